Context: an optimization exercise on an open-source flow, tuned for small area and a short achievable clock period. The choices shown serve that exercise and are no tape-out recipe. RTL that was checked went through simulation tests only; none was proved equivalent to the original. Order is by start time. A run may have started before the one above it ended, and the first run may already hold edits. Not every run is shown, and edits may drop behaviour that the tests do not exercise. For runs 3 to 8, 20 and 32, only the layout was checked, not whether the RTL still works. Power figures rest on the tool's default switching activity, not on a simulated workload.

==> design.v <==
module contador(clock, clear, out);
input clear, clock;
output [1:0] out;
reg [1:0] out;
always @(posedge clock) begin
	if(!clear) 
        out <= out + 1'b1;
	else out  <= 2'b00;
end
endmodule
module register(in, enable, clk, out);
input [15:0] in;
input enable, clk;
output [15:0] out;
reg [15:0] out;
always @(posedge clk) begin
	if(enable)
		out <= in;
end
endmodule
module decodificador(in, out);
input [2:0] in;
output [7:0] out;
reg [7:0] out;
always @(in) begin
    out = 8'b00000000;
    out[7 - in] = 1'b1; 
end
endmodule
module sinal(in, controle, out);
input [15:0] in;
input controle;
output reg [15:0] out;
always @(in or controle) begin
	if(controle)
		out = - in;
	else
		out = in;
end
endmodule
module ula(in_a, in_b, op_select, out);
    input [15:0] in_a, in_b;     
    input op_select;   
    output reg [15:0] out; 
    always @(*) begin
        case (op_select)
            1'b1: out = in_a + in_b;    
            1'b0: out = ~(in_a & in_b); 
        endcase
    end
endmodule 
module extensor(inn, out);
input [15:0]  inn;
output [15:0] out;
reg [15:0] out;
always @(inn) begin
	if(inn[9] == 1)
		out = {6'b111111, inn[9:0]};
	else
		out = {6'b000000, inn[9:0]};
end
endmodule
module mult(
	imediat, 
	r0,
	r1,
	r2,
	r3,
	r4,
	r5,
	r6,
	r7,
	r,
	imediat_select, 
	reg_select,
	r_select,
	bus);
input [15:0] imediat, r0, r1, r2, r3, r4, r5, r6, r7, r;
input imediat_select, r_select;
input [7:0] reg_select;
output [15:0] bus;
reg [15:0] bus;
 always @(*) begin
 	if(imediat_select == 1)begin
 		bus = imediat;
 	end
 	else if(r_select == 1)begin
 		bus = r;
 	end
 	else if(reg_select == 8'b10000000)begin
 		bus = r0;
 	end 
 	else if(reg_select == 8'b01000000)begin
 		bus = r1;
 	end 
 	else if(reg_select == 8'b00100000)begin
 		bus = r2;
 	end 
 	else if(reg_select == 8'b00010000)begin
 		bus = r3;
 	end 
 	else if(reg_select == 8'b00001000)begin
 		bus = r4;
 	end 
 	else if(reg_select == 8'b00000100)begin
 		bus = r5;
 	end 
 	else if(reg_select == 8'b00000010)begin
 		bus = r6;
 	end 
 	else if(reg_select == 8'b00000001)begin
 		bus = r7;
 	end
 	else bus = 16'b0000000000000000; 
 end
endmodule
module unidade_controle
(
clk,
in, 
resetn,
cont,
reg_select,
r_select,
immediate_select,
r0_enable, 
r1_enable,
r2_enable,
r3_enable,
r4_enable,
r5_enable,
r6_enable,
r7_enable,
a_enable,
r_enable,
opSelect,
clear,
negativo
);
input clk;
input [8:0] in;
input [1:0] cont;
input resetn;
output reg r_select, immediate_select;
output reg [7:0] reg_select;
output reg r0_enable, r1_enable, r2_enable, r3_enable, r4_enable, r5_enable, r6_enable, r7_enable, a_enable, r_enable, clear;
output reg opSelect, negativo;
reg [2:0] opcode;
reg [2:0] register1, register2;
reg [1:0] status;
reg negar;
wire [7:0] outRegister1, outRegister2, outEnableRegister;
decodificador d1(register1, outRegister1);
decodificador d2(register2, outRegister2);
decodificador d3(register1, outEnableRegister);
always @(*) begin
	opcode = {in[8], in[7], in[6]};
	register1 = {in[5], in[4], in[3]};
	register2 = {in[2], in[1], in[0]};
	clear = !resetn;
end
always @(posedge clk) begin
	if(!resetn) begin
		opSelect <= 1;
		status <= 2'b00;
		negar <= 0;
	end
	else if(cont == 2'b00) begin
		if(opcode == 3'b111) begin
				opSelect <= 1;  
				status <= 2'b01;
				negar <= 0;
		end
		else if(opcode == 3'b101) begin
				opSelect <= 1;  
				status <= 2'b11;
				negar <= 0;
		end
		else if(opcode == 3'b000) begin
			opSelect <= 1; 
			status <= 2'b00;
			negar <= 0;
		end 
		else if(opcode == 3'b001) begin
				opSelect <= 1; 
				status <= 2'b00;
				negar <= 1;
		end
		else if(opcode == 3'b010) begin
				opSelect <= 0;  
				status <= 2'b00;
				negar <= 0;
		end
		else if(opcode == 3'b100) begin
				opSelect <= 1;  
				status <= 2'b01;
				negar <= 0;
		end
	end
end
always @(*) begin
	r_select = 0;
	immediate_select = 0;
	reg_select = 8'b00000000;
	a_enable = 0;
	r_enable = 0;
	negativo = 0;
	r0_enable = 0;
	r1_enable = 0;
	r2_enable = 0;
	r3_enable = 0;
	r4_enable = 0;
	r5_enable = 0;
	r6_enable = 0;
	r7_enable = 0;
	case (cont)
			2'b00:begin 
			end
			2'b01:begin 
				a_enable = 1;
				if(status == 2'b00)
					reg_select = outRegister1;
			end
			2'b10:begin 
				r_enable = 1;
				if(status != 2'b11)
					reg_select = outRegister2;
				else
					immediate_select = 1;
				negativo = negar;
			end
			2'b11:begin 
				r_select = 1;
				r0_enable = outEnableRegister[7] & resetn;
				r1_enable = outEnableRegister[6] & resetn;
				r2_enable = outEnableRegister[5] & resetn;
				r3_enable = outEnableRegister[4] & resetn;
				r4_enable = outEnableRegister[3] & resetn;
				r5_enable = outEnableRegister[2] & resetn;
				r6_enable = outEnableRegister[1] & resetn;
				r7_enable = outEnableRegister[0] & resetn;
			end
		endcase
end
endmodule
module processador(clk, iin, resetn, outProcessador);
input clk, resetn;
input [15:0] iin;
output reg [15:0] outProcessador;
wire [15:0] imediat;
wire [1:0] cont;
reg [8:0] iin9;
wire immediate_select, r_select;
wire [7:0] reg_select;
wire r0_enable, r1_enable, r2_enable, r3_enable, r4_enable, r5_enable, r6_enable, r7_enable, a_enable, r_enable;
wire opSelect, clear, negativo;
wire [15:0] bus1, bus;
wire [15:0] out;
wire [15:0] r0, r1, r2, r3, r4, r5, r6, r7, r, a;
always @(*) begin 
	outProcessador = bus1;
end
always @(*) begin
	iin9 = {iin[15], iin[14],iin[13], iin[12], iin[11], iin[10],iin[9], iin[8], iin[7]};
end
sinal c2(bus1, negativo, bus);
extensor ext (iin, imediat);
contador contad(clk, clear, cont);
unidade_controle uc(
clk,
iin9, 
resetn,
cont,
reg_select, 
r_select,
immediate_select,
r0_enable, 
r1_enable,
r2_enable,
r3_enable,
r4_enable,
r5_enable,
r6_enable,
r7_enable,
a_enable,
r_enable,
opSelect,
clear, 
negativo
);
mult m(
	imediat, 
	r0,
	r1,
	r2,
	r3,
	r4,
	r5,
	r6,
	r7,
	r,
	immediate_select, 
	reg_select,
	r_select,
	bus1);
ula u(a, bus, opSelect, out);
register Rr0(bus,r0_enable, clk, r0);
register Rr1(bus,r1_enable, clk, r1);
register Rr2(bus,r2_enable, clk, r2);
register Rr3(bus,r3_enable, clk, r3);
register Rr4(bus,r4_enable, clk, r4);
register Rr5(bus,r5_enable, clk, r5);
register Rr6(bus,r6_enable, clk, r6);
register Rr7(bus,r7_enable, clk, r7);
register Rr(out,r_enable, clk, r);
register Ra(bus,a_enable, clk, a);
endmodule
==> run.sh <==
#!/bin/bash
# synth_recipe.tcl (not shown) runs the flow's synth.tcl, then flattens the netlist and writes it again
# the make line also repeats each setting of config.mk as NAME=value (left out here)
make -C /OpenROAD-flow-scripts/flow DESIGN_CONFIG=/design/flow/config.mk WORK_HOME=/design/flow/orfs CLKGATE_MAP_FILE= SYNTH_SCRIPT=/design/flow/synth_recipe.tcl finish
==> config.mk <==
export PLATFORM = sky130hd
export DESIGN_NAME = processador
export DESIGN_NICKNAME = processador
export VERILOG_FILES = /design/flow/design.v
export SDC_FILE = /design/flow/constraint.sdc
export NUM_CORES = 4
export LEC_CHECK = 0
export CAP_MARGIN = 20
export CORE_MARGIN = 2
export CORE_UTILIZATION = 40
export PLACE_DENSITY = 0.6
export SLEW_MARGIN = 20
==> constraint.sdc <==
create_clock -name core_clock -period 7.0 [get_ports {clk}]
set_input_delay 1.4000 -clock core_clock [delete_from_list [all_inputs] [get_ports {clk}]]
set_output_delay 1.4000 -clock core_clock [all_outputs]
set_load 0.01 [all_outputs]
==> reports/qor.yml, run 1 <==
status: "no timing/DRC/antenna violations"
io_pins: 34
netlist_instances: 654
final_cells: 1119
ys_ff_latch: 166
finalPower_mw: 2.826
critPathMaxFanout: 12
wire_per_inst_um: 20.29
grt_usage: 0.2120
slowest_delay_ps: 590
fin_ws_ps: 257.1
ant_nets: 0
ys.flop_type: "edfxtp_1"
synthTopCellsByArea: "edfxtp_1 (58%), ha_1 (5.2%), nand2_1 (2.8%), a221oi_1 (2.5%), o21ai_0 (2.2%)"
fillers: 1705
coreArea_mm2: 0.02036
start_kind: "input port"
crit_type: "input port to output pin"
relSlewSlack: 0.2885
port_buffers: 33
rows: 52
insertedDiodeCount: 0
yosysSeqAreaShare: 0.5901
synth_commonest_cells: "edfxtp_1 (160), nand2_1 (62), o21ai_0 (36)"
fmax_mhz: 148.3
vias_per_cell: 5.546
worstHoldStart: "contad.out[0]"
synth_top_area_share: 0.5757
place_congestion: 0.9160
die_w_um: 148.4
nets: 890
cts_tree: "done"
antenna_found_initial: 0
final_area_mm2: 0.01085
grt_pass1_vias: 6258
drv_slew: 0
placed_area_mm2: 0.01004
powerDensity_mw_per_mm2: 260.5
crit_buf_inv: 7
cp_data_arrival_time_ps: 5340
mappedNetlistNets: 708
setup_tns_ps: 0
drc: 0
cts_buffer_depth: 2
synth_cell_types: 85
path_clk_slew_ps: 70
die_y_um: 148.4
r2r_start: "contad.out[1]"
setup_violations: 0
vias: 6206
power_leakage_nw: 4.158
worst_pin_slew_ps: 1066
synth_area_mm2: 0.008346
skew_ps: 13.91
cp_top_family: "buffers and inverters"
start_util: 0.4098
areaGrowthSynthToFinish_pct: 29.97
pre_cts_ws_ps: -465.0
hpwl_um: 16720
cap_viol_max_count: 0
slowest_stage: "clkdlybuf4s50_1"
cp-end-kind: "output pin"
first_iter_violations: 490
drt-pass1-iter-count: 5
grt_max_degree: 33
hold_buffers: 0
insertion_delay_ps: 440
yosysTopAreaCell: "edfxtp_1"
dp_cells: 1080
syn_area_per_cell_um2: 12.76
synthArstFlopShare: 0
path_cells: "clkdlybuf4s50_1 > ha_1 > ha_2 > inv_1 > or4_4 > a211oi_2 > buf_4 > buf_4 > a22oi_1 > o311ai_1 > a221o_1 > a21oi_2 > buf_4 > inv_1 > clkdlybuf4s50_1"
cp-startpoint: "iin[10]"
wl_um: 22700
cts_num_sinks: 166
finalHoldViolations: 0
hold_class: "flop to flop"
grt.overflow.total: 0
numCtsBuffers: 17
required_ps: 5600
root_buffer: "clkbuf_16"
seq_area_mm2: 0.004925
min_period_ps: 6743
h-tree-depth: 4
synth.most_common_cell: "edfxtp_1"
yosysWarningCount: 9
cpMostUsedCell: "buf_4"
multi_input_area_mm2: 0.003372
grt_pass1_wl_um: 35180
dieArea_mm2: 0.02203
vdd_ir_drop_max_mv: 0.2058
finalCritPeriodShare: 0.9633
drive_gt1_frac: 0.3015
synth-edff-count: 160
## layout by cell type, fill, tap and decap left out, drive strengths merged, types with 6 or more instances in the layout
cell type and instances:
a22o 8, xnor2 19, edfxtp 160, clkdlybuf4s50 33
a21o 8, a21oi 28, inv 28, and2 8
nor2 34, clkbuf 18, ha 35, nor4 8
buf 156, o211ai 9, or4 6, xor2 7
nand2b 7, o22ai 7, nor2b 6, a22oi 16
or2 7, nor3 23, o21ai 37, a31oi 8
nand2 63, a221oi 24, dfxtp 6
## routing by layer
layer	track usage	share of wire	vias up
met2	0.3549	0.49	197
met1	0.2860	0.44	3045
li1	-	-	2936
met3	0.03067	0.050	28
met5	0	0	-
met4	0.06857	0.017	0
## what timing repair did
action                     CTS  global route
setup endpoints to repair    1             6
buffers inserted             0             7
pin swaps                    0            12
hold endpoints to repair     0             0
gates resized for setup      1            24
## report_power, final
group	internal, mW	switching (mW)	total, mW	leakage (nW)
Sequential	1.16	0.0145	1.17	1.53
Clock	0.579	0.421	1.00	0.307
Combinational	0.310	0.341	0.651	2.32
## through the flow
stage                     utilization  hold slack (ps)
after floorplan                     -            454.8
after global placement         0.4929            476.5
after detailed placement       0.4929            486.3
after CTS                      0.5243            505.8
after global routing           0.5326            548.9
final                          0.5326            496.5
## worst register-to-register path, delay by kind of cell (launching register included)
family                     cells  cell delay (ps)
AOI/OAI and AO/OA              9             1670
xor gates and xnor gates       2              260
adders and majority gates      2              580
buffers and inverters          7             1130
DFF                            1              380
and+or+nand+nor                8             1520
## sequential cells by signal (all words and copies together), names as in the netlist
register	count
Rr4.out	16
Rr5.out	16
Rr1.out	16
Rr2.out	16
Rr0.out	16
Rr7.out	16
Ra.out	16
uc.negar	1
contad.out	2
uc.opSelect	1
Rr3.out	16
uc.status	2
Rr.out	16
Rr6.out	16
## final cells by class
| cell class | instances | area share |
|---|---|---|
| inverters | 20 | 0.006921 |
| clock buffers | 18 | 0.03957 |
| repair buffers | 189 | 0.1388 |
| flip-flops and latches | 166 | 0.4540 |
| clock inverters | 14 | 0.01869 |
| well taps | 270 | 0.03115 |
| multi-input cells | 442 | 0.3109 |
## worst paths after layout
kind	depth (start not counted)	slack, ps	end
max	15	260	outProcessador[6]
min	1	500	contad.out[0]
max reg2reg	28	1180	Rr.out[13]
min reg2reg	1	500	contad.out[0]
## kinds of logic (layout without fill, tap and decap cells)
group,after synthesis,after routing,share of synthesized area
AO/OA/AOI/OAI,185,185,0.1688
XOR/XNOR,26,26,0.02729
adder cells (fa/ha/maj),36,36,0.05487
buffers and inverters,46,241,0.02549
flip-flops,166,166,0.5901
multiplexers,2,2,0.002399
AND/OR/NAND/NOR,193,193,0.1310
==> run 2: changes to the inputs <==
--- a/design.v
+++ b/design.v
@@ -246,72 +246,59 @@
 module processador(clk, iin, resetn, outProcessador);
 input clk, resetn;
 input [15:0] iin;
-output reg [15:0] outProcessador;
-wire [15:0] imediat;
-wire [1:0] cont;
-reg [8:0] iin9;
-wire immediate_select, r_select;
-wire [7:0] reg_select;
-wire r0_enable, r1_enable, r2_enable, r3_enable, r4_enable, r5_enable, r6_enable, r7_enable, a_enable, r_enable;
-wire opSelect, clear, negativo;
-wire [15:0] bus1, bus;
-wire [15:0] out;
-wire [15:0] r0, r1, r2, r3, r4, r5, r6, r7, r, a;
-always @(*) begin 
-	outProcessador = bus1;
+output [15:0] outProcessador;
+reg [1:0] cont;
+reg [2:0] hop;           
+reg [7:0] sel;           
+reg [15:0] X, Y;
+wire [2:0] op = iin[15:13];
+wire [2:0] rx = iin[12:10];
+wire [2:0] ry = iin[9:7];
+wire c0 = (cont == 2'd0);
+wire c2 = (cont == 2'd2);
+wire c3 = (cont == 2'd3);
+always @(posedge clk) begin
+	if (!resetn) cont <= 2'd0;
+	else cont <= cont + 2'd1;
 end
+always @(posedge clk) begin
+	if (!resetn) hop <= 3'b000;
+	else if (c0 && op != 3'b011 && op != 3'b110) hop <= op;
+end
+wire [7:0] rx_oh = 8'd1 << rx;
+wire [7:0] ry_oh = 8'd1 << ry;
+always @(posedge clk)
+	sel <= c0 ? ry_oh : rx_oh;
+wire [7:0] rsel = c0 ? rx_oh : sel;
+wire [15:0] rq [0:7];
+genvar g;
+generate for (g = 0; g < 8; g = g + 1) begin : R
+	reg [15:0] q;
+	always @(posedge clk)
+		if (c3 && resetn && sel[g]) q <= X;
+	assign rq[g] = q;
+end endgenerate
+wire [15:0] rd = ({16{rsel[0]}} & rq[0]) | ({16{rsel[1]}} & rq[1]) |
+                 ({16{rsel[2]}} & rq[2]) | ({16{rsel[3]}} & rq[3]) |
+                 ({16{rsel[4]}} & rq[4]) | ({16{rsel[5]}} & rq[5]) |
+                 ({16{rsel[6]}} & rq[6]) | ({16{rsel[7]}} & rq[7]);
+wire is_sub = (hop == 3'b001);
+wire is_nan = (hop == 3'b010);
+wire is_ldi = (hop == 3'b101);
+wire is_mov = hop[2] & ~is_ldi;       
+wire pass_y = cont[0] | is_mov;
+wire [15:0] imm = {{6{iin[9]}}, iin[9:0]};
+wire [15:0] sum = X + (Y ^ {16{is_sub}}) + {15'd0, is_sub};
+reg [15:0] alu;
 always @(*) begin
-	iin9 = {iin[15], iin[14],iin[13], iin[12], iin[11], iin[10],iin[9], iin[8], iin[7]};
+	if (pass_y) alu = Y;
+	else if (is_ldi) alu = imm;
+	else if (is_nan) alu = ~(X & Y);
+	else alu = sum;
+end
+always @(posedge clk) begin
+	Y <= rd;
+	X <= alu;
 end
-sinal c2(bus1, negativo, bus);
-extensor ext (iin, imediat);
-contador contad(clk, clear, cont);
-unidade_controle uc(
-clk,
-iin9, 
-resetn,
-cont,
-reg_select, 
-r_select,
-immediate_select,
-r0_enable, 
-r1_enable,
-r2_enable,
-r3_enable,
-r4_enable,
-r5_enable,
-r6_enable,
-r7_enable,
-a_enable,
-r_enable,
-opSelect,
-clear, 
-negativo
-);
-mult m(
-	imediat, 
-	r0,
-	r1,
-	r2,
-	r3,
-	r4,
-	r5,
-	r6,
-	r7,
-	r,
-	immediate_select, 
-	reg_select,
-	r_select,
-	bus1);
-ula u(a, bus, opSelect, out);
-register Rr0(bus,r0_enable, clk, r0);
-register Rr1(bus,r1_enable, clk, r1);
-register Rr2(bus,r2_enable, clk, r2);
-register Rr3(bus,r3_enable, clk, r3);
-register Rr4(bus,r4_enable, clk, r4);
-register Rr5(bus,r5_enable, clk, r5);
-register Rr6(bus,r6_enable, clk, r6);
-register Rr7(bus,r7_enable, clk, r7);
-register Rr(out,r_enable, clk, r);
-register Ra(bus,a_enable, clk, a);
+assign outProcessador = X;
 endmodule
==> run 2 against run 1 <==
Still clean on timing, DRC and antenna. Setup slack gained 3300 ps. Sequential cell count is 7 higher. Synthesized cell count is 13% lower. Non-clock buffer count fell by 149. Utilization fell by 5.8 points. Worst hold slack worse by 15 ps. Fmax increased by 95%. Sequential share of layout area grew 10 points. Critical path type is now flop to flop. Largest cell class unchanged.
==> reports/qor.yml, run 2 <==
status: "no timing/DRC/antenna violations"  # unchanged
synth-edff-count: 128  # was 160
ant_nets: 0  # unchanged
synth_top_area_share: 0.5250  # was 0.5757
synth-xor-area-share: 0.02991  # was 0.02729
cap_viol_max_count: 0  # unchanged
grt_usage: 0.1974  # was 0.2120
min_period_ps: 3450  # was 6743 ps
numCtsBuffers: 17  # unchanged
ys.flop_type: "edfxtp_1"  # unchanged
areaGrowthSynthToFinish_pct: 16.37  # was 29.97%
drc: 0  # unchanged
synth.most_common_cell: "edfxtp_1"  # unchanged
synth_top_family_by_area: "compound AO/OA/AOI/OAI gates"  # unchanged
grt_pass1_vias: 4967  # was 6,258
synth_compound_area_frac: 0.1607  # was 0.1688
finalCritPeriodShare: 0.4929  # was 0.9633
worst_pin_slew_ps: 1128  # was 1066 ps
critPathMaxFanout: 17  # was 12
start_kind: "flop"  # was input port
final_common_cell: "edfxtp_1"  # unchanged
coreArea_mm2: 0.01796  # was 0.02036 mm^2
grt_pass1_wl_um: 28480  # was 35,180 um
antenna_found_initial: 0  # unchanged
cts_buffer_depth: 2  # unchanged
placed_area_mm2: 0.007918  # was 0.01004 mm^2
vias: 5019  # was 6,206
finalHoldViolations: 0  # unchanged
hold_depth: 2  # was 1
vdd_ir_drop_max_mv: 0.1922  # was 0.2058 mV
die_y_um: 139.3  # was 148.4 um
hold_end: "Y[15]"  # was contad.out[0]
synth.area.mux_share: 0.006153  # was 0.002399
port_buffers: 33  # unchanged
yosysTopAreaCell: "edfxtp_1"  # unchanged
syn_area_per_cell_um2: 12.91  # was 12.76 um^2
path_clk_slew_ps: 70  # about the same
rows: 49  # was 52
synthAdderAreaFrac: 0.03521  # was 0.05487
insertion_delay_ps: 430  # was 440 ps
grt.overflow.total: 0  # unchanged
yosysSeqAreaShare: 0.6481  # was 0.5901
crit_type: "flop to flop"  # was input port to output pin
ff2ff_path_depth: 9  # was 28
synth_cell_types: 57  # was 85
final_cell_mix: "edfxtp_1 (128), a22oi_1 (64), nand2_1 (47), dfxtp_1 (45), clkdlybuf4s50_1 (33)"  # was edfxtp_1 (160), buf_4 (155), nand2_1 (62), ha_1 (34)
fin_util: 0.4743  # was 0.5326
synth_area_mm2: 0.007321  # was 0.008346 mm^2
start_util: 0.4075  # was 0.4098
cts_tree: "done"  # unchanged
netlist_instances: 567  # was 654
synth_commonest_cells: "edfxtp_1 (128), a22oi_1 (64), nand2_1 (47)"  # was edfxtp_1 (160), nand2_1 (62), o21ai_0 (36)
grt_max_degree: 18  # was 33
setup_violations: 0  # unchanged
drive_gt1_frac: 0.07916  # was 0.3015
relSlewSlack: 0.2470  # was 0.2885
cts_num_sinks: 173  # was 166
synthTopCellsByArea: "edfxtp_1 (53%), dfxtp_1 (12%), a22oi_1 (6.6%), ha_1 (3.2%), nand2_1 (2.4%)"  # was edfxtp_1 (58%), ha_1 (5.2%), nand2_1 (2.8%), a221oi_1 (2.5%), o21ai_0 (2.2%)
wire_per_inst_um: 22.10  # was 20.29 um
hold_buffers: 0  # unchanged
worstHoldStart: "R[2].q[15]"  # was contad.out[0]
drv_slew: 0  # unchanged
fillers: 1568  # was 1,705
cp-startpoint: "hop[0]"  # was iin[10]
setup_tns_ps: 0  # unchanged
yosysWarningCount: 1  # was 9
cts_setup_buffers: 0  # unchanged
r2r_end: "X[14]"  # was Rr.out[13]
wl_um: 18740  # was 22,700 um
synthSimpleGateAreaFrac: 0.1044  # was 0.1310
cp-end-kind: "flop"  # was output pin
dp_cells: 816  # was 1,080
final_area_mm2: 0.008519  # was 0.01085 mm^2
die_w_um: 139.3  # was 148.4 um
place_congestion: 0.8861  # was 0.9160
largest_reg_flops: 128
required_ps: 7370  # was 5600 ps
root_buffer: "clkbuf_16"  # unchanged
worst-r2r-setup-slack_ps: 3550  # was 1180 ps
cp_data_arrival_time_ps: 3820  # was 5340 ps
hold_class: "flop to flop"  # unchanged
hpwl_um: 11980  # was 16,720 um
final_cells: 848  # was 1,119
io_pins: 34  # unchanged
vias_per_cell: 5.919  # was 5.546
rsz0062_at_grt: "false"
r2r_start: "hop[0]"  # was contad.out[1]
insertedDiodeCount: 0  # unchanged
reg_top3: "R.q (128), X (16), Y (16)"
ys_ff_latch: 173  # was 166
synthArstFlopShare: 0  # unchanged
drt-pass1-iter-count: 5  # unchanged
powerDensity_mw_per_mm2: 399.8  # was 260.5 mW/mm^2
mappedNetlistNets: 605  # was 708
fmax_mhz: 289.8  # was 148.3 MHz
nets: 644  # was 890
dieArea_mm2: 0.01940  # was 0.02203 mm^2
first_iter_violations: 370  # was 490
skew_ps: 8.287  # was 13.91 ps
finalPower_mw: 3.406  # was 2.826 mW
largest_register: "R.q"
power_leakage_nw: 3.003  # was 4.158 nW
cts_resized: 0  # was 1
h-tree-depth: 4  # unchanged
## run 2: cell types whose count changed after synthesis, moves of 15 or more
cell | previous run | this run
a22oi_1 | 16 | 64
dfxtp_1 | 6 | 45
edfxtp_1 | 160 | 128
a221oi_1 | 24 | 0
ha_1 | 35 | 19
o21ai_0 | 36 | 20
nand2_1 | 62 | 47
nand4_1 | 4 | 19
## run 2: worst max-delay path, stage by stage, from the launching register on
cell and delay [ps]:
dfxtp_1 450, nor3b_4 960, xor2_1 230, fa_1 470, a21o_1 190, a21o_1 210, a31oi_1 280, o21ai_0 190
a311o_1 340, nand3_1 70
## run 2: cells by family after synthesis
family / Yosys count
fa+ha+maj: 20
mux: 4
flops: 173
simple gates: 146
xor+xnor: 25
buf+inv: 28
compound gates: 171
## run 2: report_power, final
| group | total [mW] | internal [mW] | switching [mW] |
|---|---|---|---|
| clock | 0.957 | 0.559 | 0.398 |
| sequential | 1.51 | 1.29 | 0.215 |
| combinational | 0.941 | 0.423 | 0.518 |
| total | 3.41 | 2.28 | 1.13 |
## run 2: worst max-delay path by stage
stage                     slack [ps]  cells after the start  endpoint
final                           3550                      9     X[14]
after CTS                       3520                      9     X[14]
after floorplan                 4040                     12     X[15]
after global routing            3340                      9     X[11]
after detailed placement        3520                      9     X[14]
after global placement          3590                      9     X[14]
## run 2: final cells by class
cell class                 count  area (um^2)  share of cell area
sequential                   173         4745              0.5569
tap                          229        286.5             0.03363
inverter                       8        30.03            0.003525
multi-input combinational    366         2474              0.2904
clock buffer                  21        470.5             0.05522
clock inverter                11        131.4             0.01542
timing repair buffer          40        382.9             0.04494
## run 2: through the flow
stage / worst slack [ps] / hold WS (ps)
finish: 3550 / 482.0
global route: 3338 / 498.4
CTS: 3516 / 486.1
detailed placement: 3517 / 473.2
global placement: 3588 / 458.9
floorplan: 4043 / 444.4
## run 2: per-layer routing
metal,GRT usage,vias to the layer above,routed length (um)
met5,0,-,0
met2,0.3135,200,8992
li1,-,2311,-
met3,0.05093,28,1439
met4,0.07230,0,425
met1,0.2629,2480,7884
==> run 3: changes to the inputs <==
--- a/design.v
+++ b/design.v
@@ -282,18 +282,25 @@
                  ({16{rsel[2]}} & rq[2]) | ({16{rsel[3]}} & rq[3]) |
                  ({16{rsel[4]}} & rq[4]) | ({16{rsel[5]}} & rq[5]) |
                  ({16{rsel[6]}} & rq[6]) | ({16{rsel[7]}} & rq[7]);
-wire is_sub = (hop == 3'b001);
-wire is_nan = (hop == 3'b010);
-wire is_ldi = (hop == 3'b101);
-wire is_mov = hop[2] & ~is_ldi;       
-wire pass_y = cont[0] | is_mov;
+wire h_sub = (hop == 3'b001);
+wire h_nan = (hop == 3'b010);
+wire h_ldi = (hop == 3'b101);
+wire h_mov = hop[2] & ~h_ldi;       
+wire go = (cont == 2'd1);
+reg k_sub, k_nan, k_ldi, k_pass;
+always @(posedge clk) begin
+	k_sub  <= go & h_sub;
+	k_nan  <= go & h_nan;
+	k_ldi  <= go & h_ldi;
+	k_pass <= ~go | h_mov;
+end
 wire [15:0] imm = {{6{iin[9]}}, iin[9:0]};
-wire [15:0] sum = X + (Y ^ {16{is_sub}}) + {15'd0, is_sub};
+wire [15:0] sum = X + (Y ^ {16{k_sub}}) + {15'd0, k_sub};
 reg [15:0] alu;
 always @(*) begin
-	if (pass_y) alu = Y;
-	else if (is_ldi) alu = imm;
-	else if (is_nan) alu = ~(X & Y);
+	if (k_pass) alu = Y;
+	else if (k_ldi) alu = imm;
+	else if (k_nan) alu = ~(X & Y);
 	else alu = sum;
 end
 always @(posedge clk) begin
--- a/config.mk
+++ b/config.mk
@@ -5,8 +5,10 @@
 export SDC_FILE = /design/flow/constraint.sdc
 export NUM_CORES = 4
 export LEC_CHECK = 0
+export ABC_CLOCK_PERIOD_IN_PS = 2500
 export CAP_MARGIN = 20
 export CORE_MARGIN = 2
 export CORE_UTILIZATION = 40
 export PLACE_DENSITY = 0.6
+export SETUP_SLACK_MARGIN = 4.5
 export SLEW_MARGIN = 20
==> run 3 against run 2 <==
Still clean on timing, DRC and antenna. Utilization up 2.4 points. Area after synthesis up 1.8%. Sequential power is 9% lower. Combinational power shrank 9.6%. Sequential share of layout area is 1.6 points lower. Design area grew 6.2%. Non-clock buffer count rose by 29. Setup slack improved by 970 ps. Sequential cell count increased by 4. Critical endpoint is now Y[4]. Largest cell class unchanged.
==> reports/qor.yml, run 3 <==
status: "no timing/DRC/antenna violations"  # unchanged
worstHoldStart: "R[0].q[6]"  # was R[2].q[15]
p_clk_frac: 0.296  # was 0.281
start_kind: "input port"  # was flop
die_y_um: 140.5  # was 139.3 um
final_cell_mix: "edfxtp_1 (128), dfxtp_1 (31), a22oi_1 (31), a21oi_1 (30), buf_4 (30)"  # was edfxtp_1 (128), a22oi_1 (64), nand2_1 (47), dfxtp_1 (45), clkdlybuf4s50_1 (33)
synth_cell_types: 58  # was 57
vdd_ir_drop_max_mv: 0.1953  # was 0.1922 mV
grt_usage: 0.1946  # was 0.1974
ys.flop_type: "edfxtp_1"  # unchanged
h-tree-depth: 4  # unchanged
grt_max_degree: 36  # was 18
reg_top3: "R.q (128), X (16), Y (16)"  # unchanged
grt_pass1_wl_um: 28150  # was 28,480 um
rsz0062_at_grt: "true"  # was false
pwr-share-seq: 0.435  # was 0.443
synthTopCellsByArea: "edfxtp_1 (52%), dfxtp_1 (13%), a22oi_1 (3.2%), ha_1 (3.2%), xor2_1 (2.4%)"  # was edfxtp_1 (53%), dfxtp_1 (12%), a22oi_1 (6.6%), ha_1 (3.2%), nand2_1 (2.4%)
pre_cts_ws_ps: 3555  # was 3517 ps
drc: 0  # unchanged
crit_type: "input port to flop"  # was flop to flop
mappedNetlistNets: 593  # was 605
powerDensity_mw_per_mm2: 349.5  # was 399.8 mW/mm^2
cp_data_arrival_time_ps: 2750  # was 3820 ps
coreArea_mm2: 0.01815  # was 0.01796 mm^2
largest_reg_flops: 128  # unchanged
netlist_instances: 555  # was 567
die_w_um: 140.5  # was 139.3 um
yosysSeqAreaShare: 0.6475  # was 0.6481
synthArstFlopShare: 0  # unchanged
largest_register: "R.q"  # unchanged
vias_per_cell: 5.724  # was 5.919
vias: 4894  # was 5,019
first_iter_violations: 415  # was 370
cp-end-kind: "flop"  # unchanged
final_area_mm2: 0.009046  # was 0.008519 mm^2
hold_end: "Y[6]"  # was Y[15]
yosysTopAreaCell: "edfxtp_1"  # unchanged
drv_slew: 0  # unchanged
combinationalPowerShare: 0.269  # was 0.276
synth_area_mm2: 0.007451  # was 0.007321 mm^2
cts_num_sinks: 177  # was 173
dp_cells: 793  # was 816
drt-pass1-iter-count: 5  # unchanged
worst_pin_slew_ps: 625.2  # was 1128 ps
cap_viol_max_count: 0  # unchanged
final_common_cell: "edfxtp_1"  # unchanged
critPathMaxFanout: 16  # was 17
synth-edff-count: 128  # unchanged
hold_depth: 2  # unchanged
fmax_mhz: 403.4  # was 289.8 MHz
fillers: 1552  # was 1,568
syn_area_per_cell_um2: 13.43  # was 12.91 um^2
synth_commonest_cells: "edfxtp_1 (128), dfxtp_1 (49), a22oi_1 (32)"  # was edfxtp_1 (128), a22oi_1 (64), nand2_1 (47)
wl_um: 18650  # was 18,740 um
finalPower_mw: 3.161  # was 3.406 mW
hold_buffers: 0  # unchanged
grt.overflow.total: 0  # unchanged
power_leakage_nw: 3.229  # was 3.003 nW
rows: 49  # unchanged
cts_tree: "done"  # unchanged
whs_ps: 468.3  # was 482.0 ps
p_sw_uw: 981.6  # was 1.131 mW
fin_util: 0.4985  # was 0.4743
port_buffers: 33  # unchanged
setup_tns_ps: 0  # unchanged
insertion_delay_ps: 430  # about the same
insertedDiodeCount: 0  # unchanged
required_ps: 7270  # was 7370 ps
numCtsBuffers: 17  # unchanged
worst-r2r-setup-slack_ps: 4650  # was 3550 ps
r2r_end: "X[12]"  # was X[14]
drive_gt1_frac: 0.2284  # was 0.07916
areaGrowthSynthToFinish_pct: 21.41  # was 16.37%
place_congestion: 0.8514  # was 0.8861
yosysWarningCount: 1  # unchanged
ff2ff_path_depth: 9  # unchanged
synth_top_area_share: 0.5159  # was 0.5250
fin_ws_ps: 4521  # was 3550 ps
finalHoldViolations: 0  # unchanged
r2r_start: "X[0]"  # was hop[0]
synth.most_common_cell: "edfxtp_1"  # unchanged
sw_frac_of_total: 0.3105  # was 0.3320
placed_area_mm2: 0.008059  # was 0.007918 mm^2
start_util: 0.4106  # was 0.4075
hold_class: "flop to flop"  # unchanged
hpwl_um: 10750  # was 11,980 um
path_clk_slew_ps: 70  # about the same
relSlewSlack: 0.5823  # was 0.2470
ant_nets: 0  # unchanged
ys_ff_latch: 177  # was 173
cts_buffer_depth: 2  # unchanged
setup_violations: 0  # unchanged
final_cells: 855  # was 848
antenna_found_initial: 0  # unchanged
root_buffer: "clkbuf_16"  # unchanged
nets: 651  # was 644
min_period_ps: 2479  # was 3450 ps
wire_per_inst_um: 21.81  # was 22.10 um
dieArea_mm2: 0.01973  # was 0.01940 mm^2
grt_pass1_vias: 4762  # was 4,967
io_pins: 34  # unchanged
skew_ps: 10.23  # was 8.287 ps
finalCritPeriodShare: 0.3541  # was 0.4929
power.internal_mw: 2.180  # was 2.275 mW
run 3: changes by cell type in the layout (fill, tap and decap cells not counted), moves of 17 or more:
cell,change
a22oi_1,-33
buf_4,+23
clkdlybuf4s50_1,-21
dfxtp_4,+17
nand2_1,-18
nand3_1,+18
nand4_1,-17
run 3: per-layer routing:
metal / vias to the layer above / part of all wire / global-route usage
met1: 2466 / 0.46 / 0.2686
met3: 24 / 0.043 / 0.04205
met4: 0 / 0.021 / 0.06526
met5: - / 0 / 0
li1: 2289 / - / -
met2: 115 / 0.47 / 0.3078
run 3: repair_timing:
action	4_1_cts	5_1_grt
cloned	1	1
pin swaps	0	2
endpoints found under the setup margin	173	155
resized for setup	92	25
setup buffers	15	13
run 3: worst max path at each step:
stage / startpoint / end / depth (start not counted)
floorplan: iin[10] / Y[1] / 7
global placement: resetn / R[3].q[11] / 2
detailed placement: resetn / R[3].q[11] / 2
CTS: resetn / R[6].q[9] / 2
global route: iin[12] / Y[12] / 7
finish: iin[12] / Y[4] / 7
run 3: power groups by stage:
stage	Clock, mW	Combinational (mW)	Sequential, mW
after CTS	0.945	0.811	1.38
after global placement	0	0.701	1.43
after detailed placement	0	0.710	1.44
final	0.936	0.851	1.37
after global routing	0.989	0.948	1.38
after floorplan	0	0.513	1.39
run 3: worst max-delay path, cell delays in order:
cell and delay (ps):
clkdlybuf4s18_2 310, nand3b_1 190, mux2i_2 100, buf_6 210, a22o_1 200, a221oi_2 170, nand3_1 180
run 3: cell families (layout without fill, tap and decap cells):
| kind of cell | after synthesis | after routing | share of synthesized area |
|---|---|---|---|
| AOI/OAI and AO/OA | 164 | 164 | 0.1634 |
| xor gates and xnor gates | 29 | 29 | 0.03409 |
| adders and majority gates | 20 | 20 | 0.03459 |
| buffers and inverters | 43 | 112 | 0.02720 |
| DFF | 177 | 177 | 0.6475 |
| muxes | 11 | 13 | 0.01679 |
| and+or+nand+nor | 111 | 111 | 0.07640 |
run 3: final cells by class:
cell class | instances | area [um^2] | area share
clock buffers | 18 | 429.2 | 0.04744
clock inverters | 14 | 155.1 | 0.01715
inverters | 11 | 41.29 | 0.004564
multi-input cells | 337 | 2619 | 0.2895
flip-flops and latches | 177 | 4890 | 0.5405
well taps | 229 | 286.5 | 0.03167
repair buffers | 69 | 625.6 | 0.06916
==> run 4: changes to the inputs <==
==> config.mk (replaced) <==
export PLATFORM = sky130hd
export DESIGN_NAME = processador
export DESIGN_NICKNAME = processador
export VERILOG_FILES = /design/flow/design.v
export SDC_FILE = /design/flow/constraint.sdc
export NUM_CORES = 4
export LEC_CHECK = 0
export ABC_CLOCK_PERIOD_IN_PS = 2000
export CAP_MARGIN = 20
export CORE_MARGIN = 2
export CORE_UTILIZATION = 60
export PLACE_DENSITY = 0.75
export SETUP_SLACK_MARGIN = 4.6
export SLEW_MARGIN = 20
==> run 4 against run 3 <==
Largest cell class unchanged. Global-route usage grew 11 points. Non-clock buffer count rose by 12. Via count up 7.0%. Highest routed layer unchanged. Still clean.
==> reports/qor.yml, run 4 <==
areaGrowthSynthToFinish_pct: 23.43  # was 21.41%
relSlewSlack: 0.3264  # was 0.5823
worst_pin_slew_ps: 1010  # was 625.2 ps
finalHoldViolations: 0  # unchanged
p_clk_frac: 0.301  # was 0.296
insertion_delay_ps: 430  # about the same
drv_slew: 0  # unchanged
first_iter_violations: 527  # was 415
cts_num_sinks: 177  # unchanged
port_buffers: 33  # unchanged
hold_depth: 2  # unchanged
synth_cell_types: 58  # unchanged
whs_ps: 479.2  # was 468.3 ps
die_y_um: 115.4  # was 140.5 um
skew_ps: 7.688  # was 10.23 ps
cp_data_arrival_time_ps: 2750  # about the same
final_cell_mix: "edfxtp_1 (128), buf_4 (36), a22oi_1 (32), dfxtp_1 (31), a21oi_1 (30)"  # was edfxtp_1 (128), dfxtp_1 (31), a22oi_1 (31), a21oi_1 (30), buf_4 (30)
start_util: 0.6177  # was 0.4106
coreArea_mm2: 0.01206  # was 0.01815 mm^2
yosysSeqAreaShare: 0.6475  # unchanged
path_clk_slew_ps: 60  # was 70 ps
powerDensity_mw_per_mm2: 352.9  # was 349.5 mW/mm^2
drive_gt1_frac: 0.2586  # was 0.2284
syn_area_per_cell_um2: 13.43  # unchanged
required_ps: 7310  # was 7270 ps
dp_cells: 728  # was 793
place_congestion: 0.8678  # was 0.8514
numCtsBuffers: 17  # unchanged
antenna_found_initial: 1  # was 0
hold_buffers: 0  # unchanged
drt-pass1-iter-count: 5  # unchanged
combinationalPowerShare: 0.281  # was 0.269
ant_nets: 0  # unchanged
cap_viol_max_count: 0  # unchanged
vias: 5236  # was 4,894
reg_top3: "R.q (128), X (16), Y (16)"  # unchanged
grt_pass1_vias: 5136  # was 4,762
ys_ff_latch: 177  # unchanged
yosysTopAreaCell: "edfxtp_1"  # unchanged
vdd_ir_drop_max_mv: 0.2277  # was 0.1953 mV
hpwl_um: 10590  # was 10,750 um
cp-end-kind: "flop"  # unchanged
ys.flop_type: "edfxtp_1"  # unchanged
start_kind: "flop"  # was input port
vias_per_cell: 6.496  # was 5.724
min_period_ps: 2443  # was 2479 ps
final_common_cell: "edfxtp_1"  # unchanged
worst-r2r-setup-slack_ps: 4560  # was 4650 ps
ff2ff_path_depth: 9  # unchanged
finalCritPeriodShare: 0.3490  # was 0.3541
setup_tns_ps: 0  # unchanged
grt_usage: 0.3094  # was 0.1946
largest_reg_flops: 128  # unchanged
synth_area_mm2: 0.007451  # unchanged
h-tree-depth: 4  # unchanged
cts_tree: "done"  # unchanged
grt.overflow.total: 0  # unchanged
rows: 40  # was 49
synth_commonest_cells: "edfxtp_1 (128), dfxtp_1 (49), a22oi_1 (32)"  # unchanged
power_leakage_nw: 3.321  # was 3.229 nW
dieArea_mm2: 0.01333  # was 0.01973 mm^2
status: "no timing/DRC/antenna violations"  # unchanged
synth-edff-count: 128  # unchanged
nets: 663  # was 651
power.internal_mw: 2.224  # was 2.180 mW
crit_type: "flop to flop"  # was input port to flop
wire_per_inst_um: 24.25  # was 21.81 um
setup_violations: 0  # unchanged
wl_um: 19550  # was 18,650 um
insertedDiodeCount: 0  # unchanged
cts_buffer_depth: 2  # unchanged
critPathMaxFanout: 8  # was 16
synthArstFlopShare: 0  # unchanged
sw_frac_of_total: 0.3146  # was 0.3105
root_buffer: "clkbuf_16"  # unchanged
drc: 0  # unchanged
rsz0062_at_grt: "true"  # unchanged
synth_top_area_share: 0.5159  # unchanged
finalPower_mw: 3.245  # was 3.161 mW
fillers: 722  # was 1,552
pwr-share-seq: 0.418  # was 0.435
final_cells: 806  # was 855
grt_pass1_wl_um: 29480  # was 28,150 um
mappedNetlistNets: 593  # unchanged
grt_max_degree: 36  # unchanged
synth.most_common_cell: "edfxtp_1"  # unchanged
synthTopCellsByArea: "edfxtp_1 (52%), dfxtp_1 (13%), a22oi_1 (3.2%), ha_1 (3.2%), xor2_1 (2.4%)"  # unchanged
p_sw_mw: 1.021  # was 981.6 uW
die_w_um: 115.4  # was 140.5 um
largest_register: "R.q"  # unchanged
yosysWarningCount: 1  # unchanged
fmax_mhz: 409.4  # was 403.4 MHz
hold_class: "flop to flop"  # unchanged
netlist_instances: 555  # unchanged
io_pins: 34  # unchanged
[run 4: cell counts after synthesis]
Identical to the previous run, type by type.
[run 4: what timing repair did]
action | CTS | global route
gates resized for setup | 130 | 13
pin swaps | 8 | 4
endpoints found under the setup margin | 174 | 20
cloned | 2 | 0
buffers inserted | 38 | 6
[run 4: power by group through the flow]
stage | clock network (mW) | logic, mW | registers, mW
final | 0.978 | 0.911 | 1.36
after global routing | 1.02 | 0.991 | 1.36
after CTS | 0.974 | 0.870 | 1.35
after detailed placement | 0 | 0.710 | 1.44
after global placement | 0 | 0.691 | 1.42
after floorplan | 0 | 0.516 | 1.39
[run 4: final cells by class]
| cell class | count | area (um^2) | share of cell area |
|---|---|---|---|
| tap | 168 | 210.2 | 0.02286 |
| multi-input combinational | 337 | 2669 | 0.2902 |
| clock inverter | 14 | 180.2 | 0.01959 |
| timing repair buffer | 81 | 777.0 | 0.08449 |
| inverter | 11 | 41.29 | 0.004490 |
| sequential | 177 | 4890 | 0.5317 |
| clock buffer | 18 | 429.2 | 0.04667 |
[run 4: kinds of logic (layout without fill, tap and decap cells)]
logic type,Yosys count,after routing,synth area share
flip-flops,177,177,0.6475
AO/OA/AOI/OAI,164,164,0.1634
AND/OR/NAND/NOR,111,111,0.07640
XOR/XNOR,29,29,0.03409
multiplexers,11,13,0.01679
adder cells (fa/ha/maj),20,20,0.03459
buffers and inverters,43,124,0.02720
[run 4: path summary, 6_finish.rpt]
check,end,start
hold reg to reg,Y[2],R[0].q[2]
setup / recovery,X[14],k_sub
hold / removal,Y[2],R[0].q[2]
setup reg to reg,X[14],k_sub
[run 4: critical path: stages, from the launching register on]
cell and delay (ps):
dfxtp_4 380, buf_4 190, xor2_1 170, ha_1 390
a21o_1 190, a211oi_1 370, o2bb2ai_1 180, a21oi_1 80
xnor2_1 250, a21oi_1 120
[run 4: stage by stage]
stage	utilization	instance area [um^2]	setup slack, ps
floorplan	-	7625	4372
global placement	0.6624	7990	3610
detailed placement	0.6624	7990	3524
CTS	0.7586	9150	4583
global route	0.7624	9196	4438
finish	0.7624	9196	4557
[run 4: per-layer routing]
metal | vias up | share of wire | GRT usage
li1 | 2306 | - | -
met1 | 2628 | 0.41 | 0.4171
met2 | 274 | 0.49 | 0.5084
met3 | 28 | 0.083 | 0.05492
met4 | 0 | 0.018 | 0.1149
met5 | - | 0 | 0
==> run 5: changes to the inputs <==
--- a/design.v
+++ b/design.v
@@ -250,12 +250,11 @@
 reg [1:0] cont;
 reg [2:0] hop;           
 reg [7:0] sel;           
-reg [15:0] X, Y;
+reg [15:0] X;
 wire [2:0] op = iin[15:13];
 wire [2:0] rx = iin[12:10];
 wire [2:0] ry = iin[9:7];
 wire c0 = (cont == 2'd0);
-wire c2 = (cont == 2'd2);
 wire c3 = (cont == 2'd3);
 always @(posedge clk) begin
 	if (!resetn) cont <= 2'd0;
@@ -265,11 +264,8 @@
 	if (!resetn) hop <= 3'b000;
 	else if (c0 && op != 3'b011 && op != 3'b110) hop <= op;
 end
-wire [7:0] rx_oh = 8'd1 << rx;
-wire [7:0] ry_oh = 8'd1 << ry;
 always @(posedge clk)
-	sel <= c0 ? ry_oh : rx_oh;
-wire [7:0] rsel = c0 ? rx_oh : sel;
+	sel <= (cont == 2'd1) ? (8'd1 << ry) : (8'd1 << rx);
 wire [15:0] rq [0:7];
 genvar g;
 generate for (g = 0; g < 8; g = g + 1) begin : R
@@ -278,10 +274,10 @@
 		if (c3 && resetn && sel[g]) q <= X;
 	assign rq[g] = q;
 end endgenerate
-wire [15:0] rd = ({16{rsel[0]}} & rq[0]) | ({16{rsel[1]}} & rq[1]) |
-                 ({16{rsel[2]}} & rq[2]) | ({16{rsel[3]}} & rq[3]) |
-                 ({16{rsel[4]}} & rq[4]) | ({16{rsel[5]}} & rq[5]) |
-                 ({16{rsel[6]}} & rq[6]) | ({16{rsel[7]}} & rq[7]);
+wire [15:0] rd = ({16{sel[0]}} & rq[0]) | ({16{sel[1]}} & rq[1]) |
+                 ({16{sel[2]}} & rq[2]) | ({16{sel[3]}} & rq[3]) |
+                 ({16{sel[4]}} & rq[4]) | ({16{sel[5]}} & rq[5]) |
+                 ({16{sel[6]}} & rq[6]) | ({16{sel[7]}} & rq[7]);
 wire h_sub = (hop == 3'b001);
 wire h_nan = (hop == 3'b010);
 wire h_ldi = (hop == 3'b101);
@@ -295,17 +291,15 @@
 	k_pass <= ~go | h_mov;
 end
 wire [15:0] imm = {{6{iin[9]}}, iin[9:0]};
-wire [15:0] sum = X + (Y ^ {16{k_sub}}) + {15'd0, k_sub};
+wire [15:0] sum = X + (rd ^ {16{k_sub}}) + {15'd0, k_sub};
 reg [15:0] alu;
 always @(*) begin
-	if (k_pass) alu = Y;
+	if (k_pass) alu = rd;
 	else if (k_ldi) alu = imm;
-	else if (k_nan) alu = ~(X & Y);
+	else if (k_nan) alu = ~(X & rd);
 	else alu = sum;
 end
-always @(posedge clk) begin
-	Y <= rd;
+always @(posedge clk)
 	X <= alu;
-end
 assign outProcessador = X;
 endmodule
==> config.mk (replaced) <==
export PLATFORM = sky130hd
export DESIGN_NAME = processador
export DESIGN_NICKNAME = processador
export VERILOG_FILES = /design/flow/design.v
export SDC_FILE = /design/flow/constraint.sdc
export NUM_CORES = 4
export LEC_CHECK = 0
export ABC_CLOCK_PERIOD_IN_PS = 2500
export CAP_MARGIN = 20
export CORE_MARGIN = 2
export CORE_UTILIZATION = 40
export PLACE_DENSITY = 0.6
export SETUP_SLACK_MARGIN = 4.5
export SLEW_MARGIN = 20
==> run 5 against run 4 <==
Still clean. Power decreased by 3.7%. Die area increased by 37%. Design area is 0.98% lower. Clock-buffer cell count is 4 higher. Largest power group unchanged.
==> reports/qor.yml, run 5 <==
cp_data_arrival_time_ps: 3680  # was 2750 ps
dieArea_mm2: 0.01831  # was 0.01333 mm^2
cts_num_sinks: 161  # was 177
yosysWarningCount: 1  # unchanged
start_kind: "flop"  # unchanged
syn_area_per_cell_um2: 13.39  # was 13.43 um^2
worstHoldStart: "cont[0]"  # was R[0].q[2]
synth_top_area_share: 0.5573  # was 0.5159
ys_ff_latch: 161  # was 177
skew_ps: 9.524  # was 7.688 ps
worst-r2r-setup-slack_ps: 3610  # was 4560 ps
drc: 0  # unchanged
crit_type: "flop to flop"  # unchanged
numCtsBuffers: 17  # unchanged
relSlewSlack: 0.2919  # was 0.3264
synth_area_mm2: 0.006897  # was 0.007451 mm^2
r2r_start: "R[2].q[0]"  # was k_sub
largest_reg_flops: 128  # unchanged
mappedNetlistNets: 553  # was 593
ant_nets: 0  # unchanged
yosysTopAreaCell: "edfxtp_1"  # unchanged
rows: 48  # was 40
ff2ff_path_depth: 12  # was 9
io_pins: 34  # unchanged
worst_pin_slew_ps: 1061  # was 1010 ps
setup_violations: 0  # unchanged
grt_usage: 0.2134  # was 0.3094
synth.most_common_cell: "edfxtp_1"  # unchanged
synth_cell_types: 55  # was 58
areaGrowthSynthToFinish_pct: 32.04  # was 23.43%
grt_pass1_wl_um: 28050  # was 29,480 um
start_util: 0.4043  # was 0.6177
die_y_um: 135.3  # was 115.4 um
setup_tns_ps: 0  # unchanged
insertion_delay_ps: 420  # was 430 ps
largest_register: "R.q"  # unchanged
required_ps: 7290  # was 7310 ps
cap_viol_max_count: 0  # unchanged
first_iter_violations: 537  # was 527
grt.overflow.total: 0  # unchanged
ys.flop_type: "edfxtp_1"  # unchanged
reg_top3: "R.q (128), X (16), sel (8)"  # was R.q (128), X (16), Y (16)
nets: 660  # was 663
drt-pass1-iter-count: 6  # was 5
grt_max_degree: 31  # was 36
drive_gt1_frac: 0.3055  # was 0.2586
rsz0062_at_grt: "true"  # unchanged
synthArstFlopShare: 0  # unchanged
critPathMaxFanout: 3  # was 8
finalHoldViolations: 0  # unchanged
h-tree-depth: 4  # unchanged
path_clk_slew_ps: 60  # about the same
wl_um: 19200  # was 19,550 um
synth-edff-count: 128  # unchanged
r2r_end: "X[12]"  # was X[14]
insertedDiodeCount: 0  # unchanged
hold_depth: 1  # was 2
netlist_instances: 515  # was 555
vdd_ir_drop_max_mv: 0.2197  # was 0.2277 mV
antenna_found_initial: 0  # was 1
fillers: 1384  # was 722
fmax_mhz: 295.0  # was 409.4 MHz
hold_buffers: 0  # unchanged
yosysSeqAreaShare: 0.6531  # was 0.6475
synth_commonest_cells: "edfxtp_1 (128), a22oi_1 (61), dfxtp_1 (33)"  # was edfxtp_1 (128), dfxtp_1 (49), a22oi_1 (32)
vias_per_cell: 5.759  # was 6.496
drv_slew: 0  # unchanged
power_leakage_nw: 3.250  # was 3.321 nW
hold_class: "flop to flop"  # unchanged
finalPower_mw: 3.127  # was 3.245 mW
final_cell_mix: "edfxtp_1 (128), buf_4 (70), a22oi_1 (52), nor2_1 (30), dfxtp_4 (20)"  # was edfxtp_1 (128), buf_4 (36), a22oi_1 (32), dfxtp_1 (31), a21oi_1 (30)
port_buffers: 33  # unchanged
powerDensity_mw_per_mm2: 343.4  # was 352.9 mW/mm^2
status: "no timing/DRC/antenna violations"  # unchanged
dp_cells: 748  # was 728
cp-end-kind: "flop"  # unchanged
die_w_um: 135.3  # was 115.4 um
grt_pass1_vias: 4826  # was 5,136
synthTopCellsByArea: "edfxtp_1 (56%), dfxtp_1 (9.6%), a22oi_1 (6.6%), ha_1 (3.4%), xor2_1 (1.9%)"  # was edfxtp_1 (52%), dfxtp_1 (13%), a22oi_1 (3.2%), ha_1 (3.2%), xor2_1 (2.4%)
hold_end: "cont[0]"  # was Y[2]
place_congestion: 0.8606  # was 0.8678
final_cells: 860  # was 806
finalCritPeriodShare: 0.4842  # was 0.3490
cts_tree: "done"  # unchanged
final_common_cell: "edfxtp_1"  # unchanged
cts_buffer_depth: 2  # unchanged
vias: 4953  # was 5,236
wire_per_inst_um: 22.33  # was 24.25 um
root_buffer: "clkbuf_16"  # unchanged
min_period_ps: 3390  # was 2443 ps
hpwl_um: 10550  # was 10,590 um
coreArea_mm2: 0.01706  # was 0.01206 mm^2
[run 5: changes by cell type in the layout (fill, tap and decap cells not counted), sizes merged, moves of 7 or more]
cell and change:
a22o -12, dfxtp -16, o21ai -8, a22oi +29, a311oi -8, nor2 +14
clkdlybuf4s50 +7, a21oi -10, nand3 -19, buf +19, nand4 +9, a221oi -16
a31oi +7, nand2 -11
[run 5: critical path, cell delays in order (launching register included)]
cell and delay, ps:
edfxtp_1 370, a22o_1 250, or4_4 550, mux2_2 300
fa_2 350, a21o_1 200, a21oi_2 180, o211ai_1 150
a41oi_2 200, o21bai_2 130, a211oi_1 330, a31o_2 180
a31oi_1 80
[run 5: layout make-up]
class                   instances  area [um^2]  share of cell area
inverters                      11        41.29            0.004534
repair buffers                118         1109              0.1217
clock inverters                10        156.4             0.01718
well taps                     225        281.5             0.03092
multi-input cells             313         2462              0.2704
flip-flops and latches        161         4582              0.5032
clock buffers                  22        474.2             0.05207
[run 5: through the flow]
stage / util / cell area, um^2 / hold WS [ps] / worst slack (ps)
floorplan: - / 7066 / 440.1 / 3770
global placement: 0.4387 / 7483 / 455.3 / 3330
detailed placement: 0.4387 / 7483 / 468.7 / 3240
CTS: 0.5213 / 8891 / 483.3 / 3709
global route: 0.5339 / 9106 / 488.6 / 3485
finish: 0.5339 / 9106 / 480.2 / 3610
[run 5: worst max path at each step]
stage                         start  depth (start not counted)    end  slack [ps]
final                     R[2].q[0]                         12  X[12]        3610
after global routing         sel[1]                         13  X[12]        3480
after CTS                 R[2].q[0]                         12  X[14]        3710
after detailed placement     sel[0]                         12  X[15]        3240
after global placement       sel[4]                         12  X[14]        3330
after floorplan              sel[4]                         14  X[14]        3770
[run 5: power by group]
part	switching, mW	leakage (nW)	internal, mW
clock network	0.360	0.300	0.623
logic	0.471	1.51	0.441
registers	0.0714	1.44	1.16
total	0.902	3.25	2.22
[run 5: logic make-up (layout without fill, tap and decap cells)]
kind of cell    count (synthesis)  count (layout)  synth area share
buf+inv                        41             161           0.02304
simple gates                  105             105           0.08055
flops                         161             161            0.6531
mux                             4               4          0.006168
compound gates                156             156            0.1620
xor+xnor                       28              28           0.03774
fa+ha+maj                      20              20           0.03737
[run 5: layer usage]
| layer | routed length (um) | global-route usage | up-vias |
|---|---|---|---|
| met5 | 0 | 0 | - |
| met4 | 949 | 0.1291 | 0 |
| met3 | 891 | 0.03741 | 45 |
| met2 | 9367 | 0.3474 | 148 |
| met1 | 7993 | 0.2669 | 2517 |
| li1 | - | - | 2243 |
[run 5: repair_timing]
action	4_1_cts	5_1_grt
pin swaps	22	26
endpoints found under the setup margin	159	28
resized for setup	101	29
setup buffers	65	15
hold endpoints to repair	0	0
==> run 6: changes to the inputs <==
==> config.mk (replaced) <==
export PLATFORM = sky130hd
export DESIGN_NAME = processador
export DESIGN_NICKNAME = processador
export VERILOG_FILES = /design/flow/design.v
export SDC_FILE = /design/flow/constraint.sdc
export NUM_CORES = 4
export LEC_CHECK = 0
export ABC_CLOCK_PERIOD_IN_PS = 2000
export CAP_MARGIN = 20
export CORE_MARGIN = 2
export CORE_UTILIZATION = 60
export PLACE_DENSITY = 0.75
export SETUP_SLACK_MARGIN = 4.6
export SLEW_MARGIN = 20
==> run 6 against run 5 <==
Routed wire length rose by 3.0%. Non-clock buffer count fell by 6. Sequential cell count did not move. Worst hold slack improved by 2.9 ps. Via count rose by 4.0%.
==> reports/qor.yml, run 6 <==
power.internal_mw: 2.180  # was 2.225 mW
insertion_delay_ps: 440  # was 420 ps
die_y_um: 111.2  # was 135.3 um
powerDensity_mw_per_mm2: 352.1  # was 343.4 mW/mm^2
h-tree-depth: 4  # unchanged
cp_top_family: "compound AO/OA/AOI/OAI gates"  # unchanged
final_area_mm2: 0.008895  # was 0.009106 mm^2
yosysSeqAreaShare: 0.6531  # unchanged
slowest_stage: "or4_4"  # unchanged
synth-edff-count: 128  # unchanged
cpMostUsedCell: "a41oi_2"
drv_slew: 0  # unchanged
drt-pass1-iter-count: 5  # was 6
ant_nets: 0  # unchanged
synth_cell_types: 55  # unchanged
mappedNetlistNets: 553  # unchanged
synthArstFlopShare: 0  # unchanged
crit_buf_inv: 0  # unchanged
status: "no timing/DRC/antenna violations"  # unchanged
drive_gt1_frac: 0.3238  # was 0.3055
grt.overflow.total: 0  # unchanged
cts_buffer_depth: 2  # unchanged
antenna_found_initial: 0  # unchanged
ys.flop_type: "edfxtp_1"  # unchanged
worstHoldStart: "cont[0]"  # unchanged
pwr-share-seq: 0.395  # was 0.394
dieArea_mm2: 0.01237  # was 0.01831 mm^2
vias_per_cell: 6.662  # was 5.759
cp-startpoint: "R[4].q[0]"  # was R[2].q[0]
syn_area_per_cell_um2: 13.39  # unchanged
p_sw_uw: 952.1  # was 902.1 uW
path_cells: "a22o_1 > or4_4 > mux2_2 > fa_2 > a21o_1 > a21oi_2 > o211ai_1 > a41oi_2 > o21bai_2 > a41oi_2 > xor2_1 > o41ai_2"  # was a22o_1 > or4_4 > mux2_2 > fa_2 > a21o_1 > a21oi_2 > o211ai_1 > a41oi_2 > o21bai_2 > a211oi_1 > a31o_2 > a31oi_1
setup_tns_ps: 0  # unchanged
combinationalPowerShare: 0.301  # was 0.292
yosysTopAreaCell: "edfxtp_1"  # unchanged
path_clk_slew_ps: 60  # about the same
r2r_start: "R[4].q[0]"  # was R[2].q[0]
relSlewSlack: 0.2714  # was 0.2919
cap_viol_max_count: 0  # unchanged
yosysWarningCount: 1  # unchanged
min_period_ps: 3353  # was 3390 ps
skew_ps: 14.70  # was 9.524 ps
required_ps: 7280  # was 7290 ps
dp_cells: 663  # was 748
wire_per_inst_um: 25.57  # was 22.33 um
hpwl_um: 10260  # was 10,550 um
start_util: 0.6092  # was 0.4043
critPathMaxFanout: 3  # unchanged
crit_type: "flop to flop"  # unchanged
place_congestion: 0.9575  # was 0.8606
coreArea_mm2: 0.01132  # was 0.01706 mm^2
power_leakage_nw: 3.206  # was 3.250 nW
synth_area_mm2: 0.006897  # unchanged
grt_usage: 0.3100  # was 0.2134
synth_commonest_cells: "edfxtp_1 (128), a22oi_1 (61), dfxtp_1 (33)"  # unchanged
first_iter_violations: 630  # was 537
root_buffer: "clkbuf_16"  # unchanged
numCtsBuffers: 17  # unchanged
final_cells: 773  # was 860
p_clk_frac: 0.303  # was 0.314
largest_reg_flops: 128  # unchanged
io_pins: 34  # unchanged
areaGrowthSynthToFinish_pct: 28.97  # was 32.04%
hold_class: "flop to flop"  # unchanged
fmax_mhz: 298.3  # was 295.0 MHz
finalHoldViolations: 0  # unchanged
grt_max_degree: 31  # unchanged
grt_pass1_vias: 5025  # was 4,826
synthTopCellsByArea: "edfxtp_1 (56%), dfxtp_1 (9.6%), a22oi_1 (6.6%), ha_1 (3.4%), xor2_1 (1.9%)"  # unchanged
synth.most_common_cell: "edfxtp_1"  # unchanged
vias: 5150  # was 4,953
final_common_cell: "edfxtp_1"  # unchanged
hold_buffers: 0  # unchanged
drc: 0  # unchanged
rows: 39  # was 48
slowest_delay_ps: 540  # was 550 ps
cp-end-kind: "flop"  # unchanged
nets: 655  # was 660
grt_pass1_wl_um: 28350  # was 28,050 um
placed_area_mm2: 0.007365  # was 0.007483 mm^2
port_buffers: 33  # unchanged
start_kind: "flop"  # unchanged
setup_violations: 0  # unchanged
reg_top3: "R.q (128), X (16), sel (8)"  # unchanged
largest_register: "R.q"  # unchanged
cp_data_arrival_time_ps: 3630  # was 3680 ps
synth_top_area_share: 0.5573  # unchanged
finalCritPeriodShare: 0.4790  # was 0.4842
rsz0062_at_grt: "true"  # unchanged
worst_pin_slew_ps: 1091  # was 1061 ps
die_w_um: 111.2  # was 135.3 um
ys_ff_latch: 161  # unchanged
netlist_instances: 515  # unchanged
sw_frac_of_total: 0.3040  # was 0.2885
cts_tree: "done"  # unchanged
wl_um: 19770  # was 19,200 um
vdd_ir_drop_max_mv: 0.2513  # was 0.2197 mV
final_cell_mix: "edfxtp_1 (128), buf_4 (67), a22oi_1 (48), nor2_1 (30), dfxtp_4 (21)"  # was edfxtp_1 (128), buf_4 (70), a22oi_1 (52), nor2_1 (30), dfxtp_4 (20)
insertedDiodeCount: 0  # unchanged
cts_num_sinks: 161  # unchanged
## run 6: cell counts after synthesis
Identical to the previous run, type by type.
## run 6: what timing repair did
item / 4_1_cts / 5_1_grt
gates resized for setup: 120 / 32
gates cloned: 1 / 1
buffers inserted: 60 / 16
setup endpoints to repair: 159 / 84
pin swaps: 35 / 24
## run 6: routing by layer
| layer | vias up | track usage | share of wire |
|---|---|---|---|
| li1 | 2241 | - | - |
| met1 | 2501 | 0.3770 | 0.35 |
| met2 | 346 | 0.5285 | 0.52 |
| met3 | 62 | 0.05413 | 0.083 |
| met4 | 0 | 0.1679 | 0.046 |
| met5 | - | 0 | 0 |
## run 6: through the flow
stage	util	hold slack [ps]	power, mW	setup WS, ps
2_1_floorplan	-	440.1	1.717	3770
3_3_place_gp	0.6505	453.4	1.905	3412
3_5_place_dp	0.6505	469.4	1.932	3150
4_1_cts	0.7612	483.4	3.016	3677
5_1_grt	0.7857	514.5	3.246	3529
6_report	0.7857	483.1	3.132	3647
## run 6: cells by family (layout without fill, tap and decap cells)
| family | count (synthesis) | count (layout) | synth area share |
|---|---|---|---|
| DFF | 161 | 161 | 0.6531 |
| AOI/OAI and AO/OA | 156 | 156 | 0.1620 |
| and+or+nand+nor | 105 | 106 | 0.08055 |
| buffers and inverters | 41 | 155 | 0.02304 |
| xor gates and xnor gates | 28 | 28 | 0.03774 |
| adders and majority gates | 20 | 20 | 0.03737 |
| muxes | 4 | 4 | 0.006168 |
## run 6: power groups by stage
stage	Sequential, mW	Clock, mW	Combinational (mW)
floorplan	1.25	0	0.469
global placement	1.30	0	0.608
detailed placement	1.31	0	0.627
CTS	1.24	0.949	0.827
global route	1.24	0.999	1.01
finish	1.24	0.951	0.944
## run 6: worst paths after layout
| path | end | slack, ps | cells past startpoint |
|---|---|---|---|
| setup / recovery | X[14] | 3650 | 12 |
| hold / removal | cont[0] | 480 | 1 |
| setup reg to reg | X[14] | 3650 | 12 |
| hold reg to reg | cont[0] | 480 | 1 |
## run 6: cell type report
cell class              count  area, um^2
clock buffers              19       452.9
flip-flops and latches    161        4587
well taps                 143       178.9
clock inverters            13       160.2
repair buffers            112       962.2
multi-input cells         314        2512
inverters                  11       41.29
fillers                   645        2426
## run 6: worst reg2reg max path, delay by kind of cell (launching register included)
| family | cells | cell delay (ps) |
|---|---|---|
| AND/OR/NAND/NOR | 1 | 540 |
| flip-flops | 1 | 370 |
| AO/OA/AOI/OAI | 8 | 1410 |
| multiplexers | 1 | 300 |
| XOR/XNOR | 1 | 230 |
| adder cells (fa/ha/maj) | 1 | 360 |
==> run 7: changes to the inputs <==
--- a/design.v
+++ b/design.v
@@ -283,21 +283,22 @@
 wire h_ldi = (hop == 3'b101);
 wire h_mov = hop[2] & ~h_ldi;       
 wire go = (cont == 2'd1);
-reg k_sub, k_nan, k_ldi, k_pass;
+reg k_inv, k_sub, k_nan, k_ldi, k_pass;
 always @(posedge clk) begin
+	k_inv  <= c0 & (op == 3'b001 || ((op == 3'b011 || op == 3'b110) && h_sub));
 	k_sub  <= go & h_sub;
 	k_nan  <= go & h_nan;
 	k_ldi  <= go & h_ldi;
 	k_pass <= ~go | h_mov;
 end
 wire [15:0] imm = {{6{iin[9]}}, iin[9:0]};
-wire [15:0] sum = X + (rd ^ {16{k_sub}}) + {15'd0, k_sub};
+wire [15:0] sum = X + rd;
 reg [15:0] alu;
 always @(*) begin
-	if (k_pass) alu = rd;
+	if (k_pass) alu = rd ^ {16{k_inv}};
 	else if (k_ldi) alu = imm;
 	else if (k_nan) alu = ~(X & rd);
-	else alu = sum;
+	else alu = sum ^ {16{k_sub}};
 end
 always @(posedge clk)
 	X <= alu;
==> config.mk (replaced) <==
export PLATFORM = sky130hd
export DESIGN_NAME = processador
export DESIGN_NICKNAME = processador
export VERILOG_FILES = /design/flow/design.v
export SDC_FILE = /design/flow/constraint.sdc
export NUM_CORES = 4
export LEC_CHECK = 0
export ABC_CLOCK_PERIOD_IN_PS = 1500
export CAP_MARGIN = 20
export CORE_MARGIN = 2
export CORE_UTILIZATION = 40
export PLACE_DENSITY = 0.6
export SETUP_SLACK_MARGIN = 4.6
export SLEW_MARGIN = 20
==> run 7 against run 6 <==
Area after synthesis up 2.6%. Still clean on timing, DRC and antenna. Non-clock buffer count up 15. Final cell count up 15%. Fmax up 29%. Register-to-register slack better by 760 ps. First-iteration DRC count down 14%. Clock-buffer cell count up 1. Sequential cell count up 1. Synthesized cell count up 4.3%.
==> reports/qor.yml, run 7 <==
hold_class: "flop to flop"  # unchanged
insertedDiodeCount: 0  # unchanged
synth_cell_types: 53  # was 55
grt_pass1_vias: 5120  # was 5,025
syn_area_per_cell_um2: 13.18  # was 13.39 um^2
coreArea_mm2: 0.01730  # was 0.01132 mm^2
port_buffers: 33  # unchanged
first_iter_violations: 544  # was 630
cp_data_arrival_time_ps: 2920  # was 3630 ps
largest_reg_flops: 128  # unchanged
grt.overflow.total: 0  # unchanged
numCtsBuffers: 17  # unchanged
r2r_start: "sel[2]"  # was R[4].q[0]
reg_top3: "R.q (128), X (16), sel (8)"  # unchanged
worst_pin_slew_ps: 1015  # was 1091 ps
crit_type: "flop to flop"  # unchanged
h-tree-depth: 4  # unchanged
crit_path_end: "X[15]"  # was X[14]
cts_buffer_depth: 2  # unchanged
synth_top_area_share: 0.5430  # was 0.5573
rsz0062_at_grt: "true"  # unchanged
slowest_stage: "dfxtp_4"  # was or4_4
slowest_delay_ps: 410  # was 540 ps
grt_pass1_wl_um: 29860  # was 28,350 um
cts_tree: "done"  # unchanged
ff2ff_path_depth: 10  # was 12
finalHoldViolations: 0  # unchanged
cap_viol_max_count: 0  # unchanged
skew_ps: 11.27  # was 14.70 ps
place_congestion: 0.8780  # was 0.9575
synth_commonest_cells: "edfxtp_1 (128), a22oi_1 (69), a21oi_1 (35)"  # was edfxtp_1 (128), a22oi_1 (61), dfxtp_1 (33)
finalCritPeriodShare: 0.3699  # was 0.4790
setup_violations: 0  # unchanged
nets: 691  # was 655
final_common_cell: "edfxtp_1"  # unchanged
drv_slew: 0  # unchanged
vias_per_cell: 5.903  # was 6.662
power_leakage_nw: 3.284  # was 3.206 nW
synth_area_mm2: 0.007078  # was 0.006897 mm^2
netlist_instances: 537  # was 515
dieArea_mm2: 0.01877  # was 0.01237 mm^2
final_cell_mix: "edfxtp_1 (128), buf_4 (76), a22oi_1 (58), a21oi_1 (30), dfxtp_4 (24)"  # was edfxtp_1 (128), buf_4 (67), a22oi_1 (48), nor2_1 (30), dfxtp_4 (21)
grt_max_degree: 35  # was 31
yosysWarningCount: 1  # unchanged
yosysSeqAreaShare: 0.6392  # was 0.6531
worst-r2r-setup-slack_ps: 4410  # was 3650 ps
largest_register: "R.q"  # unchanged
vdd_ir_drop_max_mv: 0.1778  # was 0.2513 mV
cp-end-kind: "flop"  # unchanged
min_period_ps: 2589  # was 3353 ps
drive_gt1_frac: 0.3333  # was 0.3238
areaGrowthSynthToFinish_pct: 31.62  # was 28.97%
status: "no timing/DRC/antenna violations"  # unchanged
worstHoldStart: "X[13]"  # was cont[0]
root_buffer: "clkbuf_16"  # unchanged
die_w_um: 137.0  # was 111.2 um
synth-edff-count: 128  # unchanged
die_y_um: 137.0  # was 111.2 um
insertion_delay_ps: 420  # was 440 ps
grt_usage: 0.2223  # was 0.3100
relSlewSlack: 0.3223  # was 0.2714
path_cells: "buf_8 > buf_4 > a22oi_2 > nand4_1 > ha_4 > a221o_1 > a221oi_2 > or3_1 > o311ai_2 > a41oi_1"  # was a22o_1 > or4_4 > mux2_2 > fa_2 > a21o_1 > a21oi_2 > o211ai_1 > a41oi_2 > o21bai_2 > a41oi_2 > xor2_1 > o41ai_2
rows: 48  # was 39
wire_per_inst_um: 23.13  # was 25.57 um
io_pins: 34  # unchanged
vias: 5242  # was 5,150
cp-startpoint: "sel[2]"  # was R[4].q[0]
finalPower_mw: 3.190  # was 3.132 mW
synthArstFlopShare: 0  # unchanged
antenna_found_initial: 0  # unchanged
fin_util: 0.5386  # was 0.7857
drc: 0  # unchanged
dp_cells: 764  # was 663
path_clk_slew_ps: 60  # about the same
start_kind: "flop"  # unchanged
synth.most_common_cell: "edfxtp_1"  # unchanged
ys_ff_latch: 162  # was 161
ys.flop_type: "edfxtp_1"  # unchanged
powerDensity_mw_per_mm2: 342.4  # was 352.1 mW/mm^2
final_cells: 888  # was 773
fillers: 1419  # was 645
hpwl_um: 11030  # was 10,260 um
mappedNetlistNets: 578  # was 553
yosysTopAreaCell: "edfxtp_1"  # unchanged
critPathMaxFanout: 8  # was 3
wl_um: 20540  # was 19,770 um
ant_nets: 0  # unchanged
drt-pass1-iter-count: 5  # unchanged
setup_tns_ps: 0  # unchanged
cts_num_sinks: 162  # was 161
required_ps: 7330  # was 7280 ps
synthTopCellsByArea: "edfxtp_1 (54%), dfxtp_1 (9.6%), a22oi_1 (7.3%), ha_1 (3.9%), xnor2_1 (3.0%)"  # was edfxtp_1 (56%), dfxtp_1 (9.6%), a22oi_1 (6.6%), ha_1 (3.4%), xor2_1 (1.9%)
start_util: 0.4092  # was 0.6092
fmax_mhz: 386.2  # was 298.3 MHz
r2r_end: "X[15]"  # was X[14]
-- run 7: cell types whose count changed in the layout (fill, tap and decap cells not counted), sizes merged, moves of 8 or more --
cell and delta:
a211oi +11, a21oi +14, a22oi +8, buf +19, xnor2 +12, nand4 +10
-- run 7: cell type report --
cell class                      instances  area [um^2]  share of cell area
Sequential cell                       162         4614              0.4953
Multi-Input combinational cell        331         2731              0.2932
Timing Repair Buffer                  127         1095              0.1175
Clock buffer                           20        436.7             0.04687
Tap cell                              225        281.5             0.03022
Clock inverter                         12        116.4             0.01249
Inverter                               11        41.29            0.004432
-- run 7: kinds of logic (layout without fill, tap and decap cells) --
| logic type | count (synthesis) | in the layout | synth area share |
|---|---|---|---|
| compound gates | 162 | 162 | 0.1584 |
| xor+xnor | 43 | 43 | 0.05321 |
| fa+ha+maj | 23 | 23 | 0.04172 |
| buf+inv | 44 | 170 | 0.02758 |
| flops | 162 | 162 | 0.6392 |
| mux | 3 | 3 | 0.004419 |
| simple gates | 100 | 100 | 0.07548 |
-- run 7: how the worst min path moves through the flow --
stage / slack (ps) / cells past startpoint / to
after floorplan: 440 / 1 / cont[0]
after global placement: 460 / 1 / cont[0]
after detailed placement: 480 / 1 / cont[0]
after CTS: 490 / 0 / R[4].q[13]
after global routing: 490 / 0 / R[1].q[11]
final: 480 / 0 / R[1].q[13]
-- run 7: worst max-delay path, delay by kind of cell (launching register included) --
family | cells | cell delay, ps
compound gates | 5 | 1090
fa+ha+maj | 1 | 280
buf+inv | 2 | 310
flops | 1 | 410
simple gates | 2 | 430
-- run 7: stage by stage --
stage | setup slack [ps] | hold WS [ps] | area (um^2)
finish | 4411 | 483.0 | 9316
global route | 4336 | 491.6 | 9316
CTS | 4484 | 487.6 | 9161
detailed placement | 3642 | 478.8 | 7557
global placement | 3717 | 457.6 | 7557
floorplan | 4600 | 440.1 | 7117
-- run 7: repair_timing --
item / in CTS / in global routing
pin swaps: 45 / 33
hold buffers: 0 / 0
resized for setup: 182 / 19
setup endpoints to repair: 159 / 17
setup buffers: 82 / 10
-- run 7: report_power, final --
part	internal (mW)	leakage, nW	switching [mW]
registers	1.18	1.45	0.0631
logic	0.503	1.57	0.562
clock network	0.519	0.260	0.360
-- run 7: per-layer routing --
layer | GRT usage | vias to the layer above | wire length, um
li1 | - | 2321 | -
met1 | 0.2867 | 2667 | 8377
met2 | 0.3762 | 230 | 10420
met3 | 0.04370 | 24 | 1460
met4 | 0.07216 | 0 | 282
met5 | 0 | - | 0
==> run 8: changes to the inputs <==
--- a/design.v
+++ b/design.v
@@ -292,7 +292,43 @@
 	k_pass <= ~go | h_mov;
 end
 wire [15:0] imm = {{6{iin[9]}}, iin[9:0]};
-wire [15:0] sum = X + rd;
+wire [15:0] sum;
+wire [15:0] pp = X ^ rd;
+wire [15:0] gg = X & rd;
+wire [15:0] G1, P1, G2, P2, G3, P3, G4, P4;
+genvar b;
+generate for (b = 0; b < 16; b = b + 1) begin : PFX
+	if (b & 1) begin
+		assign G1[b] = gg[b] | (pp[b] & gg[b-1]);
+		assign P1[b] = pp[b] & pp[b-1];
+	end else begin
+		assign G1[b] = gg[b];
+		assign P1[b] = pp[b];
+	end
+	if (b & 2) begin
+		assign G2[b] = G1[b] | (P1[b] & G1[(b & ~1) - 1]);
+		assign P2[b] = P1[b] & P1[(b & ~1) - 1];
+	end else begin
+		assign G2[b] = G1[b];
+		assign P2[b] = P1[b];
+	end
+	if (b & 4) begin
+		assign G3[b] = G2[b] | (P2[b] & G2[(b & ~3) - 1]);
+		assign P3[b] = P2[b] & P2[(b & ~3) - 1];
+	end else begin
+		assign G3[b] = G2[b];
+		assign P3[b] = P2[b];
+	end
+	if (b & 8) begin
+		assign G4[b] = G3[b] | (P3[b] & G3[(b & ~7) - 1]);
+		assign P4[b] = P3[b] & P3[(b & ~7) - 1];
+	end else begin
+		assign G4[b] = G3[b];
+		assign P4[b] = P3[b];
+	end
+	if (b == 0) assign sum[b] = pp[b];
+	else assign sum[b] = pp[b] ^ G4[b-1];
+end endgenerate
 reg [15:0] alu;
 always @(*) begin
 	if (k_pass) alu = rd ^ {16{k_inv}};
==> run 8 against run 7 <==
Via count decreased by 12%. Final cell count decreased by 6.0%. Sequential share of layout area increased by 2.2 points. Die area decreased by 1.7%. Combinational power decreased by 7%. Clock-buffer cell count increased by 4. First-iteration DRC count decreased by 8.6%. Routed wire length decreased by 14%. Clock power decreased by 2%. Non-clock buffer count decreased by 26. Critical endpoint is now X[8]. Highest routed layer unchanged.
==> reports/qor.yml, run 8 <==
worst_pin_slew_ps: 984.8  # was 1015 ps
areaGrowthSynthToFinish_pct: 27.80  # was 31.62%
die_y_um: 135.9  # was 137.0 um
wl_um: 17670  # was 20,540 um
io_pins: 34  # unchanged
reg_top3: "R.q (128), X (16), sel (8)"  # unchanged
hold_class: "flop to flop"  # unchanged
finalHoldViolations: 0  # unchanged
r2r_end: "X[8]"  # was X[15]
status: "no timing/DRC/antenna violations"  # unchanged
grt_pass1_vias: 4531  # was 5,120
setup_violations: 0  # unchanged
die_w_um: 135.9  # was 137.0 um
dieArea_mm2: 0.01846  # was 0.01877 mm^2
yosysWarningCount: 1  # unchanged
ant_nets: 0  # unchanged
critPathMaxFanout: 5  # was 8
skew_ps: 10.62  # was 11.27 ps
fillers: 1421  # was 1,419
final_cells: 835  # was 888
first_iter_violations: 497  # was 544
drt-pass1-iter-count: 8  # was 5
finalCritPeriodShare: 0.4784  # was 0.3699
power.internal_mw: 2.195  # was 2.204 mW
wire_per_inst_um: 21.16  # was 23.13 um
setup_tns_ps: 0  # unchanged
place_congestion: 0.8085  # was 0.8780
start_util: 0.4063  # was 0.4092
hold_end: "R[3].q[14]"  # was R[1].q[13]
cap_viol_max_count: 0  # unchanged
final_common_cell: "edfxtp_1"  # unchanged
vdd_ir_drop_max_mv: 0.1863  # was 0.1778 mV
grt_max_degree: 34  # was 35
grt_usage: 0.1951  # was 0.2223
synth.most_common_cell: "edfxtp_1"  # unchanged
ys_ff_latch: 162  # unchanged
grt_pass1_wl_um: 25860  # was 29,860 um
rows: 48  # unchanged
syn_area_per_cell_um2: 13.74  # was 13.18 um^2
placed_area_mm2: 0.007521  # was 0.007557 mm^2
numCtsBuffers: 17  # unchanged
synth_top_area_share: 0.5527  # was 0.5430
required_ps: 7290  # was 7330 ps
hold_buffers: 0  # unchanged
drive_gt1_frac: 0.3000  # was 0.3333
grt.overflow.total: 0  # unchanged
antenna_found_initial: 0  # unchanged
dp_cells: 738  # was 764
root_buffer: "clkbuf_16"  # unchanged
worst-r2r-setup-slack_ps: 3650  # was 4410 ps
synth_cell_types: 50  # was 53
sw_frac_of_total: 0.3003  # was 0.3091
synthTopCellsByArea: "edfxtp_1 (55%), dfxtp_1 (9.8%), a22oi_1 (6.9%), ha_1 (3.4%), xnor2_1 (3.0%)"  # was edfxtp_1 (54%), dfxtp_1 (9.6%), a22oi_1 (7.3%), ha_1 (3.9%), xnor2_1 (3.0%)
nets: 638  # was 691
r2r_start: "sel[3]"  # was sel[2]
mappedNetlistNets: 547  # was 578
ff2ff_path_depth: 15  # was 10
insertedDiodeCount: 0  # unchanged
cts_num_sinks: 162  # unchanged
yosysTopAreaCell: "edfxtp_1"  # unchanged
crit_type: "flop to flop"  # unchanged
coreArea_mm2: 0.01712  # was 0.01730 mm^2
powerDensity_mw_per_mm2: 352.9  # was 342.4 mW/mm^2
cts_buffer_depth: 2  # unchanged
power_leakage_nw: 3.125  # was 3.284 nW
rsz0062_at_grt: "true"  # unchanged
pwr-share-seq: 0.407  # was 0.390
largest_reg_flops: 128  # unchanged
start_kind: "flop"  # unchanged
port_buffers: 33  # unchanged
final_area_mm2: 0.008887  # was 0.009316 mm^2
largest_register: "R.q"  # unchanged
synth-edff-count: 128  # unchanged
synth_commonest_cells: "edfxtp_1 (128), a22oi_1 (64), dfxtp_1 (34)"  # was edfxtp_1 (128), a22oi_1 (69), a21oi_1 (35)
ys.flop_type: "edfxtp_1"  # unchanged
vias: 4592  # was 5,242
cts_tree: "done"  # unchanged
combinationalPowerShare: 0.317  # was 0.334
synthArstFlopShare: 0  # unchanged
min_period_ps: 3349  # was 2589 ps
vias_per_cell: 5.499  # was 5.903
hold_depth: 0  # unchanged
p_clk_frac: 0.276  # about the same
worstHoldStart: "X[14]"  # was X[13]
insertion_delay_ps: 430  # was 420 ps
fmax_mhz: 298.6  # was 386.2 MHz
hpwl_um: 10350  # was 11,030 um
p_sw_uw: 941.8  # was 985.8 uW
path_clk_slew_ps: 60  # about the same
cp-end-kind: "flop"  # unchanged
synth_area_mm2: 0.006954  # was 0.007078 mm^2
drc: 0  # unchanged
yosysSeqAreaShare: 0.6506  # was 0.6392
netlist_instances: 506  # was 537
relSlewSlack: 0.3426  # was 0.3223
final_cell_mix: "edfxtp_1 (128), a22oi_1 (59), buf_4 (54), nor2_1 (23), xnor2_1 (20)"  # was edfxtp_1 (128), buf_4 (76), a22oi_1 (58), a21oi_1 (30), dfxtp_4 (24)
drv_slew: 0  # unchanged
h-tree-depth: 4  # unchanged
cp_data_arrival_time_ps: 3640  # was 2920 ps
[run 8: changes by cell type after synthesis, moves of 4 or more]
cell / previous run / this run
o21ai_1: 1 / 11
a21oi_1: 35 / 18
nand4_1: 21 / 16
a22oi_1: 69 / 64
mux2i_1: 2 / 6
a31oi_1: 7 / 3
[run 8: area by class of cell]
type                    instances  area (um^2)  share of cell area
inverters                       8        30.03            0.003379
well taps                     225        281.5             0.03168
clock inverters                 8        52.55            0.005913
repair buffers                101        888.4             0.09996
multi-input cells             307         2530              0.2847
flip-flops and latches        162         4601              0.5177
clock buffers                  24        504.2             0.05674
[run 8: metal layers]
| metal | vias to the layer above | share of wire | GRT usage |
|---|---|---|---|
| met1 | 2279 | 0.42 | 0.2520 |
| met3 | 21 | 0.067 | 0.04884 |
| met5 | - | 0 | 0 |
| met2 | 153 | 0.49 | 0.3165 |
| li1 | 2139 | - | - |
| met4 | 0 | 0.016 | 0.07813 |
[run 8: critical path, stage by stage (launching register included)]
cell and delay, ps:
dfxtp_2 330, buf_12 130, a22oi_2 150, nand4_1 210, ha_2 270, fa_2 400, a211oi_4 260, o21ai_2 90
a21o_1 200, a21oi_2 140, fa_2 460, xnor2_1 140, nor2_1 140, a21oi_1 60, mux2i_1 170, o21ai_1 70
[run 8: worst max-delay path by stage]
stage,from,end,cells after the start
6_report,sel[3],X[8],15
5_1_grt,sel[3],X[8],15
4_1_cts,R[2].q[0],X[8],14
3_5_place_dp,sel[2],X[8],14
3_3_place_gp,sel[0],X[8],14
2_1_floorplan,sel[1],X[8],16
[run 8: timing repair]
item,CTS,global route
setup endpoints to repair,160,51
buffers inserted,38,27
endpoints found under the hold margin,0,0
pin swaps,20,23
gates resized for setup,119,27
[run 8: cell families after synthesis]
kind of cell / after synthesis / share of synthesized area
adder cells (fa/ha/maj): 23 / 0.04570
AND/OR/NAND/NOR: 95 / 0.07359
flip-flops: 162 / 0.6506
AO/OA/AOI/OAI: 138 / 0.1436
multiplexers: 8 / 0.01187
XOR/XNOR: 43 / 0.05416
buffers and inverters: 37 / 0.02051
[run 8: per-stage QoR]
stage	util	hold slack (ps)	total power [mW]	worst slack (ps)
CTS	0.4977	486.8	3.019	3668
floorplan	-	440.1	1.793	3839
finish	0.5192	485.7	3.136	3651
detailed placement	0.4394	483.7	2.029	3318
global route	0.5192	494.3	3.281	3503
global placement	0.4394	469.3	2.015	3466
[run 8: power groups by stage]
stage               logic (mW)  clock network (mW)  registers (mW)
floorplan                0.514                   0            1.28
global placement         0.678                   0            1.34
detailed placement       0.686                   0            1.34
CTS                      0.868               0.874            1.28
global route              1.08               0.918            1.28
finish                   0.995               0.865            1.28
==> run 9: changes to the inputs <==
--- a/design.v
+++ b/design.v
@@ -250,22 +250,26 @@
 reg [1:0] cont;
 reg [2:0] hop;           
 reg [7:0] sel;           
-reg [15:0] X;
+reg [15:0] X, Y;
 wire [2:0] op = iin[15:13];
 wire [2:0] rx = iin[12:10];
 wire [2:0] ry = iin[9:7];
 wire c0 = (cont == 2'd0);
 wire c3 = (cont == 2'd3);
+wire rep = (op == 3'b011) || (op == 3'b110);
 always @(posedge clk) begin
 	if (!resetn) cont <= 2'd0;
 	else cont <= cont + 2'd1;
 end
 always @(posedge clk) begin
 	if (!resetn) hop <= 3'b000;
-	else if (c0 && op != 3'b011 && op != 3'b110) hop <= op;
+	else if (c0 && !rep) hop <= op;
 end
+wire [7:0] rx_oh = 8'd1 << rx;
+wire [7:0] ry_oh = 8'd1 << ry;
 always @(posedge clk)
-	sel <= (cont == 2'd1) ? (8'd1 << ry) : (8'd1 << rx);
+	sel <= c0 ? ry_oh : rx_oh;
+wire [7:0] rsel = c0 ? rx_oh : sel;
 wire [15:0] rq [0:7];
 genvar g;
 generate for (g = 0; g < 8; g = g + 1) begin : R
@@ -274,10 +278,10 @@
 		if (c3 && resetn && sel[g]) q <= X;
 	assign rq[g] = q;
 end endgenerate
-wire [15:0] rd = ({16{sel[0]}} & rq[0]) | ({16{sel[1]}} & rq[1]) |
-                 ({16{sel[2]}} & rq[2]) | ({16{sel[3]}} & rq[3]) |
-                 ({16{sel[4]}} & rq[4]) | ({16{sel[5]}} & rq[5]) |
-                 ({16{sel[6]}} & rq[6]) | ({16{sel[7]}} & rq[7]);
+wire [15:0] rd = ({16{rsel[0]}} & rq[0]) | ({16{rsel[1]}} & rq[1]) |
+                 ({16{rsel[2]}} & rq[2]) | ({16{rsel[3]}} & rq[3]) |
+                 ({16{rsel[4]}} & rq[4]) | ({16{rsel[5]}} & rq[5]) |
+                 ({16{rsel[6]}} & rq[6]) | ({16{rsel[7]}} & rq[7]);
 wire h_sub = (hop == 3'b001);
 wire h_nan = (hop == 3'b010);
 wire h_ldi = (hop == 3'b101);
@@ -285,58 +289,24 @@
 wire go = (cont == 2'd1);
 reg k_inv, k_sub, k_nan, k_ldi, k_pass;
 always @(posedge clk) begin
-	k_inv  <= c0 & (op == 3'b001 || ((op == 3'b011 || op == 3'b110) && h_sub));
+	k_inv  <= c0 & (rep ? h_sub : (op == 3'b001));
 	k_sub  <= go & h_sub;
 	k_nan  <= go & h_nan;
 	k_ldi  <= go & h_ldi;
 	k_pass <= ~go | h_mov;
 end
 wire [15:0] imm = {{6{iin[9]}}, iin[9:0]};
-wire [15:0] sum;
-wire [15:0] pp = X ^ rd;
-wire [15:0] gg = X & rd;
-wire [15:0] G1, P1, G2, P2, G3, P3, G4, P4;
-genvar b;
-generate for (b = 0; b < 16; b = b + 1) begin : PFX
-	if (b & 1) begin
-		assign G1[b] = gg[b] | (pp[b] & gg[b-1]);
-		assign P1[b] = pp[b] & pp[b-1];
-	end else begin
-		assign G1[b] = gg[b];
-		assign P1[b] = pp[b];
-	end
-	if (b & 2) begin
-		assign G2[b] = G1[b] | (P1[b] & G1[(b & ~1) - 1]);
-		assign P2[b] = P1[b] & P1[(b & ~1) - 1];
-	end else begin
-		assign G2[b] = G1[b];
-		assign P2[b] = P1[b];
-	end
-	if (b & 4) begin
-		assign G3[b] = G2[b] | (P2[b] & G2[(b & ~3) - 1]);
-		assign P3[b] = P2[b] & P2[(b & ~3) - 1];
-	end else begin
-		assign G3[b] = G2[b];
-		assign P3[b] = P2[b];
-	end
-	if (b & 8) begin
-		assign G4[b] = G3[b] | (P3[b] & G3[(b & ~7) - 1]);
-		assign P4[b] = P3[b] & P3[(b & ~7) - 1];
-	end else begin
-		assign G4[b] = G3[b];
-		assign P4[b] = P3[b];
-	end
-	if (b == 0) assign sum[b] = pp[b];
-	else assign sum[b] = pp[b] ^ G4[b-1];
-end endgenerate
+wire [15:0] sum = X + Y;
 reg [15:0] alu;
 always @(*) begin
-	if (k_pass) alu = rd ^ {16{k_inv}};
+	if (k_pass) alu = Y ^ {16{k_inv}};
 	else if (k_ldi) alu = imm;
-	else if (k_nan) alu = ~(X & rd);
+	else if (k_nan) alu = ~(X & Y);
 	else alu = sum ^ {16{k_sub}};
 end
-always @(posedge clk)
+always @(posedge clk) begin
+	Y <= rd;
 	X <= alu;
+end
 assign outProcessador = X;
 endmodule
--- a/config.mk
+++ b/config.mk
@@ -5,7 +5,7 @@
 export SDC_FILE = /design/flow/constraint.sdc
 export NUM_CORES = 4
 export LEC_CHECK = 0
-export ABC_CLOCK_PERIOD_IN_PS = 1500
+export ABC_CLOCK_PERIOD_IN_PS = 2500
 export CAP_MARGIN = 20
 export CORE_MARGIN = 2
 export CORE_UTILIZATION = 40
==> run 9 against run 8 <==
Critical endpoint is now outProcessador[5]. Critical path type is now flop to output pin. Final cell count grew 2.4%. Utilization fell by 1.5 points. Sequential share of layout area grew 1.9 points. Largest cell class unchanged. Clock power grew 13%. Sequential power is 9% higher.
==> reports/qor.yml, run 9 <==
yosysTopAreaCell: "edfxtp_1"  # unchanged
synthAdderAreaFrac: 0.03449  # was 0.04570
mappedNetlistNets: 590  # was 547
insertion_delay_ps: 430  # about the same
synth_compound_area_frac: 0.1589  # was 0.1436
finalHoldViolations: 0  # unchanged
p_sw_mw: 1.014  # was 941.8 uW
wl_um: 19220  # was 17,670 um
cap_viol_max_count: 0  # unchanged
sw_frac_of_total: 0.3082  # was 0.3003
combinationalPowerShare: 0.278  # was 0.317
cp-end-kind: "output pin"  # was flop
rows: 49  # was 48
r2r_end: "X[14]"  # was X[8]
vias: 4928  # was 4,592
ys_ff_latch: 178  # was 162
pwr-share-seq: 0.425  # was 0.407
yosysSeqAreaShare: 0.6484  # was 0.6506
setup_tns_ps: 0  # unchanged
grt_use_met1: 0.2933  # was 0.2520
insertedDiodeCount: 0  # unchanged
port_buffers: 33  # unchanged
first_iter_violations: 409  # was 497
ys.flop_type: "edfxtp_1"  # unchanged
grt_pass1_wl_um: 30030  # was 25,860 um
crit_buf_inv: 1  # unchanged
power.internal_mw: 2.275  # was 2.195 mW
crit_type: "flop to output pin"  # was flop to flop
finalCritPeriodShare: 0.3350  # was 0.4784
die_y_um: 140.7  # was 135.9 um
cp_data_arrival_time_ps: 950  # was 3640 ps
h-tree-depth: 4  # unchanged
final_cell_mix: "edfxtp_1 (128), dfxtp_1 (34), a22oi_1 (33), buf_4 (32), a21oi_1 (26)"  # was edfxtp_1 (128), a22oi_1 (59), buf_4 (54), nor2_1 (23), xnor2_1 (20)
ant_nets: 0  # unchanged
vdd_ir_drop_max_mv: 0.1955  # was 0.1863 mV
synth_area_mm2: 0.007472  # was 0.006954 mm^2
p_clk_frac: 0.297  # was 0.276
power_leakage_nw: 3.270  # was 3.125 nW
rsz0062_at_grt: "false"  # was true
final_common_cell: "edfxtp_1"  # unchanged
areaGrowthSynthToFinish_pct: 22.37  # was 27.80%
largest_reg_flops: 128  # unchanged
slowest_delay_ps: 370  # was 460 ps
hpwl_um: 11340  # was 10,350 um
hold_class: "flop to flop"  # unchanged
worst_pin_slew_ps: 1114  # was 984.8 ps
drv_slew: 0  # unchanged
synth-edff-count: 128  # unchanged
cp.depth: 1  # was 15
grt_use_met2: 0.3181  # was 0.3165
synth_top_area_share: 0.5144  # was 0.5527
synth.most_common_cell: "edfxtp_1"  # unchanged
synth-xor-area-share: 0.05157  # was 0.05416
grt.overflow.total: 0  # unchanged
reg_top3: "R.q (128), X (16), Y (16)"  # was R.q (128), X (16), sel (8)
powerDensity_mw_per_mm2: 359.6  # was 352.9 mW/mm^2
synth.area.mux_share: 0.01256  # was 0.01187
pre_cts_ws_ps: 3584  # was 3318 ps
start_kind: "flop"  # unchanged
numCtsBuffers: 17  # unchanged
netlist_instances: 552  # was 506
relSlewSlack: 0.2572  # was 0.3426
worst-r2r-setup-slack_ps: 4710  # was 3650 ps
critPathMaxFanout: 6  # was 5
cts_num_sinks: 178  # was 162
nets: 651  # was 638
use_met3: 0.04993  # was 0.04884
place_congestion: 0.8455  # was 0.8085
cts_tree: "done"  # unchanged
largest_register: "R.q"  # unchanged
cp_top_family: "flip-flops"  # was adder cells
required_ps: 5600  # was 7290 ps
syn_area_per_cell_um2: 13.54  # was 13.74 um^2
coreArea_mm2: 0.01815  # was 0.01712 mm^2
die_w_um: 140.7  # was 135.9 um
drt-pass1-iter-count: 5  # was 8
dieArea_mm2: 0.01979  # was 0.01846 mm^2
synth_commonest_cells: "edfxtp_1 (128), dfxtp_1 (50), a22oi_1 (35)"  # was edfxtp_1 (128), a22oi_1 (64), dfxtp_1 (34)
io_pins: 34  # unchanged
cp-startpoint: "X[5]"  # was sel[3]
vias_per_cell: 5.764  # was 5.499
slowest_stage: "dfxtp_4"  # was fa_2
synth_cell_types: 54  # was 50
grt_max_degree: 37  # was 34
wire_per_inst_um: 22.48  # was 21.16 um
path_clk_slew_ps: 60  # about the same
cts_buffer_depth: 2  # unchanged
synthTopCellsByArea: "edfxtp_1 (51%), dfxtp_1 (13%), a22oi_1 (3.5%), ha_1 (3.2%), xor2_1 (2.7%)"  # was edfxtp_1 (55%), dfxtp_1 (9.8%), a22oi_1 (6.9%), ha_1 (3.4%), xnor2_1 (3.0%)
fmax_mhz: 426.4  # was 298.6 MHz
fin_ws_ps: 4655  # was 3651 ps
drive_gt1_frac: 0.2412  # was 0.3000
fillers: 1552  # was 1,421
r2r_start: "Y[0]"  # was sel[3]
grt_usage: 0.2052  # was 0.1951
antenna_found_initial: 0  # unchanged
synthArstFlopShare: 0  # unchanged
grt_pass1_vias: 4986  # was 4,531
gr-max-usage-layer: "met2"  # unchanged
synth_top_family_by_area: "compound AO/OA/AOI/OAI gates"  # unchanged
path_cells: "buf_4"  # was buf_12 > a22oi_2 > nand4_1 > ha_2 > fa_2 > a211oi_4 > o21ai_2 > a21o_1 > a21oi_2 > fa_2 > xnor2_1 > nor2_1 > a21oi_1 > mux2i_1 > o21ai_1
min_period_ps: 2345  # was 3349 ps
whs_ps: 475.3  # was 485.7 ps
root_buffer: "clkbuf_16"  # unchanged
crit_path_end: "outProcessador[5]"  # was X[8]
yosysWarningCount: 1  # unchanged
ff2ff_path_depth: 8  # was 15
setup_violations: 0  # unchanged
drc: 0  # unchanged
status: "no timing/DRC/antenna violations"  # unchanged
finalPower_mw: 3.288  # was 3.136 mW
skew_ps: 9.624  # was 10.62 ps
start_util: 0.4117  # was 0.4063
synthSimpleGateAreaFrac: 0.07251  # was 0.07359
==> run 9: cell types whose count changed in the layout (fill, tap and decap cells not counted), sizes merged, moves of 9 or more <==
cell and change:
a221oi +19, nor2 -12, a22o +16, nand3 +22, o21ai -9, a22oi -30
nand4 -15, buf -25, dfxtp +16
==> run 9: cells by family (layout without fill, tap and decap cells) <==
| logic type | after synthesis | count (layout) |
|---|---|---|
| flops | 178 | 178 |
| buf+inv | 39 | 112 |
| compound gates | 160 | 160 |
| simple gates | 102 | 102 |
| xor+xnor | 44 | 44 |
| mux | 9 | 10 |
| fa+ha+maj | 20 | 20 |
==> run 9: per-layer routing <==
| layer | wire length, um | part of all wire |
|---|---|---|
| met1 | 8621 | 0.45 |
| met2 | 9019 | 0.47 |
| met3 | 1307 | 0.068 |
| met4 | 273 | 0.014 |
| met5 | 0 | 0 |
==> run 9: repair_timing <==
action	in CTS	in global routing
resized for setup	127	11
setup endpoints to repair	167	23
pin swaps	4	2
hold buffers	0	0
gates cloned	1	0
buffers inserted	28	3
==> run 9: layout make-up <==
type / count / area [um^2] / area share
clock buffer: 18 / 429.2 / 0.04693
multi-input combinational: 336 / 2739 / 0.2995
tap: 229 / 286.5 / 0.03134
inverter: 10 / 37.54 / 0.004105
timing repair buffer: 70 / 573.1 / 0.06267
clock inverter: 14 / 173.9 / 0.01902
sequential: 178 / 4905 / 0.5364
==> run 9: worst min path at each step <==
| stage | start | cells after the start | endpoint |
|---|---|---|---|
| after detailed placement | R[1].q[4] | 2 | Y[4] |
| after CTS | R[7].q[9] | 2 | Y[9] |
| after floorplan | cont[0] | 1 | cont[0] |
| after global placement | R[2].q[15] | 2 | Y[15] |
| final | cont[0] | 1 | cont[0] |
| after global routing | X[11] | 0 | R[3].q[11] |
==> run 9: power by group through the flow <==
stage,registers (mW),logic (mW),clock network (mW)
after floorplan,1.41,0.542,0
after global placement,1.47,0.738,0
after detailed placement,1.47,0.753,0
after CTS,1.40,0.885,0.986
after global routing,1.41,1.02,1.03
final,1.40,0.915,0.976
==> run 9: through the flow <==
stage,cells,instance area [um^2],util
floorplan,552,7726,-
global placement,790,8179,0.4507
detailed placement,791,8194,0.4515
CTS,852,9119,0.5025
global route,855,9144,0.5039
finish,855,9144,0.5039
==> run 10: changes to the inputs <==
--- a/config.mk
+++ b/config.mk
@@ -12,3 +12,4 @@
 export PLACE_DENSITY = 0.6
 export SETUP_SLACK_MARGIN = 4.6
 export SLEW_MARGIN = 20
+export TNS_END_PERCENT = 10
==> run 10 against run 9 <==
Via count fell by 0.79%. Global-route usage shrank 0.76 points. Design area fell by 1.1%. Largest cell class unchanged. Critical endpoint is now Y[3]. Final cell count is 0.12% lower. Die area stayed put. Worst hold slack improved by 5.7 ps. Clock power down 7.2%. Routed wire length shrank 2.2%. Highest routed layer unchanged. Sequential power hardly changed. Combinational power down 3.7%.
==> reports/qor.yml, run 10 <==
worst_pin_slew_ps: 771.8  # was 1114 ps
largest_register: "R.q"  # unchanged
hold_buffers: 0  # unchanged
hold_class: "flop to flop"  # unchanged
vias: 4889  # was 4,928
vias_per_cell: 5.725  # was 5.764
slowest_stage: "clkdlybuf4s15_2"  # was dfxtp_4
start_kind: "input port"  # was flop
drc: 0  # unchanged
cp_top_family: "compound AO/OA/AOI/OAI gates"  # was flip-flops
hold_depth: 1  # unchanged
wire_per_inst_um: 22.01  # was 22.48 um
skew_ps: 5.711  # was 9.624 ps
cp-end-kind: "flop"  # was output pin
worstHoldStart: "hop[1]"  # was cont[0]
r2r_start: "Y[0]"  # unchanged
mappedNetlistNets: 590  # unchanged
powerDensity_mw_per_mm2: 351.4  # was 359.6 mW/mm^2
relSlewSlack: 0.4844  # was 0.2572
power_leakage_nw: 3.237  # was 3.270 nW
syn_area_per_cell_um2: 13.54  # unchanged
grt_max_degree: 37  # unchanged
rows: 49  # unchanged
setup_violations: 0  # unchanged
yosysTopAreaCell: "edfxtp_1"  # unchanged
grt_usage: 0.1976  # was 0.2052
synthSimpleGateAreaFrac: 0.07251  # unchanged
path_clk_slew_ps: 70  # was 60 ps
r2r_end: "X[14]"  # unchanged
insertedDiodeCount: 0  # unchanged
dp_cells: 791  # unchanged
nets: 650  # was 651
synth-xor-area-share: 0.05157  # unchanged
ff2ff_path_depth: 8  # unchanged
final_common_cell: "edfxtp_1"  # unchanged
finalCritPeriodShare: 0.3589  # was 0.3350
hpwl_um: 10940  # was 11,340 um
insertion_delay_ps: 430  # about the same
yosysSeqAreaShare: 0.6484  # unchanged
final_cells: 854  # was 855
areaGrowthSynthToFinish_pct: 21.08  # was 22.37%
cap_viol_max_count: 0  # unchanged
cts_tree: "done"  # unchanged
synthArstFlopShare: 0  # unchanged
first_iter_violations: 356  # was 409
synthAdderAreaFrac: 0.03449  # unchanged
fillers: 1530  # was 1,552
synthTopCellsByArea: "edfxtp_1 (51%), dfxtp_1 (13%), a22oi_1 (3.5%), ha_1 (3.2%), xor2_1 (2.7%)"  # unchanged
wl_um: 18800  # was 19,220 um
dieArea_mm2: 0.01979  # unchanged
h-tree-depth: 4  # unchanged
critPathMaxFanout: 16  # was 6
status: "no timing/DRC/antenna violations"  # unchanged
synth_top_family_by_area: "compound AO/OA/AOI/OAI gates"  # unchanged
fmax_mhz: 398.1  # was 426.4 MHz
drv_slew: 0  # unchanged
ys_ff_latch: 178  # unchanged
synth.area.mux_share: 0.01256  # unchanged
root_buffer: "clkbuf_16"  # unchanged
final_cell_mix: "edfxtp_1 (128), a22oi_1 (35), dfxtp_1 (34), buf_4 (29), a21oi_1 (26)"  # was edfxtp_1 (128), dfxtp_1 (34), a22oi_1 (33), buf_4 (32), a21oi_1 (26)
netlist_instances: 552  # unchanged
numCtsBuffers: 17  # unchanged
start_util: 0.4117  # unchanged
rsz0062_at_grt: "true"  # was false
synth_compound_area_frac: 0.1589  # unchanged
finalHoldViolations: 0  # unchanged
yosysWarningCount: 1  # unchanged
grt_pass1_wl_um: 28640  # was 30,030 um
drt-pass1-iter-count: 7  # was 5
hold_end: "k_nan"  # was cont[0]
synth_cell_types: 54  # unchanged
slowest_delay_ps: 290  # was 370 ps
ant_nets: 0  # unchanged
io_pins: 34  # unchanged
grt.overflow.total: 0  # unchanged
synth_area_mm2: 0.007472  # unchanged
grt_pass1_vias: 4839  # was 4,986
antenna_found_initial: 0  # unchanged
crit_buf_inv: 2  # was 1
synth_top_area_share: 0.5144  # unchanged
synth.most_common_cell: "edfxtp_1"  # unchanged
min_period_ps: 2512  # was 2345 ps
port_buffers: 33  # unchanged
reg_top3: "R.q (128), X (16), Y (16)"  # unchanged
cts_buffer_depth: 2  # unchanged
cts_num_sinks: 178  # unchanged
worst-r2r-setup-slack_ps: 4540  # was 4710 ps
place_congestion: 0.8120  # was 0.8455
setup_tns_ps: 0  # unchanged
synth_commonest_cells: "edfxtp_1 (128), dfxtp_1 (50), a22oi_1 (35)"  # unchanged
required_ps: 7290  # was 5600 ps
path_cells: "clkdlybuf4s15_2 > nand3b_1 > mux2i_4 > buf_12 > a22o_1 > a221oi_1 > nand3_1"  # was buf_4
crit_type: "input port to flop"  # was flop to output pin
coreArea_mm2: 0.01815  # unchanged
largest_reg_flops: 128  # unchanged
cp_data_arrival_time_ps: 2800  # was 950 ps
die_w_um: 140.7  # unchanged
ys.flop_type: "edfxtp_1"  # unchanged
synth-edff-count: 128  # unchanged
die_y_um: 140.7  # unchanged
vdd_ir_drop_max_mv: 0.1814  # was 0.1955 mV
drive_gt1_frac: 0.2160  # was 0.2412
run 10: cell types whose count changed in the layout (fill, tap and decap cells not counted), sizes merged:
cell	previous run	this run
buf	55	51
bufinv	3	0
clkbuf	20	19
clkdlybuf4s15	0	2
clkinv	4	6
dlygate4sd2	1	2
inv	16	18
run 10: through the flow:
| step | cell area [um^2] | total power, mW | utilization | setup slack (ps) | hold slack [ps] |
|---|---|---|---|---|---|
| global route | 9047 | 3.327 | 0.4986 | 4397 | 496.5 |
| floorplan | 7642 | 1.949 | - | 4443 | 440.1 |
| detailed placement | 8103 | 2.213 | 0.4465 | 3558 | 463.1 |
| finish | 9047 | 3.179 | 0.4986 | 4488 | 481.0 |
| global placement | 8103 | 2.199 | 0.4465 | 3584 | 456.2 |
| CTS | 9041 | 3.184 | 0.4982 | 4495 | 481.8 |
run 10: metal layers:
metal / GRT usage / vias up / wire length, um
li1: - / 2287 / -
met1: 0.2748 / 2451 / 8580
met2: 0.3186 / 135 / 9025
met3: 0.03872 / 16 / 954
met4: 0.05421 / 0 / 235
met5: 0 / - / 0
run 10: final cells by class:
type                       count  area [um^2]  area share
sequential                   178         4905      0.5421
multi-input combinational    336         2649      0.2928
timing repair buffer          69        601.8     0.06652
clock buffer                  17        425.4     0.04702
tap                          229        286.5     0.03167
clock inverter                15        142.6     0.01577
inverter                      10        37.54    0.004149
run 10: how the worst max path moves through the flow:
| stage | slack (ps) | endpoint | depth (start not counted) | start |
|---|---|---|---|---|
| 6_report | 4490 | Y[3] | 7 | iin[11] |
| 5_1_grt | 4400 | Y[3] | 7 | iin[11] |
| 4_1_cts | 4500 | X[11] | 6 | iin[9] |
| 3_5_place_dp | 3560 | R[0].q[11] | 2 | resetn |
| 3_3_place_gp | 3580 | R[0].q[11] | 2 | resetn |
| 2_1_floorplan | 4440 | X[13] | 5 | iin[9] |
run 10: logic make-up after synthesis:
logic type,Yosys count
adders and majority gates,20
DFF,178
and+or+nand+nor,102
AOI/OAI and AO/OA,160
muxes,9
xor gates and xnor gates,44
buffers and inverters,39
run 10: what timing repair did:
item,in CTS,in global routing
pin swaps,5,1
buffers inserted,29,1
gates cloned,1,0
setup endpoints to repair,167,25
resized for setup,120,8
run 10: power by group:
group          switching, mW  total, mW  internal, mW
Combinational          0.504      0.881         0.377
Clock                  0.433      0.906         0.473
Sequential            0.0809       1.39          1.31
==> run 11: changes to the inputs <==
--- a/config.mk
+++ b/config.mk
@@ -9,7 +9,8 @@
 export CAP_MARGIN = 20
 export CORE_MARGIN = 2
 export CORE_UTILIZATION = 40
+export CTS_BUF_LIST = sky130_fd_sc_hd__clkbuf_8
+export CTS_CLUSTER_SIZE = 20
 export PLACE_DENSITY = 0.6
 export SETUP_SLACK_MARGIN = 4.6
 export SLEW_MARGIN = 20
-export TNS_END_PERCENT = 10
==> run 11 against run 10 <==
Sequential cell count is the same. Worst hold slack hardly changed. Clock power down 19%. Global-route usage is 0.60 points higher. Synthesized cell count is the same. Via count is 1.5% higher. Power fell by 3.2%. Final cell count fell by 0.12%. Die area is the same. Routed wire length grew 2.2%. Setup slack gained 140 ps. Critical path type is now flop to output pin. Largest power group unchanged.
==> reports/qor.yml, run 11 <==
vias_per_cell: 5.817  # was 5.725
crit_buf_inv: 1  # was 2
nets: 649  # was 650
cap_viol_max_count: 0  # unchanged
synth_top_area_share: 0.5144  # unchanged
setup_tns_ps: 0  # unchanged
grt_usage: 0.2036  # was 0.1976
vias: 4962  # was 4,889
synth.area.mux_share: 0.01256  # unchanged
fin_util: 0.4958  # was 0.4986
mappedNetlistNets: 590  # unchanged
final_common_cell: "edfxtp_1"  # unchanged
finalPower_mw: 3.078  # was 3.179 mW
slowest_stage: "dfxtp_4"  # was clkdlybuf4s15_2
areaGrowthSynthToFinish_pct: 20.41  # was 21.08%
start_kind: "flop"  # was input port
coreArea_mm2: 0.01815  # unchanged
cp_top_family: "flip-flops"  # was compound AO/OA/AOI/OAI gates
largest_reg_flops: 128  # unchanged
path_clk_slew_ps: 90  # was 70 ps
synth-xor-area-share: 0.05157  # unchanged
powerDensity_mw_per_mm2: 342.1  # was 351.4 mW/mm^2
yosysSeqAreaShare: 0.6484  # unchanged
cp-end-kind: "output pin"  # was flop
grt_pass1_vias: 4911  # was 4,839
drv_slew: 0  # unchanged
insertedDiodeCount: 0  # unchanged
yosysWarningCount: 1  # unchanged
worst_pin_slew_ps: 841.1  # was 771.8 ps
ant_nets: 0  # unchanged
dieArea_mm2: 0.01979  # unchanged
finalCritPeriodShare: 0.3388  # was 0.3589
synth_cell_types: 54  # unchanged
reg_top3: "R.q (128), X (16), Y (16)"  # unchanged
port_buffers: 33  # unchanged
fmax_mhz: 421.6  # was 398.1 MHz
syn_area_per_cell_um2: 13.54  # unchanged
cts_num_sinks: 178  # unchanged
finalHoldViolations: 0  # unchanged
setup_violations: 0  # unchanged
drive_gt1_frac: 0.2436  # was 0.2160
wire_per_inst_um: 22.52  # was 22.01 um
insertion_delay_ps: 460  # was 430 ps
h-tree-depth: 4  # unchanged
die_w_um: 140.7  # unchanged
synth_commonest_cells: "edfxtp_1 (128), dfxtp_1 (50), a22oi_1 (35)"  # unchanged
path_cells: "buf_4"  # was clkdlybuf4s15_2 > nand3b_1 > mux2i_4 > buf_12 > a22o_1 > a221oi_1 > nand3_1
synthTopCellsByArea: "edfxtp_1 (51%), dfxtp_1 (13%), a22oi_1 (3.5%), ha_1 (3.2%), xor2_1 (2.7%)"  # unchanged
synth.most_common_cell: "edfxtp_1"  # unchanged
synth_top_family_by_area: "compound AO/OA/AOI/OAI gates"  # unchanged
cts_buffer_depth: 2  # unchanged
rows: 49  # unchanged
relSlewSlack: 0.4381  # was 0.4844
synth_compound_area_frac: 0.1589  # unchanged
ys.flop_type: "edfxtp_1"  # unchanged
drt-pass1-iter-count: 5  # was 7
grt.overflow.total: 0  # unchanged
synth_area_mm2: 0.007472  # unchanged
yosysTopAreaCell: "edfxtp_1"  # unchanged
synth-edff-count: 128  # unchanged
synthArstFlopShare: 0  # unchanged
fillers: 1578  # was 1,530
cts_tree: "done"  # unchanged
final_cell_mix: "edfxtp_1 (128), dfxtp_1 (34), a22oi_1 (33), buf_4 (32), a21oi_1 (26)"  # was edfxtp_1 (128), a22oi_1 (35), dfxtp_1 (34), buf_4 (29), a21oi_1 (26)
ys_ff_latch: 178  # unchanged
power_leakage_nw: 3.187  # was 3.237 nW
grt_pass1_wl_um: 29870  # was 28,640 um
critPathMaxFanout: 3  # was 16
grt_max_degree: 37  # unchanged
root_buffer: "clkbuf_8"  # was clkbuf_16
drc: 0  # unchanged
antenna_found_initial: 0  # unchanged
start_util: 0.4117  # unchanged
place_congestion: 0.8455  # was 0.8120
numCtsBuffers: 17  # unchanged
required_ps: 5600  # was 7290 ps
netlist_instances: 552  # unchanged
die_y_um: 140.7  # unchanged
rsz0062_at_grt: "false"  # was true
hpwl_um: 11340  # was 10,940 um
io_pins: 34  # unchanged
cp_data_arrival_time_ps: 970  # was 2800 ps
first_iter_violations: 361  # was 356
min_period_ps: 2372  # was 2512 ps
skew_ps: 10.96  # was 5.711 ps
crit_type: "flop to output pin"  # was input port to flop
slowest_delay_ps: 370  # was 290 ps
synthAdderAreaFrac: 0.03449  # unchanged
vdd_ir_drop_max_mv: 0.1449  # was 0.1814 mV
synthSimpleGateAreaFrac: 0.07251  # unchanged
wl_um: 19210  # was 18,800 um
largest_register: "R.q"  # unchanged
hold_class: "flop to flop"  # unchanged
status: "no timing/DRC/antenna violations"  # unchanged
-- run 11: per-layer routing --
metal,global-route usage,wire (um),up-vias
met5,0,0,-
met4,0.05684,284,0
met3,0.04042,1202,19
met2,0.3163,8824,154
met1,0.2929,8895,2509
li1,-,-,2280
-- run 11: final timing paths --
| path | from | to | slack [ps] | cells after the start |
|---|---|---|---|---|
| max | X[7] | outProcessador[7] | 4630 | 1 |
| min | R[7].q[9] | Y[9] | 480 | 2 |
| max reg2reg | X[0] | X[12] | 4730 | 9 |
| min reg2reg | R[7].q[9] | Y[9] | 480 | 2 |
-- run 11: cell families after synthesis --
kind of cell             count (synthesis)
flip-flops                             178
AO/OA/AOI/OAI                          160
AND/OR/NAND/NOR                        102
XOR/XNOR                                44
buffers and inverters                   39
adder cells (fa/ha/maj)                 20
multiplexers                             9
-- run 11: through the flow --
| stage | area, um^2 | setup slack [ps] | std cells | hold WS (ps) |
|---|---|---|---|---|
| 2_1_floorplan | 7726 | 4443 | 552 | 440.1 |
| 5_1_grt | 8997 | 4600 | 853 | 487.7 |
| 3_3_place_gp | 8179 | 3641 | 790 | 453.0 |
| 4_1_cts | 8947 | 4490 | 852 | 482.4 |
| 6_report | 8997 | 4628 | 853 | 480.7 |
| 3_5_place_dp | 8194 | 3584 | 791 | 467.4 |
-- run 11: final cells by class --
cell class	instances	area (um^2)	area share
flip-flops and latches	178	4905	0.5451
multi-input cells	336	2778	0.3087
repair buffers	68	579.3	0.06439
well taps	229	286.5	0.03185
clock buffers	17	234.0	0.02600
clock inverters	15	177.7	0.01975
inverters	10	37.54	0.004172
-- run 11: where the power goes --
group          total, mW  internal (mW)  switching, mW
sequential          1.40           1.31         0.0857
clock              0.736          0.357          0.379
combinational      0.946          0.414          0.532
total               3.08           2.08          0.997
-- run 11: repair_timing --
action / in CTS / in global routing
cloned: 1 / 0
pin swaps: 5 / 7
resized for setup: 125 / 23
endpoints found under the setup margin: 167 / 23
hold buffers: 0 / 0
buffers inserted: 28 / 1
==> run 12: changes to the inputs <==
--- a/config.mk
+++ b/config.mk
@@ -6,11 +6,11 @@
 export NUM_CORES = 4
 export LEC_CHECK = 0
 export ABC_CLOCK_PERIOD_IN_PS = 2500
-export CAP_MARGIN = 20
+export CAP_MARGIN = 5
 export CORE_MARGIN = 2
 export CORE_UTILIZATION = 40
 export CTS_BUF_LIST = sky130_fd_sc_hd__clkbuf_8
 export CTS_CLUSTER_SIZE = 20
 export PLACE_DENSITY = 0.6
 export SETUP_SLACK_MARGIN = 4.6
-export SLEW_MARGIN = 20
+export SLEW_MARGIN = 5
==> run 12 against run 11 <==
Design area shrank 0.26%. Worst hold slack gained 1.9 ps. Critical endpoint is now outProcessador[1]. Utilization shrank 0.13 points. Setup slack lost 82 ps.
==> reports/qor.yml, run 12 <==
status: "no timing/DRC/antenna violations"  # unchanged
mappedNetlistNets: 590  # unchanged
drt-pass1-iter-count: 4  # was 5
vias: 4990  # was 4,962
vias_per_cell: 5.829  # was 5.817
hold_class: "flop to flop"  # unchanged
sw_frac_of_total: 0.3359  # was 0.3238
cp_top_family: "flip-flops"  # unchanged
first_iter_violations: 370  # was 361
worst-r2r-setup-slack_ps: 4690  # was 4730 ps
synthArstFlopShare: 0  # unchanged
numCtsBuffers: 17  # unchanged
p_sw_mw: 1.023  # was 996.6 uW
wire_per_inst_um: 22.81  # was 22.52 um
cap_viol_max_count: 0  # unchanged
r2r_start: "X[0]"  # unchanged
finalHoldViolations: 0  # unchanged
finalCritPeriodShare: 0.3505  # was 0.3388
coreArea_mm2: 0.01815  # unchanged
rows: 49  # unchanged
combinationalPowerShare: 0.315  # was 0.307
ys_ff_latch: 178  # unchanged
root_buffer: "clkbuf_8"  # unchanged
netlist_instances: 552  # unchanged
grt_pass1_wl_um: 30230  # was 29,870 um
synth_cell_types: 54  # unchanged
path_cells: "clkdlybuf4s15_1"  # was buf_4
dieArea_mm2: 0.01979  # unchanged
whs_ps: 482.6  # was 480.7 ps
power_leakage_nw: 3.175  # was 3.187 nW
synthTopCellsByArea: "edfxtp_1 (51%), dfxtp_1 (13%), a22oi_1 (3.5%), ha_1 (3.2%), xor2_1 (2.7%)"  # unchanged
setup_tns_ps: 0  # unchanged
crit_path_end: "outProcessador[1]"  # was outProcessador[7]
place_congestion: 0.8455  # unchanged
required_ps: 5600  # about the same
min_period_ps: 2454  # was 2372 ps
synth-edff-count: 128  # unchanged
nets: 652  # was 649
critPathMaxFanout: 2  # was 3
start_kind: "flop"  # unchanged
rsz0062_at_grt: "true"  # was false
ant_nets: 0  # unchanged
r2r_end: "X[14]"  # was X[12]
worst_pin_slew_ps: 847.5  # was 841.1 ps
insertedDiodeCount: 0  # unchanged
port_buffers: 33  # unchanged
path_clk_slew_ps: 90  # about the same
final_cell_mix: "edfxtp_1 (128), buf_4 (36), dfxtp_1 (34), a22oi_1 (33), a21oi_1 (26)"  # was edfxtp_1 (128), dfxtp_1 (34), a22oi_1 (33), buf_4 (32), a21oi_1 (26)
synth_commonest_cells: "edfxtp_1 (128), dfxtp_1 (50), a22oi_1 (35)"  # unchanged
largest_register: "R.q"  # unchanged
drv_slew: 0  # unchanged
grt_pass1_vias: 5029  # was 4,911
cp.depth: 1  # unchanged
die_w_um: 140.7  # unchanged
wl_um: 19530  # was 19,210 um
yosysWarningCount: 1  # unchanged
start_util: 0.4117  # unchanged
synth_top_area_share: 0.5144  # unchanged
hold_buffers: 0  # unchanged
syn_area_per_cell_um2: 13.54  # unchanged
cp-startpoint: "X[1]"  # was X[7]
setup_violations: 0  # unchanged
skew_ps: 10.60  # was 10.96 ps
cp-end-kind: "output pin"  # unchanged
grt.overflow.total: 0  # unchanged
cts_buffer_depth: 2  # unchanged
ff2ff_path_depth: 9  # unchanged
areaGrowthSynthToFinish_pct: 20.09  # was 20.41%
reg_top3: "R.q (128), X (16), Y (16)"  # unchanged
relSlewSlack: 0.4338  # was 0.4381
ys.flop_type: "edfxtp_1"  # unchanged
synth.most_common_cell: "edfxtp_1"  # unchanged
yosysTopAreaCell: "edfxtp_1"  # unchanged
drive_gt1_frac: 0.2472  # was 0.2436
yosysSeqAreaShare: 0.6484  # unchanged
powerDensity_mw_per_mm2: 339.4  # was 342.1 mW/mm^2
crit_buf_inv: 1  # unchanged
largest_reg_flops: 128  # unchanged
synth_area_mm2: 0.007472  # unchanged
slowest_delay_ps: 360  # was 370 ps
pwr-share-seq: 0.459  # was 0.454
cts_num_sinks: 178  # unchanged
die_y_um: 140.7  # unchanged
crit_type: "flop to output pin"  # unchanged
insertion_delay_ps: 470  # was 460 ps
io_pins: 34  # unchanged
grt_usage: 0.2066  # was 0.2036
final_common_cell: "edfxtp_1"  # unchanged
vdd_ir_drop_max_mv: 0.1502  # was 0.1449 mV
antenna_found_initial: 0  # unchanged
h-tree-depth: 4  # unchanged
grt_max_degree: 37  # unchanged
p_clk_frac: 0.226  # was 0.239
fillers: 1570  # was 1,578
cts_tree: "done"  # unchanged
drc: 0  # unchanged
hpwl_um: 11280  # was 11,340 um
cp_data_arrival_time_ps: 1050  # was 970 ps
power.internal_mw: 2.023  # was 2.081 mW
fmax_mhz: 407.6  # was 421.6 MHz
slowest_stage: "dfxtp_4"  # unchanged
## run 12: cell types whose count changed in the layout (fill, tap and decap cells not counted), moves of 2 or more
cell,change
clkinvlp_4,+2
buf_4,+4
bufinv_16,-2
buf_6,+3
buf_2,-2
## run 12: kinds of logic after synthesis
| kind of cell | count (synthesis) | synth area share |
|---|---|---|
| DFF | 178 | 0.6484 |
| AOI/OAI and AO/OA | 160 | 0.1589 |
| and+or+nand+nor | 102 | 0.07251 |
| xor gates and xnor gates | 44 | 0.05157 |
| buffers and inverters | 39 | 0.02160 |
| adders and majority gates | 20 | 0.03449 |
| muxes | 9 | 0.01256 |
## run 12: repair_timing
item,CTS,global route
buffers inserted,32,1
pin swaps,4,3
cloned,1,0
endpoints found under the setup margin,167,24
gates resized for setup,128,18
## run 12: power groups by stage
stage                     Clock (mW)  Sequential [mW]  Combinational (mW)
final                          0.688             1.40               0.959
after global routing           0.736             1.41                1.06
after CTS                      0.695             1.40               0.934
after detailed placement           0             1.47               0.753
after global placement             0             1.47               0.738
after floorplan                    0             1.41               0.542
## run 12: layout make-up
class	count	area [um^2]	share of cell area
inverters	10	37.54	0.004183
flip-flops and latches	178	4905	0.5466
clock inverters	15	145.1	0.01617
repair buffers	71	603.1	0.06721
clock buffers	17	234.0	0.02607
multi-input cells	336	2763	0.3079
well taps	229	286.5	0.03193
## run 12: how the worst min path moves through the flow
stage                     cells past startpoint        end  startpoint
after floorplan                               1    cont[0]     cont[0]
after detailed placement                      1      k_nan      hop[1]
after global routing                          0  R[6].q[8]        X[8]
after global placement                        2      Y[15]  R[2].q[15]
after CTS                                     1    cont[0]     cont[0]
final                                         1    cont[0]     cont[0]
## run 12: layer usage
metal  GRT usage  routed length, um  vias up
met5           0                  0        -
met4     0.04368                218        0
met3     0.05435               1038       16
met2      0.3227               9097      122
met1      0.2929               9173     2560
li1            -                  -     2292
## run 12: per-stage QoR
stage               instances  utilization  setup WS (ps)  power [mW]  cell area (um^2)
floorplan                 552            -           4443       1.955              7726
global placement          790       0.4507           3641       2.204              8179
detailed placement        790       0.4507           3556       2.228              8179
CTS                       855       0.4927           4480       3.024              8941
global route              856       0.4945           4517       3.197              8974
finish                    856       0.4945           4546       3.046              8974
==> run 13: changes to the inputs <==
--- a/config.mk
+++ b/config.mk
@@ -6,11 +6,11 @@
 export NUM_CORES = 4
 export LEC_CHECK = 0
 export ABC_CLOCK_PERIOD_IN_PS = 2500
-export CAP_MARGIN = 5
+export CAP_MARGIN = 20
 export CORE_MARGIN = 2
-export CORE_UTILIZATION = 40
+export CORE_UTILIZATION = 55
 export CTS_BUF_LIST = sky130_fd_sc_hd__clkbuf_8
 export CTS_CLUSTER_SIZE = 20
-export PLACE_DENSITY = 0.6
+export PLACE_DENSITY = 0.7
 export SETUP_SLACK_MARGIN = 4.6
-export SLEW_MARGIN = 5
+export SLEW_MARGIN = 20
==> run 13 against run 12 <==
Still clean on timing, DRC and antenna. Utilization grew 17 points. Clock-buffer cell count did not move. Synthesized cell count is the same. First-iteration DRC count increased by 26%. Clock power decreased by 4.4%.
==> reports/qor.yml, run 13 <==
status: "no timing/DRC/antenna violations"  # unchanged
rsz0062_at_grt: "false"  # was true
hpwl_um: 10660  # was 11,280 um
synth_top_area_share: 0.5144  # unchanged
relSlewSlack: 0.4551  # was 0.4338
min_period_ps: 2387  # was 2454 ps
vias: 5033  # was 4,990
path_clk_slew_ps: 90  # about the same
yosysTopAreaCell: "edfxtp_1"  # unchanged
start_kind: "input port"  # was flop
worst_pin_slew_ps: 814.2  # was 847.5 ps
grt.overflow.total: 0  # unchanged
insertion_delay_ps: 460  # was 470 ps
yosysSeqAreaShare: 0.6484  # unchanged
nets: 653  # was 652
rows: 42  # was 49
final_cell_mix: "edfxtp_1 (128), buf_4 (36), dfxtp_1 (34), a22oi_1 (33), a21oi_1 (26)"  # unchanged
syn_area_per_cell_um2: 13.54  # unchanged
cts_buffer_depth: 2  # unchanged
drv_slew: 0  # unchanged
fillers: 971  # was 1,570
synth_cell_types: 54  # unchanged
port_buffers: 33  # unchanged
grt_pass1_wl_um: 28470  # was 30,230 um
fin_ws_ps: 4613  # was 4546 ps
cp_data_arrival_time_ps: 2710  # was 1050 ps
skew_ps: 9.784  # was 10.60 ps
wire_per_inst_um: 23.45  # was 22.81 um
root_buffer: "clkbuf_8"  # unchanged
pre_cts_ws_ps: 3553  # was 3556 ps
critPathMaxFanout: 8  # was 2
grt_max_degree: 37  # unchanged
power_leakage_nw: 3.173  # was 3.175 nW
netlist_instances: 552  # unchanged
drt-pass1-iter-count: 5  # was 4
h-tree-depth: 4  # unchanged
drt-met1-wl_um: 8207  # was 9173 um
final_common_cell: "edfxtp_1"  # unchanged
cts_num_sinks: 178  # unchanged
insertedDiodeCount: 0  # unchanged
antenna_found_initial: 0  # unchanged
numCtsBuffers: 17  # unchanged
synth.most_common_cell: "edfxtp_1"  # unchanged
largest_reg_flops: 128  # unchanged
worst-r2r-setup-slack_ps: 4740  # was 4690 ps
setup_tns_ps: 0  # unchanged
wl_um: 18850  # was 19,530 um
io_pins: 34  # unchanged
setup_violations: 0  # unchanged
crit_type: "input port to flop"  # was flop to output pin
ys.flop_type: "edfxtp_1"  # unchanged
hold_buffers: 0  # unchanged
finalHoldViolations: 0  # unchanged
vias_per_cell: 6.260  # was 5.829
powerDensity_mw_per_mm2: 335.9  # was 339.4 mW/mm^2
cts_tree: "done"  # unchanged
highest_layer: "met4"  # unchanged
hold_depth: 2  # was 1
drc: 0  # unchanged
required_ps: 7330  # was 5600 ps
areaGrowthSynthToFinish_pct: 18.25  # was 20.09%
hold_class: "flop to flop"  # unchanged
hold_end: "Y[12]"  # was cont[0]
fmax_mhz: 419.0  # was 407.6 MHz
die_y_um: 120.6  # was 140.7 um
mappedNetlistNets: 590  # unchanged
coreArea_mm2: 0.01324  # was 0.01815 mm^2
grt_pass1_vias: 4973  # was 5,029
synth-edff-count: 128  # unchanged
wl_met2_um: 8714  # was 9097 um
vdd_ir_drop_max_mv: 0.1636  # was 0.1502 mV
drive_gt1_frac: 0.2389  # was 0.2472
finalPower_mw: 2.968  # was 3.046 mW
worstHoldStart: "R[3].q[12]"  # was cont[0]
synth_area_mm2: 0.007472  # unchanged
synth_commonest_cells: "edfxtp_1 (128), dfxtp_1 (50), a22oi_1 (35)"  # unchanged
ff2ff_path_depth: 8  # was 9
ys_ff_latch: 178  # unchanged
die_w_um: 120.6  # was 140.7 um
dieArea_mm2: 0.01453  # was 0.01979 mm^2
largest_register: "R.q"  # unchanged
r2r_end: "X[14]"  # unchanged
cap_viol_max_count: 0  # unchanged
first_iter_violations: 467  # was 370
grt_usage: 0.2716  # was 0.2066
synthTopCellsByArea: "edfxtp_1 (51%), dfxtp_1 (13%), a22oi_1 (3.5%), ha_1 (3.2%), xor2_1 (2.7%)"  # unchanged
start_util: 0.5642  # was 0.4117
finalCritPeriodShare: 0.3409  # was 0.3505
place_congestion: 0.8635  # was 0.8455
synthArstFlopShare: 0  # unchanged
cp-end-kind: "flop"  # was output pin
r2r_start: "Y[0]"  # was X[0]
wl_met3_um: 1617  # was 1038 um
whs_ps: 477.7  # was 482.6 ps
yosysWarningCount: 1  # unchanged
ant_nets: 0  # unchanged
reg_top3: "R.q (128), X (16), Y (16)"  # unchanged
==> run 13: cell types whose count changed in the layout (fill, tap and decap cells not counted), moves of 2 or more <==
cell	delta
buf_2	+6
buf_6	-6
inv_6	-6
inv_1	+4
clkinv_2	+3
inv_8	-2
==> run 13: through the flow <==
step	instance area, um^2	instances	util
after detailed placement	8120	737	0.6132
after floorplan	7726	552	-
final	8836	804	0.6672
after global routing	8836	804	0.6672
after CTS	8821	801	0.6661
after global placement	8113	737	0.6126
==> run 13: how the worst max path moves through the flow <==
stage	to	start	cells after the start
2_1_floorplan	X[13]	iin[9]	5
4_1_cts	outProcessador[2]	X[2]	1
5_1_grt	outProcessador[9]	X[9]	1
6_report	Y[6]	iin[10]	6
3_3_place_gp	R[7].q[14]	resetn	2
3_5_place_dp	R[7].q[9]	resetn	2
==> run 13: cell families (layout without fill, tap and decap cells) <==
logic type,Yosys count,in the layout,share of synthesized area
muxes,9,10,0.01256
xor gates and xnor gates,44,44,0.05157
adders and majority gates,20,20,0.03449
DFF,178,178,0.6484
AOI/OAI and AO/OA,160,160,0.1589
and+or+nand+nor,102,102,0.07251
buffers and inverters,39,114,0.02160
==> run 13: layout make-up <==
type                    instances  area, um^2  area share
repair buffers                 72       571.8     0.06471
multi-input cells             336        2738      0.3098
inverters                      10       37.54    0.004248
flip-flops and latches        178        4905      0.5551
clock buffers                  17       234.0     0.02648
well taps                     176       220.2     0.02492
clock inverters                15       130.1     0.01473
==> run 13: power breakdown <==
group,switching [mW],internal (mW)
Sequential,0.0781,1.31
Clock,0.351,0.308
Combinational,0.525,0.397
==> run 13: worst max-delay path, cell delays in order <==
cell and delay [ps]:
clkdlybuf4s15_2 250, nor3b_4 200, mux2_4 350, a22o_1 220, a221oi_2 170, nand3_1 110
==> run 13: repair_timing <==
action,in CTS,in global routing
resized for setup,125,8
pin swaps,4,4
setup buffers,31,3
gates cloned,1,0
endpoints found under the setup margin,167,15
==> run 13: layer usage <==
metal / vias up / GRT usage
met4: 0 / 0.07922
li1: 2291 / -
met2: 245 / 0.4216
met3: 28 / 0.05519
met5: - / 0
met1: 2469 / 0.3912
==> run 14: changes to the inputs <==
--- a/config.mk
+++ b/config.mk
@@ -5,7 +5,7 @@
 export SDC_FILE = /design/flow/constraint.sdc
 export NUM_CORES = 4
 export LEC_CHECK = 0
-export ABC_CLOCK_PERIOD_IN_PS = 2500
+export ABC_CLOCK_PERIOD_IN_PS = 4000
 export CAP_MARGIN = 20
 export CORE_MARGIN = 2
 export CORE_UTILIZATION = 55
==> run 14 against run 13 <==
Final cell count did not move. Register-to-register slack hardly changed. Still clean. Sequential power barely moved. Via count unchanged. Clock skew stayed put. Combinational power about the same. Synthesized cell count did not move.
==> reports/qor.yml, run 14 <==
cp-end-kind: "flop"  # unchanged
drt-pass1-iter-count: 5  # unchanged
grt_usage: 0.2716  # unchanged
ys_ff_latch: 178  # unchanged
cp_data_arrival_time_ps: 2710  # about the same
skew_ps: 9.784  # unchanged
hold_buffers: 0  # unchanged
yosysWarningCount: 1  # unchanged
synthTopCellsByArea: "edfxtp_1 (51%), dfxtp_1 (13%), a22oi_1 (3.5%), ha_1 (3.2%), xor2_1 (2.7%)"  # unchanged
place_congestion: 0.8635  # unchanged
netlist_instances: 552  # unchanged
syn_area_per_cell_um2: 13.54  # unchanged
mappedNetlistNets: 590  # unchanged
cts_buffer_depth: 2  # unchanged
start_util: 0.5642  # unchanged
powerDensity_mw_per_mm2: 335.9  # unchanged
antenna_found_initial: 0  # unchanged
insertedDiodeCount: 0  # unchanged
numCtsBuffers: 17  # unchanged
areaGrowthSynthToFinish_pct: 18.25  # unchanged
io_pins: 34  # unchanged
vias: 5033  # unchanged
start_kind: "input port"  # unchanged
cts_num_sinks: 178  # unchanged
finalHoldViolations: 0  # unchanged
hold_class: "flop to flop"  # unchanged
h-tree-depth: 4  # unchanged
drive_gt1_frac: 0.2389  # unchanged
drc: 0  # unchanged
yosysSeqAreaShare: 0.6484  # unchanged
synth.most_common_cell: "edfxtp_1"  # unchanged
setup_tns_ps: 0  # unchanged
insertion_delay_ps: 460  # about the same
grt_pass1_vias: 4973  # unchanged
largest_reg_flops: 128  # unchanged
die_y_um: 120.6  # unchanged
ys.flop_type: "edfxtp_1"  # unchanged
final_cells: 804  # unchanged
finalCritPeriodShare: 0.3409  # unchanged
synthArstFlopShare: 0  # unchanged
dieArea_mm2: 0.01453  # unchanged
ant_nets: 0  # unchanged
rows: 42  # unchanged
status: "no timing/DRC/antenna violations"  # unchanged
root_buffer: "clkbuf_8"  # unchanged
dp_cells: 737  # unchanged
grt_pass1_wl_um: 28470  # unchanged
crit_type: "input port to flop"  # unchanged
coreArea_mm2: 0.01324  # unchanged
first_iter_violations: 467  # unchanged
synth-edff-count: 128  # unchanged
path_clk_slew_ps: 90  # about the same
drv_slew: 0  # unchanged
grt_max_degree: 37  # unchanged
vdd_ir_drop_max_mv: 0.1636  # unchanged
port_buffers: 33  # unchanged
final_cell_mix: "edfxtp_1 (128), buf_4 (36), dfxtp_1 (34), a22oi_1 (33), a21oi_1 (26)"  # unchanged
grt.overflow.total: 0  # unchanged
wire_per_inst_um: 23.45  # unchanged
largest_register: "R.q"  # unchanged
fmax_mhz: 419.0  # unchanged
rsz0062_at_grt: "false"  # unchanged
yosysTopAreaCell: "edfxtp_1"  # unchanged
vias_per_cell: 6.260  # unchanged
critPathMaxFanout: 8  # unchanged
cts_tree: "done"  # unchanged
reg_top3: "R.q (128), X (16), Y (16)"  # unchanged
nets: 653  # unchanged
required_ps: 7330  # about the same
wl_um: 18850  # unchanged
min_period_ps: 2387  # unchanged
worst_pin_slew_ps: 814.2  # unchanged
cap_viol_max_count: 0  # unchanged
power_leakage_nw: 3.173  # unchanged
synth_top_area_share: 0.5144  # unchanged
final_common_cell: "edfxtp_1"  # unchanged
synth_area_mm2: 0.007472  # unchanged
relSlewSlack: 0.4551  # unchanged
hpwl_um: 10660  # unchanged
die_w_um: 120.6  # unchanged
synth_commonest_cells: "edfxtp_1 (128), dfxtp_1 (50), a22oi_1 (35)"  # unchanged
setup_violations: 0  # unchanged
synth_cell_types: 54  # unchanged
==> run 14: cell counts after synthesis <==
No cell type changed its count.
==> run 14: worst max-delay path, stage by stage <==
cell and delay (ps):
clkdlybuf4s15_2 250, nor3b_4 200, mux2_4 350, a22o_1 220
a221oi_2 170, nand3_1 110
==> run 14: repair_timing <==
item,CTS,global route
pin swaps,4,4
resized for setup,125,8
buffers inserted,31,3
cloned,1,0
endpoints found under the setup margin,167,15
==> run 14: cell type report <==
class / instances / area [um^2]
Clock buffer: 17 / 234.0
Timing Repair Buffer: 72 / 571.8
Sequential cell: 178 / 4905
Clock inverter: 15 / 130.1
Tap cell: 176 / 220.2
Inverter: 10 / 37.54
Multi-Input combinational cell: 336 / 2738
Fill cell: 971 / 4407
==> run 14: per-layer routing <==
layer	GRT usage	wire [um]
met3	0.05519	1617
met1	0.3912	8207
met4	0.07922	315
met5	0	0
met2	0.4216	8714
==> run 14: path summary, 6_finish.rpt <==
check | cells after the start | from | slack [ps] | to
max | 6 | iin[10] | 4610 | Y[6]
min | 2 | R[3].q[12] | 480 | Y[12]
max reg2reg | 8 | Y[0] | 4740 | X[14]
min reg2reg | 2 | R[3].q[12] | 480 | Y[12]
==> run 14: where the power goes <==
part	total, mW	internal [mW]	switching [mW]
combinational	0.922	0.397	0.525
sequential	1.39	1.31	0.0781
clock	0.658	0.308	0.351
==> run 14: metrics by stage <==
step / setup WS [ps] / power [mW] / util / hold WS [ps] / area [um^2]
global route: 4604 / 3.107 / 0.6672 / 505.3 / 8836
CTS: 4488 / 2.944 / 0.6661 / 475.0 / 8821
detailed placement: 3553 / 2.216 / 0.6132 / 459.4 / 8120
global placement: 3630 / 2.191 / 0.6126 / 452.4 / 8113
finish: 4613 / 2.968 / 0.6672 / 477.7 / 8836
floorplan: 4443 / 1.955 / - / 440.1 / 7726
==> run 14: logic make-up after synthesis <==
group / after synthesis / synth area share
AO/OA/AOI/OAI: 160 / 0.1589
buffers and inverters: 39 / 0.02160
XOR/XNOR: 44 / 0.05157
adder cells (fa/ha/maj): 20 / 0.03449
flip-flops: 178 / 0.6484
AND/OR/NAND/NOR: 102 / 0.07251
multiplexers: 9 / 0.01256
==> run 15: changes to the inputs <==
--- a/config.mk
+++ b/config.mk
@@ -5,7 +5,7 @@
 export SDC_FILE = /design/flow/constraint.sdc
 export NUM_CORES = 4
 export LEC_CHECK = 0
-export ABC_CLOCK_PERIOD_IN_PS = 4000
+export ABC_AREA = 1
 export CAP_MARGIN = 20
 export CORE_MARGIN = 2
 export CORE_UTILIZATION = 55
==> run 15 against run 14 <==
Via count increased by 10%. Still clean on timing, DRC and antenna. Clock skew up 3.8 ps. Highest routed layer unchanged. Sequential power barely moved. First-iteration DRC count is 15% higher. Power increased by 12%. Utilization fell by 1.4 points. Synthesized cell count is 35% higher. Final cell count is 25% higher. Clock power rose by 22%. Worst hold slack worse by 36 ps. Register-to-register slack gained 80 ps. Area after synthesis rose by 3.7%.
==> reports/qor.yml, run 15 <==
status: "no timing/DRC/antenna violations"  # unchanged
finalCritPeriodShare: 0.3416  # was 0.3409
crit_type: "input port to flop"  # unchanged
required_ps: 7150  # was 7330 ps
synthTopCellsByArea: "edfxtp_1 (50%), dfxtp_1 (13%), nand2_1 (9.6%), a21oi_1 (4.5%), ha_1 (3.1%)"  # was edfxtp_1 (51%), dfxtp_1 (13%), a22oi_1 (3.5%), ha_1 (3.2%), xor2_1 (2.7%)
setup_tns_ps: 0  # unchanged
setup_violations: 0  # unchanged
place_congestion: 0.8935  # was 0.8635
cp-startpoint: "resetn"  # was iin[10]
r2r_start: "cont[0]"  # was Y[0]
path_cells: "clkdlybuf4s50_1 > nand2_4 > nor2_1 > buf_4"  # was clkdlybuf4s15_2 > nor3b_4 > mux2_4 > a22o_1 > a221oi_2 > nand3_1
h-tree-depth: 4  # unchanged
syn_area_per_cell_um2: 10.43  # was 13.54 um^2
hold_buffers: 0  # unchanged
ant_nets: 0  # unchanged
pre_cts_ws_ps: 3674  # was 3553 ps
die_y_um: 122.7  # was 120.6 um
vias: 5547  # was 5,033
die_w_um: 122.7  # was 120.6 um
insertedDiodeCount: 0  # unchanged
fillers: 1098  # was 971
cts_num_sinks: 178  # unchanged
r2r_end: "Y[0]"  # was X[14]
crit_path_end: "R[0].q[8]"  # was Y[6]
wire_per_inst_um: 18.69  # was 23.45 um
power_leakage_nw: 3.600  # was 3.173 nW
cp.depth: 4  # was 6
cap_viol_max_count: 0  # unchanged
yosysSeqAreaShare: 0.6250  # was 0.6484
slowest_stage: "clkdlybuf4s50_1"  # was mux2_4
mappedNetlistNets: 781  # was 590
numCtsBuffers: 17  # unchanged
finalPower_mw: 3.336  # was 2.968 mW
synth_area_mm2: 0.007751  # was 0.007472 mm^2
ff2ff_path_depth: 10  # was 8
ys.flop_type: "edfxtp_1"  # unchanged
synth_cell_types: 34  # was 54
start_util: 0.5606  # was 0.5642
first_iter_violations: 538  # was 467
worst_pin_slew_ps: 991.2  # was 814.2 ps
final_common_cell: "nand2_1"  # was edfxtp_1
insertion_delay_ps: 470  # was 460 ps
skew_ps: 13.63  # was 9.784 ps
grt_max_degree: 27  # was 37
start_kind: "input port"  # unchanged
synthArstFlopShare: 0  # unchanged
synth_top_area_share: 0.4959  # was 0.5144
synth_commonest_cells: "nand2_1 (198), edfxtp_1 (128), a21oi_1 (69)"  # was edfxtp_1 (128), dfxtp_1 (50), a22oi_1 (35)
synth.most_common_cell: "nand2_1"  # was edfxtp_1
nets: 851  # was 653
powerDensity_mw_per_mm2: 369.3  # was 335.9 mW/mm^2
wl_um: 18810  # was 18,850 um
hold_class: "flop to flop"  # unchanged
worst-r2r-setup-slack_ps: 4820  # was 4740 ps
fin_ws_ps: 4609  # was 4613 ps
coreArea_mm2: 0.01383  # was 0.01324 mm^2
reg_top3: "R.q (128), X (16), Y (16)"  # unchanged
antenna_found_initial: 0  # unchanged
grt_pass1_wl_um: 28910  # was 28,470 um
cts_tree: "done"  # unchanged
yosysTopAreaCell: "edfxtp_1"  # unchanged
vias_per_cell: 5.514  # was 6.260
cp-end-kind: "flop"  # unchanged
hpwl_um: 11880  # was 10,660 um
cp_data_arrival_time_ps: 2540  # was 2710 ps
areaGrowthSynthToFinish_pct: 16.51  # was 18.25%
yosysWarningCount: 1  # unchanged
crit_buf_inv: 2  # was 1
min_period_ps: 2391  # was 2387 ps
ys_ff_latch: 178  # unchanged
synth-edff-count: 128  # unchanged
dieArea_mm2: 0.01506  # was 0.01453 mm^2
drive_gt1_frac: 0.1646  # was 0.2389
port_buffers: 33  # unchanged
largest_register: "R.q"  # unchanged
final_cell_mix: "nand2_1 (194), edfxtp_1 (128), a21oi_1 (65), inv_1 (56), nand3_1 (39)"  # was edfxtp_1 (128), buf_4 (36), dfxtp_1 (34), a22oi_1 (33), a21oi_1 (26)
grt_pass1_vias: 5388  # was 4,973
slowest_delay_ps: 610  # was 350 ps
drt-pass1-iter-count: 6  # was 5
fmax_mhz: 418.2  # was 419.0 MHz
drc: 0  # unchanged
cp_top_family: "buffers and inverters"  # was compound AO/OA/AOI/OAI gates
path_clk_slew_ps: 90  # about the same
netlist_instances: 743  # was 552
drv_slew: 0  # unchanged
finalHoldViolations: 0  # unchanged
vdd_ir_drop_max_mv: 0.1949  # was 0.1636 mV
critPathMaxFanout: 16  # was 8
rsz0062_at_grt: "true"  # was false
root_buffer: "clkbuf_8"  # unchanged
grt.overflow.total: 0  # unchanged
io_pins: 34  # unchanged
rows: 43  # was 42
relSlewSlack: 0.3383  # was 0.4551
grt_usage: 0.2627  # was 0.2716
cts_buffer_depth: 2  # unchanged
largest_reg_flops: 128  # unchanged
## run 15: changes by cell type after synthesis, moves of 10 or more
cell / change
a22oi_1: -27
nand2_1: +177
a211oi_1: -12
and3_1: -10
xnor2_1: -10
nand4_1: +26
nand3_1: +17
a22o_1: -14
a221oi_1: -18
nor2_1: +20
inv_1: +48
a21oi_1: +43
## run 15: cell type report
class	count	area, um^2	share of cell area
inverter	67	271.5	0.03006
tap	180	225.2	0.02494
clock inverter	15	227.7	0.02521
clock buffer	17	234.0	0.02591
timing repair buffer	75	616.8	0.06830
multi-input combinational	474	2551	0.2825
sequential	178	4905	0.5431
## run 15: how the worst min path moves through the flow
stage,from,to,slack (ps),cells after the start
finish,hop[0],k_nan,440,1
global route,hop[0],k_nan,460,1
CTS,hop[0],k_nan,430,1
detailed placement,hop[0],k_nan,420,1
global placement,hop[0],k_nan,410,1
floorplan,hop[0],k_nan,400,1
## run 15: report_power, final
part | total (mW) | switching, mW | internal [mW]
clock | 0.800 | 0.371 | 0.429
sequential | 1.42 | 0.0965 | 1.32
combinational | 1.12 | 0.682 | 0.435
total | 3.34 | 1.15 | 2.19
## run 15: stage by stage
stage	hold WS, ps	util	instances	instance area [um^2]
after floorplan	398.7	-	743	7751
after global placement	412.5	0.5940	941	8213
after detailed placement	417.5	0.5940	941	8213
after CTS	432.6	0.6456	1000	8927
after global routing	459.1	0.6532	1006	9031
final	441.6	0.6532	1006	9031
## run 15: timing repair
item                                    4_1_cts  5_1_grt
pin swaps                                     1        1
resized for setup                           110       30
gates cloned                                  0        1
endpoints found under the setup margin      160      147
setup buffers                                27        5
## run 15: routing by layer
layer,global-route usage,share of wire
met1,0.3581,0.44
met3,0.08364,0.088
met4,0.07615,0.014
met5,0,0
met2,0.4054,0.46
## run 15: cells by family (layout without fill, tap and decap cells)
kind of cell             Yosys count  count (layout)  synth area share
AND/OR/NAND/NOR                  311             311            0.1700
flip-flops                       178             178            0.6250
AO/OA/AOI/OAI                    107             107           0.07748
buffers and inverters             91             174           0.05359
XOR/XNOR                          36              36           0.04068
adder cells (fa/ha/maj)           20              20           0.03325
==> run 16: changes to the inputs <==
--- a/config.mk
+++ b/config.mk
@@ -5,12 +5,12 @@
 export SDC_FILE = /design/flow/constraint.sdc
 export NUM_CORES = 4
 export LEC_CHECK = 0
-export ABC_AREA = 1
+export ABC_CLOCK_PERIOD_IN_PS = 2500
 export CAP_MARGIN = 20
 export CORE_MARGIN = 2
 export CORE_UTILIZATION = 55
 export CTS_BUF_LIST = sky130_fd_sc_hd__clkbuf_8
 export CTS_CLUSTER_SIZE = 20
 export PLACE_DENSITY = 0.7
-export SETUP_SLACK_MARGIN = 4.6
+export SETUP_SLACK_MARGIN = 4.45
 export SLEW_MARGIN = 20
==> run 16 against run 15 <==
Non-clock buffer count shrank 17. Clock power shrank 14%. Largest cell class unchanged. Routed wire length shrank 4.7%. Power shrank 11%. Still clean. Final cell count shrank 21%. Sequential cell count is the same. Sequential power is essentially flat. Design area shrank 4.2%. Synthesized cell count shrank 26%. Fmax shrank 9.2%. Setup slack lost 240 ps. Critical path type unchanged. Critical path depth shrank 2.
==> reports/qor.yml, run 16 <==
status: "no timing/DRC/antenna violations"  # unchanged
critPathMaxFanout: 16  # unchanged
cp_top_family: "buffers and inverters"  # unchanged
largest_register: "R.q"  # unchanged
hold_buffers: 0  # unchanged
drt-pass1-iter-count: 8  # was 6
crit_type: "input port to flop"  # unchanged
areaGrowthSynthToFinish_pct: 15.76  # was 16.51%
r2r_start: "X[0]"  # was cont[0]
yosysWarningCount: 1  # unchanged
root_buffer: "clkbuf_8"  # unchanged
drv_slew: 0  # unchanged
place_congestion: 0.8596  # was 0.8935
highest_layer: "met4"  # unchanged
grt_max_degree: 37  # was 27
insertedDiodeCount: 0  # unchanged
syn_area_per_cell_um2: 13.54  # was 10.43 um^2
slowest_delay_ps: 740  # was 610 ps
required_ps: 7100  # was 7150 ps
drc: 0  # unchanged
setup_violations: 0  # unchanged
vdd_ir_drop_max_mv: 0.2270  # was 0.1949 mV
nets: 639  # was 851
rsz0062_at_grt: "true"  # unchanged
fillers: 996  # was 1,098
dieArea_mm2: 0.01453  # was 0.01506 mm^2
grt_usage: 0.2552  # was 0.2627
finalCritPeriodShare: 0.3764  # was 0.3416
reg_top3: "R.q (128), X (16), Y (16)"  # unchanged
start_kind: "input port"  # unchanged
io_pins: 34  # unchanged
hold_class: "flop to flop"  # unchanged
seq_area_mm2: 0.004905  # unchanged
wire_per_inst_um: 22.69  # was 18.69 um
power_leakage_nw: 3.084  # was 3.600 nW
cp-startpoint: "resetn"  # unchanged
wl_um: 17930  # was 18,810 um
cap_viol_max_count: 0  # unchanged
start_util: 0.5642  # was 0.5606
die_w_um: 120.6  # was 122.7 um
ys_ff_latch: 178  # unchanged
grt.overflow.total: 0  # unchanged
powerDensity_mw_per_mm2: 343.8  # was 369.3 mW/mm^2
grt_pass1_wl_um: 26680  # was 28,910 um
synth_cell_types: 54  # was 34
antenna_found_initial: 0  # unchanged
die_y_um: 120.6  # was 122.7 um
cts_tree: "done"  # unchanged
synth_commonest_cells: "edfxtp_1 (128), dfxtp_1 (50), a22oi_1 (35)"  # was nand2_1 (198), edfxtp_1 (128), a21oi_1 (69)
largest_reg_flops: 128  # unchanged
h-tree-depth: 4  # unchanged
path_cells: "clkdlybuf4s50_1 > and3_2"  # was clkdlybuf4s50_1 > nand2_4 > nor2_1 > buf_4
rows: 42  # was 43
vias: 4950  # was 5,547
insertion_delay_ps: 460  # was 470 ps
synthArstFlopShare: 0  # unchanged
final_cell_mix: "edfxtp_1 (128), a22oi_1 (35), dfxtp_1 (34), a21oi_1 (26), nand3_1 (24)"  # was nand2_1 (194), edfxtp_1 (128), a21oi_1 (65), inv_1 (56), nand3_1 (39)
final_cells: 790  # was 1,006
cts_buffer_depth: 2  # unchanged
whs_ps: 482.6  # was 441.6 ps
final_common_cell: "edfxtp_1"  # was nand2_1
relSlewSlack: 0.2936  # was 0.3383
slowest_stage: "clkdlybuf4s50_1"  # unchanged
fin_util: 0.6532  # about the same
wl_met3_um: 1272  # was 1654 um
multi_input_area_mm2: 0.002591  # was 0.002551 mm^2
wl_met2_um: 8704  # was 8699 um
final_area_mm2: 0.008650  # was 0.009031 mm^2
fmax_mhz: 379.5  # was 418.2 MHz
ys.flop_type: "edfxtp_1"  # unchanged
port_buffers: 33  # unchanged
drt-met1-wl_um: 7609  # was 8184 um
yosysSeqAreaShare: 0.6484  # was 0.6250
worstHoldStart: "R[4].q[10]"  # was hop[0]
netlist_instances: 552  # was 743
synth_area_mm2: 0.007472  # was 0.007751 mm^2
numCtsBuffers: 17  # unchanged
cp_data_arrival_time_ps: 2740  # was 2540 ps
placed_area_mm2: 0.007976  # was 0.008213 mm^2
grt_pass1_vias: 4736  # was 5,388
setup_tns_ps: 0  # unchanged
path_clk_slew_ps: 80  # was 90 ps
coreArea_mm2: 0.01324  # was 0.01383 mm^2
dp_cells: 737  # was 941
synth-edff-count: 128  # unchanged
mappedNetlistNets: 590  # was 781
vias_per_cell: 6.266  # was 5.514
cp-end-kind: "flop"  # unchanged
min_period_ps: 2635  # was 2391 ps
yosysTopAreaCell: "edfxtp_1"  # unchanged
synthTopCellsByArea: "edfxtp_1 (51%), dfxtp_1 (13%), a22oi_1 (3.5%), ha_1 (3.2%), xor2_1 (2.7%)"  # was edfxtp_1 (50%), dfxtp_1 (13%), nand2_1 (9.6%), a21oi_1 (4.5%), ha_1 (3.1%)
synth.most_common_cell: "edfxtp_1"  # was nand2_1
ant_nets: 0  # unchanged
hpwl_um: 10610  # was 11,880 um
crit_buf_inv: 1  # was 2
cts_num_sinks: 178  # unchanged
synth_top_area_share: 0.5144  # was 0.4959
finalHoldViolations: 0  # unchanged
first_iter_violations: 565  # was 538
worst_pin_slew_ps: 1060  # was 991.2 ps
drive_gt1_frac: 0.1694  # was 0.1646
skew_ps: 12.26  # was 13.63 ps
[run 16: cell count changes in the layout (fill, tap and decap cells not counted), sizes merged, moves of 26 or more]
cell   change
a21oi     -43
buf       -32
a22oi     +27
nand2    -180
nand4     -26
inv       -54
[run 16: path summary, 6_finish.rpt]
check	endpoint	slack (ps)	depth (start not counted)
worst max-delay path	R[7].q[12]	4370	2
worst min-delay path	Y[10]	480	2
worst max register to register	X[12]	4540	9
worst min register to register	Y[10]	480	2
[run 16: cell type report]
class / instances / share of cell area
Clock buffer: 17 / 0.02705
Clock inverter: 15 / 0.01721
Inverter: 10 / 0.004340
Multi-Input combinational cell: 336 / 0.2996
Sequential cell: 178 / 0.5670
Tap cell: 176 / 0.02546
Timing Repair Buffer: 58 / 0.05931
[run 16: layer usage]
layer	up-vias	GRT usage
met5	-	0
met4	0	0.07994
met3	27	0.05236
met2	210	0.4160
met1	2447	0.3469
li1	2266	-
[run 16: report_power, final]
group          leakage [nW]  internal (mW)  switching [mW]
clock                 0.202          0.343           0.343
sequential             1.58           1.31          0.0919
combinational          1.30          0.394           0.492
total                  3.08           2.05           0.926
[run 16: stage by stage]
step	setup slack [ps]	power (mW)
floorplan	4441	1.939
global placement	3382	2.177
detailed placement	3521	2.202
CTS	4383	2.919
global route	4324	3.110
finish	4365	2.973
[run 16: cell families (layout without fill, tap and decap cells)]
| group | count (synthesis) | after routing | synth area share |
|---|---|---|---|
| buf+inv | 39 | 100 | 0.02160 |
| mux | 9 | 10 | 0.01256 |
| flops | 178 | 178 | 0.6484 |
| compound gates | 160 | 160 | 0.1589 |
| simple gates | 102 | 102 | 0.07251 |
| fa+ha+maj | 20 | 20 | 0.03449 |
| xor+xnor | 44 | 44 | 0.05157 |
[run 16: timing repair]
action,in CTS,in global routing
gates cloned,0,1
pin swaps,0,3
setup endpoints to repair,164,91
buffers inserted,10,10
resized for setup,81,18
==> run 17: changes to the inputs <==
--- a/config.mk
+++ b/config.mk
@@ -11,6 +11,7 @@
 export CORE_UTILIZATION = 55
 export CTS_BUF_LIST = sky130_fd_sc_hd__clkbuf_8
 export CTS_CLUSTER_SIZE = 20
+export GPL_TIMING_DRIVEN = 0
 export PLACE_DENSITY = 0.7
-export SETUP_SLACK_MARGIN = 4.45
+export SETUP_SLACK_MARGIN = 4.6
 export SLEW_MARGIN = 20
==> run 17 against run 16 <==
Non-clock buffer count grew 39. Sequential power barely moved. Largest power group unchanged. Critical endpoint is now Y[1]. Utilization up 3.0 points. Fmax increased by 9.7%. Area after synthesis unchanged. Final cell count rose by 5.2%. Clock power shrank 5.2%. Critical path depth up 5. Highest routed layer unchanged. Clock skew decreased by 2.0 ps. Register-to-register slack improved by 220 ps. Via count increased by 3.3%.
==> reports/qor.yml, run 17 <==
yosysSeqAreaShare: 0.6484  # unchanged
cap_viol_max_count: 0  # unchanged
crit_type: "input port to flop"  # unchanged
yosysTopAreaCell: "edfxtp_1"  # unchanged
final_common_cell: "edfxtp_1"  # unchanged
die_w_um: 120.6  # unchanged
numCtsBuffers: 17  # unchanged
synth_top_area_share: 0.5144  # unchanged
min_period_ps: 2402  # was 2635 ps
setup_tns_ps: 0  # unchanged
rsz0062_at_grt: "false"  # was true
grt_max_degree: 17  # was 37
cp.depth: 7  # was 2
critPathMaxFanout: 8  # was 16
cp-startpoint: "iin[10]"  # was resetn
power_leakage_nw: 3.308  # was 3.084 nW
dp_cells: 758  # was 737
cp-end-kind: "flop"  # unchanged
cts_tree: "done"  # unchanged
ant_nets: 0  # unchanged
synthArstFlopShare: 0  # unchanged
grt.overflow.total: 0  # unchanged
antenna_found_initial: 0  # unchanged
synth-edff-count: 128  # unchanged
ff2ff_path_depth: 8  # was 9
hold_depth: 1  # was 2
required_ps: 7300  # was 7100 ps
dieArea_mm2: 0.01453  # unchanged
crit_buf_inv: 2  # was 1
wire_per_inst_um: 23.17  # was 22.69 um
vdd_ir_drop_max_mv: 0.1710  # was 0.2270 mV
ys_ff_latch: 178  # unchanged
nets: 680  # was 639
path_cells: "buf_4 > nor3b_4 > mux2_4 > buf_4 > a22o_1 > a221oi_2 > nand3_1"  # was clkdlybuf4s50_1 > and3_2
r2r_start: "cont[0]"  # was X[0]
place_congestion: 0.8846  # was 0.8596
vias_per_cell: 6.152  # was 6.266
cts_num_sinks: 178  # unchanged
worst_pin_slew_ps: 723.6  # was 1060 ps
drv_slew: 0  # unchanged
drive_gt1_frac: 0.2504  # was 0.1694
h-tree-depth: 4  # unchanged
largest_register: "R.q"  # unchanged
whs_ps: 479.1  # was 482.6 ps
insertion_delay_ps: 450  # was 460 ps
synth_cell_types: 54  # unchanged
hold_class: "flop to flop"  # unchanged
grt_pass1_vias: 4872  # was 4,736
synth.most_common_cell: "edfxtp_1"  # unchanged
port_buffers: 30  # was 33
cp_data_arrival_time_ps: 2710  # was 2740 ps
drc: 0  # unchanged
start_kind: "input port"  # unchanged
slowest_delay_ps: 310  # was 740 ps
grt_usage: 0.2751  # was 0.2552
crit_path_end: "Y[1]"  # was R[7].q[12]
path_clk_slew_ps: 80  # about the same
drt-pass1-iter-count: 6  # was 8
ys.flop_type: "edfxtp_1"  # unchanged
r2r_end: "Y[1]"  # was X[12]
fmax_mhz: 416.4  # was 379.5 MHz
largest_reg_flops: 128  # unchanged
netlist_instances: 552  # unchanged
reg_top3: "R.q (128), X (16), Y (16)"  # unchanged
vias: 5112  # was 4,950
cpMostUsedCell: "buf_4"
coreArea_mm2: 0.01324  # unchanged
root_buffer: "clkbuf_8"  # unchanged
relSlewSlack: 0.5167  # was 0.2936
final_cell_mix: "edfxtp_1 (128), buf_4 (38), dfxtp_1 (34), a22oi_1 (33), a21oi_1 (25)"  # was edfxtp_1 (128), a22oi_1 (35), dfxtp_1 (34), a21oi_1 (26), nand3_1 (24)
cts_buffer_depth: 2  # unchanged
yosysWarningCount: 1  # unchanged
slowest_stage: "mux2_4"  # was clkdlybuf4s50_1
areaGrowthSynthToFinish_pct: 21.08  # was 15.76%
rows: 42  # unchanged
final_cells: 831  # was 790
skew_ps: 10.28  # was 12.26 ps
grt_pass1_wl_um: 28530  # was 26,680 um
fin_util: 0.6832  # was 0.6532
start_util: 0.5642  # unchanged
io_pins: 34  # unchanged
synth_commonest_cells: "edfxtp_1 (128), dfxtp_1 (50), a22oi_1 (35)"  # unchanged
syn_area_per_cell_um2: 13.54  # unchanged
insertedDiodeCount: 0  # unchanged
wl_um: 19250  # was 17,930 um
finalHoldViolations: 0  # unchanged
die_y_um: 120.6  # unchanged
worst-r2r-setup-slack_ps: 4760  # was 4540 ps
mappedNetlistNets: 590  # unchanged
finalCritPeriodShare: 0.3431  # was 0.3764
setup_violations: 0  # unchanged
synth_area_mm2: 0.007472  # unchanged
cp_top_family: "compound AO/OA/AOI/OAI gates"  # was buffers and inverters
first_iter_violations: 428  # was 565
hpwl_um: 11610  # was 10,610 um
status: "no timing/DRC/antenna violations"  # unchanged
powerDensity_mw_per_mm2: 329.8  # was 343.8 mW/mm^2
synthTopCellsByArea: "edfxtp_1 (51%), dfxtp_1 (13%), a22oi_1 (3.5%), ha_1 (3.2%), xor2_1 (2.7%)"  # unchanged
## run 17: changes by cell type in the layout (fill, tap and decap cells not counted), moves of 5 or more
cell / delta
clkdlybuf4s15_1: -5
dlygate4sd2_1: -5
buf_2: +19
a221oi_2: +13
clkbuf_8: +5
clkdlybuf4s15_2: -5
a221oi_1: -13
buf_4: +16
clkbuf_1: +8
## run 17: per-layer routing
| metal | up-vias | GRT usage | share of wire |
|---|---|---|---|
| met5 | - | 0 | 0 |
| met3 | 21 | 0.05142 | 0.077 |
| met4 | 0 | 0.08067 | 0.017 |
| li1 | 2350 | - | - |
| met1 | 2518 | 0.3925 | 0.44 |
| met2 | 223 | 0.4340 | 0.47 |
## run 17: cell type report
type	count	area (um^2)
plain buffers	29	222.7
clock buffers	18	247.7
clock inverters	14	112.6
fillers	978	4195
inverters	10	37.54
multi-input cells	338	2736
flip-flops and latches	178	4905
well taps	176	220.2
repair buffers	68	565.5
## run 17: kinds of logic (layout without fill, tap and decap cells)
| logic type | after synthesis | count (layout) | share of synthesized area |
|---|---|---|---|
| xor+xnor | 44 | 44 | 0.05157 |
| compound gates | 160 | 160 | 0.1589 |
| fa+ha+maj | 20 | 20 | 0.03449 |
| buf+inv | 39 | 139 | 0.02160 |
| flops | 178 | 178 | 0.6484 |
| mux | 9 | 9 | 0.01256 |
| simple gates | 102 | 105 | 0.07251 |
## run 17: how the worst min path moves through the flow
stage | start | end | slack (ps)
after floorplan | cont[0] | cont[0] | 440
after global placement | cont[0] | cont[0] | 450
after detailed placement | cont[0] | cont[0] | 470
after CTS | hop[1] | k_nan | 490
after global routing | hop[1] | k_nan | 500
final | cont[0] | cont[0] | 480
## run 17: worst register-to-register path, cell delays in order, from the launching register on
cell and delay, ps:
dfxtp_1 380, inv_1 60, ha_1 180, buf_2 230
buf_2 230, o21ai_2 520, clkbuf_8 330, a22oi_1 100
nand3_1 140
## run 17: timing repair
action                                  in CTS  in global routing
setup buffers                               31                  7
gates cloned                                 0                  3
pin swaps                                    5                  8
gates resized for setup                    109                 22
hold buffers                                 0                  0
endpoints found under the setup margin     163                 93
## run 17: where the power goes
group | total (mW) | internal [mW] | switching [mW]
clock network | 0.650 | 0.314 | 0.336
registers | 1.38 | 1.31 | 0.0719
logic | 0.952 | 0.409 | 0.543
## run 17: metrics by stage
stage               instance area, um^2  total power [mW]  worst slack (ps)
CTS                                8884             2.943              4388
global placement                   8247             2.212              3502
detailed placement                 8247             2.229              3523
floorplan                          7726             1.955              4443
global route                       9047             3.125              4600
finish                             9047             2.984              4598
==> run 18: changes to the inputs <==
--- a/config.mk
+++ b/config.mk
@@ -9,9 +9,8 @@
 export CAP_MARGIN = 20
 export CORE_MARGIN = 2
 export CORE_UTILIZATION = 55
-export CTS_BUF_LIST = sky130_fd_sc_hd__clkbuf_8
+export CTS_BUF_LIST = sky130_fd_sc_hd__clkbuf_4 sky130_fd_sc_hd__clkbuf_8
 export CTS_CLUSTER_SIZE = 20
-export GPL_TIMING_DRIVEN = 0
 export PLACE_DENSITY = 0.7
-export SETUP_SLACK_MARGIN = 4.6
+export SETUP_SLACK_MARGIN = 4.7
 export SLEW_MARGIN = 20
==> run 18 against run 17 <==
Utilization increased by 0.39 points. Sequential cell count unchanged. Power increased by 3.8%. Combinational power increased by 4.3%. Register-to-register slack about the same. Critical endpoint is now outProcessador[4].
==> reports/qor.yml, run 18 <==
slowest_stage: "dfxtp_4"  # was mux2_4
largest_register: "R.q"  # unchanged
grt.overflow.total: 0  # unchanged
synth-edff-count: 128  # unchanged
setup_tns_ps: 0  # unchanged
grt_usage: 0.2761  # was 0.2751
vias_per_cell: 6.240  # was 6.152
required_ps: 5600  # was 7300 ps
h-tree-depth: 4  # unchanged
synth.most_common_cell: "edfxtp_1"  # unchanged
worst_pin_slew_ps: 960.0  # was 723.6 ps
relSlewSlack: 0.3591  # was 0.5167
nets: 659  # was 680
synth_cell_types: 54  # unchanged
numCtsBuffers: 17  # unchanged
placed_area_mm2: 0.008133  # was 0.008247 mm^2
mappedNetlistNets: 590  # unchanged
rsz0062_at_grt: "true"  # was false
powerDensity_mw_per_mm2: 340.3  # was 329.8 mW/mm^2
grt_pass1_vias: 4998  # was 4,872
critPathMaxFanout: 2  # was 8
reg_top3: "R.q (128), X (16), Y (16)"  # unchanged
antenna_found_initial: 0  # unchanged
rows: 42  # unchanged
cp_data_arrival_time_ps: 960  # was 2710 ps
first_iter_violations: 617  # was 428
synth_commonest_cells: "edfxtp_1 (128), dfxtp_1 (50), a22oi_1 (35)"  # unchanged
place_congestion: 0.8575  # was 0.8846
synth_area_mm2: 0.007472  # unchanged
crit_buf_inv: 1  # was 2
dp_cells: 737  # was 758
yosysTopAreaCell: "edfxtp_1"  # unchanged
vias: 5054  # was 5,112
finalHoldViolations: 0  # unchanged
ant_nets: 0  # unchanged
cp_top_family: "flip-flops"  # was compound AO/OA/AOI/OAI gates
final_cells: 810  # was 831
final_common_cell: "edfxtp_1"  # unchanged
port_buffers: 33  # was 30
netlist_instances: 552  # unchanged
root_buffer: "clkbuf_8"  # unchanged
grt_max_degree: 37  # was 17
status: "no timing/DRC/antenna violations"  # unchanged
synth_top_area_share: 0.5144  # unchanged
crit_type: "flop to output pin"  # was input port to flop
vdd_ir_drop_max_mv: 0.1971  # was 0.1710 mV
finalPower_mw: 3.096  # was 2.984 mW
cts_buffer_depth: 2  # unchanged
final_cell_mix: "edfxtp_1 (128), buf_4 (38), dfxtp_1 (33), a22oi_1 (29), a21oi_1 (26)"  # was edfxtp_1 (128), buf_4 (38), dfxtp_1 (34), a22oi_1 (33), a21oi_1 (25)
finalCritPeriodShare: 0.3374  # was 0.3431
drv_slew: 0  # unchanged
cts_num_sinks: 178  # unchanged
hpwl_um: 10940  # was 11,610 um
syn_area_per_cell_um2: 13.54  # unchanged
io_pins: 34  # unchanged
fillers: 968  # was 978
fmax_mhz: 423.4  # was 416.4 MHz
fin_util: 0.6871  # was 0.6832
grt_pass1_wl_um: 29010  # was 28,530 um
path_cells: "buf_6"  # was buf_4 > nor3b_4 > mux2_4 > buf_4 > a22o_1 > a221oi_2 > nand3_1
slowest_delay_ps: 380  # was 310 ps
yosysSeqAreaShare: 0.6484  # unchanged
cp-end-kind: "output pin"  # was flop
coreArea_mm2: 0.01324  # unchanged
areaGrowthSynthToFinish_pct: 21.77  # was 21.08%
hold_class: "flop to flop"  # unchanged
drive_gt1_frac: 0.2729  # was 0.2504
cts_tree: "done"  # unchanged
power_leakage_nw: 3.246  # was 3.308 nW
die_y_um: 120.6  # unchanged
setup_violations: 0  # unchanged
final_area_mm2: 0.009099  # was 0.009047 mm^2
insertion_delay_ps: 470  # was 450 ps
start_util: 0.5642  # unchanged
insertedDiodeCount: 0  # unchanged
synthArstFlopShare: 0  # unchanged
die_w_um: 120.6  # unchanged
dieArea_mm2: 0.01453  # unchanged
min_period_ps: 2362  # was 2402 ps
drt-pass1-iter-count: 6  # unchanged
hold_buffers: 0  # unchanged
ys_ff_latch: 178  # unchanged
ys.flop_type: "edfxtp_1"  # unchanged
wire_per_inst_um: 23.68  # was 23.17 um
wl_um: 19180  # was 19,250 um
start_kind: "flop"  # was input port
drc: 0  # unchanged
yosysWarningCount: 1  # unchanged
synthTopCellsByArea: "edfxtp_1 (51%), dfxtp_1 (13%), a22oi_1 (3.5%), ha_1 (3.2%), xor2_1 (2.7%)"  # unchanged
largest_reg_flops: 128  # unchanged
skew_ps: 16.26  # was 10.28 ps
cap_viol_max_count: 0  # unchanged
path_clk_slew_ps: 90  # was 80 ps
[run 18: cell counts after synthesis]
Identical to the previous run, type by type.
[run 18: cell type report]
| cell class | count | area [um^2] | share of cell area |
|---|---|---|---|
| Clock buffer | 23 | 304.0 | 0.03342 |
| Tap cell | 176 | 220.2 | 0.02420 |
| Multi-Input combinational cell | 336 | 2795 | 0.3072 |
| Sequential cell | 178 | 4906 | 0.5392 |
| Timing Repair Buffer | 78 | 742.0 | 0.08155 |
| Clock inverter | 9 | 93.84 | 0.01031 |
| Inverter | 10 | 37.54 | 0.004125 |
[run 18: final timing paths]
path | from | cells after the start | slack [ps] | endpoint
max | X[4] | 1 | 4640 | outProcessador[4]
min reg2reg | R[2].q[15] | 2 | 470 | Y[15]
max reg2reg | X[0] | 9 | 4750 | X[12]
min | R[2].q[15] | 2 | 470 | Y[15]
[run 18: routing by layer]
layer,global-route usage,share of wire,up-vias
met4,0.09593,0.024,0
li1,-,-,2303
met1,0.3763,0.42,2479
met3,0.07689,0.091,40
met5,0,0,-
met2,0.4290,0.47,232
[run 18: what timing repair did]
item / 4_1_cts / 5_1_grt
endpoints found under the setup margin: 167 / 28
buffers inserted: 34 / 6
gates cloned: 1 / 0
gates resized for setup: 148 / 12
pin swaps: 7 / 7
[run 18: cells by family (layout without fill, tap and decap cells)]
kind of cell / count (synthesis) / in the layout / share of synthesized area
buffers and inverters: 39 / 120 / 0.02160
flip-flops: 178 / 178 / 0.6484
XOR/XNOR: 44 / 44 / 0.05157
adder cells (fa/ha/maj): 20 / 20 / 0.03449
multiplexers: 9 / 10 / 0.01256
AND/OR/NAND/NOR: 102 / 102 / 0.07251
AO/OA/AOI/OAI: 160 / 160 / 0.1589
[run 18: where the power goes]
part | total [mW] | switching [mW] | internal, mW
combinational | 0.993 | 0.532 | 0.461
sequential | 1.40 | 0.0931 | 1.31
clock | 0.699 | 0.368 | 0.331
total | 3.10 | 0.993 | 2.10
[run 18: metrics by stage]
stage / hold slack (ps) / setup slack (ps)
final: 467.8 / 4638
after CTS: 473.9 / 4493
after floorplan: 440.1 / 4443
after detailed placement: 460.1 / 3620
after global routing: 495.4 / 4611
after global placement: 450.0 / 3664
==> run 19: changes to the inputs <==
--- a/config.mk
+++ b/config.mk
@@ -9,8 +9,8 @@
 export CAP_MARGIN = 20
 export CORE_MARGIN = 2
 export CORE_UTILIZATION = 55
-export CTS_BUF_LIST = sky130_fd_sc_hd__clkbuf_4 sky130_fd_sc_hd__clkbuf_8
+export CTS_BUF_LIST = sky130_fd_sc_hd__clkbuf_8
 export CTS_CLUSTER_SIZE = 20
 export PLACE_DENSITY = 0.7
-export SETUP_SLACK_MARGIN = 4.7
+export SETUP_SLACK_MARGIN = 4.8
 export SLEW_MARGIN = 20
==> run 19 against run 18 <==
Still clean. First-iteration DRC count is 27% lower. Clock-buffer cell count is 6 lower. Area after synthesis stayed put. Final cell count is 0.37% higher. Clock power hardly changed. Non-clock buffer count is 3 higher. Sequential share of layout area is 0.67 points lower. Critical path type unchanged. Largest cell class unchanged.
==> reports/qor.yml, run 19 <==
yosysWarningCount: 1  # unchanged
skew_ps: 16.02  # was 16.26 ps
synth_area_mm2: 0.007472  # unchanged
vias_per_cell: 6.241  # was 6.240
start_kind: "flop"  # unchanged
final_cell_mix: "edfxtp_1 (128), buf_4 (40), dfxtp_1 (33), a22oi_1 (29), a21oi_1 (25)"  # was edfxtp_1 (128), buf_4 (38), dfxtp_1 (33), a22oi_1 (29), a21oi_1 (26)
final_common_cell: "edfxtp_1"  # unchanged
synthArstFlopShare: 0  # unchanged
coreArea_mm2: 0.01324  # unchanged
synth.most_common_cell: "edfxtp_1"  # unchanged
drt-pass1-iter-count: 5  # was 6
insertedDiodeCount: 0  # unchanged
cts_tree: "done"  # unchanged
wl_um: 18580  # was 19,180 um
gr-max-usage-layer: "met2"  # unchanged
cp_data_arrival_time_ps: 950  # was 960 ps
ant_nets: 0  # unchanged
dp_cells: 737  # unchanged
antenna_found_initial: 0  # unchanged
use_met3: 0.04670  # was 0.07689
grt_use_met2: 0.4064  # was 0.4290
start_util: 0.5642  # unchanged
finalHoldViolations: 0  # unchanged
min_period_ps: 2350  # was 2362 ps
place_congestion: 0.8575  # unchanged
path_clk_slew_ps: 90  # about the same
mappedNetlistNets: 590  # unchanged
r2r_start: "X[0]"  # unchanged
drive_gt1_frac: 0.2747  # was 0.2729
port_buffers: 33  # unchanged
status: "no timing/DRC/antenna violations"  # unchanged
vdd_ir_drop_max_mv: 0.2019  # was 0.1971 mV
cp-end-kind: "output pin"  # unchanged
grt_max_degree: 37  # unchanged
cts_buffer_depth: 2  # unchanged
numCtsBuffers: 17  # unchanged
drc: 0  # unchanged
ff2ff_path_depth: 9  # unchanged
die_w_um: 120.6  # unchanged
crit_buf_inv: 1  # unchanged
hold_buffers: 0  # unchanged
grt_use_met1: 0.3872  # was 0.3763
first_iter_violations: 452  # was 617
cp_top_family: "flip-flops"  # unchanged
slowest_delay_ps: 380  # about the same
yosysSeqAreaShare: 0.6484  # unchanged
required_ps: 5600  # about the same
io_pins: 34  # unchanged
rows: 42  # unchanged
finalPower_mw: 3.109  # was 3.096 mW
rsz0062_at_grt: "true"  # unchanged
largest_reg_flops: 128  # unchanged
powerDensity_mw_per_mm2: 337.4  # was 340.3 mW/mm^2
pre_cts_ws_ps: 3604  # was 3620 ps
worst-r2r-setup-slack_ps: 4810  # was 4750 ps
final_cells: 813  # was 810
die_y_um: 120.6  # unchanged
syn_area_per_cell_um2: 13.54  # unchanged
reg_top3: "R.q (128), X (16), Y (16)"  # unchanged
grt.overflow.total: 0  # unchanged
synth-edff-count: 128  # unchanged
worst_pin_slew_ps: 707.8  # was 960.0 ps
ys_ff_latch: 178  # unchanged
ys.flop_type: "edfxtp_1"  # unchanged
synth_top_area_share: 0.5144  # unchanged
synthTopCellsByArea: "edfxtp_1 (51%), dfxtp_1 (13%), a22oi_1 (3.5%), ha_1 (3.2%), xor2_1 (2.7%)"  # unchanged
grt_pass1_wl_um: 27840  # was 29,010 um
drv_slew: 0  # unchanged
largest_register: "R.q"  # unchanged
worstHoldStart: "R[4].q[15]"  # was R[2].q[15]
wire_per_inst_um: 22.85  # was 23.68 um
insertion_delay_ps: 460  # was 470 ps
h-tree-depth: 4  # unchanged
r2r_end: "X[14]"  # was X[12]
setup_tns_ps: 0  # unchanged
synth_cell_types: 54  # unchanged
fmax_mhz: 425.4  # was 423.4 MHz
nets: 662  # was 659
critPathMaxFanout: 2  # unchanged
slowest_stage: "dfxtp_4"  # unchanged
areaGrowthSynthToFinish_pct: 23.31  # was 21.77%
path_cells: "buf_6"  # unchanged
grt_usage: 0.2631  # was 0.2761
dieArea_mm2: 0.01453  # unchanged
netlist_instances: 552  # unchanged
cap_viol_max_count: 0  # unchanged
vias: 5074  # was 5,054
hold_depth: 2  # unchanged
relSlewSlack: 0.5275  # was 0.3591
power_leakage_nw: 3.334  # was 3.246 nW
synth_commonest_cells: "edfxtp_1 (128), dfxtp_1 (50), a22oi_1 (35)"  # unchanged
grt_pass1_vias: 4973  # was 4,998
root_buffer: "clkbuf_8"  # unchanged
yosysTopAreaCell: "edfxtp_1"  # unchanged
cts_num_sinks: 178  # unchanged
fin_ws_ps: 4650  # was 4638 ps
setup_violations: 0  # unchanged
hold_end: "Y[15]"  # unchanged
whs_ps: 476.2  # was 467.8 ps
crit_type: "flop to output pin"  # unchanged
hold_class: "flop to flop"  # unchanged
hpwl_um: 10590  # was 10,940 um
finalCritPeriodShare: 0.3358  # was 0.3374
## run 19: logic make-up after synthesis
logic type,Yosys count,synth area share
compound gates,160,0.1589
flops,178,0.6484
simple gates,102,0.07251
xor+xnor,44,0.05157
buf+inv,39,0.02160
fa+ha+maj,20,0.03449
mux,9,0.01256
## run 19: worst min-delay path: stages, from the launching register on
cell,delay (ps)
edfxtp_1,320
a22oi_1,60
nand3_1,80
## run 19: worst max-delay path by stage
stage / start / end / slack (ps) / cells past startpoint
floorplan: iin[9] / X[13] / 4440 / 5
global placement: iin[12] / Y[10] / 3660 / 6
finish: X[4] / outProcessador[4] / 4650 / 1
CTS: X[6] / outProcessador[6] / 4630 / 1
detailed placement: iin[12] / Y[10] / 3600 / 6
global route: X[9] / outProcessador[9] / 4620 / 1
## run 19: stage by stage
stage          instance area [um^2]    util
2_1_floorplan                  7776       -
3_3_place_gp                   8155  0.6158
3_5_place_dp                   8155  0.6158
4_1_cts                        9030  0.6819
5_1_grt                        9214  0.6958
6_report                       9214  0.6958
## run 19: what timing repair did
item                                    CTS  global route
cloned                                    1             3
setup buffers                            37             3
gates resized for setup                 155            22
pin swaps                                14            17
endpoints found under the setup margin  168            40
## run 19: final cells by class
type / instances / area (um^2)
Clock buffer: 17 / 234.0
Clock inverter: 15 / 157.7
Fill cell: 938 / 4029
Inverter: 10 / 37.54
Multi-Input combinational cell: 336 / 2810
Sequential cell: 178 / 4906
Tap cell: 176 / 220.2
Timing Repair Buffer: 81 / 848.3
## run 19: routing by layer
layer / up-vias / wire length (um)
met4: 0 / 289
met2: 171 / 8694
met3: 25 / 1140
li1: 2311 / -
met1: 2567 / 8451
met5: - / 0
## run 19: power by group
part           switching [mW]  internal, mW  leakage [nW]  total [mW]
combinational           0.533         0.478          1.55        1.01
sequential             0.0890          1.31          1.58        1.40
clock                   0.377         0.322         0.201       0.699
==> run 20: changes to the inputs <==
--- a/design.v
+++ b/design.v
@@ -249,7 +249,7 @@
 output [15:0] outProcessador;
 reg [1:0] cont;
 reg [2:0] hop;           
-reg [7:0] sel;           
+reg [2:0] sel;           
 reg [15:0] X, Y;
 wire [2:0] op = iin[15:13];
 wire [2:0] rx = iin[12:10];
@@ -265,17 +265,16 @@
 	if (!resetn) hop <= 3'b000;
 	else if (c0 && !rep) hop <= op;
 end
-wire [7:0] rx_oh = 8'd1 << rx;
-wire [7:0] ry_oh = 8'd1 << ry;
 always @(posedge clk)
-	sel <= c0 ? ry_oh : rx_oh;
-wire [7:0] rsel = c0 ? rx_oh : sel;
+	sel <= c0 ? ry : rx;
+wire [7:0] rsel = 8'd1 << (c0 ? rx : sel);
+wire [7:0] wsel = 8'd1 << sel;
 wire [15:0] rq [0:7];
 genvar g;
 generate for (g = 0; g < 8; g = g + 1) begin : R
 	reg [15:0] q;
 	always @(posedge clk)
-		if (c3 && resetn && sel[g]) q <= X;
+		if (c3 && resetn && wsel[g]) q <= X;
 	assign rq[g] = q;
 end endgenerate
 wire [15:0] rd = ({16{rsel[0]}} & rq[0]) | ({16{rsel[1]}} & rq[1]) |
--- a/config.mk
+++ b/config.mk
@@ -12,5 +12,5 @@
 export CTS_BUF_LIST = sky130_fd_sc_hd__clkbuf_8
 export CTS_CLUSTER_SIZE = 20
 export PLACE_DENSITY = 0.7
-export SETUP_SLACK_MARGIN = 4.8
+export SETUP_SLACK_MARGIN = 4.6
 export SLEW_MARGIN = 20
==> run 20 against run 19 <==
Still clean on timing, DRC and antenna. Fmax fell by 3.4%. Routed wire length grew 3.8%. Clock power shrank about 10%. Utilization down 3.5 points. Register-to-register slack worse by 240 ps. Synthesized cell count grew 3.1%. Via count increased by 2.2%. Sequential power is essentially flat. Sequential cell count is 5 lower. Sequential share of layout area up 1.7 points. Critical path type is now flop to flop. Critical endpoint is now X[14].
==> reports/qor.yml, run 20 <==
status: "no timing/DRC/antenna violations"  # unchanged
h-tree-depth: 4  # unchanged
drt-pass1-iter-count: 5  # unchanged
cts_tree: "done"  # unchanged
worst_pin_slew_ps: 805.5  # was 707.8 ps
cp-end-kind: "flop"  # was output pin
drive_gt1_frac: 0.2000  # was 0.2747
drv_slew: 0  # unchanged
hpwl_um: 10520  # was 10,590 um
power_leakage_nw: 3.231  # was 3.334 nW
p_sw_mw: 1.113  # was 999.3 uW
crit_type: "flop to flop"  # was flop to output pin
largest_register: "R.q"  # unchanged
vdd_ir_drop_max_mv: 0.2962  # was 0.2019 mV
grt_usage: 0.2783  # was 0.2631
yosysSeqAreaShare: 0.6365  # was 0.6484
synth_top_area_share: 0.5156  # was 0.5144
grt_pass1_wl_um: 29120  # was 27,840 um
insertedDiodeCount: 0  # unchanged
cp_data_arrival_time_ps: 2820  # was 950 ps
largest_reg_flops: 128  # unchanged
combinationalPowerShare: 0.365  # was 0.325
nets: 670  # was 662
required_ps: 7380  # was 5600 ps
port_buffers: 33  # unchanged
start_util: 0.5629  # was 0.5642
antenna_found_initial: 0  # unchanged
ys_ff_latch: 173  # was 178
vias_per_cell: 6.315  # was 6.241
netlist_instances: 569  # was 552
fin_ws_ps: 4567  # was 4650 ps
sw_frac_of_total: 0.3468  # was 0.3215
ant_nets: 0  # unchanged
coreArea_mm2: 0.01324  # unchanged
final_cells: 821  # was 813
finalHoldViolations: 0  # unchanged
placed_area_mm2: 0.007978  # was 0.008155 mm^2
synthTopCellsByArea: "edfxtp_1 (52%), dfxtp_1 (12%), a22oi_1 (4.2%), xor2_1 (3.4%), ha_1 (3.2%)"  # was edfxtp_1 (51%), dfxtp_1 (13%), a22oi_1 (3.5%), ha_1 (3.2%), xor2_1 (2.7%)
synth.most_common_cell: "edfxtp_1"  # unchanged
wl_um: 19270  # was 18,580 um
hold_class: "flop to flop"  # unchanged
finalPower_mw: 3.210  # was 3.109 mW
numCtsBuffers: 17  # unchanged
skew_ps: 14.10  # was 16.02 ps
rsz0062_at_grt: "true"  # unchanged
wire_per_inst_um: 23.47  # was 22.85 um
fin_util: 0.6607  # was 0.6958
power.internal_mw: 2.097  # was 2.109 mW
cts_num_sinks: 173  # was 178
fmax_mhz: 411.0  # was 425.4 MHz
dieArea_mm2: 0.01450  # was 0.01453 mm^2
mappedNetlistNets: 607  # was 590
yosysWarningCount: 1  # unchanged
grt.overflow.total: 0  # unchanged
vias: 5185  # was 5,074
yosysTopAreaCell: "edfxtp_1"  # unchanged
die_y_um: 120.4  # was 120.6 um
ys.flop_type: "edfxtp_1"  # unchanged
final_cell_mix: "edfxtp_1 (128), a22oi_1 (42), nand2_1 (40), buf_4 (30)"  # was edfxtp_1 (128), buf_4 (40), dfxtp_1 (33), a22oi_1 (29), a21oi_1 (25)
critPathMaxFanout: 4  # was 2
dp_cells: 758  # was 737
relSlewSlack: 0.4619  # was 0.5275
final_common_cell: "edfxtp_1"  # unchanged
final_area_mm2: 0.008750  # was 0.009214 mm^2
pwr-share-seq: 0.439  # was 0.450
synth_commonest_cells: "edfxtp_1 (128), dfxtp_1 (45), a22oi_1 (42)"  # was edfxtp_1 (128), dfxtp_1 (50), a22oi_1 (35)
synth_cell_types: 56  # was 54
syn_area_per_cell_um2: 13.10  # was 13.54 um^2
setup_violations: 0  # unchanged
cap_viol_max_count: 0  # unchanged
min_period_ps: 2433  # was 2350 ps
areaGrowthSynthToFinish_pct: 17.37  # was 23.31%
start_kind: "flop"  # unchanged
cts_buffer_depth: 2  # unchanged
setup_tns_ps: 0  # unchanged
whs_ps: 462.1  # was 476.2 ps
synth_area_mm2: 0.007455  # was 0.007472 mm^2
path_clk_slew_ps: 90  # about the same
finalCritPeriodShare: 0.3476  # was 0.3358
p_clk_frac: 0.196  # was 0.225
grt_pass1_vias: 4992  # was 4,973
rows: 42  # unchanged
insertion_delay_ps: 470  # was 460 ps
place_congestion: 0.8445  # was 0.8575
die_w_um: 120.4  # was 120.6 um
synthArstFlopShare: 0  # unchanged
powerDensity_mw_per_mm2: 366.8  # was 337.4 mW/mm^2
drc: 0  # unchanged
first_iter_violations: 628  # was 452
root_buffer: "clkbuf_8"  # unchanged
io_pins: 34  # unchanged
reg_top3: "R.q (128), X (16), Y (16)"  # unchanged
synth-edff-count: 128  # unchanged
pre_cts_ws_ps: 3555  # was 3604 ps
grt_max_degree: 36  # was 37
-- run 20: per-layer routing --
metal	vias up	GRT usage	part of all wire
li1	2329	-	-
met1	2537	0.3910	0.42
met2	271	0.4241	0.47
met3	48	0.05991	0.089
met4	0	0.1148	0.028
met5	-	0	0
-- run 20: worst paths after layout --
check,cells after the start,startpoint,slack [ps],endpoint
setup / recovery,8,Y[0],4570,X[14]
hold / removal,0,X[11],460,R[5].q[11]
setup reg to reg,8,Y[0],4570,X[14]
hold reg to reg,0,X[11],460,R[5].q[11]
-- run 20: logic make-up (layout without fill, tap and decap cells) --
kind of cell	after synthesis	after routing	synth area share
AO/OA/AOI/OAI	155	157	0.1499
XOR/XNOR	46	46	0.05404
adder cells (fa/ha/maj)	20	20	0.03458
buffers and inverters	46	118	0.02920
flip-flops	173	173	0.6365
multiplexers	15	17	0.02064
AND/OR/NAND/NOR	114	114	0.07519
-- run 20: power by group through the flow --
stage	Clock, mW	Sequential, mW	Combinational, mW
finish	0.628	1.41	1.17
global route	0.671	1.42	1.29
CTS	0.632	1.40	1.13
detailed placement	0	1.48	0.943
global placement	0	1.47	0.916
floorplan	0	1.42	0.690
-- run 20: final cells by class --
| type | instances | area, um^2 |
|---|---|---|
| repair buffers | 74 | 668.1 |
| inverters | 12 | 45.04 |
| well taps | 176 | 220.2 |
| clock inverters | 15 | 108.9 |
| flip-flops and latches | 173 | 4805 |
| fillers | 987 | 4493 |
| multi-input cells | 354 | 2669 |
| clock buffers | 17 | 234.0 |
-- run 20: timing repair --
item / 4_1_cts / 5_1_grt
setup buffers: 24 / 2
gates cloned: 5 / 0
hold buffers: 0 / 0
resized for setup: 136 / 5
pin swaps: 7 / 3
endpoints found under the setup margin: 161 / 10
-- run 20: critical path: stages (launching register included) --
cell and delay, ps:
dfxtp_1 390, ha_1 280, fa_2 390, a21oi_2 230
o22ai_2 140, or2_1 280, a221o_1 360, xnor2_1 130
a21oi_1 140
==> run 21: changes to the inputs <==
--- a/design.v
+++ b/design.v
@@ -249,7 +249,7 @@
 output [15:0] outProcessador;
 reg [1:0] cont;
 reg [2:0] hop;           
-reg [2:0] sel;           
+reg [7:0] sel;           
 reg [15:0] X, Y;
 wire [2:0] op = iin[15:13];
 wire [2:0] rx = iin[12:10];
@@ -265,16 +265,17 @@
 	if (!resetn) hop <= 3'b000;
 	else if (c0 && !rep) hop <= op;
 end
+wire [7:0] rx_oh = 8'd1 << rx;
+wire [7:0] ry_oh = 8'd1 << ry;
 always @(posedge clk)
-	sel <= c0 ? ry : rx;
-wire [7:0] rsel = 8'd1 << (c0 ? rx : sel);
-wire [7:0] wsel = 8'd1 << sel;
+	sel <= c0 ? ry_oh : rx_oh;
+wire [7:0] rsel = c0 ? rx_oh : sel;
 wire [15:0] rq [0:7];
 genvar g;
 generate for (g = 0; g < 8; g = g + 1) begin : R
 	reg [15:0] q;
 	always @(posedge clk)
-		if (c3 && resetn && wsel[g]) q <= X;
+		if (c3 && resetn && sel[g]) q <= X;
 	assign rq[g] = q;
 end endgenerate
 wire [15:0] rd = ({16{rsel[0]}} & rq[0]) | ({16{rsel[1]}} & rq[1]) |
==> flow/run.sh (new file) <==
#!/bin/bash
# Standard layout (standard.sh, unchanged synthesis) with two layout
# choices added to config.mk: clock tree synthesis without dummy load cells,
# and plain buf_2 cells as the port buffers.
set -o pipefail
cat >> config.mk <<'EOT'
export CTS_ARGS = -sink_clustering_enable -repair_clock_nets -sink_clustering_size 20 -buf_list sky130_fd_sc_hd__clkbuf_8 -dont_use_dummy_load
export BUFFER_PORTS_ARGS = -buffer_cell sky130_fd_sc_hd__buf_2
EOT
bash standard.sh finish > standard.log 2>&1
==> standard.sh (new file) <==
#!/bin/bash
# synth_recipe.tcl (not shown) runs the flow's synth.tcl, then flattens the netlist and writes it again
# the make line also repeats each setting of config.mk as NAME=value (left out here)
make -C /OpenROAD-flow-scripts/flow DESIGN_CONFIG=/design/flow/config.mk WORK_HOME=/design/flow/orfs CLKGATE_MAP_FILE= SYNTH_SCRIPT=/design/flow/synth_recipe.tcl "${@:-finish}"
--- a/config.mk
+++ b/config.mk
@@ -14,3 +14,5 @@
 export PLACE_DENSITY = 0.7
 export SETUP_SLACK_MARGIN = 4.6
 export SLEW_MARGIN = 20
+export CTS_ARGS = -sink_clustering_enable -repair_clock_nets -sink_clustering_size 20 -buf_list sky130_fd_sc_hd__clkbuf_8 -dont_use_dummy_load
+export BUFFER_PORTS_ARGS = -buffer_cell sky130_fd_sc_hd__buf_2
removed: run.sh
==> run 21 against run 20 <==
Critical path depth decreased by 2. Final cell count decreased by 5.4%. Clock-buffer cell count unchanged. Register-to-register slack improved by 140 ps. Critical path type is now input port to flop. Largest cell class unchanged. Largest power group unchanged. Highest routed layer unchanged.
==> reports/qor.yml, run 21 <==
status: "no timing/DRC/antenna violations"  # unchanged
vdd_ir_drop_max_mv: 0.1720  # was 0.2962 mV
wire_per_inst_um: 23.18  # was 23.47 um
ff2ff_path_depth: 8  # unchanged
power_leakage_nw: 3.044  # was 3.231 nW
vias_per_cell: 6.338  # was 6.315
pwr-share-seq: 0.496  # was 0.439
fmax_mhz: 418.5  # was 411.0 MHz
synth_compound_area_frac: 0.1589  # was 0.1499
antenna_found_initial: 0  # unchanged
start_kind: "input port"  # was flop
cap_viol_max_count: 0  # unchanged
cts_tree: "done"  # unchanged
synth_area_mm2: 0.007472  # was 0.007455 mm^2
synthAdderAreaFrac: 0.03449  # was 0.03458
synth.most_common_cell: "edfxtp_1"  # unchanged
root_buffer: "clkbuf_8"  # unchanged
grt_use_met1: 0.3702  # was 0.3910
drc: 0  # unchanged
wl_um: 18010  # was 19,270 um
cts_num_sinks: 178  # was 173
synth_commonest_cells: "edfxtp_1 (128), dfxtp_1 (50), a22oi_1 (35)"  # was edfxtp_1 (128), dfxtp_1 (45), a22oi_1 (42)
first_iter_violations: 488  # was 628
synth_cell_types: 54  # was 56
place_congestion: 0.8532  # was 0.8445
ant_nets: 0  # unchanged
die_w_um: 120.6  # was 120.4 um
synthSimpleGateAreaFrac: 0.07251  # was 0.07519
sw_frac_of_total: 0.3195  # was 0.3468
yosysTopAreaCell: "edfxtp_1"  # unchanged
pre_cts_ws_ps: 4066  # was 3555 ps
power.internal_mw: 1.911  # was 2.097 mW
syn_area_per_cell_um2: 13.54  # was 13.10 um^2
mappedNetlistNets: 590  # was 607
synth-xor-area-share: 0.05157  # was 0.05404
skew_ps: 23.32  # was 14.10 ps
relSlewSlack: 0.3439  # was 0.4619
drive_gt1_frac: 0.2280  # was 0.2000
crit_type: "input port to flop"  # was flop to flop
gr-max-usage-layer: "met2"  # unchanged
grt.overflow.total: 0  # unchanged
synthArstFlopShare: 0  # unchanged
insertedDiodeCount: 0  # unchanged
yosysWarningCount: 1  # unchanged
setup_violations: 0  # unchanged
netlist_instances: 552  # was 569
finalPower_mw: 2.808  # was 3.210 mW
p_sw_uw: 897.3  # was 1.113 mW
cp-startpoint: "iin[10]"  # was Y[0]
min_period_ps: 2390  # was 2433 ps
setup_tns_ps: 0  # unchanged
vias: 4925  # was 5,185
ys.flop_type: "edfxtp_1"  # unchanged
port_buffers: 33  # unchanged
final_area_mm2: 0.008472  # was 0.008750 mm^2
crit_path_end: "Y[12]"  # was X[14]
cp_data_arrival_time_ps: 2700  # was 2820 ps
die_y_um: 120.6  # was 120.4 um
combinationalPowerShare: 0.319  # was 0.365
drt-pass1-iter-count: 5  # unchanged
synth_top_family_by_area: "compound AO/OA/AOI/OAI gates"  # unchanged
insertion_delay_ps: 450  # was 470 ps
h-tree-depth: 4  # unchanged
largest_register: "R.q"  # unchanged
areaGrowthSynthToFinish_pct: 13.38  # was 17.37%
final_common_cell: "edfxtp_1"  # unchanged
grt_use_met2: 0.3927  # was 0.4241
hold_class: "flop to flop"  # unchanged
powerDensity_mw_per_mm2: 331.5  # was 366.8 mW/mm^2
worst-r2r-setup-slack_ps: 4710  # was 4570 ps
nets: 641  # was 670
yosysSeqAreaShare: 0.6484  # was 0.6365
finalCritPeriodShare: 0.3414  # was 0.3476
final_cell_mix: "edfxtp_1 (128), dfxtp_1 (34), a22oi_1 (33), buf_2 (32), a21oi_1 (26)"  # was edfxtp_1 (128), a22oi_1 (42), nand2_1 (40), buf_4 (30)
numCtsBuffers: 17  # unchanged
ys_ff_latch: 178  # was 173
hpwl_um: 10740  # was 10,520 um
rsz0062_at_grt: "false"  # was true
grt_usage: 0.2595  # was 0.2783
reg_top3: "R.q (128), X (16), Y (16)"  # unchanged
dieArea_mm2: 0.01453  # was 0.01450 mm^2
worst_pin_slew_ps: 982.8  # was 805.5 ps
r2r_end: "X[14]"  # unchanged
synth.area.mux_share: 0.01256  # was 0.02064
finalHoldViolations: 0  # unchanged
coreArea_mm2: 0.01324  # unchanged
start_util: 0.5642  # was 0.5629
cp-end-kind: "flop"  # unchanged
largest_reg_flops: 128  # unchanged
path_clk_slew_ps: 80  # was 90 ps
placed_area_mm2: 0.007951  # was 0.007978 mm^2
grt_pass1_vias: 4806  # was 4,992
cts_buffer_depth: 2  # unchanged
synth_top_area_share: 0.5144  # was 0.5156
io_pins: 34  # unchanged
use_met3: 0.05849  # was 0.05991
grt_pass1_wl_um: 27230  # was 29,120 um
fin_ws_ps: 4610  # was 4567 ps
r2r_start: "Y[0]"  # unchanged
synth-edff-count: 128  # unchanged
required_ps: 7310  # was 7380 ps
rows: 42  # unchanged
critPathMaxFanout: 14  # was 4
synthTopCellsByArea: "edfxtp_1 (51%), dfxtp_1 (13%), a22oi_1 (3.5%), ha_1 (3.2%), xor2_1 (2.7%)"  # was edfxtp_1 (52%), dfxtp_1 (12%), a22oi_1 (4.2%), xor2_1 (3.4%), ha_1 (3.2%)
drv_slew: 0  # unchanged
p_clk_frac: 0.185  # was 0.196
grt_max_degree: 37  # was 36
## run 21: cell types whose count changed after synthesis, sizes merged, moves of 7 or more
cell / delta
nand3: +17
a222oi: -8
a221oi: +13
nand2: -20
a22oi: -7
a22o: +15
nor2: -14
a31oi: -7
## run 21: how the worst min path moves through the flow
| stage | start | slack [ps] | to | cells past startpoint |
|---|---|---|---|---|
| 6_report | R[0].q[14] | 480 | Y[14] | 2 |
| 5_1_grt | R[6].q[4] | 490 | Y[4] | 2 |
| 4_1_cts | R[7].q[7] | 480 | Y[7] | 2 |
| 3_5_place_dp | R[3].q[5] | 460 | Y[5] | 2 |
| 3_3_place_gp | R[0].q[14] | 450 | Y[14] | 2 |
| 2_1_floorplan | cont[0] | 440 | cont[0] | 1 |
## run 21: final cells by class
cell class,instances,area [um^2]
repair buffers,61,410.4
flip-flops and latches,178,4905
well taps,176,220.2
fillers,1022,4771
multi-input cells,335,2665
clock buffers,17,234.0
inverters,10,37.54
## run 21: power groups by stage
| stage | clock network, mW | registers [mW] | logic, mW |
|---|---|---|---|
| detailed placement | 0 | 1.47 | 0.706 |
| CTS | 0.527 | 1.39 | 0.866 |
| finish | 0.519 | 1.39 | 0.897 |
| floorplan | 0 | 1.41 | 0.542 |
| global placement | 0 | 1.46 | 0.690 |
| global route | 0.568 | 1.40 | 0.984 |
## run 21: cell families (layout without fill, tap and decap cells)
group	Yosys count	in the layout
xor gates and xnor gates	44	44
DFF	178	178
muxes	9	9
and+or+nand+nor	102	102
buffers and inverters	39	88
AOI/OAI and AO/OA	160	160
adders and majority gates	20	20
## run 21: worst max-delay path, stage by stage
cell	delay (ps)
buf_2	150
nor3b_1	160
mux2_4	380
a22o_1	230
a221oi_2	220
nand3_1	150
## run 21: timing repair
item	4_1_cts	5_1_grt
gates resized for setup	34	3
buffers inserted	17	6
hold buffers	0	0
pin swaps	0	2
endpoints found under the setup margin	35	13
## run 21: through the flow
stage,hold WS [ps],utilization,cells
after floorplan,440.1,-,552
after global placement,449.6,0.5996,736
after detailed placement,464.5,0.6004,737
after CTS,483.8,0.6342,771
after global routing,491.0,0.6397,777
final,481.7,0.6397,777
## run 21: per-layer routing
| metal | vias up | share of wire | routed length (um) |
|---|---|---|---|
| met4 | 0 | 0.019 | 348 |
| met1 | 2457 | 0.45 | 8170 |
| met3 | 27 | 0.068 | 1230 |
| li1 | 2247 | - | - |
| met2 | 194 | 0.46 | 8261 |
| met5 | - | 0 | 0 |
==> run 22: changes to the inputs <==
==> flow/run.sh (replaced) <==
#!/bin/bash
# Standard layout (standard.sh, unchanged synthesis) with two layout
# choices added to config.mk: clock tree synthesis without dummy load cells,
# plain buf_2 cells as the port buffers, and no gate cloning in timing repair.
set -o pipefail
cat >> config.mk <<'EOT'
export CTS_ARGS = -sink_clustering_enable -repair_clock_nets -sink_clustering_size 20 -buf_list sky130_fd_sc_hd__clkbuf_8 -dont_use_dummy_load
export BUFFER_PORTS_ARGS = -buffer_cell sky130_fd_sc_hd__buf_2
export SKIP_GATE_CLONING = 1
EOT
bash standard.sh finish > standard.log 2>&1
--- a/config.mk
+++ b/config.mk
@@ -16,3 +16,4 @@
 export SLEW_MARGIN = 20
 export CTS_ARGS = -sink_clustering_enable -repair_clock_nets -sink_clustering_size 20 -buf_list sky130_fd_sc_hd__clkbuf_8 -dont_use_dummy_load
 export BUFFER_PORTS_ARGS = -buffer_cell sky130_fd_sc_hd__buf_2
+export SKIP_GATE_CLONING = 1
==> run 22 against run 21 <==
Final cell count unchanged. Global-route usage unchanged. Setup slack unchanged. Design area unchanged. Still clean. Area after synthesis unchanged. Register-to-register slack about the same. Largest cell class unchanged. Sequential share of layout area unchanged. Worst hold slack unchanged. Clock skew unchanged.
==> reports/qor.yml, run 22 <==
synth_cell_types: 54  # unchanged
yosysSeqAreaShare: 0.6484  # unchanged
ys.flop_type: "edfxtp_1"  # unchanged
synth-edff-count: 128  # unchanged
die_y_um: 120.6  # unchanged
antenna_found_initial: 0  # unchanged
hold_depth: 2  # unchanged
die_w_um: 120.6  # unchanged
status: "no timing/DRC/antenna violations"  # unchanged
insertedDiodeCount: 0  # unchanged
grt_max_degree: 37  # unchanged
start_util: 0.5642  # unchanged
finalHoldViolations: 0  # unchanged
drv_slew: 0  # unchanged
powerDensity_mw_per_mm2: 331.5  # unchanged
setup_violations: 0  # unchanged
coreArea_mm2: 0.01324  # unchanged
worst_pin_slew_ps: 982.8  # unchanged
worst-r2r-setup-slack_ps: 4710  # about the same
drive_gt1_frac: 0.2280  # unchanged
largest_register: "R.q"  # unchanged
cp_data_arrival_time_ps: 2700  # about the same
hold_class: "flop to flop"  # unchanged
p_sw_uw: 897.3  # unchanged
largest_reg_flops: 128  # unchanged
first_iter_violations: 488  # unchanged
fin_ws_ps: 4610  # unchanged
wl_um: 18010  # unchanged
io_pins: 34  # unchanged
skew_ps: 23.32  # unchanged
root_buffer: "clkbuf_8"  # unchanged
relSlewSlack: 0.3439  # unchanged
hpwl_um: 10740  # unchanged
pwr-share-seq: 0.496  # about the same
cts_buffer_depth: 2  # unchanged
place_congestion: 0.8532  # unchanged
dieArea_mm2: 0.01453  # unchanged
path_clk_slew_ps: 80  # about the same
grt_usage: 0.2595  # unchanged
power.internal_mw: 1.911  # unchanged
areaGrowthSynthToFinish_pct: 13.38  # unchanged
ff2ff_path_depth: 8  # unchanged
power_leakage_nw: 3.044  # unchanged
final_cell_mix: "edfxtp_1 (128), dfxtp_1 (34), a22oi_1 (33), buf_2 (32), a21oi_1 (26)"  # unchanged
yosysTopAreaCell: "edfxtp_1"  # unchanged
insertion_delay_ps: 450  # about the same
rsz0062_at_grt: "false"  # unchanged
cts_tree: "done"  # unchanged
vias: 4925  # unchanged
drt-pass1-iter-count: 5  # unchanged
finalCritPeriodShare: 0.3414  # unchanged
synthArstFlopShare: 0  # unchanged
grt_pass1_wl_um: 27230  # unchanged
h-tree-depth: 4  # unchanged
vias_per_cell: 6.338  # unchanged
synth.most_common_cell: "edfxtp_1"  # unchanged
synth_commonest_cells: "edfxtp_1 (128), dfxtp_1 (50), a22oi_1 (35)"  # unchanged
final_common_cell: "edfxtp_1"  # unchanged
crit_type: "input port to flop"  # unchanged
ant_nets: 0  # unchanged
synth_top_area_share: 0.5144  # unchanged
mappedNetlistNets: 590  # unchanged
grt.overflow.total: 0  # unchanged
vdd_ir_drop_max_mv: 0.1720  # unchanged
synthTopCellsByArea: "edfxtp_1 (51%), dfxtp_1 (13%), a22oi_1 (3.5%), ha_1 (3.2%), xor2_1 (2.7%)"  # unchanged
critPathMaxFanout: 14  # unchanged
ys_ff_latch: 178  # unchanged
setup_tns_ps: 0  # unchanged
synth_area_mm2: 0.007472  # unchanged
p_clk_frac: 0.185  # about the same
fmax_mhz: 418.5  # unchanged
netlist_instances: 552  # unchanged
min_period_ps: 2390  # unchanged
sw_frac_of_total: 0.3195  # unchanged
rows: 42  # unchanged
syn_area_per_cell_um2: 13.54  # unchanged
combinationalPowerShare: 0.319  # about the same
start_kind: "input port"  # unchanged
numCtsBuffers: 17  # unchanged
cp-end-kind: "flop"  # unchanged
cap_viol_max_count: 0  # unchanged
placed_area_mm2: 0.007951  # unchanged
final_area_mm2: 0.008472  # unchanged
port_buffers: 33  # unchanged
drc: 0  # unchanged
yosysWarningCount: 1  # unchanged
wire_per_inst_um: 23.18  # unchanged
reg_top3: "R.q (128), X (16), Y (16)"  # unchanged
required_ps: 7310  # about the same
cts_num_sinks: 178  # unchanged
nets: 641  # unchanged
pre_cts_ws_ps: 4066  # unchanged
grt_pass1_vias: 4806  # unchanged
==> run 22: final cells by class <==
cell class / instances / area (um^2)
Tap cell: 176 / 220.2
Inverter: 10 / 37.54
Clock buffer: 17 / 234.0
Timing Repair Buffer: 61 / 410.4
Sequential cell: 178 / 4905
Fill cell: 1022 / 4771
Multi-Input combinational cell: 335 / 2665
==> run 22: path summary, 6_finish.rpt <==
kind | startpoint | endpoint
worst min-delay path | R[0].q[14] | Y[14]
worst min register to register | R[0].q[14] | Y[14]
worst max register to register | Y[0] | X[14]
worst max-delay path | iin[10] | Y[12]
==> run 22: kinds of logic after synthesis <==
kind of cell	Yosys count	share of synthesized area
DFF	178	0.6484
AOI/OAI and AO/OA	160	0.1589
and+or+nand+nor	102	0.07251
xor gates and xnor gates	44	0.05157
buffers and inverters	39	0.02160
adders and majority gates	20	0.03449
muxes	9	0.01256
==> run 22: per-stage QoR <==
| stage | std cells | total power [mW] | hold WS, ps | util |
|---|---|---|---|---|
| 6_report | 777 | 2.808 | 481.7 | 0.6397 |
| 5_1_grt | 777 | 2.950 | 491.0 | 0.6397 |
| 4_1_cts | 771 | 2.785 | 483.8 | 0.6342 |
| 3_5_place_dp | 737 | 2.174 | 464.5 | 0.6004 |
| 3_3_place_gp | 736 | 2.147 | 449.6 | 0.5996 |
| 2_1_floorplan | 552 | 1.955 | 440.1 | - |
==> run 22: what timing repair did <==
action	4_1_cts	5_1_grt
endpoints found under the setup margin	35	13
pin swaps	0	2
resized for setup	34	3
buffers inserted	17	6
hold buffers	0	0
==> run 22: critical path, stage by stage <==
cell and delay (ps):
buf_2 150, nor3b_1 160, mux2_4 380, a22o_1 230, a221oi_2 220, nand3_1 150
==> run 22: power by group through the flow <==
stage	logic, mW	clock network [mW]	registers, mW
floorplan	0.542	0	1.41
detailed placement	0.706	0	1.47
finish	0.897	0.519	1.39
CTS	0.866	0.527	1.39
global placement	0.690	0	1.46
global route	0.984	0.568	1.40
==> run 22: per-layer routing <==
| metal | part of all wire | GRT usage |
|---|---|---|
| met1 | 0.45 | 0.3702 |
| met5 | 0 | 0 |
| met4 | 0.019 | 0.09520 |
| met3 | 0.068 | 0.05849 |
| met2 | 0.46 | 0.3927 |
==> run 23: changes to the inputs <==
==> flow/run.sh (replaced) <==
#!/bin/bash
# Standard layout (standard.sh, unchanged synthesis) with two layout
# choices added to config.mk: clock tree synthesis without dummy load cells,
# and plain buf_2 cells as the port buffers.
set -o pipefail
cat >> config.mk <<'EOT'
export CTS_ARGS = -sink_clustering_enable -repair_clock_nets -sink_clustering_size 20 -buf_list sky130_fd_sc_hd__clkbuf_8 -dont_use_dummy_load
export BUFFER_PORTS_ARGS = -buffer_cell sky130_fd_sc_hd__buf_2
EOT
bash standard.sh finish > standard.log 2>&1
--- a/config.mk
+++ b/config.mk
@@ -8,12 +8,9 @@
 export ABC_CLOCK_PERIOD_IN_PS = 2500
 export CAP_MARGIN = 20
 export CORE_MARGIN = 2
-export CORE_UTILIZATION = 55
-export CTS_BUF_LIST = sky130_fd_sc_hd__clkbuf_8
-export CTS_CLUSTER_SIZE = 20
-export PLACE_DENSITY = 0.7
+export CORE_UTILIZATION = 65
+export PLACE_DENSITY = 0.8
 export SETUP_SLACK_MARGIN = 4.6
 export SLEW_MARGIN = 20
 export CTS_ARGS = -sink_clustering_enable -repair_clock_nets -sink_clustering_size 20 -buf_list sky130_fd_sc_hd__clkbuf_8 -dont_use_dummy_load
 export BUFFER_PORTS_ARGS = -buffer_cell sky130_fd_sc_hd__buf_2
-export SKIP_GATE_CLONING = 1
==> run 23 against run 22 <==
Largest cell class unchanged. Critical path depth is 4 lower. Routed wire length down 0.22%. Synthesized cell count stayed put. Clock skew fell by 4.3 ps. First-iteration DRC count up 15%. Fmax hardly changed. Register-to-register slack is essentially flat. Via count is 1.3% higher. Sequential cell count unchanged. Sequential power about the same.
==> reports/qor.yml, run 23 <==
status: "no timing/DRC/antenna violations"  # unchanged
finalHoldViolations: 0  # unchanged
rows: 39  # was 42
antenna_found_initial: 0  # unchanged
insertion_delay_ps: 460  # was 450 ps
path_cells: "buf_2 > and3_1"  # was buf_2 > nor3b_1 > mux2_4 > a22o_1 > a221oi_2 > nand3_1
first_iter_violations: 563  # was 488
drt-met1-wl_um: 7359  # was 8170 um
path_clk_slew_ps: 90  # was 80 ps
final_area_mm2: 0.008432  # was 0.008472 mm^2
grt_pass1_vias: 4981  # was 4,806
final_cell_mix: "edfxtp_1 (128), dfxtp_1 (34), a22oi_1 (33), buf_2 (32), buf_4 (28)"  # was edfxtp_1 (128), dfxtp_1 (34), a22oi_1 (33), buf_2 (32), a21oi_1 (26)
min_period_ps: 2388  # was 2390 ps
grt_max_degree: 37  # unchanged
sw_frac_of_total: 0.3199  # was 0.3195
worst_pin_slew_ps: 1083  # was 982.8 ps
ys.flop_type: "edfxtp_1"  # unchanged
hold_class: "flop to flop"  # unchanged
p_clk_frac: 0.184  # was 0.185
drt-pass1-iter-count: 5  # unchanged
cts_buffer_depth: 2  # unchanged
cp_top_family: "simple AND/OR/NAND/NOR gates"  # was compound AO/OA/AOI/OAI gates
place_congestion: 0.8904  # was 0.8532
start_kind: "input port"  # unchanged
vias_per_cell: 6.695  # was 6.338
final_cells: 745  # was 777
grt_pass1_wl_um: 27830  # was 27,230 um
relSlewSlack: 0.2777  # was 0.3439
dieArea_mm2: 0.01237  # was 0.01453 mm^2
cp-end-kind: "flop"  # unchanged
grt_usage: 0.3027  # was 0.2595
drc: 0  # unchanged
synth_area_mm2: 0.007472  # unchanged
seq_area_mm2: 0.004905  # unchanged
synth_cell_types: 54  # unchanged
dp_cells: 704  # was 737
finalPower_mw: 2.810  # was 2.808 mW
ant_nets: 0  # unchanged
die_y_um: 111.2  # was 120.6 um
synth-edff-count: 128  # unchanged
mappedNetlistNets: 590  # unchanged
cap_viol_max_count: 0  # unchanged
grt.overflow.total: 0  # unchanged
hpwl_um: 10600  # was 10,740 um
combinationalPowerShare: 0.322  # was 0.319
finalCritPeriodShare: 0.3411  # was 0.3414
reg_top3: "R.q (128), X (16), Y (16)"  # unchanged
synth_commonest_cells: "edfxtp_1 (128), dfxtp_1 (50), a22oi_1 (35)"  # unchanged
yosysTopAreaCell: "edfxtp_1"  # unchanged
die_w_um: 111.2  # was 120.6 um
cts_num_sinks: 178  # unchanged
yosysWarningCount: 1  # unchanged
multi_input_area_mm2: 0.002666  # was 0.002665 mm^2
placed_area_mm2: 0.007906  # was 0.007951 mm^2
p_sw_uw: 899.1  # was 897.3 uW
crit_type: "input port to flop"  # unchanged
final_common_cell: "edfxtp_1"  # unchanged
synth_top_area_share: 0.5144  # unchanged
synthArstFlopShare: 0  # unchanged
powerDensity_mw_per_mm2: 333.3  # was 331.5 mW/mm^2
coreArea_mm2: 0.01132  # was 0.01324 mm^2
areaGrowthSynthToFinish_pct: 12.84  # was 13.38%
fillers: 725  # was 1,022
synth.most_common_cell: "edfxtp_1"  # unchanged
insertedDiodeCount: 0  # unchanged
h-tree-depth: 4  # unchanged
yosysSeqAreaShare: 0.6484  # unchanged
largest_register: "R.q"  # unchanged
start_util: 0.6600  # was 0.5642
root_buffer: "clkbuf_8"  # unchanged
setup_tns_ps: 0  # unchanged
power_leakage_nw: 3.047  # was 3.044 nW
slowest_stage: "and3_1"  # was mux2_4
pwr-share-seq: 0.494  # was 0.496
slowest_delay_ps: 830  # was 380 ps
vdd_ir_drop_max_mv: 0.1978  # was 0.1720 mV
hold_buffers: 0  # unchanged
power.internal_mw: 1.911  # about the same
whs_ps: 453.7  # was 481.7 ps
fmax_mhz: 418.8  # was 418.5 MHz
skew_ps: 19.06  # was 23.32 ps
cp_data_arrival_time_ps: 2440  # was 2700 ps
crit_buf_inv: 1  # unchanged
numCtsBuffers: 17  # unchanged
vias: 4988  # was 4,925
cts_tree: "done"  # unchanged
wire_per_inst_um: 24.12  # was 23.18 um
port_buffers: 33  # unchanged
drive_gt1_frac: 0.2309  # was 0.2280
highest_layer: "met4"  # unchanged
drv_slew: 0  # unchanged
syn_area_per_cell_um2: 13.54  # unchanged
wl_met3_um: 1816  # was 1230 um
synthTopCellsByArea: "edfxtp_1 (51%), dfxtp_1 (13%), a22oi_1 (3.5%), ha_1 (3.2%), xor2_1 (2.7%)"  # unchanged
netlist_instances: 552  # unchanged
nets: 642  # was 641
required_ps: 7060  # was 7310 ps
wl_um: 17970  # was 18,010 um
ys_ff_latch: 178  # unchanged
critPathMaxFanout: 16  # was 14
largest_reg_flops: 128  # unchanged
setup_violations: 0  # unchanged
io_pins: 34  # unchanged
wl_met2_um: 8364  # was 8261 um
rsz0062_at_grt: "false"  # unchanged
run 23: cell counts after synthesis:
Identical to the previous run, type by type.
run 23: repair_timing:
action                                  CTS  global route
endpoints found under the setup margin   20            32
pin swaps                                 0             2
setup buffers                            16             8
hold endpoints to repair                  0             0
resized for setup                        34             3
run 23: logic make-up (layout without fill, tap and decap cells):
| group | Yosys count | count (layout) | synth area share |
|---|---|---|---|
| AND/OR/NAND/NOR | 102 | 102 | 0.07251 |
| adder cells (fa/ha/maj) | 20 | 20 | 0.03449 |
| AO/OA/AOI/OAI | 160 | 160 | 0.1589 |
| XOR/XNOR | 44 | 44 | 0.05157 |
| buffers and inverters | 39 | 89 | 0.02160 |
| multiplexers | 9 | 9 | 0.01256 |
| flip-flops | 178 | 178 | 0.6484 |
run 23: area by class of cell:
type | count | area share
clock buffers | 17 | 0.02775
multi-input cells | 335 | 0.3162
well taps | 143 | 0.02122
flip-flops and latches | 178 | 0.5817
repair buffers | 62 | 0.04867
inverters | 10 | 0.004452
run 23: worst paths after layout:
check / end / cells past startpoint / start / slack, ps
worst max-delay path: R[6].q[0] / 2 / resetn / 4610
worst min-delay path: R[3].q[11] / 0 / X[11] / 450
worst max register to register: X[12] / 8 / Y[0] / 4720
worst min register to register: R[3].q[11] / 0 / X[11] / 450
run 23: power groups by stage:
stage	Clock, mW	Sequential, mW	Combinational (mW)
floorplan	0	1.41	0.542
global placement	0	1.45	0.689
detailed placement	0	1.46	0.707
CTS	0.519	1.39	0.862
global route	0.562	1.39	0.987
finish	0.518	1.39	0.905
run 23: routing by layer:
| layer | track usage | vias to the layer above |
|---|---|---|
| li1 | - | 2252 |
| met1 | 0.4290 | 2416 |
| met2 | 0.4618 | 285 |
| met3 | 0.06124 | 35 |
| met4 | 0.1292 | 0 |
| met5 | 0 | - |
run 23: through the flow:
stage | worst slack [ps] | util
final | 4612 | 0.7448
after global routing | 4595 | 0.7448
after CTS | 4554 | 0.7373
after detailed placement | 4118 | 0.6984
after global placement | 4154 | 0.6984
after floorplan | 4443 | -
==> run 24: changes to the inputs <==
==> flow/run.sh (replaced) <==
#!/bin/bash
# Standard layout (standard.sh, unchanged synthesis) with two layout
# choices added to config.mk: clock tree synthesis without dummy load cells,
# and plain buf_2 cells as the port buffers.
set -o pipefail
cat >> config.mk <<'EOT'
export CTS_ARGS = -sink_clustering_enable -repair_clock_nets -sink_clustering_size 30 -buf_list "sky130_fd_sc_hd__clkbuf_4 sky130_fd_sc_hd__clkbuf_8" -dont_use_dummy_load
export BUFFER_PORTS_ARGS = -buffer_cell sky130_fd_sc_hd__buf_2
EOT
bash standard.sh finish > standard.log 2>&1
==> config.mk (replaced) <==
export PLATFORM = sky130hd
export DESIGN_NAME = processador
export DESIGN_NICKNAME = processador
export VERILOG_FILES = /design/flow/design.v
export SDC_FILE = /design/flow/constraint.sdc
export NUM_CORES = 4
export LEC_CHECK = 0
export ABC_CLOCK_PERIOD_IN_PS = 2500
export CAP_MARGIN = 20
export CORE_MARGIN = 2
export CORE_UTILIZATION = 55
export CTS_BUF_LIST = sky130_fd_sc_hd__clkbuf_8
export CTS_CLUSTER_SIZE = 20
export PLACE_DENSITY = 0.7
export SETUP_SLACK_MARGIN = 4.6
export SLEW_MARGIN = 20
export CTS_ARGS = -sink_clustering_enable -repair_clock_nets -sink_clustering_size 30 -buf_list "sky130_fd_sc_hd__clkbuf_4 sky130_fd_sc_hd__clkbuf_8" -dont_use_dummy_load
export BUFFER_PORTS_ARGS = -buffer_cell sky130_fd_sc_hd__buf_2
==> run 24 against run 23 <==
Clock-buffer cell count is the same. Via count shrank 1.3%. Power is essentially flat. Critical path depth grew 4. Sequential share of layout area shrank 0.27 points. Sequential power is essentially flat. Clock skew grew 4.3 ps. Clock power is essentially flat. Largest cell class unchanged. Area after synthesis is the same. Largest power group unchanged. Worst hold slack gained 28 ps. Register-to-register slack is essentially flat. Critical path type unchanged. Synthesized cell count is the same.
==> reports/qor.yml, run 24 <==
synth_compound_area_frac: 0.1589  # unchanged
drive_gt1_frac: 0.2280  # was 0.2309
final_cells: 777  # was 745
synth_commonest_cells: "edfxtp_1 (128), dfxtp_1 (50), a22oi_1 (35)"  # unchanged
final_cell_mix: "edfxtp_1 (128), dfxtp_1 (34), a22oi_1 (33), buf_2 (32), a21oi_1 (26)"  # was edfxtp_1 (128), dfxtp_1 (34), a22oi_1 (33), buf_2 (32), buf_4 (28)
setup_tns_ps: 0  # unchanged
ys.flop_type: "edfxtp_1"  # unchanged
worst-r2r-setup-slack_ps: 4710  # was 4720 ps
rows: 42  # was 39
areaGrowthSynthToFinish_pct: 13.38  # was 12.84%
final_common_cell: "edfxtp_1"  # unchanged
yosysSeqAreaShare: 0.6484  # unchanged
drv_slew: 0  # unchanged
io_pins: 34  # unchanged
synth_cell_types: 54  # unchanged
powerDensity_mw_per_mm2: 331.5  # was 333.3 mW/mm^2
required_ps: 7310  # was 7060 ps
die_y_um: 120.6  # was 111.2 um
synth_top_family_by_area: "compound AO/OA/AOI/OAI gates"  # unchanged
ff2ff_path_depth: 8  # unchanged
cts_num_sinks: 178  # unchanged
relSlewSlack: 0.3439  # was 0.2777
grt_usage: 0.2595  # was 0.3027
hold_depth: 2  # was 0
antenna_found_initial: 0  # unchanged
first_iter_violations: 488  # was 563
yosysWarningCount: 1  # unchanged
rsz0062_at_grt: "false"  # unchanged
crit_type: "input port to flop"  # unchanged
synth.most_common_cell: "edfxtp_1"  # unchanged
drt-pass1-iter-count: 5  # unchanged
vias_per_cell: 6.338  # was 6.695
drc: 0  # unchanged
h-tree-depth: 4  # unchanged
reg_top3: "R.q (128), X (16), Y (16)"  # unchanged
insertion_delay_ps: 450  # was 460 ps
worstHoldStart: "R[0].q[14]"  # was X[11]
hold_end: "Y[14]"  # was R[3].q[11]
numCtsBuffers: 17  # unchanged
cts_buffer_depth: 2  # unchanged
cp-end-kind: "flop"  # unchanged
worst_pin_slew_ps: 982.8  # was 1083 ps
hold_buffers: 0  # unchanged
die_w_um: 120.6  # was 111.2 um
ys_ff_latch: 178  # unchanged
wire_per_inst_um: 23.18  # was 24.12 um
whs_ps: 481.7  # was 453.7 ps
cp_data_arrival_time_ps: 2700  # was 2440 ps
grt_pass1_wl_um: 27230  # was 27,830 um
hpwl_um: 10740  # was 10,600 um
synth-edff-count: 128  # unchanged
synth_area_mm2: 0.007472  # unchanged
vias: 4925  # was 4,988
dp_cells: 737  # was 704
insertedDiodeCount: 0  # unchanged
wl_um: 18010  # was 17,970 um
slowest_stage: "mux2_4"  # was and3_1
coreArea_mm2: 0.01324  # was 0.01132 mm^2
critPathMaxFanout: 14  # was 16
nets: 641  # was 642
ant_nets: 0  # unchanged
finalCritPeriodShare: 0.3414  # was 0.3411
synthTopCellsByArea: "edfxtp_1 (51%), dfxtp_1 (13%), a22oi_1 (3.5%), ha_1 (3.2%), xor2_1 (2.7%)"  # unchanged
cts_tree: "done"  # unchanged
status: "no timing/DRC/antenna violations"  # unchanged
path_clk_slew_ps: 80  # was 90 ps
synth_top_area_share: 0.5144  # unchanged
yosysTopAreaCell: "edfxtp_1"  # unchanged
grt_max_degree: 37  # unchanged
synthSimpleGateAreaFrac: 0.07251  # unchanged
start_kind: "input port"  # unchanged
cp.depth: 6  # was 2
finalPower_mw: 2.808  # was 2.810 mW
largest_reg_flops: 128  # unchanged
grt_pass1_vias: 4806  # was 4,981
crit_buf_inv: 1  # unchanged
vdd_ir_drop_max_mv: 0.1720  # was 0.1978 mV
slowest_delay_ps: 380  # was 830 ps
r2r_end: "X[14]"  # was X[12]
syn_area_per_cell_um2: 13.54  # unchanged
finalHoldViolations: 0  # unchanged
min_period_ps: 2390  # was 2388 ps
fmax_mhz: 418.5  # was 418.8 MHz
synthAdderAreaFrac: 0.03449  # unchanged
cp_top_family: "compound AO/OA/AOI/OAI gates"  # was simple AND/OR/NAND/NOR gates
synth-xor-area-share: 0.05157  # unchanged
largest_register: "R.q"  # unchanged
power_leakage_nw: 3.044  # was 3.047 nW
root_buffer: "clkbuf_8"  # unchanged
start_util: 0.5642  # was 0.6600
synth.area.mux_share: 0.01256  # unchanged
grt.overflow.total: 0  # unchanged
setup_violations: 0  # unchanged
skew_ps: 23.32  # was 19.06 ps
mappedNetlistNets: 590  # unchanged
cap_viol_max_count: 0  # unchanged
path_cells: "buf_2 > nor3b_1 > mux2_4 > a22o_1 > a221oi_2 > nand3_1"  # was buf_2 > and3_1
dieArea_mm2: 0.01453  # was 0.01237 mm^2
hold_class: "flop to flop"  # unchanged
netlist_instances: 552  # unchanged
port_buffers: 33  # unchanged
synthArstFlopShare: 0  # unchanged
r2r_start: "Y[0]"  # unchanged
place_congestion: 0.8532  # was 0.8904
## run 24: cell counts after synthesis
No cell type changed its count.
## run 24: timing repair
action / CTS / global route
pin swaps: 0 / 2
setup endpoints to repair: 35 / 13
resized for setup: 34 / 3
setup buffers: 17 / 6
## run 24: metal layers
metal | part of all wire | track usage
met1 | 0.45 | 0.3702
met2 | 0.46 | 0.3927
met3 | 0.068 | 0.05849
met4 | 0.019 | 0.09520
met5 | 0 | 0
## run 24: area by class of cell
cell class | instances | area, um^2
Clock buffer | 17 | 234.0
Fill cell | 1022 | 4771
Inverter | 10 | 37.54
Multi-Input combinational cell | 335 | 2665
Sequential cell | 178 | 4905
Tap cell | 176 | 220.2
Timing Repair Buffer | 61 | 410.4
## run 24: how the worst max path moves through the flow
stage	from	to	slack, ps
3_3_place_gp	iin[11]	Y[13]	4120
4_1_cts	X[2]	outProcessador[2]	4540
2_1_floorplan	iin[9]	X[13]	4440
3_5_place_dp	iin[11]	Y[6]	4070
6_report	iin[10]	Y[12]	4610
5_1_grt	iin[11]	Y[12]	4600
## run 24: logic make-up (layout without fill, tap and decap cells)
| family | after synthesis | count (layout) |
|---|---|---|
| flip-flops | 178 | 178 |
| XOR/XNOR | 44 | 44 |
| buffers and inverters | 39 | 88 |
| adder cells (fa/ha/maj) | 20 | 20 |
| AND/OR/NAND/NOR | 102 | 102 |
| AO/OA/AOI/OAI | 160 | 160 |
| multiplexers | 9 | 9 |
## run 24: tightest hold or removal path, cell delays in order, from the launching register on
cell and delay [ps]:
edfxtp_1 350, a221oi_2 60, nand3_1 50
## run 24: report_power, final
part,internal [mW],switching [mW]
Sequential,1.31,0.0810
Clock,0.215,0.305
Combinational,0.386,0.512
Total,1.91,0.897
## run 24: stage by stage
stage	setup WS (ps)	util	cell area, um^2
CTS	4543	0.6342	8398
finish	4610	0.6397	8472
global route	4601	0.6397	8472
global placement	4120	0.5996	7940
detailed placement	4066	0.6004	7951
floorplan	4443	-	7726
==> run 25: changes to the inputs <==
--- a/design.v
+++ b/design.v
@@ -257,6 +257,7 @@
 wire c0 = (cont == 2'd0);
 wire c3 = (cont == 2'd3);
 wire rep = (op == 3'b011) || (op == 3'b110);
+wire [2:0] eop = rep ? hop : op;     
 always @(posedge clk) begin
 	if (!resetn) cont <= 2'd0;
 	else cont <= cont + 2'd1;
@@ -267,9 +268,10 @@
 end
 wire [7:0] rx_oh = 8'd1 << rx;
 wire [7:0] ry_oh = 8'd1 << ry;
+wire e_mov = (eop == 3'b100) || (eop == 3'b111);
 always @(posedge clk)
-	sel <= c0 ? ry_oh : rx_oh;
-wire [7:0] rsel = c0 ? rx_oh : sel;
+	sel <= (c0 && e_mov) ? 8'd0 : rx_oh;
+wire [7:0] rsel = c0 ? ry_oh : sel;
 wire [15:0] rq [0:7];
 genvar g;
 generate for (g = 0; g < 8; g = g + 1) begin : R
@@ -285,24 +287,23 @@
 wire h_sub = (hop == 3'b001);
 wire h_nan = (hop == 3'b010);
 wire h_ldi = (hop == 3'b101);
-wire h_mov = hop[2] & ~h_ldi;       
 wire go = (cont == 2'd1);
 reg k_inv, k_sub, k_nan, k_ldi, k_pass;
 always @(posedge clk) begin
-	k_inv  <= c0 & (rep ? h_sub : (op == 3'b001));
+	k_inv  <= c0 & (eop == 3'b001);
 	k_sub  <= go & h_sub;
 	k_nan  <= go & h_nan;
 	k_ldi  <= go & h_ldi;
-	k_pass <= ~go | h_mov;
+	k_pass <= ~go;
 end
 wire [15:0] imm = {{6{iin[9]}}, iin[9:0]};
-wire [15:0] sum = X + Y;
+wire [15:0] sum = X + Y + {15'd0, k_sub};
 reg [15:0] alu;
 always @(*) begin
 	if (k_pass) alu = Y ^ {16{k_inv}};
 	else if (k_ldi) alu = imm;
 	else if (k_nan) alu = ~(X & Y);
-	else alu = sum ^ {16{k_sub}};
+	else alu = sum;
 end
 always @(posedge clk) begin
 	Y <= rd;
==> flow/run.sh (replaced) <==
#!/bin/bash
# Standard layout (standard.sh, unchanged synthesis) with two layout
# choices added to config.mk: clock tree synthesis without dummy load cells,
# and plain buf_2 cells as the port buffers.
set -o pipefail
cat >> config.mk <<'EOT'
export CTS_ARGS = -sink_clustering_enable -repair_clock_nets -sink_clustering_size 12 -buf_list "sky130_fd_sc_hd__clkbuf_4 sky130_fd_sc_hd__clkbuf_8" -sink_clustering_buffer sky130_fd_sc_hd__clkbuf_4 -dont_use_dummy_load
export BUFFER_PORTS_ARGS = -buffer_cell sky130_fd_sc_hd__buf_2
EOT
bash standard.sh finish > standard.log 2>&1
--- a/config.mk
+++ b/config.mk
@@ -14,5 +14,5 @@
 export PLACE_DENSITY = 0.7
 export SETUP_SLACK_MARGIN = 4.6
 export SLEW_MARGIN = 20
-export CTS_ARGS = -sink_clustering_enable -repair_clock_nets -sink_clustering_size 30 -buf_list "sky130_fd_sc_hd__clkbuf_4 sky130_fd_sc_hd__clkbuf_8" -dont_use_dummy_load
+export CTS_ARGS = -sink_clustering_enable -repair_clock_nets -sink_clustering_size 12 -buf_list "sky130_fd_sc_hd__clkbuf_4 sky130_fd_sc_hd__clkbuf_8" -sink_clustering_buffer sky130_fd_sc_hd__clkbuf_4 -dont_use_dummy_load
 export BUFFER_PORTS_ARGS = -buffer_cell sky130_fd_sc_hd__buf_2
==> run 25 against run 24 <==
Highest routed layer unchanged. Die area down 1.6%. Fmax is 1.5% higher. Global-route usage shrank 0.55 points.
==> reports/qor.yml, run 25 <==
status: "no timing/DRC/antenna violations"  # unchanged
cp_data_arrival_time_ps: 960  # was 2700 ps
wl_um: 17390  # was 18,010 um
synth_compound_area_frac: 0.1656  # was 0.1589
path_cells: "buf_2"  # was buf_2 > nor3b_1 > mux2_4 > a22o_1 > a221oi_2 > nand3_1
cts_tree: "done"  # unchanged
p_clk_frac: 0.202  # was 0.185
nets: 637  # was 641
ys_ff_latch: 178  # unchanged
grt_max_degree: 37  # unchanged
grt.overflow.total: 0  # unchanged
die_w_um: 119.6  # was 120.6 um
power.internal_mw: 1.789  # was 1.911 mW
ff2ff_path_depth: 9  # was 8
setup_violations: 0  # unchanged
r2r_end: "X[10]"  # was X[14]
path_clk_slew_ps: 90  # was 80 ps
rsz0062_at_grt: "false"  # unchanged
finalHoldViolations: 0  # unchanged
die_y_um: 119.6  # was 120.6 um
vdd_ir_drop_max_mv: 0.1810  # was 0.1720 mV
cts_num_sinks: 178  # unchanged
insertedDiodeCount: 0  # unchanged
combinationalPowerShare: 0.272  # was 0.319
slowest_delay_ps: 380  # about the same
synth-xor-area-share: 0.03098  # was 0.05157
antenna_found_initial: 0  # unchanged
drive_gt1_frac: 0.2030  # was 0.2280
synth_area_mm2: 0.007351  # was 0.007472 mm^2
areaGrowthSynthToFinish_pct: 11.80  # was 13.38%
powerDensity_mw_per_mm2: 311.6  # was 331.5 mW/mm^2
grt_pass1_wl_um: 26530  # was 27,230 um
synth.most_common_cell: "edfxtp_1"  # unchanged
crit_buf_inv: 1  # unchanged
hold_class: "flop to flop"  # unchanged
finalCritPeriodShare: 0.3365  # was 0.3414
gr-max-usage-layer: "met2"  # unchanged
crit_type: "flop to output pin"  # was input port to flop
largest_reg_flops: 128  # unchanged
sw_frac_of_total: 0.3015  # was 0.3195
start_util: 0.5595  # was 0.5642
coreArea_mm2: 0.01314  # was 0.01324 mm^2
dp_cells: 734  # was 737
synthAdderAreaFrac: 0.03779  # was 0.03449
drc: 0  # unchanged
reg_top3: "R.q (128), X (16), Y (16)"  # unchanged
grt_usage: 0.2540  # was 0.2595
use_met3: 0.06749  # was 0.05849
start_kind: "flop"  # was input port
port_buffers: 33  # unchanged
grt_pass1_vias: 4642  # was 4,806
grt_use_met1: 0.3570  # was 0.3702
grt_use_met2: 0.3886  # was 0.3927
skew_ps: 21.82  # was 23.32 ps
root_buffer: "clkbuf_8"  # unchanged
slowest_stage: "dfxtp_4"  # was mux2_4
hold_buffers: 0  # unchanged
synth_cell_types: 52  # was 54
yosysWarningCount: 1  # unchanged
worst-r2r-setup-slack_ps: 4740  # was 4710 ps
first_iter_violations: 514  # was 488
drv_slew: 0  # unchanged
synth.area.mux_share: 0.006809  # was 0.01256
fmax_mhz: 424.6  # was 418.5 MHz
setup_tns_ps: 0  # unchanged
cp.depth: 1  # was 6
synthTopCellsByArea: "edfxtp_1 (52%), dfxtp_1 (14%), a22oi_1 (3.3%), ha_1 (3.2%), a22o_1 (2.1%)"  # was edfxtp_1 (51%), dfxtp_1 (13%), a22oi_1 (3.5%), ha_1 (3.2%), xor2_1 (2.7%)
synthSimpleGateAreaFrac: 0.07762  # was 0.07251
hpwl_um: 10280  # was 10,740 um
numCtsBuffers: 17  # unchanged
vias: 4767  # was 4,925
synthArstFlopShare: 0  # unchanged
place_congestion: 0.8392  # was 0.8532
relSlewSlack: 0.4102  # was 0.3439
cp_top_family: "flip-flops"  # was compound AO/OA/AOI/OAI gates
largest_register: "R.q"  # unchanged
yosysSeqAreaShare: 0.6591  # was 0.6484
pwr-share-seq: 0.526  # was 0.496
drt-pass1-iter-count: 5  # unchanged
wire_per_inst_um: 22.52  # was 23.18 um
required_ps: 5600  # was 7310 ps
final_cells: 772  # was 777
cp-end-kind: "output pin"  # was flop
netlist_instances: 541  # was 552
synth_commonest_cells: "edfxtp_1 (128), dfxtp_1 (50), a22oi_1 (32)"  # was edfxtp_1 (128), dfxtp_1 (50), a22oi_1 (35)
cts_buffer_depth: 2  # unchanged
ant_nets: 0  # unchanged
r2r_start: "Y[0]"  # unchanged
p_sw_uw: 772.2  # was 897.3 uW
mappedNetlistNets: 580  # was 590
final_common_cell: "edfxtp_1"  # unchanged
critPathMaxFanout: 2  # was 14
power_leakage_nw: 2.951  # was 3.044 nW
vias_per_cell: 6.175  # was 6.338
synth-edff-count: 128  # unchanged
syn_area_per_cell_um2: 13.59  # was 13.54 um^2
synth_top_area_share: 0.5229  # was 0.5144
io_pins: 34  # unchanged
min_period_ps: 2355  # was 2390 ps
synth_top_family_by_area: "compound AO/OA/AOI/OAI gates"  # unchanged
worst_pin_slew_ps: 884.7  # was 982.8 ps
cp-startpoint: "X[12]"  # was iin[10]
final_cell_mix: "edfxtp_1 (128), dfxtp_1 (33), a22oi_1 (32), buf_2 (31), a21oi_1 (29)"  # was edfxtp_1 (128), dfxtp_1 (34), a22oi_1 (33), buf_2 (32), a21oi_1 (26)
worstHoldStart: "R[0].q[7]"  # was R[0].q[14]
insertion_delay_ps: 450  # about the same
h-tree-depth: 4  # unchanged
dieArea_mm2: 0.01431  # was 0.01453 mm^2
rows: 42  # unchanged
cap_viol_max_count: 0  # unchanged
crit_path_end: "outProcessador[12]"  # was Y[12]
yosysTopAreaCell: "edfxtp_1"  # unchanged
ys.flop_type: "edfxtp_1"  # unchanged
## run 25: cell types whose count changed in the layout (fill, tap and decap cells not counted), sizes merged, moves of 6 or more
cell | before | now
inv | 10 | 17
nand3 | 24 | 18
nor3 | 3 | 11
xnor2 | 21 | 8
## run 25: metrics by stage
step	setup WS, ps	hold slack (ps)	power, mW	util	instance area (um^2)
after floorplan	4600	440.1	1.773	-	7378
after global placement	4061	449.6	1.937	0.5862	7701
after detailed placement	4009	455.4	1.959	0.5862	7701
after CTS	4470	462.4	2.538	0.6190	8132
after global routing	4600	487.4	2.682	0.6255	8218
final	4645	457.6	2.561	0.6255	8218
## run 25: what timing repair did
| item | in CTS | in global routing |
|---|---|---|
| buffers inserted | 15 | 6 |
| pin swaps | 0 | 2 |
| gates resized for setup | 36 | 12 |
| setup endpoints to repair | 52 | 29 |
## run 25: final cells by class
type                    count  area (um^2)
fillers                  1021         4920
flip-flops and latches    178         4906
clock buffers              17        234.0
repair buffers             61        391.6
multi-input cells         323         2402
well taps                 176        220.2
inverters                  17        63.81
## run 25: layer usage
metal / up-vias / routed length, um
li1: 2201 / -
met1: 2405 / 7800
met2: 145 / 8237
met3: 16 / 1176
met4: 0 / 175
met5: - / 0
## run 25: cells by family (layout without fill, tap and decap cells)
| logic type | Yosys count | after routing |
|---|---|---|
| AO/OA/AOI/OAI | 160 | 160 |
| XOR/XNOR | 26 | 26 |
| adder cells (fa/ha/maj) | 21 | 21 |
| buffers and inverters | 40 | 95 |
| flip-flops | 178 | 178 |
| multiplexers | 5 | 5 |
| AND/OR/NAND/NOR | 111 | 111 |
## run 25: power groups by stage
stage | Combinational [mW] | Sequential, mW | Clock, mW
global placement | 0.524 | 1.41 | 0
detailed placement | 0.539 | 1.42 | 0
floorplan | 0.401 | 1.37 | 0
global route | 0.771 | 1.35 | 0.559
CTS | 0.669 | 1.35 | 0.522
finish | 0.697 | 1.35 | 0.516
## run 25: worst min-delay path by stage
stage          endpoint  slack (ps)  depth (start not counted)
2_1_floorplan   cont[0]         440                          1
3_3_place_gp      Y[11]         450                          2
3_5_place_dp       Y[6]         460                          2
4_1_cts            Y[7]         460                          2
5_1_grt            Y[7]         490                          2
6_report           Y[7]         460                          2
==> run 26: changes to the inputs <==
==> flow/run.sh (replaced) <==
#!/bin/bash
# Standard layout (standard.sh, unchanged synthesis) with two layout
# choices added to config.mk: clock tree synthesis without dummy load cells,
# and plain buf_2 cells as the port buffers.
set -o pipefail
cat >> config.mk <<'EOT'
export CTS_ARGS = -sink_clustering_enable -repair_clock_nets -sink_clustering_size 20 -buf_list sky130_fd_sc_hd__clkbuf_8 -dont_use_dummy_load
export BUFFER_PORTS_ARGS = -buffer_cell sky130_fd_sc_hd__buf_2
EOT
bash standard.sh finish > standard.log 2>&1
--- a/config.mk
+++ b/config.mk
@@ -14,5 +14,5 @@
 export PLACE_DENSITY = 0.7
 export SETUP_SLACK_MARGIN = 4.6
 export SLEW_MARGIN = 20
-export CTS_ARGS = -sink_clustering_enable -repair_clock_nets -sink_clustering_size 12 -buf_list "sky130_fd_sc_hd__clkbuf_4 sky130_fd_sc_hd__clkbuf_8" -sink_clustering_buffer sky130_fd_sc_hd__clkbuf_4 -dont_use_dummy_load
+export CTS_ARGS = -sink_clustering_enable -repair_clock_nets -sink_clustering_size 20 -buf_list sky130_fd_sc_hd__clkbuf_8 -dont_use_dummy_load
 export BUFFER_PORTS_ARGS = -buffer_cell sky130_fd_sc_hd__buf_2
==> run 26 against run 25 <==
Worst hold slack unchanged. Still clean on timing, DRC and antenna. Synthesized cell count unchanged. First-iteration DRC count unchanged. Routed wire length unchanged. Via count unchanged. Critical path type unchanged. Critical path depth unchanged. Area after synthesis unchanged. Die area unchanged.
==> reports/qor.yml, run 26 <==
port_buffers: 33  # unchanged
hpwl_um: 10280  # unchanged
rows: 42  # unchanged
powerDensity_mw_per_mm2: 311.6  # unchanged
slowest_delay_ps: 380  # about the same
min_period_ps: 2355  # unchanged
seq_area_mm2: 0.004906  # unchanged
cts_num_sinks: 178  # unchanged
largest_reg_flops: 128  # unchanged
r2r_end: "X[10]"  # unchanged
setup_violations: 0  # unchanged
multi_input_area_mm2: 0.002402  # unchanged
grt_pass1_wl_um: 26530  # unchanged
path_clk_slew_ps: 90  # about the same
critPathMaxFanout: 2  # unchanged
worst_pin_slew_ps: 884.7  # unchanged
die_y_um: 119.6  # unchanged
crit_buf_inv: 1  # unchanged
yosysWarningCount: 1  # unchanged
fillers: 1021  # unchanged
grt_usage: 0.2540  # unchanged
hold_end: "Y[7]"  # unchanged
grt_max_degree: 37  # unchanged
ant_nets: 0  # unchanged
required_ps: 5600  # about the same
h-tree-depth: 4  # unchanged
power_leakage_nw: 2.951  # unchanged
netlist_instances: 541  # unchanged
crit_type: "flop to output pin"  # unchanged
antenna_found_initial: 0  # unchanged
coreArea_mm2: 0.01314  # unchanged
yosysTopAreaCell: "edfxtp_1"  # unchanged
fmax_mhz: 424.6  # unchanged
wire_per_inst_um: 22.52  # unchanged
synth_commonest_cells: "edfxtp_1 (128), dfxtp_1 (50), a22oi_1 (32)"  # unchanged
start_util: 0.5595  # unchanged
io_pins: 34  # unchanged
cp_top_family: "flip-flops"  # unchanged
cts_tree: "done"  # unchanged
cts_buffer_depth: 2  # unchanged
synth.most_common_cell: "edfxtp_1"  # unchanged
hold_depth: 2  # unchanged
skew_ps: 21.82  # unchanged
start_kind: "flop"  # unchanged
nets: 637  # unchanged
slowest_stage: "dfxtp_4"  # unchanged
synth_area_mm2: 0.007351  # unchanged
cap_viol_max_count: 0  # unchanged
grt_pass1_vias: 4642  # unchanged
ys.flop_type: "edfxtp_1"  # unchanged
hold_class: "flop to flop"  # unchanged
synthTopCellsByArea: "edfxtp_1 (52%), dfxtp_1 (14%), a22oi_1 (3.3%), ha_1 (3.2%), a22o_1 (2.1%)"  # unchanged
setup_tns_ps: 0  # unchanged
drt-pass1-iter-count: 5  # unchanged
grt.overflow.total: 0  # unchanged
mappedNetlistNets: 580  # unchanged
relSlewSlack: 0.4102  # unchanged
ff2ff_path_depth: 9  # unchanged
first_iter_violations: 514  # unchanged
drive_gt1_frac: 0.2030  # unchanged
yosysSeqAreaShare: 0.6591  # unchanged
finalHoldViolations: 0  # unchanged
root_buffer: "clkbuf_8"  # unchanged
cp-end-kind: "output pin"  # unchanged
cp_data_arrival_time_ps: 960  # about the same
vdd_ir_drop_max_mv: 0.1810  # unchanged
numCtsBuffers: 17  # unchanged
worst-r2r-setup-slack_ps: 4740  # about the same
synth-edff-count: 128  # unchanged
final_common_cell: "edfxtp_1"  # unchanged
insertedDiodeCount: 0  # unchanged
finalCritPeriodShare: 0.3365  # unchanged
place_congestion: 0.8392  # unchanged
rsz0062_at_grt: "false"  # unchanged
die_w_um: 119.6  # unchanged
drv_slew: 0  # unchanged
vias_per_cell: 6.175  # unchanged
wl_um: 17390  # unchanged
r2r_start: "Y[0]"  # unchanged
insertion_delay_ps: 450  # about the same
syn_area_per_cell_um2: 13.59  # unchanged
synth_cell_types: 52  # unchanged
vias: 4767  # unchanged
worstHoldStart: "R[0].q[7]"  # unchanged
reg_top3: "R.q (128), X (16), Y (16)"  # unchanged
ys_ff_latch: 178  # unchanged
synth_top_area_share: 0.5229  # unchanged
dieArea_mm2: 0.01431  # unchanged
drc: 0  # unchanged
final_cell_mix: "edfxtp_1 (128), dfxtp_1 (33), a22oi_1 (32), buf_2 (31), a21oi_1 (29)"  # unchanged
largest_register: "R.q"  # unchanged
fin_util: 0.6255  # unchanged
path_cells: "buf_2"  # unchanged
areaGrowthSynthToFinish_pct: 11.80  # unchanged
synthArstFlopShare: 0  # unchanged
status: "no timing/DRC/antenna violations"  # unchanged
run 26: repair_timing:
| item | CTS | global route |
|---|---|---|
| pin swaps | 0 | 2 |
| gates resized for setup | 36 | 12 |
| hold buffers | 0 | 0 |
| buffers inserted | 15 | 6 |
| setup endpoints to repair | 52 | 29 |
run 26: how the worst max path moves through the flow:
stage / slack, ps / to / startpoint / cells after the start
floorplan: 4600 / Y[7] / iin[7] / 6
global placement: 4060 / Y[13] / iin[8] / 6
detailed placement: 4010 / Y[13] / iin[8] / 6
CTS: 4470 / outProcessador[0] / X[0] / 1
global route: 4600 / outProcessador[7] / X[7] / 1
finish: 4640 / outProcessador[12] / X[12] / 1
run 26: logic make-up (layout without fill, tap and decap cells):
logic type      Yosys count  after routing  share of synthesized area
fa+ha+maj                21             21                    0.03779
buf+inv                  40             95                    0.02213
mux                       5              5                   0.006809
simple gates            111            111                    0.07762
flops                   178            178                     0.6591
compound gates          160            160                     0.1656
xor+xnor                 26             26                    0.03098
run 26: per-stage QoR:
step | worst slack [ps] | instance area (um^2) | total power [mW] | std cells | hold slack, ps
global route | 4600 | 8218 | 2.682 | 772 | 487.4
CTS | 4470 | 8132 | 2.538 | 766 | 462.4
finish | 4645 | 8218 | 2.561 | 772 | 457.6
floorplan | 4600 | 7378 | 1.773 | 541 | 440.1
detailed placement | 4009 | 7701 | 1.959 | 734 | 455.4
global placement | 4061 | 7701 | 1.937 | 734 | 449.6
run 26: cell type report:
cell class                      count  share of cell area
Timing Repair Buffer               61             0.04766
Sequential cell                   178              0.5970
Inverter                           17            0.007765
Clock buffer                       17             0.02847
Multi-Input combinational cell    323              0.2923
Tap cell                          176             0.02680
run 26: layer usage:
metal  vias up  part of all wire  GRT usage
met5         -                 0          0
li1       2201                 -          -
met1      2405              0.45     0.3570
met2       145              0.47     0.3886
met3        16             0.068    0.06749
met4         0             0.010    0.08235
run 26: where the power goes:
| part | total (mW) | leakage (nW) | internal, mW | switching [mW] |
|---|---|---|---|---|
| clock | 0.516 | 0.122 | 0.215 | 0.302 |
| combinational | 0.697 | 1.25 | 0.294 | 0.403 |
| sequential | 1.35 | 1.58 | 1.28 | 0.0671 |
run 26: worst register-to-register path: cells and delay by family, from the launching register on:
kind                     cells  cell delay [ps]
adder cells (fa/ha/maj)      2              680
flip-flops                   1              360
AO/OA/AOI/OAI                3              650
buffers and inverters        1               90
XOR/XNOR                     1              150
AND/OR/NAND/NOR              2              210
==> run 27: changes to the inputs <==
--- a/config.mk
+++ b/config.mk
@@ -12,7 +12,7 @@
 export CTS_BUF_LIST = sky130_fd_sc_hd__clkbuf_8
 export CTS_CLUSTER_SIZE = 20
 export PLACE_DENSITY = 0.7
-export SETUP_SLACK_MARGIN = 4.6
+export SETUP_SLACK_MARGIN = 4.65
 export SLEW_MARGIN = 20
 export CTS_ARGS = -sink_clustering_enable -repair_clock_nets -sink_clustering_size 20 -buf_list sky130_fd_sc_hd__clkbuf_8 -dont_use_dummy_load
 export BUFFER_PORTS_ARGS = -buffer_cell sky130_fd_sc_hd__buf_2
==> run 27 against run 26 <==
Critical path depth rose by 6. Final cell count increased by 1.0%. First-iteration DRC count down 8.4%. Worst hold slack better by 15 ps. Sequential cell count is the same. Register-to-register slack lost 20 ps. Area after synthesis stayed put. Sequential power about the same. Global-route usage is 0.51 points higher. Combinational power rose by 7.0%. Critical endpoint is now Y[15]. Highest routed layer unchanged.
==> reports/qor.yml, run 27 <==
first_iter_violations: 471  # was 514
synth-xor-area-share: 0.03098  # unchanged
synth.most_common_cell: "edfxtp_1"  # unchanged
synth_top_area_share: 0.5229  # unchanged
p_clk_frac: 0.198  # was 0.202
mappedNetlistNets: 580  # unchanged
hold_buffers: 0  # unchanged
die_y_um: 119.6  # unchanged
crit_type: "input port to flop"  # was flop to output pin
grt_max_degree: 37  # unchanged
power.internal_mw: 1.827  # was 1.789 mW
synthAdderAreaFrac: 0.03779  # unchanged
synthTopCellsByArea: "edfxtp_1 (52%), dfxtp_1 (14%), a22oi_1 (3.3%), ha_1 (3.2%), a22o_1 (2.1%)"  # unchanged
synth_top_family_by_area: "compound AO/OA/AOI/OAI gates"  # unchanged
ys.flop_type: "edfxtp_1"  # unchanged
seq_area_mm2: 0.004906  # unchanged
die_w_um: 119.6  # unchanged
cp_top_family: "compound AO/OA/AOI/OAI gates"  # was flip-flops
areaGrowthSynthToFinish_pct: 15.08  # was 11.80%
skew_ps: 23.37  # was 21.82 ps
finalPower_mw: 2.622  # was 2.561 mW
multi_input_area_mm2: 0.002505  # was 0.002402 mm^2
path_cells: "buf_4 > nand2b_4 > o22ai_1 > buf_6 > a22o_1 > a221oi_2 > nand3_1"  # was buf_2
antenna_found_initial: 0  # unchanged
critPathMaxFanout: 11  # was 2
cp_data_arrival_time_ps: 2650  # was 960 ps
relSlewSlack: 0.3361  # was 0.4102
drv_slew: 0  # unchanged
synthArstFlopShare: 0  # unchanged
cts_buffer_depth: 2  # unchanged
cts_tree: "done"  # unchanged
synth_compound_area_frac: 0.1656  # unchanged
ant_nets: 0  # unchanged
place_congestion: 0.8374  # was 0.8392
finalCritPeriodShare: 0.3344  # was 0.3365
grt.overflow.total: 0  # unchanged
required_ps: 7310  # was 5600 ps
final_common_cell: "edfxtp_1"  # unchanged
fmax_mhz: 427.2  # was 424.6 MHz
finalHoldViolations: 0  # unchanged
io_pins: 34  # unchanged
cp-end-kind: "flop"  # was output pin
nets: 645  # was 637
drive_gt1_frac: 0.2301  # was 0.2030
slowest_stage: "a22o_1"  # was dfxtp_4
slowest_delay_ps: 250  # was 380 ps
sw_frac_of_total: 0.3031  # was 0.3015
worst_pin_slew_ps: 994.5  # was 884.7 ps
grt_pass1_vias: 4805  # was 4,642
port_buffers: 33  # unchanged
pwr-share-seq: 0.518  # was 0.526
power_leakage_nw: 3.042  # was 2.951 nW
vias_per_cell: 6.219  # was 6.175
synth_area_mm2: 0.007351  # unchanged
rows: 42  # unchanged
yosysSeqAreaShare: 0.6591  # unchanged
synth.area.mux_share: 0.006809  # unchanged
cts_num_sinks: 178  # unchanged
rsz0062_at_grt: "true"  # was false
root_buffer: "clkbuf_8"  # unchanged
min_period_ps: 2341  # was 2355 ps
insertion_delay_ps: 450  # about the same
combinationalPowerShare: 0.284  # was 0.272
p_sw_uw: 794.6  # was 772.2 uW
vias: 4851  # was 4,767
yosysTopAreaCell: "edfxtp_1"  # unchanged
crit_buf_inv: 2  # was 1
numCtsBuffers: 17  # unchanged
setup_violations: 0  # unchanged
vdd_ir_drop_max_mv: 0.1822  # was 0.1810 mV
yosysWarningCount: 1  # unchanged
dieArea_mm2: 0.01431  # unchanged
start_kind: "input port"  # was flop
synth_cell_types: 52  # unchanged
fillers: 973  # was 1,021
wl_um: 18070  # was 17,390 um
wire_per_inst_um: 23.17  # was 22.52 um
hold_class: "flop to flop"  # unchanged
largest_register: "R.q"  # unchanged
syn_area_per_cell_um2: 13.59  # unchanged
fin_util: 0.6439  # was 0.6255
synth_commonest_cells: "edfxtp_1 (128), dfxtp_1 (50), a22oi_1 (32)"  # unchanged
start_util: 0.5595  # unchanged
final_cell_mix: "edfxtp_1 (128), dfxtp_1 (33), buf_4 (33), a22oi_1 (32), a21oi_1 (29)"  # was edfxtp_1 (128), dfxtp_1 (33), a22oi_1 (32), buf_2 (31), a21oi_1 (29)
h-tree-depth: 4  # unchanged
reg_top3: "R.q (128), X (16), Y (16)"  # unchanged
path_clk_slew_ps: 80  # was 90 ps
ys_ff_latch: 178  # unchanged
drt-pass1-iter-count: 7  # was 5
coreArea_mm2: 0.01314  # unchanged
synth-edff-count: 128  # unchanged
largest_reg_flops: 128  # unchanged
hpwl_um: 10220  # was 10,280 um
grt_usage: 0.2591  # was 0.2540
drc: 0  # unchanged
powerDensity_mw_per_mm2: 309.9  # was 311.6 mW/mm^2
synthSimpleGateAreaFrac: 0.07762  # unchanged
insertedDiodeCount: 0  # unchanged
netlist_instances: 541  # unchanged
setup_tns_ps: 0  # unchanged
grt_pass1_wl_um: 27090  # was 26,530 um
cap_viol_max_count: 0  # unchanged
status: "no timing/DRC/antenna violations"  # unchanged
run 27: cell counts after synthesis:
No cell type changed its count.
run 27: cells by family (layout without fill, tap and decap cells):
family | after synthesis | in the layout
mux | 5 | 5
fa+ha+maj | 21 | 21
simple gates | 111 | 111
xor+xnor | 26 | 26
buf+inv | 40 | 102
flops | 178 | 178
compound gates | 160 | 161
run 27: cell type report:
cell class | instances | share of cell area
Clock buffer | 17 | 0.02766
Tap cell | 176 | 0.02603
Timing Repair Buffer | 68 | 0.06271
Sequential cell | 178 | 0.5799
Multi-Input combinational cell | 324 | 0.2961
Inverter | 17 | 0.007543
run 27: layer usage:
layer | routed length, um | vias to the layer above | track usage
met3 | 1286 | 22 | 0.05323
met1 | 7623 | 2386 | 0.3533
met4 | 309 | 0 | 0.1037
li1 | - | 2228 | -
met5 | 0 | - | 0
met2 | 8853 | 215 | 0.4104
run 27: final timing paths:
| kind | endpoint | cells after the start | slack, ps | start |
|---|---|---|---|---|
| max | Y[15] | 7 | 4660 | iin[8] |
| min | Y[5] | 2 | 470 | R[0].q[5] |
| max reg2reg | X[15] | 8 | 4720 | X[9] |
| min reg2reg | Y[5] | 2 | 470 | R[0].q[5] |
run 27: power by group through the flow:
stage | Sequential (mW) | Combinational (mW) | Clock [mW]
after floorplan | 1.37 | 0.407 | 0
after global placement | 1.41 | 0.528 | 0
after detailed placement | 1.42 | 0.543 | 0
after CTS | 1.35 | 0.691 | 0.522
after global routing | 1.36 | 0.820 | 0.561
final | 1.36 | 0.746 | 0.518
run 27: through the flow:
step	setup WS [ps]	hold slack [ps]	instance area, um^2	std cells
final	4659	473.0	8459	780
after global placement	3905	451.4	7730	730
after CTS	4651	478.0	8290	770
after detailed placement	3857	462.5	7730	730
after global routing	4581	491.0	8459	780
after floorplan	4658	440.1	7440	541
run 27: timing repair:
action	4_1_cts	5_1_grt
gates resized for setup	47	15
setup buffers	23	9
pin swaps	3	3
setup endpoints to repair	85	29
cloned	0	1
run 27: worst register-to-register path, cell delays in order (launching register included):
cell	delay [ps]
dfxtp_4	370
buf_4	150
ha_1	350
and2_4	210
and3_4	180
and2_4	170
a211oi_4	330
o21bai_1	140
a311oi_1	290
==> run 28: changes to the inputs <==
==> flow/run.sh (replaced) <==
#!/bin/bash
# Standard layout (standard.sh, unchanged synthesis) with two layout
# choices added to config.mk: clock tree synthesis without dummy load cells,
# and plain buf_2 cells as the port buffers.
set -o pipefail
cat >> config.mk <<'EOT'
export CTS_ARGS = -sink_clustering_enable -repair_clock_nets -sink_clustering_size 25 -sink_clustering_max_diameter 200 -root_buf sky130_fd_sc_hd__clkbuf_16 -buf_list sky130_fd_sc_hd__clkbuf_16 -dont_use_dummy_load
export BUFFER_PORTS_ARGS = -buffer_cell sky130_fd_sc_hd__buf_2
EOT
bash standard.sh finish > standard.log 2>&1
--- a/config.mk
+++ b/config.mk
@@ -12,7 +12,7 @@
 export CTS_BUF_LIST = sky130_fd_sc_hd__clkbuf_8
 export CTS_CLUSTER_SIZE = 20
 export PLACE_DENSITY = 0.7
-export SETUP_SLACK_MARGIN = 4.65
+export SETUP_SLACK_MARGIN = 4.6
 export SLEW_MARGIN = 20
-export CTS_ARGS = -sink_clustering_enable -repair_clock_nets -sink_clustering_size 20 -buf_list sky130_fd_sc_hd__clkbuf_8 -dont_use_dummy_load
+export CTS_ARGS = -sink_clustering_enable -repair_clock_nets -sink_clustering_size 25 -sink_clustering_max_diameter 200 -root_buf sky130_fd_sc_hd__clkbuf_16 -buf_list sky130_fd_sc_hd__clkbuf_16 -dont_use_dummy_load
 export BUFFER_PORTS_ARGS = -buffer_cell sky130_fd_sc_hd__buf_2
==> run 28 against run 27 <==
Setup slack got worse by 28 ps. Clock power is 47% higher. Via count is 1.3% lower. Synthesized cell count unchanged. Global-route usage is 0.59 points lower. Final cell count down 0.77%. Critical path depth shrank 6. Sequential share of layout area up 0.28 points. Register-to-register slack barely moved. Largest power group unchanged. Highest routed layer unchanged.
==> reports/qor.yml, run 28 <==
cp_top_family: "flip-flops"  # was compound AO/OA/AOI/OAI gates
powerDensity_mw_per_mm2: 332.9  # was 309.9 mW/mm^2
status: "no timing/DRC/antenna violations"  # unchanged
setup_tns_ps: 0  # unchanged
areaGrowthSynthToFinish_pct: 14.50  # was 15.08%
synthAdderAreaFrac: 0.03779  # unchanged
final_cell_mix: "edfxtp_1 (128), dfxtp_1 (34), a22oi_1 (32), buf_2 (31), a21oi_1 (29)"  # was edfxtp_1 (128), dfxtp_1 (33), buf_4 (33), a22oi_1 (32), a21oi_1 (29)
ant_nets: 0  # unchanged
numCtsBuffers: 17  # unchanged
yosysSeqAreaShare: 0.6591  # unchanged
synth.area.mux_share: 0.006809  # unchanged
cts_tree: "done"  # unchanged
ff2ff_path_depth: 9  # was 8
required_ps: 5600  # was 7310 ps
ys_ff_latch: 178  # unchanged
largest_register: "R.q"  # unchanged
min_period_ps: 2369  # was 2341 ps
vias: 4788  # was 4,851
mappedNetlistNets: 580  # unchanged
synth_top_area_share: 0.5229  # unchanged
final_common_cell: "edfxtp_1"  # unchanged
crit_buf_inv: 1  # was 2
die_y_um: 119.6  # unchanged
synth_area_mm2: 0.007351  # unchanged
synth_top_family_by_area: "compound AO/OA/AOI/OAI gates"  # unchanged
grt_max_degree: 37  # unchanged
vias_per_cell: 6.186  # was 6.219
port_buffers: 33  # unchanged
synth_commonest_cells: "edfxtp_1 (128), dfxtp_1 (50), a22oi_1 (32)"  # unchanged
grt_pass1_vias: 4583  # was 4,805
pre_cts_ws_ps: 4009  # was 3857 ps
synth_compound_area_frac: 0.1656  # unchanged
finalHoldViolations: 0  # unchanged
hold_end: "R[2].q[13]"  # was Y[5]
setup_violations: 0  # unchanged
cp-end-kind: "output pin"  # was flop
synthArstFlopShare: 0  # unchanged
crit_type: "flop to output pin"  # was input port to flop
fmax_mhz: 422.1  # was 427.2 MHz
drv_slew: 0  # unchanged
r2r_end: "X[10]"  # was X[15]
hold_depth: 0  # was 2
rows: 42  # unchanged
slowest_stage: "dfxtp_4"  # was a22o_1
largest_reg_flops: 128  # unchanged
synth-xor-area-share: 0.03098  # unchanged
cts_buffer_depth: 2  # unchanged
hold_class: "flop to flop"  # unchanged
path_clk_slew_ps: 60  # was 80 ps
wl_um: 17420  # was 18,070 um
start_kind: "flop"  # was input port
start_util: 0.5595  # unchanged
insertedDiodeCount: 0  # unchanged
antenna_found_initial: 0  # unchanged
synth.most_common_cell: "edfxtp_1"  # unchanged
hold_buffers: 0  # unchanged
fin_ws_ps: 4631  # was 4659 ps
worst_pin_slew_ps: 806.0  # was 994.5 ps
grt_usage: 0.2532  # was 0.2591
finalCritPeriodShare: 0.3384  # was 0.3344
drive_gt1_frac: 0.2057  # was 0.2301
cp.depth: 1  # was 7
yosysWarningCount: 1  # unchanged
drc: 0  # unchanged
cp_data_arrival_time_ps: 970  # was 2650 ps
nets: 639  # was 645
insertion_delay_ps: 430  # was 450 ps
dieArea_mm2: 0.01431  # unchanged
skew_ps: 15.56  # was 23.37 ps
wire_per_inst_um: 22.50  # was 23.17 um
synth_cell_types: 52  # unchanged
cts_num_sinks: 178  # unchanged
syn_area_per_cell_um2: 13.59  # unchanged
cap_viol_max_count: 0  # unchanged
hpwl_um: 10280  # was 10,220 um
relSlewSlack: 0.4620  # was 0.3361
die_w_um: 119.6  # unchanged
grt_pass1_wl_um: 26300  # was 27,090 um
synthTopCellsByArea: "edfxtp_1 (52%), dfxtp_1 (14%), a22oi_1 (3.3%), ha_1 (3.2%), a22o_1 (2.1%)"  # unchanged
critPathMaxFanout: 8  # was 11
r2r_start: "Y[0]"  # was X[9]
ys.flop_type: "edfxtp_1"  # unchanged
reg_top3: "R.q (128), X (16), Y (16)"  # unchanged
vdd_ir_drop_max_mv: 0.2053  # was 0.1822 mV
yosysTopAreaCell: "edfxtp_1"  # unchanged
netlist_instances: 541  # unchanged
synthSimpleGateAreaFrac: 0.07762  # unchanged
rsz0062_at_grt: "true"  # unchanged
first_iter_violations: 505  # was 471
drt-pass1-iter-count: 5  # was 7
worstHoldStart: "X[13]"  # was R[0].q[5]
grt.overflow.total: 0  # unchanged
slowest_delay_ps: 390  # was 250 ps
path_cells: "buf_2"  # was buf_4 > nand2b_4 > o22ai_1 > buf_6 > a22o_1 > a221oi_2 > nand3_1
coreArea_mm2: 0.01314  # unchanged
fillers: 983  # was 973
synth-edff-count: 128  # unchanged
h-tree-depth: 4  # unchanged
worst-r2r-setup-slack_ps: 4730  # was 4720 ps
io_pins: 34  # unchanged
root_buffer: "clkbuf_16"  # was clkbuf_8
power_leakage_nw: 3.051  # was 3.042 nW
place_congestion: 0.8392  # was 0.8374
[run 28: cell count changes in the layout (fill, tap and decap cells not counted), moves of 3 or more]
cell       change
buf_12         -3
buf_2          +9
buf_4          -5
buf_6          -7
clkbuf_16     +17
clkbuf_8      -17
nand2b_1       +3
[run 28: what timing repair did]
item | CTS | global route
setup buffers | 4 | 19
pin swaps | 0 | 2
hold endpoints to repair | 0 | 0
gates resized for setup | 37 | 9
setup endpoints to repair | 67 | 30
[run 28: power breakdown]
group | leakage (nW) | switching, mW | internal, mW
Sequential | 1.58 | 0.0803 | 1.28
Clock | 0.209 | 0.338 | 0.421
Combinational | 1.26 | 0.385 | 0.295
[run 28: kinds of logic after synthesis]
logic type	Yosys count
adders and majority gates	21
and+or+nand+nor	111
muxes	5
buffers and inverters	40
xor gates and xnor gates	26
DFF	178
AOI/OAI and AO/OA	160
[run 28: per-layer routing]
layer / global-route usage / part of all wire / vias to the layer above / wire [um]
met5: 0 / 0 / - / 0
met4: 0.09118 / 0.017 / 0 / 290
met3: 0.06797 / 0.069 / 25 / 1198
met2: 0.3818 / 0.47 / 158 / 8111
met1: 0.3564 / 0.45 / 2393 / 7815
li1: - / - / 2212 / -
[run 28: worst max path at each step]
stage / startpoint / end
2_1_floorplan: iin[7] / Y[7]
3_3_place_gp: iin[8] / Y[13]
3_5_place_dp: iin[8] / Y[13]
4_1_cts: X[0] / outProcessador[0]
5_1_grt: iin[9] / Y[1]
6_report: X[9] / outProcessador[9]
[run 28: through the flow]
stage | hold slack [ps] | instances | area (um^2) | power [mW] | util
3_5_place_dp | 455.4 | 734 | 7701 | 1.959 | 0.5862
4_1_cts | 467.8 | 755 | 8242 | 2.740 | 0.6273
6_report | 468.2 | 774 | 8417 | 2.802 | 0.6407
2_1_floorplan | 440.1 | 541 | 7378 | 1.773 | -
3_3_place_gp | 449.6 | 734 | 7701 | 1.937 | 0.5862
5_1_grt | 476.3 | 774 | 8417 | 2.920 | 0.6407
[run 28: cell type report]
| type | instances | area, um^2 | share of cell area |
|---|---|---|---|
| flip-flops and latches | 178 | 4905 | 0.5827 |
| multi-input cells | 323 | 2396 | 0.2847 |
| clock buffers | 17 | 425.4 | 0.05054 |
| repair buffers | 63 | 406.6 | 0.04831 |
| well taps | 176 | 220.2 | 0.02616 |
| inverters | 17 | 63.81 | 0.007581 |
==> run 29: changes to the inputs <==
==> flow/run.sh (replaced) <==
#!/bin/bash
# Standard layout (standard.sh, unchanged synthesis) with two layout
# choices added to config.mk: clock tree synthesis without dummy load cells,
# and plain buf_2 cells as the port buffers.
set -o pipefail
cat >> config.mk <<'EOT'
export CTS_ARGS = -sink_clustering_enable -repair_clock_nets -sink_clustering_size 20 -buf_list sky130_fd_sc_hd__clkbuf_8 -dont_use_dummy_load
export BUFFER_PORTS_ARGS = -buffer_cell sky130_fd_sc_hd__buf_2
EOT
bash standard.sh finish > standard.log 2>&1
--- a/config.mk
+++ b/config.mk
@@ -12,7 +12,7 @@
 export CTS_BUF_LIST = sky130_fd_sc_hd__clkbuf_8
 export CTS_CLUSTER_SIZE = 20
 export PLACE_DENSITY = 0.7
-export SETUP_SLACK_MARGIN = 4.6
+export SETUP_SLACK_MARGIN = 4.55
 export SLEW_MARGIN = 20
-export CTS_ARGS = -sink_clustering_enable -repair_clock_nets -sink_clustering_size 25 -sink_clustering_max_diameter 200 -root_buf sky130_fd_sc_hd__clkbuf_16 -buf_list sky130_fd_sc_hd__clkbuf_16 -dont_use_dummy_load
+export CTS_ARGS = -sink_clustering_enable -repair_clock_nets -sink_clustering_size 20 -buf_list sky130_fd_sc_hd__clkbuf_8 -dont_use_dummy_load
 export BUFFER_PORTS_ARGS = -buffer_cell sky130_fd_sc_hd__buf_2
==> run 29 against run 28 <==
Clock-buffer cell count stayed put. Global-route usage fell by 1.3 points. Area after synthesis is the same. Non-clock buffer count shrank 15. First-iteration DRC count is 35% lower. Register-to-register slack is essentially flat. Routed wire length is 4.8% lower. Worst hold slack got worse by 1.2 ps. Highest routed layer unchanged.
==> reports/qor.yml, run 29 <==
r2r_start: "Y[0]"  # unchanged
die_y_um: 119.6  # unchanged
place_congestion: 0.8522  # was 0.8392
finalCritPeriodShare: 0.3449  # was 0.3384
required_ps: 7050  # was 5600 ps
cts_tree: "done"  # unchanged
synth_area_mm2: 0.007351  # unchanged
hpwl_um: 10060  # was 10,280 um
synth-edff-count: 128  # unchanged
insertion_delay_ps: 440  # was 430 ps
synth_top_area_share: 0.5229  # unchanged
drt-pass1-iter-count: 7  # was 5
slowest_delay_ps: 850  # was 390 ps
hold_buffers: 0  # unchanged
ys_ff_latch: 178  # unchanged
final_cell_mix: "edfxtp_1 (128), dfxtp_1 (34), buf_2 (33), a22oi_1 (32), a21oi_1 (29)"  # was edfxtp_1 (128), dfxtp_1 (34), a22oi_1 (32), buf_2 (31), a21oi_1 (29)
dieArea_mm2: 0.01431  # unchanged
final_common_cell: "edfxtp_1"  # unchanged
cp_top_family: "simple AND/OR/NAND/NOR gates"  # was flip-flops
reg_top3: "R.q (128), X (16), Y (16)"  # unchanged
io_pins: 34  # unchanged
slowest_stage: "and3_1"  # was dfxtp_4
yosysWarningCount: 1  # unchanged
grt_max_degree: 37  # unchanged
mappedNetlistNets: 580  # unchanged
vdd_ir_drop_max_mv: 0.1606  # was 0.2053 mV
grt_pass1_wl_um: 25280  # was 26,300 um
synth.most_common_cell: "edfxtp_1"  # unchanged
cp.depth: 2  # was 1
path_clk_slew_ps: 80  # was 60 ps
whs_ps: 467.0  # was 468.2 ps
worst-r2r-setup-slack_ps: 4740  # was 4730 ps
cts_buffer_depth: 2  # unchanged
crit_buf_inv: 1  # unchanged
path_cells: "buf_2 > and3_1"  # was buf_2
cap_viol_max_count: 0  # unchanged
grt.overflow.total: 0  # unchanged
skew_ps: 20.87  # was 15.56 ps
start_kind: "input port"  # was flop
drv_slew: 0  # unchanged
placed_area_mm2: 0.007701  # unchanged
relSlewSlack: 0.3422  # was 0.4620
hold_class: "flop to flop"  # unchanged
nets: 624  # was 639
powerDensity_mw_per_mm2: 310.0  # was 332.9 mW/mm^2
drive_gt1_frac: 0.1818  # was 0.2057
die_w_um: 119.6  # unchanged
fin_util: 0.6162  # was 0.6407
cts_num_sinks: 178  # unchanged
critPathMaxFanout: 16  # was 8
numCtsBuffers: 17  # unchanged
status: "no timing/DRC/antenna violations"  # unchanged
synthTopCellsByArea: "edfxtp_1 (52%), dfxtp_1 (14%), a22oi_1 (3.3%), ha_1 (3.2%), a22o_1 (2.1%)"  # unchanged
crit_path_end: "R[6].q[2]"  # was outProcessador[9]
vias: 4673  # was 4,788
first_iter_violations: 330  # was 505
synth_commonest_cells: "edfxtp_1 (128), dfxtp_1 (50), a22oi_1 (32)"  # unchanged
cp_data_arrival_time_ps: 2460  # was 970 ps
wire_per_inst_um: 21.84  # was 22.50 um
fin_ws_ps: 4586  # was 4631 ps
worst_pin_slew_ps: 986.7  # was 806.0 ps
vias_per_cell: 6.157  # was 6.186
root_buffer: "clkbuf_8"  # was clkbuf_16
synth_cell_types: 52  # unchanged
dp_cells: 734  # unchanged
cp-end-kind: "flop"  # was output pin
crit_type: "input port to flop"  # was flop to output pin
largest_register: "R.q"  # unchanged
areaGrowthSynthToFinish_pct: 10.13  # was 14.50%
ant_nets: 0  # unchanged
coreArea_mm2: 0.01314  # unchanged
rows: 42  # unchanged
final_area_mm2: 0.008095  # was 0.008417 mm^2
min_period_ps: 2414  # was 2369 ps
drc: 0  # unchanged
netlist_instances: 541  # unchanged
h-tree-depth: 4  # unchanged
grt_usage: 0.2405  # was 0.2532
wl_um: 16580  # was 17,420 um
yosysSeqAreaShare: 0.6591  # unchanged
ys.flop_type: "edfxtp_1"  # unchanged
antenna_found_initial: 0  # unchanged
yosysTopAreaCell: "edfxtp_1"  # unchanged
insertedDiodeCount: 0  # unchanged
rsz0062_at_grt: "false"  # was true
finalHoldViolations: 0  # unchanged
grt_pass1_vias: 4560  # was 4,583
finalPower_mw: 2.509  # was 2.802 mW
port_buffers: 33  # unchanged
synthArstFlopShare: 0  # unchanged
ff2ff_path_depth: 9  # unchanged
r2r_end: "X[10]"  # unchanged
start_util: 0.5595  # unchanged
setup_tns_ps: 0  # unchanged
syn_area_per_cell_um2: 13.59  # unchanged
pre_cts_ws_ps: 4002  # was 4009 ps
power_leakage_nw: 2.881  # was 3.051 nW
final_cells: 759  # was 774
fmax_mhz: 414.2  # was 422.1 MHz
largest_reg_flops: 128  # unchanged
cp-startpoint: "resetn"  # was X[9]
setup_violations: 0  # unchanged
==> run 29: changes by cell type in the layout (fill, tap and decap cells not counted), moves of 2 or more <==
| cell | change |
|---|---|
| clkbuf_16 | -17 |
| buf_2 | +2 |
| buf_6 | -2 |
| buf_4 | -14 |
| clkbuf_8 | +17 |
==> run 29: final cells by class <==
type / instances / area (um^2)
flip-flops and latches: 178 / 4905
fillers: 1027 / 5042
multi-input cells: 323 / 2391
repair buffers: 48 / 281.5
well taps: 176 / 220.2
clock buffers: 17 / 234.0
inverters: 17 / 63.81
==> run 29: power by group <==
part           switching, mW  internal (mW)
sequential             0.114           1.28
clock                  0.301          0.215
combinational          0.333          0.265
==> run 29: layer usage <==
| layer | track usage | vias to the layer above | part of all wire |
|---|---|---|---|
| met5 | 0 | - | 0 |
| met4 | 0.08162 | 0 | 0.014 |
| met3 | 0.05228 | 20 | 0.083 |
| met2 | 0.3757 | 192 | 0.47 |
| met1 | 0.3377 | 2287 | 0.43 |
| li1 | - | 2174 | - |
==> run 29: timing repair <==
| action | 4_1_cts | 5_1_grt |
|---|---|---|
| setup buffers | 0 | 8 |
| gates resized for setup | 36 | 5 |
| hold endpoints to repair | 0 | 0 |
| setup endpoints to repair | 47 | 14 |
==> run 29: logic make-up after synthesis <==
| group | Yosys count | share of synthesized area |
|---|---|---|
| simple gates | 111 | 0.07762 |
| xor+xnor | 26 | 0.03098 |
| flops | 178 | 0.6591 |
| compound gates | 160 | 0.1656 |
| mux | 5 | 0.006809 |
| buf+inv | 40 | 0.02213 |
| fa+ha+maj | 21 | 0.03779 |
==> run 29: worst min path at each step <==
stage,start,end,cells after the start
6_report,R[4].q[11],Y[11],2
5_1_grt,X[14],R[2].q[14],0
4_1_cts,R[4].q[11],Y[11],2
3_5_place_dp,R[3].q[0],Y[0],2
3_3_place_gp,R[7].q[11],Y[11],2
2_1_floorplan,cont[0],cont[0],1
==> run 30: changes to the inputs <==
==> flow/run.sh (replaced) <==
#!/bin/bash
# Standard layout (standard.sh, unchanged synthesis) with two layout
# choices added to config.mk: clock tree synthesis without dummy load cells,
# and plain buf_1 cells as the port buffers.
set -o pipefail
cat >> config.mk <<'EOT'
export CTS_ARGS = -sink_clustering_enable -repair_clock_nets -sink_clustering_size 20 -buf_list sky130_fd_sc_hd__clkbuf_8 -dont_use_dummy_load
export BUFFER_PORTS_ARGS = -buffer_cell sky130_fd_sc_hd__buf_1
EOT
bash standard.sh finish > standard.log 2>&1
--- a/config.mk
+++ b/config.mk
@@ -12,7 +12,7 @@
 export CTS_BUF_LIST = sky130_fd_sc_hd__clkbuf_8
 export CTS_CLUSTER_SIZE = 20
 export PLACE_DENSITY = 0.7
-export SETUP_SLACK_MARGIN = 4.55
+export SETUP_SLACK_MARGIN = 4.6
 export SLEW_MARGIN = 20
 export CTS_ARGS = -sink_clustering_enable -repair_clock_nets -sink_clustering_size 20 -buf_list sky130_fd_sc_hd__clkbuf_8 -dont_use_dummy_load
-export BUFFER_PORTS_ARGS = -buffer_cell sky130_fd_sc_hd__buf_2
+export BUFFER_PORTS_ARGS = -buffer_cell sky130_fd_sc_hd__buf_1
==> run 30 against run 29 <==
Still clean on timing, DRC and antenna. Via count rose by 1.3%. Clock-buffer cell count stayed put. Routed wire length up 3.2%. Clock skew rose by 1.7 ps. Critical endpoint is now outProcessador[0]. Largest cell class unchanged.
==> reports/qor.yml, run 30 <==
synthAdderAreaFrac: 0.03779  # unchanged
synth.most_common_cell: "edfxtp_1"  # unchanged
drv_slew: 0  # unchanged
hold_class: "flop to flop"  # unchanged
whs_ps: 464.8  # was 467.0 ps
slowest_stage: "dfxtp_4"  # was and3_1
nets: 634  # was 624
combinationalPowerShare: 0.271  # was 0.238
port_buffers: 33  # unchanged
insertion_delay_ps: 470  # was 440 ps
cp-startpoint: "X[0]"  # was resetn
r2r_start: "X[4]"  # was Y[0]
grt.overflow.total: 0  # unchanged
synth_top_area_share: 0.5229  # unchanged
netlist_instances: 541  # unchanged
vias: 4733  # was 4,673
synthSimpleGateAreaFrac: 0.07762  # unchanged
drive_gt1_frac: 0.1737  # was 0.1818
synth_cell_types: 52  # unchanged
cap_viol_max_count: 0  # unchanged
mappedNetlistNets: 580  # unchanged
ff2ff_path_depth: 8  # was 9
pwr-share-seq: 0.526  # was 0.556
grt_usage: 0.2525  # was 0.2405
cts_buffer_depth: 2  # unchanged
synth_area_mm2: 0.007351  # unchanged
power_leakage_nw: 2.902  # was 2.881 nW
synth.area.mux_share: 0.006809  # unchanged
grt_max_degree: 37  # unchanged
drt-pass1-iter-count: 5  # was 7
insertedDiodeCount: 0  # unchanged
first_iter_violations: 448  # was 330
yosysSeqAreaShare: 0.6591  # unchanged
largest_reg_flops: 128  # unchanged
synth_commonest_cells: "edfxtp_1 (128), dfxtp_1 (50), a22oi_1 (32)"  # unchanged
r2r_end: "X[15]"  # was X[10]
numCtsBuffers: 17  # unchanged
crit_buf_inv: 1  # unchanged
setup_tns_ps: 0  # unchanged
worst_pin_slew_ps: 817.5  # was 986.7 ps
required_ps: 5600  # was 7050 ps
final_cells: 769  # was 759
root_buffer: "clkbuf_8"  # unchanged
final_common_cell: "edfxtp_1"  # unchanged
cts_num_sinks: 178  # unchanged
grt_pass1_vias: 4644  # was 4,560
finalHoldViolations: 0  # unchanged
largest_register: "R.q"  # unchanged
rows: 42  # unchanged
power.internal_mw: 1.792  # was 1.761 mW
synth_compound_area_frac: 0.1656  # unchanged
rsz0062_at_grt: "true"  # was false
worst-r2r-setup-slack_ps: 4720  # was 4740 ps
ant_nets: 0  # unchanged
wl_um: 17100  # was 16,580 um
wire_per_inst_um: 22.24  # was 21.84 um
h-tree-depth: 4  # unchanged
die_w_um: 119.6  # unchanged
ys.flop_type: "edfxtp_1"  # unchanged
critPathMaxFanout: 4  # was 16
fmax_mhz: 421.1  # was 414.2 MHz
synth-xor-area-share: 0.03098  # unchanged
vias_per_cell: 6.155  # was 6.157
coreArea_mm2: 0.01314  # unchanged
final_cell_mix: "edfxtp_1 (128), dfxtp_1 (33), a22oi_1 (32), a21oi_1 (29), nand2_1 (24)"  # was edfxtp_1 (128), dfxtp_1 (34), buf_2 (33), a22oi_1 (32), a21oi_1 (29)
setup_violations: 0  # unchanged
drc: 0  # unchanged
crit_path_end: "outProcessador[0]"  # was R[6].q[2]
ys_ff_latch: 178  # unchanged
die_y_um: 119.6  # unchanged
yosysTopAreaCell: "edfxtp_1"  # unchanged
synth-edff-count: 128  # unchanged
grt_pass1_wl_um: 26080  # was 25,280 um
min_period_ps: 2375  # was 2414 ps
areaGrowthSynthToFinish_pct: 11.44  # was 10.13%
synthArstFlopShare: 0  # unchanged
finalPower_mw: 2.563  # was 2.509 mW
place_congestion: 0.8393  # was 0.8522
finalCritPeriodShare: 0.3393  # was 0.3449
reg_top3: "R.q (128), X (16), Y (16)"  # unchanged
slowest_delay_ps: 380  # was 850 ps
fillers: 1005  # was 1,027
vdd_ir_drop_max_mv: 0.1656  # was 0.1606 mV
cp-end-kind: "output pin"  # was flop
cp.depth: 1  # was 2
p_clk_frac: 0.203  # was 0.205
hpwl_um: 10120  # was 10,060 um
path_cells: "buf_1"  # was buf_2 > and3_1
io_pins: 34  # unchanged
cp_top_family: "flip-flops"  # was simple AND/OR/NAND/NOR gates
syn_area_per_cell_um2: 13.59  # unchanged
antenna_found_initial: 0  # unchanged
status: "no timing/DRC/antenna violations"  # unchanged
start_kind: "flop"  # was input port
cp_data_arrival_time_ps: 970  # was 2460 ps
hold_buffers: 0  # unchanged
skew_ps: 22.55  # was 20.87 ps
synthTopCellsByArea: "edfxtp_1 (52%), dfxtp_1 (14%), a22oi_1 (3.3%), ha_1 (3.2%), a22o_1 (2.1%)"  # unchanged
start_util: 0.5595  # unchanged
path_clk_slew_ps: 90  # was 80 ps
powerDensity_mw_per_mm2: 312.9  # was 310.0 mW/mm^2
p_sw_uw: 771.4  # was 748.3 uW
dieArea_mm2: 0.01431  # unchanged
yosysWarningCount: 1  # unchanged
synth_top_family_by_area: "compound AO/OA/AOI/OAI gates"  # unchanged
relSlewSlack: 0.4542  # was 0.3422
crit_type: "flop to output pin"  # was input port to flop
cts_tree: "done"  # unchanged
dp_cells: 734  # unchanged
sw_frac_of_total: 0.3009  # was 0.2982
[run 30: layout make-up]
type / count / area, um^2 / area share
multi-input combinational: 323 / 2392 / 0.2920
inverter: 17 / 63.81 / 0.007790
clock buffer: 17 / 234.0 / 0.02856
sequential: 178 / 4906 / 0.5989
timing repair buffer: 58 / 375.4 / 0.04582
tap: 176 / 220.2 / 0.02688
[run 30: metal layers]
metal  track usage  vias up  routed length, um
met5             0        -                  0
met1        0.3526     2306               7523
met2        0.3825      201               7917
li1              -     2195                  -
met4        0.1037        0                412
met3       0.06179       31               1250
[run 30: worst reg2reg max path: cells and delay by family, from the launching register on]
kind	cells	cell delay (ps)
flops	1	350
buf+inv	1	170
fa+ha+maj	1	370
compound gates	6	1320
[run 30: logic make-up after synthesis]
group,Yosys count
buffers and inverters,40
xor gates and xnor gates,26
and+or+nand+nor,111
muxes,5
adders and majority gates,21
DFF,178
AOI/OAI and AO/OA,160
[run 30: worst min path at each step]
stage,cells past startpoint,slack (ps),to,from
global placement,2,450,Y[12],R[0].q[12]
floorplan,1,440,cont[0],cont[0]
finish,0,460,R[5].q[9],X[9]
global route,0,470,R[5].q[9],X[9]
CTS,0,460,R[5].q[9],X[9]
detailed placement,2,460,Y[12],R[0].q[12]
[run 30: power groups by stage]
stage	clock network [mW]	logic, mW	registers [mW]
after CTS	0.525	0.664	1.35
after floorplan	0	0.401	1.37
after global routing	0.567	0.768	1.35
final	0.520	0.695	1.35
after detailed placement	0	0.527	1.42
after global placement	0	0.514	1.41
[run 30: repair_timing]
item	CTS	global route
resized for setup	58	8
endpoints found under the setup margin	80	9
setup buffers	16	2
pin swaps	1	1
[run 30: stage by stage]
stage | worst slack, ps | cell area, um^2 | util
finish | 4625 | 8192 | 0.6235
CTS | 4462 | 8142 | 0.6197
global route | 4577 | 8192 | 0.6235
global placement | 3916 | 7660 | 0.5830
detailed placement | 3840 | 7660 | 0.5830
floorplan | 4600 | 7378 | -
==> run 31: changes to the inputs <==
==> flow/run.sh (replaced) <==
#!/bin/bash
# Standard layout (standard.sh, unchanged synthesis) with two layout
# choices added to config.mk: clock tree synthesis without dummy load cells,
# plain buf_2 cells as the port buffers, and timing repair by sizing only.
set -o pipefail
cat >> config.mk <<'EOT'
export CTS_ARGS = -sink_clustering_enable -repair_clock_nets -sink_clustering_size 20 -buf_list sky130_fd_sc_hd__clkbuf_8 -dont_use_dummy_load
export BUFFER_PORTS_ARGS = -buffer_cell sky130_fd_sc_hd__buf_2
export SETUP_MOVE_SEQUENCE = unbuffer,sizeup,swap
EOT
bash standard.sh finish > standard.log 2>&1
--- a/config.mk
+++ b/config.mk
@@ -15,4 +15,5 @@
 export SETUP_SLACK_MARGIN = 4.6
 export SLEW_MARGIN = 20
 export CTS_ARGS = -sink_clustering_enable -repair_clock_nets -sink_clustering_size 20 -buf_list sky130_fd_sc_hd__clkbuf_8 -dont_use_dummy_load
-export BUFFER_PORTS_ARGS = -buffer_cell sky130_fd_sc_hd__buf_1
+export BUFFER_PORTS_ARGS = -buffer_cell sky130_fd_sc_hd__buf_2
+export SETUP_MOVE_SEQUENCE = unbuffer,sizeup,swap
==> run 31 against run 30 <==
Clock power about the same. Global-route usage decreased by 0.47 points. Combinational power down 15%. Critical path depth did not move. First-iteration DRC count increased by 12%. Non-clock buffer count shrank 18. Critical endpoint is now outProcessador[10].
==> reports/qor.yml, run 31 <==
vias_per_cell: 6.229  # was 6.155
wl_um: 16840  # was 17,100 um
largest_reg_flops: 128  # unchanged
die_w_um: 119.6  # unchanged
grt.overflow.total: 0  # unchanged
yosysTopAreaCell: "edfxtp_1"  # unchanged
cp_top_family: "flip-flops"  # unchanged
final_cell_mix: "edfxtp_1 (128), dfxtp_1 (33), a22oi_1 (32), a21oi_1 (29), nand2_1 (23)"  # was edfxtp_1 (128), dfxtp_1 (33), a22oi_1 (32), a21oi_1 (29), nand2_1 (24)
cts_tree: "done"  # unchanged
ff2ff_path_depth: 9  # was 8
cp.depth: 1  # unchanged
pwr-share-seq: 0.564  # was 0.526
setup_tns_ps: 0  # unchanged
nets: 616  # was 634
cap_viol_max_count: 0  # unchanged
crit_type: "flop to output pin"  # unchanged
insertion_delay_ps: 450  # was 470 ps
critPathMaxFanout: 10  # was 4
worst-r2r-setup-slack_ps: 4710  # was 4720 ps
slowest_delay_ps: 440  # was 380 ps
drive_gt1_frac: 0.1739  # was 0.1737
r2r_end: "X[10]"  # was X[15]
crit_buf_inv: 1  # unchanged
synth_area_mm2: 0.007351  # unchanged
ant_nets: 0  # unchanged
r2r_start: "X[0]"  # was X[4]
netlist_instances: 541  # unchanged
grt_pass1_wl_um: 25990  # was 26,080 um
insertedDiodeCount: 0  # unchanged
hpwl_um: 10280  # was 10,120 um
final_common_cell: "edfxtp_1"  # unchanged
synth_top_area_share: 0.5229  # unchanged
min_period_ps: 2417  # was 2375 ps
wire_per_inst_um: 22.42  # was 22.24 um
ys_ff_latch: 178  # unchanged
synth_commonest_cells: "edfxtp_1 (128), dfxtp_1 (50), a22oi_1 (32)"  # unchanged
finalPower_mw: 2.536  # was 2.563 mW
rows: 42  # unchanged
worstHoldStart: "R[0].q[7]"  # was X[9]
yosysSeqAreaShare: 0.6591  # unchanged
coreArea_mm2: 0.01314  # unchanged
gr-max-usage-layer: "met2"  # unchanged
drv_slew: 0  # unchanged
reg_top3: "R.q (128), X (16), Y (16)"  # unchanged
port_buffers: 33  # unchanged
antenna_found_initial: 0  # unchanged
yosysWarningCount: 1  # unchanged
powerDensity_mw_per_mm2: 311.5  # was 312.9 mW/mm^2
grt_usage: 0.2478  # was 0.2525
start_kind: "flop"  # unchanged
dieArea_mm2: 0.01431  # unchanged
fin_util: 0.6197  # was 0.6235
grt_use_met2: 0.3857  # was 0.3825
hold_depth: 2  # was 0
cts_setup_buffers: 0  # was 16
grt_max_degree: 37  # unchanged
hold_end: "Y[7]"  # was R[5].q[9]
use_met3: 0.04990  # was 0.06179
synthTopCellsByArea: "edfxtp_1 (52%), dfxtp_1 (14%), a22oi_1 (3.3%), ha_1 (3.2%), a22o_1 (2.1%)"  # unchanged
p_sw_uw: 758.7  # was 771.4 uW
grt_pass1_vias: 4598  # was 4,644
finalCritPeriodShare: 0.3453  # was 0.3393
skew_ps: 22.18  # was 22.55 ps
worst_pin_slew_ps: 873.6  # was 817.5 ps
ys.flop_type: "edfxtp_1"  # unchanged
h-tree-depth: 4  # unchanged
cp-end-kind: "output pin"  # unchanged
setup_violations: 0  # unchanged
syn_area_per_cell_um2: 13.59  # unchanged
cts_num_sinks: 178  # unchanged
synthArstFlopShare: 0  # unchanged
synth.most_common_cell: "edfxtp_1"  # unchanged
p_clk_frac: 0.204  # was 0.203
hold_class: "flop to flop"  # unchanged
synth_cell_types: 52  # unchanged
first_iter_violations: 502  # was 448
place_congestion: 0.8392  # was 0.8393
numCtsBuffers: 17  # unchanged
status: "no timing/DRC/antenna violations"  # unchanged
die_y_um: 119.6  # unchanged
drt-pass1-iter-count: 4  # was 5
sw_frac_of_total: 0.2991  # was 0.3009
power.internal_mw: 1.778  # was 1.792 mW
power_leakage_nw: 2.874  # was 2.902 nW
synth-edff-count: 128  # unchanged
path_clk_slew_ps: 80  # was 90 ps
vdd_ir_drop_max_mv: 0.1928  # was 0.1656 mV
grt_use_met1: 0.3537  # was 0.3526
drc: 0  # unchanged
rsz0062_at_grt: "true"  # unchanged
io_pins: 34  # unchanged
cp_data_arrival_time_ps: 1020  # was 970 ps
hold_buffers: 0  # unchanged
vias: 4678  # was 4,733
combinationalPowerShare: 0.232  # was 0.271
largest_register: "R.q"  # unchanged
relSlewSlack: 0.4176  # was 0.4542
slowest_stage: "dfxtp_4"  # unchanged
start_util: 0.5595  # unchanged
path_cells: "buf_6"  # was buf_1
areaGrowthSynthToFinish_pct: 10.76  # was 11.44%
cts_buffer_depth: 2  # unchanged
mappedNetlistNets: 580  # unchanged
required_ps: 5600  # about the same
root_buffer: "clkbuf_8"  # unchanged
finalHoldViolations: 0  # unchanged
fmax_mhz: 413.8  # was 421.1 MHz
==> run 31: cell types whose count changed in the layout (fill, tap and decap cells not counted), sizes merged <==
cell and delta:
buf -19, clkbuf +1
==> run 31: logic make-up after synthesis <==
kind of cell	Yosys count	share of synthesized area
AO/OA/AOI/OAI	160	0.1656
XOR/XNOR	26	0.03098
adder cells (fa/ha/maj)	21	0.03779
buffers and inverters	40	0.02213
flip-flops	178	0.6591
multiplexers	5	0.006809
AND/OR/NAND/NOR	111	0.07762
==> run 31: how the worst max path moves through the flow <==
stage / startpoint / endpoint
global placement: iin[8] / Y[13]
floorplan: iin[7] / Y[7]
global route: X[10] / outProcessador[10]
finish: X[10] / outProcessador[10]
CTS: X[0] / outProcessador[0]
detailed placement: iin[8] / Y[13]
==> run 31: layout make-up <==
class,count,area (um^2)
clock buffers,17,234.0
fillers,1018,4996
inverters,17,63.81
multi-input cells,323,2390
flip-flops and latches,178,4906
well taps,176,220.2
repair buffers,40,327.8
==> run 31: repair_timing <==
item	in CTS	in global routing
setup endpoints to repair	52	43
pin swaps	0	1
gates resized for setup	51	10
==> run 31: stage by stage <==
step | hold slack [ps] | cells | area (um^2) | setup slack [ps]
6_report | 462.8 | 751 | 8142 | 4583
4_1_cts | 462.4 | 751 | 8113 | 4470
3_3_place_gp | 449.6 | 734 | 7701 | 4061
2_1_floorplan | 440.1 | 541 | 7378 | 4600
3_5_place_dp | 455.4 | 734 | 7701 | 4009
5_1_grt | 487.4 | 751 | 8142 | 4547
==> run 31: per-layer routing <==
metal  wire (um)  part of all wire
met5           0                 0
met4         250             0.015
met3        1067             0.063
met2        8103              0.48
met1        7416              0.44
==> run 31: power groups by stage <==
| stage | clock, mW | combinational, mW | sequential [mW] |
|---|---|---|---|
| CTS | 0.522 | 0.580 | 1.42 |
| finish | 0.517 | 0.589 | 1.43 |
| detailed placement | 0 | 0.539 | 1.42 |
| floorplan | 0 | 0.401 | 1.37 |
| global placement | 0 | 0.524 | 1.41 |
| global route | 0.559 | 0.653 | 1.44 |
==> run 32: changes to the inputs <==
--- a/design.v
+++ b/design.v
@@ -249,7 +249,6 @@
 output [15:0] outProcessador;
 reg [1:0] cont;
 reg [2:0] hop;           
-reg [7:0] sel;           
 reg [15:0] X, Y;
 wire [2:0] op = iin[15:13];
 wire [2:0] rx = iin[12:10];
@@ -269,15 +268,16 @@
 wire [7:0] rx_oh = 8'd1 << rx;
 wire [7:0] ry_oh = 8'd1 << ry;
 wire e_mov = (eop == 3'b100) || (eop == 3'b111);
+reg k_mov;               
 always @(posedge clk)
-	sel <= (c0 && e_mov) ? 8'd0 : rx_oh;
-wire [7:0] rsel = c0 ? ry_oh : sel;
+	k_mov <= c0 & e_mov;
+wire [7:0] rsel = c0 ? ry_oh : (k_mov ? 8'd0 : rx_oh);
 wire [15:0] rq [0:7];
 genvar g;
 generate for (g = 0; g < 8; g = g + 1) begin : R
 	reg [15:0] q;
 	always @(posedge clk)
-		if (c3 && resetn && sel[g]) q <= X;
+		if (c3 && resetn && rx_oh[g]) q <= X;
 	assign rq[g] = q;
 end endgenerate
 wire [15:0] rd = ({16{rsel[0]}} & rq[0]) | ({16{rsel[1]}} & rq[1]) |
==> flow/run.sh (replaced) <==
#!/bin/bash
# Standard layout (standard.sh, unchanged synthesis) with two layout
# choices added to config.mk: clock tree synthesis without dummy load cells,
# and plain buf_2 cells as the port buffers.
set -o pipefail
cat >> config.mk <<'EOT'
export CTS_ARGS = -sink_clustering_enable -repair_clock_nets -sink_clustering_size 20 -buf_list sky130_fd_sc_hd__clkbuf_8 -dont_use_dummy_load
export BUFFER_PORTS_ARGS = -buffer_cell sky130_fd_sc_hd__buf_2
EOT
bash standard.sh finish > standard.log 2>&1
--- a/config.mk
+++ b/config.mk
@@ -16,4 +16,3 @@
 export SLEW_MARGIN = 20
 export CTS_ARGS = -sink_clustering_enable -repair_clock_nets -sink_clustering_size 20 -buf_list sky130_fd_sc_hd__clkbuf_8 -dont_use_dummy_load
 export BUFFER_PORTS_ARGS = -buffer_cell sky130_fd_sc_hd__buf_2
-export SETUP_MOVE_SEQUENCE = unbuffer,sizeup,swap
==> run 32 against run 31 <==
Still clean. Fmax down 0.30%. Clock-buffer cell count unchanged. Sequential share of layout area down 3.8 points. Sequential cell count down 7. Via count up 5.7%. Combinational power up 27%. Register-to-register slack about the same. Routed wire length up 9.1%. Clock power about the same. Final cell count up 3.1%. Die area down 1.9%.
==> reports/qor.yml, run 32 <==
synth_cell_types: 57  # was 52
insertedDiodeCount: 0  # unchanged
largest_register: "R.q"  # unchanged
worst_pin_slew_ps: 987.7  # was 873.6 ps
vias_per_cell: 6.388  # was 6.229
fin_ws_ps: 4576  # was 4583 ps
final_cells: 774  # was 751
mappedNetlistNets: 568  # was 580
powerDensity_mw_per_mm2: 305.9  # was 311.5 mW/mm^2
finalPower_mw: 2.584  # was 2.536 mW
root_buffer: "clkbuf_8"  # unchanged
cts_num_sinks: 171  # was 178
syn_area_per_cell_um2: 13.62  # was 13.59 um^2
placed_area_mm2: 0.007552  # was 0.007701 mm^2
pre_cts_ws_ps: 3774  # was 4009 ps
fin_util: 0.6639  # was 0.6197
hold_buffers: 0  # unchanged
synthTopCellsByArea: "edfxtp_1 (53%), dfxtp_1 (12%), a22oi_1 (6.7%), ha_1 (3.3%), a21oi_1 (2.0%)"  # was edfxtp_1 (52%), dfxtp_1 (14%), a22oi_1 (3.3%), ha_1 (3.2%), a22o_1 (2.1%)
crit_buf_inv: 2  # was 1
first_iter_violations: 566  # was 502
cpMostUsedCell: "or3_4"
ant_nets: 0  # unchanged
wire_per_inst_um: 23.74  # was 22.42 um
start_kind: "input port"  # was flop
final_cell_mix: "edfxtp_1 (128), a22oi_1 (62), buf_4 (39), a21oi_1 (29), buf_2 (29)"  # was edfxtp_1 (128), dfxtp_1 (33), a22oi_1 (32), a21oi_1 (29), nand2_1 (23)
numCtsBuffers: 17  # unchanged
final_area_mm2: 0.008447  # was 0.008142 mm^2
vias: 4944  # was 4,678
path_clk_slew_ps: 70  # was 80 ps
finalCritPeriodShare: 0.3463  # was 0.3453
io_pins: 34  # unchanged
synth-edff-count: 128  # unchanged
grt_max_degree: 37  # unchanged
reg_top3: "R.q (128), X (16), Y (16)"  # unchanged
finalHoldViolations: 0  # unchanged
die_w_um: 118.5  # was 119.6 um
netlist_instances: 529  # was 541
nets: 643  # was 616
drt-pass1-iter-count: 5  # was 4
areaGrowthSynthToFinish_pct: 17.23  # was 10.76%
whs_ps: 476.1  # was 462.8 ps
fmax_mhz: 412.5  # was 413.8 MHz
grt_pass1_wl_um: 27110  # was 25,990 um
skew_ps: 30.61  # was 22.18 ps
place_congestion: 0.8554  # was 0.8392
setup_violations: 0  # unchanged
largest_reg_flops: 128  # unchanged
hpwl_um: 10220  # was 10,280 um
drive_gt1_frac: 0.2442  # was 0.1739
synthArstFlopShare: 0  # unchanged
ys.flop_type: "edfxtp_1"  # unchanged
critPathMaxFanout: 4  # was 10
rsz0062_at_grt: "true"  # unchanged
slowest_delay_ps: 390  # was 440 ps
rows: 41  # was 42
fillers: 949  # was 1,018
cts_tree: "done"  # unchanged
path_cells: "buf_4 > or3_4 > or3_4 > o31ai_4 > buf_6 > a22oi_1 > nand4_1"  # was buf_6
dieArea_mm2: 0.01403  # was 0.01431 mm^2
dp_cells: 711  # was 734
start_util: 0.5664  # was 0.5595
drv_slew: 0  # unchanged
cp_data_arrival_time_ps: 2820  # was 1020 ps
power_leakage_nw: 2.955  # was 2.874 nW
cap_viol_max_count: 0  # unchanged
grt_usage: 0.2632  # was 0.2478
die_y_um: 118.5  # was 119.6 um
cp_top_family: "simple AND/OR/NAND/NOR gates"  # was flip-flops
relSlewSlack: 0.3407  # was 0.4176
synth.most_common_cell: "edfxtp_1"  # unchanged
yosysSeqAreaShare: 0.6529  # was 0.6591
grt_pass1_vias: 4861  # was 4,598
wl_um: 18370  # was 16,840 um
cp-end-kind: "flop"  # was output pin
required_ps: 7390  # was 5600 ps
slowest_stage: "or3_4"  # was dfxtp_4
final_common_cell: "edfxtp_1"  # unchanged
h-tree-depth: 4  # unchanged
grt.overflow.total: 0  # unchanged
antenna_found_initial: 0  # unchanged
drc: 0  # unchanged
setup_tns_ps: 0  # unchanged
cts_buffer_depth: 2  # unchanged
synth_top_area_share: 0.5334  # was 0.5229
yosysTopAreaCell: "edfxtp_1"  # unchanged
yosysWarningCount: 1  # unchanged
insertion_delay_ps: 470  # was 450 ps
vdd_ir_drop_max_mv: 0.1879  # was 0.1928 mV
ys_ff_latch: 171  # was 178
hold_class: "flop to flop"  # unchanged
status: "no timing/DRC/antenna violations"  # unchanged
synth_commonest_cells: "edfxtp_1 (128), a22oi_1 (64), dfxtp_1 (43)"  # was edfxtp_1 (128), dfxtp_1 (50), a22oi_1 (32)
min_period_ps: 2424  # was 2417 ps
port_buffers: 33  # unchanged
synth_area_mm2: 0.007206  # was 0.007351 mm^2
crit_type: "input port to flop"  # was flop to output pin
coreArea_mm2: 0.01272  # was 0.01314 mm^2
==> run 32: changes by cell type after synthesis, sizes merged, moves of 5 or more <==
| cell | previous run | this run |
|---|---|---|
| inv | 17 | 10 |
| a31oi | 7 | 2 |
| a22oi | 32 | 64 |
| dfxtp | 50 | 43 |
| and3 | 10 | 1 |
| nand4 | 1 | 17 |
| nand3 | 18 | 4 |
| a22o | 18 | 2 |
| a221oi | 16 | 0 |
==> run 32: logic make-up after synthesis <==
kind of cell	share of synthesized area
DFF	0.6529
AOI/OAI and AO/OA	0.1681
adders and majority gates	0.03855
buffers and inverters	0.02309
xor gates and xnor gates	0.03160
muxes	0.006946
and+or+nand+nor	0.07883
==> run 32: path summary, 6_finish.rpt <==
kind | startpoint | to | slack (ps) | cells past startpoint
hold reg to reg | cont[0] | cont[0] | 480 | 1
hold / removal | cont[0] | cont[0] | 480 | 1
setup / recovery | iin[12] | Y[5] | 4580 | 7
setup reg to reg | X[6] | X[15] | 4700 | 7
==> run 32: final cells by class <==
class                           count  area, um^2  area share
Sequential cell                   171        4766      0.5642
Clock buffer                       17       234.0     0.02770
Tap cell                          172       215.2     0.02548
Inverter                           10       37.54    0.004444
Multi-Input combinational cell    321        2486      0.2943
Timing Repair Buffer               83       708.2     0.08384
==> run 32: power breakdown <==
| group | leakage, nW | switching (mW) | internal, mW |
|---|---|---|---|
| clock network | 0.122 | 0.302 | 0.214 |
| logic | 1.31 | 0.428 | 0.321 |
| registers | 1.52 | 0.0725 | 1.25 |
| total | 2.95 | 0.802 | 1.78 |
==> run 32: repair_timing <==
item	CTS	global route
gates cloned	0	1
gates resized for setup	40	16
buffers inserted	35	10
setup endpoints to repair	116	87
pin swaps	9	8
==> run 32: layer usage <==
| layer | track usage | up-vias | wire [um] |
|---|---|---|---|
| li1 | - | 2230 | - |
| met1 | 0.3656 | 2433 | 7386 |
| met2 | 0.4025 | 245 | 8837 |
| met3 | 0.05502 | 36 | 1787 |
| met4 | 0.1161 | 0 | 362 |
| met5 | 0 | - | 0 |

==> static timing again, ports no longer ideal <==
The results above use ideal ports. As a check the final layouts listed here were re-extracted and re-timed, cells and wires unchanged.
Step 1 sets driving cells, clkbuf_16 on the clock port and buf_2 on the other inputs (assumed; they add their load-dependent delay and slew).
Step 2 adds t to the input delays and takes it off the output delays; t is the mean of the earliest and latest rising clock arrival at the registers after step 1. Input paths then give back, and output paths get back, about the clock's delay inside the block.
a / b / c = ideal / step 1 / step 2; a / b = the first two.
run	t, ns	slack for setup (ns)	worst register clock-pin slew, ns	worst data-port slew with drivers (ns)
run 1	0.479	0.257 / 0.235 / -0.169	0.07 / 0.07	0.04
run 2	0.468	3.550 / 3.550 / 3.550	0.07 / 0.07	0.05
run 3	0.466	4.521 / 4.488 / 4.076	0.07 / 0.07	0.04
run 4	0.471	4.557 / 4.557 / 4.183	0.07 / 0.07	0.05
run 5	0.463	3.610 / 3.610 / 3.610	0.06 / 0.06	0.05
run 6	0.474	3.647 / 3.647 / 3.647	0.07 / 0.07	0.05
run 7	0.463	4.411 / 4.411 / 4.062	0.07 / 0.07	0.04
run 8	0.472	3.651 / 3.651 / 3.651	0.06 / 0.06	0.04
run 9	0.469	4.655 / 4.610 / 4.232	0.07 / 0.07	0.03
run 10	0.472	4.488 / 4.483 / 4.026	0.07 / 0.07	0.04
run 11	0.493	4.628 / 4.589 / 4.180	0.10 / 0.10	0.03
run 12	0.502	4.546 / 4.507 / 4.208	0.10 / 0.10	0.04
run 13	0.488	4.613 / 4.608 / 4.141	0.09 / 0.09	0.04
run 14	0.488	4.613 / 4.608 / 4.141	0.09 / 0.09	0.04
run 15	0.502	4.609 / 4.587 / 4.123	0.10 / 0.10	0.04
run 16	0.496	4.365 / 4.368 / 3.872	0.09 / 0.09	0.04
run 17	0.485	4.598 / 4.599 / 4.130	0.09 / 0.09	0.05
run 18	0.497	4.638 / 4.598 / 4.211	0.09 / 0.09	0.04
run 19	0.486	4.650 / 4.613 / 4.237	0.10 / 0.10	0.11
run 20	0.499	4.567 / 4.567 / 4.161	0.09 / 0.09	0.04
run 21	0.478	4.610 / 4.608 / 4.153	0.09 / 0.09	0.03
run 22	0.478	4.610 / 4.608 / 4.153	0.09 / 0.09	0.03
run 23	0.480	4.612 / 4.606 / 4.146	0.09 / 0.09	0.04
run 24	0.478	4.610 / 4.608 / 4.153	0.09 / 0.09	0.03
run 25	0.475	4.645 / 4.609 / 4.202	0.09 / 0.09	0.04
run 26	0.475	4.645 / 4.609 / 4.202	0.09 / 0.09	0.04
run 27	0.475	4.659 / 4.632 / 4.200	0.09 / 0.09	0.04
run 28	0.468	4.631 / 4.586 / 4.179	0.07 / 0.07	0.04
run 29	0.470	4.586 / 4.555 / 4.129	0.09 / 0.09	0.05
run 30	0.491	4.625 / 4.589 / 4.173	0.09 / 0.09	0.04
run 31	0.479	4.583 / 4.548 / 4.209	0.09 / 0.09	0.04
run 32	0.493	4.576 / 4.572 / 4.079	0.10 / 0.10	0.05
Met with ideal ports but missed after step 2: setup timing in run 1. The setup slack of run 32, which loses most, moves by -0.004 ns with the drivers and by -0.497 ns with both steps.
